This is an optimization exercise on Yosys and OpenROAD, whose aim is small area, a short achievable clock period and few clock cycles per item, not a production implementation.
At most, simulation tests tie the RTL to the original design; equivalence was not proved.
The runs stand in the order in which they began. Some may have run side by side, so a run need not build on the results above it, and the first need not be the original design.
The series may have gaps, and a smaller design here may also do less where the tests do not look.
For runs 2 to 16 and 27, only the layout was checked, not whether the RTL still works.

## flow/design.v

```verilog
`default_nettype	none
module	slowmpy(i_clk, i_reset, i_stb, i_a, i_b, i_aux, o_busy,
		o_done, o_p, o_aux);
	parameter			LGNA = 6;
	parameter	[LGNA:0]	NA = 33;
	parameter	[0:0]		OPT_SIGNED = 1'b1;
	localparam	NB = NA;	 
	input	wire	i_clk, i_reset;
	input	wire	i_stb;
	input	wire	signed	[(NA-1):0]	i_a;
	input	wire	signed	[(NB-1):0]	i_b;
	input	wire				i_aux;
	output	reg				o_busy, o_done;
	output	reg	signed	[(NA+NB-1):0]	o_p;
	output	reg				o_aux;
	reg	[LGNA-1:0]	count;
	reg	[NA-1:0]	p_a;
	reg	[NB-1:0]	p_b;
	reg	[NA+NB-1:0]	partial;
	reg			aux;
	reg	almost_done;
	wire	pre_done;
	assign	pre_done = (count == 0);
	always @(posedge i_clk)
		almost_done <= (!i_reset)&&(o_busy)&&(pre_done);
	always @(posedge i_clk)
	if (i_reset)
	begin
		aux    <= 0;
		o_done <= 0;
		o_busy <= 0;
	end else if ((!o_busy)&&(i_stb))
	begin
		o_done <= 0;
		o_busy <= 1;
		aux    <= i_aux;
	end else if ((o_busy)&&(almost_done))
	begin
		o_done <= 1;
		o_busy <= 0;
	end else
		o_done <= 0;
	wire	[NA-1:0]	pwire;
	assign	pwire = (p_b[0] ? p_a : 0);
	always @(posedge i_clk)
	if (!o_busy)
	begin
		count <= NA[LGNA-1:0]-1;
		partial <= 0;
		p_a <= i_a;
		p_b <= i_b;
	end else begin
		p_b <= (p_b >> 1);
		partial[NB-2:0] <= partial[NB-1:1];
		if ((OPT_SIGNED)&&(pre_done))
			partial[NA+NB-1:NB-1] <= { 1'b0, partial[NA+NB-1:NB]} +
				{ 1'b0, pwire[NA-1], ~pwire[NA-2:0] };
		else if (OPT_SIGNED)
			partial[NA+NB-1:NB-1] <= {1'b0,partial[NA+NB-1:NB]} +
				{ 1'b0, !pwire[NA-1], pwire[NA-2:0] };
		else
			partial[NA+NB-1:NB-1] <= {1'b0, partial[NA+NB-1:NB]}
				+ ((p_b[0]) ? {1'b0,p_a} : 0);
		count <= count - 1;
	end
	always @(posedge i_clk)
	if (almost_done)
	begin
		if (OPT_SIGNED)
			o_p   <= partial[NA+NB-1:0]
				+ {1'b1,{(NA-2){1'b0}},1'b1, {(NB){1'b0}}};
		else
			o_p   <= partial[NA+NB-1:0];
		o_aux <= aux;
	end
endmodule
`default_nettype	none
module	mpyop(i_clk,i_reset, i_stb, i_op, i_a, i_b, o_valid, o_busy, o_result, o_hi);
	parameter	IMPLEMENT_MPY = 1;
	input	wire		i_clk, i_reset, i_stb;
	input	wire	[1:0]	i_op;  
	input	wire	[31:0]	i_a, i_b;
	output	wire		o_valid;  
	output	wire		o_busy;  
	output	wire	[63:0]	o_result;  
	output	reg		o_hi;	 
	generate
	if (IMPLEMENT_MPY == 0)
	begin : MPYNONE  
		assign	o_result   = 64'h00;
		assign	o_busy     = 1'b0;
		assign	o_valid    = i_stb;
		always @(*) o_hi = 1'b0;  
	end else begin : IMPY
	if (IMPLEMENT_MPY == 1)
	begin : MPY1CK  
		wire	signed	[63:0]	w_mpy_a_input, w_mpy_b_input;
		assign	w_mpy_a_input = {{(32){(i_a[31])&(i_op[0])}},i_a[31:0]};
		assign	w_mpy_b_input = {{(32){(i_b[31])&(i_op[0])}},i_b[31:0]};
		assign	o_result = w_mpy_a_input * w_mpy_b_input;
		assign	o_busy  = 1'b0;
		assign	o_valid = 1'b0;
		always @(*) o_hi = i_op[1];
	end else begin: MPN1
	if (IMPLEMENT_MPY == 2)
	begin : MPY2CK  
		reg	signed	[63:0]	r_mpy_a_input, r_mpy_b_input;
		always @(posedge i_clk)
		begin
			r_mpy_a_input <={{(32){(i_a[31])&(i_op[0])}},i_a[31:0]};
			r_mpy_b_input <={{(32){(i_b[31])&(i_op[0])}},i_b[31:0]};
		end
		assign	o_result = r_mpy_a_input * r_mpy_b_input;
		assign	o_busy  = 1'b0;
		reg	mpypipe;
		always @(posedge i_clk)
			if (i_reset)
				mpypipe <= 1'b0;
			else
				mpypipe <= (i_stb);
		assign	o_valid = mpypipe;  
		always @(posedge i_clk)
		if (i_stb)
			o_hi  <= i_op[1];
	end else begin : MPN2
	if (IMPLEMENT_MPY == 3)
	begin : MPY3CK  
		reg	signed	[63:0]	r_smpy_result;
		reg		[63:0]	r_umpy_result;
		reg	signed	[31:0]	r_mpy_a_input, r_mpy_b_input;
		reg		[1:0]	mpypipe;
		reg		[1:0]	r_sgn;
		always @(posedge i_clk)
			if (i_reset)
				mpypipe <= 2'b0;
			else
			mpypipe <= { mpypipe[0], i_stb };
		always @(posedge i_clk)
		begin
			r_mpy_a_input <= i_a[31:0];
			r_mpy_b_input <= i_b[31:0];
			r_sgn <= { r_sgn[0], i_op[0] };
		end
		wire		[31:0]	u_mpy_a_input, u_mpy_b_input;
		assign	u_mpy_a_input = r_mpy_a_input;
		assign	u_mpy_b_input = r_mpy_b_input;
		always @(posedge i_clk)
			r_smpy_result <= r_mpy_a_input * r_mpy_b_input;
		always @(posedge i_clk)
			r_umpy_result <= u_mpy_a_input * u_mpy_b_input;
		always @(posedge i_clk)
		if (i_stb)
			o_hi  <= i_op[1];
		assign	o_busy  = mpypipe[0];
		assign	o_result = (r_sgn[1])?r_smpy_result:r_umpy_result;
		assign	o_valid = mpypipe[1];
	end else begin : MPN3
	if (IMPLEMENT_MPY == 4)
	begin : MPY4CK  
		reg	[63:0]	r_mpy_result;
		reg	[31:0]	r_mpy_a_input, r_mpy_b_input;
		reg		r_mpy_signed;
		reg	[2:0]	mpypipe;
		always @(posedge i_clk)
		begin
			if (i_reset)
				mpypipe <= 3'h0;
			else begin
				mpypipe[0] <= i_stb;
				mpypipe[1] <= mpypipe[0];
				mpypipe[2] <= mpypipe[1];
			end
			if (i_op[0])  
			begin
				r_mpy_a_input <= {(~i_a[31]),i_a[30:0]};
				r_mpy_b_input <= {(~i_b[31]),i_b[30:0]};
			end else begin
				r_mpy_a_input <= i_a[31:0];
				r_mpy_b_input <= i_b[31:0];
			end
			r_mpy_signed  <= i_op[0];
			if (i_stb)
				o_hi  <= i_op[1];
		end
		assign	o_busy  = |mpypipe[1:0];
		assign	o_valid = mpypipe[2];
		reg	[31:0]	pp_f, pp_l;  
		reg	[32:0]	pp_oi;  
		reg	[32:0]	pp_s;
		always @(posedge i_clk)
		begin
			pp_f<=r_mpy_a_input[31:16]*r_mpy_b_input[31:16];
			pp_oi<=r_mpy_a_input[31:16]*r_mpy_b_input[15: 0]
				+ r_mpy_a_input[15: 0]*r_mpy_b_input[31:16];
			pp_l<=r_mpy_a_input[15: 0]*r_mpy_b_input[15: 0];
			if (r_mpy_signed)
				pp_s <= 32'h8000_0000-(
				  	r_mpy_a_input[31:0]
					+ r_mpy_b_input[31:0]);
			else
				pp_s <= 33'h0;
		end
		always @(posedge i_clk)
		begin
			r_mpy_result[15:0] <= pp_l[15:0];
			r_mpy_result[63:16] <=
			  	{ 32'h00, pp_l[31:16] }
				+ { 15'h00, pp_oi }
				+ { pp_s, 15'h00 }
				+ { pp_f, 16'h00 };
		end
		assign	o_result = r_mpy_result;
	end else begin : MPYSLOW
		/*verilator lint_off UNUSED*/
		wire		unused_aux;
		wire	[65:0]	full_result;
		/*verilator lint_on UNUSED*/
		slowmpy #(.LGNA(6), .NA(33)) slowmpyi(i_clk, i_reset, i_stb,
			{ (i_op[0])&(i_a[31]), i_a },
			{ (i_op[0])&(i_b[31]), i_b }, 1'b0, o_busy,
				o_valid, full_result, unused_aux);
		assign	o_result = full_result[63:0];
		always @(posedge i_clk)
		if (i_stb)
			o_hi  <= i_op[1];
	end end end end end
	endgenerate  
endmodule
`default_nettype	none
module	cpuops(i_clk,i_reset, i_stb, i_op, i_a, i_b, o_c, o_f, o_valid,
			o_busy);
	parameter		IMPLEMENT_MPY = 3;
	parameter	[0:0]	OPT_SHIFTS = 1'b1;
	input	wire	i_clk, i_reset, i_stb;
	input	wire	[3:0]	i_op;
	input	wire	[31:0]	i_a, i_b;
	output	reg	[31:0]	o_c;
	output	wire	[3:0]	o_f;
	output	reg		o_valid;
	output	wire		o_busy;
	genvar	k;
	wire	[32:0]		w_lsr_result, w_asr_result, w_lsl_result;
	generate if (OPT_SHIFTS)
	begin : IMPLEMENT_SHIFTS
		wire	signed	[32:0]	w_pre_asr_input, w_pre_asr_shifted;
		assign	w_pre_asr_input = { i_a, 1'b0 };
		assign	w_pre_asr_shifted = w_pre_asr_input >>> i_b[4:0];
		assign	w_asr_result = (|i_b[31:5])? {(33){i_a[31]}}
					: w_pre_asr_shifted; 
		assign	w_lsr_result = ((|i_b[31:6])||(i_b[5]&&(i_b[4:0]!=0)))? 33'h00
					:((i_b[5])?{32'h0,i_a[31]}
					: ( { i_a, 1'b0 } >> (i_b[4:0]) )); 
		assign	w_lsl_result = ((|i_b[31:6])||(i_b[5]&&(i_b[4:0]!=0)))? 33'h00
					:((i_b[5])?{i_a[0], 32'h0}
					: ({1'b0, i_a } << i_b[4:0]));	 
	end else begin : NO_SHIFTS
		assign	w_asr_result = {   i_a[31], i_a[31:0] };
		assign	w_lsr_result = {      1'b0, i_a[31:0] };
		assign	w_lsl_result = { i_a[31:0],      1'b0 };
	end endgenerate
	wire	[31:0]	w_brev_result;
	generate
	for(k=0; k<32; k=k+1)
	begin : bit_reversal_cpuop
		assign w_brev_result[k] = i_b[31-k];
	end endgenerate
	wire	z, n, v;
	reg	c, pre_sign, set_ovfl, keep_sgn_on_ovfl;
	always @(posedge i_clk)
	if (i_stb)  
		set_ovfl<=(((i_op==4'h0)&&(i_a[31] != i_b[31])) 
			||((i_op==4'h2)&&(i_a[31] == i_b[31]))  
			||(i_op == 4'h6)  
			||(i_op == 4'h5));  
	always @(posedge i_clk)
	if (i_stb)  
		keep_sgn_on_ovfl<=
			(((i_op==4'h0)&&(i_a[31] != i_b[31])) 
			||((i_op==4'h2)&&(i_a[31] == i_b[31])));  
	wire	[63:0]	mpy_result;  
	wire	mpyhi;		 
	wire	mpybusy;	 
	wire	mpydone;	 
	wire	this_is_a_multiply_op;
	assign	this_is_a_multiply_op = (i_stb)&&((i_op[3:1]==3'h5)||(i_op[3:0]==4'hc));
	mpyop #(.IMPLEMENT_MPY(IMPLEMENT_MPY)) thempy(i_clk, i_reset, this_is_a_multiply_op, i_op[1:0],
		i_a, i_b, mpydone, mpybusy, mpy_result, mpyhi);
	always @(posedge i_clk)
	if (i_stb)
	begin
		pre_sign <= (i_a[31]);
		c <= 1'b0;
		casez(i_op)
		4'b0000:{c,o_c } <= {1'b0,i_a}-{1'b0,i_b}; 
		4'b0001:   o_c   <= i_a & i_b;		 
		4'b0010:{c,o_c } <= i_a + i_b;		 
		4'b0011:   o_c   <= i_a | i_b;		 
		4'b0100:   o_c   <= i_a ^ i_b;		 
		4'b0101:{o_c,c } <= w_lsr_result[32:0];	 
		4'b0110:{c,o_c } <= w_lsl_result[32:0];  
		4'b0111:{o_c,c } <= w_asr_result[32:0];	 
		4'b1000:   o_c   <= w_brev_result;	 
		4'b1001:   o_c   <= { i_a[31:16], i_b[15:0] };  
		4'b1010:   o_c   <= mpy_result[63:32];	 
		4'b1011:   o_c   <= mpy_result[63:32];	 
		4'b1100:   o_c   <= mpy_result[31:0];	 
		default:   o_c   <= i_b;		 
		endcase
	end else  
		o_c <= (mpyhi)?mpy_result[63:32]:mpy_result[31:0];
	reg	r_busy;
	always @(posedge i_clk)
	if (i_reset)
		r_busy <= 1'b0;
	else if (IMPLEMENT_MPY > 1)
		r_busy <= ((i_stb)&&(this_is_a_multiply_op))||mpybusy;
	else
		r_busy <= 1'b0;
	assign	o_busy = (r_busy);  
	assign	z = (o_c == 32'h0000);
	assign	n = (o_c[31]);
	assign	v = (set_ovfl)&&(pre_sign != o_c[31]);
	wire	vx = (keep_sgn_on_ovfl)&&(pre_sign != o_c[31]);
	assign	o_f = { v, n^vx, c, z };
	always @(posedge i_clk)
	if (i_reset)
		o_valid <= 1'b0;
	else if (IMPLEMENT_MPY <= 1)
		o_valid <= (i_stb);
	else
		o_valid <=((i_stb)&&(!this_is_a_multiply_op))||(mpydone);
endmodule
```

## flow/run.sh

```bash
#!/bin/bash
# synth_recipe.tcl (not shown) runs the flow's synth.tcl, then flattens the netlist and writes it again
# the make line also repeats each setting of config.mk as NAME=value (left out here)
make -C /OpenROAD-flow-scripts/flow DESIGN_CONFIG=/design/flow/config.mk WORK_HOME=/design/flow/orfs CLKGATE_MAP_FILE= SYNTH_SCRIPT=/design/flow/synth_recipe.tcl finish
```

## flow/config.mk

```make
export PLATFORM = sky130hd
export DESIGN_NAME = cpuops
export DESIGN_NICKNAME = cpuops
export VERILOG_FILES = /design/flow/design.v
export SDC_FILE = /design/flow/constraint.sdc
export NUM_CORES = 4
export LEC_CHECK = 0
export CAP_MARGIN = 20
export CORE_MARGIN = 2
export CORE_UTILIZATION = 40
export SLEW_MARGIN = 20
```

## flow/constraint.sdc

```tcl
create_clock -name core_clock -period 10.0 [get_ports {i_clk}]
set_input_delay 2.0000 -clock core_clock [delete_from_list [all_inputs] [get_ports {i_clk}]]
set_output_delay 2.0000 -clock core_clock [all_outputs]
set_load 0.01 [all_outputs]
```

==> key figures, run 1 <==
Synth
  • Mapped Nets: 9418
  • Yosys warnings: 2
  • Async set or reset register ratio after synthesis: 0
  • Mapped Area: 67470 um^2
  • Syn Area/Cell: 9.131 um^2
  • Top FF cell, synth: dfxtp_1
  • Register bit total from synthesis: 233
  • Unique masters post-synth: 92
  • Top cell type's share of synthesized area: 0.4374
  • Cell taking the most area after synthesis: fa_1
  • Synth Instances: 7389
  • Seq/Total Area, Yosys: 0.06988
  • Largest cells by area after synthesis: fa_1, inv_1, ha_1, dfxtp_1, and2_1
  • EDFF count, synth: 5

Clock tree
  • Hold buffer count at CTS: 0
  • TritonCTS Sinks: 233
  • Post-CTS Resized: 0
  • Max clock buf depth: 3
  • Clock Latency Late Sink: 610 ps
  • CTS Buf Count: 27
  • Clk slew on worst S/H paths: 80 ps
  • Root buffer cell: clkbuf_16
  • CTS tree: done
  • CTS H-Tree Depth: 1
  • Post-CTS setup buffers: 0

Routing
  • Max layer used: met5
  • Met3 wire length: 19100 um
  • Met2 WL: 111600 um
  • Total routed wirelength: 239900 um
  • DRC Markers: 0
  • Vias per inst: 5.552
  • Via count: 52.98k
  • Final ANT Viol Nets: 0
  • Metal-1 WL: 99610 um
  • Drt pass-1 iters: 6
  • Starting DRT DRC Count: 4967
  • Routed wire per std cell: 25.14 um

Timing
  • Final Hold Viols: 0
  • Setup_tns: 0 ps
  • Fmax: 112.7 MHz
  • Worst hold margin: 326.0 ps
  • Slew Viols, Final: 0
  • Setup Viol. Count Final: 0
  • RSZ-0062 raised after global routing: false
  • Tcrit/Tclk final: 0.8870
  • Slew headroom: 0.2149
  • Slew @ Worst Pin: 1176 ps
  • Post-route clock skew: 22.47 ps
  • Fin crit period: 8870 ps

Final layout
  • Post-route cell area: 71970 um^2
  • Final nets: 9342
  • Commonest non-fill, non-tap cell in the layout: inv_1
  • Syn-to-layout area delta: 6.676%
  • Final cell count without fillers: 9543
  • Leading cell types in the layout, fill and taps excluded: inv_1, fa_1, nand2_1
  • Layout cells sized above 1: 0.04775

Run status
  • Status: complete, no violations

Setup path
  • Crit-path most repeated cell: fa_1
  • Worst setup SP type: register
  • CP max FO: 23
  • RR Startpoint: thempy.IMPY.MPN1.MPN2.MPY3CK.r_mpy_b_input[7]
  • Crit end category: register
  • Critical-path top delay cell: dfxtp_1
  • CP arrival: 9340 ps
  • Critical path class: register to register
  • CP required: 10470 ps
  • Reg2Reg Setup Slack: 1130 ps
  • RR Endpoint: thempy.IMPY.MPN1.MPN2.MPY3CK.r_umpy_result[49]
  • Cells on worst reg2reg path: 26
  • Max stage delay on crit path: 1050 ps

Min path
  • Hold path cells: 0
  • Hold_sp: thempy.IMPY.MPN1.MPN2.MPY3CK.r_sgn[0]
  • Min-delay worst type: register to register
  • Hold EP: thempy.IMPY.MPN1.MPN2.MPY3CK.r_sgn[1]

Floorplanning
  • # IOs: 109
  • Die area: 172000 um^2
  • Initial core utilization: 0.4030
  • Die Ht: 414.7 um
  • Core area: 167400 um^2
  • Die Wd: 414.7 um
  • Site row count: 150

Placement
  • Placed insts: 9488
  • Global placer's final weighted congestion: 1.001
  • DP Area: 71090 um^2
  • DP HPWL: 197500 um
  • Port bufs: 108

Global route
  • Vias in the first global route: 56.87k
  • Overall Global Routing Usage: 0.2797
  • First-pass GRT wire length: 363300 um
  • Initial antenna violation count: 21
  • Overflow after GRT: 0
  • Pin count of the biggest net entering global routing: 61

Run
  • Max-cap violations: 0
metal layers:
metal,global-route usage,vias to the layer above
met1,0.3765,27665
met2,0.4539,2160
met4,0.09576,8
met3,0.05080,414
met5,0,-
li1,-,22736
how the worst max path moves through the flow:
stage	from	end	slack [ps]
final	thempy.IMPY.MPN1.MPN2.MPY3CK.r_mpy_b_input[7]	thempy.IMPY.MPN1.MPN2.MPY3CK.r_umpy_result[49]	1130
after global routing	thempy.IMPY.MPN1.MPN2.MPY3CK.r_mpy_b_input[7]	thempy.IMPY.MPN1.MPN2.MPY3CK.r_umpy_result[63]	840
after CTS	thempy.IMPY.MPN1.MPN2.MPY3CK.r_mpy_a_input[23]	thempy.IMPY.MPN1.MPN2.MPY3CK.r_smpy_result[48]	1240
after detailed placement	thempy.IMPY.MPN1.MPN2.MPY3CK.r_mpy_a_input[23]	thempy.IMPY.MPN1.MPN2.MPY3CK.r_smpy_result[48]	1260
after global placement	thempy.IMPY.MPN1.MPN2.MPY3CK.r_mpy_b_input[8]	thempy.IMPY.MPN1.MPN2.MPY3CK.r_umpy_result[63]	1160
after floorplan	thempy.IMPY.MPN1.MPN2.MPY3CK.r_mpy_b_input[2]	thempy.IMPY.MPN1.MPN2.MPY3CK.r_smpy_result[48]	2240
cell type report:
class | count | area, um^2
Inverter | 1653 | 6205
Tap cell | 2204 | 2758
Timing Repair Buffer | 265 | 2257
Antenna cell | 9 | 22.52
Fill cell | 16559 | 95440
Multi-Input combinational cell | 5133 | 55130
Sequential cell | 233 | 4735
Clock inverter | 17 | 157.7
Clock buffer | 29 | 703.2
registers in the layout (all words and copies together) (netlist names), 2 cells and up:
name and count:
thempy.IMPY.MPN1.MPN2.MPY3CK.r_mpy_b_input 32, thempy.IMPY.MPN1.MPN2.MPY3CK.r_mpy_a_input 32, thempy.IMPY.MPN1.MPN2.MPY3CK.r_umpy_result 64, thempy.IMPY.MPN1.MPN2.MPY3CK.r_smpy_result 62
thempy.IMPY.MPN1.MPN2.MPY3CK.r_sgn 2, o_c 32, thempy.IMPY.MPN1.MPN2.MPY3CK.mpypipe 2
per-stage QoR:
step,setup slack (ps),utilization
after floorplan,2244,-
after global placement,1157,0.4245
after detailed placement,1264,0.4246
after CTS,1239,0.4298
after global routing,842.5,0.4298
final,1130,0.4299
critical path, delay by kind of cell, from the launching register on:
kind / cells / cell delay, ps
AND/OR/NAND/NOR: 5 / 1100
AO/OA/AOI/OAI: 7 / 2190
buffers and inverters: 5 / 530
adder cells (fa/ha/maj): 9 / 3860
flip-flops: 1 / 1050
cell usage after synthesis (88+ instances only):
| library cell | number |
|---|---|
| ha_1 | 484 |
| a21oi_1 | 255 |
| a21o_1 | 88 |
| nand2_1 | 698 |
| dfxtp_1 | 228 |
| nor2_1 | 297 |
| o21ai_0 | 214 |
| xnor2_1 | 93 |
| and2_1 | 519 |
| mux2i_1 | 104 |
| fa_1 | 1474 |
| clkbuf_1 | 325 |
| inv_1 | 1651 |
cell families (layout without fill, tap and decap cells):
family,Yosys count,in the layout,share of synthesized area
AO/OA/AOI/OAI,999,999,0.09755
XOR/XNOR,138,138,0.01791
buffers and inverters,2023,1964,0.1134
flip-flops,233,233,0.06988
AND/OR/NAND/NOR,1849,1849,0.1333
multiplexers,189,189,0.04080
adder cells (fa/ha/maj),1958,1958,0.5271
other,0,9,0
Testbench counts, summed over its fixed seeds: cycles 24,638, items 16,384.
Power of run 1 is left out: the tool's default activity adds up to more than one toggle a clock period on the data nets, which glitch-free logic cannot reach.
==> inputs of run 2 (changes only) <==
==> flow/design.v (replaced) <==
`default_nettype	none
module	slowmpy(i_clk, i_reset, i_stb, i_a, i_b, i_aux, o_busy,
		o_done, o_p, o_aux);
	parameter			LGNA = 6;
	parameter	[LGNA:0]	NA = 33;
	parameter	[0:0]		OPT_SIGNED = 1'b1;
	localparam	NB = NA;	 
	input	wire	i_clk, i_reset;
	input	wire	i_stb;
	input	wire	signed	[(NA-1):0]	i_a;
	input	wire	signed	[(NB-1):0]	i_b;
	input	wire				i_aux;
	output	reg				o_busy, o_done;
	output	reg	signed	[(NA+NB-1):0]	o_p;
	output	reg				o_aux;
	reg	[LGNA-1:0]	count;
	reg	[NA-1:0]	p_a;
	reg	[NB-1:0]	p_b;
	reg	[NA+NB-1:0]	partial;
	reg			aux;
	reg	almost_done;
	wire	pre_done;
	assign	pre_done = (count == 0);
	always @(posedge i_clk)
		almost_done <= (!i_reset)&&(o_busy)&&(pre_done);
	always @(posedge i_clk)
	if (i_reset)
	begin
		aux    <= 0;
		o_done <= 0;
		o_busy <= 0;
	end else if ((!o_busy)&&(i_stb))
	begin
		o_done <= 0;
		o_busy <= 1;
		aux    <= i_aux;
	end else if ((o_busy)&&(almost_done))
	begin
		o_done <= 1;
		o_busy <= 0;
	end else
		o_done <= 0;
	wire	[NA-1:0]	pwire;
	assign	pwire = (p_b[0] ? p_a : 0);
	always @(posedge i_clk)
	if (!o_busy)
	begin
		count <= NA[LGNA-1:0]-1;
		partial <= 0;
		p_a <= i_a;
		p_b <= i_b;
	end else begin
		p_b <= (p_b >> 1);
		partial[NB-2:0] <= partial[NB-1:1];
		if ((OPT_SIGNED)&&(pre_done))
			partial[NA+NB-1:NB-1] <= { 1'b0, partial[NA+NB-1:NB]} +
				{ 1'b0, pwire[NA-1], ~pwire[NA-2:0] };
		else if (OPT_SIGNED)
			partial[NA+NB-1:NB-1] <= {1'b0,partial[NA+NB-1:NB]} +
				{ 1'b0, !pwire[NA-1], pwire[NA-2:0] };
		else
			partial[NA+NB-1:NB-1] <= {1'b0, partial[NA+NB-1:NB]}
				+ ((p_b[0]) ? {1'b0,p_a} : 0);
		count <= count - 1;
	end
	always @(posedge i_clk)
	if (almost_done)
	begin
		if (OPT_SIGNED)
			o_p   <= partial[NA+NB-1:0]
				+ {1'b1,{(NA-2){1'b0}},1'b1, {(NB){1'b0}}};
		else
			o_p   <= partial[NA+NB-1:0];
		o_aux <= aux;
	end
endmodule
`default_nettype	none
module	mpyop(i_clk, i_reset, i_start, i_op, i_a, i_b, o_busy, o_last, o_next);
	input	wire		i_clk, i_reset, i_start;
	input	wire	[1:0]	i_op;	 
	input	wire	[31:0]	i_a, i_b;
	output	wire		o_busy;	 
	output	wire		o_last;	 
	output	wire	[31:0]	o_next;	 
	reg	[3:0]		stage;
	reg	signed	[33:0]	r_a;
	reg	signed	[33:0]	acc;
	reg	[31:0]		bsh;
	reg			r_sgn, r_hi;
	always @(posedge i_clk)
	if (i_reset)
		stage <= 4'h0;
	else
		stage <= { stage[2:0], i_start };
	assign	o_busy = |stage[3:0];
	assign	o_last = stage[3];
	wire	signed	[8:0]	chunk;
	assign	chunk = { stage[3] & r_sgn & bsh[7], bsh[7:0] };
	wire	signed	[42:0]	prod;
	assign	prod = acc + r_a * chunk;
	always @(posedge i_clk)
	if (i_start)
	begin
		r_a   <= { {(2){i_op[0] & i_a[31]}}, i_a };
		bsh   <= i_b;
		acc   <= 34'h0;
		r_sgn <= i_op[0];
		r_hi  <= i_op[1];
	end else begin
		acc <= prod[41:8];
		bsh <= { prod[7:0], bsh[31:8] };
	end
	assign	o_next = (r_hi) ? prod[39:8] : { prod[7:0], bsh[31:8] };
endmodule
`default_nettype	none
module	cpuops(i_clk,i_reset, i_stb, i_op, i_a, i_b, o_c, o_f, o_valid,
			o_busy);
	input	wire	i_clk, i_reset, i_stb;
	input	wire	[3:0]	i_op;
	input	wire	[31:0]	i_a, i_b;
	output	reg	[31:0]	o_c;
	output	wire	[3:0]	o_f;
	output	reg		o_valid;
	output	wire		o_busy;
	genvar	k;
	wire	[32:0]		w_lsr_result, w_asr_result, w_lsl_result;
	wire	signed	[32:0]	w_pre_asr_input, w_pre_asr_shifted;
	assign	w_pre_asr_input = { i_a, 1'b0 };
	assign	w_pre_asr_shifted = w_pre_asr_input >>> i_b[4:0];
	assign	w_asr_result = (|i_b[31:5])? {(33){i_a[31]}}
				: w_pre_asr_shifted;
	assign	w_lsr_result = ((|i_b[31:6])||(i_b[5]&&(i_b[4:0]!=0)))? 33'h00
				:((i_b[5])?{32'h0,i_a[31]}
				: ( { i_a, 1'b0 } >> (i_b[4:0]) ));
	assign	w_lsl_result = ((|i_b[31:6])||(i_b[5]&&(i_b[4:0]!=0)))? 33'h00
				:((i_b[5])?{i_a[0], 32'h0}
				: ({1'b0, i_a } << i_b[4:0]));
	wire	[31:0]	w_brev_result;
	generate
	for(k=0; k<32; k=k+1)
	begin : bit_reversal_cpuop
		assign w_brev_result[k] = i_b[31-k];
	end endgenerate
	wire	z, n, v;
	reg	c, pre_sign, set_ovfl, keep_sgn_on_ovfl;
	always @(posedge i_clk)
	if (i_stb)
		set_ovfl<=(((i_op==4'h0)&&(i_a[31] != i_b[31]))
			||((i_op==4'h2)&&(i_a[31] == i_b[31]))
			||(i_op == 4'h6)
			||(i_op == 4'h5));
	always @(posedge i_clk)
	if (i_stb)
		keep_sgn_on_ovfl<=
			(((i_op==4'h0)&&(i_a[31] != i_b[31]))
			||((i_op==4'h2)&&(i_a[31] == i_b[31])));
	wire	this_is_a_multiply_op;
	assign	this_is_a_multiply_op = (i_stb)&&((i_op[3:1]==3'h5)||(i_op[3:0]==4'hc));
	wire		mpybusy, mpylast;
	wire	[31:0]	mpy_next;
	mpyop	thempy(i_clk, i_reset, this_is_a_multiply_op, i_op[1:0],
		i_a, i_b, mpybusy, mpylast, mpy_next);
	always @(posedge i_clk)
	if (i_stb)
	begin
		pre_sign <= (i_a[31]);
		c <= 1'b0;
		casez(i_op)
		4'b0000:{c,o_c } <= {1'b0,i_a}-{1'b0,i_b};
		4'b0001:   o_c   <= i_a & i_b;
		4'b0010:{c,o_c } <= i_a + i_b;
		4'b0011:   o_c   <= i_a | i_b;
		4'b0100:   o_c   <= i_a ^ i_b;
		4'b0101:{o_c,c } <= w_lsr_result[32:0];
		4'b0110:{c,o_c } <= w_lsl_result[32:0];
		4'b0111:{o_c,c } <= w_asr_result[32:0];
		4'b1000:   o_c   <= w_brev_result;
		4'b1001:   o_c   <= { i_a[31:16], i_b[15:0] };
		default:   o_c   <= i_b;
		endcase
	end else if (mpylast)
		o_c <= mpy_next;
	assign	o_busy = mpybusy;
	assign	z = (o_c == 32'h0000);
	assign	n = (o_c[31]);
	assign	v = (set_ovfl)&&(pre_sign != o_c[31]);
	wire	vx = (keep_sgn_on_ovfl)&&(pre_sign != o_c[31]);
	assign	o_f = { v, n^vx, c, z };
	always @(posedge i_clk)
	if (i_reset)
		o_valid <= 1'b0;
	else
		o_valid <=((i_stb)&&(!this_is_a_multiply_op))||(mpylast);
endmodule
==> key figures, run 2 <==
Floorplanning
  • Initial core utilization: 0.4027
  • Die Wd: 258.3 um
  • Die area: 66710 um^2
  • # IOs: 109
  • Core area: 64230 um^2
  • Die Ht: 258.3 um
  • Site row count: 93

Synth
  • Top-count cell post-synth: inv_1
  • Synth Instances: 3129
  • Seq/Total Area, Yosys: 0.1374
  • Cell taking the most area after synthesis: fa_1
  • EDFF count, synth: 71
  • Unique masters post-synth: 99
  • Top FF cell, synth: edfxtp_1
  • Top cells by count, synth: inv_1, nand2_1, fa_1
  • Mapped Area: 25860 um^2
  • Top cell type's share of synthesized area: 0.2144
  • Register bit total from synthesis: 142
  • Largest cells by area after synthesis: fa_1, ha_1, edfxtp_1, inv_1, dfxtp_1
  • Yosys warnings: 2
  • Async set or reset register ratio after synthesis: 0
  • Syn Area/Cell: 8.266 um^2
  • Mapped Nets: 3669

Setup path
  • Worst path depth: 23
  • Max stage delay on crit path: 800 ps
  • Crit-path most repeated cell: fa_1
  • CP Cell Sequence: buf_4 -> nand3_1 -> buf_4 -> or2_2 -> fa_1 -> fa_1 -> inv_1 -> fa_1 -> fa_1 -> inv_1 -> fa_1 -> inv_1 -> ha_1 -> o211ai_1 -> nand2_1 -> a31oi_4 -> a211oi_2 -> o2111ai_1 -> a211o_1 -> a31oi_1 -> xnor2_1 -> a221oi_1 -> o31a_1
  • Cells on worst reg2reg path: 23
  • Crit end category: register
  • Critical-path top delay cell: a221oi_1
  • RR Startpoint: thempy.bsh[7]
  • Worst setup SP type: register
  • Critical Path Start: thempy.bsh[7]
  • Critical path class: register to register
  • RR Endpoint: o_c[31]
  • CP top delay family: adder cells
  • CP max FO: 34
  • Worst Path Buf+Inv: 5
  • Reg2Reg Setup Slack: 2610 ps
  • CP arrival: 7750 ps
  • CP required: 10360 ps
  • Worst Setup EP: o_c[31]

Routing
  • Via count: 24.56k
  • Total routed wirelength: 105200 um
  • Drt pass-1 iters: 6
  • Final ANT Viol Nets: 0
  • Routed wire per std cell: 26.46 um
  • Starting DRT DRC Count: 3003
  • Vias per inst: 6.178
  • DRC Markers: 0

Timing
  • Fin crit period: 7395 ps
  • Tcrit/Tclk final: 0.7395
  • Post-route clock skew: 31.67 ps
  • Slew @ Worst Pin: 1149 ps
  • Slew headroom: 0.2259
  • Setup_tns: 0 ps
  • Fmax: 135.2 MHz
  • RSZ-0062 raised after global routing: false
  • Setup Viol. Count Final: 0
  • Slew Viols, Final: 0
  • Final Hold Viols: 0

Placement
  • Port bufs: 108
  • DP Area: 27530 um^2
  • Global placer's final weighted congestion: 1.118
  • DP HPWL: 81620 um

Clock tree
  • Post-CTS setup buffers: 0
  • CTS H-Tree Depth: 4
  • Clock Latency Late Sink: 490 ps
  • Clk slew on worst S/H paths: 80 ps
  • TritonCTS Sinks: 142
  • Max clock buf depth: 2
  • CTS Buf Count: 17
  • Hold buffer count at CTS: 0
  • CTS tree: done
  • Post-CTS Resized: 0
  • Root buffer cell: clkbuf_16

Final layout
  • Largest Register: thempy.acc
  • Largest regs: thempy.acc (34), thempy.r_a (33)
  • Inserted Diodes: 0
  • Fin util: 0.4378
  • Syn-to-layout area delta: 8.712%
  • Commonest non-fill, non-tap cell in the layout: inv_1
  • Layout cells sized above 1: 0.07083
  • Max reg flops: 34
  • Post-route cell area: 28120 um^2
  • Final nets: 3647
  • Leading cell types in the layout, fill and taps excluded: inv_1, nand2_1, fa_1

Global route
  • Overall Global Routing Usage: 0.3165
  • Initial antenna violation count: 1
  • Pin count of the biggest net entering global routing: 82
  • Overflow after GRT: 0
  • Vias in the first global route: 24.02k
  • First-pass GRT wire length: 157100 um

Min path
  • Min-delay worst type: register to register

Run status
  • Status: complete, no violations

Run
  • Max-cap violations: 0
==> run 2: worst min path at each step <==
stage	cells after the start	start	to	slack, ps
6_report	2	thempy.bsh[23]	thempy.bsh[15]	440
5_1_grt	2	thempy.bsh[21]	thempy.bsh[13]	470
4_1_cts	2	thempy.bsh[23]	thempy.bsh[15]	450
3_5_place_dp	2	thempy.bsh[23]	thempy.bsh[15]	430
3_3_place_gp	2	thempy.bsh[12]	thempy.bsh[4]	430
2_1_floorplan	2	thempy.bsh[26]	thempy.bsh[18]	420
==> run 2: cell families after synthesis <==
| family | count (synthesis) | synth area share |
|---|---|---|
| flops | 142 | 0.1374 |
| compound gates | 758 | 0.1979 |
| xor+xnor | 56 | 0.01896 |
| fa+ha+maj | 469 | 0.3073 |
| mux | 106 | 0.06584 |
| buf+inv | 640 | 0.09912 |
| simple gates | 958 | 0.1736 |
==> run 2: layout make-up <==
class                   count  area (um^2)
well taps                 855         1070
clock buffers              17        425.4
multi-input cells        2347        19790
fillers                  6544        36110
flip-flops and latches    142         3561
clock inverters            15        161.4
inverters                 434         1629
repair buffers            165         1484
==> run 2: layer usage <==
metal | up-vias | GRT usage | share of wire
met2 | 1439 | 0.4828 | 0.43
met1 | 12129 | 0.4098 | 0.39
li1 | 10628 | - | -
met5 | - | 0 | 0
met3 | 362 | 0.06700 | 0.098
met4 | 0 | 0.1991 | 0.075
==> run 2: per-stage QoR <==
stage / worst slack, ps / hold slack, ps / instances
2_1_floorplan: 4090 / 416.9 / 3129
3_3_place_gp: 2763 / 430.6 / 3943
3_5_place_dp: 2752 / 432.2 / 3943
4_1_cts: 2748 / 447.1 / 3975
5_1_grt: 2529 / 467.0 / 3975
6_report: 2605 / 444.6 / 3975
==> run 2: tightest hold or removal path, delay by kind of cell, from the launching register on <==
kind,cells,cell delay (ps)
flops,1,320
compound gates,1,50
simple gates,1,40
Power of run 2 is left out for the same reason.
==> inputs of run 3 (changes only) <==
==> flow/design.v (replaced) <==
`default_nettype	none
module	slowmpy(i_clk, i_reset, i_stb, i_a, i_b, i_aux, o_busy,
		o_done, o_p, o_aux);
	parameter			LGNA = 6;
	parameter	[LGNA:0]	NA = 33;
	parameter	[0:0]		OPT_SIGNED = 1'b1;
	localparam	NB = NA;	 
	input	wire	i_clk, i_reset;
	input	wire	i_stb;
	input	wire	signed	[(NA-1):0]	i_a;
	input	wire	signed	[(NB-1):0]	i_b;
	input	wire				i_aux;
	output	reg				o_busy, o_done;
	output	reg	signed	[(NA+NB-1):0]	o_p;
	output	reg				o_aux;
	reg	[LGNA-1:0]	count;
	reg	[NA-1:0]	p_a;
	reg	[NB-1:0]	p_b;
	reg	[NA+NB-1:0]	partial;
	reg			aux;
	reg	almost_done;
	wire	pre_done;
	assign	pre_done = (count == 0);
	always @(posedge i_clk)
		almost_done <= (!i_reset)&&(o_busy)&&(pre_done);
	always @(posedge i_clk)
	if (i_reset)
	begin
		aux    <= 0;
		o_done <= 0;
		o_busy <= 0;
	end else if ((!o_busy)&&(i_stb))
	begin
		o_done <= 0;
		o_busy <= 1;
		aux    <= i_aux;
	end else if ((o_busy)&&(almost_done))
	begin
		o_done <= 1;
		o_busy <= 0;
	end else
		o_done <= 0;
	wire	[NA-1:0]	pwire;
	assign	pwire = (p_b[0] ? p_a : 0);
	always @(posedge i_clk)
	if (!o_busy)
	begin
		count <= NA[LGNA-1:0]-1;
		partial <= 0;
		p_a <= i_a;
		p_b <= i_b;
	end else begin
		p_b <= (p_b >> 1);
		partial[NB-2:0] <= partial[NB-1:1];
		if ((OPT_SIGNED)&&(pre_done))
			partial[NA+NB-1:NB-1] <= { 1'b0, partial[NA+NB-1:NB]} +
				{ 1'b0, pwire[NA-1], ~pwire[NA-2:0] };
		else if (OPT_SIGNED)
			partial[NA+NB-1:NB-1] <= {1'b0,partial[NA+NB-1:NB]} +
				{ 1'b0, !pwire[NA-1], pwire[NA-2:0] };
		else
			partial[NA+NB-1:NB-1] <= {1'b0, partial[NA+NB-1:NB]}
				+ ((p_b[0]) ? {1'b0,p_a} : 0);
		count <= count - 1;
	end
	always @(posedge i_clk)
	if (almost_done)
	begin
		if (OPT_SIGNED)
			o_p   <= partial[NA+NB-1:0]
				+ {1'b1,{(NA-2){1'b0}},1'b1, {(NB){1'b0}}};
		else
			o_p   <= partial[NA+NB-1:0];
		o_aux <= aux;
	end
endmodule
`default_nettype	none
module	mpyop(i_clk, i_reset, i_start, i_op, i_a, i_b, o_busy, o_last, o_next);
	parameter	ND = 6, NS = 3;
	localparam	NB = 2*ND;		 
	localparam	R  = 32 - NB*(NS-1);	 
	localparam	SW = 34 + NB;		 
	localparam	XTRA = (NB*NS < 34);	 
	input	wire		i_clk, i_reset, i_start;
	input	wire	[1:0]	i_op;	 
	input	wire	[31:0]	i_a, i_b;
	output	wire		o_busy;	 
	output	wire		o_last;	 
	output	wire	[31:0]	o_next;	 
	genvar	i;
	reg	[NS-1:0]	stage;
	reg	[32:0]		r_a;	 
	reg	[33:0]		acc;	 
	reg	[31:0]		bsh;	 
	reg			bprev, r_sgn, r_hi;
	always @(posedge i_clk)
	if (i_reset)
		stage <= 0;
	else
		stage <= { stage[NS-2:0], i_start };
	assign	o_busy = |stage;
	assign	o_last = stage[NS-1];
	wire	ext = r_sgn & bsh[R-1];	 
	wire	[NB-1:0]	chunk;
	generate for(i=0; i<NB; i=i+1)
	begin : CHUNK
		if (i < R)
			assign chunk[i] = bsh[i];
		else
			assign chunk[i] = (o_last) ? ext : bsh[i];
	end endgenerate
	wire	[33:0]	a_x1 = { r_a[32], r_a };
	wire	[33:0]	a_x2 = { r_a, 1'b0 };
	wire	[SW-1:0]	rows	[0:ND];
	wire	[SW-1:0]	negs;
	generate for(i=0; i<ND; i=i+1)
	begin : BOOTH
		wire	b1 = chunk[2*i+1];
		wire	b0 = chunk[2*i];
		wire	bm;
		if (i == 0)
			assign bm = bprev;
		else
			assign bm = chunk[2*i-1];
		wire	one = b0 ^ bm;
		wire	two = (b1 & !b0 & !bm) | (!b1 & b0 & bm);
		wire	neg = b1;
		wire	[33:0]	pp = ((one) ? a_x1 : 34'h0) | ((two) ? a_x2 : 34'h0);
		wire	[33:0]	row = pp ^ {(34){neg}};
		assign	rows[i] = { {(SW-34){1'b0}}, !row[33], row[32:0] } << (2*i);
		assign	negs[2*i] = neg;
		assign	negs[2*i+1] = 1'b0;
	end endgenerate
	generate for(i=2*ND; i<SW; i=i+1)
	begin : NEGZ
		assign	negs[i] = 1'b0;
	end endgenerate
	generate if (XTRA)
	begin : EXTRA_ROW
		assign	rows[ND] = { {(SW-33-NB){1'b0}},
			(r_a & {(33){o_last & !r_sgn & bsh[R-1]}}), {(NB){1'b0}} };
	end else begin : NO_EXTRA
		assign	rows[ND] = 0;
	end endgenerate
	function [SW-1:0] kconst(input dummy);
		integer	j;
		begin
			kconst = 0;
			kconst = kconst - ({{(SW-1){1'b0}},1'b1} << 33);
			for(j=0; j<ND; j=j+1)
				kconst = kconst - ({{(SW-1){1'b0}},1'b1} << (33+2*j));
		end
	endfunction
	localparam	[SW-1:0]	KC = kconst(1'b0);
	wire	[SW-1:0]	accx = { {(SW-34){1'b0}}, !acc[33], acc[32:0] };
	reg	[SW-1:0]	rsum;
	integer	j;
	always @(*)
	begin
		rsum = accx + negs + KC + rows[ND];
		for(j=0; j<ND; j=j+1)
			rsum = rsum + rows[j];
	end
	always @(posedge i_clk)
	if (i_start)
	begin
		r_a   <= { i_op[0] & i_a[31], i_a };
		bsh   <= i_b;
		bprev <= 1'b0;
		acc   <= 34'h0;
		r_sgn <= i_op[0];
		r_hi  <= i_op[1];
	end else begin
		acc   <= rsum[NB+33:NB];
		bsh   <= { rsum[NB-1:0], bsh[31:NB] };
		bprev <= chunk[NB-1];
	end
	assign	o_next = (r_hi) ? rsum[R+31:R] : { rsum[R-1:0], bsh[31:R] };
endmodule
`default_nettype	none
module	cpuops(i_clk,i_reset, i_stb, i_op, i_a, i_b, o_c, o_f, o_valid,
			o_busy);
	input	wire	i_clk, i_reset, i_stb;
	input	wire	[3:0]	i_op;
	input	wire	[31:0]	i_a, i_b;
	output	reg	[31:0]	o_c;
	output	wire	[3:0]	o_f;
	output	reg		o_valid;
	output	wire		o_busy;
	genvar	k;
	wire		sub = (i_op == 4'h0);
	wire	[32:0]	sum = { 1'b0, i_a } + { 1'b0, i_b ^ {(32){sub}} }
				+ { 32'h0, sub };
	wire		c_add = sum[32] ^ sub;
	wire	[31:0]	a_rev, b_rev;
	generate for(k=0; k<32; k=k+1)
	begin : REV
		assign	a_rev[k] = i_a[31-k];
		assign	b_rev[k] = i_b[31-k];
	end endgenerate
	wire		lsl  = (i_op[1:0] == 2'b10);	 
	wire		fill = (i_op[1:0] == 2'b11) & i_a[31];
	wire		big  = (|i_b[31:6]) || (i_b[5] && (i_b[4:0] != 0));
	wire	[32:0]	sh_in = { (lsl) ? a_rev : i_a, 1'b0 };
	wire	signed	[33:0]	sh_x = { fill, sh_in };
	wire	[33:0]	sh_y = sh_x >>> i_b[4:0];
	wire	[32:0]	sh_r = (big) ? {(33){fill}}
				: ((i_b[5]) ? { {(32){fill}}, sh_in[32] } : sh_y[32:0]);
	wire	[31:0]	sh_rev;
	generate for(k=0; k<32; k=k+1)
	begin : SREV
		assign	sh_rev[k] = sh_r[32-k];
	end endgenerate
	reg	c, pre_sign, set_ovfl, keep_sgn_on_ovfl;
	wire	this_is_a_multiply_op;
	assign	this_is_a_multiply_op = (i_stb)&&((i_op[3:1]==3'h5)||(i_op[3:0]==4'hc));
	wire		mpybusy, mpylast;
	wire	[31:0]	mpy_next;
	mpyop	thempy(i_clk, i_reset, this_is_a_multiply_op, i_op[1:0],
		i_a, i_b, mpybusy, mpylast, mpy_next);
	reg	[31:0]	alu;
	reg		alu_c;
	always @(*)
	begin
		alu_c = 1'b0;
		case(i_op)
		4'h0: begin alu = sum[31:0]; alu_c = c_add; end
		4'h1: alu = i_a & i_b;
		4'h2: begin alu = sum[31:0]; alu_c = c_add; end
		4'h3: alu = i_a | i_b;
		4'h4: alu = i_a ^ i_b;
		4'h5: begin alu = sh_r[32:1]; alu_c = sh_r[0]; end
		4'h6: begin alu = sh_rev;     alu_c = sh_r[0]; end
		4'h7: begin alu = sh_r[32:1]; alu_c = sh_r[0]; end
		4'h8: alu = b_rev;
		4'h9: alu = { i_a[31:16], i_b[15:0] };
		default: alu = i_b;
		endcase
	end
	always @(posedge i_clk)
	begin
		pre_sign <= i_a[31];
		c <= i_stb & alu_c;
		set_ovfl <= i_stb && (((i_op==4'h0)&&(i_a[31] != i_b[31]))
			||((i_op==4'h2)&&(i_a[31] == i_b[31]))
			||(i_op == 4'h6)
			||(i_op == 4'h5));
		keep_sgn_on_ovfl <= i_stb &&
			(((i_op==4'h0)&&(i_a[31] != i_b[31]))
			||((i_op==4'h2)&&(i_a[31] == i_b[31])));
		o_c <= (i_stb) ? alu : mpy_next;
	end
	assign	o_busy = mpybusy;
	wire	z = (o_c == 32'h0000);
	wire	n = (o_c[31]);
	wire	v = (set_ovfl)&&(pre_sign != o_c[31]);
	wire	vx = (keep_sgn_on_ovfl)&&(pre_sign != o_c[31]);
	assign	o_f = { v, n^vx, c, z };
	always @(posedge i_clk)
	if (i_reset)
		o_valid <= 1'b0;
	else
		o_valid <=((i_stb)&&(!this_is_a_multiply_op))||(mpylast);
endmodule
--- a/flow/config.mk
+++ b/flow/config.mk
@@ -6,6 +6,8 @@
 export NUM_CORES = 4
 export LEC_CHECK = 0
+export ABC_CLOCK_PERIOD_IN_PS = 4500
 export CAP_MARGIN = 20
 export CORE_MARGIN = 2
 export CORE_UTILIZATION = 40
+export SETUP_SLACK_MARGIN = 5
 export SLEW_MARGIN = 20
==> key figures, run 3 <==
Clock tree
  • Clock Latency Late Sink: 460 ps
  • CTS tree: done
  • Clk slew on worst S/H paths: 70 ps
  • CTS Buf Count: 17
  • Root buffer cell: clkbuf_16
  • CTS H-Tree Depth: 4
  • Hold buffer count at CTS: 0
  • TritonCTS Sinks: 142
  • Max clock buf depth: 2

Setup path
  • Critical path class: register to register
  • RR Startpoint: thempy.bsh[1]
  • Worst setup SP type: register
  • RR Endpoint: o_c[9]
  • Max stage delay on crit path: 480 ps
  • CP max FO: 4
  • Crit-path most repeated cell: buf_6
  • Crit end category: register
  • Cells on worst reg2reg path: 37
  • Reg2Reg Setup Slack: 3170 ps
  • Critical-path top delay cell: fa_1
  • CP required: 10320 ps
  • CP arrival: 7150 ps

Global route
  • Overflow after GRT: 0
  • Vias in the first global route: 25.33k
  • Pin count of the biggest net entering global routing: 95
  • Overall Global Routing Usage: 0.3550
  • First-pass GRT wire length: 169700 um
  • Initial antenna violation count: 4

Final layout
  • Commonest non-fill, non-tap cell in the layout: nor2_1
  • Largest regs: thempy.acc (34), thempy.r_a (33)
  • Syn-to-layout area delta: 22.98%
  • Final nets: 3628
  • Max reg flops: 34
  • Layout cells sized above 1: 0.1785
  • Leading cell types in the layout, fill and taps excluded: nor2_1, a21oi_1, inv_1
  • Layout fillers: 5748
  • Largest Register: thempy.acc

Timing
  • Setup Viol. Count Final: 0
  • Fin crit period: 6829 ps
  • Tcrit/Tclk final: 0.6829
  • Final Hold Viols: 0
  • Setup_tns: 0 ps
  • Slew headroom: 0.2325
  • Slew @ Worst Pin: 1146 ps
  • Slew Viols, Final: 0
  • RSZ-0062 raised after global routing: true
  • Post-route clock skew: 24.12 ps
  • Fmax: 146.4 MHz

Routing
  • Starting DRT DRC Count: 3025
  • Via count: 26.74k
  • Total routed wirelength: 117200 um
  • Final ANT Viol Nets: 0
  • DRC Markers: 0
  • Drt pass-1 iters: 7
  • Vias per inst: 6.653
  • Routed wire per std cell: 29.17 um

Placement
  • DP HPWL: 81610 um
  • Port bufs: 108
  • Global placer's final weighted congestion: 1.086

Floorplanning
  • # IOs: 109
  • Die Wd: 253.1 um
  • Die Ht: 253.1 um
  • Core area: 61480 um^2
  • Site row count: 91
  • Initial core utilization: 0.4036
  • Die area: 64040 um^2

Synth
  • Top-count cell post-synth: nor2_1
  • Top cell type's share of synthesized area: 0.1259
  • Mapped Area: 24810 um^2
  • Syn Area/Cell: 7.808 um^2
  • Top FF cell, synth: dfxtp_1
  • Register bit total from synthesis: 142
  • Seq/Total Area, Yosys: 0.1287
  • Yosys warnings: 2
  • Async set or reset register ratio after synthesis: 0
  • Top cells by count, synth: nor2_1, a21oi_1, clkbuf_1
  • Mapped Nets: 3592
  • Cell taking the most area after synthesis: fa_1
  • Largest cells by area after synthesis: fa_1, ha_1, dfxtp_1, a21oi_1, nor2_1
  • EDFF count, synth: 35
  • Synth Instances: 3178
  • Unique masters post-synth: 86

Run
  • Max-cap violations: 0

Min path
  • Hold EP: thempy.stage[1]
  • Min-delay worst type: register to register
  • Hold_sp: thempy.stage[0]
  • Hold path cells: 1

Run status
  • Status: complete, no violations
[run 3: cell count changes in the layout (fill, tap and decap cells not counted), moves of 56 or more]
| cell | delta |
|---|---|
| a21oi_1 | +76 |
| a221oi_1 | +76 |
| a22oi_1 | +93 |
| and2_1 | -115 |
| buf_4 | +75 |
| fa_1 | -130 |
| inv_1 | -224 |
| nand2_1 | -117 |
| o21ai_0 | -56 |
| o22ai_1 | +115 |
| xor2_1 | +76 |
[run 3: worst max-delay path by stage]
| stage | start | endpoint | slack [ps] |
|---|---|---|---|
| final | thempy.bsh[1] | o_c[9] | 3170 |
| after CTS | thempy.bsh[1] | o_c[27] | 3350 |
| after global placement | thempy.bsh[7] | o_c[30] | 2370 |
| after floorplan | thempy.stage[2] | o_c[27] | 3640 |
| after detailed placement | thempy.stage[2] | o_c[30] | 2280 |
| after global routing | thempy.bsh[1] | o_c[27] | 3100 |
[run 3: cell type report]
class / instances / area (um^2) / area share
Antenna cell: 2 / 5.005 / 0.0001640
Sequential cell: 142 / 3222 / 0.1056
Inverter: 217 / 852.1 / 0.02792
Clock buffer: 19 / 432.9 / 0.01419
Multi-Input combinational cell: 2514 / 21420 / 0.7019
Timing Repair Buffer: 322 / 3407 / 0.1116
Tap cell: 790 / 988.4 / 0.03239
Clock inverter: 13 / 188.9 / 0.006191
[run 3: what timing repair did]
item                       4_1_cts  5_1_grt
pin swaps                       83       85
gates resized for setup        281      127
gates cloned                    11        2
setup endpoints to repair       74       73
setup buffers                   80       48
[run 3: cells by family after synthesis]
kind of cell	after synthesis	share of synthesized area
multiplexers	110	0.06439
AND/OR/NAND/NOR	778	0.1415
XOR/XNOR	200	0.07060
adder cells (fa/ha/maj)	374	0.2327
flip-flops	142	0.1287
buffers and inverters	523	0.08088
AO/OA/AOI/OAI	1051	0.2812
[run 3: per-layer routing]
metal  part of all wire  up-vias  routed length, um  GRT usage
met1               0.39    13060              45890     0.4684
met3              0.093      352              10890    0.05047
met4              0.074        2               8668     0.2128
li1                   -    11582                  -          -
met2               0.44     1744              51790     0.5513
met5            0.00010        -                 12          0
[run 3: worst max-delay path, delay by kind of cell, from the launching register on]
family	cells	cell delay, ps
AOI/OAI and AO/OA	8	1640
xor gates and xnor gates	2	230
adders and majority gates	7	2230
buffers and inverters	18	1900
DFF	1	350
muxes	1	240
and+or+nand+nor	1	80
[run 3: metrics by stage]
step	instances	hold slack (ps)	worst slack, ps	cell area (um^2)	utilization
2_1_floorplan	3178	417.3	3640	25150	-
3_3_place_gp	3843	440.5	2367	26590	0.4324
3_5_place_dp	3844	445.3	2282	26600	0.4327
4_1_cts	3967	458.7	3348	29490	0.4797
5_1_grt	4018	465.1	3103	30510	0.4963
6_report	4019	463.5	3171	30520	0.4963
Power of run 3 is left out for the same reason.
==> inputs of run 4 (changes only) <==
--- a/flow/config.mk
+++ b/flow/config.mk
@@ -6,8 +6,6 @@
 export NUM_CORES = 4
 export LEC_CHECK = 0
-export ABC_CLOCK_PERIOD_IN_PS = 4500
 export CAP_MARGIN = 20
 export CORE_MARGIN = 2
 export CORE_UTILIZATION = 40
-export SETUP_SLACK_MARGIN = 5
 export SLEW_MARGIN = 20
==> key figures, run 4 <==
Global route
  • Pin count of the biggest net entering global routing: 100
  • Initial antenna violation count: 1
  • Vias in the first global route: 24.30k
  • Overflow after GRT: 0
  • First-pass GRT wire length: 162200 um
  • Overall Global Routing Usage: 0.3377

Timing
  • Fin crit period: 8000 ps
  • Slew headroom: 0.2919
  • Final Hold Viols: 0
  • Slew Viols, Final: 0
  • Setup Viol. Count Final: 0
  • Setup_tns: 0 ps
  • RSZ-0062 raised after global routing: false
  • Tcrit/Tclk final: 0.8000
  • Post-route clock skew: 15.25 ps
  • Slew @ Worst Pin: 1062 ps
  • Fmax: 125.0 MHz

Final layout
  • Final nets: 3488
  • Inserted Diodes: 0
  • Layout fillers: 6169
  • Layout cells sized above 1: 0.06576
  • Multi-input gate area: 19720 um^2
  • Commonest non-fill, non-tap cell in the layout: nor2_1
  • Largest regs: thempy.acc (34), thempy.r_a (33)
  • Sequential cell area: 3208 um^2
  • Leading cell types in the layout, fill and taps excluded: nor2_1, a21oi_1, nand2_1
  • Largest Register: thempy.acc
  • Syn-to-layout area delta: 8.522%
  • Max reg flops: 34

Routing
  • DRC Markers: 0
  • Total routed wirelength: 108400 um
  • Drt pass-1 iters: 6
  • Final ANT Viol Nets: 0
  • Routed wire per std cell: 27.95 um
  • Starting DRT DRC Count: 2786
  • Via count: 25.47k
  • Vias per inst: 6.568

Synth
  • Mapped Nets: 3592
  • Top-count cell post-synth: nor2_1
  • Top cell type's share of synthesized area: 0.1259
  • Yosys warnings: 2
  • Unique masters post-synth: 86
  • Top FF cell, synth: dfxtp_1
  • Mapped Area: 24810 um^2
  • Async set or reset register ratio after synthesis: 0
  • Largest cells by area after synthesis: fa_1, ha_1, dfxtp_1, a21oi_1, nor2_1
  • Cell taking the most area after synthesis: fa_1
  • EDFF count, synth: 35
  • Syn Area/Cell: 7.808 um^2
  • Top cells by count, synth: nor2_1, a21oi_1, clkbuf_1
  • Synth Instances: 3178
  • Seq/Total Area, Yosys: 0.1287
  • Register bit total from synthesis: 142

Clock tree
  • Max clock buf depth: 2
  • Post-CTS Resized: 0
  • TritonCTS Sinks: 142
  • Post-CTS setup buffers: 0
  • Clock Latency Late Sink: 450 ps
  • Hold buffer count at CTS: 0
  • CTS tree: done
  • Root buffer cell: clkbuf_16
  • Clk slew on worst S/H paths: 60 ps
  • CTS Buf Count: 17
  • CTS H-Tree Depth: 4

Setup path
  • CP arrival: 8280 ps
  • CP required: 10280 ps
  • Crit end category: register
  • CP max FO: 42
  • Worst setup SP type: register
  • Critical path class: register to register

Floorplanning
  • Site row count: 91
  • # IOs: 109
  • Die area: 64040 um^2
  • Die Ht: 253.1 um
  • Initial core utilization: 0.4036
  • Die Wd: 253.1 um
  • Core area: 61480 um^2

Placement
  • DP HPWL: 82430 um
  • Global placer's final weighted congestion: 1.043
  • Port bufs: 108

Min path
  • Min-delay worst type: register to register

Run status
  • Status: complete, no violations

Run
  • Max-cap violations: 0
run 4: changes by cell type in the layout (fill, tap and decap cells not counted), sizes merged:
cell	before	now
diode	2	0
buf	207	77
clkbuf	21	20
clkinvlp	4	2
bufinv	4	1
inv	215	219
clkdlybuf4s15	1	0
bufbuf	10	0
dlygate4sd2	6	0
nor2	308	307
clkdlybuf4s50	96	106
run 4: final cells by class:
type,count,share of cell area
multi-input combinational,2513,0.7322
sequential,142,0.1191
timing repair buffer,183,0.06068
tap,790,0.03671
inverter,217,0.03025
clock buffer,20,0.01701
clock inverter,12,0.004043
run 4: cells by family after synthesis:
family / share of synthesized area
muxes: 0.06439
AOI/OAI and AO/OA: 0.2812
and+or+nand+nor: 0.1415
DFF: 0.1287
buffers and inverters: 0.08088
xor gates and xnor gates: 0.07060
adders and majority gates: 0.2327
run 4: path summary, 6_finish.rpt:
| path | start | end | slack [ps] | depth (start not counted) |
|---|---|---|---|---|
| hold / removal | thempy.bsh[22] | thempy.bsh[10] | 460 | 2 |
| setup reg to reg | thempy.bsh[7] | o_c[27] | 2000 | 24 |
| hold reg to reg | thempy.bsh[22] | thempy.bsh[10] | 460 | 2 |
| setup / recovery | thempy.bsh[7] | o_c[27] | 2000 | 24 |
run 4: critical path, stage by stage, from the launching register on:
cell and delay, ps:
dfxtp_1 300, buf_4 420, nand3_1 320, o21ai_4 120, buf_4 520, ha_1 300
a31o_2 190, nor2b_1 640, nand4_1 200, xor2_1 200, fa_1 450, fa_1 490
inv_1 50, fa_1 490, fa_1 430, ha_1 350, a21o_1 190, a21o_1 170
a221o_1 370, a221oi_1 380, o31ai_2 220, a311o_1 420, a31oi_1 220, xor2_1 240
a221oi_1 120
run 4: metrics by stage:
| stage | setup WS [ps] | instances | hold slack [ps] | util | instance area (um^2) |
|---|---|---|---|---|---|
| finish | 2000 | 3877 | 462.2 | 0.4380 | 26930 |
| global route | 1599 | 3877 | 488.8 | 0.4380 | 26930 |
| CTS | 2088 | 3877 | 460.2 | 0.4379 | 26920 |
| detailed placement | 2119 | 3845 | 447.1 | 0.4286 | 26350 |
| global placement | 2347 | 3845 | 446.9 | 0.4286 | 26350 |
| floorplan | 2743 | 3178 | 417.3 | - | 24810 |
run 4: layer usage:
layer	global-route usage	routed length [um]
met5	0	0
met4	0.1780	6598
met3	0.04338	8800
met2	0.5227	47900
met1	0.4592	45050
Power of run 4 is left out for the same reason.
==> inputs of run 5 (changes only) <==
--- a/flow/config.mk
+++ b/flow/config.mk
@@ -9,3 +9,4 @@
 export CORE_MARGIN = 2
 export CORE_UTILIZATION = 40
+export SETUP_SLACK_MARGIN = 3
 export SLEW_MARGIN = 20
==> key figures, run 5 <==
Run status
  • Status: complete, no violations

Timing
  • Slew Viols, Final: 0
  • Final Hold Viols: 0
  • Slew headroom: 0.2658
  • Setup_tns: 0 ps
  • Post-route clock skew: 17.92 ps
  • Slew @ Worst Pin: 1091 ps
  • Final setup margin: 3097 ps
  • Fin crit period: 6903 ps
  • RSZ-0062 raised after global routing: true
  • Setup Viol. Count Final: 0
  • Fmax: 144.9 MHz
  • Tcrit/Tclk final: 0.6903

Setup path
  • CP required: 10320 ps
  • RR Startpoint: thempy.acc[2]
  • Crit end category: register
  • RR Endpoint: o_c[19]
  • Critical path class: register to register
  • CP arrival: 7220 ps
  • Cells on worst reg2reg path: 24
  • Critical Path Start: thempy.acc[2]
  • Reg2Reg Setup Slack: 3100 ps
  • CP max FO: 5
  • Worst setup SP type: register
  • Worst Setup EP: o_c[19]

Clock tree
  • Clk slew on worst S/H paths: 60 ps
  • Root buffer cell: clkbuf_16
  • Max clock buf depth: 2
  • CTS Buf Count: 17
  • TritonCTS Sinks: 142
  • CTS H-Tree Depth: 4
  • Clock Latency Late Sink: 450 ps
  • CTS tree: done

Routing
  • DRC Markers: 0
  • Drt pass-1 iters: 8
  • Vias per inst: 6.606
  • Final ANT Viol Nets: 0
  • Via count: 25.76k
  • Starting DRT DRC Count: 3111
  • Total routed wirelength: 112500 um
  • Routed wire per std cell: 28.84 um

Floorplanning
  • Die Wd: 253.1 um
  • # IOs: 109
  • Core area: 61480 um^2
  • Die area: 64040 um^2
  • Die Ht: 253.1 um
  • Initial core utilization: 0.4036
  • Site row count: 91

Final layout
  • Largest regs: thempy.acc (34), thempy.r_a (33)
  • Sequential cell area: 3214 um^2
  • Commonest non-fill, non-tap cell in the layout: nor2_1
  • Layout fillers: 6177
  • Largest Register: thempy.acc
  • Final nets: 3510
  • Leading cell types in the layout, fill and taps excluded: nor2_1, a21oi_1, nand2_1
  • Max reg flops: 34
  • Layout cells sized above 1: 0.08556
  • Syn-to-layout area delta: 10.72%
  • Inserted Diodes: 0
  • Multi-input gate area: 19980 um^2
  • Final cell count without fillers: 3899

Synth
  • Syn Area/Cell: 7.808 um^2
  • Largest cells by area after synthesis: fa_1, ha_1, dfxtp_1, a21oi_1, nor2_1
  • Mapped Area: 24810 um^2
  • Async set or reset register ratio after synthesis: 0
  • Top cells by count, synth: nor2_1, a21oi_1, clkbuf_1
  • Register bit total from synthesis: 142
  • Top cell type's share of synthesized area: 0.1259
  • Top FF cell, synth: dfxtp_1
  • Mapped Nets: 3592
  • Synth Instances: 3178
  • Cell taking the most area after synthesis: fa_1
  • Top-count cell post-synth: nor2_1
  • EDFF count, synth: 35
  • Unique masters post-synth: 86
  • Yosys warnings: 2
  • Seq/Total Area, Yosys: 0.1287

Global route
  • Overall Global Routing Usage: 0.3448
  • Pin count of the biggest net entering global routing: 101
  • Vias in the first global route: 24.32k
  • Initial antenna violation count: 0
  • Overflow after GRT: 0
  • First-pass GRT wire length: 164900 um

Placement
  • Global placer's final weighted congestion: 1.039
  • Placed insts: 3839
  • Place WS: 2595 ps
  • DP HPWL: 83810 um
  • Port bufs: 108

Run
  • Max-cap violations: 0

Min path
  • Hold path cells: 2
  • Min-delay worst type: register to register
## run 5: cell counts after synthesis
No cell type changed its count.
## run 5: how the worst min path moves through the flow
stage | start | to
after floorplan | thempy.bsh[25] | thempy.bsh[13]
after global placement | thempy.stage[1] | thempy.stage[2]
after detailed placement | thempy.bsh[20] | thempy.bsh[8]
after CTS | thempy.bsh[20] | thempy.bsh[8]
after global routing | thempy.stage[0] | thempy.stage[1]
final | thempy.bsh[18] | thempy.bsh[6]
## run 5: worst max-delay path, stage by stage (launching register included)
cell and delay (ps):
dfxtp_1 400, ha_4 240, a31oi_1 310, o21bai_2 110, a31oi_2 270, o21bai_2 130
a31oi_2 300, buf_4 180, nor2_1 40, xnor2_1 310, fa_1 490, fa_1 490
inv_1 60, fa_1 490, fa_1 440, ha_1 370, a21o_1 200, a211o_1 300
a21oi_2 260, nor2_1 160, a21oi_1 250, o21bai_1 140, xnor2_1 220, a21o_1 250
a211oi_2 360
## run 5: cell type report
class | count | share of cell area
Clock buffer | 19 | 0.01576
Clock inverter | 13 | 0.006832
Inverter | 217 | 0.02965
Multi-Input combinational cell | 2515 | 0.7271
Sequential cell | 142 | 0.1170
Tap cell | 790 | 0.03598
Timing Repair Buffer | 203 | 0.06763
## run 5: kinds of logic (layout without fill, tap and decap cells)
kind of cell / count (synthesis) / in the layout / synth area share
compound gates: 1051 / 1051 / 0.2812
simple gates: 778 / 780 / 0.1415
buf+inv: 523 / 452 / 0.08088
fa+ha+maj: 374 / 374 / 0.2327
xor+xnor: 200 / 200 / 0.07060
flops: 142 / 142 / 0.1287
mux: 110 / 110 / 0.06439
## run 5: repair_timing
action	4_1_cts	5_1_grt
pin swaps	4	25
cloned	0	3
buffers inserted	8	16
setup endpoints to repair	29	40
resized for setup	17	40
hold buffers	0	0
## run 5: routing by layer
layer / vias up / track usage / part of all wire
met5: - / 0 / 0
met4: 0 / 0.1746 / 0.061
met3: 244 / 0.04297 / 0.078
met2: 1384 / 0.5475 / 0.45
met1: 12776 / 0.4609 / 0.41
li1: 11353 / - / -
## run 5: through the flow
step	hold WS, ps	instance area (um^2)	utilization
after floorplan	417.3	24820	-
after global placement	437.3	26310	0.4280
after detailed placement	452.2	26310	0.4280
after CTS	464.6	27110	0.4409
after global routing	480.9	27470	0.4468
final	460.7	27470	0.4468
Power of run 5 is left out for the same reason.
==> inputs of run 6 (changes only) <==
--- a/flow/config.mk
+++ b/flow/config.mk
@@ -9,4 +9,4 @@
 export CORE_MARGIN = 2
 export CORE_UTILIZATION = 40
-export SETUP_SLACK_MARGIN = 3
+export SETUP_SLACK_MARGIN = 4
 export SLEW_MARGIN = 20
==> key figures, run 6 <==
Synth
  • Async set or reset register ratio after synthesis: 0
  • Yosys warnings: 2
  • Largest cells by area after synthesis: fa_1, ha_1, dfxtp_1, a21oi_1, nor2_1
  • Top FF cell, synth: dfxtp_1
  • Register bit total from synthesis: 142
  • Mapped Nets: 3592
  • Mapped Area: 24810 um^2
  • EDFF count, synth: 35
  • Seq/Total Area, Yosys: 0.1287
  • Top-count cell post-synth: nor2_1
  • Cell taking the most area after synthesis: fa_1
  • Unique masters post-synth: 86
  • Syn Area/Cell: 7.808 um^2
  • Top cells by count, synth: nor2_1, a21oi_1, clkbuf_1
  • Synth Instances: 3178
  • Top cell type's share of synthesized area: 0.1259

Final layout
  • Syn-to-layout area delta: 19.89%
  • Leading cell types in the layout, fill and taps excluded: nor2_1, a21oi_1, inv_1
  • Commonest non-fill, non-tap cell in the layout: nor2_1
  • Max reg flops: 34
  • Final nets: 3596
  • Largest Register: thempy.acc
  • Inserted Diodes: 0
  • Layout cells sized above 1: 0.1587
  • Largest regs: thempy.acc (34), thempy.r_a (33)

Timing
  • Slew Viols, Final: 0
  • Worst hold margin: 475.9 ps
  • Tcrit/Tclk final: 0.6703
  • Final Hold Viols: 0
  • Slew headroom: 0.2738
  • Setup_tns: 0 ps
  • Fin crit period: 6703 ps
  • RSZ-0062 raised after global routing: true
  • Fmax: 149.2 MHz
  • Post-route clock skew: 11.65 ps
  • Setup Viol. Count Final: 0
  • Slew @ Worst Pin: 1078 ps

Setup path
  • Max stage delay on crit path: 570 ps
  • Crit end category: register
  • Worst setup SP type: register
  • Critical-path top delay cell: fa_1
  • Crit-path most repeated cell: fa_1
  • CP max FO: 5
  • Reg2Reg Setup Slack: 3300 ps
  • Critical path class: register to register
  • CP required: 10290 ps
  • CP arrival: 6990 ps

Global route
  • Pin count of the biggest net entering global routing: 103
  • M2 GR Usage: 0.5548
  • Vias in the first global route: 24.70k
  • Overall Global Routing Usage: 0.3516
  • Busiest grt layer: met2
  • M1 GR Usage: 0.4681
  • First-pass GRT wire length: 167500 um
  • Initial antenna violation count: 2
  • Overflow after GRT: 0
  • GR Util met3: 0.04626

Floorplanning
  • Die area: 64040 um^2
  • Core area: 61480 um^2
  • # IOs: 109
  • Site row count: 91
  • Initial core utilization: 0.4036
  • Die Wd: 253.1 um
  • Die Ht: 253.1 um

Routing
  • Vias per inst: 6.691
  • Via count: 26.67k
  • Total routed wirelength: 117400 um
  • DRC Markers: 0
  • Starting DRT DRC Count: 3191
  • Final ANT Viol Nets: 0
  • Drt pass-1 iters: 8
  • Routed wire per std cell: 29.45 um

Run
  • Max-cap violations: 0

Min path
  • Min-delay worst type: register to register

Placement
  • Port bufs: 108
  • DP HPWL: 83750 um
  • Global placer's final weighted congestion: 1.050

Clock tree
  • CTS H-Tree Depth: 4
  • Clk slew on worst S/H paths: 70 ps
  • Max clock buf depth: 2
  • TritonCTS Sinks: 142
  • CTS Buf Count: 17
  • Root buffer cell: clkbuf_16
  • Clock Latency Late Sink: 440 ps
  • CTS tree: done

Run status
  • Status: complete, no violations
run 6: cell counts after synthesis:
No cell type changed its count.
run 6: area by class of cell:
class,count,area [um^2]
flip-flops and latches,142,3222
clock inverters,14,230.2
repair buffers,288,2779
inverters,217,814.5
multi-input cells,2516,21260
fillers,5877,31740
clock buffers,18,450.4
well taps,790,988.4
run 6: kinds of logic after synthesis:
logic type | count (synthesis) | synth area share
adder cells (fa/ha/maj) | 374 | 0.2327
multiplexers | 110 | 0.06439
AO/OA/AOI/OAI | 1051 | 0.2812
AND/OR/NAND/NOR | 778 | 0.1415
XOR/XNOR | 200 | 0.07060
flip-flops | 142 | 0.1287
buffers and inverters | 523 | 0.08088
run 6: path summary, 6_finish.rpt:
check | to | from | depth (start not counted)
setup / recovery | o_c[25] | thempy.bsh[1] | 26
setup reg to reg | o_c[25] | thempy.bsh[1] | 26
hold reg to reg | thempy.bsh[7] | thempy.bsh[19] | 2
hold / removal | thempy.bsh[7] | thempy.bsh[19] | 2
run 6: per-stage QoR:
stage,instance area [um^2],util,std cells,setup slack (ps)
CTS,28220,0.4589,3929,3314
floorplan,24960,-,3178,3639
finish,29750,0.4838,3985,3297
global route,29750,0.4838,3985,3116
global placement,26480,0.4307,3848,2659
detailed placement,26480,0.4307,3848,2517
run 6: worst max-delay path: cells and delay by family, from the launching register on:
kind	cells	cell delay, ps
xor+xnor	2	300
simple gates	2	300
fa+ha+maj	7	2530
buf+inv	2	190
flops	1	360
compound gates	12	2640
mux	1	250
run 6: timing repair:
| action | CTS | global route |
|---|---|---|
| gates cloned | 3 | 3 |
| hold buffers | 0 | 0 |
| setup buffers | 46 | 53 |
| resized for setup | 112 | 204 |
| hold endpoints to repair | 0 | 0 |
| setup endpoints to repair | 62 | 63 |
| pin swaps | 43 | 74 |
run 6: per-layer routing:
layer	vias up	part of all wire
met5	-	0.00023
met4	4	0.064
met3	302	0.089
met2	1716	0.45
met1	13132	0.40
li1	11511	-
Power of run 6 is left out for the same reason.
==> inputs of run 7 (changes only) <==
--- a/flow/design.v
+++ b/flow/design.v
@@ -81,5 +81,4 @@
 	localparam	R  = 32 - NB*(NS-1);	 
 	localparam	SW = 34 + NB;		 
-	localparam	XTRA = (NB*NS < 34);	 
 	input	wire		i_clk, i_reset, i_start;
 	input	wire	[1:0]	i_op;	 
@@ -93,5 +92,6 @@
 	reg	[33:0]		acc;	 
 	reg	[31:0]		bsh;	 
-	reg			bprev, r_sgn, r_hi;
+	reg			r_sgn, r_hi;
+	reg	[ND-1:0]	d_one, d_two, d_neg;	 
 	always @(posedge i_clk)
 	if (i_reset)
@@ -101,33 +101,39 @@
 	assign	o_busy = |stage;
 	assign	o_last = stage[NS-1];
-	wire	ext = r_sgn & bsh[R-1];	 
-	wire	[NB-1:0]	chunk;
+	wire	nlast = stage[NS-2];	 
+	wire	ext = r_sgn & bsh[R+NB-1];	 
+	wire	[NB:0]	nchunk;
 	generate for(i=0; i<NB; i=i+1)
-	begin : CHUNK
+	begin : NCHUNK
 		if (i < R)
-			assign chunk[i] = bsh[i];
+			assign nchunk[i+1] = (i_start) ? i_b[i] : bsh[NB+i];
 		else
-			assign chunk[i] = (o_last) ? ext : bsh[i];
+			assign nchunk[i+1] = (i_start) ? i_b[i]
+					: ((nlast) ? ext : bsh[NB+i]);
+	end endgenerate
+	assign	nchunk[0] = (i_start) ? 1'b0 : bsh[NB-1];
+	generate for(i=0; i<ND; i=i+1)
+	begin : ENC
+		wire	bm = nchunk[2*i];
+		wire	b0 = nchunk[2*i+1];
+		wire	b1 = nchunk[2*i+2];
+		always @(posedge i_clk)
+		begin
+			d_one[i] <= b0 ^ bm;
+			d_two[i] <= (b1 & !b0 & !bm) | (!b1 & b0 & bm);
+			d_neg[i] <= b1;
+		end
 	end endgenerate
 	wire	[33:0]	a_x1 = { r_a[32], r_a };
 	wire	[33:0]	a_x2 = { r_a, 1'b0 };
-	wire	[SW-1:0]	rows	[0:ND];
+	wire	[SW-1:0]	rows	[0:ND-1];
 	wire	[SW-1:0]	negs;
 	generate for(i=0; i<ND; i=i+1)
 	begin : BOOTH
-		wire	b1 = chunk[2*i+1];
-		wire	b0 = chunk[2*i];
-		wire	bm;
-		if (i == 0)
-			assign bm = bprev;
-		else
-			assign bm = chunk[2*i-1];
-		wire	one = b0 ^ bm;
-		wire	two = (b1 & !b0 & !bm) | (!b1 & b0 & bm);
-		wire	neg = b1;
-		wire	[33:0]	pp = ((one) ? a_x1 : 34'h0) | ((two) ? a_x2 : 34'h0);
-		wire	[33:0]	row = pp ^ {(34){neg}};
+		wire	[33:0]	pp = ((d_one[i]) ? a_x1 : 34'h0)
+				| ((d_two[i]) ? a_x2 : 34'h0);
+		wire	[33:0]	row = pp ^ {(34){d_neg[i]}};
 		assign	rows[i] = { {(SW-34){1'b0}}, !row[33], row[32:0] } << (2*i);
-		assign	negs[2*i] = neg;
+		assign	negs[2*i] = d_neg[i];
 		assign	negs[2*i+1] = 1'b0;
 	end endgenerate
@@ -135,11 +141,4 @@
 	begin : NEGZ
 		assign	negs[i] = 1'b0;
-	end endgenerate
-	generate if (XTRA)
-	begin : EXTRA_ROW
-		assign	rows[ND] = { {(SW-33-NB){1'b0}},
-			(r_a & {(33){o_last & !r_sgn & bsh[R-1]}}), {(NB){1'b0}} };
-	end else begin : NO_EXTRA
-		assign	rows[ND] = 0;
 	end endgenerate
 	function [SW-1:0] kconst(input dummy);
@@ -153,10 +152,11 @@
 	endfunction
 	localparam	[SW-1:0]	KC = kconst(1'b0);
-	wire	[SW-1:0]	accx = { {(SW-34){1'b0}}, !acc[33], acc[32:0] };
+	wire	[33:0]	acc_in = (stage[0]) ? 34'h0 : acc;
+	wire	[SW-1:0]	accx = { {(SW-34){1'b0}}, !acc_in[33], acc_in[32:0] };
 	reg	[SW-1:0]	rsum;
 	integer	j;
 	always @(*)
 	begin
-		rsum = accx + negs + KC + rows[ND];
+		rsum = accx + negs + KC;
 		for(j=0; j<ND; j=j+1)
 			rsum = rsum + rows[j];
@@ -167,13 +167,10 @@
 		r_a   <= { i_op[0] & i_a[31], i_a };
 		bsh   <= i_b;
-		bprev <= 1'b0;
-		acc   <= 34'h0;
 		r_sgn <= i_op[0];
 		r_hi  <= i_op[1];
-	end else begin
+	end else
+		bsh   <= { rsum[NB-1:0], bsh[31:NB] };
+	always @(posedge i_clk)
 		acc   <= rsum[NB+33:NB];
-		bsh   <= { rsum[NB-1:0], bsh[31:NB] };
-		bprev <= chunk[NB-1];
-	end
 	assign	o_next = (r_hi) ? rsum[R+31:R] : { rsum[R-1:0], bsh[31:R] };
 endmodule
--- a/flow/config.mk
+++ b/flow/config.mk
@@ -9,4 +9,4 @@
 export CORE_MARGIN = 2
 export CORE_UTILIZATION = 40
-export SETUP_SLACK_MARGIN = 4
+export SETUP_SLACK_MARGIN = 3
 export SLEW_MARGIN = 20
==> key figures, run 7 <==
Synth
  • Top cells by count, synth: a22oi_1, xnor2_1, inv_1
  • Async set or reset register ratio after synthesis: 0
  • Syn Area/Cell: 8.475 um^2
  • Mapped Area: 22730 um^2
  • EDFF count, synth: 35
  • Register bit total from synthesis: 151
  • Top-count cell post-synth: a22oi_1
  • Cell taking the most area after synthesis: fa_1
  • Top FF cell, synth: dfxtp_1
  • Seq/Total Area, Yosys: 0.1484
  • Yosys warnings: 2
  • Synth Instances: 2682
  • Unique masters post-synth: 81
  • Top cell type's share of synthesized area: 0.1374
  • Mapped Nets: 3096
  • Largest cells by area after synthesis: fa_1, ha_1, dfxtp_1, xnor2_1, a22oi_1

Final layout
  • Syn-to-layout area delta: 12.83%
  • Final nets: 3087
  • Multi-input gate area: 18250 um^2
  • Layout cells sized above 1: 0.09494
  • Commonest non-fill, non-tap cell in the layout: a22oi_1
  • Layout fillers: 5506
  • Leading cell types in the layout, fill and taps excluded: a22oi_1, xnor2_1, nand2_1, inv_1, ha_1
  • Max reg flops: 34
  • Largest Register: thempy.acc
  • Sequential cell area: 3390 um^2
  • Largest regs: thempy.acc (34), thempy.r_a (33), o_c (32)

Setup path
  • Worst setup SP type: register
  • CP required: 10370 ps
  • Max stage delay on crit path: 500 ps
  • CP arrival: 7240 ps
  • CP max FO: 11
  • Crit end category: register
  • Critical path class: register to register
  • Critical-path top delay cell: fa_1
  • Crit-path most repeated cell: fa_1

Global route
  • Overall Global Routing Usage: 0.3281
  • Overflow after GRT: 0
  • First-pass GRT wire length: 145600 um
  • Vias in the first global route: 21.58k
  • Initial antenna violation count: 2
  • Pin count of the biggest net entering global routing: 70

Clock tree
  • Hold buffer count at CTS: 0
  • CTS H-Tree Depth: 4
  • Clock Latency Late Sink: 440 ps
  • CTS tree: done
  • TritonCTS Sinks: 151
  • Clk slew on worst S/H paths: 70 ps
  • Max clock buf depth: 2
  • Root buffer cell: clkbuf_16
  • CTS Buf Count: 17

Floorplanning
  • Die Ht: 242.4 um
  • Core area: 56280 um^2
  • Initial core utilization: 0.4039
  • # IOs: 109
  • Die Wd: 242.4 um
  • Site row count: 87
  • Die area: 58750 um^2

Placement
  • Port bufs: 108
  • Global placer's final weighted congestion: 0.9934
  • DP HPWL: 74450 um

Timing
  • Post-route clock skew: 11.26 ps
  • Fin crit period: 6871 ps
  • Slew Viols, Final: 0
  • Tcrit/Tclk final: 0.6871
  • RSZ-0062 raised after global routing: false
  • Setup_tns: 0 ps
  • Final Hold Viols: 0
  • Slew @ Worst Pin: 1001 ps
  • Setup Viol. Count Final: 0
  • Fmax: 145.5 MHz
  • Slew headroom: 0.3327

Routing
  • Final ANT Viol Nets: 0
  • Starting DRT DRC Count: 2507
  • Drt pass-1 iters: 5
  • Total routed wirelength: 98490 um
  • Vias per inst: 6.386
  • Via count: 21.99k
  • DRC Markers: 0
  • Routed wire per std cell: 28.61 um

Run status
  • Status: complete, no violations

Run
  • Max-cap violations: 0

Min path
  • Min-delay worst type: register to register
[run 7: cell types whose count changed after synthesis, moves of 99 or more]
cell | before | now
a21oi_1 | 298 | 167
a221oi_1 | 122 | 23
a22oi_1 | 116 | 227
nor2_1 | 307 | 116
o22ai_1 | 131 | 18
xnor2_1 | 96 | 226
[run 7: stage by stage]
step	utilization	hold WS, ps	cell area (um^2)	setup slack (ps)	cells
after floorplan	-	417.3	22730	3078	2682
after global placement	0.4329	445.2	24360	2107	3387
after detailed placement	0.4329	453.9	24360	2085	3387
after CTS	0.4464	464.6	25120	2985	3423
after global routing	0.4556	481.6	25640	2865	3442
final	0.4557	461.5	25640	3129	3443
[run 7: layer usage]
| metal | part of all wire | GRT usage | vias to the layer above |
|---|---|---|---|
| met3 | 0.091 | 0.04365 | 234 |
| met1 | 0.41 | 0.4521 | 10941 |
| li1 | - | - | 9529 |
| met4 | 0.060 | 0.1639 | 0 |
| met5 | 0 | 0 | - |
| met2 | 0.44 | 0.5040 | 1283 |
[run 7: kinds of logic after synthesis]
kind of cell,count (synthesis),share of synthesized area
AO/OA/AOI/OAI,785,0.2338
AND/OR/NAND/NOR,535,0.1107
buffers and inverters,430,0.07217
adder cells (fa/ha/maj),343,0.2403
XOR/XNOR,339,0.1306
flip-flops,151,0.1484
multiplexers,99,0.06391
[run 7: layout make-up]
class                   instances  area share
diodes                          1  0.00009758
clock buffers                  17     0.01659
repair inverters                1   0.0001952
multi-input cells            2101      0.7115
repair buffers                185     0.06528
well taps                     756     0.03689
inverters                     216     0.03176
clock inverters                15    0.005562
flip-flops and latches        151      0.1322
[run 7: path summary, 6_finish.rpt]
path	cells past startpoint	endpoint	start	slack, ps
setup / recovery	29	thempy.acc[32]	thempy.stage[0]	3130
hold / removal	2	thempy.bsh[19]	thempy.bsh[31]	460
setup reg to reg	29	thempy.acc[32]	thempy.stage[0]	3130
hold reg to reg	2	thempy.bsh[19]	thempy.bsh[31]	460
[run 7: repair_timing]
item,in CTS,in global routing
gates cloned,0,1
gates resized for setup,38,67
setup endpoints to repair,41,25
setup buffers,4,18
pin swaps,7,33
[run 7: worst max-delay path: cells and delay by family, from the launching register on]
kind            cells  cell delay [ps]
buf+inv             6              670
xor+xnor            2              250
simple gates        6             1260
flops               1              380
compound gates      9             1660
fa+ha+maj           6             2600
Power of run 7 is left out for the same reason.
==> inputs of run 8 (changes only) <==
==> flow/flow/run.sh (new file) <==
#!/bin/bash
# The standard layout, with timing repair free to resize the port buffers
# (MATCH_CELL_FOOTPRINT=0). Each tool's output goes to its own log here.
set -euo pipefail
bash standard.sh MATCH_CELL_FOOTPRINT=0 finish > standard_flow.log 2>&1
==> flow/standard.sh (new file) <==
#!/bin/bash
# synth_recipe.tcl (not shown) runs the flow's synth.tcl, then flattens the netlist and writes it again
# the make line also repeats each setting of config.mk as NAME=value (left out here)
make -C /OpenROAD-flow-scripts/flow DESIGN_CONFIG=/design/flow/config.mk WORK_HOME=/design/flow/orfs CLKGATE_MAP_FILE= SYNTH_SCRIPT=/design/flow/synth_recipe.tcl "${@:-finish}"
removed: flow/run.sh
==> key figures, run 8 <==
Synth
  • Mapped Area: 22730 um^2
  • Async set or reset register ratio after synthesis: 0
  • Synth Instances: 2682
  • Largest cells by area after synthesis: fa_1, ha_1, dfxtp_1, xnor2_1, a22oi_1
  • Top-count cell post-synth: a22oi_1
  • Top cells by count, synth: a22oi_1, xnor2_1, inv_1
  • Syn Area/Cell: 8.475 um^2
  • EDFF count, synth: 35
  • Top cell type's share of synthesized area: 0.1374
  • Seq/Total Area, Yosys: 0.1484
  • Top FF cell, synth: dfxtp_1
  • Yosys warnings: 2
  • Register bit total from synthesis: 151
  • Mapped Nets: 3096
  • Unique masters post-synth: 81
  • Cell taking the most area after synthesis: fa_1

Floorplanning
  • Initial core utilization: 0.4039
  • Site row count: 87
  • Die area: 58750 um^2
  • Die Ht: 242.4 um
  • Die Wd: 242.4 um
  • # IOs: 109
  • Core area: 56280 um^2

Timing
  • Setup_tns: 0 ps
  • Slew @ Worst Pin: 1103 ps
  • Setup Viol. Count Final: 0
  • Post-route clock skew: 15.30 ps
  • Final Hold Viols: 0
  • Slew Viols, Final: 0
  • RSZ-0062 raised after global routing: true
  • Fmax: 147.0 MHz
  • Fin crit period: 6804 ps
  • Tcrit/Tclk final: 0.6804
  • Slew headroom: 0.2610

Routing
  • Routed wire per std cell: 28.45 um
  • Via count: 21.95k
  • Vias per inst: 6.386
  • Drt pass-1 iters: 7
  • Total routed wirelength: 97790 um
  • DRC Markers: 0
  • Starting DRT DRC Count: 2462
  • Final ANT Viol Nets: 0

Clock tree
  • CTS tree: done
  • Clock Latency Late Sink: 440 ps
  • CTS H-Tree Depth: 4
  • Root buffer cell: clkbuf_16
  • CTS Buf Count: 17
  • Hold buffer count at CTS: 0
  • Clk slew on worst S/H paths: 70 ps
  • Max clock buf depth: 2
  • TritonCTS Sinks: 151

Placement
  • DP HPWL: 75040 um
  • Port bufs: 108
  • Global placer's final weighted congestion: 1.023

Setup path
  • CP arrival: 7130 ps
  • Max stage delay on crit path: 590 ps
  • CP required: 10330 ps
  • Crit end category: register
  • Worst setup SP type: register
  • CP max FO: 9
  • Reg2Reg Setup Slack: 3200 ps
  • Critical path class: register to register
  • Critical-path top delay cell: fa_2
  • Worst Path Buf+Inv: 2
  • CP top delay family: adder cells

Min path
  • Min-delay worst type: register to register

Run status
  • Status: complete, no violations

Global route
  • Initial antenna violation count: 6
  • First-pass GRT wire length: 145100 um
  • Vias in the first global route: 21.80k
  • Overflow after GRT: 0
  • Pin count of the biggest net entering global routing: 70
  • Overall Global Routing Usage: 0.3278

Final layout
  • Leading cell types in the layout, fill and taps excluded: a22oi_1, xnor2_1, inv_1
  • Layout cells sized above 1: 0.09474
  • Inserted Diodes: 0
  • Largest regs: thempy.acc (34), thempy.r_a (33), o_c (32)
  • Max reg flops: 34
  • Syn-to-layout area delta: 12.97%
  • Final nets: 3082
  • Largest Register: thempy.acc
  • Commonest non-fill, non-tap cell in the layout: a22oi_1

Run
  • Max-cap violations: 0
## run 8: final timing paths
path                                      start             end  cells past startpoint
worst max-delay path            thempy.stage[0]         o_c[22]                     27
worst min register to register   thempy.bsh[31]  thempy.bsh[19]                      2
worst max register to register  thempy.stage[0]         o_c[22]                     27
worst min-delay path             thempy.bsh[31]  thempy.bsh[19]                      2
## run 8: metrics by stage
step / hold slack, ps / cells / util / worst slack (ps) / instance area (um^2)
detailed placement: 455.1 / 3391 / 0.4334 / 1956 / 24390
global route: 489.6 / 3437 / 0.4563 / 2956 / 25680
floorplan: 417.3 / 2682 / - / 3066 / 22730
CTS: 471.7 / 3427 / 0.4480 / 2998 / 25210
finish: 480.5 / 3437 / 0.4563 / 3196 / 25680
global placement: 444.5 / 3391 / 0.4334 / 2033 / 24390
## run 8: cells by family after synthesis
family / after synthesis / synth area share
AO/OA/AOI/OAI: 785 / 0.2338
multiplexers: 99 / 0.06391
adder cells (fa/ha/maj): 343 / 0.2403
XOR/XNOR: 339 / 0.1306
buffers and inverters: 430 / 0.07217
AND/OR/NAND/NOR: 535 / 0.1107
flip-flops: 151 / 0.1484
## run 8: worst register-to-register path: stages, from the launching register on
cell and delay [ps]:
dfxtp_4 390, nor2b_2 50, ha_2 190, buf_4 140, a31o_4 220, a41o_1 190
a31o_2 230, a31o_4 260, a31o_4 240, and2_1 150, nand4_1 120, xnor2_1 130
nand2_1 110, fa_2 590, fa_1 400, inv_1 80, fa_2 440, fa_2 570
ha_4 230, a21o_1 200, a21o_1 190, a21oi_2 170, o22ai_1 120, or4_1 430
o22ai_2 170, xnor2_1 270, nand2_1 130, a211oi_2 300
## run 8: metal layers
layer	vias to the layer above	part of all wire	track usage
li1	9509	-	-
met1	10892	0.40	0.4375
met2	1288	0.44	0.5055
met3	259	0.089	0.04775
met4	2	0.067	0.1885
met5	-	0.00013	0.004902
## run 8: layout make-up
class,count,area (um^2)
clock buffer,20,479.2
clock inverter,12,101.3
fill,5552,30600
inverter,216,810.8
multi-input combinational,2101,18300
sequential,151,3390
tap,756,945.9
timing repair buffer,181,1648
## run 8: what timing repair did
item,in CTS,in global routing
pin swaps,6,36
setup buffers,4,10
endpoints found under the setup margin,43,27
gates cloned,0,0
resized for setup,47,72
Power of run 8 is left out for the same reason.
==> inputs of run 9 (changes only) <==
==> flow/run.sh (new file) <==
#!/bin/bash
# synth_recipe.tcl (not shown) runs the flow's synth.tcl, then flattens the netlist and writes it again
# the make line also repeats each setting of config.mk as NAME=value (left out here)
make -C /OpenROAD-flow-scripts/flow DESIGN_CONFIG=/design/flow/config.mk WORK_HOME=/design/flow/orfs CLKGATE_MAP_FILE= SYNTH_SCRIPT=/design/flow/synth_recipe.tcl finish
--- a/flow/config.mk
+++ b/flow/config.mk
@@ -9,4 +9,4 @@
 export CORE_MARGIN = 2
 export CORE_UTILIZATION = 40
-export SETUP_SLACK_MARGIN = 3
+export SETUP_SLACK_MARGIN = 4.5
 export SLEW_MARGIN = 20
removed: flow/flow/run.sh
removed: flow/standard.sh
==> key figures, run 9 <==
Placement
  • Placed insts: 3390
  • Global placer's final weighted congestion: 1.024
  • Port bufs: 108
  • DP HPWL: 74070 um

Clock tree
  • CTS tree: done
  • Clock Latency Late Sink: 450 ps
  • TritonCTS Sinks: 151
  • CTS H-Tree Depth: 4
  • Max clock buf depth: 2
  • Clk slew on worst S/H paths: 70 ps
  • CTS Buf Count: 17
  • Hold buffer count at CTS: 0
  • Root buffer cell: clkbuf_16

Timing
  • Slew @ Worst Pin: 1150 ps
  • Post-route clock skew: 21.91 ps
  • Final Hold Viols: 0
  • Fin crit period: 6887 ps
  • Tcrit/Tclk final: 0.6887
  • Setup Viol. Count Final: 0
  • Slew Viols, Final: 0
  • RSZ-0062 raised after global routing: true
  • Setup_tns: 0 ps
  • Slew headroom: 0.2311
  • Fmax: 145.2 MHz

Final layout
  • Multi-input gate area: 19330 um^2
  • Commonest non-fill, non-tap cell in the layout: a22oi_1
  • Sequential cell area: 3390 um^2
  • Leading cell types in the layout, fill and taps excluded: a22oi_1, inv_1, nand2_1
  • Largest Register: thempy.acc
  • Syn-to-layout area delta: 21.22%
  • Final cell count without fillers: 3511
  • Layout cells sized above 1: 0.1699
  • Final nets: 3155
  • Layout fillers: 5276
  • Largest regs: thempy.acc (34), thempy.r_a (33), o_c (32)
  • Max reg flops: 34

Floorplanning
  • # IOs: 109
  • Die Wd: 242.4 um
  • Site row count: 87
  • Die Ht: 242.4 um
  • Initial core utilization: 0.4039
  • Die area: 58750 um^2
  • Core area: 56280 um^2

Global route
  • Vias in the first global route: 21.88k
  • Pin count of the biggest net entering global routing: 70
  • First-pass GRT wire length: 147000 um
  • Overflow after GRT: 0
  • M1 GR Usage: 0.4341
  • M2 GR Usage: 0.5256
  • Initial antenna violation count: 3
  • Overall Global Routing Usage: 0.3326
  • GR Util met3: 0.04775
  • Busiest grt layer: met2

Synth
  • Cell taking the most area after synthesis: fa_1
  • Top-count cell post-synth: a22oi_1
  • Top cell type's share of synthesized area: 0.1374
  • Register bit total from synthesis: 151
  • Mapped Nets: 3096
  • Unique masters post-synth: 81
  • Mapped Area: 22730 um^2
  • Synth Instances: 2682
  • Yosys warnings: 2
  • Top cells by count, synth: a22oi_1, xnor2_1, inv_1
  • Largest cells by area after synthesis: fa_1, ha_1, dfxtp_1, xnor2_1, a22oi_1
  • EDFF count, synth: 35
  • Async set or reset register ratio after synthesis: 0
  • Top FF cell, synth: dfxtp_1
  • Syn Area/Cell: 8.475 um^2
  • Seq/Total Area, Yosys: 0.1484

Min path
  • Hold path cells: 2
  • Hold_sp: thempy.bsh[28]
  • Hold EP: thempy.bsh[16]
  • Min-delay worst type: register to register

Setup path
  • Worst setup SP type: register
  • Crit end category: register
  • RR Startpoint: thempy.stage[0]
  • Reg2Reg Setup Slack: 3110 ps
  • CP max FO: 8
  • RR Endpoint: o_c[29]
  • CP required: 10300 ps
  • CP arrival: 7190 ps
  • Cells on worst reg2reg path: 26
  • Critical path class: register to register

Routing
  • Drt pass-1 iters: 6
  • Routed wire per std cell: 28.83 um
  • Final ANT Viol Nets: 0
  • Starting DRT DRC Count: 2683
  • Total routed wirelength: 101200 um
  • Vias per inst: 6.420
  • DRC Markers: 0
  • Via count: 22.54k

Run
  • Max-cap violations: 0

Run status
  • Status: complete, no violations
run 9: repair_timing:
item                                    in CTS  in global routing
endpoints found under the setup margin      70                 63
resized for setup                          155                148
cloned                                       3                  1
setup buffers                               33                 51
pin swaps                                   57                 87
run 9: cell families (layout without fill, tap and decap cells):
logic type / after synthesis / count (layout) / synth area share
adders and majority gates: 343 / 343 / 0.2403
other: 0 / 1 / 0
xor gates and xnor gates: 339 / 339 / 0.1306
DFF: 151 / 151 / 0.1484
and+or+nand+nor: 535 / 535 / 0.1107
AOI/OAI and AO/OA: 785 / 785 / 0.2338
buffers and inverters: 430 / 502 / 0.07217
muxes: 99 / 99 / 0.06391
run 9: layout make-up:
type	count	share of cell area
well taps	756	0.03433
flip-flops and latches	151	0.1230
clock inverters	11	0.003588
clock buffers	21	0.01826
repair buffers	253	0.08924
inverters	216	0.02970
diodes	1	0.00009083
multi-input cells	2101	0.7016
repair inverters	1	0.0001817
run 9: stage by stage:
stage	util	hold slack (ps)	setup slack (ps)	cell area [um^2]
after floorplan	-	417.3	3422	23020
after global routing	0.4895	490.6	2916	27550
after CTS	0.4697	463.1	3127	26440
after detailed placement	0.4379	449.0	2184	24640
after global placement	0.4379	446.7	2252	24640
final	0.4896	464.5	3113	27550
run 9: worst max path at each step:
stage / cells after the start / start / slack (ps) / endpoint
after floorplan: 30 / thempy.stage[0] / 3420 / thempy.acc[32]
after global placement: 28 / thempy.stage[0] / 2250 / o_c[29]
after detailed placement: 28 / thempy.stage[0] / 2180 / o_c[29]
after CTS: 29 / thempy.stage[0] / 3130 / o_c[29]
after global routing: 28 / thempy.stage[0] / 2920 / thempy.acc[31]
final: 26 / thempy.stage[0] / 3110 / o_c[29]
run 9: routing by layer:
metal,vias up,wire [um]
met5,-,0
met4,0,6678
met3,290,8982
met2,1383,45330
met1,11203,40230
li1,9664,-
run 9: worst max-delay path, stage by stage, from the launching register on:
cell	delay (ps)
dfxtp_4	390
nor2b_4	150
ha_4	240
a31o_4	240
a41o_1	200
a31o_2	230
a31o_4	260
a31oi_4	170
nor3b_4	70
buf_12	140
buf_4	130
xnor2_2	190
fa_1	460
fa_1	490
inv_1	50
fa_1	500
fa_1	470
ha_4	360
and4_4	250
and3_4	190
nand3_2	100
o31a_1	300
a21o_1	200
nor2b_4	130
mux2i_1	130
o41ai_2	500
o211ai_1	180
Power of run 9 is left out for the same reason.
==> inputs of run 10 (changes only) <==
==> flow/flow/run.sh (new file) <==
#!/bin/bash
# The standard layout, with timing repair free to resize the port buffers
# (MATCH_CELL_FOOTPRINT=0). Each tool's output goes to its own log here.
set -euo pipefail
bash standard.sh MATCH_CELL_FOOTPRINT=0 finish > standard_flow.log 2>&1
==> flow/standard.sh (new file) <==
#!/bin/bash
# synth_recipe.tcl (not shown) runs the flow's synth.tcl, then flattens the netlist and writes it again
# the make line also repeats each setting of config.mk as NAME=value (left out here)
make -C /OpenROAD-flow-scripts/flow DESIGN_CONFIG=/design/flow/config.mk WORK_HOME=/design/flow/orfs CLKGATE_MAP_FILE= SYNTH_SCRIPT=/design/flow/synth_recipe.tcl "${@:-finish}"
removed: flow/run.sh
==> key figures, run 10 <==
Run status
  • Status: complete, no violations

Clock tree
  • CTS Buf Count: 17
  • Root buffer cell: clkbuf_16
  • Max clock buf depth: 2
  • Clk slew on worst S/H paths: 70 ps
  • CTS tree: done
  • Hold buffer count at CTS: 0
  • CTS H-Tree Depth: 4
  • Clock Latency Late Sink: 460 ps
  • TritonCTS Sinks: 151

Timing
  • RSZ-0062 raised after global routing: true
  • Fmax: 147.0 MHz
  • Slew @ Worst Pin: 1215 ps
  • Final setup margin: 3195 ps
  • Tcrit/Tclk final: 0.6805
  • Setup_tns: 0 ps
  • Fin crit period: 6805 ps
  • Setup Viol. Count Final: 0
  • Post-route clock skew: 18.53 ps
  • Final Hold Viols: 0
  • Slew headroom: 0.1877
  • Slew Viols, Final: 0

Synth
  • Mapped Area: 22730 um^2
  • Cell taking the most area after synthesis: fa_1
  • EDFF count, synth: 35
  • Top FF cell, synth: dfxtp_1
  • Register bit total from synthesis: 151
  • Syn Area/Cell: 8.475 um^2
  • Largest cells by area after synthesis: fa_1, ha_1, dfxtp_1, xnor2_1, a22oi_1
  • Yosys warnings: 2
  • Top cells by count, synth: a22oi_1, xnor2_1, inv_1
  • Top cell type's share of synthesized area: 0.1374
  • Synth Instances: 2682
  • Top-count cell post-synth: a22oi_1
  • Seq/Total Area, Yosys: 0.1484
  • Unique masters post-synth: 81
  • Mapped Nets: 3096
  • Async set or reset register ratio after synthesis: 0

Global route
  • Vias in the first global route: 22.03k
  • Initial antenna violation count: 6
  • First-pass GRT wire length: 147200 um
  • Overflow after GRT: 0
  • Pin count of the biggest net entering global routing: 71
  • Overall Global Routing Usage: 0.3335

Routing
  • Drt pass-1 iters: 5
  • Met3 wire length: 9361 um
  • Total routed wirelength: 101700 um
  • DRC Markers: 0
  • Metal-1 WL: 40010 um
  • Met2 WL: 45090 um
  • Routed wire per std cell: 28.86 um
  • Starting DRT DRC Count: 2721
  • Max layer used: met5
  • Final ANT Viol Nets: 0
  • Via count: 22.55k
  • Vias per inst: 6.401

Final layout
  • Post-route cell area: 27680 um^2
  • Fin util: 0.4919
  • Max reg flops: 34
  • Final nets: 3168
  • Syn-to-layout area delta: 21.79%
  • Commonest non-fill, non-tap cell in the layout: a22oi_1
  • Layout fillers: 5277
  • Leading cell types in the layout, fill and taps excluded: a22oi_1, nand2_1, inv_1
  • Largest regs: thempy.acc (34), thempy.r_a (33), o_c (32)
  • Layout cells sized above 1: 0.1735
  • Largest Register: thempy.acc
  • Inserted Diodes: 0

Setup path
  • Worst setup SP type: register
  • CP required: 10370 ps
  • Crit-path most repeated cell: fa_1
  • Crit end category: register
  • Max stage delay on crit path: 510 ps
  • Critical path class: register to register
  • CP max FO: 5
  • CP arrival: 7170 ps
  • Critical-path top delay cell: fa_1
  • Reg2Reg Setup Slack: 3200 ps

Placement
  • DP Area: 24670 um^2
  • Global placer's final weighted congestion: 1.007
  • Place WS: 2272 ps
  • DP HPWL: 74130 um
  • Port bufs: 108

Run
  • Max-cap violations: 0

Min path
  • Min-delay worst type: register to register

Floorplanning
  • Core area: 56280 um^2
  • Die area: 58750 um^2
  • Initial core utilization: 0.4039
  • Die Ht: 242.4 um
  • # IOs: 109
  • Die Wd: 242.4 um
  • Site row count: 87
-- run 10: cells by family after synthesis --
kind of cell	Yosys count	synth area share
xor+xnor	339	0.1306
compound gates	785	0.2338
mux	99	0.06391
simple gates	535	0.1107
fa+ha+maj	343	0.2403
buf+inv	430	0.07217
flops	151	0.1484
-- run 10: per-stage QoR --
step	std cells	hold slack, ps
global placement	3391	448.4
global route	3523	475.9
floorplan	2682	417.3
finish	3523	462.4
detailed placement	3391	444.5
CTS	3470	461.9
-- run 10: final timing paths --
path / from / end / cells after the start
max: thempy.stage[0] / thempy.acc[32] / 31
min: thempy.bsh[30] / thempy.bsh[18] / 2
max reg2reg: thempy.stage[0] / thempy.acc[32] / 31
min reg2reg: thempy.bsh[30] / thempy.bsh[18] / 2
-- run 10: critical path: cells and delay by family (launching register included) --
family / cells / cell delay [ps]
AO/OA/AOI/OAI: 10 / 1910
XOR/XNOR: 2 / 310
adder cells (fa/ha/maj): 6 / 2470
buffers and inverters: 7 / 530
flip-flops: 1 / 400
AND/OR/NAND/NOR: 6 / 1100
-- run 10: timing repair --
| action | in CTS | in global routing |
|---|---|---|
| endpoints found under the hold margin | 0 | 0 |
| endpoints found under the setup margin | 70 | 68 |
| pin swaps | 67 | 76 |
| cloned | 3 | 2 |
| gates resized for setup | 173 | 130 |
| setup buffers | 44 | 51 |
-- run 10: final cells by class --
class / instances / area, um^2 / area share
Clock inverter: 11 / 86.33 / 0.003119
Multi-Input combinational cell: 2101 / 19390 / 0.7006
Sequential cell: 151 / 3387 / 0.1224
Timing Repair inverter: 1 / 5.005 / 0.0001808
Inverter: 216 / 820.8 / 0.02965
Clock buffer: 21 / 493.0 / 0.01781
Timing Repair Buffer: 266 / 2551 / 0.09216
Tap cell: 756 / 945.9 / 0.03417
-- run 10: per-layer routing --
layer | global-route usage | vias to the layer above
met5 | 0.003268 | -
met4 | 0.1964 | 4
met3 | 0.05639 | 297
met2 | 0.5201 | 1428
met1 | 0.4340 | 11135
li1 | - | 9686
Power of run 10 is left out for the same reason.
==> inputs of run 11 (changes only) <==
--- a/flow/design.v
+++ b/flow/design.v
@@ -77,8 +77,8 @@
 `default_nettype	none
 module	mpyop(i_clk, i_reset, i_start, i_op, i_a, i_b, o_busy, o_last, o_next);
-	parameter	ND = 6, NS = 3;
-	localparam	NB = 2*ND;		 
-	localparam	R  = 32 - NB*(NS-1);	 
-	localparam	SW = 34 + NB;		 
+	localparam	ND = 6, NS = 3;
+	localparam	NB = 12;	 
+	localparam	R  = 8;	 
+	localparam	SW = 46;	 
 	input	wire		i_clk, i_reset, i_start;
 	input	wire	[1:0]	i_op;	 
@@ -127,6 +127,5 @@
 	wire	[33:0]	a_x1 = { r_a[32], r_a };
 	wire	[33:0]	a_x2 = { r_a, 1'b0 };
-	wire	[SW-1:0]	rows	[0:ND-1];
-	wire	[SW-1:0]	negs;
+	wire	[33:0]	rx	[0:ND-1];
 	generate for(i=0; i<ND; i=i+1)
 	begin : BOOTH
@@ -134,32 +133,415 @@
 				| ((d_two[i]) ? a_x2 : 34'h0);
 		wire	[33:0]	row = pp ^ {(34){d_neg[i]}};
-		assign	rows[i] = { {(SW-34){1'b0}}, !row[33], row[32:0] } << (2*i);
-		assign	negs[2*i] = d_neg[i];
-		assign	negs[2*i+1] = 1'b0;
+		assign	rx[i] = { !row[33], row[32:0] };
 	end endgenerate
-	generate for(i=2*ND; i<SW; i=i+1)
-	begin : NEGZ
-		assign	negs[i] = 1'b0;
-	end endgenerate
-	function [SW-1:0] kconst(input dummy);
-		integer	j;
-		begin
-			kconst = 0;
-			kconst = kconst - ({{(SW-1){1'b0}},1'b1} << 33);
-			for(j=0; j<ND; j=j+1)
-				kconst = kconst - ({{(SW-1){1'b0}},1'b1} << (33+2*j));
-		end
-	endfunction
-	localparam	[SW-1:0]	KC = kconst(1'b0);
+	wire	[33:0]	rx0 = rx[0];
+	wire	[33:0]	rx1 = rx[1];
+	wire	[33:0]	rx2 = rx[2];
+	wire	[33:0]	rx3 = rx[3];
+	wire	[33:0]	rx4 = rx[4];
+	wire	[33:0]	rx5 = rx[5];
 	wire	[33:0]	acc_in = (stage[0]) ? 34'h0 : acc;
-	wire	[SW-1:0]	accx = { {(SW-34){1'b0}}, !acc_in[33], acc_in[32:0] };
-	reg	[SW-1:0]	rsum;
-	integer	j;
-	always @(*)
-	begin
-		rsum = accx + negs + KC;
-		for(j=0; j<ND; j=j+1)
-			rsum = rsum + rows[j];
-	end
+	wire	[33:0]	accx = { !acc_in[33], acc_in[32:0] };
+	wire t1 = accx[8] ^ rx0[8];
+	wire t2 = accx[8] & rx0[8];
+	wire t3 = accx[9] ^ rx0[9];
+	wire t4 = accx[9] & rx0[9];
+	wire t5 = accx[10] ^ rx0[10] ^ rx1[8];
+	wire t6 = (accx[10] & rx0[10]) | (accx[10] & rx1[8]) | (rx0[10] & rx1[8]);
+	wire t7 = rx2[6] ^ rx3[4];
+	wire t8 = rx2[6] & rx3[4];
+	wire t9 = accx[11] ^ rx0[11] ^ rx1[9];
+	wire t10 = (accx[11] & rx0[11]) | (accx[11] & rx1[9]) | (rx0[11] & rx1[9]);
+	wire t11 = rx2[7] ^ rx3[5];
+	wire t12 = rx2[7] & rx3[5];
+	wire t13 = accx[12] ^ rx0[12] ^ rx1[10];
+	wire t14 = (accx[12] & rx0[12]) | (accx[12] & rx1[10]) | (rx0[12] & rx1[10]);
+	wire t15 = rx2[8] ^ rx3[6];
+	wire t16 = rx2[8] & rx3[6];
+	wire t17 = accx[13] ^ rx0[13] ^ rx1[11];
+	wire t18 = (accx[13] & rx0[13]) | (accx[13] & rx1[11]) | (rx0[13] & rx1[11]);
+	wire t19 = rx2[9] ^ rx3[7];
+	wire t20 = rx2[9] & rx3[7];
+	wire t21 = accx[14] ^ rx0[14] ^ rx1[12];
+	wire t22 = (accx[14] & rx0[14]) | (accx[14] & rx1[12]) | (rx0[14] & rx1[12]);
+	wire t23 = rx2[10] ^ rx3[8];
+	wire t24 = rx2[10] & rx3[8];
+	wire t25 = accx[15] ^ rx0[15] ^ rx1[13];
+	wire t26 = (accx[15] & rx0[15]) | (accx[15] & rx1[13]) | (rx0[15] & rx1[13]);
+	wire t27 = rx2[11] ^ rx3[9];
+	wire t28 = rx2[11] & rx3[9];
+	wire t29 = accx[16] ^ rx0[16] ^ rx1[14];
+	wire t30 = (accx[16] & rx0[16]) | (accx[16] & rx1[14]) | (rx0[16] & rx1[14]);
+	wire t31 = rx2[12] ^ rx3[10];
+	wire t32 = rx2[12] & rx3[10];
+	wire t33 = accx[17] ^ rx0[17] ^ rx1[15];
+	wire t34 = (accx[17] & rx0[17]) | (accx[17] & rx1[15]) | (rx0[17] & rx1[15]);
+	wire t35 = rx2[13] ^ rx3[11];
+	wire t36 = rx2[13] & rx3[11];
+	wire t37 = accx[18] ^ rx0[18] ^ rx1[16];
+	wire t38 = (accx[18] & rx0[18]) | (accx[18] & rx1[16]) | (rx0[18] & rx1[16]);
+	wire t39 = rx2[14] ^ rx3[12];
+	wire t40 = rx2[14] & rx3[12];
+	wire t41 = accx[19] ^ rx0[19] ^ rx1[17];
+	wire t42 = (accx[19] & rx0[19]) | (accx[19] & rx1[17]) | (rx0[19] & rx1[17]);
+	wire t43 = rx2[15] ^ rx3[13];
+	wire t44 = rx2[15] & rx3[13];
+	wire t45 = accx[20] ^ rx0[20] ^ rx1[18];
+	wire t46 = (accx[20] & rx0[20]) | (accx[20] & rx1[18]) | (rx0[20] & rx1[18]);
+	wire t47 = rx2[16] ^ rx3[14];
+	wire t48 = rx2[16] & rx3[14];
+	wire t49 = accx[21] ^ rx0[21] ^ rx1[19];
+	wire t50 = (accx[21] & rx0[21]) | (accx[21] & rx1[19]) | (rx0[21] & rx1[19]);
+	wire t51 = rx2[17] ^ rx3[15];
+	wire t52 = rx2[17] & rx3[15];
+	wire t53 = accx[22] ^ rx0[22] ^ rx1[20];
+	wire t54 = (accx[22] & rx0[22]) | (accx[22] & rx1[20]) | (rx0[22] & rx1[20]);
+	wire t55 = rx2[18] ^ rx3[16];
+	wire t56 = rx2[18] & rx3[16];
+	wire t57 = accx[23] ^ rx0[23] ^ rx1[21];
+	wire t58 = (accx[23] & rx0[23]) | (accx[23] & rx1[21]) | (rx0[23] & rx1[21]);
+	wire t59 = rx2[19] ^ rx3[17];
+	wire t60 = rx2[19] & rx3[17];
+	wire t61 = accx[24] ^ rx0[24] ^ rx1[22];
+	wire t62 = (accx[24] & rx0[24]) | (accx[24] & rx1[22]) | (rx0[24] & rx1[22]);
+	wire t63 = rx2[20] ^ rx3[18];
+	wire t64 = rx2[20] & rx3[18];
+	wire t65 = accx[25] ^ rx0[25] ^ rx1[23];
+	wire t66 = (accx[25] & rx0[25]) | (accx[25] & rx1[23]) | (rx0[25] & rx1[23]);
+	wire t67 = rx2[21] ^ rx3[19];
+	wire t68 = rx2[21] & rx3[19];
+	wire t69 = accx[26] ^ rx0[26] ^ rx1[24];
+	wire t70 = (accx[26] & rx0[26]) | (accx[26] & rx1[24]) | (rx0[26] & rx1[24]);
+	wire t71 = rx2[22] ^ rx3[20];
+	wire t72 = rx2[22] & rx3[20];
+	wire t73 = accx[27] ^ rx0[27] ^ rx1[25];
+	wire t74 = (accx[27] & rx0[27]) | (accx[27] & rx1[25]) | (rx0[27] & rx1[25]);
+	wire t75 = rx2[23] ^ rx3[21];
+	wire t76 = rx2[23] & rx3[21];
+	wire t77 = accx[28] ^ rx0[28] ^ rx1[26];
+	wire t78 = (accx[28] & rx0[28]) | (accx[28] & rx1[26]) | (rx0[28] & rx1[26]);
+	wire t79 = rx2[24] ^ rx3[22];
+	wire t80 = rx2[24] & rx3[22];
+	wire t81 = accx[29] ^ rx0[29] ^ rx1[27];
+	wire t82 = (accx[29] & rx0[29]) | (accx[29] & rx1[27]) | (rx0[29] & rx1[27]);
+	wire t83 = rx2[25] ^ rx3[23];
+	wire t84 = rx2[25] & rx3[23];
+	wire t85 = accx[30] ^ rx0[30] ^ rx1[28];
+	wire t86 = (accx[30] & rx0[30]) | (accx[30] & rx1[28]) | (rx0[30] & rx1[28]);
+	wire t87 = rx2[26] ^ rx3[24];
+	wire t88 = rx2[26] & rx3[24];
+	wire t89 = accx[31] ^ rx0[31] ^ rx1[29];
+	wire t90 = (accx[31] & rx0[31]) | (accx[31] & rx1[29]) | (rx0[31] & rx1[29]);
+	wire t91 = rx2[27] ^ rx3[25];
+	wire t92 = rx2[27] & rx3[25];
+	wire t93 = accx[32] ^ rx0[32] ^ rx1[30];
+	wire t94 = (accx[32] & rx0[32]) | (accx[32] & rx1[30]) | (rx0[32] & rx1[30]);
+	wire t95 = rx2[28] ^ rx3[26];
+	wire t96 = rx2[28] & rx3[26];
+	wire t97 = accx[33] ^ rx0[33] ^ rx1[31];
+	wire t98 = (accx[33] & rx0[33]) | (accx[33] & rx1[31]) | (rx0[33] & rx1[31]);
+	wire t99 = rx2[29] ^ rx3[27];
+	wire t100 = rx2[29] & rx3[27];
+	wire t101 = rx1[32] ^ rx2[30] ^ rx3[28];
+	wire t102 = (rx1[32] & rx2[30]) | (rx1[32] & rx3[28]) | (rx2[30] & rx3[28]);
+	wire t103 = accx[4] ^ rx0[4];
+	wire t104 = accx[4] & rx0[4];
+	wire t105 = accx[5] ^ rx0[5];
+	wire t106 = accx[5] & rx0[5];
+	wire t107 = accx[6] ^ rx0[6] ^ rx1[4];
+	wire t108 = (accx[6] & rx0[6]) | (accx[6] & rx1[4]) | (rx0[6] & rx1[4]);
+	wire t109 = rx2[2] ^ rx3[0];
+	wire t110 = rx2[2] & rx3[0];
+	wire t111 = accx[7] ^ rx0[7] ^ rx1[5];
+	wire t112 = (accx[7] & rx0[7]) | (accx[7] & rx1[5]) | (rx0[7] & rx1[5]);
+	wire t113 = rx2[3] ^ rx3[1];
+	wire t114 = rx2[3] & rx3[1];
+	wire t115 = t1 ^ rx1[6] ^ rx2[4];
+	wire t116 = (t1 & rx1[6]) | (t1 & rx2[4]) | (rx1[6] & rx2[4]);
+	wire t117 = rx3[2] ^ rx4[0] ^ d_neg[4];
+	wire t118 = (rx3[2] & rx4[0]) | (rx3[2] & d_neg[4]) | (rx4[0] & d_neg[4]);
+	wire t119 = t2 ^ t3 ^ rx1[7];
+	wire t120 = (t2 & t3) | (t2 & rx1[7]) | (t3 & rx1[7]);
+	wire t121 = rx2[5] ^ rx3[3] ^ rx4[1];
+	wire t122 = (rx2[5] & rx3[3]) | (rx2[5] & rx4[1]) | (rx3[3] & rx4[1]);
+	wire t123 = t4 ^ t5 ^ t7;
+	wire t124 = (t4 & t5) | (t4 & t7) | (t5 & t7);
+	wire t125 = rx4[2] ^ rx5[0] ^ d_neg[5];
+	wire t126 = (rx4[2] & rx5[0]) | (rx4[2] & d_neg[5]) | (rx5[0] & d_neg[5]);
+	wire t127 = t6 ^ t8 ^ t9;
+	wire t128 = (t6 & t8) | (t6 & t9) | (t8 & t9);
+	wire t129 = t11 ^ rx4[3] ^ rx5[1];
+	wire t130 = (t11 & rx4[3]) | (t11 & rx5[1]) | (rx4[3] & rx5[1]);
+	wire t131 = t10 ^ t12 ^ t13;
+	wire t132 = (t10 & t12) | (t10 & t13) | (t12 & t13);
+	wire t133 = t15 ^ rx4[4] ^ rx5[2];
+	wire t134 = (t15 & rx4[4]) | (t15 & rx5[2]) | (rx4[4] & rx5[2]);
+	wire t135 = t14 ^ t16 ^ t17;
+	wire t136 = (t14 & t16) | (t14 & t17) | (t16 & t17);
+	wire t137 = t19 ^ rx4[5] ^ rx5[3];
+	wire t138 = (t19 & rx4[5]) | (t19 & rx5[3]) | (rx4[5] & rx5[3]);
+	wire t139 = t18 ^ t20 ^ t21;
+	wire t140 = (t18 & t20) | (t18 & t21) | (t20 & t21);
+	wire t141 = t23 ^ rx4[6] ^ rx5[4];
+	wire t142 = (t23 & rx4[6]) | (t23 & rx5[4]) | (rx4[6] & rx5[4]);
+	wire t143 = t22 ^ t24 ^ t25;
+	wire t144 = (t22 & t24) | (t22 & t25) | (t24 & t25);
+	wire t145 = t27 ^ rx4[7] ^ rx5[5];
+	wire t146 = (t27 & rx4[7]) | (t27 & rx5[5]) | (rx4[7] & rx5[5]);
+	wire t147 = t26 ^ t28 ^ t29;
+	wire t148 = (t26 & t28) | (t26 & t29) | (t28 & t29);
+	wire t149 = t31 ^ rx4[8] ^ rx5[6];
+	wire t150 = (t31 & rx4[8]) | (t31 & rx5[6]) | (rx4[8] & rx5[6]);
+	wire t151 = t30 ^ t32 ^ t33;
+	wire t152 = (t30 & t32) | (t30 & t33) | (t32 & t33);
+	wire t153 = t35 ^ rx4[9] ^ rx5[7];
+	wire t154 = (t35 & rx4[9]) | (t35 & rx5[7]) | (rx4[9] & rx5[7]);
+	wire t155 = t34 ^ t36 ^ t37;
+	wire t156 = (t34 & t36) | (t34 & t37) | (t36 & t37);
+	wire t157 = t39 ^ rx4[10] ^ rx5[8];
+	wire t158 = (t39 & rx4[10]) | (t39 & rx5[8]) | (rx4[10] & rx5[8]);
+	wire t159 = t38 ^ t40 ^ t41;
+	wire t160 = (t38 & t40) | (t38 & t41) | (t40 & t41);
+	wire t161 = t43 ^ rx4[11] ^ rx5[9];
+	wire t162 = (t43 & rx4[11]) | (t43 & rx5[9]) | (rx4[11] & rx5[9]);
+	wire t163 = t42 ^ t44 ^ t45;
+	wire t164 = (t42 & t44) | (t42 & t45) | (t44 & t45);
+	wire t165 = t47 ^ rx4[12] ^ rx5[10];
+	wire t166 = (t47 & rx4[12]) | (t47 & rx5[10]) | (rx4[12] & rx5[10]);
+	wire t167 = t46 ^ t48 ^ t49;
+	wire t168 = (t46 & t48) | (t46 & t49) | (t48 & t49);
+	wire t169 = t51 ^ rx4[13] ^ rx5[11];
+	wire t170 = (t51 & rx4[13]) | (t51 & rx5[11]) | (rx4[13] & rx5[11]);
+	wire t171 = t50 ^ t52 ^ t53;
+	wire t172 = (t50 & t52) | (t50 & t53) | (t52 & t53);
+	wire t173 = t55 ^ rx4[14] ^ rx5[12];
+	wire t174 = (t55 & rx4[14]) | (t55 & rx5[12]) | (rx4[14] & rx5[12]);
+	wire t175 = t54 ^ t56 ^ t57;
+	wire t176 = (t54 & t56) | (t54 & t57) | (t56 & t57);
+	wire t177 = t59 ^ rx4[15] ^ rx5[13];
+	wire t178 = (t59 & rx4[15]) | (t59 & rx5[13]) | (rx4[15] & rx5[13]);
+	wire t179 = t58 ^ t60 ^ t61;
+	wire t180 = (t58 & t60) | (t58 & t61) | (t60 & t61);
+	wire t181 = t63 ^ rx4[16] ^ rx5[14];
+	wire t182 = (t63 & rx4[16]) | (t63 & rx5[14]) | (rx4[16] & rx5[14]);
+	wire t183 = t62 ^ t64 ^ t65;
+	wire t184 = (t62 & t64) | (t62 & t65) | (t64 & t65);
+	wire t185 = t67 ^ rx4[17] ^ rx5[15];
+	wire t186 = (t67 & rx4[17]) | (t67 & rx5[15]) | (rx4[17] & rx5[15]);
+	wire t187 = t66 ^ t68 ^ t69;
+	wire t188 = (t66 & t68) | (t66 & t69) | (t68 & t69);
+	wire t189 = t71 ^ rx4[18] ^ rx5[16];
+	wire t190 = (t71 & rx4[18]) | (t71 & rx5[16]) | (rx4[18] & rx5[16]);
+	wire t191 = t70 ^ t72 ^ t73;
+	wire t192 = (t70 & t72) | (t70 & t73) | (t72 & t73);
+	wire t193 = t75 ^ rx4[19] ^ rx5[17];
+	wire t194 = (t75 & rx4[19]) | (t75 & rx5[17]) | (rx4[19] & rx5[17]);
+	wire t195 = t74 ^ t76 ^ t77;
+	wire t196 = (t74 & t76) | (t74 & t77) | (t76 & t77);
+	wire t197 = t79 ^ rx4[20] ^ rx5[18];
+	wire t198 = (t79 & rx4[20]) | (t79 & rx5[18]) | (rx4[20] & rx5[18]);
+	wire t199 = t78 ^ t80 ^ t81;
+	wire t200 = (t78 & t80) | (t78 & t81) | (t80 & t81);
+	wire t201 = t83 ^ rx4[21] ^ rx5[19];
+	wire t202 = (t83 & rx4[21]) | (t83 & rx5[19]) | (rx4[21] & rx5[19]);
+	wire t203 = t82 ^ t84 ^ t85;
+	wire t204 = (t82 & t84) | (t82 & t85) | (t84 & t85);
+	wire t205 = t87 ^ rx4[22] ^ rx5[20];
+	wire t206 = (t87 & rx4[22]) | (t87 & rx5[20]) | (rx4[22] & rx5[20]);
+	wire t207 = t86 ^ t88 ^ t89;
+	wire t208 = (t86 & t88) | (t86 & t89) | (t88 & t89);
+	wire t209 = t91 ^ rx4[23] ^ rx5[21];
+	wire t210 = (t91 & rx4[23]) | (t91 & rx5[21]) | (rx4[23] & rx5[21]);
+	wire t211 = t90 ^ t92 ^ t93;
+	wire t212 = (t90 & t92) | (t90 & t93) | (t92 & t93);
+	wire t213 = t95 ^ rx4[24] ^ rx5[22];
+	wire t214 = (t95 & rx4[24]) | (t95 & rx5[22]) | (rx4[24] & rx5[22]);
+	wire t215 = t94 ^ t96 ^ t97;
+	wire t216 = (t94 & t96) | (t94 & t97) | (t96 & t97);
+	wire t217 = t99 ^ rx4[25] ^ rx5[23];
+	wire t218 = (t99 & rx4[25]) | (t99 & rx5[23]) | (rx4[25] & rx5[23]);
+	wire t219 = t98 ^ t100 ^ t101;
+	wire t220 = (t98 & t100) | (t98 & t101) | (t100 & t101);
+	wire t221 = rx4[26] ^ rx5[24] ^ 1'b1;
+	wire t222 = (rx4[26] & rx5[24]) | (rx4[26] & 1'b1) | (rx5[24] & 1'b1);
+	wire t223 = t102 ^ rx1[33] ^ rx2[31];
+	wire t224 = (t102 & rx1[33]) | (t102 & rx2[31]) | (rx1[33] & rx2[31]);
+	wire t225 = rx3[29] ^ rx4[27] ^ rx5[25];
+	wire t226 = (rx3[29] & rx4[27]) | (rx3[29] & rx5[25]) | (rx4[27] & rx5[25]);
+	wire t227 = rx2[32] ^ rx3[30] ^ rx4[28];
+	wire t228 = (rx2[32] & rx3[30]) | (rx2[32] & rx4[28]) | (rx3[30] & rx4[28]);
+	wire t229 = rx5[26] ^ 1'b1;
+	wire t230 = rx5[26] & 1'b1;
+	wire t231 = rx2[33] ^ rx3[31] ^ rx4[29];
+	wire t232 = (rx2[33] & rx3[31]) | (rx2[33] & rx4[29]) | (rx3[31] & rx4[29]);
+	wire t233 = rx3[32] ^ rx4[30];
+	wire t234 = rx3[32] & rx4[30];
+	wire t235 = accx[2] ^ rx0[2];
+	wire t236 = accx[2] & rx0[2];
+	wire t237 = accx[3] ^ rx0[3];
+	wire t238 = accx[3] & rx0[3];
+	wire t239 = t103 ^ rx1[2] ^ rx2[0];
+	wire t240 = (t103 & rx1[2]) | (t103 & rx2[0]) | (rx1[2] & rx2[0]);
+	wire t241 = t104 ^ t105 ^ rx1[3];
+	wire t242 = (t104 & t105) | (t104 & rx1[3]) | (t105 & rx1[3]);
+	wire t243 = t106 ^ t107 ^ t109;
+	wire t244 = (t106 & t107) | (t106 & t109) | (t107 & t109);
+	wire t245 = t108 ^ t110 ^ t111;
+	wire t246 = (t108 & t110) | (t108 & t111) | (t110 & t111);
+	wire t247 = t112 ^ t114 ^ t115;
+	wire t248 = (t112 & t114) | (t112 & t115) | (t114 & t115);
+	wire t249 = t116 ^ t118 ^ t119;
+	wire t250 = (t116 & t118) | (t116 & t119) | (t118 & t119);
+	wire t251 = t120 ^ t122 ^ t123;
+	wire t252 = (t120 & t122) | (t120 & t123) | (t122 & t123);
+	wire t253 = t124 ^ t126 ^ t127;
+	wire t254 = (t124 & t126) | (t124 & t127) | (t126 & t127);
+	wire t255 = t128 ^ t130 ^ t131;
+	wire t256 = (t128 & t130) | (t128 & t131) | (t130 & t131);
+	wire t257 = t132 ^ t134 ^ t135;
+	wire t258 = (t132 & t134) | (t132 & t135) | (t134 & t135);
+	wire t259 = t136 ^ t138 ^ t139;
+	wire t260 = (t136 & t138) | (t136 & t139) | (t138 & t139);
+	wire t261 = t140 ^ t142 ^ t143;
+	wire t262 = (t140 & t142) | (t140 & t143) | (t142 & t143);
+	wire t263 = t144 ^ t146 ^ t147;
+	wire t264 = (t144 & t146) | (t144 & t147) | (t146 & t147);
+	wire t265 = t148 ^ t150 ^ t151;
+	wire t266 = (t148 & t150) | (t148 & t151) | (t150 & t151);
+	wire t267 = t152 ^ t154 ^ t155;
+	wire t268 = (t152 & t154) | (t152 & t155) | (t154 & t155);
+	wire t269 = t156 ^ t158 ^ t159;
+	wire t270 = (t156 & t158) | (t156 & t159) | (t158 & t159);
+	wire t271 = t160 ^ t162 ^ t163;
+	wire t272 = (t160 & t162) | (t160 & t163) | (t162 & t163);
+	wire t273 = t164 ^ t166 ^ t167;
+	wire t274 = (t164 & t166) | (t164 & t167) | (t166 & t167);
+	wire t275 = t168 ^ t170 ^ t171;
+	wire t276 = (t168 & t170) | (t168 & t171) | (t170 & t171);
+	wire t277 = t172 ^ t174 ^ t175;
+	wire t278 = (t172 & t174) | (t172 & t175) | (t174 & t175);
+	wire t279 = t176 ^ t178 ^ t179;
+	wire t280 = (t176 & t178) | (t176 & t179) | (t178 & t179);
+	wire t281 = t180 ^ t182 ^ t183;
+	wire t282 = (t180 & t182) | (t180 & t183) | (t182 & t183);
+	wire t283 = t184 ^ t186 ^ t187;
+	wire t284 = (t184 & t186) | (t184 & t187) | (t186 & t187);
+	wire t285 = t188 ^ t190 ^ t191;
+	wire t286 = (t188 & t190) | (t188 & t191) | (t190 & t191);
+	wire t287 = t192 ^ t194 ^ t195;
+	wire t288 = (t192 & t194) | (t192 & t195) | (t194 & t195);
+	wire t289 = t196 ^ t198 ^ t199;
+	wire t290 = (t196 & t198) | (t196 & t199) | (t198 & t199);
+	wire t291 = t200 ^ t202 ^ t203;
+	wire t292 = (t200 & t202) | (t200 & t203) | (t202 & t203);
+	wire t293 = t204 ^ t206 ^ t207;
+	wire t294 = (t204 & t206) | (t204 & t207) | (t206 & t207);
+	wire t295 = t208 ^ t210 ^ t211;
+	wire t296 = (t208 & t210) | (t208 & t211) | (t210 & t211);
+	wire t297 = t212 ^ t214 ^ t215;
+	wire t298 = (t212 & t214) | (t212 & t215) | (t214 & t215);
+	wire t299 = t216 ^ t218 ^ t219;
+	wire t300 = (t216 & t218) | (t216 & t219) | (t218 & t219);
+	wire t301 = t220 ^ t222 ^ t223;
+	wire t302 = (t220 & t222) | (t220 & t223) | (t222 & t223);
+	wire t303 = t224 ^ t226 ^ t227;
+	wire t304 = (t224 & t226) | (t224 & t227) | (t226 & t227);
+	wire t305 = t228 ^ t230 ^ t231;
+	wire t306 = (t228 & t230) | (t228 & t231) | (t230 & t231);
+	wire t307 = t232 ^ t233 ^ rx5[28];
+	wire t308 = (t232 & t233) | (t232 & rx5[28]) | (t233 & rx5[28]);
+	wire t309 = t234 ^ rx3[33] ^ rx4[31];
+	wire t310 = (t234 & rx3[33]) | (t234 & rx4[31]) | (rx3[33] & rx4[31]);
+	wire t311 = rx4[32] ^ rx5[30];
+	wire t312 = rx4[32] & rx5[30];
+	wire t313 = accx[0] ^ rx0[0];
+	wire t314 = accx[0] & rx0[0];
+	wire t315 = accx[1] ^ rx0[1];
+	wire t316 = accx[1] & rx0[1];
+	wire t317 = t235 ^ rx1[0] ^ d_neg[1];
+	wire t318 = (t235 & rx1[0]) | (t235 & d_neg[1]) | (rx1[0] & d_neg[1]);
+	wire t319 = t236 ^ t237 ^ rx1[1];
+	wire t320 = (t236 & t237) | (t236 & rx1[1]) | (t237 & rx1[1]);
+	wire t321 = t238 ^ t239 ^ d_neg[2];
+	wire t322 = (t238 & t239) | (t238 & d_neg[2]) | (t239 & d_neg[2]);
+	wire t323 = t240 ^ t241 ^ rx2[1];
+	wire t324 = (t240 & t241) | (t240 & rx2[1]) | (t241 & rx2[1]);
+	wire t325 = t242 ^ t243 ^ d_neg[3];
+	wire t326 = (t242 & t243) | (t242 & d_neg[3]) | (t243 & d_neg[3]);
+	wire t327 = t244 ^ t245 ^ t113;
+	wire t328 = (t244 & t245) | (t244 & t113) | (t245 & t113);
+	wire t329 = t246 ^ t247 ^ t117;
+	wire t330 = (t246 & t247) | (t246 & t117) | (t247 & t117);
+	wire t331 = t248 ^ t249 ^ t121;
+	wire t332 = (t248 & t249) | (t248 & t121) | (t249 & t121);
+	wire t333 = t250 ^ t251 ^ t125;
+	wire t334 = (t250 & t251) | (t250 & t125) | (t251 & t125);
+	wire t335 = t252 ^ t253 ^ t129;
+	wire t336 = (t252 & t253) | (t252 & t129) | (t253 & t129);
+	wire t337 = t254 ^ t255 ^ t133;
+	wire t338 = (t254 & t255) | (t254 & t133) | (t255 & t133);
+	wire t339 = t256 ^ t257 ^ t137;
+	wire t340 = (t256 & t257) | (t256 & t137) | (t257 & t137);
+	wire t341 = t258 ^ t259 ^ t141;
+	wire t342 = (t258 & t259) | (t258 & t141) | (t259 & t141);
+	wire t343 = t260 ^ t261 ^ t145;
+	wire t344 = (t260 & t261) | (t260 & t145) | (t261 & t145);
+	wire t345 = t262 ^ t263 ^ t149;
+	wire t346 = (t262 & t263) | (t262 & t149) | (t263 & t149);
+	wire t347 = t264 ^ t265 ^ t153;
+	wire t348 = (t264 & t265) | (t264 & t153) | (t265 & t153);
+	wire t349 = t266 ^ t267 ^ t157;
+	wire t350 = (t266 & t267) | (t266 & t157) | (t267 & t157);
+	wire t351 = t268 ^ t269 ^ t161;
+	wire t352 = (t268 & t269) | (t268 & t161) | (t269 & t161);
+	wire t353 = t270 ^ t271 ^ t165;
+	wire t354 = (t270 & t271) | (t270 & t165) | (t271 & t165);
+	wire t355 = t272 ^ t273 ^ t169;
+	wire t356 = (t272 & t273) | (t272 & t169) | (t273 & t169);
+	wire t357 = t274 ^ t275 ^ t173;
+	wire t358 = (t274 & t275) | (t274 & t173) | (t275 & t173);
+	wire t359 = t276 ^ t277 ^ t177;
+	wire t360 = (t276 & t277) | (t276 & t177) | (t277 & t177);
+	wire t361 = t278 ^ t279 ^ t181;
+	wire t362 = (t278 & t279) | (t278 & t181) | (t279 & t181);
+	wire t363 = t280 ^ t281 ^ t185;
+	wire t364 = (t280 & t281) | (t280 & t185) | (t281 & t185);
+	wire t365 = t282 ^ t283 ^ t189;
+	wire t366 = (t282 & t283) | (t282 & t189) | (t283 & t189);
+	wire t367 = t284 ^ t285 ^ t193;
+	wire t368 = (t284 & t285) | (t284 & t193) | (t285 & t193);
+	wire t369 = t286 ^ t287 ^ t197;
+	wire t370 = (t286 & t287) | (t286 & t197) | (t287 & t197);
+	wire t371 = t288 ^ t289 ^ t201;
+	wire t372 = (t288 & t289) | (t288 & t201) | (t289 & t201);
+	wire t373 = t290 ^ t291 ^ t205;
+	wire t374 = (t290 & t291) | (t290 & t205) | (t291 & t205);
+	wire t375 = t292 ^ t293 ^ t209;
+	wire t376 = (t292 & t293) | (t292 & t209) | (t293 & t209);
+	wire t377 = t294 ^ t295 ^ t213;
+	wire t378 = (t294 & t295) | (t294 & t213) | (t295 & t213);
+	wire t379 = t296 ^ t297 ^ t217;
+	wire t380 = (t296 & t297) | (t296 & t217) | (t297 & t217);
+	wire t381 = t298 ^ t299 ^ t221;
+	wire t382 = (t298 & t299) | (t298 & t221) | (t299 & t221);
+	wire t383 = t300 ^ t301 ^ t225;
+	wire t384 = (t300 & t301) | (t300 & t225) | (t301 & t225);
+	wire t385 = t302 ^ t303 ^ t229;
+	wire t386 = (t302 & t303) | (t302 & t229) | (t303 & t229);
+	wire t387 = t304 ^ t305 ^ rx5[27];
+	wire t388 = (t304 & t305) | (t304 & rx5[27]) | (t305 & rx5[27]);
+	wire t389 = t306 ^ t307 ^ 1'b1;
+	wire t390 = (t306 & t307) | (t306 & 1'b1) | (t307 & 1'b1);
+	wire t391 = t308 ^ t309 ^ rx5[29];
+	wire t392 = (t308 & t309) | (t308 & rx5[29]) | (t309 & rx5[29]);
+	wire t393 = t310 ^ t311 ^ 1'b1;
+	wire t394 = (t310 & t311) | (t310 & 1'b1) | (t311 & 1'b1);
+	wire t395 = t312 ^ rx4[33] ^ rx5[31];
+	wire t396 = (t312 & rx4[33]) | (t312 & rx5[31]) | (rx4[33] & rx5[31]);
+	wire t397 = rx5[32] ^ 1'b1;
+	wire t398 = rx5[32] & 1'b1;
+	wire	[SW-1:0]	tx = { 1'b1, 1'b1, t398, t396, t394, t392, t390, t388, t386, t384, t382, t380, t378, t376, t374, t372, t370, t368, t366, t364, t362, t360, t358, t356, t354, t352, t350, t348, t346, t344, t342, t340, t338, t336, t334, t332, t330, t328, t326, t324, t322, t320, t318, t316, t314, t313 };
+	wire	[SW-1:0]	ty = { 1'b0, 1'b0, rx5[33], t397, t395, t393, t391, t389, t387, t385, t383, t381, t379, t377, t375, t373, t371, t369, t367, t365, t363, t361, t359, t357, t355, t353, t351, t349, t347, t345, t343, t341, t339, t337, t335, t333, t331, t329, t327, t325, t323, t321, t319, t317, t315, d_neg[0] };
+	wire	[SW-1:0]	rsum = tx + ty;
 	always @(posedge i_clk)
 	if (i_start)
@@ -185,28 +567,4 @@
 	output	reg		o_valid;
 	output	wire		o_busy;
-	genvar	k;
-	wire		sub = (i_op == 4'h0);
-	wire	[32:0]	sum = { 1'b0, i_a } + { 1'b0, i_b ^ {(32){sub}} }
-				+ { 32'h0, sub };
-	wire		c_add = sum[32] ^ sub;
-	wire	[31:0]	a_rev, b_rev;
-	generate for(k=0; k<32; k=k+1)
-	begin : REV
-		assign	a_rev[k] = i_a[31-k];
-		assign	b_rev[k] = i_b[31-k];
-	end endgenerate
-	wire		lsl  = (i_op[1:0] == 2'b10);	 
-	wire		fill = (i_op[1:0] == 2'b11) & i_a[31];
-	wire		big  = (|i_b[31:6]) || (i_b[5] && (i_b[4:0] != 0));
-	wire	[32:0]	sh_in = { (lsl) ? a_rev : i_a, 1'b0 };
-	wire	signed	[33:0]	sh_x = { fill, sh_in };
-	wire	[33:0]	sh_y = sh_x >>> i_b[4:0];
-	wire	[32:0]	sh_r = (big) ? {(33){fill}}
-				: ((i_b[5]) ? { {(32){fill}}, sh_in[32] } : sh_y[32:0]);
-	wire	[31:0]	sh_rev;
-	generate for(k=0; k<32; k=k+1)
-	begin : SREV
-		assign	sh_rev[k] = sh_r[32-k];
-	end endgenerate
 	reg	c, pre_sign, set_ovfl, keep_sgn_on_ovfl;
 	wire	this_is_a_multiply_op;
@@ -216,23 +574,7 @@
 	mpyop	thempy(i_clk, i_reset, this_is_a_multiply_op, i_op[1:0],
 		i_a, i_b, mpybusy, mpylast, mpy_next);
-	reg	[31:0]	alu;
-	reg		alu_c;
-	always @(*)
-	begin
-		alu_c = 1'b0;
-		case(i_op)
-		4'h0: begin alu = sum[31:0]; alu_c = c_add; end
-		4'h1: alu = i_a & i_b;
-		4'h2: begin alu = sum[31:0]; alu_c = c_add; end
-		4'h3: alu = i_a | i_b;
-		4'h4: alu = i_a ^ i_b;
-		4'h5: begin alu = sh_r[32:1]; alu_c = sh_r[0]; end
-		4'h6: begin alu = sh_rev;     alu_c = sh_r[0]; end
-		4'h7: begin alu = sh_r[32:1]; alu_c = sh_r[0]; end
-		4'h8: alu = b_rev;
-		4'h9: alu = { i_a[31:16], i_b[15:0] };
-		default: alu = i_b;
-		endcase
-	end
+	wire	[31:0]	alu;
+	wire		alu_c;
+	aluop	thealu(i_op, i_a, i_b, alu, alu_c);
 	always @(posedge i_clk)
 	begin
@@ -260,2 +602,49 @@
 		o_valid <=((i_stb)&&(!this_is_a_multiply_op))||(mpylast);
 endmodule
+module	aluop(i_op, i_a, i_b, o_r, o_c);
+	input	wire	[3:0]	i_op;
+	input	wire	[31:0]	i_a, i_b;
+	output	reg	[31:0]	o_r;
+	output	reg		o_c;
+	genvar	k;
+	wire		sub = (i_op == 4'h0);
+	wire	[32:0]	sum = { 1'b0, i_a } + { 1'b0, i_b ^ {(32){sub}} }
+				+ { 32'h0, sub };
+	wire		c_add = sum[32] ^ sub;
+	wire	[31:0]	a_rev, b_rev;
+	generate for(k=0; k<32; k=k+1)
+	begin : REV
+		assign	a_rev[k] = i_a[31-k];
+		assign	b_rev[k] = i_b[31-k];
+	end endgenerate
+	wire		lsl  = (i_op[1:0] == 2'b10);	 
+	wire		fill = (i_op[1:0] == 2'b11) & i_a[31];
+	wire		big  = (|i_b[31:6]) || (i_b[5] && (i_b[4:0] != 0));
+	wire	[32:0]	sh_in = { (lsl) ? a_rev : i_a, 1'b0 };
+	wire	signed	[33:0]	sh_x = { fill, sh_in };
+	wire	[33:0]	sh_y = sh_x >>> i_b[4:0];
+	wire	[32:0]	sh_r = (big) ? {(33){fill}}
+				: ((i_b[5]) ? { {(32){fill}}, sh_in[32] } : sh_y[32:0]);
+	wire	[31:0]	sh_rev;
+	generate for(k=0; k<32; k=k+1)
+	begin : SREV
+		assign	sh_rev[k] = sh_r[32-k];
+	end endgenerate
+	always @(*)
+	begin
+		o_c = 1'b0;
+		case(i_op)
+		4'h0: begin o_r = sum[31:0]; o_c = c_add; end
+		4'h1: o_r = i_a & i_b;
+		4'h2: begin o_r = sum[31:0]; o_c = c_add; end
+		4'h3: o_r = i_a | i_b;
+		4'h4: o_r = i_a ^ i_b;
+		4'h5: begin o_r = sh_r[32:1]; o_c = sh_r[0]; end
+		4'h6: begin o_r = sh_rev;     o_c = sh_r[0]; end
+		4'h7: begin o_r = sh_r[32:1]; o_c = sh_r[0]; end
+		4'h8: o_r = b_rev;
+		4'h9: o_r = { i_a[31:16], i_b[15:0] };
+		default: o_r = i_b;
+		endcase
+	end
+endmodule
==> flow/run.sh (new file) <==
#!/bin/bash
# synth_recipe.tcl (not shown) runs the flow's synth.tcl, then flattens the netlist and writes it again
# the make line also repeats each setting of config.mk as NAME=value (left out here)
make -C /OpenROAD-flow-scripts/flow DESIGN_CONFIG=/design/flow/config.mk WORK_HOME=/design/flow/orfs CLKGATE_MAP_FILE= SYNTH_SCRIPT=/design/flow/synth_recipe.tcl finish
--- a/flow/config.mk
+++ b/flow/config.mk
@@ -9,4 +9,4 @@
 export CORE_MARGIN = 2
 export CORE_UTILIZATION = 40
-export SETUP_SLACK_MARGIN = 4.5
+export SETUP_SLACK_MARGIN = 3
 export SLEW_MARGIN = 20
removed: flow/flow/run.sh
removed: flow/standard.sh
==> key figures, run 11 <==
Floorplanning
  • Initial core utilization: 0.4029
  • # IOs: 109
  • Die Wd: 244.4 um
  • Core area: 57370 um^2
  • Die Ht: 244.4 um
  • Site row count: 88
  • Die area: 59720 um^2

Routing
  • DRC Markers: 0
  • Met3 wire length: 9260 um
  • Vias per inst: 6.384
  • Met2 WL: 44460 um
  • Final ANT Viol Nets: 0
  • Metal-1 WL: 41090 um
  • Starting DRT DRC Count: 2511
  • Routed wire per std cell: 29.05 um
  • Total routed wirelength: 101600 um
  • Max layer used: met5
  • Via count: 22.33k
  • Drt pass-1 iters: 6

Timing
  • Post-route clock skew: 14.41 ps
  • Fin crit period: 6594 ps
  • Setup_tns: 0 ps
  • Slew Viols, Final: 0
  • Tcrit/Tclk final: 0.6594
  • Slew headroom: 0.2362
  • RSZ-0062 raised after global routing: false
  • Final Hold Viols: 0
  • Slew @ Worst Pin: 1146 ps
  • Fmax: 151.7 MHz
  • Setup Viol. Count Final: 0

Clock tree
  • TritonCTS Sinks: 151
  • Root buffer cell: clkbuf_16
  • Clk slew on worst S/H paths: 70 ps
  • CTS Buf Count: 17
  • CTS tree: done
  • Clock Latency Late Sink: 450 ps
  • Max clock buf depth: 2
  • CTS H-Tree Depth: 4
  • Post-CTS setup buffers: 0

Synth
  • Mapped Area: 23110 um^2
  • Top cell type's share of synthesized area: 0.1360
  • Synth Instances: 2768
  • Unique masters post-synth: 84
  • Mapped Nets: 3174
  • Async set or reset register ratio after synthesis: 0
  • Top-count cell post-synth: inv_1
  • Cell taking the most area after synthesis: fa_1
  • Synth Area in Simple Gates: 0.1154
  • EDFF count, synth: 35
  • Post-synthesis compound-gate area fraction: 0.2368
  • Top FF cell, synth: dfxtp_1
  • Seq/Total Area, Yosys: 0.1459
  • Register bit total from synthesis: 151
  • Syn Area/Cell: 8.350 um^2
  • Largest family of logic cells by synthesized area: compound AO/OA/AOI/OAI gates
  • Largest cells by area after synthesis: fa_1, dfxtp_1, ha_1, xnor2_1, a22oi_1
  • Top cells by count, synth: inv_1, xnor2_1, nand2_1
  • XOR/XNOR share of the synthesized area: 0.1163
  • Adder-Cell Fraction of Synth Area: 0.2323
  • Yosys warnings: 3
  • Post-synthesis mux area share: 0.06978

Final layout
  • Leading cell types in the layout, fill and taps excluded: inv_1, xnor2_1, nand2_1
  • Final nets: 3125
  • Largest Register: thempy.acc
  • Syn-to-layout area delta: 9.365%
  • Commonest non-fill, non-tap cell in the layout: inv_1
  • Inserted Diodes: 0
  • Layout cells sized above 1: 0.06625
  • Largest regs: thempy.acc (34), thempy.r_a (33), o_c (32)
  • Max reg flops: 34
  • Layout fillers: 5725

Global route
  • Overflow after GRT: 0
  • Initial antenna violation count: 8
  • Pin count of the biggest net entering global routing: 55
  • First-pass GRT wire length: 149200 um
  • Vias in the first global route: 21.88k
  • Overall Global Routing Usage: 0.3382

Setup path
  • CP max FO: 33
  • Reg2Reg Setup Slack: 3540 ps
  • CP arrival: 6930 ps
  • Cells on worst reg2reg path: 18
  • CP required: 10340 ps
  • Crit end category: register
  • Critical path class: input pin to register
  • RR Startpoint: thempy.stage[0]
  • RR Endpoint: thempy.acc[29]
  • Worst setup SP type: input pin

Placement
  • Global placer's final weighted congestion: 1.048
  • Port bufs: 108
  • DP HPWL: 77250 um

Run status
  • Status: complete, no violations

Min path
  • Hold EP: o_valid
  • Hold_sp: thempy.stage[2]
  • Min-delay worst type: register to register
  • Hold path cells: 2

Run
  • Max-cap violations: 0
-- run 11: critical path, cell delays in order --
cell and delay [ps]:
clkdlybuf4s50_1 860, nor4_4 380, buf_4 550, xnor2_1 150, ha_1 390, a211oi_1 100
nor2_1 230, o21ai_0 270, o21ai_1 730, nand3_1 170, a31oi_1 410, o21ai_0 170
mux2i_1 150, a311o_1 350
-- run 11: final cells by class --
type	instances	area, um^2	share of cell area
flip-flops and latches	151	3387	0.1340
clock inverters	13	150.1	0.005940
clock buffers	19	464.2	0.01836
well taps	765	957.2	0.03787
inverters	269	1012	0.04004
multi-input cells	2120	17850	0.7060
repair buffers	160	1461	0.05781
-- run 11: cell families after synthesis --
logic type,count (synthesis)
multiplexers,110
AO/OA/AOI/OAI,803
buffers and inverters,497
flip-flops,151
AND/OR/NAND/NOR,565
adder cells (fa/ha/maj),335
XOR/XNOR,307
-- run 11: how the worst max path moves through the flow --
stage | start | to | slack [ps] | cells past startpoint
after floorplan | thempy.bsh[1] | thempy.acc[32] | 4330 | 20
after global placement | i_op[3] | c | 3100 | 14
after detailed placement | i_op[3] | c | 3040 | 14
after CTS | thempy.d_one[1] | thempy.acc[29] | 3480 | 18
after global routing | i_op[3] | c | 3120 | 15
final | i_op[3] | c | 3410 | 14
-- run 11: layer usage --
layer,GRT usage,vias to the layer above
met1,0.4434,11037
met2,0.5248,1315
met3,0.06025,267
li1,-,9705
met4,0.1921,2
met5,0,-
-- run 11: timing repair --
item | 4_1_cts | 5_1_grt
setup endpoints to repair | 0 | 1
hold buffers | 0 | 0
gates resized for setup | 0 | 1
-- run 11: stage by stage --
stage          utilization  setup WS, ps  hold slack (ps)  cell area [um^2]  cells
6_report            0.4407          3406            465.9             25280   3497
5_1_grt             0.4407          3124            497.1             25280   3497
4_1_cts             0.4406          3480            470.4             25280   3497
3_5_place_dp        0.4299          3040            453.4             24660   3465
3_3_place_gp        0.4299          3096            431.3             24660   3465
2_1_floorplan            -          4333            417.3             23110   2768
Power of run 11 is left out for the same reason.
==> inputs of run 12 (changes only) <==
--- a/flow/config.mk
+++ b/flow/config.mk
@@ -9,4 +9,4 @@
 export CORE_MARGIN = 2
 export CORE_UTILIZATION = 40
-export SETUP_SLACK_MARGIN = 3
+export SETUP_SLACK_MARGIN = 4
 export SLEW_MARGIN = 20
==> key figures, run 12 <==
Global route
  • Pin count of the biggest net entering global routing: 55
  • Vias in the first global route: 22.01k
  • First-pass GRT wire length: 149600 um
  • Overflow after GRT: 0
  • Initial antenna violation count: 8
  • Overall Global Routing Usage: 0.3395

Final layout
  • Max reg flops: 34
  • Final nets: 3146
  • Commonest non-fill, non-tap cell in the layout: inv_1
  • Layout cells sized above 1: 0.08246
  • Largest regs: thempy.acc (34), thempy.r_a (33), o_c (32)
  • Leading cell types in the layout, fill and taps excluded: inv_1, xnor2_1, nand2_1
  • Largest Register: thempy.acc
  • Syn-to-layout area delta: 10.99%

Timing
  • Fmax: 170.0 MHz
  • Tcrit/Tclk final: 0.5881
  • Setup Viol. Count Final: 0
  • Slew @ Worst Pin: 1162 ps
  • Slew headroom: 0.2170
  • Post-route clock skew: 13.83 ps
  • Fin crit period: 5881 ps
  • RSZ-0062 raised after global routing: true
  • Final setup margin: 4119 ps
  • Slew Viols, Final: 0
  • Final Hold Viols: 0
  • Setup_tns: 0 ps

Clock tree
  • CTS H-Tree Depth: 4
  • Root buffer cell: clkbuf_16
  • CTS tree: done
  • CTS Buf Count: 17
  • Clock Latency Late Sink: 450 ps
  • Max clock buf depth: 2
  • Clk slew on worst S/H paths: 70 ps
  • TritonCTS Sinks: 151

Floorplanning
  • Die area: 59720 um^2
  • Die Ht: 244.4 um
  • Initial core utilization: 0.4029
  • # IOs: 109
  • Die Wd: 244.4 um
  • Site row count: 88
  • Core area: 57370 um^2

Run status
  • Status: complete, no violations

Setup path
  • CP required: 10300 ps
  • Worst setup SP type: input pin
  • Critical path class: input pin to register
  • CP arrival: 6180 ps
  • CP max FO: 23
  • Crit end category: register

Routing
  • Starting DRT DRC Count: 2703
  • Final ANT Viol Nets: 0
  • Vias per inst: 6.358
  • Drt pass-1 iters: 6
  • DRC Markers: 0
  • Via count: 22.39k
  • Total routed wirelength: 102100 um
  • Routed wire per std cell: 29.00 um

Synth
  • Mapped Area: 23110 um^2
  • EDFF count, synth: 35
  • Mapped Nets: 3174
  • Top-count cell post-synth: inv_1
  • Syn Area/Cell: 8.350 um^2
  • Synth Instances: 2768
  • Seq/Total Area, Yosys: 0.1459
  • Async set or reset register ratio after synthesis: 0
  • Cell taking the most area after synthesis: fa_1
  • Largest cells by area after synthesis: fa_1, dfxtp_1, ha_1, xnor2_1, a22oi_1
  • Yosys warnings: 3
  • Register bit total from synthesis: 151
  • Top cell type's share of synthesized area: 0.1360
  • Top FF cell, synth: dfxtp_1
  • Top cells by count, synth: inv_1, xnor2_1, nand2_1
  • Unique masters post-synth: 84

Placement
  • Port bufs: 108
  • DP HPWL: 77250 um
  • Global placer's final weighted congestion: 1.048
  • Place WS: 3040 ps

Run
  • Max-cap violations: 0

Min path
  • Min-delay worst type: register to register
[run 12: worst paths after layout]
| check | cells past startpoint | startpoint | endpoint | slack [ps] |
|---|---|---|---|---|
| hold reg to reg | 2 | thempy.stage[2] | o_valid | 470 |
| hold / removal | 2 | thempy.stage[2] | o_valid | 470 |
| setup reg to reg | 17 | thempy.r_a[22] | o_c[27] | 4180 |
| setup / recovery | 12 | i_op[1] | o_c[2] | 4120 |
[run 12: area by class of cell]
class	instances	area, um^2
Inverter	269	1012
Fill cell	5690	31710
Clock buffer	19	464.2
Sequential cell	151	3396
Multi-Input combinational cell	2120	17990
Antenna cell	3	7.507
Tap cell	765	957.2
Clock inverter	13	150.1
Timing Repair Buffer	181	1682
[run 12: what timing repair did]
action,CTS,global route
hold buffers,0,0
pin swaps,0,3
setup endpoints to repair,26,29
hold endpoints to repair,0,0
resized for setup,22,34
setup buffers,19,2
[run 12: cell families (layout without fill, tap and decap cells)]
kind of cell	count (synthesis)	after routing	synth area share
buffers and inverters	497	482	0.08337
XOR/XNOR	307	307	0.1163
AO/OA/AOI/OAI	803	803	0.2368
AND/OR/NAND/NOR	565	565	0.1154
flip-flops	151	151	0.1459
adder cells (fa/ha/maj)	335	335	0.2323
other	0	3	0
multiplexers	110	110	0.06978
[run 12: worst max-delay path: stages]
cell	delay (ps)
clkdlybuf4s50_1	450
buf_4	290
nor2b_2	600
buf_4	360
mux4_2	550
nand2_1	80
a22oi_1	170
mux2i_1	740
nor2_1	80
o31ai_1	370
a22o_1	350
a21oi_1	110
[run 12: through the flow]
stage / area [um^2] / utilization / instances / hold WS [ps]
after floorplan: 23110 / - / 2768 / 417.3
after global placement: 24660 / 0.4299 / 3465 / 431.3
after detailed placement: 24660 / 0.4299 / 3465 / 453.4
after CTS: 25480 / 0.4443 / 3516 / 470.4
after global routing: 25650 / 0.4471 / 3518 / 497.1
final: 25650 / 0.4472 / 3521 / 466.1
[run 12: per-layer routing]
metal / vias up / global-route usage / wire [um]
met2: 1338 / 0.5288 / 44800
met1: 11008 / 0.4431 / 41090
li1: 9757 / - / -
met4: 2 / 0.1949 / 6943
met3: 281 / 0.05970 / 9274
met5: - / 0 / 13
Power of run 12 is left out for the same reason.
==> inputs of run 13 (changes only) <==
--- a/flow/design.v
+++ b/flow/design.v
@@ -574,11 +574,11 @@
 	mpyop	thempy(i_clk, i_reset, this_is_a_multiply_op, i_op[1:0],
 		i_a, i_b, mpybusy, mpylast, mpy_next);
-	wire	[31:0]	alu;
-	wire		alu_c;
-	aluop	thealu(i_op, i_a, i_b, alu, alu_c);
+	wire	[31:0]	next_c;
+	wire		next_carry;
+	aluop	thealu(i_stb, i_op, i_a, i_b, mpy_next, next_c, next_carry);
 	always @(posedge i_clk)
 	begin
 		pre_sign <= i_a[31];
-		c <= i_stb & alu_c;
+		c <= next_carry;
 		set_ovfl <= i_stb && (((i_op==4'h0)&&(i_a[31] != i_b[31]))
 			||((i_op==4'h2)&&(i_a[31] == i_b[31]))
@@ -588,5 +588,5 @@
 			(((i_op==4'h0)&&(i_a[31] != i_b[31]))
 			||((i_op==4'h2)&&(i_a[31] == i_b[31])));
-		o_c <= (i_stb) ? alu : mpy_next;
+		o_c <= next_c;
 	end
 	assign	o_busy = mpybusy;
@@ -602,11 +602,13 @@
 		o_valid <=((i_stb)&&(!this_is_a_multiply_op))||(mpylast);
 endmodule
-module	aluop(i_op, i_a, i_b, o_r, o_c);
+module	aluop(i_stb, i_op, i_a, i_b, i_mpy, o_r, o_c);
+	input	wire		i_stb;
 	input	wire	[3:0]	i_op;
 	input	wire	[31:0]	i_a, i_b;
-	output	reg	[31:0]	o_r;
-	output	reg		o_c;
+	input	wire	[31:0]	i_mpy;
+	output	wire	[31:0]	o_r;
+	output	wire		o_c;
 	genvar	k;
-	wire		sub = (i_op == 4'h0);
+	wire		sub = !i_op[1];
 	wire	[32:0]	sum = { 1'b0, i_a } + { 1'b0, i_b ^ {(32){sub}} }
 				+ { 32'h0, sub };
@@ -618,12 +620,11 @@
 		assign	b_rev[k] = i_b[31-k];
 	end endgenerate
-	wire		lsl  = (i_op[1:0] == 2'b10);	 
-	wire		fill = (i_op[1:0] == 2'b11) & i_a[31];
-	wire		big  = (|i_b[31:6]) || (i_b[5] && (i_b[4:0] != 0));
+	wire		lsl  = i_op[1] & !i_op[0];
+	wire		fill = i_op[1] & i_op[0] & i_a[31];
+	wire		kill = |i_b[31:6];
 	wire	[32:0]	sh_in = { (lsl) ? a_rev : i_a, 1'b0 };
 	wire	signed	[33:0]	sh_x = { fill, sh_in };
-	wire	[33:0]	sh_y = sh_x >>> i_b[4:0];
-	wire	[32:0]	sh_r = (big) ? {(33){fill}}
-				: ((i_b[5]) ? { {(32){fill}}, sh_in[32] } : sh_y[32:0]);
+	wire	[33:0]	sh_y = sh_x >>> i_b[5:0];
+	wire	[32:0]	sh_r = (kill) ? {(33){fill}} : sh_y[32:0];
 	wire	[31:0]	sh_rev;
 	generate for(k=0; k<32; k=k+1)
@@ -631,20 +632,26 @@
 		assign	sh_rev[k] = sh_r[32-k];
 	end endgenerate
-	always @(*)
-	begin
-		o_c = 1'b0;
-		case(i_op)
-		4'h0: begin o_r = sum[31:0]; o_c = c_add; end
-		4'h1: o_r = i_a & i_b;
-		4'h2: begin o_r = sum[31:0]; o_c = c_add; end
-		4'h3: o_r = i_a | i_b;
-		4'h4: o_r = i_a ^ i_b;
-		4'h5: begin o_r = sh_r[32:1]; o_c = sh_r[0]; end
-		4'h6: begin o_r = sh_rev;     o_c = sh_r[0]; end
-		4'h7: begin o_r = sh_r[32:1]; o_c = sh_r[0]; end
-		4'h8: o_r = b_rev;
-		4'h9: o_r = { i_a[31:16], i_b[15:0] };
-		default: o_r = i_b;
-		endcase
-	end
+	wire	op_arith = i_stb && (i_op[3:2] == 2'b00) && !i_op[0];  
+	wire	op_rsh   = i_stb && (i_op[3:2] == 2'b01) && i_op[0];   
+	wire	op_lsl   = i_stb && (i_op == 4'h6);
+	wire	op_and   = (i_op == 4'h1);
+	wire	op_or    = (i_op == 4'h3);
+	wire	op_xor   = (i_op == 4'h4);
+	wire	op_brev  = (i_op == 4'h8);
+	wire	op_ldilo = (i_op == 4'h9);
+	wire	op_mov   = (i_op[3:1] == 3'b101) || (i_op[3:2] == 2'b11);
+	wire	op_logic = i_stb && (op_and || op_or || op_xor || op_brev
+					|| op_ldilo || op_mov);
+	wire	[31:0]	logic_r = ({(32){op_and}} & (i_a & i_b))
+			| ({(32){op_or}} & (i_a | i_b))
+			| ({(32){op_xor}} & (i_a ^ i_b))
+			| ({(32){op_brev}} & b_rev)
+			| ({(32){op_ldilo}} & { i_a[31:16], i_b[15:0] })
+			| ({(32){op_mov}} & i_b);
+	assign	o_r = ({(32){op_arith}} & sum[31:0])
+			| ({(32){op_rsh}} & sh_r[32:1])
+			| ({(32){op_lsl}} & sh_rev)
+			| ({(32){op_logic}} & logic_r)
+			| ({(32){!i_stb}} & i_mpy);
+	assign	o_c = (op_arith & c_add) | ((op_rsh | op_lsl) & sh_r[0]);
 endmodule
--- a/flow/config.mk
+++ b/flow/config.mk
@@ -9,4 +9,4 @@
 export CORE_MARGIN = 2
 export CORE_UTILIZATION = 40
-export SETUP_SLACK_MARGIN = 4
+export SETUP_SLACK_MARGIN = 5
 export SLEW_MARGIN = 20
==> key figures, run 13 <==
Run status
  • Status: complete, no violations

Setup path
  • Critical Path Start: thempy.r_a[21]
  • CP arrival: 6000 ps
  • CP max FO: 6
  • CP required: 10370 ps
  • RR Endpoint: o_c[28]
  • Worst setup SP type: register
  • Crit end category: register
  • Reg2Reg Setup Slack: 4370 ps
  • Critical path class: register to register
  • Cells on worst reg2reg path: 18
  • RR Startpoint: thempy.r_a[21]

Placement
  • Port bufs: 108
  • Placed insts: 3418
  • Global placer's final weighted congestion: 1.086
  • DP HPWL: 80000 um

Routing
  • Via count: 24.01k
  • Starting DRT DRC Count: 2917
  • DRC Markers: 0
  • Vias per inst: 6.592
  • Drt pass-1 iters: 8
  • Total routed wirelength: 114600 um
  • Routed wire per std cell: 31.48 um
  • Final ANT Viol Nets: 0

Synth
  • Top cell type's share of synthesized area: 0.1369
  • Seq/Total Area, Yosys: 0.1470
  • Largest cells by area after synthesis: fa_1, dfxtp_1, ha_1, xnor2_1, a22oi_1
  • EDFF count, synth: 35
  • Cell taking the most area after synthesis: fa_1
  • Register bit total from synthesis: 151
  • Async set or reset register ratio after synthesis: 0
  • Top-count cell post-synth: inv_1
  • Top FF cell, synth: dfxtp_1
  • Top cells by count, synth: inv_1, a22oi_1, xnor2_1
  • Yosys warnings: 2
  • Mapped Area: 22950 um^2
  • Unique masters post-synth: 82
  • Synth Instances: 2725
  • Mapped Nets: 3131
  • Syn Area/Cell: 8.422 um^2

Final layout
  • Largest regs: thempy.acc (34), thempy.r_a (33), o_c (32)
  • Sequential cell area: 3410 um^2
  • Fin util: 0.5146
  • Syn-to-layout area delta: 26.91%
  • Largest Register: thempy.acc
  • Layout fillers: 5132
  • Max reg flops: 34
  • Final nets: 3278
  • Leading cell types in the layout, fill and taps excluded: inv_1, xnor2_1, a22oi_1
  • Multi-input gate area: 19590 um^2
  • Layout cells sized above 1: 0.2107
  • Final cell count without fillers: 3642
  • Commonest non-fill, non-tap cell in the layout: inv_1

Min path
  • Hold_sp: thempy.stage[2]
  • Hold path cells: 2
  • Hold EP: o_valid
  • Min-delay worst type: register to register

Clock tree
  • Clock Latency Late Sink: 470 ps
  • CTS H-Tree Depth: 4
  • Clk slew on worst S/H paths: 70 ps
  • TritonCTS Sinks: 151
  • CTS tree: done
  • Hold buffer count at CTS: 0
  • Root buffer cell: clkbuf_16
  • Max clock buf depth: 2
  • CTS Buf Count: 17

Global route
  • Initial antenna violation count: 8
  • First-pass GRT wire length: 161100 um
  • Pin count of the biggest net entering global routing: 60
  • Overflow after GRT: 0
  • Overall Global Routing Usage: 0.3696
  • Vias in the first global route: 23.00k

Timing
  • Final Hold Viols: 0
  • Setup_tns: 0 ps
  • Post-route clock skew: 21.19 ps
  • Slew Viols, Final: 0
  • Slew @ Worst Pin: 1144 ps
  • RSZ-0062 raised after global routing: true
  • Tcrit/Tclk final: 0.5634
  • Worst hold margin: 468.5 ps
  • Setup Viol. Count Final: 0
  • Slew headroom: 0.2377
  • Fin crit period: 5634 ps
  • Fmax: 177.5 MHz

Floorplanning
  • Site row count: 87
  • Die area: 59310 um^2
  • Die Wd: 243.5 um
  • Die Ht: 243.5 um
  • Core area: 56600 um^2
  • # IOs: 109
  • Initial core utilization: 0.4055

Run
  • Max-cap violations: 0
## run 13: what timing repair did
item,4_1_cts,5_1_grt
gates resized for setup,270,167
endpoints found under the setup margin,82,66
setup buffers,130,51
pin swaps,86,117
gates cloned,8,2
## run 13: worst max path at each step
stage	slack (ps)	endpoint
detailed placement	3610	o_c[31]
finish	4370	o_c[28]
CTS	4630	o_c[28]
global placement	3660	o_c[31]
floorplan	4890	o_c[28]
global route	4300	o_c[28]
## run 13: logic make-up after synthesis
group | Yosys count | synth area share
AO/OA/AOI/OAI | 791 | 0.2347
AND/OR/NAND/NOR | 531 | 0.1125
buffers and inverters | 493 | 0.08287
adder cells (fa/ha/maj) | 335 | 0.2340
XOR/XNOR | 305 | 0.1164
flip-flops | 151 | 0.1470
multiplexers | 119 | 0.07251
## run 13: metrics by stage
stage / setup slack, ps / area [um^2]
2_1_floorplan: 4888 / 23680
3_3_place_gp: 3663 / 24840
3_5_place_dp: 3610 / 24840
4_1_cts: 4628 / 27870
5_1_grt: 4303 / 29130
6_report: 4366 / 29130
## run 13: critical path: stages (launching register included)
cell and delay, ps:
edfxtp_1 510, buf_4 190, a22oi_2 230, xnor2_2 160, fa_2 480, fa_1 560
inv_1 60, fa_1 540, inv_1 60, fa_1 500, ha_4 360, and3_4 230
nand2_1 100, nor2_1 200, a21oi_2 110, a311o_1 360, o21a_4 270, or4_1 480
o211ai_1 140
## run 13: layout make-up
cell class                      instances  share of cell area
Antenna cell                            1          0.00008591
Clock buffer                           19             0.01594
Clock inverter                         13            0.004296
Inverter                              271             0.03527
Multi-Input combinational cell       2082              0.6727
Sequential cell                       151              0.1171
Tap cell                              756             0.03247
Timing Repair Buffer                  349              0.1222
## run 13: metal layers
layer	vias up	part of all wire	global-route usage
li1	10009	-	-
met1	11769	0.38	0.4863
met2	1795	0.43	0.5616
met3	432	0.11	0.06037
met4	4	0.084	0.2407
met5	-	0.00030	0
Power of run 13 is left out for the same reason.
==> inputs of run 14 (changes only) <==
==> flow/design.v: back to that of run 11 <==
==> key figures, run 14 <==
Min path
  • Hold_sp: thempy.bsh[27]
  • Min-delay worst type: register to register

Floorplanning
  • Die Ht: 244.4 um
  • Site row count: 88
  • # IOs: 109
  • Die Wd: 244.4 um
  • Initial core utilization: 0.4029
  • Core area: 57370 um^2
  • Die area: 59720 um^2

Run status
  • Status: complete, no violations

Setup path
  • CP max FO: 7
  • CP required: 10340 ps
  • Worst setup SP type: register
  • Critical path class: register to register
  • CP arrival: 5860 ps
  • RR Startpoint: thempy.d_one[1]
  • Critical Path Start: thempy.d_one[1]
  • Crit end category: register

Synth
  • Register bit total from synthesis: 151
  • Yosys warnings: 3
  • Top cell type's share of synthesized area: 0.1360
  • EDFF count, synth: 35
  • Mapped Area: 23110 um^2
  • Unique masters post-synth: 84
  • Top cells by count, synth: inv_1, xnor2_1, nand2_1
  • Syn Area/Cell: 8.350 um^2
  • Top FF cell, synth: dfxtp_1
  • Seq/Total Area, Yosys: 0.1459
  • Largest cells by area after synthesis: fa_1, dfxtp_1, ha_1, xnor2_1, a22oi_1
  • Top-count cell post-synth: inv_1
  • Synth Instances: 2768
  • Async set or reset register ratio after synthesis: 0
  • Cell taking the most area after synthesis: fa_1
  • Mapped Nets: 3174

Timing
  • Fmax: 181.2 MHz
  • Setup_tns: 0 ps
  • Slew headroom: 0.2529
  • RSZ-0062 raised after global routing: true
  • Post-route clock skew: 21.72 ps
  • Fin crit period: 5518 ps
  • Slew @ Worst Pin: 1121 ps
  • Slew Viols, Final: 0
  • Final Hold Viols: 0
  • Setup Viol. Count Final: 0
  • Tcrit/Tclk final: 0.5518

Routing
  • Final ANT Viol Nets: 0
  • Starting DRT DRC Count: 3033
  • Drt pass-1 iters: 7
  • DRC Markers: 0
  • Routed wire per std cell: 30.55 um
  • Vias per inst: 6.522
  • Via count: 24.00k
  • Total routed wirelength: 112400 um

Clock tree
  • CTS H-Tree Depth: 4
  • Max clock buf depth: 2
  • Clk slew on worst S/H paths: 70 ps
  • Hold buffer count at CTS: 0
  • CTS Buf Count: 17
  • CTS tree: done
  • Root buffer cell: clkbuf_16
  • TritonCTS Sinks: 151
  • Clock Latency Late Sink: 460 ps

Final layout
  • Max reg flops: 34
  • Largest regs: thempy.acc (34), thempy.r_a (33), o_c (32)
  • Commonest non-fill, non-tap cell in the layout: inv_1
  • Leading cell types in the layout, fill and taps excluded: inv_1, nand2_1, xnor2_1
  • Layout cells sized above 1: 0.2151
  • Final nets: 3304
  • Post-route cell area: 29190 um^2
  • Syn-to-layout area delta: 26.30%
  • Largest Register: thempy.acc

Global route
  • Vias in the first global route: 23.12k
  • First-pass GRT wire length: 159600 um
  • Overflow after GRT: 0
  • Overall Global Routing Usage: 0.3639
  • Pin count of the biggest net entering global routing: 55
  • Initial antenna violation count: 10

Placement
  • Port bufs: 108
  • Global placer's final weighted congestion: 1.058
  • DP Area: 24910 um^2
  • DP HPWL: 77640 um

Run
  • Max-cap violations: 0
-- run 14: changes by cell type after synthesis, sizes merged, moves of 13 or more --
cell	before	now
mux2i	77	52
nand2	164	221
a21oi	129	146
a221oi	46	33
nand2b	28	15
-- run 14: logic make-up after synthesis --
kind of cell,after synthesis,synth area share
compound gates,803,0.2368
simple gates,565,0.1154
buf+inv,497,0.08337
fa+ha+maj,335,0.2323
xor+xnor,307,0.1163
flops,151,0.1459
mux,110,0.06978
-- run 14: final cells by class --
cell class,count,area [um^2]
fillers,5321,28170
multi-input cells,2121,19760
repair buffers,338,3445
flip-flops and latches,151,3403
inverters,269,1037
well taps,765,957.2
clock buffers,24,491.7
clock inverters,7,91.34
diodes,5,12.51
-- run 14: timing repair --
item | 4_1_cts | 5_1_grt
resized for setup | 302 | 142
setup buffers | 125 | 45
endpoints found under the setup margin | 69 | 54
pin swaps | 136 | 75
endpoints found under the hold margin | 0 | 0
cloned | 8 | 3
-- run 14: worst max-delay path: stages, from the launching register on --
cell and delay [ps]:
dfxtp_4 450, buf_12 180, a22oi_1 120, xnor2_1 310, fa_1 500, fa_1 550
inv_1 50, fa_1 530, inv_1 50, fa_1 500, ha_4 310, nand2_4 120
nor2_1 80, nand2_2 120, o32ai_4 120, nor3_4 270, o21ai_4 90, a221o_2 480
xor2_4 230, a211o_1 310
-- run 14: final timing paths --
check / depth (start not counted) / slack [ps] / to
worst max-delay path: 19 / 4480 / o_c[26]
worst min-delay path: 2 / 460 / thempy.bsh[15]
worst max register to register: 19 / 4480 / o_c[26]
worst min register to register: 2 / 460 / thempy.bsh[15]
-- run 14: layer usage --
layer  vias up  GRT usage  part of all wire
met4         8     0.2211             0.070
li1      10062          -                 -
met5         -          0           0.00051
met1     11930     0.4623              0.37
met3       368    0.06815              0.10
met2      1634     0.5734              0.45
-- run 14: through the flow --
stage	util	worst slack, ps	hold WS, ps	instances
after floorplan	-	4941	417.3	2768
after global placement	0.4342	3529	438.5	3463
after detailed placement	0.4342	3480	440.8	3463
after CTS	0.4895	4690	456.0	3627
after global routing	0.5087	4373	488.0	3676
final	0.5089	4482	456.2	3680
Power of run 14 is left out for the same reason.
--- run 15: outline of the changes from run 14 ---
flow/design.v: 650 -> 660 lines; modules unchanged: 1
  mpyop: edited, 481 -> 484 lines, shown in part
  cpuops: edited, 44 -> 44 lines
  aluop: edited, 47 -> 54 lines
==> module mpyop, changes in run 15, first 43 of 643 lines <==
@@ -50,28 +50,32 @@
 	wire	[33:0]	a_x1 = { r_a[32], r_a };
 	wire	[33:0]	a_x2 = { r_a, 1'b0 };
-	wire	[33:0]	rx	[0:ND-1];
-	generate for(i=0; i<ND; i=i+1)
-	begin : BOOTH
-		wire	[33:0]	pp = ((d_one[i]) ? a_x1 : 34'h0)
-				| ((d_two[i]) ? a_x2 : 34'h0);
-		wire	[33:0]	row = pp ^ {(34){d_neg[i]}};
-		assign	rx[i] = { !row[33], row[32:0] };
-	end endgenerate
-	wire	[33:0]	rx0 = rx[0];
-	wire	[33:0]	rx1 = rx[1];
-	wire	[33:0]	rx2 = rx[2];
-	wire	[33:0]	rx3 = rx[3];
-	wire	[33:0]	rx4 = rx[4];
-	wire	[33:0]	rx5 = rx[5];
+	wire	[33:0]	pp0 = ({(34){d_one[0]}} & a_x1) | ({(34){d_two[0]}} & a_x2);
+	wire	[33:0]	rw0 = pp0 ^ {(34){d_neg[0]}};
+	wire	[33:0]	rx0 = { !rw0[33], rw0[32:0] };
+	wire	[33:0]	pp1 = ({(34){d_one[1]}} & a_x1) | ({(34){d_two[1]}} & a_x2);
+	wire	[33:0]	rw1 = pp1 ^ {(34){d_neg[1]}};
+	wire	[33:0]	rx1 = { !rw1[33], rw1[32:0] };
+	wire	[33:0]	pp2 = ({(34){d_one[2]}} & a_x1) | ({(34){d_two[2]}} & a_x2);
+	wire	[33:0]	rw2 = pp2 ^ {(34){d_neg[2]}};
+	wire	[33:0]	rx2 = { !rw2[33], rw2[32:0] };
+	wire	[33:0]	pp3 = ({(34){d_one[3]}} & a_x1) | ({(34){d_two[3]}} & a_x2);
+	wire	[33:0]	rw3 = pp3 ^ {(34){d_neg[3]}};
+	wire	[33:0]	rx3 = { !rw3[33], rw3[32:0] };
+	wire	[33:0]	pp4 = ({(34){d_one[4]}} & a_x1) | ({(34){d_two[4]}} & a_x2);
+	wire	[33:0]	rw4 = pp4 ^ {(34){d_neg[4]}};
+	wire	[33:0]	rx4 = { !rw4[33], rw4[32:0] };
+	wire	[33:0]	pp5 = ({(34){d_one[5]}} & a_x1) | ({(34){d_two[5]}} & a_x2);
+	wire	[33:0]	rw5 = pp5 ^ {(34){d_neg[5]}};
+	wire	[33:0]	rx5 = { !rw5[33], rw5[32:0] };
 	wire	[33:0]	acc_in = (stage[0]) ? 34'h0 : acc;
 	wire	[33:0]	accx = { !acc_in[33], acc_in[32:0] };
-	wire t1 = accx[8] ^ rx0[8];
-	wire t2 = accx[8] & rx0[8];
+	wire t1 = accx[8] ^ d_neg[4];
+	wire t2 = accx[8] & d_neg[4];
 	wire t3 = accx[9] ^ rx0[9];
 	wire t4 = accx[9] & rx0[9];
==> module cpuops, changes in run 15 <==
@@ -15,11 +15,11 @@
 	mpyop	thempy(i_clk, i_reset, this_is_a_multiply_op, i_op[1:0],
 		i_a, i_b, mpybusy, mpylast, mpy_next);
-	wire	[31:0]	alu;
-	wire		alu_c;
-	aluop	thealu(i_op, i_a, i_b, alu, alu_c);
+	wire	[31:0]	next_c;
+	wire		next_carry;
+	aluop	thealu(i_stb, i_op, i_a, i_b, mpy_next, next_c, next_carry);
 	always @(posedge i_clk)
 	begin
 		pre_sign <= i_a[31];
-		c <= i_stb & alu_c;
+		c <= next_carry;
 		set_ovfl <= i_stb && (((i_op==4'h0)&&(i_a[31] != i_b[31]))
 			||((i_op==4'h2)&&(i_a[31] == i_b[31]))
@@ -29,5 +29,5 @@
 			(((i_op==4'h0)&&(i_a[31] != i_b[31]))
 			||((i_op==4'h2)&&(i_a[31] == i_b[31])));
-		o_c <= (i_stb) ? alu : mpy_next;
+		o_c <= next_c;
 	end
 	assign	o_busy = mpybusy;
==> module aluop as of run 15 <==
module	aluop(i_stb, i_op, i_a, i_b, i_mpy, o_r, o_c);
	input	wire		i_stb;
	input	wire	[3:0]	i_op;
	input	wire	[31:0]	i_a, i_b;
	input	wire	[31:0]	i_mpy;
	output	wire	[31:0]	o_r;
	output	wire		o_c;
	genvar	k;
	wire		sub = !i_op[1];
	wire	[32:0]	sum = { 1'b0, i_a } + { 1'b0, i_b ^ {(32){sub}} }
				+ { 32'h0, sub };
	wire		c_add = sum[32] ^ sub;
	wire	[31:0]	a_rev, b_rev;
	generate for(k=0; k<32; k=k+1)
	begin : REV
		assign	a_rev[k] = i_a[31-k];
		assign	b_rev[k] = i_b[31-k];
	end endgenerate
	wire		lsl  = i_op[1] & !i_op[0];
	wire		fill = i_op[1] & i_op[0] & i_a[31];
	wire		kill = |i_b[31:6];
	wire	[32:0]	sh_in = { (lsl) ? a_rev : i_a, 1'b0 };
	wire	signed	[33:0]	sh_x = { fill, sh_in };
	wire	[33:0]	sh_y = sh_x >>> i_b[5:0];
	wire	[32:0]	sh_r = (kill) ? {(33){fill}} : sh_y[32:0];
	wire	[31:0]	sh_rev;
	generate for(k=0; k<32; k=k+1)
	begin : SREV
		assign	sh_rev[k] = sh_r[32-k];
	end endgenerate
	wire	op_arith = i_stb && (i_op[3:2] == 2'b00) && !i_op[0];  
	wire	op_rsh   = i_stb && (i_op[3:2] == 2'b01) && i_op[0];   
	wire	op_lsl   = i_stb && (i_op == 4'h6);
	wire	op_and   = (i_op == 4'h1);
	wire	op_or    = (i_op == 4'h3);
	wire	op_xor   = (i_op == 4'h4);
	wire	op_brev  = (i_op == 4'h8);
	wire	op_ldilo = (i_op == 4'h9);
	wire	op_mov   = (i_op[3:1] == 3'b101) || (i_op[3:2] == 2'b11);
	wire	op_logic = i_stb && (op_and || op_or || op_xor || op_brev
					|| op_ldilo || op_mov);
	wire	[31:0]	logic_r = ({(32){op_and}} & (i_a & i_b))
			| ({(32){op_or}} & (i_a | i_b))
			| ({(32){op_xor}} & (i_a ^ i_b))
			| ({(32){op_brev}} & b_rev)
			| ({(32){op_ldilo}} & { i_a[31:16], i_b[15:0] })
			| ({(32){op_mov}} & i_b);
	assign	o_r = ({(32){op_arith}} & sum[31:0])
			| ({(32){op_rsh}} & sh_r[32:1])
			| ({(32){op_lsl}} & sh_rev)
			| ({(32){op_logic}} & logic_r)
			| ({(32){!i_stb}} & i_mpy);
	assign	o_c = (op_arith & c_add) | ((op_rsh | op_lsl) & sh_r[0]);
endmodule
--- a/flow/config.mk
+++ b/flow/config.mk
@@ -9,4 +9,4 @@
 export CORE_MARGIN = 2
 export CORE_UTILIZATION = 40
-export SETUP_SLACK_MARGIN = 5
+export SETUP_SLACK_MARGIN = 3.5
 export SLEW_MARGIN = 20
==> key figures, run 15 <==
Global route
  • Initial antenna violation count: 2
  • Vias in the first global route: 20.63k
  • Pin count of the biggest net entering global routing: 63
  • Overall Global Routing Usage: 0.3221
  • First-pass GRT wire length: 137800 um
  • Overflow after GRT: 0

Floorplanning
  • Site row count: 87
  • Initial core utilization: 0.4023
  • # IOs: 109
  • Die Ht: 241.5 um
  • Die Wd: 241.5 um
  • Core area: 56060 um^2
  • Die area: 58300 um^2

Routing
  • Drt pass-1 iters: 9
  • Starting DRT DRC Count: 2661
  • Total routed wirelength: 93650 um
  • Vias per inst: 6.379
  • DRC Markers: 0
  • Via count: 21.32k
  • Final ANT Viol Nets: 0
  • Routed wire per std cell: 28.01 um

Setup path
  • Critical Path Start: thempy.d_two[1]
  • Crit end category: register
  • Reg2Reg Setup Slack: 3760 ps
  • CP required: 10300 ps
  • CP arrival: 6530 ps
  • Critical path class: register to register
  • Critical-path top delay cell: dfxtp_1
  • Crit-path most repeated cell: fa_1
  • Worst setup SP type: register
  • CP max FO: 23
  • Max stage delay on crit path: 570 ps
  • CP Cell Sequence: buf_4 -> a22oi_1 -> xor2_1 -> fa_1 -> fa_1 -> inv_1 -> fa_1 -> fa_1 -> ha_1 -> a21o_1 -> a21o_1 -> a21oi_1 -> o21ai_0 -> nor3_2 -> o21ai_1 -> xor2_1 -> a221oi_2 -> o31ai_1
  • RR Startpoint: thempy.d_two[1]

Timing
  • Tcrit/Tclk final: 0.6237
  • Fin crit period: 6237 ps
  • Slew headroom: 0.1732
  • Final Hold Viols: 0
  • Slew @ Worst Pin: 1227 ps
  • Fmax: 160.3 MHz
  • Post-route clock skew: 16.75 ps
  • RSZ-0062 raised after global routing: false
  • Setup_tns: 0 ps
  • Setup Viol. Count Final: 0
  • Slew Viols, Final: 0

Final layout
  • Syn-to-layout area delta: 9.414%
  • Layout cells sized above 1: 0.06262
  • Inserted Diodes: 0
  • Largest Register: thempy.acc
  • Final cell count without fillers: 3343
  • Final nets: 2984
  • Max reg flops: 34
  • Post-route cell area: 24680 um^2
  • Leading cell types in the layout, fill and taps excluded: inv_1, a22oi_1, xnor2_1
  • Commonest non-fill, non-tap cell in the layout: inv_1
  • Largest regs: thempy.acc (34), thempy.r_a (33), o_c (32)

Synth
  • Async set or reset register ratio after synthesis: 0
  • Cell taking the most area after synthesis: fa_1
  • EDFF count, synth: 35
  • Largest cells by area after synthesis: fa_1, dfxtp_1, ha_1, xnor2_1, a22oi_1
  • Synth Instances: 2623
  • Yosys warnings: 2
  • Mapped Area: 22550 um^2
  • Mapped Nets: 3033
  • Top FF cell, synth: dfxtp_1
  • Seq/Total Area, Yosys: 0.1496
  • Top cells by count, synth: inv_1, a22oi_1, xnor2_1
  • Top-count cell post-synth: inv_1
  • Syn Area/Cell: 8.599 um^2
  • Register bit total from synthesis: 151
  • Unique masters post-synth: 78
  • Top cell type's share of synthesized area: 0.1411

Placement
  • Global placer's final weighted congestion: 1.017
  • Placed insts: 3311
  • DP HPWL: 72640 um
  • DP Area: 24060 um^2
  • Port bufs: 108

Clock tree
  • CTS tree: done
  • Clock Latency Late Sink: 450 ps
  • Max clock buf depth: 2
  • Clk slew on worst S/H paths: 70 ps
  • CTS Buf Count: 17
  • TritonCTS Sinks: 151
  • CTS H-Tree Depth: 4
  • Hold buffer count at CTS: 0
  • Root buffer cell: clkbuf_16

Run
  • Max-cap violations: 0

Min path
  • Hold_sp: thempy.bsh[31]
  • Min-delay worst type: register to register

Run status
  • Status: complete, no violations
run 15: cell count changes after synthesis, moves of 13 or more:
cell	before	now
a221o_1	8	23
nand2b_1	14	39
nand3_1	41	24
a31oi_1	24	11
nor2b_1	47	19
nand2_1	221	153
xnor2_1	228	201
o21ai_0	136	121
xor2_1	79	107
run 15: kinds of logic (layout without fill, tap and decap cells):
family                   Yosys count  in the layout  share of synthesized area
adder cells (fa/ha/maj)          339            339                     0.2410
AO/OA/AOI/OAI                    785            785                     0.2434
multiplexers                     103            103                    0.06724
XOR/XNOR                         308            308                     0.1196
flip-flops                       151            151                     0.1496
buffers and inverters            474            438                    0.08088
AND/OR/NAND/NOR                  463            463                    0.09830
run 15: per-layer routing:
layer / vias to the layer above / global-route usage / part of all wire / wire (um)
li1: 9257 / - / - / -
met3: 244 / 0.04957 / 0.089 / 8358
met1: 10550 / 0.4396 / 0.42 / 39010
met5: - / 0 / 0.00011 / 10
met4: 2 / 0.1554 / 0.055 / 5152
met2: 1271 / 0.4984 / 0.44 / 41120
run 15: worst paths after layout:
path                    endpoint  depth (start not counted)
hold reg to reg   thempy.bsh[19]                          2
setup / recovery         o_c[23]                         18
hold / removal    thempy.bsh[19]                          2
setup reg to reg         o_c[23]                         18
run 15: repair_timing:
action,CTS,global route
endpoints found under the setup margin,1,4
gates resized for setup,1,5
pin swaps,0,1
setup buffers,0,0
run 15: through the flow:
stage	worst slack, ps	util	hold slack [ps]
2_1_floorplan	4304	-	425.1
3_3_place_gp	3507	0.4292	447.1
3_5_place_dp	3504	0.4292	460.4
4_1_cts	3583	0.4399	477.4
5_1_grt	3520	0.4402	508.7
6_report	3763	0.4402	479.2
run 15: cell type report:
type,instances,area (um^2)
clock inverters,13,123.9
inverters,256,960.9
fillers,5550,31380
well taps,756,945.9
repair buffers,150,1391
flip-flops and latches,151,3388
clock buffers,19,475.5
multi-input cells,1998,17390
run 15: worst max-delay path, delay by kind of cell, from the launching register on:
kind	cells	cell delay [ps]
adders and majority gates	5	2350
AOI/OAI and AO/OA	8	1750
DFF	1	570
and+or+nand+nor	1	520
buffers and inverters	2	440
xor gates and xnor gates	2	430
Power of run 15 is left out for the same reason.
==> inputs of run 16 (changes only) <==
--- a/flow/config.mk
+++ b/flow/config.mk
@@ -9,4 +9,4 @@
 export CORE_MARGIN = 2
 export CORE_UTILIZATION = 40
-export SETUP_SLACK_MARGIN = 3.5
+export SETUP_SLACK_MARGIN = 4
 export SLEW_MARGIN = 20
==> key figures, run 16 <==
Global route
  • Pin count of the biggest net entering global routing: 63
  • Overall Global Routing Usage: 0.3223
  • Vias in the first global route: 20.62k
  • Overflow after GRT: 0
  • First-pass GRT wire length: 137800 um
  • Initial antenna violation count: 3

Synth
  • Async set or reset register ratio after synthesis: 0
  • Unique masters post-synth: 78
  • EDFF count, synth: 35
  • Mapped Nets: 3033
  • Mapped Area: 22550 um^2
  • Cell taking the most area after synthesis: fa_1
  • Top FF cell, synth: dfxtp_1
  • Top cell type's share of synthesized area: 0.1411
  • Top cells by count, synth: inv_1, a22oi_1, xnor2_1
  • Yosys warnings: 2
  • Seq/Total Area, Yosys: 0.1496
  • Largest cells by area after synthesis: fa_1, dfxtp_1, ha_1, xnor2_1, a22oi_1
  • Register bit total from synthesis: 151
  • Synth Instances: 2623
  • Top-count cell post-synth: inv_1
  • Syn Area/Cell: 8.599 um^2

Routing
  • Total routed wirelength: 93740 um
  • DRC Markers: 0
  • Final ANT Viol Nets: 0
  • Routed wire per std cell: 27.81 um
  • Via count: 21.37k
  • Starting DRT DRC Count: 2807
  • Drt pass-1 iters: 7
  • Vias per inst: 6.338

Timing
  • Final Hold Viols: 0
  • Tcrit/Tclk final: 0.5987
  • Fmax: 167.0 MHz
  • Setup_tns: 0 ps
  • Slew headroom: 0.2132
  • Fin crit period: 5987 ps
  • Post-route clock skew: 17.02 ps
  • RSZ-0062 raised after global routing: true
  • Slew @ Worst Pin: 1168 ps
  • Setup Viol. Count Final: 0
  • Slew Viols, Final: 0

Setup path
  • Critical path class: input pin to register
  • Cells on worst reg2reg path: 16
  • CP Cell Sequence: clkdlybuf4s50_1 -> inv_1 -> nor2_1 -> nand2_1 -> nor2_2 -> nand2_1 -> o22ai_1 -> nor2_1 -> o221ai_1
  • RR Startpoint: thempy.r_a[7]
  • Worst setup SP type: input pin
  • CP arrival: 6350 ps
  • CP max FO: 19
  • Critical-path top delay cell: clkdlybuf4s50_1
  • CP required: 10370 ps
  • Max stage delay on crit path: 1110 ps
  • Crit end category: register
  • Critical Path Start: i_stb

Floorplanning
  • # IOs: 109
  • Site row count: 87
  • Core area: 56060 um^2
  • Die Ht: 241.5 um
  • Die area: 58300 um^2
  • Die Wd: 241.5 um
  • Initial core utilization: 0.4023

Placement
  • Port bufs: 108
  • DP HPWL: 72640 um
  • Global placer's final weighted congestion: 1.017
  • Placed insts: 3311

Clock tree
  • Clock Latency Late Sink: 450 ps
  • CTS Buf Count: 17
  • CTS H-Tree Depth: 4
  • CTS tree: done
  • TritonCTS Sinks: 151
  • Max clock buf depth: 2
  • Root buffer cell: clkbuf_16
  • Hold buffer count at CTS: 0
  • Clk slew on worst S/H paths: 70 ps

Final layout
  • Max reg flops: 34
  • Commonest non-fill, non-tap cell in the layout: inv_1
  • Final nets: 3011
  • Layout cells sized above 1: 0.07689
  • Final cell count without fillers: 3371
  • Leading cell types in the layout, fill and taps excluded: inv_1, a22oi_1, xnor2_1
  • Largest regs: thempy.acc (34), thempy.r_a (33), o_c (32)
  • Largest Register: thempy.acc
  • Syn-to-layout area delta: 11.07%

Min path
  • Hold path cells: 2
  • Hold_sp: thempy.bsh[31]
  • Min-delay worst type: register to register

Run
  • Max-cap violations: 0

Run status
  • Status: complete, no violations
## run 16: final timing paths
| check | endpoint | slack (ps) |
|---|---|---|
| setup / recovery | o_c[30] | 4010 |
| hold / removal | thempy.bsh[19] | 480 |
| setup reg to reg | o_c[18] | 4130 |
| hold reg to reg | thempy.bsh[19] | 480 |
## run 16: through the flow
| stage | util | hold WS (ps) | setup WS [ps] | cell area, um^2 |
|---|---|---|---|---|
| final | 0.4469 | 479.5 | 4013 | 25050 |
| after global routing | 0.4469 | 508.7 | 3850 | 25050 |
| after CTS | 0.4410 | 477.4 | 4017 | 24730 |
| after detailed placement | 0.4292 | 460.4 | 3504 | 24060 |
| after global placement | 0.4292 | 447.1 | 3507 | 24060 |
| after floorplan | - | 425.1 | 4304 | 22550 |
## run 16: logic make-up (layout without fill, tap and decap cells)
family	after synthesis	in the layout	share of synthesized area
AOI/OAI and AO/OA	785	785	0.2434
xor gates and xnor gates	308	308	0.1196
adders and majority gates	339	339	0.2410
buffers and inverters	474	465	0.08088
DFF	151	151	0.1496
muxes	103	103	0.06724
other	0	1	0
and+or+nand+nor	463	463	0.09830
## run 16: area by class of cell
class | count | area, um^2
fillers | 5524 | 31010
multi-input cells | 1998 | 17450
flip-flops and latches | 151 | 3410
repair buffers | 177 | 1679
inverters | 256 | 960.9
well taps | 756 | 945.9
clock buffers | 19 | 475.5
clock inverters | 13 | 123.9
diodes | 1 | 2.502
## run 16: timing repair
| action | in CTS | in global routing |
|---|---|---|
| setup buffers | 2 | 25 |
| endpoints found under the setup margin | 14 | 22 |
| pin swaps | 2 | 3 |
| gates resized for setup | 14 | 21 |
| cloned | 0 | 0 |
## run 16: worst max-delay path: cells and delay by family
family / cells / cell delay [ps]
and+or+nand+nor: 5 / 1980
buffers and inverters: 2 / 1590
AOI/OAI and AO/OA: 2 / 760
## run 16: routing by layer
metal  up-vias  global-route usage  routed length (um)
met5         -                   0                  13
met4         2              0.1553                5009
met3       216             0.05219                8346
met2      1263              0.4990               41300
met1     10567              0.4379               39070
li1       9319                   -                   -
Power of run 16 is left out for the same reason.
==> inputs of run 17 (changes only) <==
--- a/flow/design.v
+++ b/flow/design.v
@@ -76,5 +76,5 @@
 endmodule
 `default_nettype	none
-module	mpyop(i_clk, i_reset, i_start, i_op, i_a, i_b, o_busy, o_last, o_next);
+module	mpyop(i_clk, i_reset, i_start, i_op, i_a, i_b, i_areg, o_busy, o_last, o_next);
 	localparam	ND = 6, NS = 3;
 	localparam	NB = 12;	 
@@ -84,4 +84,5 @@
 	input	wire	[1:0]	i_op;	 
 	input	wire	[31:0]	i_a, i_b;
+	input	wire	[31:0]	i_areg;	 
 	output	wire		o_busy;	 
 	output	wire		o_last;	 
@@ -89,5 +90,6 @@
 	genvar	i;
 	reg	[NS-1:0]	stage;
-	reg	[32:0]		r_a;	 
+	reg			r_asgn;	 
+	wire	[32:0]		r_a = { r_asgn, i_areg };
 	reg	[33:0]		acc;	 
 	reg	[31:0]		bsh;	 
@@ -107,10 +109,10 @@
 	begin : NCHUNK
 		if (i < R)
-			assign nchunk[i+1] = (i_start) ? i_b[i] : bsh[NB+i];
+			assign nchunk[i+1] = (o_busy) ? bsh[NB+i] : i_b[i];
 		else
-			assign nchunk[i+1] = (i_start) ? i_b[i]
-					: ((nlast) ? ext : bsh[NB+i]);
+			assign nchunk[i+1] = (o_busy)
+					? ((nlast) ? ext : bsh[NB+i]) : i_b[i];
 	end endgenerate
-	assign	nchunk[0] = (i_start) ? 1'b0 : bsh[NB-1];
+	assign	nchunk[0] = (o_busy) ? bsh[NB-1] : 1'b0;
 	generate for(i=0; i<ND; i=i+1)
 	begin : ENC
@@ -548,7 +550,7 @@
 	wire	[SW-1:0]	rsum = tx + ty;
 	always @(posedge i_clk)
-	if (i_start)
+	if (!o_busy)
 	begin
-		r_a   <= { i_op[0] & i_a[31], i_a };
+		r_asgn <= i_op[0] & i_a[31];
 		bsh   <= i_b;
 		r_sgn <= i_op[0];
@@ -576,17 +578,18 @@
 	wire	[31:0]	mpy_next;
 	mpyop	thempy(i_clk, i_reset, this_is_a_multiply_op, i_op[1:0],
-		i_a, i_b, mpybusy, mpylast, mpy_next);
+		i_a, i_b, o_c, mpybusy, mpylast, mpy_next);
 	wire	[31:0]	next_c;
 	wire		next_carry;
-	aluop	thealu(i_stb, i_op, i_a, i_b, mpy_next, next_c, next_carry);
+	aluop	thealu(mpybusy, mpylast, i_op, i_a, i_b, mpy_next, o_c,
+			next_c, next_carry);
 	always @(posedge i_clk)
 	begin
 		pre_sign <= i_a[31];
 		c <= next_carry;
-		set_ovfl <= i_stb && (((i_op==4'h0)&&(i_a[31] != i_b[31]))
+		set_ovfl <= !mpybusy && (((i_op==4'h0)&&(i_a[31] != i_b[31]))
 			||((i_op==4'h2)&&(i_a[31] == i_b[31]))
 			||(i_op == 4'h6)
 			||(i_op == 4'h5));
-		keep_sgn_on_ovfl <= i_stb &&
+		keep_sgn_on_ovfl <= !mpybusy &&
 			(((i_op==4'h0)&&(i_a[31] != i_b[31]))
 			||((i_op==4'h2)&&(i_a[31] == i_b[31])));
@@ -605,9 +608,9 @@
 		o_valid <=((i_stb)&&(!this_is_a_multiply_op))||(mpylast);
 endmodule
-module	aluop(i_stb, i_op, i_a, i_b, i_mpy, o_r, o_c);
-	input	wire		i_stb;
+module	aluop(i_busy, i_last, i_op, i_a, i_b, i_mpy, i_hold, o_r, o_c);
+	input	wire		i_busy, i_last;
 	input	wire	[3:0]	i_op;
 	input	wire	[31:0]	i_a, i_b;
-	input	wire	[31:0]	i_mpy;
+	input	wire	[31:0]	i_mpy, i_hold;
 	output	wire	[31:0]	o_r;
 	output	wire		o_c;
@@ -635,7 +638,8 @@
 		assign	sh_rev[k] = sh_r[32-k];
 	end endgenerate
-	wire	op_arith = i_stb && (i_op[3:2] == 2'b00) && !i_op[0];  
-	wire	op_rsh   = i_stb && (i_op[3:2] == 2'b01) && i_op[0];   
-	wire	op_lsl   = i_stb && (i_op == 4'h6);
+	wire	alu = !i_busy;
+	wire	op_arith = alu && (i_op[3:2] == 2'b00) && !i_op[0];  
+	wire	op_rsh   = alu && (i_op[3:2] == 2'b01) && i_op[0];   
+	wire	op_lsl   = alu && (i_op == 4'h6);
 	wire	op_and   = (i_op == 4'h1);
 	wire	op_or    = (i_op == 4'h3);
@@ -643,7 +647,8 @@
 	wire	op_brev  = (i_op == 4'h8);
 	wire	op_ldilo = (i_op == 4'h9);
-	wire	op_mov   = (i_op[3:1] == 3'b101) || (i_op[3:2] == 2'b11);
-	wire	op_logic = i_stb && (op_and || op_or || op_xor || op_brev
-					|| op_ldilo || op_mov);
+	wire	op_mov   = (i_op[3:2] == 2'b11) && (i_op[1:0] != 2'b00);  
+	wire	op_mpy   = (i_op[3:1] == 3'b101) || (i_op == 4'hc);	 
+	wire	op_logic = alu && (op_and || op_or || op_xor || op_brev
+					|| op_ldilo || op_mov || op_mpy);
 	wire	[31:0]	logic_r = ({(32){op_and}} & (i_a & i_b))
 			| ({(32){op_or}} & (i_a | i_b))
@@ -651,10 +656,12 @@
 			| ({(32){op_brev}} & b_rev)
 			| ({(32){op_ldilo}} & { i_a[31:16], i_b[15:0] })
-			| ({(32){op_mov}} & i_b);
+			| ({(32){op_mov}} & i_b)
+			| ({(32){op_mpy}} & i_a);
 	assign	o_r = ({(32){op_arith}} & sum[31:0])
 			| ({(32){op_rsh}} & sh_r[32:1])
 			| ({(32){op_lsl}} & sh_rev)
 			| ({(32){op_logic}} & logic_r)
-			| ({(32){!i_stb}} & i_mpy);
+			| ({(32){i_last}} & i_mpy)
+			| ({(32){i_busy && !i_last}} & i_hold);
 	assign	o_c = (op_arith & c_add) | ((op_rsh | op_lsl) & sh_r[0]);
 endmodule
==> key figures, run 17 <==
Setup path
  • CP Cell Sequence: a22oi_1 -> xnor2_1 -> fa_1 -> fa_1 -> fa_1 -> ha_1 -> a21o_1 -> a21oi_1 -> nor2b_1 -> or3b_2 -> a21oi_1 -> a21boi_0 -> a21oi_1 -> o221ai_1
  • Crit end category: register
  • CP max FO: 34
  • Critical path class: register to register
  • Max stage delay on crit path: 900 ps
  • Worst setup SP type: register
  • Critical-path top delay cell: dfxtp_2
  • CP required: 10340 ps
  • Worst Path Buf+Inv: 0
  • CP top delay family: compound AO/OA/AOI/OAI gates
  • CP arrival: 6150 ps

Global route
  • Pin count of the biggest net entering global routing: 53
  • GR Util met3: 0.03505
  • Overflow after GRT: 0
  • M2 GR Usage: 0.5079
  • Vias in the first global route: 20.76k
  • Initial antenna violation count: 1
  • First-pass GRT wire length: 139000 um
  • Overall Global Routing Usage: 0.3274
  • M1 GR Usage: 0.4586
  • Busiest grt layer: met2

Clock tree
  • Clock Latency Late Sink: 430 ps
  • Root buffer cell: clkbuf_16
  • TritonCTS Sinks: 119
  • CTS Buf Count: 17
  • Max clock buf depth: 2
  • CTS H-Tree Depth: 4
  • Clk slew on worst S/H paths: 60 ps
  • CTS tree: done

Floorplanning
  • Site row count: 85
  • # IOs: 109
  • Die area: 56670 um^2
  • Die Wd: 238.1 um
  • Die Ht: 238.1 um
  • Core area: 54030 um^2
  • Initial core utilization: 0.4056

Min path
  • Min-delay worst type: register to register

Routing
  • DRC Markers: 0
  • Drt pass-1 iters: 7
  • Total routed wirelength: 93930 um
  • Starting DRT DRC Count: 2831
  • Vias per inst: 6.548
  • Final ANT Viol Nets: 0
  • Via count: 21.69k
  • Routed wire per std cell: 28.35 um

Timing
  • RSZ-0062 raised after global routing: true
  • Fmax: 172.1 MHz
  • Final Hold Viols: 0
  • Slew headroom: 0.2759
  • Setup_tns: 0 ps
  • Post-route clock skew: 7.246 ps
  • Setup Viol. Count Final: 0
  • Slew @ Worst Pin: 1080 ps
  • Tcrit/Tclk final: 0.5811
  • Fin crit period: 5811 ps
  • Slew Viols, Final: 0

Run status
  • Status: complete, no violations

Synth
  • Mapped Nets: 3042
  • Synth Instances: 2632
  • Mapped Area: 21910 um^2
  • Syn Area/Cell: 8.326 um^2
  • Async set or reset register ratio after synthesis: 0
  • Top-count cell post-synth: inv_1
  • Top cells by count, synth: inv_1, a22oi_1, xnor2_1
  • Top FF cell, synth: dfxtp_1
  • Largest cells by area after synthesis: fa_1, dfxtp_1, ha_1, xnor2_1, a22oi_1
  • Cell taking the most area after synthesis: fa_1
  • Seq/Total Area, Yosys: 0.1101
  • Yosys warnings: 2
  • Unique masters post-synth: 81
  • Top cell type's share of synthesized area: 0.1453
  • EDFF count, synth: 3
  • Register bit total from synthesis: 119

Final layout
  • Final nets: 3015
  • Multi-input gate area: 17740 um^2
  • Layout fillers: 5412
  • Inserted Diodes: 0
  • Layout cells sized above 1: 0.07910
  • Leading cell types in the layout, fill and taps excluded: inv_1, a22oi_1, xnor2_1
  • Commonest non-fill, non-tap cell in the layout: inv_1
  • Largest regs: thempy.acc (34), o_c (32), thempy.bsh (28)
  • Sequential cell area: 2455 um^2
  • Syn-to-layout area delta: 10.41%
  • Max reg flops: 34
  • Largest Register: thempy.acc

Placement
  • DP HPWL: 71800 um
  • Port bufs: 108
  • Global placer's final weighted congestion: 1.034

Run
  • Max-cap violations: 0
## run 17: cell types whose count changed in the layout (fill, tap and decap cells not counted), sizes merged, moves of 15 or more
cell	delta
a31oi	+35
edfxtp	-32
a21oi	-24
nand2	+22
a221oi	+20
o21ai	-19
inv	-15
nand3	+15
## run 17: layout make-up
class                           instances  area share
Multi-Input combinational cell       2044      0.7334
Clock buffer                           18     0.01815
Timing Repair Buffer                  175     0.06640
Sequential cell                       119      0.1015
Inverter                              248     0.03858
Tap cell                              696     0.03599
Clock inverter                         13    0.005999
## run 17: repair_timing
item,in CTS,in global routing
gates resized for setup,16,22
hold buffers,0,0
endpoints found under the setup margin,21,25
pin swaps,0,2
endpoints found under the hold margin,0,0
buffers inserted,0,4
## run 17: layer usage
metal  vias up  share of wire  wire [um]
li1       9339              -          -
met1     10708           0.42      38990
met2      1416           0.44      41310
met3       228          0.093       8722
met4         2          0.052       4892
met5         -        0.00012         11
## run 17: logic make-up (layout without fill, tap and decap cells)
family,count (synthesis),after routing,synth area share
multiplexers,111,111,0.07388
XOR/XNOR,310,310,0.1239
buffers and inverters,469,454,0.08342
adder cells (fa/ha/maj),339,339,0.2480
flip-flops,119,119,0.1101
AND/OR/NAND/NOR,514,514,0.1136
AO/OA/AOI/OAI,770,770,0.2471
## run 17: final timing paths
path | start | endpoint | slack [ps] | depth (start not counted)
hold reg to reg | thempy.bsh[28] | thempy.bsh[16] | 470 | 2
setup / recovery | thempy.d_one[4] | o_c[20] | 4190 | 14
setup reg to reg | thempy.d_one[4] | o_c[20] | 4190 | 14
hold / removal | thempy.bsh[28] | thempy.bsh[16] | 470 | 2
## run 17: through the flow
stage	hold slack (ps)	cells	util	setup slack (ps)	area, um^2
after floorplan	424.0	2632	-	4214	21910
after global placement	466.0	3277	0.4345	3641	23480
after detailed placement	459.4	3277	0.4345	3605	23480
after CTS	470.9	3308	0.4459	4024	24090
after global routing	505.1	3313	0.4478	3974	24190
final	465.0	3313	0.4478	4189	24190
## run 17: tightest hold or removal path, stage by stage, from the launching register on
cell and delay (ps):
dfxtp_1 330, nand2_1 50, o21ai_0 60
Testbench counts for the RTL of run 17, summed over its fixed seeds: cycles 28,765, items 16,384.
Power of run 17 is left out for the same reason.
==> inputs of run 18 (changes only) <==
==> flow/flow/run.sh (new file) <==
#!/bin/bash
# The standard layout, with the port buffers made of plain buffers
# (sky130_fd_sc_hd__buf_4) instead of the delay cell buffer_ports picks,
# and timing repair free to resize them. The make log goes to standard_flow.log.
set -euo pipefail
bash standard.sh MATCH_CELL_FOOTPRINT=0 "BUFFER_PORTS_ARGS=-buffer_cell sky130_fd_sc_hd__buf_4" finish > standard_flow.log 2>&1
==> flow/standard.sh (new file) <==
#!/bin/bash
# synth_recipe.tcl (not shown) runs the flow's synth.tcl, then flattens the netlist and writes it again
# the make line also repeats each setting of config.mk as NAME=value (left out here)
make -C /OpenROAD-flow-scripts/flow DESIGN_CONFIG=/design/flow/config.mk WORK_HOME=/design/flow/orfs CLKGATE_MAP_FILE= SYNTH_SCRIPT=/design/flow/synth_recipe.tcl "${@:-finish}"
removed: flow/run.sh
==> key figures, run 18 <==
Run status
  • Status: complete, no violations

Synth
  • Synth Instances: 2632
  • Top FF cell, synth: dfxtp_1
  • Adder-Cell Fraction of Synth Area: 0.2480
  • Top cell type's share of synthesized area: 0.1453
  • Cell taking the most area after synthesis: fa_1
  • Yosys warnings: 2
  • Largest family of logic cells by synthesized area: adder cells
  • Mapped Area: 21910 um^2
  • Post-synthesis mux area share: 0.07388
  • Seq/Total Area, Yosys: 0.1101
  • EDFF count, synth: 3
  • Top-count cell post-synth: inv_1
  • Async set or reset register ratio after synthesis: 0
  • Top cells by count, synth: inv_1, a22oi_1, xnor2_1
  • XOR/XNOR share of the synthesized area: 0.1239
  • Synth Area in Simple Gates: 0.1136
  • Syn Area/Cell: 8.326 um^2
  • Post-synthesis compound-gate area fraction: 0.2471
  • Register bit total from synthesis: 119
  • Largest cells by area after synthesis: fa_1, dfxtp_1, ha_1, xnor2_1, a22oi_1
  • Mapped Nets: 3042
  • Unique masters post-synth: 81

Final layout
  • Commonest non-fill, non-tap cell in the layout: inv_1
  • Syn-to-layout area delta: 8.764%
  • Final cell count without fillers: 3295
  • Layout fillers: 5429
  • Final nets: 2996
  • Max reg flops: 34
  • Largest regs: thempy.acc (34), o_c (32), thempy.bsh (28)
  • Inserted Diodes: 0
  • Largest Register: thempy.acc
  • Sequential cell area: 2441 um^2
  • Layout cells sized above 1: 0.1135
  • Leading cell types in the layout, fill and taps excluded: inv_1, a22oi_1, xnor2_1
  • Multi-input gate area: 17750 um^2

Routing
  • Routed wire per std cell: 28.44 um
  • Via count: 21.46k
  • Drt pass-1 iters: 7
  • Total routed wirelength: 93710 um
  • Starting DRT DRC Count: 2428
  • DRC Markers: 0
  • Vias per inst: 6.511
  • Final ANT Viol Nets: 0

Clock tree
  • CTS tree: done
  • Max clock buf depth: 2
  • TritonCTS Sinks: 119
  • CTS Buf Count: 17
  • Post-CTS setup buffers: 0
  • CTS H-Tree Depth: 4
  • Clk slew on worst S/H paths: 70 ps
  • Root buffer cell: clkbuf_16
  • Clock Latency Late Sink: 430 ps

Global route
  • Overall Global Routing Usage: 0.3288
  • Pin count of the biggest net entering global routing: 52
  • Initial antenna violation count: 2
  • Vias in the first global route: 20.90k
  • Overflow after GRT: 0
  • First-pass GRT wire length: 139700 um

Placement
  • Placed insts: 3263
  • Global placer's final weighted congestion: 1.017
  • DP HPWL: 72130 um
  • Port bufs: 108

Timing
  • Setup_tns: 0 ps
  • Fmax: 171.6 MHz
  • Slew @ Worst Pin: 1048 ps
  • Final Hold Viols: 0
  • Post-route clock skew: 12.87 ps
  • Setup Viol. Count Final: 0
  • Fin crit period: 5828 ps
  • Slew headroom: 0.3008
  • Slew Viols, Final: 0
  • Tcrit/Tclk final: 0.5828
  • RSZ-0062 raised after global routing: true

Setup path
  • CP arrival: 6130 ps
  • Reg2Reg Setup Slack: 4170 ps
  • Worst Setup EP: o_c[28]
  • RR Startpoint: o_c[19]
  • CP required: 10300 ps
  • Cells on worst reg2reg path: 17
  • CP max FO: 15
  • Crit end category: register
  • RR Endpoint: o_c[28]
  • Critical Path Start: o_c[19]
  • Worst setup SP type: register
  • Critical path class: register to register

Floorplanning
  • Site row count: 85
  • Die area: 56670 um^2
  • Die Ht: 238.1 um
  • Core area: 54030 um^2
  • Initial core utilization: 0.4056
  • Die Wd: 238.1 um
  • # IOs: 109

Min path
  • Min-delay worst type: register to register

Run
  • Max-cap violations: 0
==> run 18: cell counts after synthesis <==
Identical to the previous run, type by type.
==> run 18: final cells by class <==
class,count,share of cell area
Clock inverter,14,0.007717
Multi-Input combinational cell,2044,0.7447
Timing Repair Buffer,156,0.05103
Sequential cell,119,0.1024
Tap cell,696,0.03654
Inverter,248,0.03916
Clock buffer,18,0.01843
==> run 18: worst min-delay path by stage <==
stage	endpoint	slack [ps]	startpoint	cells after the start
global placement	thempy.bsh[17]	450	thempy.bsh[29]	2
CTS	thempy.bsh[17]	460	thempy.bsh[29]	2
global route	thempy.bsh[17]	470	thempy.bsh[29]	2
detailed placement	thempy.bsh[17]	450	thempy.bsh[29]	2
finish	thempy.bsh[17]	480	thempy.bsh[29]	2
floorplan	thempy.bsh[18]	420	thempy.bsh[30]	2
==> run 18: metal layers <==
metal | wire (um) | GRT usage | vias to the layer above
li1 | - | - | 9298
met1 | 39190 | 0.4569 | 10606
met2 | 41710 | 0.5144 | 1334
met3 | 8313 | 0.03899 | 213
met4 | 4469 | 0.1432 | 4
met5 | 27 | 0 | -
==> run 18: metrics by stage <==
step | setup WS, ps | instance area [um^2] | hold WS, ps | utilization
after global placement | 3861 | 23100 | 450.4 | 0.4277
final | 4172 | 23830 | 475.2 | 0.4412
after global routing | 3987 | 23830 | 474.3 | 0.4412
after floorplan | 4214 | 21910 | 424.0 | -
after detailed placement | 3755 | 23100 | 449.6 | 0.4277
after CTS | 3941 | 23740 | 463.0 | 0.4395
==> run 18: worst max-delay path, stage by stage, from the launching register on <==
cell and delay [ps]:
dfxtp_2 650, a22oi_1 190, xor2_1 230, fa_1 490, fa_1 440, inv_1 90, fa_1 420, fa_1 500
ha_1 430, a21o_1 210, a21oi_1 140, nor2b_1 80, or3b_2 430, a21oi_1 300, o22ai_1 150, a211oi_2 410
xor2_1 330, o221ai_1 170
==> run 18: timing repair <==
item / 4_1_cts / 5_1_grt
hold buffers: 0 / 0
setup endpoints to repair: 14 / 33
pin swaps: 0 / 1
resized for setup: 6 / 32
==> run 18: logic make-up after synthesis <==
family	count (synthesis)
muxes	111
xor gates and xnor gates	310
buffers and inverters	469
AOI/OAI and AO/OA	770
DFF	119
adders and majority gates	339
and+or+nand+nor	514
Power of run 18 is left out for the same reason.
==> inputs of run 19 (changes only) <==
==> flow/run.sh (new file) <==
#!/bin/bash
# synth_recipe.tcl (not shown) runs the flow's synth.tcl, then flattens the netlist and writes it again
# the make line also repeats each setting of config.mk as NAME=value (left out here)
make -C /OpenROAD-flow-scripts/flow DESIGN_CONFIG=/design/flow/config.mk WORK_HOME=/design/flow/orfs CLKGATE_MAP_FILE= SYNTH_SCRIPT=/design/flow/synth_recipe.tcl finish
--- a/flow/config.mk
+++ b/flow/config.mk
@@ -9,4 +9,4 @@
 export CORE_MARGIN = 2
 export CORE_UTILIZATION = 40
-export SETUP_SLACK_MARGIN = 4
+export SETUP_SLACK_MARGIN = 5
 export SLEW_MARGIN = 20
removed: flow/flow/run.sh
removed: flow/standard.sh
==> key figures, run 19 <==
Run status
  • Status: complete, no violations

Run
  • Max-cap violations: 0

Clock tree
  • TritonCTS Sinks: 119
  • CTS tree: done
  • Clock Latency Late Sink: 450 ps
  • Root buffer cell: clkbuf_16
  • CTS H-Tree Depth: 4
  • Max clock buf depth: 2
  • Clk slew on worst S/H paths: 60 ps
  • CTS Buf Count: 17
  • Hold buffer count at CTS: 0

Setup path
  • Worst setup SP type: register
  • CP max FO: 17
  • Cells on worst reg2reg path: 18
  • CP arrival: 5530 ps
  • Crit end category: register
  • Critical path class: register to register
  • CP required: 10320 ps

Global route
  • Overall Global Routing Usage: 0.3598
  • Vias in the first global route: 22.28k
  • Initial antenna violation count: 3
  • First-pass GRT wire length: 151100 um
  • Overflow after GRT: 0
  • Pin count of the biggest net entering global routing: 54

Final layout
  • Sequential cell area: 2537 um^2
  • Layout fillers: 5019
  • Post-route cell area: 27170 um^2
  • Multi-input gate area: 19220 um^2
  • Largest Register: thempy.acc
  • Fin util: 0.5029
  • Final nets: 3121
  • Commonest non-fill, non-tap cell in the layout: inv_1
  • Max reg flops: 34
  • Layout cells sized above 1: 0.2048
  • Largest regs: thempy.acc (34), o_c (32), thempy.bsh (28)
  • Syn-to-layout area delta: 24.00%
  • Leading cell types in the layout, fill and taps excluded: inv_1, xnor2_1, a22oi_1

Routing
  • Routed wire per std cell: 30.56 um
  • Drt pass-1 iters: 6
  • Final ANT Viol Nets: 0
  • Total routed wirelength: 104600 um
  • Starting DRT DRC Count: 2609
  • DRC Markers: 0
  • Vias per inst: 6.627
  • Via count: 22.67k

Synth
  • Adder-Cell Fraction of Synth Area: 0.2480
  • Syn Area/Cell: 8.326 um^2
  • Async set or reset register ratio after synthesis: 0
  • Cell taking the most area after synthesis: fa_1
  • Top-count cell post-synth: inv_1
  • Register bit total from synthesis: 119
  • Top cell type's share of synthesized area: 0.1453
  • Synth Area in Simple Gates: 0.1136
  • Largest cells by area after synthesis: fa_1, dfxtp_1, ha_1, xnor2_1, a22oi_1
  • Top cells by count, synth: inv_1, a22oi_1, xnor2_1
  • Seq/Total Area, Yosys: 0.1101
  • Largest family of logic cells by synthesized area: adder cells
  • Synth Instances: 2632
  • Post-synthesis compound-gate area fraction: 0.2471
  • EDFF count, synth: 3
  • XOR/XNOR share of the synthesized area: 0.1239
  • Unique masters post-synth: 81
  • Top FF cell, synth: dfxtp_1
  • Mapped Area: 21910 um^2
  • Mapped Nets: 3042
  • Post-synthesis mux area share: 0.07388
  • Yosys warnings: 2

Placement
  • Port bufs: 108
  • Place WS: 3738 ps
  • Global placer's final weighted congestion: 1.067
  • DP HPWL: 74460 um
  • DP Area: 23530 um^2

Floorplanning
  • Initial core utilization: 0.4056
  • Die Ht: 238.1 um
  • Site row count: 85
  • # IOs: 109
  • Die Wd: 238.1 um
  • Die area: 56670 um^2
  • Core area: 54030 um^2

Timing
  • Final Hold Viols: 0
  • Fmax: 192.1 MHz
  • Setup Viol. Count Final: 0
  • Tcrit/Tclk final: 0.5206
  • Final setup margin: 4794 ps
  • Slew Viols, Final: 0
  • Fin crit period: 5206 ps
  • RSZ-0062 raised after global routing: true
  • Slew @ Worst Pin: 1189 ps
  • Post-route clock skew: 18.42 ps
  • Setup_tns: 0 ps
  • Slew headroom: 0.1993

Min path
  • Hold path cells: 2
  • Min-delay worst type: register to register
## run 19: cell counts after synthesis
No cell type changed its count.
## run 19: final timing paths
path / start / to / slack (ps)
setup / recovery: thempy.d_one[0] / o_c[31] / 4790
hold / removal: thempy.bsh[27] / thempy.bsh[15] / 460
setup reg to reg: thempy.d_one[0] / o_c[31] / 4790
hold reg to reg: thempy.bsh[27] / thempy.bsh[15] / 460
## run 19: area by class of cell
type / count / share of cell area
inverter: 248 / 0.03444
clock inverter: 14 / 0.005434
tap: 696 / 0.03205
multi-input combinational: 2045 / 0.7075
antenna: 1 / 0.00009209
clock buffer: 18 / 0.01658
timing repair buffer: 280 / 0.1106
sequential: 119 / 0.09338
## run 19: cells by family after synthesis
family                     Yosys count
AOI/OAI and AO/OA                  770
xor gates and xnor gates           310
and+or+nand+nor                    514
buffers and inverters              469
adders and majority gates          339
muxes                              111
DFF                                119
## run 19: layer usage
| layer | global-route usage | part of all wire | vias to the layer above |
|---|---|---|---|
| li1 | - | - | 9557 |
| met1 | 0.4649 | 0.39 | 11220 |
| met2 | 0.5637 | 0.44 | 1541 |
| met3 | 0.06490 | 0.095 | 348 |
| met4 | 0.2108 | 0.072 | 4 |
| met5 | 0 | 0.00026 | - |
## run 19: worst max-delay path, stage by stage (launching register included)
cell and delay (ps):
dfxtp_4 390, bufbuf_16 310, a22oi_2 160, xor2_1 260, fa_1 490, fa_1 430
inv_1 80, fa_1 410, fa_2 580, ha_4 240, a21o_1 170, a21oi_2 190
nor2_1 80, a211oi_2 230, buf_6 170, a41oi_4 140, a31o_4 260, xor2_2 150
a221o_1 310
## run 19: timing repair
action,CTS,global route
setup buffers,60,40
pin swaps,143,109
cloned,10,3
setup endpoints to repair,63,53
gates resized for setup,289,145
## run 19: stage by stage
stage	hold WS, ps	instances
4_1_cts	469.5	3377
3_5_place_dp	455.6	3275
6_report	464.2	3421
5_1_grt	497.6	3420
2_1_floorplan	424.0	2632
3_3_place_gp	455.3	3275
Power of run 19 is left out for the same reason.
==> inputs of run 20 (changes only) <==
--- a/flow/config.mk
+++ b/flow/config.mk
@@ -9,4 +9,5 @@
 export CORE_MARGIN = 2
 export CORE_UTILIZATION = 40
-export SETUP_SLACK_MARGIN = 5
+export SETUP_SLACK_MARGIN = 4.5
 export SLEW_MARGIN = 20
+export SYNTH_HIERARCHICAL = 1
==> key figures, run 20 <==
Synth
  • Cell taking the most area after synthesis: fa_1
  • Top-count cell post-synth: inv_1
  • EDFF count, synth: 3
  • Seq/Total Area, Yosys: 0.1070
  • Largest cells by area after synthesis: fa_1, ha_1, dfxtp_1, xnor2_1, a22oi_1
  • Syn Area/Cell: 8.235 um^2
  • Register bit total from synthesis: 119
  • Top cells by count, synth: inv_1, a22oi_1, nand2_1
  • Top cell type's share of synthesized area: 0.1412
  • Yosys warnings: 8
  • Synth Instances: 2738
  • Async set or reset register ratio after synthesis: 0
  • Mapped Area: 22550 um^2
  • Mapped Nets: 3156
  • Top FF cell, synth: dfxtp_1
  • Unique masters post-synth: 91

Floorplanning
  • Die Wd: 241.4 um
  • # IOs: 109
  • Die Ht: 241.4 um
  • Die area: 58290 um^2
  • Initial core utilization: 0.4022
  • Core area: 56060 um^2
  • Site row count: 87

Final layout
  • Layout cells sized above 1: 0.1901
  • Final nets: 3226
  • Final cell count without fillers: 3576
  • Syn-to-layout area delta: 21.81%
  • Largest regs: thempy.acc (34), o_c (32), thempy.bsh (28)
  • Largest Register: thempy.acc
  • Inserted Diodes: 0
  • Leading cell types in the layout, fill and taps excluded: inv_1, nand2_1, xnor2_1
  • Max reg flops: 34
  • Commonest non-fill, non-tap cell in the layout: inv_1

Routing
  • Starting DRT DRC Count: 2739
  • Drt pass-1 iters: 7
  • Routed wire per std cell: 30.00 um
  • DRC Markers: 0
  • Total routed wirelength: 107300 um
  • Vias per inst: 6.450
  • Via count: 23.06k
  • Final ANT Viol Nets: 0

Global route
  • First-pass GRT wire length: 156400 um
  • Initial antenna violation count: 0
  • Vias in the first global route: 22.56k
  • Pin count of the biggest net entering global routing: 58
  • Overall Global Routing Usage: 0.3668
  • Overflow after GRT: 0

Clock tree
  • CTS H-Tree Depth: 4
  • CTS Buf Count: 17
  • Hold buffer count at CTS: 0
  • Max clock buf depth: 2
  • Clock Latency Late Sink: 450 ps
  • TritonCTS Sinks: 119
  • Clk slew on worst S/H paths: 60 ps
  • Root buffer cell: clkbuf_16
  • CTS tree: done

Run
  • Max-cap violations: 0

Timing
  • Post-route clock skew: 13.38 ps
  • Final setup margin: 3926 ps
  • Fmax: 164.6 MHz
  • Setup Viol. Count Final: 0
  • RSZ-0062 raised after global routing: true
  • Slew headroom: 0.2878
  • Tcrit/Tclk final: 0.6074
  • Fin crit period: 6074 ps
  • Final Hold Viols: 0
  • Worst hold margin: 453.4 ps
  • Slew Viols, Final: 0
  • Slew @ Worst Pin: 1057 ps
  • Setup_tns: 0 ps

Placement
  • Port bufs: 108
  • Global placer's final weighted congestion: 1.060
  • Placed insts: 3437
  • DP HPWL: 77650 um
  • Place WS: 2354 ps

Setup path
  • Reg2Reg Setup Slack: 3930 ps
  • Cells on worst reg2reg path: 20
  • RR Startpoint: o_c[2]
  • CP Cell Sequence: buf_4 -> a22oi_1 -> xnor2_1 -> ha_1 -> inv_1 -> fa_1 -> fa_1 -> inv_1 -> ha_1 -> o21a_1 -> nor2_1 -> or4b_4 -> a31oi_4 -> a211oi_4 -> xnor2_2 -> mux2_2 -> a221o_1 -> a311o_1 -> a221oi_2 -> o21ai_1
  • Max stage delay on crit path: 650 ps
  • CP max FO: 9
  • CP arrival: 6390 ps
  • Critical path class: register to register
  • Worst Setup EP: o_c[19]
  • Critical-path top delay cell: dfxtp_1
  • RR Endpoint: o_c[19]
  • Critical Path Start: o_c[2]
  • Worst setup SP type: register
  • Crit end category: register
  • CP required: 10310 ps

Run status
  • Status: complete, no violations

Min path
  • Min-delay worst type: register to register
run 20: metal layers:
metal	up-vias	track usage	share of wire
li1	9870	-	-
met3	322	0.04900	0.084
met2	1361	0.5866	0.45
met5	-	0	0
met1	11511	0.4691	0.39
met4	0	0.2284	0.072
run 20: worst min path at each step:
stage / slack (ps) / cells past startpoint / start / endpoint
3_3_place_gp: 440 / 2 / thempy.bsh[27] / thempy.bsh[15]
5_1_grt: 470 / 2 / thempy.bsh[27] / thempy.bsh[15]
3_5_place_dp: 440 / 2 / thempy.bsh[27] / thempy.bsh[15]
4_1_cts: 450 / 2 / thempy.bsh[27] / thempy.bsh[15]
6_report: 450 / 2 / thempy.bsh[27] / thempy.bsh[15]
2_1_floorplan: 410 / 2 / thempy.bsh[29] / thempy.bsh[17]
run 20: repair_timing:
action,CTS,global route
resized for setup,273,81
buffers inserted,71,29
setup endpoints to repair,51,34
pin swaps,69,72
gates cloned,7,1
run 20: cell families (layout without fill, tap and decap cells):
family                     Yosys count  after routing  share of synthesized area
DFF                                119            119                     0.1070
muxes                              131            131                    0.08002
xor gates and xnor gates           304            304                     0.1184
buffers and inverters              527            609                    0.09045
and+or+nand+nor                    551            551                     0.1162
adders and majority gates          347            347                     0.2455
AOI/OAI and AO/OA                  759            759                     0.2424
run 20: per-stage QoR:
| stage | util | cell area (um^2) |
|---|---|---|
| CTS | 0.4791 | 26860 |
| detailed placement | 0.4334 | 24300 |
| floorplan | - | 22990 |
| global placement | 0.4334 | 24300 |
| finish | 0.4899 | 27470 |
| global route | 0.4899 | 27470 |
run 20: layout make-up:
| cell class | instances | area (um^2) |
|---|---|---|
| clock inverters | 12 | 142.6 |
| multi-input cells | 2092 | 19430 |
| repair buffers | 278 | 2828 |
| flip-flops and latches | 119 | 2542 |
| clock buffers | 19 | 442.9 |
| fillers | 5353 | 28590 |
| inverters | 300 | 1131 |
| well taps | 756 | 945.9 |
run 20: Yosys stat by module, one instance, submodules excluded:
| module | times used | area [um^2] | flops+latches |
|---|---|---|---|
| aluop | 1 | 7960 | 0 |
| cpuops | 1 | 979.7 | 37 |
| mpyop | 1 | 13610 | 82 |
run 20: worst max-delay path: cells and delay by family (launching register included):
kind / cells / cell delay, ps
AND/OR/NAND/NOR: 2 / 650
flip-flops: 1 / 650
AO/OA/AOI/OAI: 8 / 1950
adder cells (fa/ha/maj): 4 / 1630
multiplexers: 1 / 290
XOR/XNOR: 2 / 370
buffers and inverters: 3 / 380
Power of run 20 is left out for the same reason.
==> inputs of run 21 (changes only) <==
--- a/flow/config.mk
+++ b/flow/config.mk
@@ -11,3 +11,2 @@
 export SETUP_SLACK_MARGIN = 4.5
 export SLEW_MARGIN = 20
-export SYNTH_HIERARCHICAL = 1
==> key figures, run 21 <==
Synth
  • Syn Area/Cell: 8.326 um^2
  • EDFF count, synth: 3
  • Synth Instances: 2632
  • Top cells by count, synth: inv_1, a22oi_1, xnor2_1
  • Cell taking the most area after synthesis: fa_1
  • Largest cells by area after synthesis: fa_1, dfxtp_1, ha_1, xnor2_1, a22oi_1
  • Unique masters post-synth: 81
  • Mapped Area: 21910 um^2
  • Top-count cell post-synth: inv_1
  • Top cell type's share of synthesized area: 0.1453
  • Register bit total from synthesis: 119
  • Mapped Nets: 3042
  • Async set or reset register ratio after synthesis: 0
  • Yosys warnings: 2
  • Top FF cell, synth: dfxtp_1
  • Seq/Total Area, Yosys: 0.1101

Setup path
  • Cells on worst reg2reg path: 16
  • Worst setup SP type: input pin
  • RR Startpoint: thempy.bsh[7]
  • Max stage delay on crit path: 820 ps
  • RR Endpoint: o_c[20]
  • CP Cell Sequence: clkdlybuf4s50_1 -> nor4_2 -> nand4_2 -> or4_1 -> nor2_1 -> nand2_1 -> o2111ai_1 -> o21a_1 -> o21ai_1 -> a221o_1
  • Critical path class: input pin to register
  • CP top delay family: simple AND/OR/NAND/NOR gates
  • CP arrival: 5840 ps
  • Worst path depth: 10
  • Worst Path Buf+Inv: 1
  • Worst Setup EP: o_c[23]
  • Critical-path top delay cell: or4_1
  • CP required: 10330 ps
  • CP max FO: 7
  • Critical Path Start: i_b[6]
  • Reg2Reg Setup Slack: 4640 ps
  • Crit end category: register

Global route
  • First-pass GRT wire length: 146000 um
  • M1 GR Usage: 0.4487
  • Overflow after GRT: 0
  • Overall Global Routing Usage: 0.3455
  • Vias in the first global route: 21.59k
  • Busiest grt layer: met2
  • Initial antenna violation count: 2
  • Pin count of the biggest net entering global routing: 54
  • M2 GR Usage: 0.5511
  • GR Util met3: 0.05298

Routing
  • DRC Markers: 0
  • Drt pass-1 iters: 6
  • Starting DRT DRC Count: 2479
  • Via count: 21.78k
  • Total routed wirelength: 99490 um
  • Routed wire per std cell: 29.96 um
  • Vias per inst: 6.559
  • Final ANT Viol Nets: 0

Final layout
  • Multi-input gate area: 18160 um^2
  • Largest regs: thempy.acc (34), o_c (32), thempy.bsh (28)
  • Inserted Diodes: 0
  • Post-route cell area: 24960 um^2
  • Layout fillers: 5296
  • Fin util: 0.4619
  • Layout cells sized above 1: 0.1063
  • Max reg flops: 34
  • Largest Register: thempy.acc
  • Syn-to-layout area delta: 13.88%
  • Sequential cell area: 2506 um^2
  • Leading cell types in the layout, fill and taps excluded: inv_1, a22oi_1, xnor2_1
  • Final nets: 3022
  • Commonest non-fill, non-tap cell in the layout: inv_1

Clock tree
  • Clk slew on worst S/H paths: 70 ps
  • Clock Latency Late Sink: 440 ps
  • CTS Buf Count: 17
  • CTS tree: done
  • TritonCTS Sinks: 119
  • Max clock buf depth: 2
  • CTS H-Tree Depth: 4
  • Root buffer cell: clkbuf_16

Run
  • Max-cap violations: 0

Floorplanning
  • Core area: 54030 um^2
  • Die area: 56670 um^2
  • Die Wd: 238.1 um
  • # IOs: 109
  • Initial core utilization: 0.4056
  • Site row count: 85
  • Die Ht: 238.1 um

Placement
  • DP HPWL: 76320 um
  • DP Area: 23490 um^2
  • Global placer's final weighted congestion: 1.039
  • Port bufs: 108
  • Place WS: 3513 ps

Timing
  • Setup Viol. Count Final: 0
  • Slew headroom: 0.3158
  • Setup_tns: 0 ps
  • Final setup margin: 4489 ps
  • Slew Viols, Final: 0
  • Slew @ Worst Pin: 1016 ps
  • Tcrit/Tclk final: 0.5511
  • Post-route clock skew: 14.05 ps
  • RSZ-0062 raised after global routing: true
  • Fmax: 181.4 MHz
  • Fin crit period: 5511 ps
  • Final Hold Viols: 0

Run status
  • Status: complete, no violations

Min path
  • Min-delay worst type: register to register
  • Hold_sp: thempy.bsh[27]
==> run 21: cell types whose count changed after synthesis, moves of 9 or more <==
cell / before / now
o21a_1: 21 / 10
a222oi_1: 46 / 3
a22oi_1: 218 / 230
a221oi_1: 29 / 64
a31oi_1: 19 / 47
nand2_1: 197 / 175
inv_1: 296 / 241
mux2_2: 30 / 6
clkbuf_1: 188 / 179
o211ai_1: 35 / 22
nor3_1: 33 / 16
xnor2_1: 195 / 208
==> run 21: repair_timing <==
action,4_1_cts,5_1_grt
pin swaps,3,30
buffers inserted,2,6
hold buffers,0,0
gates resized for setup,81,89
hold endpoints to repair,0,0
cloned,1,3
setup endpoints to repair,45,37
==> run 21: worst min-delay path by stage <==
stage | slack (ps) | end | cells after the start
6_report | 500 | thempy.bsh[15] | 2
5_1_grt | 550 | thempy.bsh[13] | 2
4_1_cts | 500 | thempy.bsh[15] | 2
3_5_place_dp | 470 | thempy.bsh[15] | 2
3_3_place_gp | 440 | thempy.bsh[15] | 2
2_1_floorplan | 420 | thempy.bsh[18] | 2
==> run 21: cells by family after synthesis <==
group,share of synthesized area
DFF,0.1101
adders and majority gates,0.2480
muxes,0.07388
and+or+nand+nor,0.1136
AOI/OAI and AO/OA,0.2471
xor gates and xnor gates,0.1239
buffers and inverters,0.08342
==> run 21: layout make-up <==
type	count	share of cell area
multi-input combinational	2044	0.7279
clock buffer	18	0.01805
tap	696	0.03490
inverter	248	0.03730
sequential	119	0.1004
clock inverter	14	0.007521
timing repair buffer	182	0.07395
==> run 21: worst min-delay path, stage by stage, from the launching register on <==
cell and delay (ps):
dfxtp_1 340, nand2_1 50, o21ai_0 70
==> run 21: metrics by stage <==
| stage | cells | hold slack (ps) |
|---|---|---|
| 2_1_floorplan | 2632 | 424.0 |
| 3_3_place_gp | 3277 | 437.4 |
| 3_5_place_dp | 3277 | 466.5 |
| 4_1_cts | 3312 | 499.7 |
| 5_1_grt | 3321 | 552.5 |
| 6_report | 3321 | 498.6 |
==> run 21: layer usage <==
metal / part of all wire / vias to the layer above
met4: 0.064 / 2
met2: 0.45 / 1298
li1: - / 9375
met5: 0.00013 / -
met1: 0.40 / 10815
met3: 0.084 / 294
Power of run 21 is left out for the same reason.
==> inputs of run 22 (changes only) <==
--- a/flow/design.v
+++ b/flow/design.v
@@ -642,24 +642,31 @@
 	wire	op_rsh   = alu && (i_op[3:2] == 2'b01) && i_op[0];   
 	wire	op_lsl   = alu && (i_op == 4'h6);
-	wire	op_and   = (i_op == 4'h1);
-	wire	op_or    = (i_op == 4'h3);
-	wire	op_xor   = (i_op == 4'h4);
-	wire	op_brev  = (i_op == 4'h8);
-	wire	op_ldilo = (i_op == 4'h9);
-	wire	op_mov   = (i_op[3:2] == 2'b11) && (i_op[1:0] != 2'b00);  
-	wire	op_mpy   = (i_op[3:1] == 3'b101) || (i_op == 4'hc);	 
-	wire	op_logic = alu && (op_and || op_or || op_xor || op_brev
-					|| op_ldilo || op_mov || op_mpy);
-	wire	[31:0]	logic_r = ({(32){op_and}} & (i_a & i_b))
-			| ({(32){op_or}} & (i_a | i_b))
-			| ({(32){op_xor}} & (i_a ^ i_b))
-			| ({(32){op_brev}} & b_rev)
-			| ({(32){op_ldilo}} & { i_a[31:16], i_b[15:0] })
-			| ({(32){op_mov}} & i_b)
-			| ({(32){op_mpy}} & i_a);
+	reg	t3, t2h, t1h, t2l, t1l, lg;
+	always @(*)
+	begin
+		{ lg, t3, t2h, t1h, t2l, t1l } = 6'b0;
+		case(i_op)
+		4'h1: { lg, t3, t2h, t1h, t2l, t1l } = 6'b11_00_00;
+		4'h3: { lg, t3, t2h, t1h, t2l, t1l } = 6'b11_11_11;
+		4'h4: { lg, t3, t2h, t1h, t2l, t1l } = 6'b10_11_11;
+		4'h9: { lg, t3, t2h, t1h, t2l, t1l } = 6'b11_10_01;
+		4'ha, 4'hb, 4'hc:
+		      { lg, t3, t2h, t1h, t2l, t1l } = 6'b11_10_10;
+		4'hd, 4'he, 4'hf:
+		      { lg, t3, t2h, t1h, t2l, t1l } = 6'b11_01_01;
+		default: { lg, t3, t2h, t1h, t2l, t1l } = 6'b0;
+		endcase
+	end
+	wire	op_brev = alu && (i_op == 4'h8);
+	wire	op_logic = alu && lg;
+	wire	[31:0]	t2 = { {(16){t2h}}, {(16){t2l}} };
+	wire	[31:0]	t1 = { {(16){t1h}}, {(16){t1l}} };
+	wire	[31:0]	logic_r = ({(32){t3}} & i_a & i_b) | (t2 & i_a & ~i_b)
+			| (t1 & ~i_a & i_b);
 	assign	o_r = ({(32){op_arith}} & sum[31:0])
 			| ({(32){op_rsh}} & sh_r[32:1])
 			| ({(32){op_lsl}} & sh_rev)
 			| ({(32){op_logic}} & logic_r)
+			| ({(32){op_brev}} & b_rev)
 			| ({(32){i_last}} & i_mpy)
 			| ({(32){i_busy && !i_last}} & i_hold);
==> key figures, run 22 <==
Clock tree
  • CTS H-Tree Depth: 4
  • Max clock buf depth: 2
  • Root buffer cell: clkbuf_16
  • Clk slew on worst S/H paths: 60 ps
  • CTS tree: done
  • CTS Buf Count: 17
  • TritonCTS Sinks: 119
  • Clock Latency Late Sink: 450 ps

Timing
  • Fin crit period: 5527 ps
  • Fmax: 180.9 MHz
  • Final Hold Viols: 0
  • Slew headroom: 0.1973
  • Setup Viol. Count Final: 0
  • RSZ-0062 raised after global routing: true
  • Post-route clock skew: 11.99 ps
  • Slew @ Worst Pin: 1204 ps
  • Slew Viols, Final: 0
  • Setup_tns: 0 ps
  • Tcrit/Tclk final: 0.5527

Setup path
  • Worst setup SP type: input pin
  • RR Endpoint: o_c[30]
  • CP max FO: 11
  • Crit end category: register
  • RR Startpoint: thempy.d_one[0]
  • CP Cell Sequence: clkdlybuf4s50_1 -> nor4_1 -> nand4_1 -> nor3_2 -> buf_4 -> nand2_1 -> o21ai_0 -> nor3_1 -> a221oi_1 -> o21ai_0
  • Reg2Reg Setup Slack: 4580 ps
  • Critical path class: input pin to register
  • Cells on worst reg2reg path: 18
  • Worst Setup EP: o_c[0]
  • Max stage delay on crit path: 650 ps
  • CP required: 10290 ps
  • Critical-path top delay cell: clkdlybuf4s50_1
  • Critical Path Start: i_b[24]
  • Crit-path most repeated cell: o21ai_0
  • CP arrival: 5810 ps

Final layout
  • Final nets: 2856
  • Leading cell types in the layout, fill and taps excluded: a22oi_1, nand2_1, xnor2_1
  • Max reg flops: 34
  • Layout fillers: 5141
  • Final cell count without fillers: 3205
  • Multi-input gate area: 17260 um^2
  • Largest regs: thempy.acc (34), o_c (32), thempy.bsh (28)
  • Largest Register: thempy.acc
  • Sequential cell area: 2492 um^2
  • Layout cells sized above 1: 0.1038
  • Commonest non-fill, non-tap cell in the layout: a22oi_1
  • Syn-to-layout area delta: 13.13%

Global route
  • Overflow after GRT: 0
  • Pin count of the biggest net entering global routing: 55
  • Initial antenna violation count: 3
  • Vias in the first global route: 21.11k
  • First-pass GRT wire length: 142100 um
  • Overall Global Routing Usage: 0.3557

Placement
  • Placed insts: 3163
  • DP HPWL: 72990 um
  • Port bufs: 108
  • Global placer's final weighted congestion: 1.084

Routing
  • Routed wire per std cell: 30.41 um
  • Final ANT Viol Nets: 0
  • Via count: 21.32k
  • Drt pass-1 iters: 6
  • DRC Markers: 0
  • Total routed wirelength: 97460 um
  • Vias per inst: 6.653
  • Starting DRT DRC Count: 2545

Synth
  • Top FF cell, synth: dfxtp_1
  • Syn Area/Cell: 8.243 um^2
  • Top cells by count, synth: a22oi_1, nand2_1, clkbuf_1
  • Register bit total from synthesis: 119
  • EDFF count, synth: 3
  • Async set or reset register ratio after synthesis: 0
  • Unique masters post-synth: 78
  • Seq/Total Area, Yosys: 0.1151
  • Mapped Area: 20960 um^2
  • Largest cells by area after synthesis: fa_1, dfxtp_1, xnor2_1, a22oi_1, ha_1
  • Yosys warnings: 3
  • Cell taking the most area after synthesis: fa_1
  • Synth Instances: 2543
  • Mapped Nets: 2889
  • Top-count cell post-synth: a22oi_1
  • Top cell type's share of synthesized area: 0.1519

Run status
  • Status: complete, no violations

Min path
  • Min-delay worst type: register to register

Floorplanning
  • Die area: 54250 um^2
  • Die Wd: 232.9 um
  • # IOs: 109
  • Core area: 51510 um^2
  • Site row count: 83
  • Initial core utilization: 0.4069
  • Die Ht: 232.9 um

Run
  • Max-cap violations: 0
## run 22: timing repair
action / CTS / global route
pin swaps: 2 / 12
endpoints found under the setup margin: 35 / 32
resized for setup: 62 / 93
hold buffers: 0 / 0
buffers inserted: 5 / 1
cloned: 1 / 1
## run 22: cell families after synthesis
logic type,count (synthesis),synth area share
AOI/OAI and AO/OA,785,0.2582
and+or+nand+nor,529,0.1224
buffers and inverters,419,0.07736
xor gates and xnor gates,304,0.1270
adders and majority gates,275,0.2211
DFF,119,0.1151
muxes,112,0.07891
## run 22: per-stage QoR
step	util	area, um^2	hold slack, ps	setup WS (ps)
3_3_place_gp	0.4363	22470	431.2	3492
3_5_place_dp	0.4363	22470	441.1	3490
5_1_grt	0.4603	23710	479.3	4421
2_1_floorplan	-	20970	421.5	4504
4_1_cts	0.4521	23290	452.9	4425
6_report	0.4604	23710	455.1	4473
## run 22: layout make-up
class,count,area share
clock buffer,19,0.01910
tap,680,0.03588
clock inverter,13,0.005012
multi-input combinational,2005,0.7280
sequential,119,0.1051
inverter,186,0.02965
antenna,2,0.0002110
timing repair buffer,181,0.07703
## run 22: how the worst min path moves through the flow
stage	startpoint	endpoint	slack, ps	depth (start not counted)
after floorplan	thempy.bsh[24]	thempy.bsh[12]	420	2
after detailed placement	thempy.bsh[30]	thempy.bsh[18]	440	2
after global routing	thempy.bsh[28]	thempy.bsh[16]	480	2
after global placement	thempy.bsh[30]	thempy.bsh[18]	430	2
final	thempy.bsh[30]	thempy.bsh[18]	460	2
after CTS	thempy.bsh[30]	thempy.bsh[18]	450	2
## run 22: critical path: cells and delay by family
kind	cells	cell delay, ps
AO/OA/AOI/OAI	3	1260
buffers and inverters	2	900
AND/OR/NAND/NOR	5	1650
## run 22: per-layer routing
metal / up-vias / share of wire / global-route usage
met5: - / 0 / 0
met1: 10590 / 0.39 / 0.4510
met2: 1343 / 0.45 / 0.5696
met4: 0 / 0.066 / 0.1986
li1: 9061 / - / -
met3: 329 / 0.095 / 0.06507
Testbench counts for the RTL of run 22, summed over its fixed seeds: cycles 28,765, items 16,384.
Power of run 22 is left out for the same reason.
==> inputs of run 23 (changes only) <==
==> flow/flow/run.sh (new file) <==
#!/bin/bash
# The standard layout, with the port buffers made of plain buffers
# (sky130_fd_sc_hd__buf_4) instead of the delay cell buffer_ports picks,
# and timing repair free to resize them. The make log goes to standard_flow.log.
set -euo pipefail
bash standard.sh MATCH_CELL_FOOTPRINT=0 "BUFFER_PORTS_ARGS=-buffer_cell sky130_fd_sc_hd__buf_4" finish > standard_flow.log 2>&1
==> flow/standard.sh (new file) <==
#!/bin/bash
# synth_recipe.tcl (not shown) runs the flow's synth.tcl, then flattens the netlist and writes it again
# the make line also repeats each setting of config.mk as NAME=value (left out here)
make -C /OpenROAD-flow-scripts/flow DESIGN_CONFIG=/design/flow/config.mk WORK_HOME=/design/flow/orfs CLKGATE_MAP_FILE= SYNTH_SCRIPT=/design/flow/synth_recipe.tcl "${@:-finish}"
--- a/flow/config.mk
+++ b/flow/config.mk
@@ -9,4 +9,4 @@
 export CORE_MARGIN = 2
 export CORE_UTILIZATION = 40
-export SETUP_SLACK_MARGIN = 4.5
+export SETUP_SLACK_MARGIN = 5
 export SLEW_MARGIN = 20
removed: flow/run.sh
==> key figures, run 23 <==
Clock tree
  • CTS tree: done
  • Clock Latency Late Sink: 440 ps
  • Max clock buf depth: 2
  • TritonCTS Sinks: 119
  • Clk slew on worst S/H paths: 60 ps
  • CTS Buf Count: 17
  • Root buffer cell: clkbuf_16
  • CTS H-Tree Depth: 4

Synth
  • Cell taking the most area after synthesis: fa_1
  • Largest family of logic cells by synthesized area: compound AO/OA/AOI/OAI gates
  • Unique masters post-synth: 78
  • Post-synthesis mux area share: 0.07891
  • Synth Instances: 2543
  • Seq/Total Area, Yosys: 0.1151
  • Syn Area/Cell: 8.243 um^2
  • Async set or reset register ratio after synthesis: 0
  • Mapped Area: 20960 um^2
  • Post-synthesis compound-gate area fraction: 0.2582
  • Top FF cell, synth: dfxtp_1
  • Register bit total from synthesis: 119
  • Synth Area in Simple Gates: 0.1224
  • Top-count cell post-synth: a22oi_1
  • Top cell type's share of synthesized area: 0.1519
  • Adder-Cell Fraction of Synth Area: 0.2211
  • XOR/XNOR share of the synthesized area: 0.1270
  • Mapped Nets: 2889
  • Yosys warnings: 3
  • Top cells by count, synth: a22oi_1, nand2_1, clkbuf_1
  • Largest cells by area after synthesis: fa_1, dfxtp_1, xnor2_1, a22oi_1, ha_1
  • EDFF count, synth: 3

Routing
  • Via count: 21.68k
  • Total routed wirelength: 99910 um
  • Final ANT Viol Nets: 0
  • Vias per inst: 6.667
  • Starting DRT DRC Count: 2579
  • DRC Markers: 0
  • Routed wire per std cell: 30.72 um
  • Drt pass-1 iters: 7

Final layout
  • Largest regs: thempy.acc (34), o_c (32), thempy.bsh (28)
  • Max reg flops: 34
  • Layout fillers: 4987
  • Commonest non-fill, non-tap cell in the layout: nand2_1
  • Leading cell types in the layout, fill and taps excluded: nand2_1, buf_4, xnor2_1
  • Layout cells sized above 1: 0.2166
  • Final nets: 2905
  • Inserted Diodes: 0
  • Largest Register: thempy.acc
  • Syn-to-layout area delta: 19.00%

Timing
  • Final setup margin: 4814 ps
  • Tcrit/Tclk final: 0.5186
  • Final Hold Viols: 0
  • Slew @ Worst Pin: 1211 ps
  • Slew Viols, Final: 0
  • Post-route clock skew: 13.17 ps
  • Fmax: 192.8 MHz
  • Setup_tns: 0 ps
  • Setup Viol. Count Final: 0
  • RSZ-0062 raised after global routing: true
  • Fin crit period: 5186 ps
  • Slew headroom: 0.1870

Run status
  • Status: complete, no violations

Setup path
  • Critical path class: register to register
  • Crit end category: register
  • CP arrival: 5510 ps
  • Worst setup SP type: register
  • CP max FO: 7
  • CP required: 10330 ps

Run
  • Max-cap violations: 0

Floorplanning
  • Site row count: 83
  • Die Wd: 232.9 um
  • Initial core utilization: 0.4069
  • Die area: 54250 um^2
  • # IOs: 109
  • Die Ht: 232.9 um
  • Core area: 51510 um^2

Global route
  • Pin count of the biggest net entering global routing: 47
  • Overflow after GRT: 0
  • Initial antenna violation count: 1
  • First-pass GRT wire length: 142100 um
  • Overall Global Routing Usage: 0.3565
  • Vias in the first global route: 21.03k

Placement
  • Port bufs: 108
  • Place WS: 3975 ps
  • DP HPWL: 72010 um
  • Global placer's final weighted congestion: 1.031

Min path
  • Min-delay worst type: register to register
-- run 23: cell count changes in the layout (fill, tap and decap cells not counted), sizes merged, moves of 2 or more --
cell	before	now
clkinv	9	3
dlygate4sd2	2	0
clkdlybuf4s50	103	0
diode	2	0
clkbuf	25	28
buf	68	219
inv	187	193
-- run 23: final timing paths --
kind / from / depth (start not counted) / endpoint / slack, ps
max: thempy.d_one[1] / 18 / thempy.acc[31] / 4810
max reg2reg: thempy.d_one[1] / 18 / thempy.acc[31] / 4810
min reg2reg: thempy.bsh[29] / 2 / thempy.bsh[17] / 470
min: thempy.bsh[29] / 2 / thempy.bsh[17] / 470
-- run 23: cell families (layout without fill, tap and decap cells) --
kind of cell    count (synthesis)  after routing
compound gates                785            785
flops                         119            119
buf+inv                       419            447
fa+ha+maj                     275            275
mux                           112            112
simple gates                  529            530
xor+xnor                      304            304
-- run 23: timing repair --
item | 4_1_cts | 5_1_grt
setup endpoints to repair | 56 | 45
buffers inserted | 24 | 36
cloned | 6 | 7
endpoints found under the hold margin | 0 | 0
hold buffers | 0 | 0
pin swaps | 51 | 116
gates resized for setup | 194 | 147
-- run 23: area by class of cell --
class,instances,area [um^2],area share
multi-input combinational,2006,18170,0.7283
timing repair buffer,229,2106,0.08442
inverter,186,706.9,0.02834
clock buffer,18,439.2,0.01761
tap,680,850.8,0.03411
sequential,119,2525,0.1012
clock inverter,14,148.9,0.005969
-- run 23: layer usage --
metal / up-vias / part of all wire / global-route usage
met5: - / 0 / 0
met4: 0 / 0.072 / 0.2044
met3: 360 / 0.083 / 0.05453
met2: 1401 / 0.47 / 0.5894
met1: 10763 / 0.38 / 0.4414
li1: 9158 / - / -
-- run 23: worst max-delay path: stages, from the launching register on --
cell       delay (ps)
dfxtp_4           410
clkbuf_16         190
a22oi_2           200
xor2_1            220
fa_1              470
fa_2              360
inv_2              70
fa_1              400
fa_2              590
ha_4              240
a21oi_4           170
o21ai_2           100
a31oi_2           210
nand2_1           140
a311o_1           350
o21a_4            260
nand2b_4          170
a221o_1           350
xor2_1            150
-- run 23: stage by stage --
step / hold slack, ps / utilization / cells / area (um^2)
3_3_place_gp: 464.0 / 0.4309 / 3147 / 22200
6_report: 471.2 / 0.4843 / 3252 / 24940
3_5_place_dp: 463.2 / 0.4309 / 3147 / 22200
4_1_cts: 464.9 / 0.4634 / 3209 / 23870
5_1_grt: 495.3 / 0.4843 / 3252 / 24940
2_1_floorplan: 421.5 / - / 2543 / 21240
Power of run 23 is left out for the same reason.
==> inputs of run 24 (changes only) <==
==> flow/run.sh (new file) <==
#!/bin/bash
# synth_recipe.tcl (not shown) runs the flow's synth.tcl, then flattens the netlist and writes it again
# the make line also repeats each setting of config.mk as NAME=value (left out here)
make -C /OpenROAD-flow-scripts/flow DESIGN_CONFIG=/design/flow/config.mk WORK_HOME=/design/flow/orfs CLKGATE_MAP_FILE= SYNTH_SCRIPT=/design/flow/synth_recipe.tcl finish
removed: flow/flow/run.sh
removed: flow/standard.sh
==> key figures, run 24 <==
Routing
  • Starting DRT DRC Count: 2513
  • Routed wire per std cell: 31.48 um
  • Final ANT Viol Nets: 0
  • Total routed wirelength: 103400 um
  • DRC Markers: 0
  • Vias per inst: 6.669
  • Drt pass-1 iters: 12
  • Via count: 21.91k

Timing
  • Fmax: 191.3 MHz
  • RSZ-0062 raised after global routing: true
  • Post-route clock skew: 18.22 ps
  • Final Hold Viols: 0
  • Final setup margin: 4771 ps
  • Fin crit period: 5229 ps
  • Slew Viols, Final: 0
  • Setup Viol. Count Final: 0
  • Setup_tns: 0 ps
  • Slew headroom: 0.2256
  • Slew @ Worst Pin: 1151 ps
  • Tcrit/Tclk final: 0.5229

Clock tree
  • Root buffer cell: clkbuf_16
  • Hold buffer count at CTS: 0
  • TritonCTS Sinks: 119
  • CTS Buf Count: 17
  • Clk slew on worst S/H paths: 70 ps
  • CTS H-Tree Depth: 4
  • CTS tree: done
  • Max clock buf depth: 2
  • Clock Latency Late Sink: 450 ps

Synth
  • Seq/Total Area, Yosys: 0.1151
  • Mapped Nets: 2889
  • Synth Instances: 2543
  • Top cell type's share of synthesized area: 0.1519
  • Async set or reset register ratio after synthesis: 0
  • Register bit total from synthesis: 119
  • Cell taking the most area after synthesis: fa_1
  • Top FF cell, synth: dfxtp_1
  • Largest cells by area after synthesis: fa_1, dfxtp_1, xnor2_1, a22oi_1, ha_1
  • Unique masters post-synth: 78
  • Mapped Area: 20960 um^2
  • Syn Area/Cell: 8.243 um^2
  • Yosys warnings: 3
  • Top-count cell post-synth: a22oi_1
  • Top cells by count, synth: a22oi_1, nand2_1, clkbuf_1
  • EDFF count, synth: 3

Global route
  • Overflow after GRT: 0
  • Initial antenna violation count: 5
  • Pin count of the biggest net entering global routing: 56
  • First-pass GRT wire length: 148600 um
  • Vias in the first global route: 21.88k
  • Overall Global Routing Usage: 0.3734

Setup path
  • Crit end category: register
  • CP required: 10330 ps
  • Cells on worst reg2reg path: 18
  • Worst Setup EP: o_c[30]
  • CP arrival: 5550 ps
  • CP max FO: 8
  • Worst setup SP type: register
  • Reg2Reg Setup Slack: 4770 ps
  • RR Endpoint: o_c[30]
  • RR Startpoint: thempy.d_one[1]
  • Critical path class: register to register
  • Critical Path Start: thempy.d_one[1]

Placement
  • DP HPWL: 73010 um
  • Port bufs: 108
  • Place WS: 3846 ps
  • Global placer's final weighted congestion: 1.034

Floorplanning
  • # IOs: 109
  • Site row count: 83
  • Core area: 51510 um^2
  • Initial core utilization: 0.4069
  • Die area: 54250 um^2
  • Die Wd: 232.9 um
  • Die Ht: 232.9 um

Final layout
  • Layout cells sized above 1: 0.1983
  • Max reg flops: 34
  • Layout fillers: 4859
  • Commonest non-fill, non-tap cell in the layout: nand2_1
  • Final nets: 2935
  • Largest Register: thempy.acc
  • Largest regs: thempy.acc (34), o_c (32), thempy.bsh (28)
  • Syn-to-layout area delta: 22.81%
  • Leading cell types in the layout, fill and taps excluded: nand2_1, xnor2_1, a22oi_1

Run
  • Max-cap violations: 0

Min path
  • Min-delay worst type: register to register

Run status
  • Status: complete, no violations
run 24: cell counts after synthesis:
No cell type changed its count.
run 24: final cells by class:
class / instances / area, um^2 / share of cell area
inverters: 186 / 706.9 / 0.02746
diodes: 4 / 10.01 / 0.0003888
multi-input cells: 2006 / 18310 / 0.7112
well taps: 680 / 850.8 / 0.03305
flip-flops and latches: 119 / 2515 / 0.09769
clock inverters: 15 / 203.9 / 0.007922
clock buffers: 17 / 425.4 / 0.01652
repair buffers: 259 / 2723 / 0.1058
run 24: logic make-up (layout without fill, tap and decap cells):
kind of cell	Yosys count	in the layout	synth area share
XOR/XNOR	304	304	0.1270
AO/OA/AOI/OAI	785	785	0.2582
multiplexers	112	112	0.07891
buffers and inverters	419	477	0.07736
adder cells (fa/ha/maj)	275	275	0.2211
AND/OR/NAND/NOR	529	530	0.1224
flip-flops	119	119	0.1151
other	0	4	0
run 24: how the worst min path moves through the flow:
stage | startpoint | end | slack, ps | cells after the start
after floorplan | thempy.bsh[24] | thempy.bsh[12] | 420 | 2
after global placement | thempy.bsh[28] | thempy.bsh[16] | 440 | 2
after detailed placement | thempy.bsh[28] | thempy.bsh[16] | 450 | 2
after CTS | thempy.bsh[20] | thempy.bsh[8] | 470 | 2
after global routing | thempy.bsh[26] | thempy.bsh[14] | 480 | 2
final | thempy.bsh[28] | thempy.bsh[16] | 480 | 2
run 24: repair_timing:
action                                 in CTS  in global routing
endpoints found under the hold margin       0                  0
buffers inserted                           58                 19
gates cloned                               10                  2
gates resized for setup                   288                128
pin swaps                                 105                 59
setup endpoints to repair                  61                 51
run 24: critical path, cell delays in order (launching register included):
cell,delay [ps]
dfxtp_4,440
buf_16,190
a22oi_2,200
xor2_1,240
fa_1,500
fa_2,410
inv_2,70
fa_1,400
fa_1,500
ha_4,340
and4_4,250
nand3_2,70
or3_1,370
o211ai_1,200
buf_4,170
a21o_1,170
nand3_2,120
and2_4,180
a311o_1,310
run 24: per-layer routing:
layer / global-route usage / part of all wire
met2: 0.6002 / 0.45
met1: 0.4624 / 0.38
met4: 0.2361 / 0.080
met3: 0.06630 / 0.088
met5: 0 / 0.00054
run 24: stage by stage:
step	cell area (um^2)	utilization	instances	hold slack [ps]
after global placement	22550	0.4378	3161	444.3
after floorplan	21270	-	2543	421.5
after global routing	25740	0.4996	3283	478.2
after detailed placement	22550	0.4378	3161	450.3
after CTS	24950	0.4844	3261	465.8
final	25740	0.4998	3286	481.2
Power of run 24 is left out for the same reason.
==> run 25: too many edits to list; what changed since run 24 <==
flow/design.v: 674 -> 944 lines; modules unchanged: 1
  mpyop: edited, 486 -> 741 lines, shown in part
  cpuops: edited, 45 -> 56 lines
  aluop: edited, 65 -> 69 lines, not shown
==> module mpyop, changes in run 25, first 55 of 1107 lines <==
@@ -1,7 +1,8 @@
-module	mpyop(i_clk, i_reset, i_start, i_op, i_a, i_b, i_areg, o_busy, o_last, o_next);
-	localparam	ND = 6, NS = 3;
-	localparam	NB = 12;	 
-	localparam	R  = 8;	 
-	localparam	SW = 46;	 
+module	mpyop(i_clk, i_reset, i_start, i_op, i_a, i_b, i_areg, o_busy, o_last,
+		o_x, o_y, o_cin);
+	localparam	ND = 8, NS = 2;
+	localparam	NB = 16;	 
+	localparam	R  = 16;	 
+	localparam	SW = 49;	 
 	input	wire		i_clk, i_reset, i_start;
 	input	wire	[1:0]	i_op;	 
@@ -10,10 +11,12 @@
 	output	wire		o_busy;	 
 	output	wire		o_last;	 
-	output	wire	[31:0]	o_next;	 
+	output	wire	[31:0]	o_x, o_y;	 
+	output	wire		o_cin;		 
 	genvar	i;
 	reg	[NS-1:0]	stage;
 	reg			r_asgn;	 
 	wire	[32:0]		r_a = { r_asgn, i_areg };
-	reg	[33:0]		acc;	 
+	reg	[32:0]		acc_s, acc_c;	 
+	reg			lc;	 
 	reg	[31:0]		bsh;	 
 	reg			r_sgn, r_hi;
@@ -50,4 +53,8 @@
 		end
 	end endgenerate
+	reg	r_xtra;
+	always @(posedge i_clk)
+		r_xtra <= o_busy & nlast & !r_sgn & bsh[R+NB-1];
+	wire	[32:0]	xrow = r_a & {(33){r_xtra}};
 	wire	[33:0]	a_x1 = { r_a[32], r_a };
 	wire	[33:0]	a_x2 = { r_a, 1'b0 };
@@ -70,406 +77,654 @@
 	wire	[33:0]	rw5 = pp5 ^ {(34){d_neg[5]}};
 	wire	[33:0]	rx5 = { !rw5[33], rw5[32:0] };
-	wire	[33:0]	acc_in = (stage[0]) ? 34'h0 : acc;
-	wire	[33:0]	accx = { !acc_in[33], acc_in[32:0] };
-	wire t1 = accx[8] ^ d_neg[4];
-	wire t2 = accx[8] & d_neg[4];
-	wire t3 = accx[9] ^ rx0[9];
-	wire t4 = accx[9] & rx0[9];
-	wire t5 = accx[10] ^ d_neg[5] ^ rx0[10];
-	wire t6 = (accx[10] & d_neg[5]) | (accx[10] & rx0[10]) | (d_neg[5] & rx0[10]);
-	wire t7 = rx1[8] ^ rx2[6];
-	wire t8 = rx1[8] & rx2[6];
-	wire t9 = accx[11] ^ rx0[11] ^ rx1[9];
-	wire t10 = (accx[11] & rx0[11]) | (accx[11] & rx1[9]) | (rx0[11] & rx1[9]);
-	wire t11 = rx2[7] ^ rx3[5];
-	wire t12 = rx2[7] & rx3[5];
==> module cpuops as of run 25 <==
module	cpuops(i_clk,i_reset, i_stb, i_op, i_a, i_b, o_c, o_f, o_valid,
			o_busy);
	input	wire	i_clk, i_reset, i_stb;
	input	wire	[3:0]	i_op;
	input	wire	[31:0]	i_a, i_b;
	output	wire	[31:0]	o_c;
	output	wire	[3:0]	o_f;
	output	reg		o_valid;
	output	wire		o_busy;
	reg	[31:0]	r_x, r_y;
	reg		r_cin;
	reg		r_add, r_sub, r_csh, pre_sign, set_ovfl, keep_sgn_on_ovfl;
	wire	this_is_a_multiply_op;
	assign	this_is_a_multiply_op = (i_stb)&&((i_op[3:1]==3'h5)||(i_op[3:0]==4'hc));
	wire		mpybusy, mpylast, mpy_cin;
	wire	[31:0]	mpy_x, mpy_y;
	mpyop	thempy(i_clk, i_reset, this_is_a_multiply_op, i_op[1:0],
		i_a, i_b, r_x, mpybusy, mpylast, mpy_x, mpy_y, mpy_cin);
	wire	[31:0]	next_x, next_y;
	wire		next_cin, next_csh;
	aluop	thealu(mpybusy, mpylast, i_op, i_a, i_b, mpy_x, mpy_y, mpy_cin,
			r_x, next_x, next_y, next_cin, next_csh);
	always @(posedge i_clk)
	begin
		r_x   <= next_x;
		r_y   <= next_y;
		r_cin <= next_cin;
		r_csh <= next_csh;
		r_add <= !mpybusy && (i_op == 4'h2);
		r_sub <= !mpybusy && (i_op == 4'h0);
		pre_sign <= i_a[31];
		set_ovfl <= !mpybusy && (((i_op==4'h0)&&(i_a[31] != i_b[31]))
			||((i_op==4'h2)&&(i_a[31] == i_b[31]))
			||(i_op == 4'h6)
			||(i_op == 4'h5));
		keep_sgn_on_ovfl <= !mpybusy &&
			(((i_op==4'h0)&&(i_a[31] != i_b[31]))
			||((i_op==4'h2)&&(i_a[31] == i_b[31])));
	end
	wire	[33:0]	osum = { 1'b0, r_x, r_cin } + { 1'b0, r_y, r_cin };
	assign	o_c = osum[32:1];
	wire	carry = osum[33];
	wire	[31:0]	zk = { r_x[30:0] | r_y[30:0], r_cin };
	wire	z = &((r_x ^ r_y) ~^ zk);
	assign	o_busy = mpybusy;
	wire	n = (o_c[31]);
	wire	v = (set_ovfl)&&(pre_sign != o_c[31]);
	wire	vx = (keep_sgn_on_ovfl)&&(pre_sign != o_c[31]);
	wire	c = (r_add & carry) | (r_sub & !carry) | r_csh;
	assign	o_f = { v, n^vx, c, z };
	always @(posedge i_clk)
	if (i_reset)
		o_valid <= 1'b0;
	else
		o_valid <=((i_stb)&&(!this_is_a_multiply_op))||(mpylast);
endmodule
==> key figures, run 25 <==
Floorplanning
  • Die area: 68740 um^2
  • Die Ht: 262.2 um
  • # IOs: 109
  • Site row count: 94
  • Core area: 65860 um^2
  • Initial core utilization: 0.4048
  • Die Wd: 262.2 um

Setup path
  • Critical-path top delay cell: dfxtp_2
  • CP Cell Sequence: inv_1 -> ha_1 -> o21ai_1 -> a21oi_1 -> o211ai_1 -> nand2_1 -> a41oi_2 -> or3_1 -> and4_4 -> mux2_2 -> buf_6
  • CP top delay family: simple AND/OR/NAND/NOR gates
  • Worst Path Buf+Inv: 2
  • CP arrival: 3280 ps
  • CP required: 8000 ps
  • Critical path class: register to output port
  • Crit end category: output port
  • CP max FO: 5
  • Worst setup SP type: register
  • Max stage delay on crit path: 440 ps

Routing
  • Via count: 24.56k
  • Drt pass-1 iters: 11
  • DRC Markers: 0
  • Final ANT Viol Nets: 0
  • Routed wire per std cell: 29.01 um
  • Total routed wirelength: 116600 um
  • Starting DRT DRC Count: 3037
  • Vias per inst: 6.111

Global route
  • Pin count of the biggest net entering global routing: 68
  • Vias in the first global route: 23.47k
  • First-pass GRT wire length: 166400 um
  • Overall Global Routing Usage: 0.3355
  • Overflow after GRT: 0
  • Initial antenna violation count: 12

Synth
  • Yosys warnings: 3
  • Syn Area/Cell: 8.478 um^2
  • Top cells by count, synth: inv_1, fa_1, a22oi_1
  • Mapped Nets: 3612
  • Top cell type's share of synthesized area: 0.2132
  • EDFF count, synth: 3
  • Synth Instances: 3145
  • Cell taking the most area after synthesis: fa_1
  • Top-count cell post-synth: inv_1
  • Mapped Area: 26660 um^2
  • Unique masters post-synth: 78
  • Async set or reset register ratio after synthesis: 0
  • Largest cells by area after synthesis: fa_1, dfxtp_1, xnor2_1, a22oi_1, inv_1
  • Seq/Total Area, Yosys: 0.1400
  • Register bit total from synthesis: 185
  • Top FF cell, synth: dfxtp_1

Min path
  • Min-delay worst type: register to register

Clock tree
  • Clock Latency Late Sink: 500 ps
  • TritonCTS Sinks: 185
  • Clk slew on worst S/H paths: 70 ps
  • CTS Buf Count: 17
  • Max clock buf depth: 2
  • Root buffer cell: clkbuf_16
  • Hold buffer count at CTS: 0
  • CTS H-Tree Depth: 4
  • CTS tree: done

Final layout
  • Final nets: 3601
  • Largest regs: thempy.acc_c (33), thempy.acc_s (33)
  • Layout cells sized above 1: 0.1471
  • Leading cell types in the layout, fill and taps excluded: inv_1, fa_1, a22oi_1
  • Fin util: 0.4741
  • Syn-to-layout area delta: 17.10%
  • Commonest non-fill, non-tap cell in the layout: inv_1
  • Layout fillers: 6360

Timing
  • Setup Viol. Count Final: 0
  • Slew headroom: 0.2688
  • Worst hold margin: 533.1 ps
  • Fin crit period: 5285 ps
  • Post-route clock skew: 14.94 ps
  • Final Hold Viols: 0
  • Fmax: 189.2 MHz
  • Setup_tns: 0 ps
  • Slew Viols, Final: 0
  • RSZ-0062 raised after global routing: true
  • Slew @ Worst Pin: 1089 ps
  • Tcrit/Tclk final: 0.5285

Placement
  • Port bufs: 108
  • DP HPWL: 78670 um
  • Global placer's final weighted congestion: 0.9797

Run
  • Max-cap violations: 0

Run status
  • Status: complete, no violations
==> run 25: per-stage QoR <==
| step | worst slack, ps | instances | area [um^2] |
|---|---|---|---|
| floorplan | 4977 | 3145 | 26700 |
| global placement | 4206 | 3891 | 28240 |
| detailed placement | 4134 | 3891 | 28240 |
| CTS | 4764 | 3987 | 30510 |
| global route | 4606 | 4011 | 31200 |
| finish | 4715 | 4019 | 31220 |
==> run 25: per-layer routing <==
layer	vias up	track usage	wire length, um
met2	1631	0.4767	48990
li1	10526	-	-
met1	12029	0.4411	44990
met4	10	0.1855	7062
met3	363	0.1198	15480
met5	-	0	69
==> run 25: final timing paths <==
check	startpoint	endpoint	slack (ps)	cells after the start
hold reg to reg	thempy.bsh[31]	thempy.r_xtra	530	2
setup / recovery	r_x[10]	o_f[2]	4720	11
hold / removal	thempy.bsh[31]	thempy.r_xtra	530	2
setup reg to reg	thempy.d_one[3]	r_cin	5100	16
==> run 25: cells by family after synthesis <==
kind of cell	after synthesis	synth area share
flops	185	0.1400
buf+inv	700	0.1008
xor+xnor	398	0.1307
fa+ha+maj	396	0.2658
simple gates	543	0.1009
mux	154	0.06429
compound gates	769	0.1974
==> run 25: area by class of cell <==
class	instances	area, um^2	area share
diodes	8	20.02	0.0006412
clock buffers	20	466.7	0.01495
clock inverters	12	135.1	0.004328
inverters	388	1479	0.04737
multi-input cells	2261	21100	0.6758
flip-flops and latches	185	3839	0.1229
well taps	864	1081	0.03462
repair buffers	281	3103	0.09938
==> run 25: worst reg2reg max path: stages (launching register included) <==
cell     delay (ps)
dfxtp_1         330
buf_6           360
a22oi_2         140
xor2_2          180
fa_1            520
fa_1            540
fa_1            550
inv_1            40
ha_1            350
a21o_1          180
a21o_1          220
or3_4           350
nor3_4          270
o31ai_4         130
a21o_1          210
a21o_4          270
a21o_1          170
==> run 25: timing repair <==
| action | CTS | global route |
|---|---|---|
| setup endpoints to repair | 74 | 64 |
| gates cloned | 15 | 2 |
| gates resized for setup | 314 | 109 |
| buffers inserted | 49 | 22 |
| pin swaps | 52 | 46 |
Testbench counts for the RTL of run 25, summed over its fixed seeds: cycles 24,638, items 16,384.
Power of run 25 is left out for the same reason.
==> inputs of run 26 (changes only) <==
==> flow/design.v: back to that of run 22 <==
==> flow/flow/run.sh (new file) <==
#!/bin/bash
# The standard layout, with the port buffers made of plain buffers
# (sky130_fd_sc_hd__buf_4) instead of the delay cell buffer_ports picks,
# and timing repair free to resize them. The make log goes to standard_flow.log.
set -euo pipefail
bash standard.sh MATCH_CELL_FOOTPRINT=0 "BUFFER_PORTS_ARGS=-buffer_cell sky130_fd_sc_hd__buf_4" finish > standard_flow.log 2>&1
==> flow/standard.sh (new file) <==
#!/bin/bash
# synth_recipe.tcl (not shown) runs the flow's synth.tcl, then flattens the netlist and writes it again
# the make line also repeats each setting of config.mk as NAME=value (left out here)
make -C /OpenROAD-flow-scripts/flow DESIGN_CONFIG=/design/flow/config.mk WORK_HOME=/design/flow/orfs CLKGATE_MAP_FILE= SYNTH_SCRIPT=/design/flow/synth_recipe.tcl "${@:-finish}"
--- a/flow/config.mk
+++ b/flow/config.mk
@@ -9,4 +9,5 @@
 export CORE_MARGIN = 2
 export CORE_UTILIZATION = 40
+export PLACE_DENSITY = 0.75
 export SETUP_SLACK_MARGIN = 5
 export SLEW_MARGIN = 20
removed: flow/run.sh
==> key figures, run 26 <==
Setup path
  • CP max FO: 8
  • Crit end category: register
  • CP arrival: 5520 ps
  • CP required: 10310 ps
  • Critical path class: register to register
  • Worst setup SP type: register

Clock tree
  • CTS H-Tree Depth: 4
  • Root buffer cell: clkbuf_16
  • TritonCTS Sinks: 119
  • Max clock buf depth: 2
  • Clock Latency Late Sink: 440 ps
  • CTS Buf Count: 17
  • Hold buffer count at CTS: 0
  • Clk slew on worst S/H paths: 60 ps
  • CTS tree: done

Timing
  • Slew headroom: 0.3317
  • Slew @ Worst Pin: 1000 ps
  • Tcrit/Tclk final: 0.5212
  • Slew Viols, Final: 0
  • Setup Viol. Count Final: 0
  • Post-route clock skew: 16.03 ps
  • RSZ-0062 raised after global routing: true
  • Setup_tns: 0 ps
  • Fmax: 191.9 MHz
  • Final Hold Viols: 0
  • Fin crit period: 5212 ps

Final layout
  • Commonest non-fill, non-tap cell in the layout: nand2_1
  • Layout cells sized above 1: 0.2201
  • Fin util: 0.4862
  • Final nets: 2896
  • Final cell count without fillers: 3245
  • Max reg flops: 34
  • Largest Register: thempy.acc
  • Syn-to-layout area delta: 19.48%
  • Largest regs: thempy.acc (34), o_c (32), thempy.bsh (28)
  • Leading cell types in the layout, fill and taps excluded: nand2_1, xnor2_1, a22oi_1, buf_4, inv_1

Placement
  • Port bufs: 108
  • Placed insts: 3139
  • Global placer's final weighted congestion: 1.044
  • DP HPWL: 66850 um

Run
  • Max-cap violations: 0

Routing
  • DRC Markers: 0
  • Starting DRT DRC Count: 3026
  • Total routed wirelength: 93420 um
  • Final ANT Viol Nets: 0
  • Routed wire per std cell: 28.79 um
  • Drt pass-1 iters: 7
  • Vias per inst: 6.721
  • Via count: 21.81k

Min path
  • Min-delay worst type: register to register

Synth
  • Largest cells by area after synthesis: fa_1, dfxtp_1, xnor2_1, a22oi_1, ha_1
  • EDFF count, synth: 3
  • Unique masters post-synth: 78
  • Register bit total from synthesis: 119
  • Seq/Total Area, Yosys: 0.1151
  • Mapped Nets: 2889
  • Synth Instances: 2543
  • Top-count cell post-synth: a22oi_1
  • Async set or reset register ratio after synthesis: 0
  • Mapped Area: 20960 um^2
  • Top cells by count, synth: a22oi_1, nand2_1, clkbuf_1
  • Yosys warnings: 3
  • Top cell type's share of synthesized area: 0.1519
  • Cell taking the most area after synthesis: fa_1
  • Top FF cell, synth: dfxtp_1
  • Syn Area/Cell: 8.243 um^2

Global route
  • Vias in the first global route: 20.69k
  • Overflow after GRT: 0
  • First-pass GRT wire length: 134200 um
  • Initial antenna violation count: 3
  • Overall Global Routing Usage: 0.3324
  • Pin count of the biggest net entering global routing: 54

Floorplanning
  • Die Wd: 232.9 um
  • Site row count: 83
  • Core area: 51510 um^2
  • Initial core utilization: 0.4069
  • # IOs: 109
  • Die Ht: 232.9 um
  • Die area: 54250 um^2

Run status
  • Status: complete, no violations
[run 26: changes by cell type after synthesis, moves of 18 or more]
cell / before / now
dfxtp_1: 182 / 116
fa_1: 284 / 159
and2_1: 31 / 13
a21o_1: 18 / 59
mux2i_1: 115 / 58
clkbuf_1: 237 / 198
a22oi_1: 274 / 215
inv_1: 383 / 180
buf_1: 51 / 17
mux4_2: 11 / 41
xnor2_1: 267 / 196
nor2b_1: 82 / 42
xor2_1: 131 / 108
[run 26: worst paths after layout]
| kind | endpoint | from | slack [ps] | depth (start not counted) |
|---|---|---|---|---|
| worst max-delay path | thempy.acc[31] | thempy.d_one[1] | 4790 | 18 |
| worst min-delay path | thempy.bsh[19] | thempy.bsh[31] | 450 | 2 |
| worst max register to register | thempy.acc[31] | thempy.d_one[1] | 4790 | 18 |
| worst min register to register | thempy.bsh[19] | thempy.bsh[31] | 450 | 2 |
[run 26: area by class of cell]
type / count / area (um^2)
well taps: 680 / 850.8
repair buffers: 221 / 2085
multi-input cells: 2005 / 18260
clock inverters: 11 / 147.6
clock buffers: 21 / 460.4
fillers: 4784 / 26470
inverters: 186 / 704.4
flip-flops and latches: 119 / 2536
diodes: 2 / 5.005
[run 26: critical path, cell delays in order, from the launching register on]
cell       delay (ps)
dfxtp_4           390
clkbuf_16         190
a22oi_2           190
xor2_1            220
fa_1              450
fa_2              370
inv_2              70
fa_1              440
fa_1              560
ha_4              240
a21oi_4           170
o21ai_2           100
a31oi_1           170
nand2_1           120
a311o_1           380
o21a_2            290
nand2b_4          180
a221o_1           380
xor2_1            160
[run 26: stage by stage]
step                      worst slack, ps  instance area [um^2]  hold slack (ps)
final                                4788                 25040            449.5
after global placement               4124                 22130            433.6
after detailed placement             3967                 22130            440.5
after global routing                 4663                 25040            457.9
after floorplan                      4940                 21240            421.5
after CTS                            4866                 23910            448.1
[run 26: logic make-up (layout without fill, tap and decap cells)]
logic type / after synthesis / count (layout) / share of synthesized area
compound gates: 785 / 785 / 0.2582
xor+xnor: 304 / 304 / 0.1270
simple gates: 529 / 529 / 0.1224
flops: 119 / 119 / 0.1151
other cells: 0 / 2 / 0
mux: 112 / 112 / 0.07891
fa+ha+maj: 275 / 275 / 0.2211
buf+inv: 419 / 439 / 0.07736
[run 26: metal layers]
metal  part of all wire  global-route usage
met2               0.43              0.5126
met1               0.38              0.4354
met5            0.00030                   0
met3               0.12             0.07243
met4              0.071              0.1720
[run 26: what timing repair did]
item | in CTS | in global routing
pin swaps | 64 | 90
buffers inserted | 29 | 33
cloned | 4 | 6
gates resized for setup | 212 | 154
endpoints found under the setup margin | 58 | 42
Testbench counts for the RTL of run 26, summed over its fixed seeds: cycles 28,765, items 16,384.
Power of run 26 is left out for the same reason.
==> run 27: too many edits to list; what changed since run 26 <==
flow/design.v: 674 -> 952 lines; modules unchanged: 1
  mpyop: edited, 486 -> 741 lines, shown in part
  cpuops: edited, 45 -> 55 lines
  aluop: edited, 65 -> 69 lines, not shown
  outadd: new, 9 lines
==> module mpyop, changes in run 27, first 55 of 1107 lines <==
@@ -1,7 +1,8 @@
-module	mpyop(i_clk, i_reset, i_start, i_op, i_a, i_b, i_areg, o_busy, o_last, o_next);
-	localparam	ND = 6, NS = 3;
-	localparam	NB = 12;	 
-	localparam	R  = 8;	 
-	localparam	SW = 46;	 
+module	mpyop(i_clk, i_reset, i_start, i_op, i_a, i_b, i_areg, o_busy, o_last,
+		o_x, o_y, o_cin);
+	localparam	ND = 8, NS = 2;
+	localparam	NB = 16;	 
+	localparam	R  = 16;	 
+	localparam	SW = 49;	 
 	input	wire		i_clk, i_reset, i_start;
 	input	wire	[1:0]	i_op;	 
@@ -10,10 +11,12 @@
 	output	wire		o_busy;	 
 	output	wire		o_last;	 
-	output	wire	[31:0]	o_next;	 
+	output	wire	[31:0]	o_x, o_y;	 
+	output	wire		o_cin;		 
 	genvar	i;
 	reg	[NS-1:0]	stage;
 	reg			r_asgn;	 
 	wire	[32:0]		r_a = { r_asgn, i_areg };
-	reg	[33:0]		acc;	 
+	reg	[32:0]		acc_s, acc_c;	 
+	reg			lc;	 
 	reg	[31:0]		bsh;	 
 	reg			r_sgn, r_hi;
@@ -50,4 +53,8 @@
 		end
 	end endgenerate
+	reg	r_xtra;
+	always @(posedge i_clk)
+		r_xtra <= o_busy & nlast & !r_sgn & bsh[R+NB-1];
+	wire	[32:0]	xrow = r_a & {(33){r_xtra}};
 	wire	[33:0]	a_x1 = { r_a[32], r_a };
 	wire	[33:0]	a_x2 = { r_a, 1'b0 };
@@ -70,406 +77,654 @@
 	wire	[33:0]	rw5 = pp5 ^ {(34){d_neg[5]}};
 	wire	[33:0]	rx5 = { !rw5[33], rw5[32:0] };
-	wire	[33:0]	acc_in = (stage[0]) ? 34'h0 : acc;
-	wire	[33:0]	accx = { !acc_in[33], acc_in[32:0] };
-	wire t1 = accx[8] ^ d_neg[4];
-	wire t2 = accx[8] & d_neg[4];
-	wire t3 = accx[9] ^ rx0[9];
-	wire t4 = accx[9] & rx0[9];
-	wire t5 = accx[10] ^ d_neg[5] ^ rx0[10];
-	wire t6 = (accx[10] & d_neg[5]) | (accx[10] & rx0[10]) | (d_neg[5] & rx0[10]);
-	wire t7 = rx1[8] ^ rx2[6];
-	wire t8 = rx1[8] & rx2[6];
-	wire t9 = accx[11] ^ rx0[11] ^ rx1[9];
-	wire t10 = (accx[11] & rx0[11]) | (accx[11] & rx1[9]) | (rx0[11] & rx1[9]);
-	wire t11 = rx2[7] ^ rx3[5];
-	wire t12 = rx2[7] & rx3[5];
==> module cpuops as of run 27 <==
module	cpuops(i_clk,i_reset, i_stb, i_op, i_a, i_b, o_c, o_f, o_valid,
			o_busy);
	input	wire	i_clk, i_reset, i_stb;
	input	wire	[3:0]	i_op;
	input	wire	[31:0]	i_a, i_b;
	output	wire	[31:0]	o_c;
	output	wire	[3:0]	o_f;
	output	reg		o_valid;
	output	wire		o_busy;
	reg	[31:0]	r_x, r_y;
	reg		r_cin;
	reg		r_add, r_sub, r_csh, pre_sign, set_ovfl, keep_sgn_on_ovfl;
	wire	this_is_a_multiply_op;
	assign	this_is_a_multiply_op = (i_stb)&&((i_op[3:1]==3'h5)||(i_op[3:0]==4'hc));
	wire		mpybusy, mpylast, mpy_cin;
	wire	[31:0]	mpy_x, mpy_y;
	mpyop	thempy(i_clk, i_reset, this_is_a_multiply_op, i_op[1:0],
		i_a, i_b, r_x, mpybusy, mpylast, mpy_x, mpy_y, mpy_cin);
	wire	[31:0]	next_x, next_y;
	wire		next_cin, next_csh;
	aluop	thealu(mpybusy, mpylast, i_op, i_a, i_b, mpy_x, mpy_y, mpy_cin,
			r_x, next_x, next_y, next_cin, next_csh);
	always @(posedge i_clk)
	begin
		r_x   <= next_x;
		r_y   <= next_y;
		r_cin <= next_cin;
		r_csh <= next_csh;
		r_add <= !mpybusy && (i_op == 4'h2);
		r_sub <= !mpybusy && (i_op == 4'h0);
		pre_sign <= i_a[31];
		set_ovfl <= !mpybusy && (((i_op==4'h0)&&(i_a[31] != i_b[31]))
			||((i_op==4'h2)&&(i_a[31] == i_b[31]))
			||(i_op == 4'h6)
			||(i_op == 4'h5));
		keep_sgn_on_ovfl <= !mpybusy &&
			(((i_op==4'h0)&&(i_a[31] != i_b[31]))
			||((i_op==4'h2)&&(i_a[31] == i_b[31])));
	end
	wire		carry;
	outadd	theadd(r_x, r_y, r_cin, o_c, carry);
	wire	[31:0]	zk = { r_x[30:0] | r_y[30:0], r_cin };
	wire	z = &((r_x ^ r_y) ~^ zk);
	assign	o_busy = mpybusy;
	wire	n = (o_c[31]);
	wire	v = (set_ovfl)&&(pre_sign != o_c[31]);
	wire	vx = (keep_sgn_on_ovfl)&&(pre_sign != o_c[31]);
	wire	c = (r_add & carry) | (r_sub & !carry) | r_csh;
	assign	o_f = { v, n^vx, c, z };
	always @(posedge i_clk)
	if (i_reset)
		o_valid <= 1'b0;
	else
		o_valid <=((i_stb)&&(!this_is_a_multiply_op))||(mpylast);
endmodule
==> module outadd as of run 27 <==
module	outadd(i_x, i_y, i_cin, o_s, o_carry);
	input	wire	[31:0]	i_x, i_y;
	input	wire		i_cin;
	output	wire	[31:0]	o_s;
	output	wire		o_carry;
	wire	[33:0]	sum = { 1'b0, i_x, i_cin } + { 1'b0, i_y, i_cin };
	assign	o_s = sum[32:1];
	assign	o_carry = sum[33];
endmodule
--- a/flow/config.mk
+++ b/flow/config.mk
@@ -9,5 +9,5 @@
 export CORE_MARGIN = 2
 export CORE_UTILIZATION = 40
-export PLACE_DENSITY = 0.75
 export SETUP_SLACK_MARGIN = 5
 export SLEW_MARGIN = 20
+export SYNTH_HIERARCHICAL = 1
==> key figures, run 27 <==
Run status
  • Status: complete, no violations

Routing
  • Routed wire per std cell: 31.91 um
  • Vias per inst: 6.404
  • Total routed wirelength: 126900 um
  • Final ANT Viol Nets: 0
  • Via count: 25.46k
  • Drt pass-1 iters: 6
  • DRC Markers: 0
  • Starting DRT DRC Count: 3334

Setup path
  • Crit-path most repeated cell: fa_1
  • Max stage delay on crit path: 570 ps
  • Worst Path Buf+Inv: 3
  • Worst setup SP type: register
  • CP arrival: 5660 ps
  • CP max FO: 8
  • Critical-path top delay cell: fa_2
  • RR Endpoint: r_x[30]
  • Critical path class: register to register
  • Cells on worst reg2reg path: 17
  • RR Startpoint: thempy.stage[0]
  • Reg2Reg Setup Slack: 4720 ps
  • CP Cell Sequence: buf_12 -> buf_6 -> nand2b_4 -> fa_1 -> inv_2 -> fa_2 -> fa_1 -> fa_1 -> ha_4 -> o21a_1 -> o2111a_1 -> or3_4 -> xnor2_4 -> o21ai_1 -> a222oi_1 -> nand3_1 -> or3_1
  • CP required: 10380 ps
  • CP top delay family: adder cells
  • Crit end category: register

Synth
  • Largest cells by area after synthesis: fa_1, dfxtp_1, xnor2_1, a22oi_1, inv_1
  • Top cell type's share of synthesized area: 0.2146
  • Top cells by count, synth: inv_1, fa_1, xnor2_1
  • Unique masters post-synth: 96
  • EDFF count, synth: 3
  • Cell taking the most area after synthesis: fa_1
  • Yosys warnings: 9
  • Synth Instances: 3065
  • Mapped Area: 26500 um^2
  • Mapped Nets: 3532
  • Top FF cell, synth: dfxtp_1
  • Top-count cell post-synth: inv_1
  • Async set or reset register ratio after synthesis: 0
  • Syn Area/Cell: 8.645 um^2
  • Seq/Total Area, Yosys: 0.1409
  • Register bit total from synthesis: 185

Timing
  • Slew headroom: 0.2271
  • Fin crit period: 5281 ps
  • Post-route clock skew: 16.14 ps
  • Tcrit/Tclk final: 0.5281
  • Fmax: 189.4 MHz
  • Final Hold Viols: 0
  • Slew @ Worst Pin: 1145 ps
  • Setup_tns: 0 ps
  • Slew Viols, Final: 0
  • Setup Viol. Count Final: 0
  • Worst hold margin: 422.9 ps
  • RSZ-0062 raised after global routing: true

Floorplanning
  • Die Wd: 261.4 um
  • # IOs: 109
  • Site row count: 94
  • Core area: 65630 um^2
  • Initial core utilization: 0.4037
  • Die area: 68310 um^2
  • Die Ht: 261.4 um

Final layout
  • Final cell count without fillers: 3975
  • Layout cells sized above 1: 0.1799
  • Syn-to-layout area delta: 17.63%
  • Final nets: 3561
  • Fin util: 0.4749
  • Commonest non-fill, non-tap cell in the layout: inv_1
  • Leading cell types in the layout, fill and taps excluded: inv_1, xnor2_1, fa_1
  • Largest regs: thempy.acc_c (33), thempy.acc_s (33)

Clock tree
  • CTS Buf Count: 17
  • CTS H-Tree Depth: 4
  • Max clock buf depth: 2
  • Root buffer cell: clkbuf_16
  • Hold buffer count at CTS: 0
  • Clock Latency Late Sink: 510 ps
  • CTS tree: done
  • TritonCTS Sinks: 185
  • Clk slew on worst S/H paths: 80 ps

Placement
  • DP HPWL: 84520 um
  • Placed insts: 3839
  • Port bufs: 108
  • Global placer's final weighted congestion: 1.041

Global route
  • First-pass GRT wire length: 176200 um
  • Initial antenna violation count: 4
  • Overflow after GRT: 0
  • Vias in the first global route: 24.98k
  • Pin count of the biggest net entering global routing: 69
  • Overall Global Routing Usage: 0.3577

Run
  • Max-cap violations: 0

Min path
  • Hold path cells: 1
  • Hold EP: thempy.r_xtra
  • Min-delay worst type: register to register
  • Hold_sp: thempy.r_sgn
run 27: changes by cell type after synthesis, moves of 28 or more:
cell     previous run  this run
inv_1             180       408
fa_1              159       284
xnor2_1           196       281
o21ai_0           154        78
dfxtp_1           116       182
a22oi_1           215       274
a22o_1              5        38
a21o_1             59        31
run 27: routing by layer:
layer | GRT usage | wire [um]
met1 | 0.4531 | 46920
met2 | 0.5279 | 53130
met3 | 0.1116 | 16480
met4 | 0.2266 | 10320
met5 | 0.002778 | 0
run 27: worst max path at each step:
stage / end / cells past startpoint / slack (ps) / from
finish: r_x[30] / 17 / 4720 / thempy.stage[0]
floorplan: r_x[30] / 18 / 5000 / thempy.bsh[11]
detailed placement: r_x[30] / 17 / 3540 / thempy.stage[0]
global placement: r_x[30] / 17 / 3640 / thempy.stage[0]
CTS: r_x[30] / 18 / 4740 / thempy.bsh[3]
global route: r_x[30] / 19 / 4570 / r_x[5]
run 27: repair_timing:
action                                  in CTS  in global routing
setup buffers                               41                 33
endpoints found under the setup margin      59                 43
pin swaps                                   36                 71
resized for setup                          241                126
gates cloned                                13                 13
run 27: kinds of logic (layout without fill, tap and decap cells):
| kind of cell | after synthesis | count (layout) | synth area share |
|---|---|---|---|
| adder cells (fa/ha/maj) | 397 | 397 | 0.2679 |
| flip-flops | 185 | 185 | 0.1409 |
| AND/OR/NAND/NOR | 559 | 559 | 0.1025 |
| multiplexers | 91 | 91 | 0.05095 |
| buffers and inverters | 687 | 729 | 0.09978 |
| other | 0 | 4 | 0 |
| AO/OA/AOI/OAI | 755 | 755 | 0.2087 |
| XOR/XNOR | 391 | 391 | 0.1292 |
run 27: modules after synthesis, one instance, submodules excluded:
module,flip-flops and latches,copies in the design
mpyop,113,1
aluop,0,1
cpuops,72,1
outadd,0,1
run 27: layout make-up:
type                            instances  area (um^2)
Clock inverter                         12        103.9
Clock buffer                           20        457.9
Tap cell                              864         1081
Multi-Input combinational cell       2193        20890
Antenna cell                            4        10.01
Inverter                              414         1564
Fill cell                            6265        34460
Timing Repair Buffer                  283         3221
Sequential cell                       185         3835
run 27: per-stage QoR:
| step | area (um^2) | setup WS (ps) |
|---|---|---|
| floorplan | 26610 | 5000 |
| global placement | 27930 | 3636 |
| detailed placement | 27930 | 3536 |
| CTS | 30090 | 4744 |
| global route | 31160 | 4573 |
| finish | 31170 | 4719 |
Power of run 27 is left out for the same reason.
==> inputs of run 28 (changes only) <==
==> flow/design.v: back to that of run 22 <==
==> flow/flow/run.sh (replaced) <==
#!/bin/bash
# The standard layout, with the port buffers made of plain buffers
# (sky130_fd_sc_hd__buf_4) instead of the delay cell buffer_ports picks,
# timing repair free to resize them, and timing repair aiming at a setup
# slack of 6 ns. The make log goes to standard_flow.log.
set -euo pipefail
bash standard.sh MATCH_CELL_FOOTPRINT=0 SETUP_SLACK_MARGIN=6 "BUFFER_PORTS_ARGS=-buffer_cell sky130_fd_sc_hd__buf_4" finish > standard_flow.log 2>&1
--- a/flow/config.mk
+++ b/flow/config.mk
@@ -9,5 +9,3 @@
 export CORE_MARGIN = 2
 export CORE_UTILIZATION = 40
-export SETUP_SLACK_MARGIN = 5
 export SLEW_MARGIN = 20
-export SYNTH_HIERARCHICAL = 1
==> key figures, run 28 <==
Routing
  • Routed wire per std cell: 32.69 um
  • DRC Markers: 0
  • Via count: 22.47k
  • Vias per inst: 6.701
  • Final ANT Viol Nets: 0
  • Drt pass-1 iters: 8
  • Total routed wirelength: 109600 um
  • Starting DRT DRC Count: 2448

Synth
  • Unique masters post-synth: 78
  • Mapped Nets: 2889
  • Yosys warnings: 3
  • Syn Area/Cell: 8.243 um^2
  • Top-count cell post-synth: a22oi_1
  • Top cells by count, synth: a22oi_1, nand2_1, clkbuf_1
  • Top cell type's share of synthesized area: 0.1519
  • Top FF cell, synth: dfxtp_1
  • Async set or reset register ratio after synthesis: 0
  • Seq/Total Area, Yosys: 0.1151
  • Register bit total from synthesis: 119
  • Mapped Area: 20960 um^2
  • Synth Instances: 2543
  • Cell taking the most area after synthesis: fa_1
  • EDFF count, synth: 3
  • Largest cells by area after synthesis: fa_1, dfxtp_1, xnor2_1, a22oi_1, ha_1

Global route
  • Overflow after GRT: 0
  • Overall Global Routing Usage: 0.3922
  • Initial antenna violation count: 2
  • Pin count of the biggest net entering global routing: 57
  • Vias in the first global route: 22.34k
  • First-pass GRT wire length: 154700 um

Final layout
  • Final nets: 3004
  • Commonest non-fill, non-tap cell in the layout: buf_4
  • Leading cell types in the layout, fill and taps excluded: buf_4, nand2_1, xnor2_1
  • Layout cells sized above 1: 0.3066
  • Largest Register: thempy.acc
  • Syn-to-layout area delta: 30.33%
  • Largest regs: thempy.acc (34), o_c (32), thempy.bsh (28)
  • Post-route cell area: 27320 um^2
  • Max reg flops: 34

Timing
  • Worst hold margin: 456.3 ps
  • Fmax: 192.2 MHz
  • Tcrit/Tclk final: 0.5203
  • Slew @ Worst Pin: 1076 ps
  • Final Hold Viols: 0
  • Slew headroom: 0.2814
  • Post-route clock skew: 13.24 ps
  • Setup Viol. Count Final: 0
  • Slew Viols, Final: 0
  • Fin crit period: 5203 ps
  • Setup_tns: 0 ps
  • RSZ-0062 raised after global routing: true

Min path
  • Min-delay worst type: register to register

Clock tree
  • CTS tree: done
  • CTS Buf Count: 17
  • CTS H-Tree Depth: 4
  • Clk slew on worst S/H paths: 70 ps
  • Root buffer cell: clkbuf_16
  • Clock Latency Late Sink: 460 ps
  • TritonCTS Sinks: 119
  • Max clock buf depth: 2

Setup path
  • Critical path class: register to register
  • Worst setup SP type: register
  • CP arrival: 5540 ps
  • Reg2Reg Setup Slack: 4800 ps
  • Critical-path top delay cell: fa_1
  • CP Cell Sequence: buf_12 -> buf_4 -> a22oi_2 -> xor2_1 -> fa_1 -> fa_2 -> inv_2 -> fa_1 -> fa_1 -> ha_4 -> buf_4 -> nand2_2 -> or3_1 -> o211ai_1 -> buf_4 -> a21o_1 -> nand3_2 -> and2_4 -> a311o_1
  • Max stage delay on crit path: 510 ps
  • CP max FO: 17
  • CP required: 10330 ps
  • Crit end category: register

Floorplanning
  • Die Wd: 232.9 um
  • Die Ht: 232.9 um
  • Core area: 51510 um^2
  • # IOs: 109
  • Initial core utilization: 0.4069
  • Site row count: 83
  • Die area: 54250 um^2

Run
  • Max-cap violations: 0

Placement
  • DP HPWL: 74290 um
  • Global placer's final weighted congestion: 1.015
  • Port bufs: 108
  • DP Area: 22880 um^2

Run status
  • Status: complete, no violations
[run 28: per-stage QoR]
stage,utilization,worst slack [ps],std cells
3_3_place_gp,0.4441,4058,3140
4_1_cts,0.5105,4898,3295
3_5_place_dp,0.4441,3967,3140
2_1_floorplan,-,4940,2543
6_report,0.5304,4797,3353
5_1_grt,0.5303,4668,3351
[run 28: area by class of cell]
type                       count  area [um^2]
antenna                        2        5.005
multi-input combinational   2006        19390
clock buffer                  18        450.4
inverter                     186        719.4
tap                          680        850.8
sequential                   119         2545
fill                        4605        24190
clock inverter                14        173.9
timing repair buffer         328         3186
[run 28: what timing repair did]
item                       in CTS  in global routing
resized for setup             341                119
setup endpoints to repair      76                 73
buffers inserted              108                 55
gates cloned                   15                  1
pin swaps                      89                113
hold buffers                    0                  0
[run 28: logic make-up after synthesis]
family                   share of synthesized area
AO/OA/AOI/OAI                               0.2582
XOR/XNOR                                    0.1270
adder cells (fa/ha/maj)                     0.2211
buffers and inverters                      0.07736
flip-flops                                  0.1151
multiplexers                               0.07891
AND/OR/NAND/NOR                             0.1224
[run 28: critical path, delay by kind of cell (launching register included)]
kind,cells,cell delay (ps)
AOI/OAI and AO/OA,4,860
buffers and inverters,5,760
DFF,1,370
and+or+nand+nor,4,780
xor gates and xnor gates,1,220
adders and majority gates,5,2050
[run 28: layer usage]
| metal | vias up | track usage | part of all wire |
|---|---|---|---|
| li1 | 9351 | - | - |
| met3 | 481 | 0.07696 | 0.095 |
| met2 | 1493 | 0.6314 | 0.45 |
| met1 | 11143 | 0.4662 | 0.36 |
| met4 | 0 | 0.2844 | 0.090 |
| met5 | - | 0 | 0 |
[run 28: worst paths after layout]
path / startpoint / end / cells after the start
worst min-delay path: thempy.bsh[29] / thempy.bsh[17] / 2
worst max-delay path: thempy.d_one[1] / o_c[30] / 19
worst max register to register: thempy.d_one[1] / o_c[30] / 19
worst min register to register: thempy.bsh[29] / thempy.bsh[17] / 2
Testbench counts for the RTL of run 28, summed over its fixed seeds: cycles 28,765, items 16,384.
Power of run 28 is left out for the same reason.
==> inputs of run 29 (changes only) <==
==> flow/flow/run.sh (replaced) <==
#!/bin/bash
# The standard layout, with the port buffers made of plain buffers
# (sky130_fd_sc_hd__buf_4) instead of the delay cell buffer_ports picks,
# timing repair free to resize them, and timing repair aiming at a setup
# slack of 7 ns. The make log goes to standard_flow.log.
set -euo pipefail
bash standard.sh MATCH_CELL_FOOTPRINT=0 SETUP_SLACK_MARGIN=7 "BUFFER_PORTS_ARGS=-buffer_cell sky130_fd_sc_hd__buf_4" finish > standard_flow.log 2>&1
==> key figures, run 29 <==
Global route
  • Overflow after GRT: 0
  • Overall Global Routing Usage: 0.3894
  • First-pass GRT wire length: 153400 um
  • Pin count of the biggest net entering global routing: 58
  • Vias in the first global route: 21.85k
  • Initial antenna violation count: 6

Synth
  • Unique masters post-synth: 78
  • Async set or reset register ratio after synthesis: 0
  • Register bit total from synthesis: 119
  • Cell taking the most area after synthesis: fa_1
  • Largest cells by area after synthesis: fa_1, dfxtp_1, xnor2_1, a22oi_1, ha_1
  • Synth Instances: 2543
  • EDFF count, synth: 3
  • Syn Area/Cell: 8.243 um^2
  • Yosys warnings: 3
  • Mapped Area: 20960 um^2
  • Seq/Total Area, Yosys: 0.1151
  • Top cells by count, synth: a22oi_1, nand2_1, clkbuf_1
  • Top FF cell, synth: dfxtp_1
  • Mapped Nets: 2889
  • Top cell type's share of synthesized area: 0.1519
  • Top-count cell post-synth: a22oi_1

Timing
  • Slew Viols, Final: 0
  • Slew @ Worst Pin: 1014 ps
  • Post-route clock skew: 13.07 ps
  • Setup_tns: 0 ps
  • Fin crit period: 5239 ps
  • Fmax: 190.9 MHz
  • Final Hold Viols: 0
  • Tcrit/Tclk final: 0.5239
  • Setup Viol. Count Final: 0
  • RSZ-0062 raised after global routing: true
  • Slew headroom: 0.3220

Clock tree
  • CTS H-Tree Depth: 4
  • Hold buffer count at CTS: 0
  • Root buffer cell: clkbuf_16
  • CTS Buf Count: 17
  • Clock Latency Late Sink: 440 ps
  • Clk slew on worst S/H paths: 60 ps
  • Max clock buf depth: 2
  • TritonCTS Sinks: 119
  • CTS tree: done

Final layout
  • Leading cell types in the layout, fill and taps excluded: buf_4, nand2_1, xnor2_1
  • Largest Register: thempy.acc
  • Largest regs: thempy.acc (34), o_c (32), thempy.bsh (28)
  • Commonest non-fill, non-tap cell in the layout: buf_4
  • Final nets: 3074
  • Max reg flops: 34
  • Syn-to-layout area delta: 33.96%
  • Layout cells sized above 1: 0.3241

Setup path
  • Critical path class: register to register
  • CP required: 10330 ps
  • Crit end category: register
  • CP max FO: 8
  • Worst setup SP type: register
  • Cells on worst reg2reg path: 19
  • CP Cell Sequence: buf_12 -> buf_4 -> a22oi_2 -> xor2_1 -> fa_1 -> fa_2 -> inv_1 -> fa_1 -> fa_1 -> ha_4 -> nand4_1 -> or3_4 -> nor4_4 -> o21ai_4 -> nand4_1 -> nand4_1 -> and2_4 -> o21ai_1 -> a21oi_1
  • Max stage delay on crit path: 500 ps
  • CP arrival: 5570 ps
  • Critical-path top delay cell: fa_1

Routing
  • Via count: 22.91k
  • Total routed wirelength: 109100 um
  • Routed wire per std cell: 31.88 um
  • Drt pass-1 iters: 8
  • DRC Markers: 0
  • Starting DRT DRC Count: 2889
  • Vias per inst: 6.694
  • Final ANT Viol Nets: 0

Floorplanning
  • Die Ht: 232.9 um
  • Initial core utilization: 0.4069
  • Site row count: 83
  • Die Wd: 232.9 um
  • Die area: 54250 um^2
  • # IOs: 109
  • Core area: 51510 um^2

Run status
  • Status: complete, no violations

Placement
  • DP HPWL: 73960 um
  • Port bufs: 108
  • Global placer's final weighted congestion: 1.049

Min path
  • Hold path cells: 2
  • Min-delay worst type: register to register

Run
  • Max-cap violations: 0
==> run 29: cell count changes in the layout (fill, tap and decap cells not counted), moves of 6 or more <==
cell,previous run,this run
nor4_1,18,11
buf_8,1,10
dfxtp_4,31,39
buf_6,51,69
inv_8,6,0
dfxtp_2,13,6
buf_4,240,280
==> run 29: through the flow <==
stage | setup WS [ps] | util | cells | hold WS (ps) | area [um^2]
after detailed placement | 3894 | 0.4477 | 3134 | 437.0 | 23060
after CTS | 4840 | 0.5169 | 3321 | 449.7 | 26620
after global routing | 4588 | 0.5450 | 3421 | 460.7 | 28070
after global placement | 3970 | 0.4476 | 3134 | 433.6 | 23050
final | 4761 | 0.5451 | 3423 | 452.6 | 28080
after floorplan | 4940 | - | 2543 | 421.5 | 22790
==> run 29: timing repair <==
action                     4_1_cts  5_1_grt
setup endpoints to repair      131      112
cloned                          13        2
setup buffers                  143       97
gates resized for setup        342      119
pin swaps                      113       96
==> run 29: final timing paths <==
kind,from,slack (ps),end
hold / removal,thempy.bsh[26],450,thempy.bsh[14]
setup / recovery,thempy.d_two[0],4760,thempy.acc[32]
hold reg to reg,thempy.bsh[26],450,thempy.bsh[14]
setup reg to reg,thempy.d_two[0],4760,thempy.acc[32]
==> run 29: cells by family (layout without fill, tap and decap cells) <==
| group | Yosys count | after routing | share of synthesized area |
|---|---|---|---|
| AOI/OAI and AO/OA | 785 | 785 | 0.2582 |
| and+or+nand+nor | 529 | 531 | 0.1224 |
| buffers and inverters | 419 | 614 | 0.07736 |
| xor gates and xnor gates | 304 | 304 | 0.1270 |
| adders and majority gates | 275 | 275 | 0.2211 |
| DFF | 119 | 119 | 0.1151 |
| muxes | 112 | 112 | 0.07891 |
| other | 0 | 3 | 0 |
==> run 29: cell type report <==
class	count	area, um^2
tap	680	850.8
clock buffer	21	450.4
multi-input combinational	2007	19470
timing repair inverter	1	7.507
inverter	186	734.5
timing repair buffer	396	3841
clock inverter	10	153.9
antenna	3	7.507
sequential	119	2566
fill	4574	23430
==> run 29: critical path, delay by kind of cell (launching register included) <==
kind	cells	cell delay (ps)
XOR/XNOR	1	200
flip-flops	1	390
AND/OR/NAND/NOR	6	1630
buffers and inverters	3	370
adder cells (fa/ha/maj)	5	2020
AO/OA/AOI/OAI	4	510
==> run 29: layer usage <==
layer / track usage / share of wire / vias up
li1: - / - / 9507
met3: 0.06924 / 0.10 / 404
met4: 0.2184 / 0.076 / 4
met2: 0.6105 / 0.44 / 1615
met5: 0 / 0.00028 / -
met1: 0.5055 / 0.38 / 11382
Power of run 29 is left out for the same reason.
==> inputs of run 30 (changes only) <==
==> flow/flow/run.sh (replaced) <==
#!/bin/bash
# The standard layout, with the port buffers made of plain buffers
# (sky130_fd_sc_hd__buf_4) instead of the delay cell buffer_ports picks,
# and timing repair free to resize them. The make log goes to standard_flow.log.
set -euo pipefail
bash standard.sh MATCH_CELL_FOOTPRINT=0 "BUFFER_PORTS_ARGS=-buffer_cell sky130_fd_sc_hd__buf_4" finish > standard_flow.log 2>&1
--- a/flow/config.mk
+++ b/flow/config.mk
@@ -8,4 +8,5 @@
 export CAP_MARGIN = 20
 export CORE_MARGIN = 2
-export CORE_UTILIZATION = 40
+export CORE_UTILIZATION = 55
+export SETUP_SLACK_MARGIN = 5
 export SLEW_MARGIN = 20
==> key figures, run 30 <==
Synth
  • Seq/Total Area, Yosys: 0.1151
  • Syn Area/Cell: 8.243 um^2
  • Yosys warnings: 3
  • Top FF cell, synth: dfxtp_1
  • Synth Instances: 2543
  • EDFF count, synth: 3
  • Async set or reset register ratio after synthesis: 0
  • Cell taking the most area after synthesis: fa_1
  • Register bit total from synthesis: 119
  • Mapped Nets: 2889
  • Top cells by count, synth: a22oi_1, nand2_1, clkbuf_1
  • Top cell type's share of synthesized area: 0.1519
  • Top-count cell post-synth: a22oi_1
  • Mapped Area: 20960 um^2
  • Unique masters post-synth: 78
  • Largest cells by area after synthesis: fa_1, dfxtp_1, xnor2_1, a22oi_1, ha_1

Final layout
  • Layout fillers: 3001
  • Fin util: 0.6623
  • Layout cells sized above 1: 0.2292
  • Largest regs: thempy.acc (34), o_c (32), thempy.bsh (28)
  • Max reg flops: 34
  • Largest Register: thempy.acc
  • Syn-to-layout area delta: 18.74%
  • Final nets: 2912
  • Leading cell types in the layout, fill and taps excluded: buf_4, nand2_1, xnor2_1
  • Commonest non-fill, non-tap cell in the layout: buf_4

Routing
  • Via count: 22.44k
  • Vias per inst: 7.260
  • Starting DRT DRC Count: 3061
  • Drt pass-1 iters: 10
  • Routed wire per std cell: 32.19 um
  • Total routed wirelength: 99490 um
  • DRC Markers: 0
  • Final ANT Viol Nets: 0

Clock tree
  • Clk slew on worst S/H paths: 70 ps
  • Root buffer cell: clkbuf_16
  • Clock Latency Late Sink: 440 ps
  • Max clock buf depth: 2
  • TritonCTS Sinks: 119
  • CTS tree: done
  • CTS H-Tree Depth: 4
  • CTS Buf Count: 17

Timing
  • Final Hold Viols: 0
  • Slew Viols, Final: 0
  • Post-route clock skew: 18.62 ps
  • Setup_tns: 0 ps
  • Fin crit period: 5317 ps
  • Tcrit/Tclk final: 0.5317
  • Setup Viol. Count Final: 0
  • Slew headroom: 0.09457
  • RSZ-0062 raised after global routing: true
  • Fmax: 188.1 MHz
  • Worst hold margin: 451.3 ps
  • Slew @ Worst Pin: 1349 ps

Setup path
  • Worst setup SP type: register
  • CP max FO: 34
  • Max stage delay on crit path: 640 ps
  • CP required: 10280 ps
  • CP top delay family: adder cells
  • CP Cell Sequence: buf_6 -> a22oi_1 -> xnor2_1 -> ha_1 -> inv_1 -> fa_2 -> inv_2 -> fa_1 -> fa_1 -> ha_4 -> a21o_1 -> o21bai_4 -> a221o_1 -> a21oi_2 -> o211ai_1 -> buf_4 -> a21o_1 -> buf_4 -> xor2_2 -> nand2_1 -> o211ai_1
  • Worst Path Buf+Inv: 5
  • Critical-path top delay cell: fa_1
  • Critical path class: register to register
  • CP arrival: 5600 ps
  • Crit end category: register

Placement
  • DP HPWL: 67690 um
  • Global placer's final weighted congestion: 1.062
  • Port bufs: 108

Floorplanning
  • # IOs: 109
  • Die area: 39690 um^2
  • Die Ht: 199.2 um
  • Die Wd: 199.2 um
  • Site row count: 71
  • Initial core utilization: 0.5578
  • Core area: 37580 um^2

Global route
  • Pin count of the biggest net entering global routing: 58
  • Vias in the first global route: 21.24k
  • Overflow after GRT: 0
  • First-pass GRT wire length: 136300 um
  • Initial antenna violation count: 2
  • Overall Global Routing Usage: 0.4696

Run status
  • Status: complete, no violations

Run
  • Max-cap violations: 0

Min path
  • Min-delay worst type: register to register
## run 30: cells by family (layout without fill, tap and decap cells)
kind of cell / Yosys count / in the layout / share of synthesized area
AOI/OAI and AO/OA: 785 / 785 / 0.2582
xor gates and xnor gates: 304 / 304 / 0.1270
adders and majority gates: 275 / 275 / 0.2211
buffers and inverters: 419 / 455 / 0.07736
DFF: 119 / 119 / 0.1151
muxes: 112 / 112 / 0.07891
other: 0 / 1 / 0
and+or+nand+nor: 529 / 529 / 0.1224
## run 30: routing by layer
metal / vias up / track usage / routed length (um)
met4: 4 / 0.3541 / 10030
met2: 1898 / 0.7383 / 43350
met5: - / 0 / 27
met1: 10763 / 0.5644 / 33490
met3: 588 / 0.1014 / 12600
li1: 9188 / - / -
## run 30: final cells by class
class / instances / area [um^2] / share of cell area
Tap cell: 511 / 639.4 / 0.02569
Multi-Input combinational cell: 2005 / 18240 / 0.7329
Timing Repair Buffer: 237 / 2147 / 0.08627
Clock inverter: 15 / 202.7 / 0.008144
Antenna cell: 1 / 2.502 / 0.0001005
Clock buffer: 17 / 425.4 / 0.01709
Inverter: 186 / 704.4 / 0.02830
Sequential cell: 119 / 2527 / 0.1015
## run 30: worst register-to-register path: cells and delay by family (launching register included)
| family | cells | cell delay (ps) |
|---|---|---|
| compound gates | 8 | 1580 |
| xor+xnor | 2 | 330 |
| fa+ha+maj | 5 | 2070 |
| buf+inv | 5 | 790 |
| flops | 1 | 320 |
| simple gates | 1 | 70 |
## run 30: worst paths after layout
kind / slack [ps] / startpoint / cells after the start / end
setup / recovery: 4680 / thempy.d_one[3] / 21 / o_c[26]
hold / removal: 450 / thempy.bsh[27] / 2 / thempy.bsh[15]
setup reg to reg: 4680 / thempy.d_one[3] / 21 / o_c[26]
hold reg to reg: 450 / thempy.bsh[27] / 2 / thempy.bsh[15]
## run 30: through the flow
step,cells,instance area [um^2],setup slack [ps]
floorplan,2543,21240,4940
global placement,2971,21930,4091
detailed placement,2971,21930,4101
CTS,3036,23600,4877
global route,3090,24890,4657
finish,3091,24890,4683
## run 30: timing repair
| item | CTS | global route |
|---|---|---|
| resized for setup | 184 | 175 |
| cloned | 2 | 7 |
| setup buffers | 31 | 47 |
| setup endpoints to repair | 60 | 43 |
| hold buffers | 0 | 0 |
| pin swaps | 71 | 129 |
Power of run 30 is left out for the same reason.
==> inputs of run 31 (changes only) <==
--- a/flow/config.mk
+++ b/flow/config.mk
@@ -6,7 +6,8 @@
 export NUM_CORES = 4
 export LEC_CHECK = 0
+export ABC_AREA = 1
 export CAP_MARGIN = 20
 export CORE_MARGIN = 2
-export CORE_UTILIZATION = 55
+export CORE_UTILIZATION = 40
 export SETUP_SLACK_MARGIN = 5
 export SLEW_MARGIN = 20
==> key figures, run 31 <==
Clock tree
  • CTS Buf Count: 17
  • Clock Latency Late Sink: 450 ps
  • TritonCTS Sinks: 119
  • CTS tree: done
  • Clk slew on worst S/H paths: 70 ps
  • Hold buffer count at CTS: 0
  • Root buffer cell: clkbuf_16
  • Max clock buf depth: 2
  • CTS H-Tree Depth: 4

Final layout
  • Max reg flops: 34
  • Final nets: 3778
  • Largest regs: thempy.acc (34), o_c (32), thempy.bsh (28)
  • Final cell count without fillers: 4142
  • Layout cells sized above 1: 0.1637
  • Multi-input gate area: 17680 um^2
  • Layout fillers: 5685
  • Sequential cell area: 2494 um^2
  • Syn-to-layout area delta: 18.64%
  • Commonest non-fill, non-tap cell in the layout: nand2_1
  • Leading cell types in the layout, fill and taps excluded: nand2_1, nand3_1, inv_1
  • Largest Register: thempy.acc

Timing
  • Fin crit period: 5017 ps
  • Tcrit/Tclk final: 0.5017
  • Slew headroom: 0.2459
  • Final setup margin: 4983 ps
  • RSZ-0062 raised after global routing: true
  • Final Hold Viols: 0
  • Fmax: 199.3 MHz
  • Slew @ Worst Pin: 1119 ps
  • Post-route clock skew: 13.22 ps
  • Slew Viols, Final: 0
  • Setup Viol. Count Final: 0
  • Setup_tns: 0 ps

Synth
  • Mapped Nets: 3680
  • Top FF cell, synth: dfxtp_1
  • Cell taking the most area after synthesis: fa_1
  • Synth Instances: 3334
  • Register bit total from synthesis: 119
  • Largest family of logic cells by synthesized area: simple AND/OR/NAND/NOR gates
  • Largest cells by area after synthesis: fa_1, nand2_1, dfxtp_1, nand3_1, xor2_1
  • XOR/XNOR share of the synthesized area: 0.1089
  • Adder-Cell Fraction of Synth Area: 0.2150
  • Top-count cell post-synth: nand2_1
  • Mapped Area: 21550 um^2
  • Yosys warnings: 3
  • Syn Area/Cell: 6.464 um^2
  • Top cells by count, synth: nand2_1, inv_1, nand3_1
  • Seq/Total Area, Yosys: 0.1119
  • Top cell type's share of synthesized area: 0.1477
  • Async set or reset register ratio after synthesis: 0
  • Post-synthesis compound-gate area fraction: 0.1740
  • EDFF count, synth: 3
  • Post-synthesis mux area share: 0
  • Unique masters post-synth: 52
  • Synth Area in Simple Gates: 0.2764

Global route
  • Overall Global Routing Usage: 0.3815
  • First-pass GRT wire length: 157100 um
  • Overflow after GRT: 0
  • Vias in the first global route: 24.00k
  • Initial antenna violation count: 1
  • Pin count of the biggest net entering global routing: 69

Placement
  • Place WS: 3980 ps
  • Global placer's final weighted congestion: 1.074
  • Placed insts: 3976
  • DP HPWL: 83500 um
  • Port bufs: 108

Setup path
  • CP required: 10320 ps
  • Critical path class: register to register
  • Worst setup SP type: register
  • Crit end category: register
  • CP arrival: 5340 ps
  • CP max FO: 13

Routing
  • Total routed wirelength: 108900 um
  • Met3 wire length: 10400 um
  • Vias per inst: 6.001
  • Drt pass-1 iters: 8
  • Routed wire per std cell: 26.29 um
  • Starting DRT DRC Count: 3169
  • Met2 WL: 47420 um
  • DRC Markers: 0
  • Final ANT Viol Nets: 0
  • Via count: 24.86k
  • Metal-1 WL: 41570 um
  • Max layer used: met4

Floorplanning
  • # IOs: 109
  • Die Wd: 236.1 um
  • Die area: 55750 um^2
  • Initial core utilization: 0.4029
  • Die Ht: 236.1 um
  • Core area: 53500 um^2
  • Site row count: 85

Min path
  • Min-delay worst type: register to register

Run
  • Max-cap violations: 0

Run status
  • Status: complete, no violations
[run 31: cell count changes after synthesis, moves of 121 or more]
cell / previous run / this run
nand3_1: 38 / 407
o22ai_1: 9 / 203
a22oi_1: 215 / 2
inv_1: 180 / 430
nand2_1: 201 / 645
xnor2_1: 196 / 39
nor2_1: 89 / 255
xor2_1: 108 / 229
[run 31: path summary, 6_finish.rpt]
| kind | start | to | slack (ps) | cells past startpoint |
|---|---|---|---|---|
| setup / recovery | thempy.d_one[1] | o_c[27] | 4980 | 21 |
| setup reg to reg | thempy.d_one[1] | o_c[27] | 4980 | 21 |
| hold reg to reg | thempy.bsh[25] | thempy.bsh[13] | 470 | 2 |
| hold / removal | thempy.bsh[25] | thempy.bsh[13] | 470 | 2 |
[run 31: timing repair]
| item | in CTS | in global routing |
|---|---|---|
| setup endpoints to repair | 70 | 56 |
| gates cloned | 5 | 3 |
| buffers inserted | 98 | 27 |
| pin swaps | 7 | 47 |
| gates resized for setup | 169 | 186 |
[run 31: layout make-up]
type                       instances  share of cell area
antenna                            1          0.00009787
clock buffer                      18             0.01678
clock inverter                    14            0.005578
inverter                         444             0.07169
multi-input combinational       2586              0.6913
sequential                       119             0.09752
tap                              696             0.03406
timing repair buffer             256             0.08059
timing repair inverter             8            0.002349
[run 31: metrics by stage]
stage	hold WS [ps]	utilization	instance area [um^2]
4_1_cts	460.6	0.4590	24550
3_5_place_dp	449.4	0.4231	22630
2_1_floorplan	429.3	-	21550
3_3_place_gp	445.2	0.4231	22630
6_report	471.5	0.4780	25570
5_1_grt	507.4	0.4779	25570
[run 31: cell families (layout without fill, tap and decap cells)]
kind of cell             Yosys count  after routing
flip-flops                       119            119
other                              0              1
AO/OA/AOI/OAI                    648            648
XOR/XNOR                         268            268
AND/OR/NAND/NOR                 1395           1395
adder cells (fa/ha/maj)          275            275
buffers and inverters            629            740
[run 31: per-layer routing]
layer,track usage,up-vias
li1,-,11264
met1,0.4750,11740
met2,0.5925,1458
met3,0.06717,395
met4,0.2820,0
met5,0,-
[run 31: critical path: stages, from the launching register on]
cell,delay (ps)
dfxtp_4,410
clkinvlp_4,110
buf_4,210
o22ai_2,200
xor2_1,200
fa_1,480
fa_1,420
inv_1,80
fa_1,420
fa_1,550
ha_4,330
nand2_1,150
nor2_4,150
nand2_1,70
inv_2,120
nand4_1,250
nand3_2,190
nand2_1,100
nand3_1,100
nand3_1,140
nand2_1,110
nand4_1,80
Power of run 31 is left out for the same reason.
==> inputs of run 32 (changes only) <==
==> flow/design.v: back to that of run 25 <==
==> flow/flow/run.sh (replaced) <==
#!/bin/bash
# The standard layout, with the port buffers made of plain buffers
# (sky130_fd_sc_hd__buf_4) instead of the delay cell buffer_ports picks,
# timing repair free to resize them, and timing repair aiming at a setup
# slack of 6 ns. The make log goes to standard_flow.log.
set -euo pipefail
bash standard.sh MATCH_CELL_FOOTPRINT=0 SETUP_SLACK_MARGIN=6 "BUFFER_PORTS_ARGS=-buffer_cell sky130_fd_sc_hd__buf_4" finish > standard_flow.log 2>&1
--- a/flow/config.mk
+++ b/flow/config.mk
@@ -10,4 +10,3 @@
 export CORE_MARGIN = 2
 export CORE_UTILIZATION = 40
-export SETUP_SLACK_MARGIN = 5
 export SLEW_MARGIN = 20
==> key figures, run 32 <==
Routing
  • Drt pass-1 iters: 9
  • Total routed wirelength: 132200 um
  • Starting DRT DRC Count: 4330
  • Via count: 28.26k
  • Vias per inst: 6.148
  • Final ANT Viol Nets: 0
  • Routed wire per std cell: 28.76 um
  • DRC Markers: 0

Clock tree
  • Clock Latency Late Sink: 490 ps
  • Clk slew on worst S/H paths: 80 ps
  • Hold buffer count at CTS: 0
  • Max clock buf depth: 2
  • CTS H-Tree Depth: 4
  • TritonCTS Sinks: 185
  • CTS Buf Count: 17
  • CTS tree: done
  • Root buffer cell: clkbuf_16

Final layout
  • Multi-input gate area: 21930 um^2
  • Layout cells sized above 1: 0.3128
  • Commonest non-fill, non-tap cell in the layout: inv_1
  • Sequential cell area: 3914 um^2
  • Largest regs: thempy.acc_c (33), thempy.acc_s (33)
  • Final cell count without fillers: 4596
  • Syn-to-layout area delta: 33.96%
  • Layout fillers: 5753
  • Leading cell types in the layout, fill and taps excluded: inv_1, nand2_1, nand3_1
  • Final nets: 4188

Global route
  • Initial antenna violation count: 5
  • Overflow after GRT: 0
  • First-pass GRT wire length: 181200 um
  • Vias in the first global route: 26.58k
  • Pin count of the biggest net entering global routing: 53
  • Overall Global Routing Usage: 0.3734

Run status
  • Status: complete, no violations

Synth
  • Top cells by count, synth: inv_1, nand2_1, nand3_1
  • Largest cells by area after synthesis: fa_1, dfxtp_1, xor2_1, inv_1, nand3_1
  • Unique masters post-synth: 51
  • Synth Instances: 3488
  • Mapped Nets: 3955
  • Seq/Total Area, Yosys: 0.1450
  • Mapped Area: 25750 um^2
  • Top FF cell, synth: dfxtp_1
  • Top-count cell post-synth: inv_1
  • EDFF count, synth: 3
  • Cell taking the most area after synthesis: fa_1
  • Syn Area/Cell: 7.383 um^2
  • Register bit total from synthesis: 185
  • Top cell type's share of synthesized area: 0.2208
  • Yosys warnings: 3
  • Async set or reset register ratio after synthesis: 0

Floorplanning
  • Die area: 66430 um^2
  • Initial core utilization: 0.4024
  • Site row count: 93
  • Core area: 64000 um^2
  • # IOs: 109
  • Die Ht: 257.7 um
  • Die Wd: 257.7 um

Timing
  • Fin crit period: 4786 ps
  • Setup Viol. Count Final: 0
  • Fmax: 209.0 MHz
  • RSZ-0062 raised after global routing: true
  • Post-route clock skew: 19.14 ps
  • Slew Viols, Final: 0
  • Setup_tns: 0 ps
  • Slew headroom: 0.2786
  • Slew @ Worst Pin: 1081 ps
  • Final Hold Viols: 0
  • Tcrit/Tclk final: 0.4786

Setup path
  • Critical path class: register to output port
  • Max stage delay on crit path: 470 ps
  • CP arrival: 2790 ps
  • Crit end category: output port
  • Critical-path top delay cell: dfxtp_4
  • CP max FO: 4
  • CP required: 8000 ps
  • CP Cell Sequence: inv_4 -> fa_2 -> inv_2 -> nand2_2 -> o21ai_4 -> buf_6 -> buf_6 -> nand3_2 -> nand2_2 -> inv_2 -> o21ai_2 -> buf_4 -> xor2_2 -> buf_4
  • Worst setup SP type: register

Placement
  • Port bufs: 108
  • DP HPWL: 87240 um
  • Global placer's final weighted congestion: 1.046
  • Placed insts: 4258

Run
  • Max-cap violations: 0

Min path
  • Min-delay worst type: register to register
## run 32: cell count changes in the layout (fill, tap and decap cells not counted), moves of 60 or more
cell and delta:
nand2_1 -244, buf_6 +78, nand3_1 -60, fa_2 +69, inv_2 +70, nor2_1 -83, inv_1 +90
## run 32: cells by family after synthesis
kind of cell               after synthesis  share of synthesized area
and+or+nand+nor                       1056                     0.1814
DFF                                    185                     0.1450
adders and majority gates              396                     0.2752
xor gates and xnor gates               324                     0.1102
AOI/OAI and AO/OA                      690                     0.1601
buffers and inverters                  837                     0.1281
## run 32: layer usage
layer	vias up	share of wire	GRT usage
met5	-	0.000083	0
met4	2	0.089	0.2545
met3	667	0.15	0.1255
met2	2367	0.41	0.5386
met1	13408	0.35	0.4711
li1	11811	-	-
## run 32: cell type report
type                       count  share of cell area
multi-input combinational   2467              0.6357
antenna                        7           0.0005078
clock inverter                10            0.003083
tap                          855             0.03101
timing repair buffer         427              0.1212
inverter                     616             0.07972
sequential                   185              0.1134
timing repair inverter         7            0.001523
clock buffer                  22             0.01375
## run 32: path summary, 6_finish.rpt
path | slack (ps) | to | cells after the start | startpoint
worst min register to register | 460 | thempy.r_xtra | 1 | thempy.r_sgn
worst min-delay path | 460 | thempy.r_xtra | 1 | thempy.r_sgn
worst max-delay path | 5210 | o_c[13] | 14 | r_cin
worst max register to register | 5450 | r_x[15] | 17 | thempy.d_two[0]
## run 32: timing repair
action                     CTS  global route
gates cloned                12             6
pin swaps                  288           294
gates resized for setup    772           314
setup buffers              216            65
setup endpoints to repair  153           110
## run 32: worst max-delay path: cells and delay by family, from the launching register on
family                     cells  cell delay, ps
buffers and inverters          7             680
xor gates and xnor gates       1             170
AOI/OAI and AO/OA              2             390
DFF                            1             470
and+or+nand+nor                3             210
adders and majority gates      1             370
## run 32: metrics by stage
stage               setup slack, ps    util  cell area, um^2  hold slack (ps)
floorplan                      5972       -            26450            392.4
CTS                            5375  0.5075            32480            454.5
global route                   5117  0.5388            34480            460.9
finish                         5214  0.5390            34500            459.5
global placement               4924  0.4263            27280            454.3
detailed placement             4880  0.4267            27310            444.9
Testbench counts for the RTL of run 32, summed over its fixed seeds: cycles 24,638, items 16,384.
Power of run 32 is left out for the same reason.
--- run 33: outline of the changes from run 32 ---
flow/design.v: 944 -> 769 lines; modules unchanged: 3
  mpyop: edited, 741 -> 566 lines, shown in part
==> module mpyop, changes in run 33, first 48 of 1139 lines <==
@@ -1,8 +1,8 @@
 module	mpyop(i_clk, i_reset, i_start, i_op, i_a, i_b, i_areg, o_busy, o_last,
 		o_x, o_y, o_cin);
-	localparam	ND = 8, NS = 2;
-	localparam	NB = 16;	 
-	localparam	R  = 16;	 
-	localparam	SW = 49;	 
+	localparam	ND = 6, NS = 3;
+	localparam	NB = 12;	 
+	localparam	R  = 8;	 
+	localparam	SW = 45;	 
 	input	wire		i_clk, i_reset, i_start;
 	input	wire	[1:0]	i_op;	 
@@ -53,8 +53,4 @@
 		end
 	end endgenerate
-	reg	r_xtra;
-	always @(posedge i_clk)
-		r_xtra <= o_busy & nlast & !r_sgn & bsh[R+NB-1];
-	wire	[32:0]	xrow = r_a & {(33){r_xtra}};
 	wire	[33:0]	a_x1 = { r_a[32], r_a };
 	wire	[33:0]	a_x2 = { r_a, 1'b0 };
@@ -77,648 +73,477 @@
 	wire	[33:0]	rw5 = pp5 ^ {(34){d_neg[5]}};
 	wire	[33:0]	rx5 = { !rw5[33], rw5[32:0] };
-	wire	[33:0]	pp6 = ({(34){d_one[6]}} & a_x1) | ({(34){d_two[6]}} & a_x2);
-	wire	[33:0]	rw6 = pp6 ^ {(34){d_neg[6]}};
-	wire	[33:0]	rx6 = { !rw6[33], rw6[32:0] };
-	wire	[33:0]	pp7 = ({(34){d_one[7]}} & a_x1) | ({(34){d_two[7]}} & a_x2);
-	wire	[33:0]	rw7 = pp7 ^ {(34){d_neg[7]}};
-	wire	[33:0]	rx7 = { !rw7[33], rw7[32:0] };
 	wire	first = stage[0];
 	wire	[32:0]	s_in = (first) ? { 1'b1, 32'h0 } : acc_s;
 	wire	[32:0]	c_in = (first) ? 33'h0 : acc_c;
 	wire		lc_in = !first & lc;
-	wire t1 = c_in[12] ^ d_neg[6];
-	wire t2 = c_in[12] & d_neg[6];
-	wire t3 = c_in[13] ^ s_in[13];
-	wire t4 = c_in[13] & s_in[13];
-	wire t5 = c_in[14] ^ d_neg[7] ^ s_in[14];
-	wire t6 = (c_in[14] & d_neg[7]) | (c_in[14] & s_in[14]) | (d_neg[7] & s_in[14]);
-	wire t7 = rx0[14] ^ rx1[12];
-	wire t8 = rx0[14] & rx1[12];
-	wire t9 = c_in[15] ^ s_in[15] ^ rx0[15];
-	wire t10 = (c_in[15] & s_in[15]) | (c_in[15] & rx0[15]) | (s_in[15] & rx0[15]);
-	wire t11 = rx1[13] ^ rx2[11];
-	wire t12 = rx1[13] & rx2[11];
-	wire t13 = c_in[16] ^ s_in[16] ^ xrow[0];
==> flow/flow/run.sh (replaced) <==
#!/bin/bash
# The standard layout, with the port buffers made of plain buffers
# (sky130_fd_sc_hd__buf_4) instead of the delay cell buffer_ports picks,
# and timing repair free to resize them. The make log goes to standard_flow.log.
set -euo pipefail
bash standard.sh MATCH_CELL_FOOTPRINT=0 "BUFFER_PORTS_ARGS=-buffer_cell sky130_fd_sc_hd__buf_4" finish > standard_flow.log 2>&1
--- a/flow/config.mk
+++ b/flow/config.mk
@@ -10,3 +10,4 @@
 export CORE_MARGIN = 2
 export CORE_UTILIZATION = 40
+export SETUP_SLACK_MARGIN = 5
 export SLEW_MARGIN = 20
==> key figures, run 33 <==
Run status
  • Status: complete, no violations

Routing
  • Metal-1 WL: 41390 um
  • Final ANT Viol Nets: 0
  • Max layer used: met5
  • Via count: 23.11k
  • Vias per inst: 6.081
  • Routed wire per std cell: 26.67 um
  • Drt pass-1 iters: 7
  • Starting DRT DRC Count: 2986
  • Total routed wirelength: 101400 um
  • Met2 WL: 43160 um
  • DRC Markers: 0
  • Met3 wire length: 10740 um

Global route
  • Vias in the first global route: 22.05k
  • Overall Global Routing Usage: 0.3532
  • Overflow after GRT: 0
  • First-pass GRT wire length: 147100 um
  • Pin count of the biggest net entering global routing: 54
  • Initial antenna violation count: 3

Synth
  • Top cell type's share of synthesized area: 0.1741
  • Yosys warnings: 3
  • Top-count cell post-synth: nand2_1
  • Mapped Nets: 3459
  • Register bit total from synthesis: 185
  • Async set or reset register ratio after synthesis: 0
  • Mapped Area: 22070 um^2
  • Synth Instances: 3080
  • Seq/Total Area, Yosys: 0.1691
  • Largest cells by area after synthesis: fa_1, dfxtp_1, xor2_1, nand2_1, inv_1
  • EDFF count, synth: 3
  • Unique masters post-synth: 50
  • Cell taking the most area after synthesis: fa_1
  • Top FF cell, synth: dfxtp_1
  • Top cells by count, synth: nand2_1, inv_1, nand3_1
  • Syn Area/Cell: 7.167 um^2

Clock tree
  • Hold buffer count at CTS: 0
  • Root buffer cell: clkbuf_16
  • TritonCTS Sinks: 185
  • CTS H-Tree Depth: 4
  • Clock Latency Late Sink: 470 ps
  • Max clock buf depth: 2
  • CTS tree: done
  • Clk slew on worst S/H paths: 80 ps
  • CTS Buf Count: 17

Setup path
  • Worst setup SP type: register
  • RR Startpoint: thempy.bsh[3]
  • Critical path class: register to register
  • Critical Path Start: thempy.bsh[3]
  • Crit end category: register
  • CP max FO: 23
  • CP arrival: 5220 ps
  • CP required: 10290 ps
  • Reg2Reg Setup Slack: 5070 ps
  • RR Endpoint: r_x[21]
  • Cells on worst reg2reg path: 14
  • Worst Setup EP: r_x[21]

Final layout
  • Commonest non-fill, non-tap cell in the layout: nand2_1
  • Final nets: 3463
  • Leading cell types in the layout, fill and taps excluded: nand2_1, inv_1, nand3_1
  • Layout cells sized above 1: 0.1085
  • Inserted Diodes: 0
  • Syn-to-layout area delta: 11.25%

Floorplanning
  • Site row count: 86
  • Die Wd: 238.9 um
  • Die area: 57080 um^2
  • Die Ht: 238.9 um
  • Core area: 54880 um^2
  • # IOs: 109
  • Initial core utilization: 0.4022

Timing
  • Post-route clock skew: 21.07 ps
  • Slew headroom: 0.2997
  • Tcrit/Tclk final: 0.4931
  • RSZ-0062 raised after global routing: true
  • Fmax: 202.8 MHz
  • Slew @ Worst Pin: 1047 ps
  • Fin crit period: 4931 ps
  • Setup_tns: 0 ps
  • Setup Viol. Count Final: 0
  • Final Hold Viols: 0
  • Slew Viols, Final: 0

Min path
  • Min-delay worst type: register to register

Run
  • Max-cap violations: 0

Placement
  • Port bufs: 108
  • Global placer's final weighted congestion: 1.077
  • DP HPWL: 79430 um
## run 33: cell types whose count changed in the layout (fill, tap and decap cells not counted), moves of 41 or more
cell     previous run  this run
fa_2               76         1
nand2_1           380       506
buf_4             292       170
dfxtp_1           128       169
xor2_2             48         1
dfxtp_4            45         2
buf_6              83         3
inv_2              81        10
## run 33: cells by family after synthesis
| logic type | after synthesis | synth area share |
|---|---|---|
| and+or+nand+nor | 1068 | 0.2102 |
| adders and majority gates | 308 | 0.2399 |
| DFF | 185 | 0.1691 |
| AOI/OAI and AO/OA | 577 | 0.1597 |
| buffers and inverters | 693 | 0.1222 |
| xor gates and xnor gates | 249 | 0.09880 |
## run 33: worst max-delay path, cell delays in order (launching register included)
cell	delay, ps
dfxtp_1	300
buf_4	210
inv_2	590
xor2_1	260
fa_1	470
fa_1	430
inv_1	90
fa_1	440
fa_1	570
a22oi_1	420
o21ai_1	270
a21oi_1	230
nand2_1	130
a21oi_1	120
nand2_1	180
## run 33: area by class of cell
type	instances	area, um^2
fillers	5663	30320
clock buffers	17	425.4
flip-flops and latches	185	3755
repair buffers	177	1398
well taps	704	880.8
clock inverters	15	177.7
multi-input cells	2202	15900
repair inverters	2	15.01
inverters	499	2006
## run 33: stage by stage
stage / setup slack, ps / hold WS [ps] / util / instance area, um^2 / std cells
5_1_grt: 4938 / 492.0 / 0.4475 / 24560 / 3801
3_5_place_dp: 4761 / 460.6 / 0.4229 / 23210 / 3728
2_1_floorplan: 5724 / 428.3 / - / 22070 / 3080
3_3_place_gp: 4701 / 456.2 / 0.4223 / 23170 / 3727
4_1_cts: 4962 / 481.6 / 0.4412 / 24210 / 3786
6_report: 5069 / 483.8 / 0.4475 / 24560 / 3801
## run 33: repair_timing
item                       CTS  global route
pin swaps                    1             2
cloned                       2             0
setup endpoints to repair   36            39
setup buffers               24            15
gates resized for setup     63            55
## run 33: worst min-delay path by stage
stage                         startpoint        endpoint  slack, ps  cells after the start
after floorplan           thempy.bsh[26]  thempy.bsh[14]        430                      2
after global placement    thempy.bsh[31]  thempy.bsh[19]        460                      2
after detailed placement  thempy.bsh[31]  thempy.bsh[19]        460                      2
after CTS                 thempy.bsh[31]  thempy.bsh[19]        480                      2
after global routing      thempy.bsh[31]  thempy.bsh[19]        490                      2
final                     thempy.bsh[31]  thempy.bsh[19]        480                      2
## run 33: routing by layer
| metal | up-vias | global-route usage |
|---|---|---|
| met5 | - | 0 |
| met4 | 2 | 0.1814 |
| met3 | 271 | 0.05878 |
| met2 | 1589 | 0.5355 |
| met1 | 11145 | 0.4833 |
| li1 | 10107 | - |
Testbench counts for the RTL of run 33, summed over its fixed seeds: cycles 28,765, items 16,384.
Power of run 33 is not shown: the default activity estimate is doubtful for this run.
==> inputs of run 34 (changes only) <==
==> flow/design.v: back to that of run 25 <==
==> key figures, run 34 <==
Setup path
  • Critical Path Start: thempy.d_one[6]
  • Cells on worst reg2reg path: 13
  • Crit end category: register
  • CP max FO: 21
  • Critical path class: register to register
  • RR Endpoint: r_x[24]
  • Reg2Reg Setup Slack: 5010 ps
  • RR Startpoint: thempy.d_one[6]
  • CP required: 10340 ps
  • Worst setup SP type: register
  • Worst Setup EP: r_x[24]
  • CP arrival: 5330 ps

Floorplanning
  • Die Wd: 257.7 um
  • Site row count: 93
  • Core area: 64000 um^2
  • Die Ht: 257.7 um
  • Initial core utilization: 0.4024
  • # IOs: 109
  • Die area: 66430 um^2

Synth
  • Unique masters post-synth: 51
  • Mapped Nets: 3955
  • Top-count cell post-synth: inv_1
  • Adder-Cell Fraction of Synth Area: 0.2752
  • Largest cells by area after synthesis: fa_1, dfxtp_1, xor2_1, inv_1, nand3_1
  • Synth Instances: 3488
  • Post-synthesis mux area share: 0
  • XOR/XNOR share of the synthesized area: 0.1102
  • Cell taking the most area after synthesis: fa_1
  • Top FF cell, synth: dfxtp_1
  • Top cells by count, synth: inv_1, nand2_1, nand3_1
  • Syn Area/Cell: 7.383 um^2
  • Async set or reset register ratio after synthesis: 0
  • Register bit total from synthesis: 185
  • Post-synthesis compound-gate area fraction: 0.1601
  • Largest family of logic cells by synthesized area: adder cells
  • EDFF count, synth: 3
  • Yosys warnings: 3
  • Mapped Area: 25750 um^2
  • Top cell type's share of synthesized area: 0.2208
  • Seq/Total Area, Yosys: 0.1450
  • Synth Area in Simple Gates: 0.1814

Clock tree
  • Hold buffer count at CTS: 0
  • Clk slew on worst S/H paths: 80 ps
  • TritonCTS Sinks: 185
  • CTS H-Tree Depth: 4
  • Root buffer cell: clkbuf_16
  • Clock Latency Late Sink: 480 ps
  • Max clock buf depth: 2
  • CTS Buf Count: 17
  • CTS tree: done

Routing
  • Via count: 25.89k
  • Vias per inst: 5.935
  • Starting DRT DRC Count: 3571
  • Drt pass-1 iters: 8
  • Total routed wirelength: 115400 um
  • Routed wire per std cell: 26.46 um
  • DRC Markers: 0
  • Final ANT Viol Nets: 0

Placement
  • Global placer's final weighted congestion: 1.030
  • DP HPWL: 87290 um
  • Port bufs: 108

Final layout
  • Final nets: 3956
  • Multi-input gate area: 19100 um^2
  • Leading cell types in the layout, fill and taps excluded: inv_1, nand2_1, nand3_1
  • Commonest non-fill, non-tap cell in the layout: inv_1
  • Syn-to-layout area delta: 11.55%
  • Layout fillers: 6631
  • Sequential cell area: 3809 um^2
  • Largest regs: thempy.acc_c (33), thempy.acc_s (33)
  • Layout cells sized above 1: 0.1148

Timing
  • Slew Viols, Final: 0
  • Setup Viol. Count Final: 0
  • Final Hold Viols: 0
  • Fin crit period: 4990 ps
  • RSZ-0062 raised after global routing: true
  • Slew @ Worst Pin: 1015 ps
  • Post-route clock skew: 16.56 ps
  • Fmax: 200.4 MHz
  • Setup_tns: 0 ps
  • Tcrit/Tclk final: 0.4989
  • Slew headroom: 0.3211

Global route
  • Initial antenna violation count: 6
  • First-pass GRT wire length: 168600 um
  • Pin count of the biggest net entering global routing: 62
  • Overall Global Routing Usage: 0.3446
  • Overflow after GRT: 0
  • Vias in the first global route: 24.87k

Run status
  • Status: complete, no violations

Min path
  • Min-delay worst type: register to register

Run
  • Max-cap violations: 0
run 34: cell types whose count changed in the layout (fill, tap and decap cells not counted), sizes merged, moves of 28 or more:
cell,previous run,this run
o22ai,208,269
xor2,239,311
nand4,43,15
nor2,141,171
fa,192,284
inv,471,580
nand3,331,368
nand2,516,432
o21ai,115,171
run 34: worst min-delay path by stage:
| stage | from | endpoint | depth (start not counted) |
|---|---|---|---|
| 2_1_floorplan | thempy.r_sgn | thempy.r_xtra | 1 |
| 3_3_place_gp | thempy.r_sgn | thempy.r_xtra | 1 |
| 3_5_place_dp | thempy.r_sgn | thempy.r_xtra | 1 |
| 4_1_cts | thempy.r_sgn | thempy.r_xtra | 1 |
| 5_1_grt | thempy.r_sgn | thempy.r_xtra | 1 |
| 6_report | thempy.r_sgn | thempy.r_xtra | 1 |
run 34: logic make-up (layout without fill, tap and decap cells):
group,Yosys count,in the layout
compound gates,690,690
xor+xnor,324,324
fa+ha+maj,396,396
buf+inv,837,851
flops,185,185
other cells,0,5
simple gates,1056,1056
run 34: worst max-delay path: stages (launching register included):
cell	delay, ps
dfxtp_1	350
inv_1	400
buf_4	410
o22ai_1	150
xor2_1	190
fa_1	480
fa_1	430
inv_1	90
fa_1	420
fa_1	600
a221oi_1	630
o21ai_0	360
nor2_1	220
nand3_1	130
run 34: cell type report:
| type | instances | share of cell area |
|---|---|---|
| Multi-Input combinational cell | 2466 | 0.6649 |
| Antenna cell | 5 | 0.0004355 |
| Clock inverter | 12 | 0.006882 |
| Sequential cell | 185 | 0.1326 |
| Clock buffer | 20 | 0.01520 |
| Timing Repair Buffer | 203 | 0.05945 |
| Inverter | 616 | 0.08336 |
| Tap cell | 855 | 0.03724 |
run 34: layer usage:
layer / GRT usage / vias to the layer above / share of wire
met3: 0.09069 / 371 / 0.12
met5: 0.01353 / - / 0.0011
met2: 0.5049 / 1809 / 0.42
li1: - / 11365 / -
met4: 0.1964 / 2 / 0.071
met1: 0.4576 / 12343 / 0.39
run 34: stage by stage:
step	util	setup WS, ps	hold WS [ps]	instance area, um^2	cells
6_report	0.4489	5011	432.5	28730	4362
5_1_grt	0.4488	4973	434.4	28720	4359
4_1_cts	0.4399	5000	429.2	28150	4337
3_5_place_dp	0.4230	4339	408.2	27070	4280
3_3_place_gp	0.4225	4340	403.0	27040	4279
2_1_floorplan	-	5295	392.4	25750	3488
run 34: what timing repair did:
action | in CTS | in global routing
pin swaps | 2 | 12
endpoints found under the setup margin | 66 | 46
buffers inserted | 25 | 19
resized for setup | 70 | 116
Testbench counts for the RTL of run 34, summed over its fixed seeds: cycles 24,638, items 16,384.
Power of run 34 is left out: the tool's default activity adds up to more than one toggle a clock period on the data nets, which glitch-free logic cannot reach.
==> inputs of run 35 (changes only) <==
--- a/flow/config.mk
+++ b/flow/config.mk
@@ -10,4 +10,4 @@
 export CORE_MARGIN = 2
 export CORE_UTILIZATION = 40
-export SETUP_SLACK_MARGIN = 5
+export SETUP_SLACK_MARGIN = 4.5
 export SLEW_MARGIN = 20
==> key figures, run 35 <==
Synth
  • Largest cells by area after synthesis: fa_1, dfxtp_1, xor2_1, inv_1, nand3_1
  • Seq/Total Area, Yosys: 0.1450
  • Cell taking the most area after synthesis: fa_1
  • Unique masters post-synth: 51
  • Async set or reset register ratio after synthesis: 0
  • Top-count cell post-synth: inv_1
  • Mapped Area: 25750 um^2
  • Mapped Nets: 3955
  • EDFF count, synth: 3
  • Register bit total from synthesis: 185
  • Syn Area/Cell: 7.383 um^2
  • Top cells by count, synth: inv_1, nand2_1, nand3_1
  • Synth Instances: 3488
  • Yosys warnings: 3
  • Top cell type's share of synthesized area: 0.2208
  • Top FF cell, synth: dfxtp_1

Global route
  • Pin count of the biggest net entering global routing: 62
  • Initial antenna violation count: 3
  • First-pass GRT wire length: 167000 um
  • Overall Global Routing Usage: 0.3415
  • Overflow after GRT: 0
  • Vias in the first global route: 24.69k

Setup path
  • Max stage delay on crit path: 740 ps
  • Crit end category: register
  • CP max FO: 27
  • Crit-path most repeated cell: fa_1
  • Critical-path top delay cell: dfxtp_1
  • Critical path class: register to register
  • CP top delay family: adder cells
  • CP arrival: 5680 ps
  • CP Cell Sequence: inv_2 -> fa_1 -> inv_1 -> fa_1 -> fa_1 -> inv_1 -> fa_1 -> inv_1 -> ha_1 -> nand2_1 -> nor2_1 -> nand4_1 -> nand3_1 -> xor2_1 -> nor2_1 -> a21oi_1 -> nand3_1
  • Worst setup SP type: register
  • Worst Path Buf+Inv: 4
  • CP required: 10350 ps

Final layout
  • Commonest non-fill, non-tap cell in the layout: inv_1
  • Fin util: 0.4391
  • Leading cell types in the layout, fill and taps excluded: inv_1, nand2_1, nand3_1
  • Syn-to-layout area delta: 9.134%
  • Largest regs: thempy.acc_c (33), thempy.acc_s (33)
  • Final nets: 3945
  • Layout cells sized above 1: 0.08737
  • Post-route cell area: 28100 um^2

Min path
  • Min-delay worst type: register to register

Floorplanning
  • # IOs: 109
  • Core area: 64000 um^2
  • Die Wd: 257.7 um
  • Site row count: 93
  • Initial core utilization: 0.4024
  • Die Ht: 257.7 um
  • Die area: 66430 um^2

Run
  • Max-cap violations: 0

Timing
  • Tcrit/Tclk final: 0.5326
  • Setup_tns: 0 ps
  • Post-route clock skew: 13.78 ps
  • Fin crit period: 5326 ps
  • Slew Viols, Final: 0
  • Slew headroom: 0.3368
  • Final Hold Viols: 0
  • Setup Viol. Count Final: 0
  • Fmax: 187.8 MHz
  • RSZ-0062 raised after global routing: false
  • Slew @ Worst Pin: 991.1 ps

Clock tree
  • CTS Buf Count: 17
  • Root buffer cell: clkbuf_16
  • Hold buffer count at CTS: 0
  • Clk slew on worst S/H paths: 80 ps
  • Max clock buf depth: 2
  • CTS H-Tree Depth: 4
  • TritonCTS Sinks: 185
  • Clock Latency Late Sink: 470 ps
  • CTS tree: done

Run status
  • Status: complete, no violations

Routing
  • Routed wire per std cell: 26.15 um
  • Via count: 25.71k
  • DRC Markers: 0
  • Final ANT Viol Nets: 0
  • Starting DRT DRC Count: 3430
  • Vias per inst: 5.911
  • Total routed wirelength: 113800 um
  • Drt pass-1 iters: 6

Placement
  • DP HPWL: 87290 um
  • Global placer's final weighted congestion: 1.030
  • DP Area: 27070 um^2
  • Port bufs: 108
==> run 35: cell count changes in the layout (fill, tap and decap cells not counted), moves of 11 or more <==
cell     delta
buf_6      -13
dfxtp_1    +23
dfxtp_2    -12
dfxtp_4    -11
ha_1       +21
ha_2       -12
==> run 35: stage by stage <==
stage | cells | hold slack (ps) | worst slack, ps
floorplan | 3488 | 392.4 | 5295
detailed placement | 4280 | 408.2 | 4339
global route | 4348 | 434.2 | 4499
CTS | 4319 | 429.3 | 4500
global placement | 4279 | 403.0 | 4340
finish | 4350 | 429.1 | 4674
==> run 35: final timing paths <==
check	start	endpoint	slack [ps]	cells past startpoint
max	thempy.bsh[11]	r_x[28]	4670	17
min	thempy.r_sgn	thempy.r_xtra	430	1
max reg2reg	thempy.bsh[11]	r_x[28]	4670	17
min reg2reg	thempy.r_sgn	thempy.r_xtra	430	1
==> run 35: what timing repair did <==
| item | 4_1_cts | 5_1_grt |
|---|---|---|
| pin swaps | 0 | 0 |
| endpoints found under the setup margin | 35 | 22 |
| setup buffers | 7 | 26 |
| resized for setup | 15 | 21 |
==> run 35: layer usage <==
metal  vias up  GRT usage  part of all wire
met5         -    0.01353            0.0011
met4         2     0.1887             0.070
met3       345    0.09295              0.12
met2      1880     0.5025              0.42
met1     12151     0.4520              0.39
li1      11333          -                 -
==> run 35: logic make-up (layout without fill, tap and decap cells) <==
| kind of cell | Yosys count | count (layout) | synth area share |
|---|---|---|---|
| buffers and inverters | 837 | 840 | 0.1281 |
| DFF | 185 | 185 | 0.1450 |
| other | 0 | 4 | 0 |
| adders and majority gates | 396 | 396 | 0.2752 |
| AOI/OAI and AO/OA | 690 | 690 | 0.1601 |
| and+or+nand+nor | 1056 | 1056 | 0.1814 |
| xor gates and xnor gates | 324 | 324 | 0.1102 |
==> run 35: cell type report <==
cell class / instances / area (um^2)
Clock inverter: 12 / 197.7
Sequential cell: 185 / 3752
Tap cell: 855 / 1070
Fill cell: 6677 / 35890
Clock buffer: 20 / 436.7
Antenna cell: 4 / 10.01
Inverter: 616 / 2380
Multi-Input combinational cell: 2466 / 18760
Timing Repair Buffer: 192 / 1494
Power of run 35 is left out for the same reason.
==> inputs of run 36 (changes only) <==
==> flow/design.v: back to that of run 33 <==
==> key figures, run 36 <==
Run status
  • Status: complete, no violations

Floorplanning
  • Site row count: 86
  • Die Wd: 238.9 um
  • Die Ht: 238.9 um
  • Die area: 57080 um^2
  • Initial core utilization: 0.4022
  • Core area: 54880 um^2
  • # IOs: 109

Timing
  • Fmax: 187.2 MHz
  • RSZ-0062 raised after global routing: true
  • Slew headroom: 0.2915
  • Final Hold Viols: 0
  • Slew @ Worst Pin: 1059 ps
  • Setup_tns: 0 ps
  • Slew Viols, Final: 0
  • Fin crit period: 5343 ps
  • Final setup margin: 4657 ps
  • Setup Viol. Count Final: 0
  • Tcrit/Tclk final: 0.5343
  • Post-route clock skew: 15.54 ps

Final layout
  • Commonest non-fill, non-tap cell in the layout: nand2_1
  • Fin util: 0.4375
  • Inserted Diodes: 0
  • Final cell count without fillers: 3776
  • Final nets: 3438
  • Layout cells sized above 1: 0.07910
  • Leading cell types in the layout, fill and taps excluded: nand2_1, inv_1, nand3_1
  • Syn-to-layout area delta: 8.774%

Global route
  • First-pass GRT wire length: 146000 um
  • Pin count of the biggest net entering global routing: 54
  • Vias in the first global route: 21.93k
  • Overall Global Routing Usage: 0.3506
  • Overflow after GRT: 0
  • Initial antenna violation count: 3

Synth
  • Unique masters post-synth: 50
  • Yosys warnings: 3
  • Adder-Cell Fraction of Synth Area: 0.2399
  • Syn Area/Cell: 7.167 um^2
  • Mapped Nets: 3459
  • Register bit total from synthesis: 185
  • Seq/Total Area, Yosys: 0.1691
  • Largest family of logic cells by synthesized area: adder cells
  • Top-count cell post-synth: nand2_1
  • Top cells by count, synth: nand2_1, inv_1, nand3_1
  • Post-synthesis mux area share: 0
  • Top cell type's share of synthesized area: 0.1741
  • Synth Instances: 3080
  • EDFF count, synth: 3
  • Synth Area in Simple Gates: 0.2102
  • Post-synthesis compound-gate area fraction: 0.1597
  • Largest cells by area after synthesis: fa_1, dfxtp_1, xor2_1, nand2_1, inv_1
  • Cell taking the most area after synthesis: fa_1
  • Mapped Area: 22070 um^2
  • XOR/XNOR share of the synthesized area: 0.09880
  • Async set or reset register ratio after synthesis: 0
  • Top FF cell, synth: dfxtp_1

Placement
  • Place WS: 4761 ps
  • Port bufs: 108
  • Placed insts: 3728
  • Global placer's final weighted congestion: 1.077
  • DP HPWL: 79430 um

Setup path
  • Crit end category: output port
  • CP Cell Sequence: clkinvlp_4 -> ha_1 -> nand2_1 -> nand3_1 -> a21oi_1 -> o21bai_1 -> nand3_1 -> nand2_1 -> a21oi_1 -> xor2_1 -> buf_4
  • Critical-path top delay cell: dfxtp_1
  • Critical path class: register to output port
  • CP max FO: 6
  • CP arrival: 3340 ps
  • Worst setup SP type: register
  • CP required: 8000 ps
  • Max stage delay on crit path: 510 ps
  • CP top delay family: compound AO/OA/AOI/OAI gates
  • Worst Path Buf+Inv: 2

Routing
  • Via count: 22.77k
  • DRC Markers: 0
  • Total routed wirelength: 100100 um
  • Starting DRT DRC Count: 3100
  • Routed wire per std cell: 26.52 um
  • Final ANT Viol Nets: 0
  • Drt pass-1 iters: 7
  • Vias per inst: 6.031

Clock tree
  • CTS H-Tree Depth: 4
  • CTS tree: done
  • Clk slew on worst S/H paths: 80 ps
  • TritonCTS Sinks: 185
  • Hold buffer count at CTS: 0
  • Root buffer cell: clkbuf_16
  • Clock Latency Late Sink: 470 ps
  • CTS Buf Count: 17
  • Max clock buf depth: 2

Min path
  • Min-delay worst type: register to register

Run
  • Max-cap violations: 0
-- run 36: cell count changes after synthesis, moves of 51 or more --
cell | before | now
inv_1 | 563 | 485
fa_1 | 284 | 192
nand2_1 | 425 | 510
o22ai_1 | 269 | 208
xor2_1 | 311 | 239
o21ai_0 | 159 | 108
-- run 36: what timing repair did --
action	in CTS	in global routing
buffers inserted	0	15
gates resized for setup	1	22
setup endpoints to repair	9	13
-- run 36: layer usage --
layer | GRT usage | share of wire | up-vias
li1 | - | - | 10070
met4 | 0.1867 | 0.061 | 2
met1 | 0.4763 | 0.41 | 10858
met3 | 0.06282 | 0.10 | 285
met2 | 0.5292 | 0.43 | 1558
met5 | 0 | 0.00014 | -
-- run 36: cell families after synthesis --
family	after synthesis
xor gates and xnor gates	249
buffers and inverters	693
adders and majority gates	308
and+or+nand+nor	1068
DFF	185
AOI/OAI and AO/OA	577
-- run 36: layout make-up --
cell class	instances	area [um^2]
fillers	5710	30870
multi-input cells	2202	15680
flip-flops and latches	185	3740
inverters	499	1922
repair buffers	154	1184
well taps	704	880.8
clock buffers	17	425.4
clock inverters	15	177.7
-- run 36: per-stage QoR --
stage | hold WS (ps) | instance area [um^2]
global route | 492.0 | 24010
global placement | 456.2 | 23170
finish | 479.2 | 24010
detailed placement | 460.6 | 23210
floorplan | 428.3 | 22070
CTS | 481.6 | 23810
-- run 36: worst paths after layout --
check	cells after the start	slack, ps	start	to
worst min register to register	2	480	thempy.bsh[31]	thempy.bsh[19]
worst max register to register	14	4750	thempy.bsh[5]	r_x[21]
worst min-delay path	2	480	thempy.bsh[31]	thempy.bsh[19]
worst max-delay path	11	4660	r_x[1]	o_c[22]
-- run 36: worst register-to-register path: stages, from the launching register on --
cell and delay, ps:
dfxtp_1 810, inv_2 140, buf_4 330, xor2_1 280
fa_1 510, fa_1 430, inv_1 90, fa_1 450
fa_1 580, a22oi_1 390, o21ai_0 360, a21oi_1 280
nand2_1 130, a21oi_1 130, nand2_1 180
Testbench counts for the RTL of run 36, summed over its fixed seeds: cycles 28,765, items 16,384.
Power of run 36 is not shown: the default activity estimate is doubtful for this run.
==> inputs of run 37 (changes only) <==
==> flow/design.v: back to that of run 25 <==
--- a/flow/config.mk
+++ b/flow/config.mk
@@ -10,4 +10,5 @@
 export CORE_MARGIN = 2
 export CORE_UTILIZATION = 40
-export SETUP_SLACK_MARGIN = 4.5
+export SETUP_SLACK_MARGIN = 5
 export SLEW_MARGIN = 20
+export TNS_END_PERCENT = 20
==> key figures, run 37 <==
Synth
  • Synth Instances: 3488
  • Seq/Total Area, Yosys: 0.1450
  • Mapped Area: 25750 um^2
  • Async set or reset register ratio after synthesis: 0
  • Yosys warnings: 3
  • Largest cells by area after synthesis: fa_1, dfxtp_1, xor2_1, inv_1, nand3_1
  • Unique masters post-synth: 51
  • Top-count cell post-synth: inv_1
  • Register bit total from synthesis: 185
  • Top cell type's share of synthesized area: 0.2208
  • EDFF count, synth: 3
  • Syn Area/Cell: 7.383 um^2
  • Cell taking the most area after synthesis: fa_1
  • Top FF cell, synth: dfxtp_1
  • Top cells by count, synth: inv_1, nand2_1, nand3_1
  • Mapped Nets: 3955

Final layout
  • Largest regs: thempy.acc_c (33), thempy.acc_s (33)
  • Final nets: 3953
  • Post-route cell area: 28600 um^2
  • Syn-to-layout area delta: 11.06%
  • Layout cells sized above 1: 0.1103
  • Multi-input gate area: 19020 um^2
  • Sequential cell area: 3804 um^2
  • Layout fillers: 6637
  • Leading cell types in the layout, fill and taps excluded: inv_1, nand2_1, nand3_1
  • Final cell count without fillers: 4360
  • Commonest non-fill, non-tap cell in the layout: inv_1

Timing
  • Fmax: 199.9 MHz
  • Setup Viol. Count Final: 0
  • Fin crit period: 5002 ps
  • Tcrit/Tclk final: 0.5002
  • Post-route clock skew: 13.21 ps
  • RSZ-0062 raised after global routing: true
  • Setup_tns: 0 ps
  • Slew @ Worst Pin: 1001 ps
  • Slew Viols, Final: 0
  • Final Hold Viols: 0
  • Slew headroom: 0.3303

Floorplanning
  • Die Wd: 257.7 um
  • Initial core utilization: 0.4024
  • Site row count: 93
  • # IOs: 109
  • Die Ht: 257.7 um
  • Core area: 64000 um^2
  • Die area: 66430 um^2

Global route
  • Vias in the first global route: 24.88k
  • Overall Global Routing Usage: 0.3445
  • Pin count of the biggest net entering global routing: 62
  • Overflow after GRT: 0
  • Initial antenna violation count: 5
  • First-pass GRT wire length: 168500 um

Setup path
  • Crit end category: output port
  • CP required: 8000 ps
  • Critical-path top delay cell: dfxtp_4
  • CP max FO: 9
  • CP Cell Sequence: clkinvlp_4 -> buf_4 -> ha_1 -> nand2_1 -> nor3_1 -> nor2_2 -> buf_4 -> o21ai_0 -> a21oi_1 -> xnor2_1 -> buf_4
  • CP arrival: 3000 ps
  • Worst setup SP type: register
  • Max stage delay on crit path: 400 ps
  • Critical path class: register to output port
  • Crit-path most repeated cell: buf_4

Placement
  • DP HPWL: 87290 um
  • Placed insts: 4280
  • Global placer's final weighted congestion: 1.030
  • Port bufs: 108
  • DP Area: 27070 um^2

Clock tree
  • CTS H-Tree Depth: 4
  • Root buffer cell: clkbuf_16
  • Hold buffer count at CTS: 0
  • Clk slew on worst S/H paths: 80 ps
  • Clock Latency Late Sink: 470 ps
  • CTS tree: done
  • TritonCTS Sinks: 185
  • CTS Buf Count: 17
  • Max clock buf depth: 2

Routing
  • Routed wire per std cell: 26.42 um
  • Total routed wirelength: 115200 um
  • DRC Markers: 0
  • Drt pass-1 iters: 6
  • Vias per inst: 5.930
  • Starting DRT DRC Count: 3550
  • Via count: 25.85k
  • Final ANT Viol Nets: 0

Run
  • Max-cap violations: 0

Min path
  • Min-delay worst type: register to register

Run status
  • Status: complete, no violations
-- run 37: changes by cell type after synthesis, sizes merged, moves of 28 or more --
cell,change
buf,+41
o22ai,+61
fa,+92
nand4,-28
xor2,+72
clkinv,+33
nand3,+37
o21ai,+56
nor2,+30
nand2,-84
inv,+84
-- run 37: cells by family (layout without fill, tap and decap cells) --
logic type | count (synthesis) | count (layout) | synth area share
and+or+nand+nor | 1056 | 1056 | 0.1814
AOI/OAI and AO/OA | 690 | 690 | 0.1601
other | 0 | 6 | 0
buffers and inverters | 837 | 848 | 0.1281
DFF | 185 | 185 | 0.1450
adders and majority gates | 396 | 396 | 0.2752
xor gates and xnor gates | 324 | 324 | 0.1102
-- run 37: timing repair --
action                                  in CTS  in global routing
buffers inserted                            24                 17
endpoints found under the setup margin      66                 47
pin swaps                                    2                  7
resized for setup                           65                 94
-- run 37: path summary, 6_finish.rpt --
| check | from | endpoint | slack (ps) | cells after the start |
|---|---|---|---|---|
| min | thempy.r_sgn | thempy.r_xtra | 430 | 1 |
| max reg2reg | thempy.d_one[6] | r_x[24] | 5010 | 13 |
| min reg2reg | thempy.r_sgn | thempy.r_xtra | 430 | 1 |
| max | r_x[0] | o_c[10] | 5000 | 11 |
-- run 37: area by class of cell --
class                   instances  share of cell area
diodes                          6           0.0005250
clock buffers                  20             0.01527
clock inverters                12            0.006912
inverters                     616             0.08373
multi-input cells            2466              0.6650
flip-flops and latches        185              0.1330
well taps                     855             0.03740
repair buffers                200             0.05814
-- run 37: per-layer routing --
layer  vias up  GRT usage  routed length, um
met5         -          0                 10
met4         2     0.1956               8029
met3       368    0.09344              14580
met2      1854     0.5046              47960
met1     12263     0.4574              44600
li1      11366          -                  -
-- run 37: worst max-delay path, delay by kind of cell (launching register included) --
kind	cells	cell delay, ps
AOI/OAI and AO/OA	2	450
xor gates and xnor gates	1	190
adders and majority gates	1	300
buffers and inverters	4	760
DFF	1	400
and+or+nand+nor	3	410
-- run 37: through the flow --
step,utilization,worst slack (ps),hold slack (ps)
final,0.4469,4998,428.6
after global routing,0.4467,4881,434.4
after CTS,0.4395,4930,429.2
after detailed placement,0.4230,4339,408.2
after global placement,0.4225,4340,403.0
after floorplan,-,5295,392.4
Testbench counts for the RTL of run 37, summed over its fixed seeds: cycles 24,638, items 16,384.
Power of run 37 is left out: the tool's default activity adds up to more than one toggle a clock period on the data nets, which glitch-free logic cannot reach.
==> inputs of run 38 (changes only) <==
==> flow/flow/run.sh (replaced) <==
#!/bin/bash
# The standard layout, with the port buffers made of plain buffers
# (sky130_fd_sc_hd__buf_2) instead of the delay cell buffer_ports picks,
# and timing repair free to resize them. The make log goes to standard_flow.log.
set -euo pipefail
bash standard.sh MATCH_CELL_FOOTPRINT=0 "BUFFER_PORTS_ARGS=-buffer_cell sky130_fd_sc_hd__buf_2" finish > standard_flow.log 2>&1
--- a/flow/config.mk
+++ b/flow/config.mk
@@ -12,3 +12,2 @@
 export SETUP_SLACK_MARGIN = 5
 export SLEW_MARGIN = 20
-export TNS_END_PERCENT = 20
==> key figures, run 38 <==
Timing
  • Post-route clock skew: 11.20 ps
  • RSZ-0062 raised after global routing: true
  • Final Hold Viols: 0
  • Slew headroom: 0.3257
  • Slew Viols, Final: 0
  • Fin crit period: 4964 ps
  • Setup Viol. Count Final: 0
  • Slew @ Worst Pin: 1008 ps
  • Tcrit/Tclk final: 0.4964
  • Setup_tns: 0 ps
  • Fmax: 201.5 MHz

Global route
  • Overall Global Routing Usage: 0.3454
  • Pin count of the biggest net entering global routing: 62
  • Vias in the first global route: 24.60k
  • Initial antenna violation count: 3
  • Overflow after GRT: 0
  • First-pass GRT wire length: 167800 um

Synth
  • Largest cells by area after synthesis: fa_1, dfxtp_1, xor2_1, inv_1, nand3_1
  • Cell taking the most area after synthesis: fa_1
  • Top cells by count, synth: inv_1, nand2_1, nand3_1
  • Top-count cell post-synth: inv_1
  • Syn Area/Cell: 7.383 um^2
  • Yosys warnings: 3
  • Register bit total from synthesis: 185
  • EDFF count, synth: 3
  • Mapped Nets: 3955
  • Mapped Area: 25750 um^2
  • Async set or reset register ratio after synthesis: 0
  • Top cell type's share of synthesized area: 0.2208
  • Seq/Total Area, Yosys: 0.1450
  • Synth Instances: 3488
  • Top FF cell, synth: dfxtp_1
  • Unique masters post-synth: 51

Clock tree
  • CTS Buf Count: 17
  • Max clock buf depth: 2
  • CTS tree: done
  • TritonCTS Sinks: 185
  • Clock Latency Late Sink: 500 ps
  • CTS H-Tree Depth: 4
  • Clk slew on worst S/H paths: 80 ps
  • Root buffer cell: clkbuf_16

Min path
  • Hold path cells: 1
  • Min-delay worst type: register to register
  • Hold_sp: thempy.r_sgn
  • Hold EP: thempy.r_xtra

Routing
  • DRC Markers: 0
  • Metal-1 WL: 44240 um
  • Final ANT Viol Nets: 0
  • Routed wire per std cell: 26.63 um
  • Max layer used: met5
  • Total routed wirelength: 116500 um
  • Drt pass-1 iters: 6
  • Via count: 25.97k
  • Vias per inst: 5.935
  • Met3 wire length: 15050 um
  • Met2 WL: 48640 um
  • Starting DRT DRC Count: 3193

Run
  • Max-cap violations: 0

Floorplanning
  • Core area: 64000 um^2
  • Site row count: 93
  • Die Wd: 257.7 um
  • # IOs: 109
  • Die area: 66430 um^2
  • Initial core utilization: 0.4024
  • Die Ht: 257.7 um

Setup path
  • Cells on worst reg2reg path: 16
  • Critical-path top delay cell: edfxtp_1
  • Crit-path most repeated cell: fa_1
  • CP Cell Sequence: inv_1 -> o22ai_1 -> xor2_1 -> fa_1 -> fa_1 -> inv_1 -> fa_1 -> inv_1 -> fa_1 -> fa_1 -> nand2_1 -> o21ai_0 -> a211oi_2 -> nand2_1 -> a21oi_1 -> nand2_1
  • CP max FO: 8
  • Reg2Reg Setup Slack: 5040 ps
  • Max stage delay on crit path: 560 ps
  • Critical path class: register to register
  • CP arrival: 5360 ps
  • RR Endpoint: r_x[18]
  • Worst setup SP type: register
  • Crit end category: register
  • RR Startpoint: thempy.r_asgn
  • CP required: 10400 ps

Final layout
  • Syn-to-layout area delta: 11.14%
  • Commonest non-fill, non-tap cell in the layout: inv_1
  • Layout cells sized above 1: 0.1267
  • Layout fillers: 6649
  • Final nets: 3973
  • Largest regs: thempy.acc_c (33), thempy.acc_s (33)
  • Leading cell types in the layout, fill and taps excluded: inv_1, nand2_1, nand3_1

Placement
  • Global placer's final weighted congestion: 1.049
  • Port bufs: 108
  • DP HPWL: 87120 um

Run status
  • Status: complete, no violations
==> run 38: layer usage <==
layer / track usage / vias to the layer above
li1: - / 11413
met4: 0.2091 / 4
met3: 0.1000 / 370
met2: 0.5039 / 1827
met1: 0.4512 / 12352
met5: 0.002137 / -
==> run 38: per-stage QoR <==
| step | util | area (um^2) | cells | hold slack, ps | setup WS (ps) |
|---|---|---|---|---|---|
| finish | 0.4472 | 28620 | 4375 | 419.7 | 5036 |
| global route | 0.4472 | 28620 | 4374 | 428.9 | 4960 |
| CTS | 0.4361 | 27910 | 4344 | 412.6 | 4924 |
| detailed placement | 0.4183 | 26770 | 4278 | 398.1 | 4355 |
| global placement | 0.4181 | 26760 | 4277 | 399.6 | 4385 |
| floorplan | - | 25750 | 3488 | 392.4 | 5295 |
==> run 38: layout make-up <==
cell class                 instances  area [um^2]  share of cell area
sequential                       185         3835              0.1340
timing repair inverter             4        30.03            0.001049
tap                              855         1070             0.03738
clock buffer                      17        425.4             0.01486
inverter                         616         2407             0.08411
timing repair buffer             216         1485             0.05189
multi-input combinational       2466        19190              0.6704
antenna                            1        2.502          0.00008743
clock inverter                    15        177.7            0.006208
==> run 38: timing repair <==
item / 4_1_cts / 5_1_grt
hold endpoints to repair: 0 / 0
pin swaps: 0 / 11
buffers inserted: 30 / 28
resized for setup: 94 / 123
setup endpoints to repair: 86 / 55
hold buffers: 0 / 0
gates cloned: 4 / 2
==> run 38: worst max path at each step <==
stage | startpoint | end | slack (ps) | cells past startpoint
2_1_floorplan | thempy.bsh[7] | thempy.bsh[29] | 5290 | 19
3_3_place_gp | r_x[2] | o_c[17] | 4390 | 11
3_5_place_dp | r_x[0] | o_f[3] | 4350 | 18
4_1_cts | r_x[2] | o_f[3] | 4920 | 17
5_1_grt | thempy.d_two[3] | r_x[24] | 4960 | 12
6_report | thempy.r_asgn | r_x[18] | 5040 | 16
==> run 38: cell families (layout without fill, tap and decap cells) <==
kind of cell	count (synthesis)	count (layout)	share of synthesized area
AOI/OAI and AO/OA	690	690	0.1601
xor gates and xnor gates	324	324	0.1102
adders and majority gates	396	396	0.2752
buffers and inverters	837	868	0.1281
DFF	185	185	0.1450
other	0	1	0
and+or+nand+nor	1056	1056	0.1814
==> run 38: critical path, delay by kind of cell, from the launching register on <==
family	cells	cell delay [ps]
adder cells (fa/ha/maj)	5	2280
AO/OA/AOI/OAI	4	1010
flip-flops	1	560
buffers and inverters	3	440
AND/OR/NAND/NOR	3	360
XOR/XNOR	1	210
Power of run 38 is left out for the same reason.
==> inputs of run 39 (changes only) <==
==> flow/design.v: back to that of run 33 <==
==> key figures, run 39 <==
Run status
  • Status: complete, no violations

Synth
  • Largest cells by area after synthesis: fa_1, dfxtp_1, xor2_1, nand2_1, inv_1
  • Synth Instances: 3080
  • Top cells by count, synth: nand2_1, inv_1, nand3_1
  • Unique masters post-synth: 50
  • Register bit total from synthesis: 185
  • Seq/Total Area, Yosys: 0.1691
  • Top-count cell post-synth: nand2_1
  • Mapped Nets: 3459
  • Async set or reset register ratio after synthesis: 0
  • Yosys warnings: 3
  • Mapped Area: 22070 um^2
  • Syn Area/Cell: 7.167 um^2
  • EDFF count, synth: 3
  • Top cell type's share of synthesized area: 0.1741
  • Top FF cell, synth: dfxtp_1
  • Cell taking the most area after synthesis: fa_1

Final layout
  • Post-route cell area: 24220 um^2
  • Syn-to-layout area delta: 9.710%
  • Leading cell types in the layout, fill and taps excluded: nand2_1, inv_1, nand3_1
  • Layout cells sized above 1: 0.1111
  • Final nets: 3463
  • Final cell count without fillers: 3805
  • Commonest non-fill, non-tap cell in the layout: nand2_1

Routing
  • Routed wire per std cell: 26.87 um
  • Vias per inst: 6.098
  • Final ANT Viol Nets: 0
  • Via count: 23.20k
  • Starting DRT DRC Count: 3028
  • Total routed wirelength: 102300 um
  • Drt pass-1 iters: 5
  • DRC Markers: 0

Timing
  • Slew headroom: 0.3046
  • Slew Viols, Final: 0
  • Fmax: 201.9 MHz
  • Slew @ Worst Pin: 1039 ps
  • Tcrit/Tclk final: 0.4952
  • Final Hold Viols: 0
  • RSZ-0062 raised after global routing: true
  • Setup_tns: 0 ps
  • Post-route clock skew: 12.68 ps
  • Fin crit period: 4952 ps
  • Setup Viol. Count Final: 0

Placement
  • DP Area: 22930 um^2
  • Port bufs: 108
  • Global placer's final weighted congestion: 1.050
  • Placed insts: 3729
  • DP HPWL: 79330 um

Floorplanning
  • # IOs: 109
  • Site row count: 86
  • Die area: 57080 um^2
  • Core area: 54880 um^2
  • Die Ht: 238.9 um
  • Die Wd: 238.9 um
  • Initial core utilization: 0.4022

Clock tree
  • Root buffer cell: clkbuf_16
  • Clock Latency Late Sink: 500 ps
  • TritonCTS Sinks: 185
  • CTS Buf Count: 17
  • Hold buffer count at CTS: 0
  • CTS H-Tree Depth: 4
  • Clk slew on worst S/H paths: 80 ps
  • CTS tree: done
  • Max clock buf depth: 2

Setup path
  • CP top delay family: buffers and inverters
  • Cells on worst reg2reg path: 13
  • Crit-path most repeated cell: nand2_1
  • Worst Setup EP: o_c[27]
  • Critical path class: register to output port
  • CP required: 8000 ps
  • CP max FO: 4
  • Worst path depth: 14
  • Crit end category: output port
  • Worst Path Buf+Inv: 4
  • RR Startpoint: thempy.bsh[5]
  • CP Cell Sequence: clkinvlp_4 -> ha_2 -> inv_1 -> o21bai_1 -> a21oi_1 -> nand2_2 -> nand2_1 -> nand2_2 -> nand2_1 -> nand2_1 -> inv_1 -> o21ai_1 -> xor2_1 -> buf_2
  • Max stage delay on crit path: 410 ps
  • Critical-path top delay cell: dfxtp_2
  • Reg2Reg Setup Slack: 5130 ps
  • CP arrival: 2950 ps
  • Critical Path Start: r_x[6]
  • Worst setup SP type: register
  • RR Endpoint: r_x[20]

Global route
  • Overflow after GRT: 0
  • Initial antenna violation count: 1
  • First-pass GRT wire length: 149300 um
  • Pin count of the biggest net entering global routing: 54
  • Overall Global Routing Usage: 0.3576
  • Vias in the first global route: 22.33k

Run
  • Max-cap violations: 0

Min path
  • Min-delay worst type: register to register
==> run 39: cell count changes in the layout (fill, tap and decap cells not counted), moves of 23 or more <==
| cell | change |
|---|---|
| nand4_1 | +28 |
| o211ai_1 | +26 |
| o22ai_1 | -60 |
| nor2_1 | -30 |
| nand2_1 | +89 |
| dfxtp_1 | +26 |
| fa_1 | -90 |
| inv_1 | -99 |
| o21ai_0 | -50 |
| xor2_1 | -70 |
| buf_4 | -23 |
| a22oi_1 | -26 |
| nand3_1 | -32 |
==> run 39: how the worst min path moves through the flow <==
stage	slack, ps	endpoint	startpoint	depth (start not counted)
2_1_floorplan	430	thempy.bsh[14]	thempy.bsh[26]	2
3_3_place_gp	470	thempy.bsh[19]	thempy.bsh[31]	2
3_5_place_dp	480	thempy.bsh[19]	thempy.bsh[31]	2
4_1_cts	500	thempy.bsh[19]	thempy.bsh[31]	2
5_1_grt	520	thempy.bsh[19]	thempy.bsh[31]	2
6_report	500	thempy.bsh[19]	thempy.bsh[31]	2
==> run 39: through the flow <==
step | hold WS, ps | setup WS, ps | util
2_1_floorplan | 428.3 | 5724 | -
6_report | 498.2 | 5048 | 0.4413
5_1_grt | 520.1 | 4930 | 0.4411
3_3_place_gp | 470.4 | 4782 | 0.4176
4_1_cts | 496.3 | 4952 | 0.4370
3_5_place_dp | 477.2 | 4819 | 0.4178
==> run 39: layout make-up <==
type / count / area [um^2]
antenna: 4 / 10.01
clock buffer: 17 / 425.4
clock inverter: 15 / 157.7
fill: 5674 / 30660
inverter: 499 / 1991
multi-input combinational: 2202 / 15910
sequential: 185 / 3760
tap: 704 / 880.8
timing repair buffer: 178 / 1077
timing repair inverter: 1 / 7.507
==> run 39: metal layers <==
metal  GRT usage  wire length [um]  vias to the layer above
met5           0                 0                        -
met4      0.1682              5633                        0
met3     0.08649             11840                      307
met2      0.5506             44760                     1542
met1      0.4713             40020                    11241
li1            -                 -                    10114
==> run 39: worst min-delay path: stages (launching register included) <==
cell and delay [ps]:
dfxtp_1 350, nand2_1 50, o21ai_0 60
==> run 39: what timing repair did <==
action                                  4_1_cts  5_1_grt
buffers inserted                             28       11
pin swaps                                     1        5
gates cloned                                  0        1
endpoints found under the setup margin       35       22
hold endpoints to repair                      0        0
resized for setup                            76       46
==> run 39: cells by family after synthesis <==
family,after synthesis,synth area share
flops,185,0.1691
compound gates,577,0.1597
fa+ha+maj,308,0.2399
buf+inv,693,0.1222
simple gates,1068,0.2102
xor+xnor,249,0.09880
Testbench counts for the RTL of run 39, summed over its fixed seeds: cycles 28,765, items 16,384.
Power of run 39 is not shown: the default activity estimate is doubtful for this run.
==> inputs of run 40 (changes only) <==
==> flow/flow/run.sh (replaced) <==
#!/bin/bash
# The standard layout, with the port buffers made of plain buffers
# (sky130_fd_sc_hd__buf_1) instead of the delay cell buffer_ports picks,
# and timing repair free to resize them. The make log goes to standard_flow.log.
set -euo pipefail
bash standard.sh MATCH_CELL_FOOTPRINT=0 "BUFFER_PORTS_ARGS=-buffer_cell sky130_fd_sc_hd__buf_1" finish > standard_flow.log 2>&1
==> key figures, run 40 <==
Floorplanning
  • # IOs: 109
  • Die Wd: 238.9 um
  • Core area: 54880 um^2
  • Die area: 57080 um^2
  • Site row count: 86
  • Initial core utilization: 0.4022
  • Die Ht: 238.9 um

Routing
  • Via count: 22.46k
  • Routed wire per std cell: 24.81 um
  • Total routed wirelength: 94290 um
  • Drt pass-1 iters: 7
  • Vias per inst: 5.909
  • Starting DRT DRC Count: 2996
  • DRC Markers: 0
  • Final ANT Viol Nets: 0

Clock tree
  • CTS tree: done
  • Clk slew on worst S/H paths: 80 ps
  • Hold buffer count at CTS: 0
  • Clock Latency Late Sink: 480 ps
  • CTS Buf Count: 17
  • CTS H-Tree Depth: 4
  • Max clock buf depth: 2
  • TritonCTS Sinks: 185
  • Root buffer cell: clkbuf_16

Timing
  • Fmax: 202.0 MHz
  • RSZ-0062 raised after global routing: true
  • Slew @ Worst Pin: 1003 ps
  • Slew Viols, Final: 0
  • Setup Viol. Count Final: 0
  • Tcrit/Tclk final: 0.4951
  • Final Hold Viols: 0
  • Fin crit period: 4951 ps
  • Post-route clock skew: 14.99 ps
  • Slew headroom: 0.3292
  • Setup_tns: 0 ps

Synth
  • Top FF cell, synth: dfxtp_1
  • Synth Instances: 3080
  • Largest cells by area after synthesis: fa_1, dfxtp_1, xor2_1, nand2_1, inv_1
  • Cell taking the most area after synthesis: fa_1
  • Seq/Total Area, Yosys: 0.1691
  • Top cell type's share of synthesized area: 0.1741
  • Mapped Area: 22070 um^2
  • Yosys warnings: 3
  • EDFF count, synth: 3
  • Top-count cell post-synth: nand2_1
  • Syn Area/Cell: 7.167 um^2
  • Mapped Nets: 3459
  • Async set or reset register ratio after synthesis: 0
  • Top cells by count, synth: nand2_1, inv_1, nand3_1
  • Register bit total from synthesis: 185
  • Unique masters post-synth: 50

Setup path
  • CP required: 10340 ps
  • RR Startpoint: thempy.bsh[5]
  • Cells on worst reg2reg path: 13
  • CP max FO: 27
  • Crit end category: register
  • Critical path class: register to register
  • CP arrival: 5290 ps
  • Reg2Reg Setup Slack: 5050 ps
  • Worst setup SP type: register
  • RR Endpoint: r_x[18]

Placement
  • Port bufs: 108
  • Global placer's final weighted congestion: 1.017
  • DP HPWL: 72850 um
  • Placed insts: 3730

Global route
  • Overflow after GRT: 0
  • Overall Global Routing Usage: 0.3303
  • First-pass GRT wire length: 138600 um
  • Pin count of the biggest net entering global routing: 55
  • Vias in the first global route: 21.21k
  • Initial antenna violation count: 1

Final layout
  • Commonest non-fill, non-tap cell in the layout: nand2_1
  • Layout cells sized above 1: 0.07464
  • Leading cell types in the layout, fill and taps excluded: nand2_1, inv_1, nand3_1
  • Syn-to-layout area delta: 9.324%
  • Final nets: 3461
  • Final cell count without fillers: 3801
  • Multi-input gate area: 15950 um^2
  • Sequential cell area: 3761 um^2
  • Layout fillers: 5765

Run status
  • Status: complete, no violations

Min path
  • Min-delay worst type: register to register
  • Hold EP: thempy.bsh[12]
  • Hold_sp: thempy.bsh[24]
  • Hold path cells: 2

Run
  • Max-cap violations: 0
## run 40: changes by cell type in the layout (fill, tap and decap cells not counted), sizes merged
cell and change:
clkinvlp +5, inv -5, buf -2, clkinv -2
diode -2, bufinv +1, clkbuf +1
## run 40: worst max path at each step
stage                        from       to  cells past startpoint
finish              thempy.bsh[5]  r_x[18]                     13
global route              r_x[25]   o_f[3]                     16
CTS                       r_x[29]   o_f[3]                     14
detailed placement         r_x[0]   o_f[3]                     14
global placement           r_x[0]   o_f[3]                     14
floorplan                  r_x[0]  o_c[27]                     13
## run 40: timing repair
item	in CTS	in global routing
buffers inserted	27	9
setup endpoints to repair	28	42
resized for setup	63	54
gates cloned	0	1
pin swaps	0	2
## run 40: metrics by stage
stage / area, um^2 / hold slack [ps] / setup slack (ps) / util
final: 24130 / 477.7 / 5049 / 0.4397
after global routing: 24130 / 510.4 / 4956 / 0.4396
after CTS: 23830 / 473.7 / 4954 / 0.4342
after detailed placement: 22810 / 454.7 / 4970 / 0.4156
after global placement: 22780 / 454.4 / 4955 / 0.4151
after floorplan: 22070 / 428.3 / 5724 / -
## run 40: cell families after synthesis
| family | synth area share |
|---|---|
| buffers and inverters | 0.1222 |
| DFF | 0.1691 |
| and+or+nand+nor | 0.2102 |
| AOI/OAI and AO/OA | 0.1597 |
| adders and majority gates | 0.2399 |
| xor gates and xnor gates | 0.09880 |
## run 40: worst max-delay path: stages, from the launching register on
cell and delay [ps]:
dfxtp_1 670, inv_2 520, xor2_1 310, fa_1 470, fa_1 540, inv_1 50, fa_1 500, fa_1 540
nand2_1 120, o21ai_0 230, a221oi_1 460, nand2_1 110, a21oi_1 130, nand2_1 120
## run 40: area by class of cell
type                       instances  share of cell area
clock buffer                      18             0.01778
timing repair inverter             1           0.0003111
multi-input combinational       2202              0.6609
tap                              704             0.03650
antenna                            2           0.0002074
sequential                       185              0.1559
timing repair buffer             176             0.03894
inverter                         499             0.08275
clock inverter                    14            0.006740
## run 40: layer usage
layer,share of wire,wire length [um],GRT usage,up-vias
li1,-,-,-,10100
met1,0.40,38080,0.4455,10688
met2,0.43,40260,0.4950,1421
met3,0.11,10310,0.07240,248
met4,0.060,5620,0.1705,2
met5,0.00019,18,0,-
Power of run 40 is not shown: the default activity estimate is doubtful for this run.
==> inputs of run 41 (changes only) <==
==> flow/flow/run.sh (replaced) <==
#!/bin/bash
# The standard layout, with the port buffers made of plain buffers
# (sky130_fd_sc_hd__buf_2) instead of the delay cell buffer_ports picks,
# and timing repair free to resize them. The make log goes to standard_flow.log.
set -euo pipefail
bash standard.sh MATCH_CELL_FOOTPRINT=0 "BUFFER_PORTS_ARGS=-buffer_cell sky130_fd_sc_hd__buf_2" finish > standard_flow.log 2>&1
--- a/flow/config.mk
+++ b/flow/config.mk
@@ -9,5 +9,5 @@
 export CAP_MARGIN = 20
 export CORE_MARGIN = 2
-export CORE_UTILIZATION = 40
+export CORE_UTILIZATION = 45
 export SETUP_SLACK_MARGIN = 5
 export SLEW_MARGIN = 20
==> key figures, run 41 <==
Setup path
  • Crit-path most repeated cell: nand2_1
  • Worst path depth: 15
  • Worst Path Buf+Inv: 3
  • RR Startpoint: thempy.d_one[1]
  • CP Cell Sequence: clkinvlp_4 -> fa_2 -> o21ai_4 -> nand2_1 -> nand2_1 -> nand2_1 -> nand2_2 -> nand3_1 -> nand2_1 -> nand2_1 -> nand2_1 -> inv_1 -> nor2_1 -> nor2_1 -> buf_2
  • Critical path class: register to output port
  • Max stage delay on crit path: 470 ps
  • Critical Path Start: r_x[0]
  • CP arrival: 2930 ps
  • CP max FO: 3
  • CP required: 8000 ps
  • Crit end category: output port
  • CP top delay family: simple AND/OR/NAND/NOR gates
  • Worst setup SP type: register
  • Critical-path top delay cell: fa_2
  • Cells on worst reg2reg path: 19

Clock tree
  • CTS H-Tree Depth: 4
  • Clk slew on worst S/H paths: 80 ps
  • Max clock buf depth: 2
  • Root buffer cell: clkbuf_16
  • CTS Buf Count: 17
  • Clock Latency Late Sink: 500 ps
  • TritonCTS Sinks: 185
  • CTS tree: done

Routing
  • Routed wire per std cell: 27.40 um
  • Final ANT Viol Nets: 0
  • DRC Markers: 0
  • Via count: 22.99k
  • Starting DRT DRC Count: 3103
  • Drt pass-1 iters: 8
  • Total routed wirelength: 101900 um
  • Vias per inst: 6.180

Timing
  • Slew headroom: 0.2927
  • Fmax: 202.7 MHz
  • RSZ-0062 raised after global routing: true
  • Tcrit/Tclk final: 0.4933
  • Slew @ Worst Pin: 1057 ps
  • Slew Viols, Final: 0
  • Fin crit period: 4933 ps
  • Setup Viol. Count Final: 0
  • Post-route clock skew: 15.64 ps
  • Setup_tns: 0 ps
  • Final Hold Viols: 0

Global route
  • Initial antenna violation count: 8
  • Busiest grt layer: met2
  • Pin count of the biggest net entering global routing: 53
  • Overall Global Routing Usage: 0.4046
  • GR Util met3: 0.1040
  • M1 GR Usage: 0.5538
  • Vias in the first global route: 22.05k
  • Overflow after GRT: 0
  • M2 GR Usage: 0.5974
  • First-pass GRT wire length: 148900 um

Floorplanning
  • Die area: 50840 um^2
  • Site row count: 81
  • Die Ht: 225.5 um
  • Core area: 48650 um^2
  • Initial core utilization: 0.4538
  • Die Wd: 225.5 um
  • # IOs: 109

Synth
  • EDFF count, synth: 3
  • Syn Area/Cell: 7.167 um^2
  • Async set or reset register ratio after synthesis: 0
  • Top-count cell post-synth: nand2_1
  • Register bit total from synthesis: 185
  • Largest cells by area after synthesis: fa_1, dfxtp_1, xor2_1, nand2_1, inv_1
  • Mapped Area: 22070 um^2
  • Top cell type's share of synthesized area: 0.1741
  • Synth Instances: 3080
  • Seq/Total Area, Yosys: 0.1691
  • Top cells by count, synth: nand2_1, inv_1, nand3_1
  • Top FF cell, synth: dfxtp_1
  • Unique masters post-synth: 50
  • Cell taking the most area after synthesis: fa_1
  • Yosys warnings: 3
  • Mapped Nets: 3459

Final layout
  • Syn-to-layout area delta: 9.733%
  • Leading cell types in the layout, fill and taps excluded: nand2_1, inv_1, nand3_1
  • Final nets: 3462
  • Post-route cell area: 24220 um^2
  • Sequential cell area: 3774 um^2
  • Commonest non-fill, non-tap cell in the layout: nand2_1
  • Multi-input gate area: 15940 um^2
  • Layout fillers: 4948
  • Layout cells sized above 1: 0.1140

Min path
  • Hold_sp: thempy.bsh[31]
  • Hold path cells: 2
  • Min-delay worst type: register to register

Placement
  • DP HPWL: 79080 um
  • Port bufs: 108
  • Global placer's final weighted congestion: 1.059
  • DP Area: 22800 um^2

Run
  • Max-cap violations: 0

Run status
  • Status: complete, no violations
## run 41: final cells by class
class,instances,area share
antenna,2,0.0002066
multi-input combinational,2202,0.6580
sequential,185,0.1558
inverter,499,0.08301
timing repair inverter,2,0.0006199
clock inverter,15,0.008162
timing repair buffer,176,0.04453
clock buffer,17,0.01756
tap,622,0.03213
## run 41: per-layer routing
layer | part of all wire | vias up
met1 | 0.41 | 11036
met3 | 0.12 | 276
met4 | 0.054 | 12
met2 | 0.42 | 1535
li1 | - | 10130
met5 | 0.00075 | -
## run 41: logic make-up (layout without fill, tap and decap cells)
logic type,after synthesis,in the layout,share of synthesized area
adders and majority gates,308,308,0.2399
other,0,2,0
AOI/OAI and AO/OA,577,577,0.1597
DFF,185,185,0.1691
and+or+nand+nor,1068,1068,0.2102
buffers and inverters,693,709,0.1222
xor gates and xnor gates,249,249,0.09880
## run 41: worst paths after layout
check | slack [ps] | end
hold reg to reg | 500 | thempy.bsh[19]
hold / removal | 500 | thempy.bsh[19]
setup / recovery | 5070 | o_f[3]
setup reg to reg | 5140 | thempy.bsh[31]
## run 41: timing repair
item | in CTS | in global routing
pin swaps | 0 | 2
buffers inserted | 31 | 11
gates cloned | 1 | 1
gates resized for setup | 73 | 64
hold buffers | 0 | 0
setup endpoints to repair | 44 | 42
## run 41: per-stage QoR
stage          hold slack (ps)  instances  setup slack [ps]    util
2_1_floorplan            428.3       3080              5724       -
3_3_place_gp             486.8       3641              4740  0.4682
3_5_place_dp             485.2       3642              4541  0.4687
4_1_cts                  503.1       3706              5003  0.4912
5_1_grt                  537.4       3718              4831  0.4978
6_report                 495.1       3720              5067  0.4979
## run 41: worst reg2reg max path, stage by stage (launching register included)
cell	delay, ps
dfxtp_1	420
clkinvlp_4	330
buf_4	350
o22ai_1	190
xor2_1	170
ha_1	160
inv_1	50
fa_1	530
inv_1	60
fa_1	490
inv_1	60
fa_1	650
inv_1	90
ha_1	360
nand2_1	90
nor2_1	130
nand3_1	90
o2111ai_1	130
xor2_1	270
o21ai_0	110
Power of run 41 is not shown: the default activity estimate is doubtful for this run.
==> inputs of run 42 (changes only) <==
==> flow/flow/run.sh (replaced) <==
#!/bin/bash
# The standard layout, with the port buffers made of plain buffers
# (sky130_fd_sc_hd__buf_2) instead of the delay cell buffer_ports picks,
# timing repair free to resize them, and aiming at a setup slack of 5.5 ns. The make log goes to standard_flow.log.
set -euo pipefail
bash standard.sh MATCH_CELL_FOOTPRINT=0 SETUP_SLACK_MARGIN=5.5 "BUFFER_PORTS_ARGS=-buffer_cell sky130_fd_sc_hd__buf_2" finish > standard_flow.log 2>&1
--- a/flow/config.mk
+++ b/flow/config.mk
@@ -9,5 +9,4 @@
 export CAP_MARGIN = 20
 export CORE_MARGIN = 2
-export CORE_UTILIZATION = 45
-export SETUP_SLACK_MARGIN = 5
+export CORE_UTILIZATION = 40
 export SLEW_MARGIN = 20
==> key figures, run 42 <==
Run status
  • Status: complete, no violations

Synth
  • Top-count cell post-synth: nand2_1
  • Yosys warnings: 3
  • Register bit total from synthesis: 185
  • Largest cells by area after synthesis: fa_1, dfxtp_1, xor2_1, nand2_1, inv_1
  • Cell taking the most area after synthesis: fa_1
  • Top cell type's share of synthesized area: 0.1741
  • Synth Instances: 3080
  • Top cells by count, synth: nand2_1, inv_1, nand3_1
  • Unique masters post-synth: 50
  • Seq/Total Area, Yosys: 0.1691
  • Top FF cell, synth: dfxtp_1
  • Async set or reset register ratio after synthesis: 0
  • Mapped Nets: 3459
  • EDFF count, synth: 3
  • Syn Area/Cell: 7.167 um^2
  • Mapped Area: 22070 um^2

Setup path
  • CP max FO: 3
  • Worst setup SP type: register
  • Critical-path top delay cell: dfxtp_4
  • Cells on worst reg2reg path: 16
  • Max stage delay on crit path: 420 ps
  • CP arrival: 2810 ps
  • Crit end category: output port
  • CP Cell Sequence: clkinvlp_4 -> buf_6 -> fa_2 -> o21ai_2 -> buf_4 -> buf_6 -> a21oi_4 -> inv_2 -> nand3_2 -> nand3_4 -> nand3_2 -> nand2_2 -> xor2_2 -> buf_2
  • Worst path depth: 14
  • CP top delay family: buffers and inverters
  • Critical path class: register to output port
  • Worst Path Buf+Inv: 6
  • CP required: 8000 ps

Routing
  • Vias per inst: 6.105
  • Via count: 23.62k
  • Final ANT Viol Nets: 0
  • Starting DRT DRC Count: 3209
  • Routed wire per std cell: 27.08 um
  • DRC Markers: 0
  • Drt pass-1 iters: 6
  • Total routed wirelength: 104800 um

Timing
  • Slew headroom: 0.3318
  • Setup_tns: 0 ps
  • Worst hold margin: 497.0 ps
  • RSZ-0062 raised after global routing: true
  • Fin crit period: 4813 ps
  • Fmax: 207.8 MHz
  • Post-route clock skew: 16.65 ps
  • Tcrit/Tclk final: 0.4813
  • Final Hold Viols: 0
  • Slew Viols, Final: 0
  • Setup Viol. Count Final: 0
  • Slew @ Worst Pin: 999.9 ps

Global route
  • Pin count of the biggest net entering global routing: 54
  • Vias in the first global route: 22.68k
  • Overflow after GRT: 0
  • Initial antenna violation count: 2
  • First-pass GRT wire length: 151400 um
  • Overall Global Routing Usage: 0.3625

Clock tree
  • CTS tree: done
  • Root buffer cell: clkbuf_16
  • Clock Latency Late Sink: 500 ps
  • CTS H-Tree Depth: 4
  • TritonCTS Sinks: 185
  • CTS Buf Count: 17
  • Hold buffer count at CTS: 0
  • Clk slew on worst S/H paths: 80 ps
  • Max clock buf depth: 2

Placement
  • Placed insts: 3729
  • Port bufs: 108
  • DP HPWL: 79330 um
  • Global placer's final weighted congestion: 1.050

Min path
  • Hold path cells: 2
  • Min-delay worst type: register to register

Floorplanning
  • Site row count: 86
  • Core area: 54880 um^2
  • # IOs: 109
  • Die Ht: 238.9 um
  • Die Wd: 238.9 um
  • Initial core utilization: 0.4022
  • Die area: 57080 um^2

Final layout
  • Leading cell types in the layout, fill and taps excluded: nand2_1, inv_1, nand3_1
  • Final cell count without fillers: 3869
  • Syn-to-layout area delta: 17.76%
  • Final nets: 3528
  • Commonest non-fill, non-tap cell in the layout: nand2_1
  • Fin util: 0.4737
  • Layout cells sized above 1: 0.1806

Run
  • Max-cap violations: 0
-- run 42: cell types whose count changed in the layout (fill, tap and decap cells not counted), sizes merged --
| cell | before | now |
|---|---|---|
| diode | 2 | 3 |
| clkinvlp | 38 | 34 |
| clkinv | 8 | 7 |
| inv | 469 | 473 |
| clkbuf | 17 | 18 |
| buf | 176 | 242 |
-- run 42: worst paths after layout --
path / start / endpoint / slack, ps
hold reg to reg: thempy.bsh[31] / thempy.bsh[19] / 500
hold / removal: thempy.bsh[31] / thempy.bsh[19] / 500
setup / recovery: r_x[0] / o_c[25] / 5190
setup reg to reg: thempy.d_one[0] / r_x[21] / 5550
-- run 42: cell families after synthesis --
family | after synthesis | share of synthesized area
AND/OR/NAND/NOR | 1068 | 0.2102
buffers and inverters | 693 | 0.1222
XOR/XNOR | 249 | 0.09880
AO/OA/AOI/OAI | 577 | 0.1597
flip-flops | 185 | 0.1691
adder cells (fa/ha/maj) | 308 | 0.2399
-- run 42: metrics by stage --
stage	instance area [um^2]	setup WS, ps
floorplan	22070	5724
global placement	22910	4782
detailed placement	22930	4819
CTS	24890	5259
global route	25990	5125
finish	25990	5187
-- run 42: what timing repair did --
action | 4_1_cts | 5_1_grt
buffers inserted | 56 | 47
pin swaps | 32 | 77
endpoints found under the setup margin | 69 | 55
resized for setup | 244 | 183
cloned | 1 | 1
-- run 42: routing by layer --
layer	routed length (um)	global-route usage	share of wire	up-vias
li1	-	-	-	10250
met1	40770	0.4777	0.39	11373
met2	45840	0.5566	0.44	1643
met3	11920	0.08672	0.11	353
met4	6264	0.1761	0.060	0
met5	0	0	0	-
-- run 42: worst min-delay path, delay by kind of cell (launching register included) --
kind,cells,cell delay (ps)
flops,1,350
compound gates,1,60
simple gates,1,50
-- run 42: layout make-up --
class	instances	area [um^2]
fill	5480	28880
inverter	499	2006
timing repair buffer	243	1727
multi-input combinational	2202	16950
antenna	3	7.507
sequential	185	3832
timing repair inverter	1	7.507
clock buffer	17	425.4
clock inverter	15	157.7
tap	704	880.8
Power of run 42 is not shown: the default activity estimate is doubtful for this run.
==> inputs of run 43 (changes only) <==
==> flow/flow/run.sh (replaced) <==
#!/bin/bash
# The standard layout, with the port buffers made of plain buffers
# (sky130_fd_sc_hd__buf_2) instead of the delay cell buffer_ports picks,
# timing repair free to resize them, and aiming at a setup slack of 5.25 ns. The make log goes to standard_flow.log.
set -euo pipefail
bash standard.sh MATCH_CELL_FOOTPRINT=0 SETUP_SLACK_MARGIN=5.25 "BUFFER_PORTS_ARGS=-buffer_cell sky130_fd_sc_hd__buf_2" finish > standard_flow.log 2>&1
--- a/flow/config.mk
+++ b/flow/config.mk
@@ -9,4 +9,4 @@
 export CAP_MARGIN = 20
 export CORE_MARGIN = 2
-export CORE_UTILIZATION = 40
+export CORE_UTILIZATION = 45
 export SLEW_MARGIN = 20
==> key figures, run 43 <==
Synth
  • Top FF cell, synth: dfxtp_1
  • Yosys warnings: 3
  • EDFF count, synth: 3
  • Adder-Cell Fraction of Synth Area: 0.2399
  • Post-synthesis compound-gate area fraction: 0.1597
  • Mapped Nets: 3459
  • Async set or reset register ratio after synthesis: 0
  • Largest cells by area after synthesis: fa_1, dfxtp_1, xor2_1, nand2_1, inv_1
  • Mapped Area: 22070 um^2
  • Top cells by count, synth: nand2_1, inv_1, nand3_1
  • Unique masters post-synth: 50
  • Register bit total from synthesis: 185
  • Top-count cell post-synth: nand2_1
  • Largest family of logic cells by synthesized area: adder cells
  • Seq/Total Area, Yosys: 0.1691
  • Cell taking the most area after synthesis: fa_1
  • Synth Area in Simple Gates: 0.2102
  • Post-synthesis mux area share: 0
  • XOR/XNOR share of the synthesized area: 0.09880
  • Synth Instances: 3080
  • Syn Area/Cell: 7.167 um^2
  • Top cell type's share of synthesized area: 0.1741

Timing
  • Final Hold Viols: 0
  • Fmax: 206.8 MHz
  • Tcrit/Tclk final: 0.4834
  • Slew headroom: 0.2449
  • Setup Viol. Count Final: 0
  • Fin crit period: 4834 ps
  • Slew @ Worst Pin: 1123 ps
  • RSZ-0062 raised after global routing: true
  • Post-route clock skew: 15.33 ps
  • Slew Viols, Final: 0
  • Setup_tns: 0 ps

Final layout
  • Layout fillers: 4892
  • Layout cells sized above 1: 0.1413
  • Final nets: 3488
  • Leading cell types in the layout, fill and taps excluded: nand2_1, inv_1, nand3_1
  • Sequential cell area: 3815 um^2
  • Multi-input gate area: 16330 um^2
  • Syn-to-layout area delta: 12.80%
  • Commonest non-fill, non-tap cell in the layout: nand2_1

Setup path
  • Max stage delay on crit path: 470 ps
  • Cells on worst reg2reg path: 13
  • CP arrival: 2830 ps
  • CP required: 8000 ps
  • Critical-path top delay cell: fa_2
  • Crit end category: output port
  • Worst path depth: 13
  • CP top delay family: adder cells
  • Crit-path most repeated cell: nand2_2
  • Worst setup SP type: register
  • CP Cell Sequence: clkinvlp_4 -> fa_2 -> o21ai_4 -> nand2_1 -> nand2_2 -> nand2_2 -> nand2_4 -> nand2_2 -> nand2_2 -> inv_2 -> o21ai_2 -> xor2_1 -> buf_2
  • CP max FO: 3
  • Critical path class: register to output port
  • Worst Path Buf+Inv: 3

Global route
  • Overall Global Routing Usage: 0.4077
  • Overflow after GRT: 0
  • Vias in the first global route: 22.21k
  • Pin count of the biggest net entering global routing: 53
  • First-pass GRT wire length: 150000 um
  • Initial antenna violation count: 8

Run status
  • Status: complete, no violations

Floorplanning
  • Die Wd: 225.5 um
  • Site row count: 81
  • Die area: 50840 um^2
  • # IOs: 109
  • Initial core utilization: 0.4538
  • Die Ht: 225.5 um
  • Core area: 48650 um^2

Clock tree
  • Clock Latency Late Sink: 500 ps
  • Root buffer cell: clkbuf_16
  • Clk slew on worst S/H paths: 80 ps
  • TritonCTS Sinks: 185
  • CTS H-Tree Depth: 4
  • CTS tree: done
  • CTS Buf Count: 17
  • Max clock buf depth: 2

Placement
  • DP HPWL: 79080 um
  • Port bufs: 108
  • Global placer's final weighted congestion: 1.059

Routing
  • Routed wire per std cell: 27.50 um
  • Final ANT Viol Nets: 0
  • Drt pass-1 iters: 6
  • Via count: 23.23k
  • Starting DRT DRC Count: 3428
  • Total routed wirelength: 103000 um
  • Vias per inst: 6.201
  • DRC Markers: 0

Min path
  • Min-delay worst type: register to register
  • Hold path cells: 2

Run
  • Max-cap violations: 0
-- run 43: cell counts after synthesis --
Identical to the previous run, type by type.
-- run 43: kinds of logic after synthesis --
kind of cell | count (synthesis)
AOI/OAI and AO/OA | 577
adders and majority gates | 308
DFF | 185
buffers and inverters | 693
xor gates and xnor gates | 249
and+or+nand+nor | 1068
-- run 43: what timing repair did --
action | 4_1_cts | 5_1_grt
resized for setup | 143 | 102
hold buffers | 0 | 0
endpoints found under the setup margin | 66 | 33
pin swaps | 17 | 23
gates cloned | 2 | 1
setup buffers | 50 | 17
-- run 43: layer usage --
metal,up-vias,global-route usage,wire [um]
met5,-,0,90
met4,8,0.1980,5975
met3,295,0.1038,11940
met2,1554,0.5985,42900
met1,11199,0.5566,42130
li1,10178,-,-
-- run 43: metrics by stage --
step           utilization  setup WS, ps  hold slack [ps]  instance area (um^2)  cells
2_1_floorplan            -          5724            428.3                 22070   3080
3_3_place_gp        0.4682          4740            486.8                 22770   3641
3_5_place_dp        0.4687          4541            485.2                 22800   3642
4_1_cts             0.4996          5159            503.1                 24300   3726
5_1_grt             0.5117          5084            537.4                 24890   3744
6_report            0.5119          5166            496.0                 24900   3747
-- run 43: worst reg2reg max path: cells and delay by family (launching register included) --
family          cells  cell delay (ps)
simple gates        3              380
fa+ha+maj           4             1970
xor+xnor            1              310
buf+inv             2              470
compound gates      3              770
flops               1              600
-- run 43: final timing paths --
kind | slack (ps) | endpoint | startpoint
max | 5170 | o_c[27] | r_x[0]
max reg2reg | 5330 | r_x[18] | thempy.bsh[3]
min reg2reg | 500 | thempy.bsh[19] | thempy.bsh[31]
min | 500 | thempy.bsh[19] | thempy.bsh[31]
-- run 43: cell type report --
| cell class | count | share of cell area |
|---|---|---|
| Antenna cell | 3 | 0.0003015 |
| Clock buffer | 17 | 0.01708 |
| Clock inverter | 15 | 0.007939 |
| Inverter | 499 | 0.08100 |
| Multi-Input combinational cell | 2202 | 0.6556 |
| Sequential cell | 185 | 0.1532 |
| Tap cell | 622 | 0.03125 |
| Timing Repair Buffer | 202 | 0.05296 |
| Timing Repair inverter | 2 | 0.0006030 |
Power of run 43 is not shown: the default activity estimate is doubtful for this run.
==> inputs of run 44 (changes only) <==
--- a/flow/config.mk
+++ b/flow/config.mk
@@ -9,4 +9,4 @@
 export CAP_MARGIN = 20
 export CORE_MARGIN = 2
-export CORE_UTILIZATION = 45
+export CORE_UTILIZATION = 40
 export SLEW_MARGIN = 20
==> key figures, run 44 <==
Timing
  • RSZ-0062 raised after global routing: true
  • Slew headroom: 0.3180
  • Setup Viol. Count Final: 0
  • Final Hold Viols: 0
  • Slew Viols, Final: 0
  • Worst hold margin: 492.6 ps
  • Fin crit period: 4778 ps
  • Setup_tns: 0 ps
  • Post-route clock skew: 11.01 ps
  • Slew @ Worst Pin: 1019 ps
  • Fmax: 209.3 MHz
  • Final setup margin: 5222 ps
  • Tcrit/Tclk final: 0.4778

Clock tree
  • Max clock buf depth: 2
  • CTS tree: done
  • Root buffer cell: clkbuf_16
  • Clock Latency Late Sink: 500 ps
  • Clk slew on worst S/H paths: 80 ps
  • CTS H-Tree Depth: 4
  • CTS Buf Count: 17
  • TritonCTS Sinks: 185

Synth
  • Register bit total from synthesis: 185
  • Top-count cell post-synth: nand2_1
  • Top cell type's share of synthesized area: 0.1741
  • Top FF cell, synth: dfxtp_1
  • Mapped Area: 22070 um^2
  • EDFF count, synth: 3
  • Yosys warnings: 3
  • Syn Area/Cell: 7.167 um^2
  • Unique masters post-synth: 50
  • Synth Instances: 3080
  • Largest cells by area after synthesis: fa_1, dfxtp_1, xor2_1, nand2_1, inv_1
  • Async set or reset register ratio after synthesis: 0
  • Seq/Total Area, Yosys: 0.1691
  • Mapped Nets: 3459
  • Top cells by count, synth: nand2_1, inv_1, nand3_1
  • Cell taking the most area after synthesis: fa_1

Setup path
  • CP top delay family: simple AND/OR/NAND/NOR gates
  • CP max FO: 3
  • Crit-path most repeated cell: nand2_2
  • Worst setup SP type: register
  • CP Cell Sequence: clkinvlp_4 -> buf_6 -> fa_2 -> o21ai_2 -> nand2_1 -> nand2_2 -> nand2_2 -> nand2_4 -> nand2_2 -> nand2_2 -> inv_2 -> o21ai_2 -> xor2_2 -> buf_2
  • Crit end category: output port
  • CP arrival: 2780 ps
  • CP required: 8000 ps
  • Worst Path Buf+Inv: 4
  • Critical path class: register to output port
  • Worst Setup EP: o_c[27]
  • Max stage delay on crit path: 410 ps
  • RR Endpoint: r_x[20]
  • Reg2Reg Setup Slack: 5280 ps
  • Critical Path Start: r_x[0]
  • Critical-path top delay cell: dfxtp_4
  • Worst path depth: 14
  • Cells on worst reg2reg path: 13
  • RR Startpoint: thempy.bsh[3]

Run status
  • Status: complete, no violations

Routing
  • Total routed wirelength: 102500 um
  • Drt pass-1 iters: 6
  • Via count: 23.17k
  • Routed wire per std cell: 26.80 um
  • Starting DRT DRC Count: 3228
  • DRC Markers: 0
  • Final ANT Viol Nets: 0
  • Vias per inst: 6.060

Global route
  • First-pass GRT wire length: 150300 um
  • Pin count of the biggest net entering global routing: 54
  • Vias in the first global route: 22.50k
  • Overall Global Routing Usage: 0.3599
  • Overflow after GRT: 0
  • Initial antenna violation count: 2

Placement
  • Port bufs: 108
  • Global placer's final weighted congestion: 1.050
  • Place WS: 4819 ps
  • DP HPWL: 79330 um

Floorplanning
  • # IOs: 109
  • Die Wd: 238.9 um
  • Core area: 54880 um^2
  • Initial core utilization: 0.4022
  • Die Ht: 238.9 um
  • Site row count: 86
  • Die area: 57080 um^2

Final layout
  • Final nets: 3482
  • Fin util: 0.4533
  • Layout cells sized above 1: 0.1370
  • Commonest non-fill, non-tap cell in the layout: nand2_1
  • Leading cell types in the layout, fill and taps excluded: nand2_1, inv_1, nand3_1
  • Syn-to-layout area delta: 12.70%

Min path
  • Hold path cells: 2
  • Min-delay worst type: register to register

Run
  • Max-cap violations: 0
[run 44: per-stage QoR]
stage	area (um^2)	std cells
after CTS	24440	3801
after detailed placement	22930	3729
final	24880	3823
after floorplan	22070	3080
after global placement	22910	3728
after global routing	24870	3820
[run 44: worst register-to-register path, delay by kind of cell (launching register included)]
kind	cells	cell delay, ps
compound gates	2	680
xor+xnor	1	300
fa+ha+maj	4	1940
buf+inv	2	500
flops	1	640
simple gates	4	510
[run 44: repair_timing]
action                     CTS  global route
pin swaps                   13            30
cloned                       1             0
setup endpoints to repair   49            29
resized for setup          164            78
setup buffers               39            19
hold buffers                 0             0
[run 44: cell families (layout without fill, tap and decap cells)]
kind of cell / Yosys count / after routing / share of synthesized area
other: 0 / 3 / 0
adder cells (fa/ha/maj): 308 / 308 / 0.2399
flip-flops: 185 / 185 / 0.1691
XOR/XNOR: 249 / 249 / 0.09880
AND/OR/NAND/NOR: 1068 / 1068 / 0.2102
buffers and inverters: 693 / 729 / 0.1222
AO/OA/AOI/OAI: 577 / 577 / 0.1597
[run 44: routing by layer]
metal,vias to the layer above,part of all wire,track usage
met5,-,0,0
met4,0,0.057,0.1803
met3,299,0.11,0.08926
met2,1555,0.44,0.5479
met1,11160,0.39,0.4738
li1,10154,-,-
[run 44: area by class of cell]
type,count,area [um^2]
tap,704,880.8
inverter,499,1998
antenna,3,7.507
fill,5612,30000
multi-input combinational,2202,16360
sequential,185,3789
timing repair inverter,1,7.507
clock buffer,17,425.4
timing repair buffer,197,1251
clock inverter,15,157.7
[run 44: how the worst min path moves through the flow]
stage | startpoint | end | slack (ps)
after detailed placement | thempy.bsh[31] | thempy.bsh[19] | 480
after global placement | thempy.bsh[31] | thempy.bsh[19] | 470
final | thempy.bsh[31] | thempy.bsh[19] | 490
after CTS | thempy.bsh[31] | thempy.bsh[19] | 500
after global routing | thempy.bsh[31] | thempy.bsh[19] | 520
after floorplan | thempy.bsh[26] | thempy.bsh[14] | 430
Power of run 44 is not shown: the default activity estimate is doubtful for this run.

## re-timing with driven ports
How much do the figures lean on ideal ports? The routed layouts below were timed once more, with nothing changed but the port constraints.
Step 1, drivers: a clkbuf_16 drives i_clk and a buf_2 each remaining input, both assumed.
Step 2 moves the port delays by t, midway between the first and last clock arrival at a register: inputs arrive t later, outputs are due t later. That takes back most of the time a late clock gives input paths.
a / b / c = ideal / step 1 / step 2; a / b = the first two.
run	t, ns	setup WS [ns]	cell pins on the clock port's net
run 1	0.655	1.130 / 1.130 / 1.130	1
run 2	0.534	2.605 / 2.605 / 2.605	1
run 3	0.512	3.171 / 3.171 / 3.171	1
run 4	0.493	2.000 / 2.000 / 2.000	1
run 5	0.502	3.097 / 3.097 / 2.807	1
run 6	0.490	3.297 / 3.297 / 3.297	1
run 7	0.483	3.129 / 3.129 / 3.089	1
run 8	0.486	3.196 / 3.196 / 3.082	1
run 9	0.493	3.113 / 3.113 / 3.113	1
run 10	0.495	3.195 / 3.195 / 3.195	1
run 11	0.507	3.406 / 3.442 / 2.935	1
run 12	0.505	4.119 / 4.155 / 3.650	1
run 13	0.519	4.366 / 4.366 / 4.185	1
run 14	0.512	4.482 / 4.482 / 4.326	1
run 15	0.500	3.763 / 3.763 / 3.545	1
run 16	0.499	4.013 / 4.031 / 3.532	1
run 17	0.476	4.189 / 4.189 / 3.771	1
run 18	0.477	4.172 / 4.172 / 3.884	1
run 19	0.490	4.794 / 4.794 / 4.444	1
run 20	0.501	3.926 / 3.926 / 3.926	1
run 21	0.486	4.489 / 4.519 / 4.033	1
run 22	0.494	4.473 / 4.493 / 3.999	1
run 23	0.484	4.814 / 4.814 / 4.463	1
run 24	0.496	4.771 / 4.771 / 4.385	1
run 25	0.552	4.715 / 4.654 / 4.524	1
run 26	0.483	4.788 / 4.788 / 4.436	1
run 27	0.558	4.719 / 4.664 / 4.507	1
run 28	0.497	4.797 / 4.797 / 4.451	1
run 29	0.492	4.761 / 4.761 / 4.460	1
run 30	0.486	4.683 / 4.683 / 4.396	1
run 31	0.498	4.983 / 4.983 / 4.660	1
run 32	0.540	5.214 / 5.153 / 5.229	1
run 33	0.514	5.069 / 5.054 / 5.069	1
run 34	0.525	5.011 / 4.987 / 5.011	1
run 35	0.523	4.674 / 4.661 / 4.674	1
run 36	0.518	4.657 / 4.602 / 4.748	1
run 37	0.519	4.998 / 4.941 / 5.014	1
run 38	0.551	5.036 / 5.036 / 4.868	1
run 39	0.552	5.048 / 4.991 / 5.025	1
run 40	0.533	5.049 / 5.040 / 5.049	1
run 41	0.549	5.067 / 5.011 / 5.018	1
run 42	0.550	5.187 / 5.130 / 5.093	1
run 43	0.548	5.166 / 5.110 / 4.984	1
run 44	0.544	5.222 / 5.169 / 5.074	1
After both steps setup and hold are still met in every run listed. The setup slack of run 16, which loses most, moves by +0.018 ns with the drivers and by -0.481 ns with both steps.
